What follows belongs to an exercise in optimizing a design on an open flow for small area; a production flow would make more cautious choices. Where RTL was checked, it was by simulation tests only, not by an equivalence proof against the original. Runs are listed by start time; runs that overlapped did not see each other's results, and the first one shown may already differ from the original design. Some runs may be left out. An edit can pass the tests and still lose a function that they never use. Function not checked in runs 12, 19, 23 and 24: the RTL went through the layout flow alone. Power and IR drop assume default switching activity.

==> design/flow/design.v <==
module sdm_dac_1st #(
    parameter int dac_bw = 16
)(
    input  logic              clk,
    input  logic              rst_n,
    input  logic              valid_in,    
    input  logic [15 : 0]     din,
    output logic              valid_out,   
    output logic              dout
);
    localparam int bw_ext = 2;
    localparam int bw_tot = dac_bw + bw_ext;
    logic                    dout_r;
    logic                    dac_dout;
    logic signed [bw_tot-1:0] DAC_acc_1st;
    logic signed [bw_tot-1:0] dac_val;
    logic signed [bw_tot-1:0] in_ext;
    logic signed [bw_tot-1:0] delta_s0_c0;
    logic signed [bw_tot-1:0] delta_s0_c1;
    localparam logic signed [bw_tot-1:0] max_val = (2 ** (dac_bw - 1)) - 1;
    localparam logic signed [bw_tot-1:0] min_val = -(2 ** (dac_bw - 1));
    always_comb begin
        dac_val = (!dout_r) ? max_val : min_val;
    end
    always_comb begin
        in_ext = {{bw_ext{din[dac_bw - 1]}}, din};
    end
    always_comb begin
        delta_s0_c0 = in_ext + dac_val;
        delta_s0_c1 = DAC_acc_1st + delta_s0_c0;
    end
    always_ff @(posedge clk or negedge rst_n) begin
        if (!rst_n) begin
            DAC_acc_1st <= '0;
        end else if (valid_in) begin  
            DAC_acc_1st <= delta_s0_c1;
        end
    end
    always_ff @(posedge clk or negedge rst_n) begin
        if (!rst_n) begin
            dout_r     <= 1'b0;
            dac_dout   <= 1'b0;
            valid_out  <= 1'b0;
        end else if (valid_in) begin  
            dout_r     <= delta_s0_c1[bw_tot-1];
            dac_dout   <= ~dout_r;
            valid_out  <= 1'b1;  
        end else begin
            valid_out  <= 1'b0;  
        end
    end
    assign dout = dout_r;
endmodule
module comb_decimator #(
    parameter DECIMATION_FACTOR = 16  
)(
    input  logic clk,               
    input  logic reset,             
    input  logic valid_in,          
    input  logic signed [15:0] data_in,  
    output logic valid_out,         
    output logic signed [15:0] data_out  
);
    logic signed [31:0] integrator_reg;  
    logic signed [31:0] decimated_reg;   
    logic signed [31:0] comb_reg;        
    logic [3:0] sample_count;            
    logic valid_decimate;                
    always_ff @(posedge clk or posedge reset) begin
        if (reset) begin
            integrator_reg <= 32'd0;
        end else if (valid_in) begin
            integrator_reg <= integrator_reg + data_in;
        end
    end
    always_ff @(posedge clk or posedge reset) begin
        if (reset) begin
            sample_count <= 4'd0;
            decimated_reg <= 32'd0;
            valid_decimate <= 1'b0;
        end else if (valid_in) begin
            if (sample_count == DECIMATION_FACTOR - 1) begin
                decimated_reg <= integrator_reg;  
                valid_decimate <= 1'b1;          
                sample_count <= 4'd0;            
            end else begin
                sample_count <= sample_count + 4'd1;
                valid_decimate <= 1'b0;
            end
        end else begin
            valid_decimate <= 1'b0;  
        end
    end
    always_ff @(posedge clk or posedge reset) begin
        if (reset) begin
            comb_reg <= 32'd0;
            data_out <= 16'd0;
            valid_out <= 1'b0;
        end else if (valid_decimate) begin
            data_out <= (decimated_reg - comb_reg) >>> 4;  
            comb_reg <= decimated_reg;  
            valid_out <= 1'b1;         
        end else begin
            valid_out <= 1'b0;
        end
    end
endmodule
module fir_decimator #(
    parameter COEFF_WIDTH = 16,
    parameter DATA_WIDTH = 16,
    parameter TAPS = 17,
    parameter DECIMATION_FACTOR = 4
)(
    input  logic clk,
    input  logic rst_n,
    input  logic valid_in,                      
    input  logic signed [DATA_WIDTH-1:0] data_in,  
    output logic valid_out,                     
    output logic signed [DATA_WIDTH-1:0] data_out  
);
    localparam logic [TAPS*COEFF_WIDTH-1:0] COEFFS = {
         -16'sd119, 16'sd197, 16'sd692, 16'sd0,
         -16'sd2613, -16'sd2855, 16'sd5177, 16'sd18681,
         16'sd25580, 16'sd18681, 16'sd5177, -16'sd2855,
         -16'sd2613, 16'sd0, 16'sd692, 16'sd197, -16'sd119
    };
    logic signed [COEFF_WIDTH-1:0] coeff [TAPS];
    always_comb begin
        for (int i = 0; i < TAPS; i++)
            coeff[i] = COEFFS[COEFF_WIDTH*(TAPS-1-i) +: COEFF_WIDTH];
    end
    logic signed [DATA_WIDTH-1:0] delay_line [TAPS-1:0];
    logic valid_pipeline [TAPS-1:0];
    logic signed [DATA_WIDTH+COEFF_WIDTH-1:0] mac_result;
    logic [1:0] decimation_counter;
    always_ff @(posedge clk or negedge rst_n) begin
        if (!rst_n) begin
            for (int i = 0; i < TAPS; i++) begin
                delay_line[i] <= '0;
                valid_pipeline[i] <= 1'b0;
            end
            decimation_counter <= 2'b00;
        end else begin
            if (valid_in) begin
                for (int i = TAPS-1; i > 0; i--) begin
                    delay_line[i] <= delay_line[i-1];
                    valid_pipeline[i] <= valid_pipeline[i-1];
                end
                delay_line[0] <= data_in;
                valid_pipeline[0] <= 1'b1;
                decimation_counter <= decimation_counter + 1;
                if (decimation_counter == DECIMATION_FACTOR - 1) begin
                    decimation_counter <= 2'b00;
                end else begin
                    valid_pipeline[0] <= 1'b0;  
                end
            end else begin
                valid_pipeline[0] <= 1'b0;
            end
        end
    end
    always_comb begin
        mac_result = '0;
        for (int i = 0; i < TAPS; i++) begin
            mac_result = mac_result + delay_line[i] * coeff[i];
        end
    end
    assign data_out = mac_result[DATA_WIDTH+COEFF_WIDTH-1:COEFF_WIDTH];
    assign valid_out = (decimation_counter == DECIMATION_FACTOR - 1);
endmodule
module sdm_adc_art (
    input  logic              clk,
    input  logic              rst_n,
    input  logic              valid_in,    
    input  logic      			din,  
    output logic              valid_out,   
    output logic signed   [15 : 0]   dout  
);
	logic signed [15:0] sdm_bound;
	logic signed [15:0] avg;
	logic						valid;
	 always_comb begin
        sdm_bound = (din) ? 16'sd32767 : -16'sd32767;  
    end
    comb_decimator inst1 (
        .clk(clk),
        .reset(!rst_n),
        .valid_in(valid_in),
        .data_in(sdm_bound),
		  .valid_out(valid),
        .data_out(avg)
    );
	 fir_decimator inst2 (
        .clk(clk),
        .rst_n(rst_n),
        .valid_in(valid),
        .data_in(avg),
		  .valid_out(valid_out),
        .data_out(dout)
    );
endmodule
module top (
    input  logic              		clk,
    input  logic              		rst_n,
    input  logic              		valid_in_dac,    
    input  logic signed [15 : 0]    audio_in,        
    input  logic              		valid_in_adc,    
    input  logic              		sdm_in,          
    output logic              		valid_out_dac,
    output logic              		sdm_out,
    output logic              		valid_out_adc,
    output logic signed [15 : 0]    audio_out
);
  logic valid_out_dac_int;
  logic sdm_out_int;
  logic valid_out_adc_int;
  logic signed [15 : 0] audio_out_int;
  sdm_dac_1st dac_1st_order (
      .clk       (clk),
      .rst_n     (rst_n),
      .valid_in  (valid_in_dac),
      .din       (audio_in),
      .valid_out (valid_out_dac_int),
      .dout      (sdm_out_int)
  );
  assign valid_out_dac = valid_out_dac_int;
  assign sdm_out       = sdm_out_int;
  assign valid_out_adc = valid_out_adc_int;
  assign audio_out     = audio_out_int;
  sdm_adc_art adc_art (
      .clk       (clk),
      .rst_n     (rst_n),
      .valid_in  (valid_in_adc),
      .din       (sdm_in),
      .valid_out (valid_out_adc_int),
      .dout      (audio_out_int)
  );
endmodule
==> design/flow/run.sh <==
#!/bin/bash
# synth_recipe.tcl (not shown) runs the flow's synth.tcl, then flattens the netlist and writes it again
# the make line also repeats each setting of config.mk as NAME=value (left out here)
make -C /OpenROAD-flow-scripts/flow DESIGN_CONFIG=/design/flow/config.mk WORK_HOME=/design/flow/orfs CLKGATE_MAP_FILE= SYNTH_SCRIPT=/design/flow/synth_recipe.tcl finish
==> design/flow/config.mk <==
export PLATFORM = sky130hd
export DESIGN_NAME = top
export DESIGN_NICKNAME = top
export VERILOG_FILES = /design/flow/design.v
export SDC_FILE = /design/flow/constraint.sdc
export NUM_CORES = 4
export LEC_CHECK = 0
export CAP_MARGIN = 20
export CORE_MARGIN = 2
export CORE_UTILIZATION = 40
export SLEW_MARGIN = 20
==> design/flow/constraint.sdc <==
create_clock -name core_clock -period 20.0 [get_ports {clk}]
set_input_delay 4.0000 -clock core_clock [delete_from_list [all_inputs] [get_ports {clk}]]
set_output_delay 4.0000 -clock core_clock [all_outputs]
set_load 0.01 [all_outputs]
==> results of run 1 <==
==> worst max-delay path: cells and delay by family (launching register included) <==
kind                       cells  cell delay, ns
AOI/OAI and AO/OA             11            3.03
xor gates and xnor gates       2            0.64
adders and majority gates     18            7.85
buffers and inverters         13            1.30
DFF                            1            0.56
and+or+nand+nor                2            0.37
==> cells by family after synthesis <==
logic type / Yosys count / share of synthesized area
muxes: 155 / 0.02259
xor gates and xnor gates: 241 / 0.02775
buffers and inverters: 2271 / 0.1114
AOI/OAI and AO/OA: 509 / 0.03923
adders and majority gates: 2989 / 0.6446
DFF: 375 / 0.1226
and+or+nand+nor: 553 / 0.03187
==> layout make-up <==
type,instances,share of cell area
repair buffers,71,0.008058
flip-flops and latches,375,0.1146
inverters,2191,0.1003
multi-input cells,4447,0.7153
well taps,2511,0.03832
clock buffers,75,0.01868
clock inverters,29,0.004655
diodes,3,0.00009157
==> layer usage <==
metal,track usage,vias to the layer above,routed length [microns]
li1,-,21450,-
met1,0.3194,24770,95510
met2,0.3884,942,103500
met3,0.03106,276,10750
met4,0.06978,4,7706
met5,0,-,27
==> worst paths after layout <==
check | cells after the start | slack (ns) | endpoint | from
hold / removal | 1 | 0.48 | adc_art.inst1.integrator_reg[19] | adc_art.inst1.integrator_reg[19]
min in group asynchronous | 1 | 3.22 | dac_1st_order.DAC_acc_1st[8] | rst_n
setup reg to reg | 16 | 15.75 | dac_1st_order.DAC_acc_1st[17] | dac_1st_order.DAC_acc_1st[17]
setup / recovery | 46 | 1.50 | audio_out[15] | adc_art.inst2.delay_line[8][0]
max in group asynchronous | 5 | 13.07 | adc_art.inst2.delay_line[1][8] | rst_n
hold reg to reg | 1 | 0.48 | adc_art.inst1.integrator_reg[19] | adc_art.inst1.integrator_reg[19]
==> synthesized netlist by cell type (2+ instances only) <==
library cell / instances / area, sq um
inv_1: 2189 / 8217
fa_1: 1591 / 31850
ha_1: 1398 / 17490
dfrtp_1: 375 / 9384
nand2_1: 313 / 1175
o21ai_0: 250 / 1251
xnor2_1: 181 / 1585
mux2_2: 142 / 1599
a21oi_1: 100 / 500.5
nor2_1: 86 / 322.8
clkbuf_1: 70 / 262.8
xor2_1: 59 / 516.8
a21o_1: 47 / 352.8
nor3_1: 27 / 135.1
nand3_1: 24 / 120.1
a211oi_1: 20 / 150.1
nor2b_1: 20 / 125.1
nand2b_1: 18 / 112.6
or3_1: 17 / 106.4
o21bai_1: 15 / 112.6
mux2i_1: 13 / 130.1
o31ai_1: 12 / 90.09
o21a_1: 11 / 82.58
buf_1: 10 / 37.54
a31oi_1: 9 / 56.30
and2_1: 9 / 56.30
and3_1: 8 / 50.05
or2_2: 6 / 37.54
a21boi_0: 5 / 37.54
and4_1: 5 / 43.79
a41o_1: 4 / 40.04
nand4_1: 4 / 25.02
nor3b_1: 4 / 30.03
o211ai_1: 4 / 30.03
a211o_1: 3 / 26.28
a31o_2: 3 / 26.28
nand4b_1: 3 / 26.28
o221ai_1: 3 / 26.28
or4_1: 3 / 22.52
a221oi_1: 2 / 17.52
a41oi_1: 2 / 17.52
clkinv_1: 2 / 7.510
nor4b_1: 2 / 17.52
o2111ai_1: 2 / 17.52
==> per-stage QoR <==
step / instance area, sq um / instances / setup WS, ns / utilization / hold WS (ns)
after floorplan: 76550 / 7093 / 4.068 / - / 0.3704
after global placement: 80060 / 9595 / 2.285 / 0.4210 / 0.4623
after detailed placement: 80060 / 9595 / 2.323 / 0.4210 / 0.4699
after CTS: 81980 / 9699 / 1.504 / 0.4310 / 0.4840
after global routing: 81980 / 9699 / 0.8318 / 0.4310 / 0.5044
final: 81980 / 9702 / 1.503 / 0.4311 / 0.4791
==> run summary, run 1 <==
- Slowest-stage cell, CP: dfrtp_1
* Transition time at the pin with the least slew margin: between 1 and 1.5 ns
- Derived from the worst setup path, the maximum achievable clock frequency is approximately 54 MHz.
- The floorplan step set the die height to 441.5 microns.
* CP peak stage delay: 0.56 ns
- Count of final hold-check violations: 0
* DR vias: 47430
- Worst setup path class: reg2out
- Most instantiated flip-flop cell in the synthesis netlist: dfrtp_1
* Post-Syn Instances: between 7000 and 8000
- Hold Crit Class: reg2reg
- Subtracting the final worst setup slack from the clock period gives roughly 18 ns.
- For this run, the post-layout net count is slightly above 10000.
- Wire length of the first global-routing pass: roughly 340000 microns
- Number of library cell types mapped by synthesis: 66
* CTS root buf: clkbuf_16
* Fraction of layout cells with a size suffix above 1: 0.03993
- CTS clk-pin slew, worst paths: 0.06 ns
- Post-Syn Area per Cell: about 11 sq um
- The flow ran to the end and the layout has no timing, DRC or antenna violations.
- Syn_nets: 10100
- Multi-input combinational cell area: between 0.05 and 0.06 sq mm
- For this run, the register share of the synthesized area comes to 0.1226.
- Reported max-cap violation count: 0
* CP Launch Type: flop
- Counting the buffers created by CTS gives 55.
- For this run, the total global-route usage over all layers was measured as 0.2340.
* Number of buffers added to fix hold violations after cts: 0
- Full die area: 0.1949 sq mm
* Wirelength per Cell: 22.41 microns
* Remaining number of nets flagged by the antenna check after routing: 0
- Setup violations remaining at the end of the flow were counted as 0.
* Post-CTS sizing: 0
- Total length of routed wires: 217400 microns
- Worst Path Arrival: 14.50 ns
- Summing all flip-flop and latch instances after layout gives between 0.009 and 0.01 sq mm.
* Width of the die: approximately 440 microns
- Detailed-routing iteration count for the pre-antenna-repair pass: 5
- Post-Synthesis Cell Area: around 0.077 sq mm
- Routability cong.: ~0.94
* Leading cell type in the layout, fill and taps excluded: inv_1
- Initial DRC Count: between 2000 and 2500
* Post-detail-place hpwl: slightly below 200000 microns
- The area growth from synthesis to layout is 7.104%.
- The clock drives 375 sinks.
* Post-synth EDFFs: 0
- Site Rows: 160
- The register with the most flip-flops in the layout has between 200 and 300 of them.
* Ys async rst share: 1.000
* Synth warn: 7
- The library cells used most frequently in the layout, excluding fill and tap cells, are 2189 x inv_1, 1591 x fa_1, 1398 x ha_1, 371 x dfrtp_1, 313 x nand2_1.
* Required time of the critical path: ~16 ns
- In this run the count of I/O pins placed on the die edge is 40.
- Via count of the first global-routing pass: 53490
* PortBufs: 39
- Final Cycle Share: 0.9249
- The total overflow left after global routing is 0.
- More flip-flops sit in one register than any other, and that register is adc_art.inst2.delay_line.
- Worst-case headroom to the max-slew limit: 0.2026
* CP Capture Type: primary output
- After detailed routing, the number of remaining DRC violations is 0.
- After synthesis the netlist holds a flip-flop and latch count of approximately 380.
- Unrepaired setup endpoints after global routing: false
* Clock Tree Buf Depth: 3
- Starting utilization of the core area: 0.4025
* Final max-slew violation count: 0
- The total area inside the core boundary comes to ~0.19 sq mm.
- Setup total negative slack: 0 ns
- Count of buffers added by post-CTS timing repair for setup: 0
- Entering global routing, the biggest net connects between 100 and 150 pins.
- The initial antenna violation count is 11.
- Clock latency on the worst-skew pair, taken at its later pin, is roughly 0.72 ns.
- TritonCTS built the clock tree.
- Using the TritonRoute via totals, the vias-per-cell ratio works out to between 4 and 5.
* CP Max Fanout: 7
- H-tree depth reported by CTS: 2
- Between clock sinks in the finished design, the worst skew comes to 0.1148 ns.
- Worst path most repeated cell: fa_1
* Filler cell count: roughly 18000
Power of run 1 is not shown: default switching activity piles up to over one toggle a cycle in this logic, so the estimate is an artifact.
==> inputs of run 2 (changes only) <==
==> design/flow/design.v (replaced) <==
module sdm_dac_1st (
    input  logic        clk,
    input  logic        rst_n,
    input  logic        valid_in,
    input  logic [15:0] din,
    output logic        valid_out,
    output logic        dout
);
    logic [17:0] acc;
    logic        s;
    assign s = acc[17];
    always_ff @(posedge clk or negedge rst_n) begin
        if (!rst_n) begin
            acc       <= '0;
            valid_out <= 1'b0;
        end else begin
            valid_out <= valid_in;
            if (valid_in)
                acc <= acc + {s, s, din[15] ^ 1'b1, din[14:0]} - {17'd0, ~s};
        end
    end
    assign dout = s;
endmodule
module comb_decimator (
    input  logic       clk,
    input  logic       rst_n,
    input  logic       valid_in,
    input  logic       din,
    output logic       take,       
    output logic [4:0] blk         
);
    logic [3:0] cnt;
    assign take = valid_in & (cnt == 4'd15);
    always_ff @(posedge clk or negedge rst_n) begin
        if (!rst_n) begin
            cnt <= 4'd0;
            blk <= 5'b11000;   
        end else if (valid_in) begin
            cnt <= cnt + 4'd1;
            if (take) blk <= {4'b1100, din};
            else      blk <= blk + {4'd0, din};
        end
    end
endmodule
module fir_decimator (
    input  logic               clk,
    input  logic               rst_n,
    input  logic               take,
    input  logic [4:0]         blk,
    output logic               valid_out,
    output logic signed [15:0] data_out
);
    localparam logic [1:0] IDLE = 2'd0, WAIT = 2'd1, RUN = 2'd2;
    logic [4:0]  hold;       
    logic [3:0]  wp;         
    logic        wrapped;    
    logic        v1, v2;     
    logic [1:0]  cnt4;       
    logic [3:0]  ph;         
    logic        clr;        
    logic        opp;        
    logic [1:0]  st;         
    logic [79:0] ring;       
    logic [31:0] acc;
    logic [3:0]  n;
    logic        op_a, op_b, op_c, use_ring, en, load, f;
    logic [3:0]  s, k, kc;
    logic [4:0]  o;
    assign n      = {wp[3:2], 2'b11};
    assign kc     = n - ph;
    assign op_a   = v2 & (cnt4 == 2'd2);
    assign op_b   = opp & (ph == wp);
    assign op_c   = (st == RUN) & (kc != 4'd1) & (kc != 4'd2) & (kc != 4'd3) & (kc != 4'd13);
    assign use_ring = op_c;
    assign en     = op_a | op_b | op_c;
    assign s      = use_ring ? ph : wp;
    assign k      = n - s;
    assign o      = use_ring ? ring[4:0] : hold;
    assign f      = (s == 4'd1) & ~wrapped;
    assign load   = clr | (v2 & (cnt4 == 2'd3));
    always_ff @(posedge clk or negedge rst_n) begin
        if (!rst_n) begin
            hold    <= '0;
            wp      <= '0;
            wrapped <= 1'b0;
            v1      <= 1'b0;
            v2      <= 1'b0;
            cnt4    <= '0;
            ph      <= '0;
            clr     <= 1'b1;
            opp     <= 1'b0;
            st      <= WAIT;
        end else begin
            ph <= ph + 4'd1;
            if (ph == 4'd15) clr <= 1'b0;
            v1 <= take;
            v2 <= v1;
            if (v2) cnt4 <= cnt4 + 2'd1;
            if (take) begin
                hold <= blk;
                wp   <= wp + 4'd1;
                if (wp == 4'd15) wrapped <= 1'b1;
                opp  <= (wp[1:0] == 2'd0) | (wp[1:0] == 2'd1);
            end else if (op_b) begin
                opp <= 1'b0;
            end
            if (v2 & (cnt4 == 2'd3))          st <= WAIT;
            else if (st == WAIT && ph == 4'd15) st <= RUN;
            else if (st == RUN && ph == 4'd15)  st <= IDLE;
        end
    end
    always_ff @(posedge clk) begin
        ring[74:0]  <= ring[79:5];
        ring[79:75] <= clr ? 5'd0 : (ph == wp) ? hold : ring[4:0];
    end
    logic signed [15:0] c;
    always_comb begin
        case (k)
            4'd0:  c = -16'sd119;
            4'd1:  c = 16'sd197;
            4'd2:  c = 16'sd692;
            4'd3:  c = 16'sd0;
            4'd4:  c = -16'sd2613;
            4'd5:  c = -16'sd2855;
            4'd6:  c = 16'sd5177;
            4'd7:  c = 16'sd18681;
            4'd8:  c = 16'sd25580;
            4'd9:  c = 16'sd18681;
            4'd10: c = 16'sd5177;
            4'd11: c = -16'sd2855;
            4'd12: c = -16'sd2613;
            4'd13: c = 16'sd0;
            4'd14: c = 16'sd692;
            default: c = 16'sd197;
        endcase
    end
    logic signed [2:0] d0, d1;
    logic signed [1:0] e;
    logic signed [2:0] o4s, o1s;
    assign o4s = o[4:2];
    assign o1s = {2'b00, o[1]};
    always_comb begin
        d0 = o[1] ? (o[0] ? -3'sd1 : -3'sd2) : (o[0] ? 3'sd1 : 3'sd0);
        d1 = o4s + o1s;
        if (f) e = (o[4] == 1'b0) ? -2'sd1 : 2'sd0;
        else   e = (o[4] == 1'b0 && o != 5'd0) ? -2'sd1 : (o == 5'b11000) ? 2'sd1 : 2'sd0;
    end
    logic signed [31:0] p0, p1, pe, addend, kload;
    assign p0 = c * d0;
    assign p1 = c * d1;
    assign pe = c * e;
    assign addend = (p0 <<< 12) + (p1 <<< 14) + pe;
    assign kload = wrapped ? 32'sd0 : (wp[3] ^ wp[2]) ? 32'sd5177 * 2048 : 32'sd692 * 2048;
    always_ff @(posedge clk) begin
        if (load)    acc[15:0] <= kload[15:0];
        else if (en) acc[15:0] <= sum[15:0];
    end
    logic [31:0] sum;
    assign sum = acc + addend;
    always_ff @(posedge clk or negedge rst_n) begin
        if (!rst_n)  acc[31:16] <= '0;
        else if (load) acc[31:16] <= kload[31:16];
        else if (en) acc[31:16] <= sum[31:16];
    end
    assign valid_out = (cnt4 == 2'd3);
    assign data_out  = acc[31:16];
endmodule
module sdm_adc_art (
    input  logic               clk,
    input  logic               rst_n,
    input  logic               valid_in,
    input  logic               din,
    output logic               valid_out,
    output logic signed [15:0] dout
);
    logic       take;
    logic [4:0] blk;
    comb_decimator inst1 (
        .clk(clk), .rst_n(rst_n), .valid_in(valid_in), .din(din),
        .take(take), .blk(blk)
    );
    fir_decimator inst2 (
        .clk(clk), .rst_n(rst_n), .take(take), .blk(blk),
        .valid_out(valid_out), .data_out(dout)
    );
endmodule
module top (
    input  logic              		clk,
    input  logic              		rst_n,
    input  logic              		valid_in_dac,    
    input  logic signed [15 : 0]    audio_in,        
    input  logic              		valid_in_adc,    
    input  logic              		sdm_in,          
    output logic              		valid_out_dac,
    output logic              		sdm_out,
    output logic              		valid_out_adc,
    output logic signed [15 : 0]    audio_out
);
  logic valid_out_dac_int;
  logic sdm_out_int;
  logic valid_out_adc_int;
  logic signed [15 : 0] audio_out_int;
  sdm_dac_1st dac_1st_order (
      .clk       (clk),
      .rst_n     (rst_n),
      .valid_in  (valid_in_dac),
      .din       (audio_in),
      .valid_out (valid_out_dac_int),
      .dout      (sdm_out_int)
  );
  assign valid_out_dac = valid_out_dac_int;
  assign sdm_out       = sdm_out_int;
  assign valid_out_adc = valid_out_adc_int;
  assign audio_out     = audio_out_int;
  sdm_adc_art adc_art (
      .clk       (clk),
      .rst_n     (rst_n),
      .valid_in  (valid_in_adc),
      .din       (sdm_in),
      .valid_out (valid_out_adc_int),
      .dout      (audio_out_int)
  );
endmodule
==> run 2 against run 1 <==
  * Critical endpoint is now adc_art.inst2.acc[31]
  * Worst setup slack better by 7.6 ns
  * Register-to-register slack lost 6.6 ns
  * Worst hold slack lost 0.16 ns
  * Area after synthesis fell by 83%
  * Die area down 82%
  * Synthesized cell count shrank 79%
  * First-iteration DRC count is 77% lower
  * Core utilization is 2.0 points higher
  * Design area shrank 82%
  * Maximum frequency increased by 70%
  * Still clean on timing, DRC and antenna
  * Flip-flop and latch count decreased by 213
  * Sequential share of layout area grew 14 points
==> run summary, run 2 <==
* Wirelength per Cell: 15.74 microns (-30%)
- The CTS sink count is 162 (-57%).
- The overall track demand over capacity in global routing came to 0.1824 (-0.05162).
- The worst setup slack for register-to-register paths was 9.15 ns (-6.60 ns).
* Boundary pin count: 40 (unchanged)
- Post-Syn Instances: 1470 (-79%)
- Post-Syn Area per Cell: 9.047 sq um (-16%)
- Syn_nets: 1766 (-83%)
- Worst Skew: 0.01837 ns (-0.09644 ns)
- Site Rows: 66 (-59%)
* Worst hold endpoint: adc_art.inst2.ring[24]
* Number of library cell types mapped by synthesis: 71 (+7.6%)
- CTS clk-pin slew, worst paths: 0.08 ns (+0.02 ns)
- The worst slew slack as a fraction of its limit is 0.3202 (+0.1176).
* Post-synth EDFFs: 16 (+16)
- The CTS buffer count was 17 (-69%).
- Via count of the first global-routing pass: 9682 (-82%)
* Transition time at the pin with the least slew margin: 1.007 ns (-0.1801 ns)
- Slowest-stage cell, CP: nor2_1
* Largest registers ranked by flip-flop count: adc_art.inst2.ring (80), adc_art.inst2.acc (32), dac_1st_order.acc (18)
* Area leader, netlist: ha_1
- DR vias: 9878 (-79%)
* Unrepaired setup endpoints after global routing: false
- Worst setup path class: reg2reg
- Number of register bits inferred by synthesis: 162 (-57%)
- The floorplan die area was 0.03472 sq mm (-82%).
* Number of buffers added to fix hold violations after cts: 0 (unchanged)
* Routability cong.: 0.8940 (-5.3%)
- Sequential cell area fraction in the yosys report: 0.2811 (+0.1585)
- The utilization after layout was 0.4506 (+0.01951).
- H-tree depth reported by CTS: 4 (+2)
- Min cycle time layout: 10.85 ns (-7.646 ns)
* Leading cell type in the layout, fill and taps excluded: inv_1
- The post-CTS setup-driven buffer insertion count came to 0 (unchanged).
* Post-layout nets: 1789 (-82%)
- The min-delay analysis places its worst path in the category reg2reg.
- The chip width was 186.3 microns (-58%).
* Detailed-routing iteration count for the pre-antenna-repair pass: 7 (+2)
* Most instantiated flip-flop cell in the synthesis netlist: dfxtp_1
* Endpoints failing setup: 0 (unchanged)
* Delay-heaviest family, CP: compound AO/OA/AOI/OAI gates
* CP Launch Type: flop
- Largest register FFs: 80 (-71%)
- Number of buffers and inverters on the critical path: 2 (-11)
- The vertical extent of the die came to 186.3 microns (-58%).
- Wire length of the first global-routing pass: 50360 microns (-85%)
- Vias per cell: 5.068 (+3.7%)
- The startpoint identified for the worst hold timing path is adc_art.inst2.ring[29].
* Clock Tree Buf Depth: 2 (-1)
- In the layout the commonest cells are 252 x inv_1, 187 x ha_1, 149 x nand2_1, 121 x nor2_1, 88 x fa_1.
- DRC Markers: 0 (unchanged)
* Pin count of the biggest net entering global routing: 67 (-53%)
* Count leader, synth: inv_1
* CP Max Fanout: 12 (+5)
- Required time of the critical path: 20.33 ns (+4.33 ns)
- Count of final hold-check violations: 0 (unchanged)
- The maximum single-stage delay on the critical path came to 0.68 ns (+0.12 ns).
- Clock insertion delay at the later pin of the skew report: 0.44 ns (-0.28 ns)
- The count of buffers from port buffering is 39 (unchanged).
- Post-CTS sizing: 0 (unchanged)
- Starting utilization of the core area: 0.4077 (+0.005217)
- The worst reg-to-reg path cell count is 40 (+24).
* Final max-slew violation count: 0 (unchanged)
- Initial DRC Count: 572 (-77%)
- Ranked by flip-flop count, first place goes to adc_art.inst2.ring.
- The flow ran to the end and the layout has no timing, DRC or antenna violations.
- Total length of routed wires: 30690 microns (-86%)
* Worst Path Arrival: 11.18 ns (-3.32 ns)
- CTS root buf: clkbuf_16
- Area share of the leading cell type in the synthesized netlist: 0.1759 (-0.2402)
- Core area: 0.03262 sq mm (-83%)
- The fraction of final layout cells with drive strength greater than 1 is 0.04648 (+0.006553).
* Final Cycle Share: 0.5426 (-0.3823)
* Synth warn: 3 (-4)
- Grt total ovfl: 0 (unchanged)
* Ys async rst share: 0.4074 (-0.5926)
- Hold Crit Depth: 0 (-1)
- Relative area change from synthesis to final layout: 10.52%
- Setup total negative slack: 0 ns (unchanged)
- TritonCTS built the clock tree.
- Reg-to-reg critical path startpoint: adc_art.inst2.wp[2]
- Top post-synthesis cells by count: 252 x inv_1, 187 x ha_1, 149 x nand2_1
* Reg2Reg Capture Point: adc_art.inst2.acc[31]
* CP Capture Type: flop
- Top cells by area, synth: ha_1 18%, fa_1 13%, dfxtp_1 12%
- The post-synthesis cell area came to 0.01330 sq mm (-83%).
* Remaining number of nets flagged by the antenna check after routing: 0 (unchanged)
- The most numerous cell type found on the critical path is fa_1.
- Reported max-cap violation count: 0 (unchanged)
- The HPWL reported at the end of detailed placement is 24370 microns (-87%).
- Filler cell count: 3109 (-83%)
* Initial antenna violation count: 0 (-11)
* Max frequency: 92.16 MHz (+70%)
## run 2: cell count changes after synthesis, moves of 35 or more
| cell | before | now |
|---|---|---|
| a21oi_1 | 100 | 63 |
| clkbuf_1 | 70 | 23 |
| dfrtp_1 | 375 | 62 |
| dfxtp_1 | 0 | 80 |
| fa_1 | 1591 | 88 |
| ha_1 | 1398 | 187 |
| inv_1 | 2189 | 252 |
| mux2_2 | 142 | 7 |
| nand2_1 | 313 | 149 |
| nor2_1 | 86 | 121 |
| o21ai_0 | 250 | 74 |
| xnor2_1 | 181 | 44 |
## run 2: per-stage QoR
step / std cells / setup WS [ns] / hold WS (ns) / instance area (sq um)
global route: 1948 / 8.342 / 0.3321 / 14700
floorplan: 1470 / 10.30 / 0.3096 / 13300
detailed placement: 1916 / 9.283 / 0.3121 / 14080
global placement: 1916 / 9.645 / 0.3098 / 14080
CTS: 1948 / 9.235 / 0.3259 / 14700
finish: 1949 / 9.149 / 0.3220 / 14700
## run 2: cells by family after synthesis
group,Yosys count,synth area share
fa+ha+maj,275,0.3084
flops,162,0.2811
compound gates,271,0.1318
simple gates,368,0.1222
xor+xnor,79,0.05306
buf+inv,296,0.08844
mux,19,0.01496
## run 2: worst max path at each step
stage	cells after the start	slack (ns)	endpoint	from
floorplan	42	10.30	adc_art.inst2.acc[31]	adc_art.inst2.wp[2]
global placement	39	9.65	adc_art.inst2.acc[31]	adc_art.inst2.wp[2]
detailed placement	40	9.28	adc_art.inst2.acc[31]	adc_art.inst2.wp[2]
CTS	39	9.23	adc_art.inst2.acc[31]	adc_art.inst2.wp[2]
global route	39	8.34	adc_art.inst2.acc[31]	adc_art.inst2.wp[2]
finish	40	9.15	adc_art.inst2.acc[31]	adc_art.inst2.wp[2]
## run 2: final cells by class
class	count	area, sq um	area share
diodes	1	2.502	0.0001703
clock buffers	18	429.2	0.02920
clock inverters	14	188.9	0.01285
inverters	253	949.7	0.06461
multi-input cells	1012	8388	0.5707
flip-flops and latches	162	3739	0.2544
well taps	442	553.0	0.03763
repair buffers	47	447.9	0.03048
## run 2: per-layer routing
layer | global-route usage | up-vias | part of all wire
met2 | 0.2834 | 235 | 0.45
met3 | 0.03423 | 34 | 0.055
li1 | - | 4869 | -
met5 | 0 | - | 0
met4 | 0.05015 | 0 | 0.018
met1 | 0.2595 | 4740 | 0.48
Power of run 2 is left out for the same reason.
==> inputs of run 3 (changes only) <==
--- a/design/flow/design.v
+++ b/design/flow/design.v
@@ -7,7 +7,20 @@
     output logic        dout
 );
-    logic [17:0] acc;
+    logic [17:0] acc, y, t;
+    logic [15:0] u;
+    logic [16:0] z;    
     logic        s;
     assign s = acc[17];
+    assign u = {~din[15], din[14:0]};
+    always_comb begin
+        z[0] = ~s;
+        for (int i = 0; i < 16; i++) begin
+            z[i+1] = z[i] & ~u[i];
+            y[i]   = u[i] ^ z[i];
+        end
+        y[16] = s | z[16];
+        y[17] = s | z[16];
+    end
+    dac_sum add (.acc(acc), .y(y), .t(t));
     always_ff @(posedge clk or negedge rst_n) begin
         if (!rst_n) begin
@@ -16,10 +29,105 @@
         end else begin
             valid_out <= valid_in;
-            if (valid_in)
-                acc <= acc + {s, s, din[15] ^ 1'b1, din[14:0]} - {17'd0, ~s};
+            if (valid_in) acc <= t;
         end
     end
     assign dout = s;
 endmodule
+module dac_sum (
+    input  logic [17:0] acc,
+    input  logic [17:0] y,
+    output logic [17:0] t
+);
+  logic d_s1;
+  logic d_c1;
+  logic d_s2;
+  logic d_c2;
+  logic d_s3;
+  logic d_c3;
+  logic d_s4;
+  logic d_c4;
+  logic d_s5;
+  logic d_c5;
+  logic d_s6;
+  logic d_c6;
+  logic d_s7;
+  logic d_c7;
+  logic d_s8;
+  logic d_c8;
+  logic d_s9;
+  logic d_c9;
+  logic d_s10;
+  logic d_c10;
+  logic d_s11;
+  logic d_c11;
+  logic d_s12;
+  logic d_c12;
+  logic d_s13;
+  logic d_c13;
+  logic d_s14;
+  logic d_c14;
+  logic d_s15;
+  logic d_c15;
+  logic d_s16;
+  logic d_c16;
+  logic d_s17;
+  logic d_c17;
+  logic d_s18;
+  logic d_c18;
+  assign d_s1 = acc[0] ^ y[0];
+  assign d_c1 = acc[0] & y[0];
+  assign t[0] = d_s1;
+  assign d_s2 = acc[1] ^ y[1] ^ d_c1;
+  assign d_c2 = (acc[1] & y[1]) | (acc[1] & d_c1) | (y[1] & d_c1);
+  assign t[1] = d_s2;
+  assign d_s3 = acc[2] ^ y[2] ^ d_c2;
+  assign d_c3 = (acc[2] & y[2]) | (acc[2] & d_c2) | (y[2] & d_c2);
+  assign t[2] = d_s3;
+  assign d_s4 = acc[3] ^ y[3] ^ d_c3;
+  assign d_c4 = (acc[3] & y[3]) | (acc[3] & d_c3) | (y[3] & d_c3);
+  assign t[3] = d_s4;
+  assign d_s5 = acc[4] ^ y[4] ^ d_c4;
+  assign d_c5 = (acc[4] & y[4]) | (acc[4] & d_c4) | (y[4] & d_c4);
+  assign t[4] = d_s5;
+  assign d_s6 = acc[5] ^ y[5] ^ d_c5;
+  assign d_c6 = (acc[5] & y[5]) | (acc[5] & d_c5) | (y[5] & d_c5);
+  assign t[5] = d_s6;
+  assign d_s7 = acc[6] ^ y[6] ^ d_c6;
+  assign d_c7 = (acc[6] & y[6]) | (acc[6] & d_c6) | (y[6] & d_c6);
+  assign t[6] = d_s7;
+  assign d_s8 = acc[7] ^ y[7] ^ d_c7;
+  assign d_c8 = (acc[7] & y[7]) | (acc[7] & d_c7) | (y[7] & d_c7);
+  assign t[7] = d_s8;
+  assign d_s9 = acc[8] ^ y[8] ^ d_c8;
+  assign d_c9 = (acc[8] & y[8]) | (acc[8] & d_c8) | (y[8] & d_c8);
+  assign t[8] = d_s9;
+  assign d_s10 = acc[9] ^ y[9] ^ d_c9;
+  assign d_c10 = (acc[9] & y[9]) | (acc[9] & d_c9) | (y[9] & d_c9);
+  assign t[9] = d_s10;
+  assign d_s11 = acc[10] ^ y[10] ^ d_c10;
+  assign d_c11 = (acc[10] & y[10]) | (acc[10] & d_c10) | (y[10] & d_c10);
+  assign t[10] = d_s11;
+  assign d_s12 = acc[11] ^ y[11] ^ d_c11;
+  assign d_c12 = (acc[11] & y[11]) | (acc[11] & d_c11) | (y[11] & d_c11);
+  assign t[11] = d_s12;
+  assign d_s13 = acc[12] ^ y[12] ^ d_c12;
+  assign d_c13 = (acc[12] & y[12]) | (acc[12] & d_c12) | (y[12] & d_c12);
+  assign t[12] = d_s13;
+  assign d_s14 = acc[13] ^ y[13] ^ d_c13;
+  assign d_c14 = (acc[13] & y[13]) | (acc[13] & d_c13) | (y[13] & d_c13);
+  assign t[13] = d_s14;
+  assign d_s15 = acc[14] ^ y[14] ^ d_c14;
+  assign d_c15 = (acc[14] & y[14]) | (acc[14] & d_c14) | (y[14] & d_c14);
+  assign t[14] = d_s15;
+  assign d_s16 = acc[15] ^ y[15] ^ d_c15;
+  assign d_c16 = (acc[15] & y[15]) | (acc[15] & d_c15) | (y[15] & d_c15);
+  assign t[15] = d_s16;
+  assign d_s17 = acc[16] ^ y[16] ^ d_c16;
+  assign d_c17 = (acc[16] & y[16]) | (acc[16] & d_c16) | (y[16] & d_c16);
+  assign t[16] = d_s17;
+  assign d_s18 = acc[17] ^ y[17] ^ d_c17;
+  assign d_c18 = (acc[17] & y[17]) | (acc[17] & d_c17) | (y[17] & d_c17);
+  assign t[17] = d_s18;
+endmodule
 module comb_decimator (
     input  logic       clk,
@@ -30,6 +138,9 @@
     output logic [4:0] blk         
 );
-    logic [3:0] cnt;
+    logic [3:0] cnt, cnt_n;
+    logic [4:0] blk_n;
     assign take = valid_in & (cnt == 4'd15);
+    inc4 ic (.x(cnt), .ci(1'b1), .y(cnt_n));
+    inc5 ib (.x(blk), .ci(din), .y(blk_n));
     always_ff @(posedge clk or negedge rst_n) begin
         if (!rst_n) begin
@@ -37,10 +148,37 @@
             blk <= 5'b11000;   
         end else if (valid_in) begin
-            cnt <= cnt + 4'd1;
+            cnt <= cnt_n;
             if (take) blk <= {4'b1100, din};
-            else      blk <= blk + {4'd0, din};
+            else      blk <= blk_n;
         end
     end
 endmodule
+module inc5 (
+    input  logic [4:0] x,
+    input  logic ci,
+    output logic [4:0] y
+);
+  logic inc5_s1;
+  logic inc5_c1;
+  logic inc5_s2;
+  logic inc5_c2;
+  logic inc5_s3;
+  logic inc5_c3;
+  logic inc5_s4;
+  logic inc5_c4;
+  assign inc5_s1 = x[0] ^ ci;
+  assign inc5_c1 = x[0] & ci;
+  assign y[0] = inc5_s1;
+  assign inc5_s2 = x[1] ^ inc5_c1;
+  assign inc5_c2 = x[1] & inc5_c1;
+  assign y[1] = inc5_s2;
+  assign inc5_s3 = x[2] ^ inc5_c2;
+  assign inc5_c3 = x[2] & inc5_c2;
+  assign y[2] = inc5_s3;
+  assign inc5_s4 = x[3] ^ inc5_c3;
+  assign inc5_c4 = x[3] & inc5_c3;
+  assign y[3] = inc5_s4;
+  assign y[4] = (x[4] ^ inc5_c4);
+endmodule
 module fir_decimator (
     input  logic               clk,
@@ -63,10 +201,14 @@
     logic [79:0] ring;       
     logic [31:0] acc;
-    logic [3:0]  n;
+    logic [3:0]  n, ph_n, wp_n;
+    logic [1:0]  cnt4_n;
+    inc4 iph (.x(ph), .ci(1'b1), .y(ph_n));
+    inc4 iwp (.x(wp), .ci(1'b1), .y(wp_n));
+    inc2 ic4 (.x(cnt4), .ci(1'b1), .y(cnt4_n));
     logic        op_a, op_b, op_c, use_ring, en, load, f;
     logic [3:0]  s, k, kc;
     logic [4:0]  o;
     assign n      = {wp[3:2], 2'b11};
-    assign kc     = n - ph;
+    sub4 skc (.x(n), .y(ph), .d(kc));
     assign op_a   = v2 & (cnt4 == 2'd2);
     assign op_b   = opp & (ph == wp);
@@ -75,5 +217,5 @@
     assign en     = op_a | op_b | op_c;
     assign s      = use_ring ? ph : wp;
-    assign k      = n - s;
+    sub4 sk (.x(n), .y(s), .d(k));
     assign o      = use_ring ? ring[4:0] : hold;
     assign f      = (s == 4'd1) & ~wrapped;
@@ -92,12 +234,12 @@
             st      <= WAIT;
         end else begin
-            ph <= ph + 4'd1;
+            ph <= ph_n;
             if (ph == 4'd15) clr <= 1'b0;
             v1 <= take;
             v2 <= v1;
-            if (v2) cnt4 <= cnt4 + 2'd1;
+            if (v2) cnt4 <= cnt4_n;
             if (take) begin
                 hold <= blk;
-                wp   <= wp + 4'd1;
+                wp   <= wp_n;
                 if (wp == 4'd15) wrapped <= 1'b1;
                 opp  <= (wp[1:0] == 2'd0) | (wp[1:0] == 2'd1);
@@ -116,5 +258,6 @@
     logic signed [15:0] c;
     always_comb begin
-        case (k)
+        if (!en) c = 16'sd0;
+        else case (k)
             4'd0:  c = -16'sd119;
             4'd1:  c = 16'sd197;
@@ -135,35 +278,418 @@
         endcase
     end
-    logic signed [2:0] d0, d1;
-    logic signed [1:0] e;
-    logic signed [2:0] o4s, o1s;
-    assign o4s = o[4:2];
-    assign o1s = {2'b00, o[1]};
+    logic [2:0] d1;
+    logic       neg0, two0, one0, neg1, two1, one1, neg3, one3;
+    logic [16:0] m0, m1, t0, t1;
+    logic [15:0] m3, t3;
+    assign d1   = o[4:2] + {2'b00, o[1]};
+    assign neg0 = en & o[1];
+    assign two0 = o[1] & ~o[0];
+    assign one0 = o[0];
+    assign neg1 = en & d1[2];
+    assign two1 = (d1 == 3'd2) | (d1 == 3'b110);
+    assign one1 = d1[0];
     always_comb begin
-        d0 = o[1] ? (o[0] ? -3'sd1 : -3'sd2) : (o[0] ? 3'sd1 : 3'sd0);
-        d1 = o4s + o1s;
-        if (f) e = (o[4] == 1'b0) ? -2'sd1 : 2'sd0;
-        else   e = (o[4] == 1'b0 && o != 5'd0) ? -2'sd1 : (o == 5'b11000) ? 2'sd1 : 2'sd0;
-    end
-    logic signed [31:0] p0, p1, pe, addend, kload;
-    assign p0 = c * d0;
-    assign p1 = c * d1;
-    assign pe = c * e;
-    assign addend = (p0 <<< 12) + (p1 <<< 14) + pe;
-    assign kload = wrapped ? 32'sd0 : (wp[3] ^ wp[2]) ? 32'sd5177 * 2048 : 32'sd692 * 2048;
+        if (f) begin
+            one3 = ~o[4];
+            neg3 = en & ~o[4];
+        end else begin
+            one3 = (~o[4] & (o != 5'd0)) | (o == 5'b11000);
+            neg3 = en & ~o[4] & (o != 5'd0);
+        end
+    end
+    assign m0 = two0 ? {c, 1'b0} : one0 ? {c[15], c} : 17'd0;
+    assign m1 = two1 ? {c, 1'b0} : one1 ? {c[15], c} : 17'd0;
+    assign m3 = one3 ? c : 16'd0;
+    assign t0 = m0 ^ {17{neg0}};
+    assign t1 = m1 ^ {17{neg1}};
+    assign t3 = m3 ^ {16{neg3}};
+    logic [16:0] a0, a1;
+    logic [15:0] a3;
+    logic [31:0] sum, kload;
+    assign a0 = {en & ~t0[16], t0[15:0]};
+    assign a1 = {en & ~t1[16], t1[15:0]};
+    assign a3 = {en & ~t3[15], t3[14:0]};
+    fir_sum add (.acc(acc), .a3(a3), .a0(a0), .a1(a1), .neg0(neg0), .neg1(neg1), .neg3(neg3), .sum(sum));
+    localparam logic [31:0] KBASE = 32'd0 - 32'd15 * (32'h10000000 + 32'h40000000 + 32'h00008000);
+    assign kload = KBASE + (wrapped ? 32'd0 : (wp[3] ^ wp[2]) ? 32'd5177 * 2048 : 32'd692 * 2048);
     always_ff @(posedge clk) begin
-        if (load)    acc[15:0] <= kload[15:0];
-        else if (en) acc[15:0] <= sum[15:0];
+        if (load) acc[15:0] <= kload[15:0];
+        else      acc[15:0] <= sum[15:0];
     end
-    logic [31:0] sum;
-    assign sum = acc + addend;
     always_ff @(posedge clk or negedge rst_n) begin
-        if (!rst_n)  acc[31:16] <= '0;
+        if (!rst_n)    acc[31:16] <= '0;
         else if (load) acc[31:16] <= kload[31:16];
-        else if (en) acc[31:16] <= sum[31:16];
+        else           acc[31:16] <= sum[31:16];
     end
     assign valid_out = (cnt4 == 2'd3);
     assign data_out  = acc[31:16];
 endmodule
+module fir_sum (
+    input  logic [31:0] acc,
+    input  logic [15:0] a3,
+    input  logic [16:0] a0,
+    input  logic [16:0] a1,
+    input  logic neg0,
+    input  logic neg1,
+    input  logic neg3,
+    output logic [31:0] sum
+);
+  logic e_s1;
+  logic e_c1;
+  logic e_s2;
+  logic e_c2;
+  logic e_s3;
+  logic e_c3;
+  logic e_s4;
+  logic e_c4;
+  logic e_s5;
+  logic e_c5;
+  logic e_s6;
+  logic e_c6;
+  logic e_s7;
+  logic e_c7;
+  logic e_s8;
+  logic e_c8;
+  logic e_s9;
+  logic e_c9;
+  logic e_s10;
+  logic e_c10;
+  logic e_s11;
+  logic e_c11;
+  logic e_s12;
+  logic e_c12;
+  logic e_s13;
+  logic e_c13;
+  logic e_s14;
+  logic e_c14;
+  logic e_s15;
+  logic e_c15;
+  logic e_s16;
+  logic e_c16;
+  logic e_s17;
+  logic e_c17;
+  logic e_s18;
+  logic e_c18;
+  logic e_s19;
+  logic e_c19;
+  logic e_s20;
+  logic e_c20;
+  logic e_s21;
+  logic e_c21;
+  logic e_s22;
+  logic e_c22;
+  logic e_s23;
+  logic e_c23;
+  logic e_s24;
+  logic e_c24;
+  logic e_s25;
+  logic e_c25;
+  logic e_s26;
+  logic e_c26;
+  logic e_s27;
+  logic e_c27;
+  logic e_s28;
+  logic e_c28;
+  logic e_s29;
+  logic e_c29;
+  logic e_s30;
+  logic e_c30;
+  logic e_s31;
+  logic e_c31;
+  logic e_s32;
+  logic e_c32;
+  logic e_s33;
+  logic e_c33;
+  logic e_s34;
+  logic e_c34;
+  logic e_s35;
+  logic e_c35;
+  logic e_s36;
+  logic e_c36;
+  logic e_s37;
+  logic e_c37;
+  logic e_s38;
+  logic e_c38;
+  logic e_s39;
+  logic e_c39;
+  logic e_s40;
+  logic e_c40;
+  logic e_s41;
+  logic e_c41;
+  logic e_s42;
+  logic e_c42;
+  logic e_s43;
+  logic e_c43;
+  logic e_s44;
+  logic e_c44;
+  logic e_s45;
+  logic e_c45;
+  logic e_s46;
+  logic e_c46;
+  logic e_s47;
+  logic e_c47;
+  logic e_s48;
+  logic e_c48;
+  logic e_s49;
+  logic e_c49;
+  logic e_s50;
+  logic e_c50;
+  logic e_s51;
+  logic e_c51;
+  logic e_s52;
+  logic e_c52;
+  logic e_s53;
+  logic e_c53;
+  logic e_s54;
+  logic e_c54;
+  logic e_s55;
+  logic e_c55;
+  logic e_s56;
+  logic e_c56;
+  logic e_s57;
+  logic e_c57;
+  logic e_s58;
+  logic e_c58;
+  logic e_s59;
+  logic e_c59;
+  logic e_s60;
+  logic e_c60;
+  logic e_s61;
+  logic e_c61;
+  logic e_s62;
+  logic e_c62;
+  logic e_s63;
+  logic e_c63;
+  logic e_s64;
+  logic e_c64;
+  logic e_s65;
+  logic e_c65;
+  logic e_s66;
+  logic e_c66;
+  assign e_s1 = acc[0] ^ a3[0] ^ neg3;
+  assign e_c1 = (acc[0] & a3[0]) | (acc[0] & neg3) | (a3[0] & neg3);
+  assign sum[0] = e_s1;
+  assign e_s2 = acc[1] ^ a3[1] ^ e_c1;
+  assign e_c2 = (acc[1] & a3[1]) | (acc[1] & e_c1) | (a3[1] & e_c1);
+  assign sum[1] = e_s2;
+  assign e_s3 = acc[2] ^ a3[2] ^ e_c2;
+  assign e_c3 = (acc[2] & a3[2]) | (acc[2] & e_c2) | (a3[2] & e_c2);
+  assign sum[2] = e_s3;
+  assign e_s4 = acc[3] ^ a3[3] ^ e_c3;
+  assign e_c4 = (acc[3] & a3[3]) | (acc[3] & e_c3) | (a3[3] & e_c3);
+  assign sum[3] = e_s4;
+  assign e_s5 = acc[4] ^ a3[4] ^ e_c4;
+  assign e_c5 = (acc[4] & a3[4]) | (acc[4] & e_c4) | (a3[4] & e_c4);
+  assign sum[4] = e_s5;
+  assign e_s6 = acc[5] ^ a3[5] ^ e_c5;
+  assign e_c6 = (acc[5] & a3[5]) | (acc[5] & e_c5) | (a3[5] & e_c5);
+  assign sum[5] = e_s6;
+  assign e_s7 = acc[6] ^ a3[6] ^ e_c6;
+  assign e_c7 = (acc[6] & a3[6]) | (acc[6] & e_c6) | (a3[6] & e_c6);
+  assign sum[6] = e_s7;
+  assign e_s8 = acc[7] ^ a3[7] ^ e_c7;
+  assign e_c8 = (acc[7] & a3[7]) | (acc[7] & e_c7) | (a3[7] & e_c7);
+  assign sum[7] = e_s8;
+  assign e_s9 = acc[8] ^ a3[8] ^ e_c8;
+  assign e_c9 = (acc[8] & a3[8]) | (acc[8] & e_c8) | (a3[8] & e_c8);
+  assign sum[8] = e_s9;
+  assign e_s10 = acc[9] ^ a3[9] ^ e_c9;
+  assign e_c10 = (acc[9] & a3[9]) | (acc[9] & e_c9) | (a3[9] & e_c9);
+  assign sum[9] = e_s10;
+  assign e_s11 = acc[10] ^ a3[10] ^ e_c10;
+  assign e_c11 = (acc[10] & a3[10]) | (acc[10] & e_c10) | (a3[10] & e_c10);
+  assign sum[10] = e_s11;
+  assign e_s12 = acc[11] ^ a3[11] ^ e_c11;
+  assign e_c12 = (acc[11] & a3[11]) | (acc[11] & e_c11) | (a3[11] & e_c11);
+  assign sum[11] = e_s12;
+  assign e_s13 = acc[12] ^ a3[12] ^ a0[0];
+  assign e_c13 = (acc[12] & a3[12]) | (acc[12] & a0[0]) | (a3[12] & a0[0]);
+  assign e_s14 = neg0 ^ e_c12 ^ e_s13;
+  assign e_c14 = (neg0 & e_c12) | (neg0 & e_s13) | (e_c12 & e_s13);
+  assign sum[12] = e_s14;
+  assign e_s15 = acc[13] ^ a3[13] ^ a0[1];
+  assign e_c15 = (acc[13] & a3[13]) | (acc[13] & a0[1]) | (a3[13] & a0[1]);
+  assign e_s16 = e_c13 ^ e_c14 ^ e_s15;
+  assign e_c16 = (e_c13 & e_c14) | (e_c13 & e_s15) | (e_c14 & e_s15);
+  assign sum[13] = e_s16;
+  assign e_s17 = acc[14] ^ a3[14] ^ a0[2];
+  assign e_c17 = (acc[14] & a3[14]) | (acc[14] & a0[2]) | (a3[14] & a0[2]);
+  assign e_s18 = a1[0] ^ neg1 ^ e_c15;
+  assign e_c18 = (a1[0] & neg1) | (a1[0] & e_c15) | (neg1 & e_c15);
+  assign e_s19 = e_c16 ^ e_s17 ^ e_s18;
+  assign e_c19 = (e_c16 & e_s17) | (e_c16 & e_s18) | (e_s17 & e_s18);
+  assign sum[14] = e_s19;
+  assign e_s20 = acc[15] ^ a3[15] ^ a0[3];
+  assign e_c20 = (acc[15] & a3[15]) | (acc[15] & a0[3]) | (a3[15] & a0[3]);
+  assign e_s21 = a1[1] ^ e_c17 ^ e_c18;
+  assign e_c21 = (a1[1] & e_c17) | (a1[1] & e_c18) | (e_c17 & e_c18);
+  assign e_s22 = e_c19 ^ e_s20 ^ e_s21;
+  assign e_c22 = (e_c19 & e_s20) | (e_c19 & e_s21) | (e_s20 & e_s21);
+  assign sum[15] = e_s22;
+  assign e_s23 = acc[16] ^ a0[4] ^ a1[2];
+  assign e_c23 = (acc[16] & a0[4]) | (acc[16] & a1[2]) | (a0[4] & a1[2]);
+  assign e_s24 = e_c20 ^ e_c21 ^ e_c22;
+  assign e_c24 = (e_c20 & e_c21) | (e_c20 & e_c22) | (e_c21 & e_c22);
+  assign e_s25 = e_s23 ^ e_s24;
+  assign e_c25 = e_s23 & e_s24;
+  assign sum[16] = e_s25;
+  assign e_s26 = acc[17] ^ a0[5] ^ a1[3];
+  assign e_c26 = (acc[17] & a0[5]) | (acc[17] & a1[3]) | (a0[5] & a1[3]);
+  assign e_s27 = e_c23 ^ e_c24 ^ e_c25;
+  assign e_c27 = (e_c23 & e_c24) | (e_c23 & e_c25) | (e_c24 & e_c25);
+  assign e_s28 = e_s26 ^ e_s27;
+  assign e_c28 = e_s26 & e_s27;
+  assign sum[17] = e_s28;
+  assign e_s29 = acc[18] ^ a0[6] ^ a1[4];
+  assign e_c29 = (acc[18] & a0[6]) | (acc[18] & a1[4]) | (a0[6] & a1[4]);
+  assign e_s30 = e_c26 ^ e_c27 ^ e_c28;
+  assign e_c30 = (e_c26 & e_c27) | (e_c26 & e_c28) | (e_c27 & e_c28);
+  assign e_s31 = e_s29 ^ e_s30;
+  assign e_c31 = e_s29 & e_s30;
+  assign sum[18] = e_s31;
+  assign e_s32 = acc[19] ^ a0[7] ^ a1[5];
+  assign e_c32 = (acc[19] & a0[7]) | (acc[19] & a1[5]) | (a0[7] & a1[5]);
+  assign e_s33 = e_c29 ^ e_c30 ^ e_c31;
+  assign e_c33 = (e_c29 & e_c30) | (e_c29 & e_c31) | (e_c30 & e_c31);
+  assign e_s34 = e_s32 ^ e_s33;
+  assign e_c34 = e_s32 & e_s33;
+  assign sum[19] = e_s34;
+  assign e_s35 = acc[20] ^ a0[8] ^ a1[6];
+  assign e_c35 = (acc[20] & a0[8]) | (acc[20] & a1[6]) | (a0[8] & a1[6]);
+  assign e_s36 = e_c32 ^ e_c33 ^ e_c34;
+  assign e_c36 = (e_c32 & e_c33) | (e_c32 & e_c34) | (e_c33 & e_c34);
+  assign e_s37 = e_s35 ^ e_s36;
+  assign e_c37 = e_s35 & e_s36;
+  assign sum[20] = e_s37;
+  assign e_s38 = acc[21] ^ a0[9] ^ a1[7];
+  assign e_c38 = (acc[21] & a0[9]) | (acc[21] & a1[7]) | (a0[9] & a1[7]);
+  assign e_s39 = e_c35 ^ e_c36 ^ e_c37;
+  assign e_c39 = (e_c35 & e_c36) | (e_c35 & e_c37) | (e_c36 & e_c37);
+  assign e_s40 = e_s38 ^ e_s39;
+  assign e_c40 = e_s38 & e_s39;
+  assign sum[21] = e_s40;
+  assign e_s41 = acc[22] ^ a0[10] ^ a1[8];
+  assign e_c41 = (acc[22] & a0[10]) | (acc[22] & a1[8]) | (a0[10] & a1[8]);
+  assign e_s42 = e_c38 ^ e_c39 ^ e_c40;
+  assign e_c42 = (e_c38 & e_c39) | (e_c38 & e_c40) | (e_c39 & e_c40);
+  assign e_s43 = e_s41 ^ e_s42;
+  assign e_c43 = e_s41 & e_s42;
+  assign sum[22] = e_s43;
+  assign e_s44 = acc[23] ^ a0[11] ^ a1[9];
+  assign e_c44 = (acc[23] & a0[11]) | (acc[23] & a1[9]) | (a0[11] & a1[9]);
+  assign e_s45 = e_c41 ^ e_c42 ^ e_c43;
+  assign e_c45 = (e_c41 & e_c42) | (e_c41 & e_c43) | (e_c42 & e_c43);
+  assign e_s46 = e_s44 ^ e_s45;
+  assign e_c46 = e_s44 & e_s45;
+  assign sum[23] = e_s46;
+  assign e_s47 = acc[24] ^ a0[12] ^ a1[10];
+  assign e_c47 = (acc[24] & a0[12]) | (acc[24] & a1[10]) | (a0[12] & a1[10]);
+  assign e_s48 = e_c44 ^ e_c45 ^ e_c46;
+  assign e_c48 = (e_c44 & e_c45) | (e_c44 & e_c46) | (e_c45 & e_c46);
+  assign e_s49 = e_s47 ^ e_s48;
+  assign e_c49 = e_s47 & e_s48;
+  assign sum[24] = e_s49;
+  assign e_s50 = acc[25] ^ a0[13] ^ a1[11];
+  assign e_c50 = (acc[25] & a0[13]) | (acc[25] & a1[11]) | (a0[13] & a1[11]);
+  assign e_s51 = e_c47 ^ e_c48 ^ e_c49;
+  assign e_c51 = (e_c47 & e_c48) | (e_c47 & e_c49) | (e_c48 & e_c49);
+  assign e_s52 = e_s50 ^ e_s51;
+  assign e_c52 = e_s50 & e_s51;
+  assign sum[25] = e_s52;
+  assign e_s53 = acc[26] ^ a0[14] ^ a1[12];
+  assign e_c53 = (acc[26] & a0[14]) | (acc[26] & a1[12]) | (a0[14] & a1[12]);
+  assign e_s54 = e_c50 ^ e_c51 ^ e_c52;
+  assign e_c54 = (e_c50 & e_c51) | (e_c50 & e_c52) | (e_c51 & e_c52);
+  assign e_s55 = e_s53 ^ e_s54;
+  assign e_c55 = e_s53 & e_s54;
+  assign sum[26] = e_s55;
+  assign e_s56 = acc[27] ^ a0[15] ^ a1[13];
+  assign e_c56 = (acc[27] & a0[15]) | (acc[27] & a1[13]) | (a0[15] & a1[13]);
+  assign e_s57 = e_c53 ^ e_c54 ^ e_c55;
+  assign e_c57 = (e_c53 & e_c54) | (e_c53 & e_c55) | (e_c54 & e_c55);
+  assign e_s58 = e_s56 ^ e_s57;
+  assign e_c58 = e_s56 & e_s57;
+  assign sum[27] = e_s58;
+  assign e_s59 = acc[28] ^ a0[16] ^ a1[14];
+  assign e_c59 = (acc[28] & a0[16]) | (acc[28] & a1[14]) | (a0[16] & a1[14]);
+  assign e_s60 = e_c56 ^ e_c57 ^ e_c58;
+  assign e_c60 = (e_c56 & e_c57) | (e_c56 & e_c58) | (e_c57 & e_c58);
+  assign e_s61 = e_s59 ^ e_s60;
+  assign e_c61 = e_s59 & e_s60;
+  assign sum[28] = e_s61;
+  assign e_s62 = acc[29] ^ a1[15] ^ e_c59;
+  assign e_c62 = (acc[29] & a1[15]) | (acc[29] & e_c59) | (a1[15] & e_c59);
+  assign e_s63 = e_c60 ^ e_c61 ^ e_s62;
+  assign e_c63 = (e_c60 & e_c61) | (e_c60 & e_s62) | (e_c61 & e_s62);
+  assign sum[29] = e_s63;
+  assign e_s64 = acc[30] ^ a1[16] ^ e_c62;
+  assign e_c64 = (acc[30] & a1[16]) | (acc[30] & e_c62) | (a1[16] & e_c62);
+  assign e_s65 = e_c63 ^ e_s64;
+  assign e_c65 = e_c63 & e_s64;
+  assign sum[30] = e_s65;
+  assign e_s66 = acc[31] ^ e_c64 ^ e_c65;
+  assign e_c66 = (acc[31] & e_c64) | (acc[31] & e_c65) | (e_c64 & e_c65);
+  assign sum[31] = e_s66;
+endmodule
+module inc4 (
+    input  logic [3:0] x,
+    input  logic ci,
+    output logic [3:0] y
+);
+  logic inc4_s1;
+  logic inc4_c1;
+  logic inc4_s2;
+  logic inc4_c2;
+  logic inc4_s3;
+  logic inc4_c3;
+  assign inc4_s1 = x[0] ^ ci;
+  assign inc4_c1 = x[0] & ci;
+  assign y[0] = inc4_s1;
+  assign inc4_s2 = x[1] ^ inc4_c1;
+  assign inc4_c2 = x[1] & inc4_c1;
+  assign y[1] = inc4_s2;
+  assign inc4_s3 = x[2] ^ inc4_c2;
+  assign inc4_c3 = x[2] & inc4_c2;
+  assign y[2] = inc4_s3;
+  assign y[3] = (x[3] ^ inc4_c3);
+endmodule
+module inc2 (
+    input  logic [1:0] x,
+    input  logic ci,
+    output logic [1:0] y
+);
+  logic inc2_s1;
+  logic inc2_c1;
+  assign inc2_s1 = x[0] ^ ci;
+  assign inc2_c1 = x[0] & ci;
+  assign y[0] = inc2_s1;
+  assign y[1] = (x[1] ^ inc2_c1);
+endmodule
+module sub4 (
+    input  logic [3:0] x,
+    input  logic [3:0] y,
+    output logic [3:0] d
+);
+  logic sb_s1;
+  logic sb_c1;
+  logic sb_s2;
+  logic sb_c2;
+  logic sb_s3;
+  logic sb_c3;
+  logic sb_s4;
+  logic sb_c4;
+  assign sb_s1 = x[0] ^ ~y[0] ^ 1'b1;
+  assign sb_c1 = (x[0] & ~y[0]) | (x[0] & 1'b1) | (~y[0] & 1'b1);
+  assign d[0] = sb_s1;
+  assign sb_s2 = x[1] ^ ~y[1] ^ sb_c1;
+  assign sb_c2 = (x[1] & ~y[1]) | (x[1] & sb_c1) | (~y[1] & sb_c1);
+  assign d[1] = sb_s2;
+  assign sb_s3 = x[2] ^ ~y[2] ^ sb_c2;
+  assign sb_c3 = (x[2] & ~y[2]) | (x[2] & sb_c2) | (~y[2] & sb_c2);
+  assign d[2] = sb_s3;
+  assign sb_s4 = x[3] ^ ~y[3] ^ sb_c3;
+  assign sb_c4 = (x[3] & ~y[3]) | (x[3] & sb_c3) | (~y[3] & sb_c3);
+  assign d[3] = sb_s4;
+endmodule
 module sdm_adc_art (
     input  logic               clk,
==> run 3 against run 2 <==
  * Critical path depth grew 26
  * Largest cell class unchanged
  * Wire length shrank 40%
  * Still clean on timing, DRC and antenna
  * Clock skew shrank 0.0082 ns
  * Area after synthesis shrank 32%
  * Core utilization grew 0.82 points
  * Maximum frequency shrank 43%
==> run summary, run 3 <==
* Detailed route wirelength on metal3: 744 microns (-56%)
- Filler cell count: 2113 (-32%)
* Clock sink count: 162 (unchanged)
- Wire length of the first global-routing pass: 31150 microns (-38%)
- Post-synth EDFFs: 0 (-16)
- The pin slew with the least headroom to its limit was 0.9262 ns (-0.08067 ns).
* Count leader, synth: inv_1
- PortBufs: 39 (unchanged)
* Reported max-cap violation count: 0 (unchanged)
* Hold Crit Class: reg2reg
- Synth warn: 3 (unchanged)
- The share of the clock period used by the worst path is 0.9527 (+0.4102).
- Starting utilization of the core area: 0.4049 (-0.002858)
- CP peak stage delay: 0.58 ns (-0.10 ns)
* Via count of the first global-routing pass: 5901 (-39%)
- The starting DRC count in detailed routing is 366 (-36%).
* CTS root buf: clkbuf_16
- The later-pin clock latency in the skew report is 0.43 ns (about the same).
- The slowest stage of the critical path belongs to the cell or4_4.
- Worst Skew: 0.01017 ns (-0.008199 ns)
* Post-detail-place hpwl: 13160 microns (-46%)
- Worst path most repeated cell: fa_1
- The proportion of synthesized flip-flops having asynchronous set or reset is 0.4074 (unchanged).
* Total length of routed wires: 18340 microns (-40%)
- H-tree depth reported by CTS: 4 (unchanged)
- The total nets after synthesis is 995 (-44%).
- Number of library cell types mapped by synthesis: 77 (+8.5%)
- Leaving out fill and tap cells, the most frequent cells in the layout are 114 x inv_1, 96 x dfxtp_1, 68 x nand2_1, 65 x fa_1.
* Largest Register: adc_art.inst2.ring
* Detailed-routing iteration count for the pre-antenna-repair pass: 5 (-2)
- Number of register bits inferred by synthesis: 162 (unchanged)
- Largest registers ranked by flip-flop count: adc_art.inst2.ring (80), adc_art.inst2.acc (32), dac_1st_order.acc (18)
* Remaining number of nets flagged by the antenna check after routing: 0 (unchanged)
- Final non-filler cell total: 1169 (-40%)
- The routed length per instance was 15.69 microns (-0.38%).
- Site Rows: 55 (-17%)
- Worst setup path class: reg2reg
- The vertical extent of the die came to 154.7 microns (-17%).
- Reg-to-reg slack, setup: 0.95 ns (-8.20 ns)
- The routability-driven placement congestion ratio is 0.8761 (-2.0%).
* Vias per cell: 4.941 (-2.5%)
* Post-Syn Area per Cell: 10.72 sq um (+19%)
- The final-report hold violation count came to 0 (unchanged).
- Unrepaired setup endpoints after global routing: false
- Number of clock buffers inserted by TritonCTS: 17 (unchanged)
* DRC Markers: 0 (unchanged)
- The total congestion overflow after global routing came to 0 (unchanged).
* Leading cell type in the layout, fill and taps excluded: inv_1
- The largest buffer count on any clock path was 2 (unchanged).
- The accumulated negative setup slack is 0 ns (unchanged).
- Endpoints failing setup: 0 (unchanged)
- The number of pins exceeding their max-slew limit in the final report was 0 (unchanged).
- The initial antenna violation count was 0 (unchanged).
- Wire length the detailed router placed on met1: 8869 microns (-39%)
* CP Capture Type: flop
* DR vias: 5776 (-42%)
- TritonCTS built the clock tree.
- DP Cell Count: 1137 (-41%)
- The sequential-to-total area share from yosys stat is 0.3940 (+0.1129).
- The top cell type's share of synthesized area was 0.2116 (+0.03567).
* Max frequency: 52.48 MHz (-43%)
- Number of buffers added to fix hold violations after cts: 0 (unchanged)
* Antenna diode count: 0 (-1)
- The largest net degree at the start of global routing was 67 (unchanged).
- GRT Resource Usage Total: 0.1654 (-0.01699)
- The floorplan die area is 0.02393 sq mm (-31%).
- The highest metal layer carrying signal wires in the routed design is met4.
* Met2 wire length: 8340 microns (-40%)
* Delay-heaviest family, CP: adder cells
* CTS clk-pin slew, worst paths: 0.07 ns (about the same)
- The flip-flop count of the largest register after layout came to 80 (unchanged).
- CP Launch Type: flop
- Top post-synthesis cells by count: 114 x inv_1, 96 x dfxtp_1, 68 x nand2_1
* Fraction of layout cells with a size suffix above 1: 0.09842 (+0.05194)
- The flow ran to the end and the layout has no timing, DRC or antenna violations.
* Post-Synthesis Cell Area: 0.009082 sq mm (-32%)
- Among all flip-flop cells after synthesis, the most frequent one is dfxtp_1.
- The core outline area is 0.02243 sq mm (-31%).
- CP Max Fanout: 11 (-1)
- The count of buffer and inverter cells on the critical path is 8 (+6).
* Worst-case headroom to the max-slew limit: 0.3648 (+0.04463)
* Post-layout nets: 1019 (-43%)
- Top cells by area, synth: dfxtp_1 21%, dfrtp_1 17%, fa_1 14%
- Required time of the critical path: 20.31 ns (-0.02 ns)
- The biggest area contributor in the post-synthesis netlist is dfxtp_1.
- Min cycle time layout: 19.05 ns (+8.204 ns)
- The arrival time of the worst setup path was 19.36 ns (+8.18 ns).
* Post-Syn Instances: 847 (-42%)
- The utilization after layout came to 0.4588 (+0.008189).
- The chip width came to 154.7 microns (-17%).
- Relative area change from synthesis to final layout: 13.32%
- Boundary pin count: 40 (unchanged)
## run 3: cell types whose count changed after synthesis, moves of 16 or more
cell / change
xnor2_1: -20
nand2_1: -81
a21oi_1: -34
inv_1: -138
xor2_1: -24
ha_1: -125
a21o_1: -29
o21ai_0: -49
dfxtp_1: +16
nor2_1: -79
edfxtp_1: -16
mux2i_1: +30
fa_1: -23
## run 3: metrics by stage
stage / instance area (sq um) / hold WS, ns / setup WS [ns]
after global placement: 9663 / 0.3100 / 1.071
after global routing: 10290 / 0.3311 / 0.005871
after CTS: 10290 / 0.3284 / 0.7418
after detailed placement: 9663 / 0.3121 / 0.8289
final: 10290 / 0.3259 / 0.9450
after floorplan: 9082 / 0.3096 / 1.687
## run 3: worst paths after layout
kind | endpoint | cells after the start | startpoint
worst max-delay path | adc_art.inst2.acc[31] | 66 | adc_art.inst2.ph[0]
worst min-delay path | adc_art.inst2.ring[37] | 0 | adc_art.inst2.ring[42]
worst max register to register | adc_art.inst2.acc[31] | 66 | adc_art.inst2.ph[0]
worst min register to register | adc_art.inst2.ring[37] | 0 | adc_art.inst2.ring[42]
max in group asynchronous | adc_art.inst2.wp[1] | 1 | rst_n
min in group asynchronous | adc_art.inst2.acc[29] | 1 | rst_n
## run 3: logic make-up after synthesis
family | share of synthesized area
and+or+nand+nor | 0.09988
buffers and inverters | 0.07425
muxes | 0.06929
DFF | 0.3940
AOI/OAI and AO/OA | 0.09175
adders and majority gates | 0.2287
xor gates and xnor gates | 0.04215
## run 3: layout make-up
cell class	count	area, sq um	share of cell area
Timing Repair Buffer	49	457.9	0.04449
Tap cell	285	356.6	0.03465
Multi-Input combinational cell	526	4836	0.4699
Inverter	115	431.7	0.04194
Clock buffer	17	425.4	0.04133
Sequential cell	162	3578	0.3477
Clock inverter	15	206.4	0.02006
## run 3: what timing repair did
item	CTS	global route
endpoints found under the setup margin	0	1
setup buffers	0	0
resized for setup	0	1
## run 3: metal layers
metal | vias to the layer above | track usage
met5 | - | 0
met4 | 0 | 0.05952
met1 | 2795 | 0.2275
li1 | 2820 | -
met2 | 131 | 0.2611
met3 | 30 | 0.03222
Power of run 3 is not shown: the default activity estimate is doubtful for this run.
==> inputs of run 4 (changes only) <==
--- a/design/flow/config.mk
+++ b/design/flow/config.mk
@@ -9,3 +9,4 @@
 export CORE_MARGIN = 2
 export CORE_UTILIZATION = 40
+export CTS_BUF_LIST = sky130_fd_sc_hd__clkbuf_8
 export SLEW_MARGIN = 20
==> run 4 against run 3 <==
  * Worst hold slack gained 0.0053 ns
  * Wire length is 0.95% lower
  * Die area unchanged
  * Clock skew up 0.0018 ns
  * Critical path depth unchanged
  * Flip-flop and latch count stayed put
  * Still clean
  * Design area shrank 1.9%
  * Area after synthesis is the same
  * Global-route usage is 0.24 points lower
  * Synthesized cell count unchanged
  * Critical endpoint unchanged
  * Register-to-register slack hardly changed
  * Count of clock-buffer cells in the layout did not move
==> run summary, run 4 <==
* Unrepaired setup endpoints after global routing: false
- Required time of the critical path: 20.34 ns (+0.03 ns)
* Worst setup path class: reg2reg
* Site Rows: 55 (unchanged)
* Antenna diode count: 0 (unchanged)
* Number of buffers added to fix hold violations after cts: 0 (unchanged)
- Largest registers ranked by flip-flop count: adc_art.inst2.ring (80), adc_art.inst2.acc (32), dac_1st_order.acc (18)
- The fraction of final layout cells with drive strength greater than 1 is 0.09842 (unchanged).
* PortBufs: 39 (unchanged)
- Vias per cell: 4.957 (+0.33%)
- GRT Resource Usage Total: 0.1630 (-0.002411)
- Count of buffers added by post-CTS timing repair for setup: 0 (unchanged)
- The final count of negative-setup-slack endpoints is 0 (unchanged).
* Detailed-routing iteration count for the pre-antenna-repair pass: 5 (unchanged)
* H-tree depth reported by CTS: 4 (unchanged)
- TritonCTS built the clock tree.
- The maximum fanout count along the critical path is 11 (unchanged).
- DR vias: 5795 (+0.33%)
- Largest register FFs: 80 (unchanged)
- Post-Synthesis Cell Area: 0.009082 sq mm (unchanged)
- Core area: 0.02243 sq mm (unchanged)
* Initial DRC Count: 411 (+12%)
- The routability-driven placement congestion ratio is 0.8761 (unchanged).
- Total length of routed wires: 18160 microns (-0.95%)
- Area share of the leading cell type in the synthesized netlist: 0.2116 (unchanged)
- Post-layout nets: 1019 (unchanged)
- Setup total negative slack: 0 ns (unchanged)
* Run status: timing/DRC/antenna clean
* Post-CTS sizing: 0 (unchanged)
* Worst path most repeated cell: fa_1
- Worst Path Arrival: 19.39 ns (+0.03 ns)
- Post-Place Worst Slack: 0.8289 ns (unchanged)
- The chip width came to 154.7 microns (unchanged).
- The largest buffer count on any clock path is 2 (unchanged).
- The mean area per synthesized cell was 10.72 sq um (unchanged).
- Syn_nets: 995 (unchanged)
- Full die area: 0.02393 sq mm (unchanged)
- The number of global-route vias before repair was 5812 (-1.5%).
- Number of clock buffers inserted by TritonCTS: 17 (unchanged)
- Most instantiated flip-flop cell in the synthesis netlist: dfxtp_1
- The wire length of the first global-routing pass came to 30690 microns (-1.5%).
- The proportion of synthesized flip-flops having asynchronous set or reset came to 0.4074 (unchanged).
- Boundary pin count: 40 (unchanged)
* Min cycle time layout: 19.05 ns (-0.009131 ns)
- Yosys attributes the largest share of cell area to dfxtp_1 21%, dfrtp_1 17%, fa_1 14%.
* Delay-heaviest family, CP: adder cells
* CTS root buf: clkbuf_8
- Die boundary height: 154.7 microns (unchanged)
- Commonest non-fill, non-tap cells in the layout: 114 x inv_1, 96 x dfxtp_1, 68 x nand2_1, 65 x fa_1
- The worst slew slack as a fraction of its limit came to 0.3746 (+0.009749).
- Count leader, synth: inv_1
- Worst-case setup margin in the final layout: 0.9542 ns (+0.009131 ns)
* Leading cell type in the layout, fill and taps excluded: inv_1
* Number of register bits inferred by synthesis: 162 (unchanged)
- The later-pin clock latency in the skew report was 0.47 ns (+0.04 ns).
- The number of synthesized flops with an enable pin was 0 (unchanged).
* Top post-synthesis cells by count: 114 x inv_1, 96 x dfxtp_1, 68 x nand2_1
- The CTS sink count came to 162 (unchanged).
- Starting utilization of the core area: 0.4049 (unchanged)
* Relative area change from synthesis to final layout: 11.21%
* Final max-slew violation count: 0 (unchanged)
* Largest Register: adc_art.inst2.ring
- The pin slew with the least headroom to its limit came to 0.9120 ns (-0.01422 ns).
- Max frequency: 52.50 MHz (about the same)
- Count of final hold-check violations: 0 (unchanged)
- Wirelength per Cell: 15.54 microns (-0.95%)
- DRC Markers: 0 (unchanged)
- The maximum single-stage delay on the critical path came to 0.58 ns (about the same).
- Area leader, netlist: dfxtp_1
* Hold Crit Class: reg2reg
* Initial antenna violation count: 0 (unchanged)
* Remaining number of nets flagged by the antenna check after routing: 0 (unchanged)
- The slowest stage of the critical path is the or4_4 cell.
- Grt total ovfl: 0 (unchanged)
- CTS clk-pin slew, worst paths: 0.11 ns (+0.04 ns)
- Number of buffers and inverters on the critical path: 8 (unchanged)
- The number of warnings printed during yosys synthesis came to 3 (unchanged).
- The number of cells produced by synthesis is 847 (unchanged).
* CP Launch Type: flop
- The largest net degree at the start of global routing is 67 (unchanged).
* Number of library cell types mapped by synthesis: 77 (unchanged)
- The sequential-to-total area share from yosys stat is 0.3940 (unchanged).
- Post-detail-place hpwl: 13160 microns (unchanged)
- The max-capacitance violation count was 0 (unchanged).
* CP Capture Type: flop
* Worst Skew: 0.01198 ns (+0.001814 ns)
- Final Cycle Share: 0.9523 (about the same)
==> run 4: changes by cell type in the layout (fill, tap and decap cells not counted) <==
| cell | change |
|---|---|
| clkbuf_16 | -17 |
| clkbuf_8 | +17 |
==> run 4: worst paths after layout <==
| path | start | to | slack, ns | cells after the start |
|---|---|---|---|---|
| max in group asynchronous | rst_n | adc_art.inst1.blk[0] | 15.76 | 1 |
| hold reg to reg | adc_art.inst2.ring[42] | adc_art.inst2.ring[37] | 0.33 | 0 |
| setup / recovery | adc_art.inst2.ph[0] | adc_art.inst2.acc[31] | 0.95 | 66 |
| hold / removal | adc_art.inst2.ring[42] | adc_art.inst2.ring[37] | 0.33 | 0 |
| setup reg to reg | adc_art.inst2.ph[0] | adc_art.inst2.acc[31] | 0.95 | 66 |
| min in group asynchronous | rst_n | adc_art.inst2.acc[29] | 3.63 | 1 |
==> run 4: cells by family after synthesis <==
logic type,after synthesis,synth area share
multiplexers,57,0.06929
XOR/XNOR,38,0.04215
AO/OA/AOI/OAI,116,0.09175
buffers and inverters,159,0.07425
flip-flops,162,0.3940
adder cells (fa/ha/maj),127,0.2287
AND/OR/NAND/NOR,188,0.09988
==> run 4: through the flow <==
stage          instances  cell area (sq um)  utilization  hold slack, ns
2_1_floorplan        847               9082            -          0.3096
3_3_place_gp        1137               9663       0.4307          0.3100
3_5_place_dp        1137               9663       0.4307          0.3121
4_1_cts             1169              10100       0.4504          0.3285
5_1_grt             1169              10100       0.4503          0.3284
6_report            1169              10100       0.4503          0.3312
==> run 4: layout make-up <==
class                           count  area (sq um)
Fill cell                        2150         12330
Multi-Input combinational cell    526          4836
Clock buffer                       17         234.0
Inverter                          115         431.7
Sequential cell                   162          3578
Clock inverter                     15         206.4
Timing Repair Buffer               49         457.9
Tap cell                          285         356.6
==> run 4: routing by layer <==
layer,part of all wire,vias up,GRT usage
met5,0,-,0
met4,0.016,0,0.05644
met3,0.036,25,0.03026
met2,0.46,117,0.2564
met1,0.49,2818,0.2267
li1,-,2835,-
Power of run 4 is not shown: the default activity estimate is doubtful for this run.
==> inputs of run 5 (changes only) <==
--- a/design/flow/design.v
+++ b/design/flow/design.v
@@ -79,53 +79,53 @@
   assign t[0] = d_s1;
   assign d_s2 = acc[1] ^ y[1] ^ d_c1;
-  assign d_c2 = (acc[1] & y[1]) | (acc[1] & d_c1) | (y[1] & d_c1);
+  assign d_c2 = (acc[1] | y[1]) & (acc[1] | d_c1) & (y[1] | d_c1);
   assign t[1] = d_s2;
   assign d_s3 = acc[2] ^ y[2] ^ d_c2;
-  assign d_c3 = (acc[2] & y[2]) | (acc[2] & d_c2) | (y[2] & d_c2);
+  assign d_c3 = (acc[2] | y[2]) & (acc[2] | d_c2) & (y[2] | d_c2);
   assign t[2] = d_s3;
   assign d_s4 = acc[3] ^ y[3] ^ d_c3;
-  assign d_c4 = (acc[3] & y[3]) | (acc[3] & d_c3) | (y[3] & d_c3);
+  assign d_c4 = (acc[3] | y[3]) & (acc[3] | d_c3) & (y[3] | d_c3);
   assign t[3] = d_s4;
   assign d_s5 = acc[4] ^ y[4] ^ d_c4;
-  assign d_c5 = (acc[4] & y[4]) | (acc[4] & d_c4) | (y[4] & d_c4);
+  assign d_c5 = (acc[4] | y[4]) & (acc[4] | d_c4) & (y[4] | d_c4);
   assign t[4] = d_s5;
   assign d_s6 = acc[5] ^ y[5] ^ d_c5;
-  assign d_c6 = (acc[5] & y[5]) | (acc[5] & d_c5) | (y[5] & d_c5);
+  assign d_c6 = (acc[5] | y[5]) & (acc[5] | d_c5) & (y[5] | d_c5);
   assign t[5] = d_s6;
   assign d_s7 = acc[6] ^ y[6] ^ d_c6;
-  assign d_c7 = (acc[6] & y[6]) | (acc[6] & d_c6) | (y[6] & d_c6);
+  assign d_c7 = (acc[6] | y[6]) & (acc[6] | d_c6) & (y[6] | d_c6);
   assign t[6] = d_s7;
   assign d_s8 = acc[7] ^ y[7] ^ d_c7;
-  assign d_c8 = (acc[7] & y[7]) | (acc[7] & d_c7) | (y[7] & d_c7);
+  assign d_c8 = (acc[7] | y[7]) & (acc[7] | d_c7) & (y[7] | d_c7);
   assign t[7] = d_s8;
   assign d_s9 = acc[8] ^ y[8] ^ d_c8;
-  assign d_c9 = (acc[8] & y[8]) | (acc[8] & d_c8) | (y[8] & d_c8);
+  assign d_c9 = (acc[8] | y[8]) & (acc[8] | d_c8) & (y[8] | d_c8);
   assign t[8] = d_s9;
   assign d_s10 = acc[9] ^ y[9] ^ d_c9;
-  assign d_c10 = (acc[9] & y[9]) | (acc[9] & d_c9) | (y[9] & d_c9);
+  assign d_c10 = (acc[9] | y[9]) & (acc[9] | d_c9) & (y[9] | d_c9);
   assign t[9] = d_s10;
   assign d_s11 = acc[10] ^ y[10] ^ d_c10;
-  assign d_c11 = (acc[10] & y[10]) | (acc[10] & d_c10) | (y[10] & d_c10);
+  assign d_c11 = (acc[10] | y[10]) & (acc[10] | d_c10) & (y[10] | d_c10);
   assign t[10] = d_s11;
   assign d_s12 = acc[11] ^ y[11] ^ d_c11;
-  assign d_c12 = (acc[11] & y[11]) | (acc[11] & d_c11) | (y[11] & d_c11);
+  assign d_c12 = (acc[11] | y[11]) & (acc[11] | d_c11) & (y[11] | d_c11);
   assign t[11] = d_s12;
   assign d_s13 = acc[12] ^ y[12] ^ d_c12;
-  assign d_c13 = (acc[12] & y[12]) | (acc[12] & d_c12) | (y[12] & d_c12);
+  assign d_c13 = (acc[12] | y[12]) & (acc[12] | d_c12) & (y[12] | d_c12);
   assign t[12] = d_s13;
   assign d_s14 = acc[13] ^ y[13] ^ d_c13;
-  assign d_c14 = (acc[13] & y[13]) | (acc[13] & d_c13) | (y[13] & d_c13);
+  assign d_c14 = (acc[13] | y[13]) & (acc[13] | d_c13) & (y[13] | d_c13);
   assign t[13] = d_s14;
   assign d_s15 = acc[14] ^ y[14] ^ d_c14;
-  assign d_c15 = (acc[14] & y[14]) | (acc[14] & d_c14) | (y[14] & d_c14);
+  assign d_c15 = (acc[14] | y[14]) & (acc[14] | d_c14) & (y[14] | d_c14);
   assign t[14] = d_s15;
   assign d_s16 = acc[15] ^ y[15] ^ d_c15;
-  assign d_c16 = (acc[15] & y[15]) | (acc[15] & d_c15) | (y[15] & d_c15);
+  assign d_c16 = (acc[15] | y[15]) & (acc[15] | d_c15) & (y[15] | d_c15);
   assign t[15] = d_s16;
   assign d_s17 = acc[16] ^ y[16] ^ d_c16;
-  assign d_c17 = (acc[16] & y[16]) | (acc[16] & d_c16) | (y[16] & d_c16);
+  assign d_c17 = (acc[16] | y[16]) & (acc[16] | d_c16) & (y[16] | d_c16);
   assign t[16] = d_s17;
   assign d_s18 = acc[17] ^ y[17] ^ d_c17;
-  assign d_c18 = (acc[17] & y[17]) | (acc[17] & d_c17) | (y[17] & d_c17);
+  assign d_c18 = (acc[17] | y[17]) & (acc[17] | d_c17) & (y[17] | d_c17);
   assign t[17] = d_s18;
 endmodule
@@ -194,7 +194,5 @@
     logic        wrapped;    
     logic        v1, v2;     
-    logic [1:0]  cnt4;       
     logic [3:0]  ph;         
-    logic        clr;        
     logic        opp;        
     logic [1:0]  st;         
@@ -202,14 +200,14 @@
     logic [31:0] acc;
     logic [3:0]  n, ph_n, wp_n;
-    logic [1:0]  cnt4_n;
     inc4 iph (.x(ph), .ci(1'b1), .y(ph_n));
     inc4 iwp (.x(wp), .ci(1'b1), .y(wp_n));
-    inc2 ic4 (.x(cnt4), .ci(1'b1), .y(cnt4_n));
-    logic        op_a, op_b, op_c, use_ring, en, load, f;
+    logic        op_a, op_b, op_c, use_ring, en, load, f, clr, late;
+    assign clr  = (st == WAIT) & (wp == 4'd0) & ~wrapped;
+    assign late = v1 | v2;
     logic [3:0]  s, k, kc;
     logic [4:0]  o;
     assign n      = {wp[3:2], 2'b11};
     sub4 skc (.x(n), .y(ph), .d(kc));
-    assign op_a   = v2 & (cnt4 == 2'd2);
+    assign op_a   = v2 & (wp[1:0] == 2'd3);
     assign op_b   = opp & (ph == wp);
     assign op_c   = (st == RUN) & (kc != 4'd1) & (kc != 4'd2) & (kc != 4'd3) & (kc != 4'd13);
@@ -220,5 +218,5 @@
     assign o      = use_ring ? ring[4:0] : hold;
     assign f      = (s == 4'd1) & ~wrapped;
-    assign load   = clr | (v2 & (cnt4 == 2'd3));
+    assign load   = clr | (v2 & (wp[1:0] == 2'd0));
     always_ff @(posedge clk or negedge rst_n) begin
         if (!rst_n) begin
@@ -228,15 +226,11 @@
             v1      <= 1'b0;
             v2      <= 1'b0;
-            cnt4    <= '0;
             ph      <= '0;
-            clr     <= 1'b1;
             opp     <= 1'b0;
             st      <= WAIT;
         end else begin
             ph <= ph_n;
-            if (ph == 4'd15) clr <= 1'b0;
             v1 <= take;
             v2 <= v1;
-            if (v2) cnt4 <= cnt4_n;
             if (take) begin
                 hold <= blk;
@@ -247,5 +241,5 @@
                 opp <= 1'b0;
             end
-            if (v2 & (cnt4 == 2'd3))          st <= WAIT;
+            if (v2 & (wp[1:0] == 2'd0))       st <= WAIT;
             else if (st == WAIT && ph == 4'd15) st <= RUN;
             else if (st == RUN && ph == 4'd15)  st <= IDLE;
@@ -322,5 +316,5 @@
         else           acc[31:16] <= sum[31:16];
     end
-    assign valid_out = (cnt4 == 2'd3);
+    assign valid_out = late ? (wp[1:0] == 2'd0) : (wp[1:0] == 2'd3);
     assign data_out  = acc[31:16];
 endmodule
@@ -468,166 +462,166 @@
   logic e_c66;
   assign e_s1 = acc[0] ^ a3[0] ^ neg3;
-  assign e_c1 = (acc[0] & a3[0]) | (acc[0] & neg3) | (a3[0] & neg3);
+  assign e_c1 = (acc[0] | a3[0]) & (acc[0] | neg3) & (a3[0] | neg3);
   assign sum[0] = e_s1;
   assign e_s2 = acc[1] ^ a3[1] ^ e_c1;
-  assign e_c2 = (acc[1] & a3[1]) | (acc[1] & e_c1) | (a3[1] & e_c1);
+  assign e_c2 = (acc[1] | a3[1]) & (acc[1] | e_c1) & (a3[1] | e_c1);
   assign sum[1] = e_s2;
   assign e_s3 = acc[2] ^ a3[2] ^ e_c2;
-  assign e_c3 = (acc[2] & a3[2]) | (acc[2] & e_c2) | (a3[2] & e_c2);
+  assign e_c3 = (acc[2] | a3[2]) & (acc[2] | e_c2) & (a3[2] | e_c2);
   assign sum[2] = e_s3;
   assign e_s4 = acc[3] ^ a3[3] ^ e_c3;
-  assign e_c4 = (acc[3] & a3[3]) | (acc[3] & e_c3) | (a3[3] & e_c3);
+  assign e_c4 = (acc[3] | a3[3]) & (acc[3] | e_c3) & (a3[3] | e_c3);
   assign sum[3] = e_s4;
   assign e_s5 = acc[4] ^ a3[4] ^ e_c4;
-  assign e_c5 = (acc[4] & a3[4]) | (acc[4] & e_c4) | (a3[4] & e_c4);
+  assign e_c5 = (acc[4] | a3[4]) & (acc[4] | e_c4) & (a3[4] | e_c4);
   assign sum[4] = e_s5;
   assign e_s6 = acc[5] ^ a3[5] ^ e_c5;
-  assign e_c6 = (acc[5] & a3[5]) | (acc[5] & e_c5) | (a3[5] & e_c5);
+  assign e_c6 = (acc[5] | a3[5]) & (acc[5] | e_c5) & (a3[5] | e_c5);
   assign sum[5] = e_s6;
   assign e_s7 = acc[6] ^ a3[6] ^ e_c6;
-  assign e_c7 = (acc[6] & a3[6]) | (acc[6] & e_c6) | (a3[6] & e_c6);
+  assign e_c7 = (acc[6] | a3[6]) & (acc[6] | e_c6) & (a3[6] | e_c6);
   assign sum[6] = e_s7;
   assign e_s8 = acc[7] ^ a3[7] ^ e_c7;
-  assign e_c8 = (acc[7] & a3[7]) | (acc[7] & e_c7) | (a3[7] & e_c7);
+  assign e_c8 = (acc[7] | a3[7]) & (acc[7] | e_c7) & (a3[7] | e_c7);
   assign sum[7] = e_s8;
   assign e_s9 = acc[8] ^ a3[8] ^ e_c8;
-  assign e_c9 = (acc[8] & a3[8]) | (acc[8] & e_c8) | (a3[8] & e_c8);
+  assign e_c9 = (acc[8] | a3[8]) & (acc[8] | e_c8) & (a3[8] | e_c8);
   assign sum[8] = e_s9;
   assign e_s10 = acc[9] ^ a3[9] ^ e_c9;
-  assign e_c10 = (acc[9] & a3[9]) | (acc[9] & e_c9) | (a3[9] & e_c9);
+  assign e_c10 = (acc[9] | a3[9]) & (acc[9] | e_c9) & (a3[9] | e_c9);
   assign sum[9] = e_s10;
   assign e_s11 = acc[10] ^ a3[10] ^ e_c10;
-  assign e_c11 = (acc[10] & a3[10]) | (acc[10] & e_c10) | (a3[10] & e_c10);
+  assign e_c11 = (acc[10] | a3[10]) & (acc[10] | e_c10) & (a3[10] | e_c10);
   assign sum[10] = e_s11;
   assign e_s12 = acc[11] ^ a3[11] ^ e_c11;
-  assign e_c12 = (acc[11] & a3[11]) | (acc[11] & e_c11) | (a3[11] & e_c11);
+  assign e_c12 = (acc[11] | a3[11]) & (acc[11] | e_c11) & (a3[11] | e_c11);
   assign sum[11] = e_s12;
   assign e_s13 = acc[12] ^ a3[12] ^ a0[0];
-  assign e_c13 = (acc[12] & a3[12]) | (acc[12] & a0[0]) | (a3[12] & a0[0]);
+  assign e_c13 = (acc[12] | a3[12]) & (acc[12] | a0[0]) & (a3[12] | a0[0]);
   assign e_s14 = neg0 ^ e_c12 ^ e_s13;
-  assign e_c14 = (neg0 & e_c12) | (neg0 & e_s13) | (e_c12 & e_s13);
+  assign e_c14 = (neg0 | e_c12) & (neg0 | e_s13) & (e_c12 | e_s13);
   assign sum[12] = e_s14;
   assign e_s15 = acc[13] ^ a3[13] ^ a0[1];
-  assign e_c15 = (acc[13] & a3[13]) | (acc[13] & a0[1]) | (a3[13] & a0[1]);
+  assign e_c15 = (acc[13] | a3[13]) & (acc[13] | a0[1]) & (a3[13] | a0[1]);
   assign e_s16 = e_c13 ^ e_c14 ^ e_s15;
-  assign e_c16 = (e_c13 & e_c14) | (e_c13 & e_s15) | (e_c14 & e_s15);
+  assign e_c16 = (e_c13 | e_c14) & (e_c13 | e_s15) & (e_c14 | e_s15);
   assign sum[13] = e_s16;
   assign e_s17 = acc[14] ^ a3[14] ^ a0[2];
-  assign e_c17 = (acc[14] & a3[14]) | (acc[14] & a0[2]) | (a3[14] & a0[2]);
+  assign e_c17 = (acc[14] | a3[14]) & (acc[14] | a0[2]) & (a3[14] | a0[2]);
   assign e_s18 = a1[0] ^ neg1 ^ e_c15;
-  assign e_c18 = (a1[0] & neg1) | (a1[0] & e_c15) | (neg1 & e_c15);
+  assign e_c18 = (a1[0] | neg1) & (a1[0] | e_c15) & (neg1 | e_c15);
   assign e_s19 = e_c16 ^ e_s17 ^ e_s18;
-  assign e_c19 = (e_c16 & e_s17) | (e_c16 & e_s18) | (e_s17 & e_s18);
+  assign e_c19 = (e_c16 | e_s17) & (e_c16 | e_s18) & (e_s17 | e_s18);
   assign sum[14] = e_s19;
   assign e_s20 = acc[15] ^ a3[15] ^ a0[3];
-  assign e_c20 = (acc[15] & a3[15]) | (acc[15] & a0[3]) | (a3[15] & a0[3]);
+  assign e_c20 = (acc[15] | a3[15]) & (acc[15] | a0[3]) & (a3[15] | a0[3]);
   assign e_s21 = a1[1] ^ e_c17 ^ e_c18;
-  assign e_c21 = (a1[1] & e_c17) | (a1[1] & e_c18) | (e_c17 & e_c18);
+  assign e_c21 = (a1[1] | e_c17) & (a1[1] | e_c18) & (e_c17 | e_c18);
   assign e_s22 = e_c19 ^ e_s20 ^ e_s21;
-  assign e_c22 = (e_c19 & e_s20) | (e_c19 & e_s21) | (e_s20 & e_s21);
+  assign e_c22 = (e_c19 | e_s20) & (e_c19 | e_s21) & (e_s20 | e_s21);
   assign sum[15] = e_s22;
   assign e_s23 = acc[16] ^ a0[4] ^ a1[2];
-  assign e_c23 = (acc[16] & a0[4]) | (acc[16] & a1[2]) | (a0[4] & a1[2]);
+  assign e_c23 = (acc[16] | a0[4]) & (acc[16] | a1[2]) & (a0[4] | a1[2]);
   assign e_s24 = e_c20 ^ e_c21 ^ e_c22;
-  assign e_c24 = (e_c20 & e_c21) | (e_c20 & e_c22) | (e_c21 & e_c22);
+  assign e_c24 = (e_c20 | e_c21) & (e_c20 | e_c22) & (e_c21 | e_c22);
   assign e_s25 = e_s23 ^ e_s24;
   assign e_c25 = e_s23 & e_s24;
   assign sum[16] = e_s25;
   assign e_s26 = acc[17] ^ a0[5] ^ a1[3];
-  assign e_c26 = (acc[17] & a0[5]) | (acc[17] & a1[3]) | (a0[5] & a1[3]);
+  assign e_c26 = (acc[17] | a0[5]) & (acc[17] | a1[3]) & (a0[5] | a1[3]);
   assign e_s27 = e_c23 ^ e_c24 ^ e_c25;
-  assign e_c27 = (e_c23 & e_c24) | (e_c23 & e_c25) | (e_c24 & e_c25);
+  assign e_c27 = (e_c23 | e_c24) & (e_c23 | e_c25) & (e_c24 | e_c25);
   assign e_s28 = e_s26 ^ e_s27;
   assign e_c28 = e_s26 & e_s27;
   assign sum[17] = e_s28;
   assign e_s29 = acc[18] ^ a0[6] ^ a1[4];
-  assign e_c29 = (acc[18] & a0[6]) | (acc[18] & a1[4]) | (a0[6] & a1[4]);
+  assign e_c29 = (acc[18] | a0[6]) & (acc[18] | a1[4]) & (a0[6] | a1[4]);
   assign e_s30 = e_c26 ^ e_c27 ^ e_c28;
-  assign e_c30 = (e_c26 & e_c27) | (e_c26 & e_c28) | (e_c27 & e_c28);
+  assign e_c30 = (e_c26 | e_c27) & (e_c26 | e_c28) & (e_c27 | e_c28);
   assign e_s31 = e_s29 ^ e_s30;
   assign e_c31 = e_s29 & e_s30;
   assign sum[18] = e_s31;
   assign e_s32 = acc[19] ^ a0[7] ^ a1[5];
-  assign e_c32 = (acc[19] & a0[7]) | (acc[19] & a1[5]) | (a0[7] & a1[5]);
+  assign e_c32 = (acc[19] | a0[7]) & (acc[19] | a1[5]) & (a0[7] | a1[5]);
   assign e_s33 = e_c29 ^ e_c30 ^ e_c31;
-  assign e_c33 = (e_c29 & e_c30) | (e_c29 & e_c31) | (e_c30 & e_c31);
+  assign e_c33 = (e_c29 | e_c30) & (e_c29 | e_c31) & (e_c30 | e_c31);
   assign e_s34 = e_s32 ^ e_s33;
   assign e_c34 = e_s32 & e_s33;
   assign sum[19] = e_s34;
   assign e_s35 = acc[20] ^ a0[8] ^ a1[6];
-  assign e_c35 = (acc[20] & a0[8]) | (acc[20] & a1[6]) | (a0[8] & a1[6]);
+  assign e_c35 = (acc[20] | a0[8]) & (acc[20] | a1[6]) & (a0[8] | a1[6]);
   assign e_s36 = e_c32 ^ e_c33 ^ e_c34;
-  assign e_c36 = (e_c32 & e_c33) | (e_c32 & e_c34) | (e_c33 & e_c34);
+  assign e_c36 = (e_c32 | e_c33) & (e_c32 | e_c34) & (e_c33 | e_c34);
   assign e_s37 = e_s35 ^ e_s36;
   assign e_c37 = e_s35 & e_s36;
   assign sum[20] = e_s37;
   assign e_s38 = acc[21] ^ a0[9] ^ a1[7];
-  assign e_c38 = (acc[21] & a0[9]) | (acc[21] & a1[7]) | (a0[9] & a1[7]);
+  assign e_c38 = (acc[21] | a0[9]) & (acc[21] | a1[7]) & (a0[9] | a1[7]);
   assign e_s39 = e_c35 ^ e_c36 ^ e_c37;
-  assign e_c39 = (e_c35 & e_c36) | (e_c35 & e_c37) | (e_c36 & e_c37);
+  assign e_c39 = (e_c35 | e_c36) & (e_c35 | e_c37) & (e_c36 | e_c37);
   assign e_s40 = e_s38 ^ e_s39;
   assign e_c40 = e_s38 & e_s39;
   assign sum[21] = e_s40;
   assign e_s41 = acc[22] ^ a0[10] ^ a1[8];
-  assign e_c41 = (acc[22] & a0[10]) | (acc[22] & a1[8]) | (a0[10] & a1[8]);
+  assign e_c41 = (acc[22] | a0[10]) & (acc[22] | a1[8]) & (a0[10] | a1[8]);
   assign e_s42 = e_c38 ^ e_c39 ^ e_c40;
-  assign e_c42 = (e_c38 & e_c39) | (e_c38 & e_c40) | (e_c39 & e_c40);
+  assign e_c42 = (e_c38 | e_c39) & (e_c38 | e_c40) & (e_c39 | e_c40);
   assign e_s43 = e_s41 ^ e_s42;
   assign e_c43 = e_s41 & e_s42;
   assign sum[22] = e_s43;
   assign e_s44 = acc[23] ^ a0[11] ^ a1[9];
-  assign e_c44 = (acc[23] & a0[11]) | (acc[23] & a1[9]) | (a0[11] & a1[9]);
+  assign e_c44 = (acc[23] | a0[11]) & (acc[23] | a1[9]) & (a0[11] | a1[9]);
   assign e_s45 = e_c41 ^ e_c42 ^ e_c43;
-  assign e_c45 = (e_c41 & e_c42) | (e_c41 & e_c43) | (e_c42 & e_c43);
+  assign e_c45 = (e_c41 | e_c42) & (e_c41 | e_c43) & (e_c42 | e_c43);
   assign e_s46 = e_s44 ^ e_s45;
   assign e_c46 = e_s44 & e_s45;
   assign sum[23] = e_s46;
   assign e_s47 = acc[24] ^ a0[12] ^ a1[10];
-  assign e_c47 = (acc[24] & a0[12]) | (acc[24] & a1[10]) | (a0[12] & a1[10]);
+  assign e_c47 = (acc[24] | a0[12]) & (acc[24] | a1[10]) & (a0[12] | a1[10]);
   assign e_s48 = e_c44 ^ e_c45 ^ e_c46;
-  assign e_c48 = (e_c44 & e_c45) | (e_c44 & e_c46) | (e_c45 & e_c46);
+  assign e_c48 = (e_c44 | e_c45) & (e_c44 | e_c46) & (e_c45 | e_c46);
   assign e_s49 = e_s47 ^ e_s48;
   assign e_c49 = e_s47 & e_s48;
   assign sum[24] = e_s49;
   assign e_s50 = acc[25] ^ a0[13] ^ a1[11];
-  assign e_c50 = (acc[25] & a0[13]) | (acc[25] & a1[11]) | (a0[13] & a1[11]);
+  assign e_c50 = (acc[25] | a0[13]) & (acc[25] | a1[11]) & (a0[13] | a1[11]);
   assign e_s51 = e_c47 ^ e_c48 ^ e_c49;
-  assign e_c51 = (e_c47 & e_c48) | (e_c47 & e_c49) | (e_c48 & e_c49);
+  assign e_c51 = (e_c47 | e_c48) & (e_c47 | e_c49) & (e_c48 | e_c49);
   assign e_s52 = e_s50 ^ e_s51;
   assign e_c52 = e_s50 & e_s51;
   assign sum[25] = e_s52;
   assign e_s53 = acc[26] ^ a0[14] ^ a1[12];
-  assign e_c53 = (acc[26] & a0[14]) | (acc[26] & a1[12]) | (a0[14] & a1[12]);
+  assign e_c53 = (acc[26] | a0[14]) & (acc[26] | a1[12]) & (a0[14] | a1[12]);
   assign e_s54 = e_c50 ^ e_c51 ^ e_c52;
-  assign e_c54 = (e_c50 & e_c51) | (e_c50 & e_c52) | (e_c51 & e_c52);
+  assign e_c54 = (e_c50 | e_c51) & (e_c50 | e_c52) & (e_c51 | e_c52);
   assign e_s55 = e_s53 ^ e_s54;
   assign e_c55 = e_s53 & e_s54;
   assign sum[26] = e_s55;
   assign e_s56 = acc[27] ^ a0[15] ^ a1[13];
-  assign e_c56 = (acc[27] & a0[15]) | (acc[27] & a1[13]) | (a0[15] & a1[13]);
+  assign e_c56 = (acc[27] | a0[15]) & (acc[27] | a1[13]) & (a0[15] | a1[13]);
   assign e_s57 = e_c53 ^ e_c54 ^ e_c55;
-  assign e_c57 = (e_c53 & e_c54) | (e_c53 & e_c55) | (e_c54 & e_c55);
+  assign e_c57 = (e_c53 | e_c54) & (e_c53 | e_c55) & (e_c54 | e_c55);
   assign e_s58 = e_s56 ^ e_s57;
   assign e_c58 = e_s56 & e_s57;
   assign sum[27] = e_s58;
   assign e_s59 = acc[28] ^ a0[16] ^ a1[14];
-  assign e_c59 = (acc[28] & a0[16]) | (acc[28] & a1[14]) | (a0[16] & a1[14]);
+  assign e_c59 = (acc[28] | a0[16]) & (acc[28] | a1[14]) & (a0[16] | a1[14]);
   assign e_s60 = e_c56 ^ e_c57 ^ e_c58;
-  assign e_c60 = (e_c56 & e_c57) | (e_c56 & e_c58) | (e_c57 & e_c58);
+  assign e_c60 = (e_c56 | e_c57) & (e_c56 | e_c58) & (e_c57 | e_c58);
   assign e_s61 = e_s59 ^ e_s60;
   assign e_c61 = e_s59 & e_s60;
   assign sum[28] = e_s61;
   assign e_s62 = acc[29] ^ a1[15] ^ e_c59;
-  assign e_c62 = (acc[29] & a1[15]) | (acc[29] & e_c59) | (a1[15] & e_c59);
+  assign e_c62 = (acc[29] | a1[15]) & (acc[29] | e_c59) & (a1[15] | e_c59);
   assign e_s63 = e_c60 ^ e_c61 ^ e_s62;
-  assign e_c63 = (e_c60 & e_c61) | (e_c60 & e_s62) | (e_c61 & e_s62);
+  assign e_c63 = (e_c60 | e_c61) & (e_c60 | e_s62) & (e_c61 | e_s62);
   assign sum[29] = e_s63;
   assign e_s64 = acc[30] ^ a1[16] ^ e_c62;
-  assign e_c64 = (acc[30] & a1[16]) | (acc[30] & e_c62) | (a1[16] & e_c62);
+  assign e_c64 = (acc[30] | a1[16]) & (acc[30] | e_c62) & (a1[16] | e_c62);
   assign e_s65 = e_c63 ^ e_s64;
   assign e_c65 = e_c63 & e_s64;
   assign sum[30] = e_s65;
   assign e_s66 = acc[31] ^ e_c64 ^ e_c65;
-  assign e_c66 = (acc[31] & e_c64) | (acc[31] & e_c65) | (e_c64 & e_c65);
+  assign e_c66 = (acc[31] | e_c64) & (acc[31] | e_c65) & (e_c64 | e_c65);
   assign sum[31] = e_s66;
 endmodule
@@ -654,16 +648,4 @@
   assign y[3] = (x[3] ^ inc4_c3);
 endmodule
-module inc2 (
-    input  logic [1:0] x,
-    input  logic ci,
-    output logic [1:0] y
-);
-  logic inc2_s1;
-  logic inc2_c1;
-  assign inc2_s1 = x[0] ^ ci;
-  assign inc2_c1 = x[0] & ci;
-  assign y[0] = inc2_s1;
-  assign y[1] = (x[1] ^ inc2_c1);
-endmodule
 module sub4 (
     input  logic [3:0] x,
@@ -680,14 +662,14 @@
   logic sb_c4;
   assign sb_s1 = x[0] ^ ~y[0] ^ 1'b1;
-  assign sb_c1 = (x[0] & ~y[0]) | (x[0] & 1'b1) | (~y[0] & 1'b1);
+  assign sb_c1 = (x[0] | ~y[0]) & (x[0] | 1'b1) & (~y[0] | 1'b1);
   assign d[0] = sb_s1;
   assign sb_s2 = x[1] ^ ~y[1] ^ sb_c1;
-  assign sb_c2 = (x[1] & ~y[1]) | (x[1] & sb_c1) | (~y[1] & sb_c1);
+  assign sb_c2 = (x[1] | ~y[1]) & (x[1] | sb_c1) & (~y[1] | sb_c1);
   assign d[1] = sb_s2;
   assign sb_s3 = x[2] ^ ~y[2] ^ sb_c2;
-  assign sb_c3 = (x[2] & ~y[2]) | (x[2] & sb_c2) | (~y[2] & sb_c2);
+  assign sb_c3 = (x[2] | ~y[2]) & (x[2] | sb_c2) & (~y[2] | sb_c2);
   assign d[2] = sb_s3;
   assign sb_s4 = x[3] ^ ~y[3] ^ sb_c3;
-  assign sb_c4 = (x[3] & ~y[3]) | (x[3] & sb_c3) | (~y[3] & sb_c3);
+  assign sb_c4 = (x[3] | ~y[3]) & (x[3] | sb_c3) & (~y[3] | sb_c3);
   assign d[3] = sb_s4;
 endmodule
==> run 5 against run 4 <==
  * Core utilization is 0.24 points higher
  * Global-route usage up 0.23 points
  * Flip-flop and latch count decreased by 3
  * Worst setup slack better by 0.099 ns
  * Largest cell class unchanged
  * Worst hold slack lost 0.0042 ns
  * Non-clock buffer count stayed put
  * Highest routed layer unchanged
  * Register-to-register slack improved by 0.099 ns
  * Maximum frequency up 0.52%
==> run summary, run 5 <==
- Following the worst setup path forward leads to its endpoint at adc_art.inst2.acc[31].
- The antenna cell count came to 0 (unchanged).
- The final-report hold violation count is 0 (unchanged).
- Post-Place Worst Slack: 0.8569 ns (+0.02800 ns)
* Worst Skew: 0.02085 ns (+0.008868 ns)
- Reported max-cap violation count: 0 (unchanged)
- The clock input transition at the sequential cells of the worst setup and hold paths was 0.11 ns (about the same).
- The mean area per synthesized cell is 10.68 sq um (-0.39%).
- The total congestion overflow after global routing was 0 (unchanged).
* CTS root buf: clkbuf_8
* Worst-case headroom to the max-slew limit: 0.4492 (+0.07456)
- Fraction of layout cells with a size suffix above 1: 0.09711 (-0.001306)
- The startpoint identified for the worst register-to-register timing path is adc_art.inst2.wp[2].
* Clock insertion delay at the later pin of the skew report: 0.47 ns (about the same)
- The total detailed-routing wirelength was 18100 microns (-0.32%).
- The flip-flop count of the largest register after layout was 80 (unchanged).
- Delay-heaviest family, CP: adder cells
- The number of global-route vias before repair was 5830 (+0.31%).
* Syn_nets: 976 (-1.9%)
- The post-CTS setup-driven buffer insertion count came to 0 (unchanged).
- Initial antenna violation count: 0 (unchanged)
- The starting density of the core was 0.4070 (+0.002153).
- The maximum single-stage delay on the critical path is 0.52 ns (-0.06 ns).
- Non-Filler Cell Area, Final: 0.009847 sq mm (-2.5%)
- Placed instance area: 0.009414 sq mm (-2.6%)
- Transition time at the pin with the least slew margin: 0.8263 ns (-0.08575 ns)
- Worst-case setup margin in the final layout: 1.054 ns (+0.09936 ns)
- Width of the die: 152.8 microns (-1.2%)
* Reg2Reg Capture Point: adc_art.inst2.acc[31]
- Commonest non-fill, non-tap cells in the layout: 96 x dfxtp_1, 86 x inv_1, 66 x nand2_1, 65 x fa_1
- The vertical extent of the die came to 152.8 microns (-1.2%).
* Hold slack: 0.3269 ns (-0.004244 ns)
- Required time of the critical path: 20.36 ns (+0.02 ns)
* Depth of the worst register-to-register path: 62 (-6.1%)
- The worst hold path belongs to the class reg2reg.
- The arrival time of the worst setup path came to 19.31 ns (-0.08 ns).
- Remaining number of nets flagged by the antenna check after routing: 0 (unchanged)
- Most instantiated flip-flop cell in the synthesis netlist: dfxtp_1
- The net count of the finished layout was 999 (-2.0%).
- Worst setup path startpoint: adc_art.inst2.wp[2]
- Final max-slew violation count: 0 (unchanged)
* Area leader, netlist: dfxtp_1
- The CTS buffer count was 17 (unchanged).
- Full die area: 0.02334 sq mm (-2.4%)
* Clock sink count: 159 (-1.9%)
- Core area: 0.02176 sq mm (-3.0%)
* Number of register bits inferred by synthesis: 159 (-1.9%)
- On the critical path, the stage with the largest delay is an instance of nor2_1.
- Largest Register: adc_art.inst2.ring
* Top post-synthesis cells by count: 96 x dfxtp_1, 86 x inv_1, 66 x nand2_1
- STA classifies the critical path startpoint as a flop.
- Wirelength per Cell: 15.81 microns (+1.8%)
- The total number of cells along the worst setup path came to 62 (-6.1%).
- The growth of design area from synthesis to finish is 11.21% (about the same).
- Run status: timing/DRC/antenna clean
- Post-synth EDFFs: 0 (unchanged)
* CP Capture Type: flop
* Post-CTS sizing: 0 (unchanged)
- Site Rows: 54 (-1.8%)
- Vias per cell: 5.105 (+3.0%)
- Initial DRC Count: 356 (-13%)
* Largest registers ranked by flip-flop count: adc_art.inst2.ring (80), adc_art.inst2.acc (32), dac_1st_order.acc (18)
* CTS tree: built
- The post-synthesis cell area is 0.008855 sq mm (-2.5%).
* GRT Resource Usage Total: 0.1653 (+0.002287)
- Wire length of the first global-routing pass: 30750 microns (+0.18%)
- The final count of negative-setup-slack endpoints came to 0 (unchanged).
- The largest net degree at the start of global routing is 64 (-4.5%).
- The number of buffers inserted for hold repair after clock tree synthesis was 0 (unchanged).
* Post-detail-place hpwl: 13180 microns (+0.16%)
- Setup repair after global routing left no endpoint under its margin.
- Number of buffers and inverters on the critical path: 5 (-3)
* Post-Syn Instances: 829 (-2.1%)
* Count leader, synth: dfxtp_1
* Setup total negative slack: 0 ns (unchanged)
- Sequential cell area fraction in the yosys report: 0.3955 (+0.001513)
- The top cell type's share of synthesized area came to 0.2170 (+0.005442).
* Worst setup path class: reg2reg
* Met2 Use GR: 0.2501 (-0.006324)
- Number of library cell types mapped by synthesis: 72 (-6.5%)
- CP Max Fanout: 12 (+1)
- Synth warn: 3 (unchanged)
- Detailed-routing iteration count for the pre-antenna-repair pass: 5 (unchanged)
- Leading cell type in the layout, fill and taps excluded: dfxtp_1
- Worst path most repeated cell: fa_1
- The fraction of met1 tracks used by global routing is 0.2355 (+0.008797).
- The timing-limited maximum frequency came to 52.78 MHz (+0.52%).
- The share of the clock period used by the worst path was 0.9473 (-0.004968).
- The depth of the CTS H-tree is 4 (unchanged).
- Boundary pin count: 40 (unchanged)
* Filler cell count: 2102 (-2.2%)
* DR vias: 5845 (+0.86%)
- The proportion of synthesized flip-flops having asynchronous set or reset is 0.3962 (-0.01118).
- In this run the most used layer during global routing was met2.
* Top cells by area, synth: dfxtp_1 22%, dfrtp_1 17%, fa_1 15%
- Reg-to-reg slack, setup: 1.05 ns (+0.10 ns)
* PortBufs: 39 (unchanged)
- DRC Markers: 0 (unchanged)
* Min cycle time layout: 18.95 ns (-0.09936 ns)
- The met3 track demand over resource is 0.03356 (+0.003300).
- Clock Tree Buf Depth: 2 (unchanged)
- The routability-driven placement congestion ratio was 0.8870 (+1.2%).
[run 5: kinds of logic after synthesis]
logic type                 share of synthesized area
xor gates and xnor gates                     0.03094
adders and majority gates                     0.2331
buffers and inverters                        0.06613
DFF                                           0.3955
AOI/OAI and AO/OA                             0.1051
muxes                                        0.06698
and+or+nand+nor                               0.1022
[run 5: area by class of cell]
| class | count | area [sq um] | share of cell area |
|---|---|---|---|
| repair buffers | 49 | 460.4 | 0.04676 |
| multi-input cells | 537 | 4776 | 0.4850 |
| inverters | 88 | 330.3 | 0.03355 |
| clock buffers | 17 | 234.0 | 0.02376 |
| flip-flops and latches | 159 | 3502 | 0.3557 |
| clock inverters | 15 | 193.9 | 0.01970 |
| well taps | 280 | 350.3 | 0.03558 |
[run 5: worst min path at each step]
stage          depth (start not counted)                   start                     end  slack, ns
5_1_grt                                0  adc_art.inst2.ring[21]  adc_art.inst2.ring[16]       0.32
3_5_place_dp                           0  adc_art.inst2.ring[72]  adc_art.inst2.ring[67]       0.31
6_report                               0  adc_art.inst2.ring[21]  adc_art.inst2.ring[16]       0.33
4_1_cts                                0  adc_art.inst2.ring[20]  adc_art.inst2.ring[15]       0.33
2_1_floorplan                          0   adc_art.inst2.ring[5]   adc_art.inst2.ring[0]       0.31
3_3_place_gp                           0  adc_art.inst2.ring[66]  adc_art.inst2.ring[61]       0.31
[run 5: through the flow]
step           cells    util
6_report        1145  0.4526
5_1_grt         1145  0.4526
4_1_cts         1145  0.4524
3_5_place_dp    1113  0.4327
3_3_place_gp    1113  0.4327
2_1_floorplan    829       -
[run 5: per-layer routing]
metal | share of wire | vias to the layer above | wire length [microns]
li1 | - | 2833 | -
met1 | 0.48 | 2836 | 8769
met2 | 0.45 | 142 | 8115
met3 | 0.041 | 34 | 750
met4 | 0.026 | 0 | 467
met5 | 0 | - | 0
Power of run 5 is not shown: the default activity estimate is doubtful for this run.
==> inputs of run 6 (changes only) <==
--- a/design/flow/design.v
+++ b/design/flow/design.v
@@ -189,5 +189,4 @@
     output logic signed [15:0] data_out
 );
-    localparam logic [1:0] IDLE = 2'd0, WAIT = 2'd1, RUN = 2'd2;
     logic [4:0]  hold;       
     logic [3:0]  wp;         
@@ -195,28 +194,33 @@
     logic        v1, v2;     
     logic [3:0]  ph;         
-    logic        opp;        
+    logic        px, py;     
     logic [1:0]  st;         
+    logic        s0;         
+    logic        clr;        
     logic [79:0] ring;       
     logic [31:0] acc;
-    logic [3:0]  n, ph_n, wp_n;
+    localparam logic [1:0] IDLE = 2'd0, WAIT = 2'd1, SW1 = 2'd2, SW2 = 2'd3;
+    logic [3:0]  n, ph_n, wp_n, kc, k, s;
+    logic        late, run, elig, x_a, y_a, x_b, y_b, use_ring, en, isy, load, f;
+    logic [4:0]  o;
     inc4 iph (.x(ph), .ci(1'b1), .y(ph_n));
     inc4 iwp (.x(wp), .ci(1'b1), .y(wp_n));
-    logic        op_a, op_b, op_c, use_ring, en, load, f, clr, late;
-    assign clr  = (st == WAIT) & (wp == 4'd0) & ~wrapped;
+    assign n    = {wp[3:2], 2'b11};
     assign late = v1 | v2;
-    logic [3:0]  s, k, kc;
-    logic [4:0]  o;
-    assign n      = {wp[3:2], 2'b11};
+    assign run  = st[1];
     sub4 skc (.x(n), .y(ph), .d(kc));
-    assign op_a   = v2 & (wp[1:0] == 2'd3);
-    assign op_b   = opp & (ph == wp);
-    assign op_c   = (st == RUN) & (kc != 4'd1) & (kc != 4'd2) & (kc != 4'd3) & (kc != 4'd13);
-    assign use_ring = op_c;
-    assign en     = op_a | op_b | op_c;
-    assign s      = use_ring ? ph : wp;
+    assign elig = run & (kc != 4'd1) & (kc != 4'd2) & (kc != 4'd3) & (kc != 4'd13);
+    assign x_a  = v1 & (wp[1:0] == 2'd3);
+    assign y_a  = v2 & (wp[1:0] == 2'd3);
+    assign x_b  = px & (ph == wp);
+    assign y_b  = py & (ph_n == wp);
+    assign use_ring = elig;
+    assign isy  = use_ring ? st[0] : (y_a | y_b);
+    assign en   = elig | x_a | y_a | x_b | y_b;
+    assign s    = use_ring ? ph : wp;
     sub4 sk (.x(n), .y(s), .d(k));
-    assign o      = use_ring ? ring[4:0] : hold;
-    assign f      = (s == 4'd1) & ~wrapped;
-    assign load   = clr | (v2 & (wp[1:0] == 2'd0));
+    assign o    = use_ring ? ring[4:0] : hold;
+    assign f    = (s == 4'd1) & ~wrapped;
+    assign load = clr | (v2 & (wp[1:0] == 2'd0));
     always_ff @(posedge clk or negedge rst_n) begin
         if (!rst_n) begin
@@ -227,6 +231,9 @@
             v2      <= 1'b0;
             ph      <= '0;
-            opp     <= 1'b0;
-            st      <= WAIT;
+            px      <= 1'b0;
+            py      <= 1'b0;
+            st      <= IDLE;
+            s0      <= 1'b0;
+            clr     <= 1'b1;
         end else begin
             ph <= ph_n;
@@ -234,14 +241,18 @@
             v2 <= v1;
             if (take) begin
-                hold <= blk;
-                wp   <= wp_n;
+                hold    <= blk;
+                wp      <= wp_n;
                 if (wp == 4'd15) wrapped <= 1'b1;
-                opp  <= (wp[1:0] == 2'd0) | (wp[1:0] == 2'd1);
-            end else if (op_b) begin
-                opp <= 1'b0;
             end
-            if (v2 & (wp[1:0] == 2'd0))       st <= WAIT;
-            else if (st == WAIT && ph == 4'd15) st <= RUN;
-            else if (st == RUN && ph == 4'd15)  st <= IDLE;
+            if (ph == 4'd15) clr <= 1'b0;
+            if (take)     px <= (wp[1:0] == 2'd0) | (wp[1:0] == 2'd1);
+            else if (x_b) px <= 1'b0;
+            if (take)     py <= (wp[1:0] == 2'd0) | (wp[1:0] == 2'd1);
+            else if (y_b) py <= 1'b0;
+            if (v2 & (wp[1:0] == 2'd0)) st <= WAIT;
+            else if (ph[2:0] == 3'd7 && (st == WAIT || ph[3] != s0)) begin
+                s0 <= ph_n[3];
+                st <= (st == WAIT) ? SW1 : (st == SW1) ? SW2 : IDLE;
+            end
         end
     end
@@ -273,38 +284,37 @@
     end
     logic [2:0] d1;
-    logic       neg0, two0, one0, neg1, two1, one1, neg3, one3;
-    logic [16:0] m0, m1, t0, t1;
-    logic [15:0] m3, t3;
-    assign d1   = o[4:2] + {2'b00, o[1]};
-    assign neg0 = en & o[1];
-    assign two0 = o[1] & ~o[0];
-    assign one0 = o[0];
-    assign neg1 = en & d1[2];
-    assign two1 = (d1 == 3'd2) | (d1 == 3'b110);
-    assign one1 = d1[0];
+    logic       neg, two, one, neg3, one3, enx;
+    assign d1  = o[4:2] + {2'b00, o[1]};
+    assign neg = en & (isy ? o[1] : d1[2]);
+    assign two = isy ? (o[1] & ~o[0]) : ((d1 == 3'd2) | (d1 == 3'b110));
+    assign one = isy ? o[0] : d1[0];
+    assign enx = en & ~isy;
     always_comb begin
         if (f) begin
             one3 = ~o[4];
-            neg3 = en & ~o[4];
+            neg3 = enx & ~o[4];
         end else begin
             one3 = (~o[4] & (o != 5'd0)) | (o == 5'b11000);
-            neg3 = en & ~o[4] & (o != 5'd0);
+            neg3 = enx & ~o[4] & (o != 5'd0);
         end
     end
-    assign m0 = two0 ? {c, 1'b0} : one0 ? {c[15], c} : 17'd0;
-    assign m1 = two1 ? {c, 1'b0} : one1 ? {c[15], c} : 17'd0;
-    assign m3 = one3 ? c : 16'd0;
-    assign t0 = m0 ^ {17{neg0}};
-    assign t1 = m1 ^ {17{neg1}};
+    logic [16:0] m, t, ap;
+    logic [15:0] m3, t3, a3;
+    logic [18:0] pp;         
+    assign m  = two ? {c, 1'b0} : one ? {c[15], c} : 17'd0;
+    assign t  = m ^ {17{neg}};
+    assign ap = {en & ~t[16], t[15:0]};
+    assign pp = isy ? {2'b00, ap} : {ap, 2'b00};
+    assign m3 = (one3 & ~isy) ? c : 16'd0;
     assign t3 = m3 ^ {16{neg3}};
-    logic [16:0] a0, a1;
-    logic [15:0] a3;
+    assign a3 = {enx & ~t3[15], t3[14:0]};
     logic [31:0] sum, kload;
-    assign a0 = {en & ~t0[16], t0[15:0]};
-    assign a1 = {en & ~t1[16], t1[15:0]};
-    assign a3 = {en & ~t3[15], t3[14:0]};
-    fir_sum add (.acc(acc), .a3(a3), .a0(a0), .a1(a1), .neg0(neg0), .neg1(neg1), .neg3(neg3), .sum(sum));
-    localparam logic [31:0] KBASE = 32'd0 - 32'd15 * (32'h10000000 + 32'h40000000 + 32'h00008000);
-    assign kload = KBASE + (wrapped ? 32'd0 : (wp[3] ^ wp[2]) ? 32'd5177 * 2048 : 32'd692 * 2048);
+    fir_sum add (.acc(acc), .a3(a3), .pp(pp), .neg12(neg & isy), .neg14(neg & ~isy),
+                 .neg3(neg3), .sum(sum));
+    localparam logic [31:0] KSTEP  = 32'h40000000 + 32'h10000000 + 32'h00008000;
+    localparam logic [31:0] KBASE  = 32'd0 - 32'd15 * KSTEP;
+    localparam logic [31:0] KFIRST = 32'd0 - 32'd3 * KSTEP + 32'd692 * 2048;
+    assign kload = clr ? KFIRST :
+                   KBASE + (wrapped ? 32'd0 : (wp[3] ^ wp[2]) ? 32'd5177 * 2048 : 32'd692 * 2048);
     always_ff @(posedge clk) begin
         if (load) acc[15:0] <= kload[15:0];
@@ -322,8 +332,7 @@
     input  logic [31:0] acc,
     input  logic [15:0] a3,
-    input  logic [16:0] a0,
-    input  logic [16:0] a1,
-    input  logic neg0,
-    input  logic neg1,
+    input  logic [18:0] pp,
+    input  logic neg12,
+    input  logic neg14,
     input  logic neg3,
     output logic [31:0] sum
@@ -435,30 +444,4 @@
   logic e_s53;
   logic e_c53;
-  logic e_s54;
-  logic e_c54;
-  logic e_s55;
-  logic e_c55;
-  logic e_s56;
-  logic e_c56;
-  logic e_s57;
-  logic e_c57;
-  logic e_s58;
-  logic e_c58;
-  logic e_s59;
-  logic e_c59;
-  logic e_s60;
-  logic e_c60;
-  logic e_s61;
-  logic e_c61;
-  logic e_s62;
-  logic e_c62;
-  logic e_s63;
-  logic e_c63;
-  logic e_s64;
-  logic e_c64;
-  logic e_s65;
-  logic e_c65;
-  logic e_s66;
-  logic e_c66;
   assign e_s1 = acc[0] ^ a3[0] ^ neg3;
   assign e_c1 = (acc[0] | a3[0]) & (acc[0] | neg3) & (a3[0] | neg3);
@@ -497,132 +480,106 @@
   assign e_c12 = (acc[11] | a3[11]) & (acc[11] | e_c11) & (a3[11] | e_c11);
   assign sum[11] = e_s12;
-  assign e_s13 = acc[12] ^ a3[12] ^ a0[0];
-  assign e_c13 = (acc[12] | a3[12]) & (acc[12] | a0[0]) & (a3[12] | a0[0]);
-  assign e_s14 = neg0 ^ e_c12 ^ e_s13;
-  assign e_c14 = (neg0 | e_c12) & (neg0 | e_s13) & (e_c12 | e_s13);
+  assign e_s13 = acc[12] ^ a3[12] ^ pp[0];
+  assign e_c13 = (acc[12] | a3[12]) & (acc[12] | pp[0]) & (a3[12] | pp[0]);
+  assign e_s14 = neg12 ^ e_c12 ^ e_s13;
+  assign e_c14 = (neg12 | e_c12) & (neg12 | e_s13) & (e_c12 | e_s13);
   assign sum[12] = e_s14;
-  assign e_s15 = acc[13] ^ a3[13] ^ a0[1];
-  assign e_c15 = (acc[13] | a3[13]) & (acc[13] | a0[1]) & (a3[13] | a0[1]);
+  assign e_s15 = acc[13] ^ a3[13] ^ pp[1];
+  assign e_c15 = (acc[13] | a3[13]) & (acc[13] | pp[1]) & (a3[13] | pp[1]);
   assign e_s16 = e_c13 ^ e_c14 ^ e_s15;
   assign e_c16 = (e_c13 | e_c14) & (e_c13 | e_s15) & (e_c14 | e_s15);
   assign sum[13] = e_s16;
-  assign e_s17 = acc[14] ^ a3[14] ^ a0[2];
-  assign e_c17 = (acc[14] | a3[14]) & (acc[14] | a0[2]) & (a3[14] | a0[2]);
-  assign e_s18 = a1[0] ^ neg1 ^ e_c15;
-  assign e_c18 = (a1[0] | neg1) & (a1[0] | e_c15) & (neg1 | e_c15);
-  assign e_s19 = e_c16 ^ e_s17 ^ e_s18;
-  assign e_c19 = (e_c16 | e_s17) & (e_c16 | e_s18) & (e_s17 | e_s18);
+  assign e_s17 = acc[14] ^ a3[14] ^ pp[2];
+  assign e_c17 = (acc[14] | a3[14]) & (acc[14] | pp[2]) & (a3[14] | pp[2]);
+  assign e_s18 = neg14 ^ e_c15 ^ e_c16;
+  assign e_c18 = (neg14 | e_c15) & (neg14 | e_c16) & (e_c15 | e_c16);
+  assign e_s19 = e_s17 ^ e_s18;
+  assign e_c19 = e_s17 & e_s18;
   assign sum[14] = e_s19;
-  assign e_s20 = acc[15] ^ a3[15] ^ a0[3];
-  assign e_c20 = (acc[15] | a3[15]) & (acc[15] | a0[3]) & (a3[15] | a0[3]);
-  assign e_s21 = a1[1] ^ e_c17 ^ e_c18;
-  assign e_c21 = (a1[1] | e_c17) & (a1[1] | e_c18) & (e_c17 | e_c18);
-  assign e_s22 = e_c19 ^ e_s20 ^ e_s21;
-  assign e_c22 = (e_c19 | e_s20) & (e_c19 | e_s21) & (e_s20 | e_s21);
+  assign e_s20 = acc[15] ^ a3[15] ^ pp[3];
+  assign e_c20 = (acc[15] | a3[15]) & (acc[15] | pp[3]) & (a3[15] | pp[3]);
+  assign e_s21 = e_c17 ^ e_c18 ^ e_c19;
+  assign e_c21 = (e_c17 | e_c18) & (e_c17 | e_c19) & (e_c18 | e_c19);
+  assign e_s22 = e_s20 ^ e_s21;
+  assign e_c22 = e_s20 & e_s21;
   assign sum[15] = e_s22;
-  assign e_s23 = acc[16] ^ a0[4] ^ a1[2];
-  assign e_c23 = (acc[16] | a0[4]) & (acc[16] | a1[2]) & (a0[4] | a1[2]);
-  assign e_s24 = e_c20 ^ e_c21 ^ e_c22;
-  assign e_c24 = (e_c20 | e_c21) & (e_c20 | e_c22) & (e_c21 | e_c22);
-  assign e_s25 = e_s23 ^ e_s24;
-  assign e_c25 = e_s23 & e_s24;
-  assign sum[16] = e_s25;
-  assign e_s26 = acc[17] ^ a0[5] ^ a1[3];
-  assign e_c26 = (acc[17] | a0[5]) & (acc[17] | a1[3]) & (a0[5] | a1[3]);
-  assign e_s27 = e_c23 ^ e_c24 ^ e_c25;
-  assign e_c27 = (e_c23 | e_c24) & (e_c23 | e_c25) & (e_c24 | e_c25);
-  assign e_s28 = e_s26 ^ e_s27;
-  assign e_c28 = e_s26 & e_s27;
-  assign sum[17] = e_s28;
-  assign e_s29 = acc[18] ^ a0[6] ^ a1[4];
-  assign e_c29 = (acc[18] | a0[6]) & (acc[18] | a1[4]) & (a0[6] | a1[4]);
-  assign e_s30 = e_c26 ^ e_c27 ^ e_c28;
-  assign e_c30 = (e_c26 | e_c27) & (e_c26 | e_c28) & (e_c27 | e_c28);
-  assign e_s31 = e_s29 ^ e_s30;
-  assign e_c31 = e_s29 & e_s30;
-  assign sum[18] = e_s31;
-  assign e_s32 = acc[19] ^ a0[7] ^ a1[5];
-  assign e_c32 = (acc[19] | a0[7]) & (acc[19] | a1[5]) & (a0[7] | a1[5]);
-  assign e_s33 = e_c29 ^ e_c30 ^ e_c31;
-  assign e_c33 = (e_c29 | e_c30) & (e_c29 | e_c31) & (e_c30 | e_c31);
-  assign e_s34 = e_s32 ^ e_s33;
-  assign e_c34 = e_s32 & e_s33;
-  assign sum[19] = e_s34;
-  assign e_s35 = acc[20] ^ a0[8] ^ a1[6];
-  assign e_c35 = (acc[20] | a0[8]) & (acc[20] | a1[6]) & (a0[8] | a1[6]);
-  assign e_s36 = e_c32 ^ e_c33 ^ e_c34;
-  assign e_c36 = (e_c32 | e_c33) & (e_c32 | e_c34) & (e_c33 | e_c34);
-  assign e_s37 = e_s35 ^ e_s36;
-  assign e_c37 = e_s35 & e_s36;
-  assign sum[20] = e_s37;
-  assign e_s38 = acc[21] ^ a0[9] ^ a1[7];
-  assign e_c38 = (acc[21] | a0[9]) & (acc[21] | a1[7]) & (a0[9] | a1[7]);
-  assign e_s39 = e_c35 ^ e_c36 ^ e_c37;
-  assign e_c39 = (e_c35 | e_c36) & (e_c35 | e_c37) & (e_c36 | e_c37);
-  assign e_s40 = e_s38 ^ e_s39;
-  assign e_c40 = e_s38 & e_s39;
-  assign sum[21] = e_s40;
-  assign e_s41 = acc[22] ^ a0[10] ^ a1[8];
-  assign e_c41 = (acc[22] | a0[10]) & (acc[22] | a1[8]) & (a0[10] | a1[8]);
-  assign e_s42 = e_c38 ^ e_c39 ^ e_c40;
-  assign e_c42 = (e_c38 | e_c39) & (e_c38 | e_c40) & (e_c39 | e_c40);
-  assign e_s43 = e_s41 ^ e_s42;
-  assign e_c43 = e_s41 & e_s42;
-  assign sum[22] = e_s43;
-  assign e_s44 = acc[23] ^ a0[11] ^ a1[9];
-  assign e_c44 = (acc[23] | a0[11]) & (acc[23] | a1[9]) & (a0[11] | a1[9]);
-  assign e_s45 = e_c41 ^ e_c42 ^ e_c43;
-  assign e_c45 = (e_c41 | e_c42) & (e_c41 | e_c43) & (e_c42 | e_c43);
-  assign e_s46 = e_s44 ^ e_s45;
-  assign e_c46 = e_s44 & e_s45;
-  assign sum[23] = e_s46;
-  assign e_s47 = acc[24] ^ a0[12] ^ a1[10];
-  assign e_c47 = (acc[24] | a0[12]) & (acc[24] | a1[10]) & (a0[12] | a1[10]);
-  assign e_s48 = e_c44 ^ e_c45 ^ e_c46;
-  assign e_c48 = (e_c44 | e_c45) & (e_c44 | e_c46) & (e_c45 | e_c46);
-  assign e_s49 = e_s47 ^ e_s48;
-  assign e_c49 = e_s47 & e_s48;
-  assign sum[24] = e_s49;
-  assign e_s50 = acc[25] ^ a0[13] ^ a1[11];
-  assign e_c50 = (acc[25] | a0[13]) & (acc[25] | a1[11]) & (a0[13] | a1[11]);
-  assign e_s51 = e_c47 ^ e_c48 ^ e_c49;
-  assign e_c51 = (e_c47 | e_c48) & (e_c47 | e_c49) & (e_c48 | e_c49);
-  assign e_s52 = e_s50 ^ e_s51;
-  assign e_c52 = e_s50 & e_s51;
-  assign sum[25] = e_s52;
-  assign e_s53 = acc[26] ^ a0[14] ^ a1[12];
-  assign e_c53 = (acc[26] | a0[14]) & (acc[26] | a1[12]) & (a0[14] | a1[12]);
-  assign e_s54 = e_c50 ^ e_c51 ^ e_c52;
-  assign e_c54 = (e_c50 | e_c51) & (e_c50 | e_c52) & (e_c51 | e_c52);
-  assign e_s55 = e_s53 ^ e_s54;
-  assign e_c55 = e_s53 & e_s54;
-  assign sum[26] = e_s55;
-  assign e_s56 = acc[27] ^ a0[15] ^ a1[13];
-  assign e_c56 = (acc[27] | a0[15]) & (acc[27] | a1[13]) & (a0[15] | a1[13]);
-  assign e_s57 = e_c53 ^ e_c54 ^ e_c55;
-  assign e_c57 = (e_c53 | e_c54) & (e_c53 | e_c55) & (e_c54 | e_c55);
-  assign e_s58 = e_s56 ^ e_s57;
-  assign e_c58 = e_s56 & e_s57;
-  assign sum[27] = e_s58;
-  assign e_s59 = acc[28] ^ a0[16] ^ a1[14];
-  assign e_c59 = (acc[28] | a0[16]) & (acc[28] | a1[14]) & (a0[16] | a1[14]);
-  assign e_s60 = e_c56 ^ e_c57 ^ e_c58;
-  assign e_c60 = (e_c56 | e_c57) & (e_c56 | e_c58) & (e_c57 | e_c58);
-  assign e_s61 = e_s59 ^ e_s60;
-  assign e_c61 = e_s59 & e_s60;
-  assign sum[28] = e_s61;
-  assign e_s62 = acc[29] ^ a1[15] ^ e_c59;
-  assign e_c62 = (acc[29] | a1[15]) & (acc[29] | e_c59) & (a1[15] | e_c59);
-  assign e_s63 = e_c60 ^ e_c61 ^ e_s62;
-  assign e_c63 = (e_c60 | e_c61) & (e_c60 | e_s62) & (e_c61 | e_s62);
-  assign sum[29] = e_s63;
-  assign e_s64 = acc[30] ^ a1[16] ^ e_c62;
-  assign e_c64 = (acc[30] | a1[16]) & (acc[30] | e_c62) & (a1[16] | e_c62);
-  assign e_s65 = e_c63 ^ e_s64;
-  assign e_c65 = e_c63 & e_s64;
-  assign sum[30] = e_s65;
-  assign e_s66 = acc[31] ^ e_c64 ^ e_c65;
-  assign e_c66 = (acc[31] | e_c64) & (acc[31] | e_c65) & (e_c64 | e_c65);
-  assign sum[31] = e_s66;
+  assign e_s23 = acc[16] ^ pp[4] ^ e_c20;
+  assign e_c23 = (acc[16] | pp[4]) & (acc[16] | e_c20) & (pp[4] | e_c20);
+  assign e_s24 = e_c21 ^ e_c22 ^ e_s23;
+  assign e_c24 = (e_c21 | e_c22) & (e_c21 | e_s23) & (e_c22 | e_s23);
+  assign sum[16] = e_s24;
+  assign e_s25 = acc[17] ^ pp[5] ^ e_c23;
+  assign e_c25 = (acc[17] | pp[5]) & (acc[17] | e_c23) & (pp[5] | e_c23);
+  assign e_s26 = e_c24 ^ e_s25;
+  assign e_c26 = e_c24 & e_s25;
+  assign sum[17] = e_s26;
+  assign e_s27 = acc[18] ^ pp[6] ^ e_c25;
+  assign e_c27 = (acc[18] | pp[6]) & (acc[18] | e_c25) & (pp[6] | e_c25);
+  assign e_s28 = e_c26 ^ e_s27;
+  assign e_c28 = e_c26 & e_s27;
+  assign sum[18] = e_s28;
+  assign e_s29 = acc[19] ^ pp[7] ^ e_c27;
+  assign e_c29 = (acc[19] | pp[7]) & (acc[19] | e_c27) & (pp[7] | e_c27);
+  assign e_s30 = e_c28 ^ e_s29;
+  assign e_c30 = e_c28 & e_s29;
+  assign sum[19] = e_s30;
+  assign e_s31 = acc[20] ^ pp[8] ^ e_c29;
+  assign e_c31 = (acc[20] | pp[8]) & (acc[20] | e_c29) & (pp[8] | e_c29);
+  assign e_s32 = e_c30 ^ e_s31;
+  assign e_c32 = e_c30 & e_s31;
+  assign sum[20] = e_s32;
+  assign e_s33 = acc[21] ^ pp[9] ^ e_c31;
+  assign e_c33 = (acc[21] | pp[9]) & (acc[21] | e_c31) & (pp[9] | e_c31);
+  assign e_s34 = e_c32 ^ e_s33;
+  assign e_c34 = e_c32 & e_s33;
+  assign sum[21] = e_s34;
+  assign e_s35 = acc[22] ^ pp[10] ^ e_c33;
+  assign e_c35 = (acc[22] | pp[10]) & (acc[22] | e_c33) & (pp[10] | e_c33);
+  assign e_s36 = e_c34 ^ e_s35;
+  assign e_c36 = e_c34 & e_s35;
+  assign sum[22] = e_s36;
+  assign e_s37 = acc[23] ^ pp[11] ^ e_c35;
+  assign e_c37 = (acc[23] | pp[11]) & (acc[23] | e_c35) & (pp[11] | e_c35);
+  assign e_s38 = e_c36 ^ e_s37;
+  assign e_c38 = e_c36 & e_s37;
+  assign sum[23] = e_s38;
+  assign e_s39 = acc[24] ^ pp[12] ^ e_c37;
+  assign e_c39 = (acc[24] | pp[12]) & (acc[24] | e_c37) & (pp[12] | e_c37);
+  assign e_s40 = e_c38 ^ e_s39;
+  assign e_c40 = e_c38 & e_s39;
+  assign sum[24] = e_s40;
+  assign e_s41 = acc[25] ^ pp[13] ^ e_c39;
+  assign e_c41 = (acc[25] | pp[13]) & (acc[25] | e_c39) & (pp[13] | e_c39);
+  assign e_s42 = e_c40 ^ e_s41;
+  assign e_c42 = e_c40 & e_s41;
+  assign sum[25] = e_s42;
+  assign e_s43 = acc[26] ^ pp[14] ^ e_c41;
+  assign e_c43 = (acc[26] | pp[14]) & (acc[26] | e_c41) & (pp[14] | e_c41);
+  assign e_s44 = e_c42 ^ e_s43;
+  assign e_c44 = e_c42 & e_s43;
+  assign sum[26] = e_s44;
+  assign e_s45 = acc[27] ^ pp[15] ^ e_c43;
+  assign e_c45 = (acc[27] | pp[15]) & (acc[27] | e_c43) & (pp[15] | e_c43);
+  assign e_s46 = e_c44 ^ e_s45;
+  assign e_c46 = e_c44 & e_s45;
+  assign sum[27] = e_s46;
+  assign e_s47 = acc[28] ^ pp[16] ^ e_c45;
+  assign e_c47 = (acc[28] | pp[16]) & (acc[28] | e_c45) & (pp[16] | e_c45);
+  assign e_s48 = e_c46 ^ e_s47;
+  assign e_c48 = e_c46 & e_s47;
+  assign sum[28] = e_s48;
+  assign e_s49 = acc[29] ^ pp[17] ^ e_c47;
+  assign e_c49 = (acc[29] | pp[17]) & (acc[29] | e_c47) & (pp[17] | e_c47);
+  assign e_s50 = e_c48 ^ e_s49;
+  assign e_c50 = e_c48 & e_s49;
+  assign sum[29] = e_s50;
+  assign e_s51 = acc[30] ^ pp[18] ^ e_c49;
+  assign e_c51 = (acc[30] | pp[18]) & (acc[30] | e_c49) & (pp[18] | e_c49);
+  assign e_s52 = e_c50 ^ e_s51;
+  assign e_c52 = e_c50 & e_s51;
+  assign sum[30] = e_s52;
+  assign e_s53 = acc[31] ^ e_c51 ^ e_c52;
+  assign e_c53 = (acc[31] | e_c51) & (acc[31] | e_c52) & (e_c51 | e_c52);
+  assign sum[31] = e_s53;
 endmodule
 module inc4 (
==> run 6 against run 5 <==
  * Worst setup slack improved by 5.5 ns
  * Highest routed layer unchanged
  * Maximum frequency rose by 41%
  * Flip-flop and latch count rose by 3
==> run summary, run 6 <==
- The total detailed-routing wirelength is 16450 microns (-9.1%).
- The flow ran to the end and the layout has no timing, DRC or antenna violations.
- The HPWL reported at the end of detailed placement came to 12240 microns (-7.1%).
- Hold Crit Depth: 0 (unchanged)
* Static Leak: approximately 4.4 nW
- The number of vias per cell came to 4.871 (-4.6%).
- GRT Resource Usage Total: 0.1581 (-0.007143)
* Clock Tree Buf Depth: 2 (unchanged)
- PortBufs: 39 (unchanged)
* Depth of the worst register-to-register path: 55 (-11%)
- Utilization after layout: 0.4513 (-0.001269)
* Remaining number of nets flagged by the antenna check after routing: 0 (unchanged)
- The internal portion of the total power is approximately 0.90 mW.
- Largest Register: adc_art.inst2.ring
- Post-CTS sizing: 0 (unchanged)
* Worst Skew: 0.01432 ns (-0.006532 ns)
- STA classifies the critical path endpoint as a flop.
- Post-synth EDFFs: 0 (unchanged)
- Design Power: 1.579 mW
- The chip width is 150.3 microns (-1.6%).
- The post-CTS setup-driven buffer insertion count was 0 (unchanged).
- The pin slew with the least headroom to its limit came to 1.062 ns (+0.2353 ns).
- The CTS sink count was 162 (+1.9%).
- Required time of the critical path: 20.34 ns (-0.02 ns)
- The share of the clock period used by the worst path is 0.6734 (-0.2739).
* Power share of the sequential group: 0.309
- The number of global-route vias before repair was 5381 (-7.7%).
- The I/O pin count is 40 (unchanged).
* Count leader, synth: dfxtp_1
- Hold path startpoint: adc_art.inst2.ring[8]
* Relative area change from synthesis to final layout: 10.81%
- The number of warnings printed during yosys synthesis came to 3 (unchanged).
- Min cycle time layout: 13.47 ns (-5.478 ns)
* Slowest-stage cell, CP: a21o_1
* Count of final hold-check violations: 0 (unchanged)
- The detailed-route via count came to 5343 (-8.6%).
- Switching fraction of total power: 0.4287
* Unrepaired setup endpoints after global routing: false
- CTS tree: built
- Share of total power in combinational logic: 0.529
- The number of buffers inserted for hold repair after clock tree synthesis is 0 (unchanged).
- Sequential cell area fraction in the yosys report: 0.4178 (+0.02229)
- The share of total power dissipated in the clock network is 0.162.
- Fraction of layout cells with a size suffix above 1: 0.08881 (-0.008302)
- Power density normalized to cell area: around 170 mW/mm^2
* Die boundary height: 150.3 microns (-1.6%)
- Worst-case headroom to the max-slew limit: 0.2875 (-0.1617)
- Detailed-routing iteration count for the pre-antenna-repair pass: 5 (unchanged)
- NetSw: about 0.68 mW
* Wirelength per Cell: 14.99 microns (-5.2%)
* DRC Markers: 0 (unchanged)
* Pin count of the biggest net entering global routing: 67 (+4.7%)
- The clock input transition at the sequential cells of the worst setup and hold paths is 0.11 ns (about the same).
- Post-Synthesis Cell Area: 0.008562 sq mm (-3.3%)
- Worst-case setup margin in the final layout: 6.531 ns (+5.478 ns)
- Top cells by area, synth: dfxtp_1 22%, dfrtp_1 18%, fa_1 12%
- Worst Path Arrival: 13.81 ns (-5.50 ns)
- For this run, the leading register cell type out of synthesis is dfxtp_1.
* Number of library cell types mapped by synthesis: 70 (-2.8%)
- The accumulated negative setup slack was 0 ns (unchanged).
- The max-capacitance violation count was 0 (unchanged).
- Leading cell type in the layout, fill and taps excluded: dfxtp_1
* CP Launch Type: flop
- The net count of the finished layout is 944 (-5.5%).
- The total congestion overflow after global routing is 0 (unchanged).
- Final max-slew violation count: 0 (unchanged)
- Reg-to-reg critical path startpoint: adc_art.inst2.ph[0]
* CTS root buf: clkbuf_8
* Reg-to-reg slack, setup: 6.53 ns (+5.48 ns)
- Top post-synthesis cells by count: 96 x dfxtp_1, 82 x inv_1, 81 x nand2_1
- Initial DRC Count: 302 (-15%)
- Area leader, netlist: dfxtp_1
* Antenna diode count: 0 (unchanged)
- CP peak stage delay: 0.61 ns (+0.09 ns)
- The total of flip-flops plus latches after synthesis was 162 (+1.9%).
* Largest register FFs: 80 (unchanged)
- The maximum fanout count along the critical path is 21 (+9).
* Commonest non-fill, non-tap cells in the layout: 96 x dfxtp_1, 82 x inv_1, 81 x nand2_1, 63 x ha_1, 63 x dfrtp_1
- The worst register-to-register path ends at adc_art.inst2.acc[31].
- The minimum setup slack after placement was 6.564 ns (+5.707 ns).
* Worst setup path class: reg2reg
- The mean area per synthesized cell was 10.81 sq um (+1.2%).
- The core outline area is 0.02102 sq mm (-3.4%).
- The number of cells produced by synthesis was 792 (-4.5%).
- The floorplan die area was 0.02259 sq mm (-3.2%).
- Ys async rst share: 0.4074 (+0.01118)
* H-tree depth reported by CTS: 4 (unchanged)
* Starting utilization of the core area: 0.4073 (about the same)
- Wire length of the first global-routing pass: 27520 microns (-10%)
- The CTS buffer count is 17 (unchanged).
- The initial antenna violation count is 0 (unchanged).
* Largest registers ranked by flip-flop count: adc_art.inst2.ring (80), adc_art.inst2.acc (32), dac_1st_order.acc (18)
* Clock insertion delay at the later pin of the skew report: 0.46 ns (about the same)
- Endpoints failing setup: 0 (unchanged)
* Worst path most repeated cell: ha_1
- The min-delay analysis places its worst path in the category reg2reg.
- The row count was 53 (-1.9%).
- Worst vdd ir: around 0.000053 V
- Area share of the leading cell type in the synthesized netlist: 0.2245 (+0.007422)
* Max frequency: 74.25 MHz (+41%)
* Routability cong.: 0.9023 (+1.7%)
* Syn_nets: 927 (-5.0%)
* Worst hold endpoint: adc_art.inst2.ring[3]
[run 6: cell count changes in the layout (fill, tap and decap cells not counted), sizes merged, moves of 6 or more]
cell and delta:
nand2b -6, xor2 +14, nand2 +14, nor2 -13, o21ai -12, fa -14
[run 6: cell type report]
type	count	area, sq um
multi-input cells	501	4387
clock buffers	17	234.0
clock inverters	15	211.5
repair buffers	44	422.9
well taps	275	344.1
flip-flops and latches	162	3577
fillers	1938	11530
inverters	83	311.5
[run 6: worst max-delay path, delay by kind of cell (launching register included)]
kind	cells	cell delay, ns
compound gates	4	1.52
buf+inv	7	0.46
fa+ha+maj	34	9.12
mux	1	0.18
xor+xnor	2	0.30
flops	1	0.45
simple gates	7	1.29
[run 6: logic make-up after synthesis]
logic type | Yosys count | synth area share
fa+ha+maj | 114 | 0.2113
flops | 162 | 0.4178
mux | 48 | 0.05816
compound gates | 99 | 0.08418
buf+inv | 129 | 0.06985
simple gates | 194 | 0.1074
xor+xnor | 46 | 0.05129
[run 6: stage by stage]
| stage | hold slack (ns) | instance area, sq um | cells |
|---|---|---|---|
| after floorplan | 0.3096 | 8562 | 792 |
| final | 0.3246 | 9488 | 1097 |
| after detailed placement | 0.3121 | 9042 | 1065 |
| after CTS | 0.3329 | 9488 | 1097 |
| after global routing | 0.3347 | 9488 | 1097 |
| after global placement | 0.3101 | 9042 | 1065 |
[run 6: power by group through the flow]
stage / clock [mW] / combinational [mW] / sequential (mW)
2_1_floorplan: 0 / 0.672 / 0.475
3_3_place_gp: 0 / 0.825 / 0.495
3_5_place_dp: 0 / 0.840 / 0.496
4_1_cts: 0.265 / 0.845 / 0.490
5_1_grt: 0.279 / 0.961 / 0.502
6_report: 0.256 / 0.835 / 0.488
[run 6: how the worst max path moves through the flow]
stage / start / to / slack, ns / depth (start not counted)
floorplan: adc_art.inst2.ph[0] / adc_art.inst2.acc[31] / 7.63 / 57
global placement: adc_art.inst2.ph[0] / adc_art.inst2.acc[31] / 6.89 / 55
detailed placement: adc_art.inst2.ph[0] / adc_art.inst2.acc[31] / 6.56 / 55
CTS: adc_art.inst2.ph[0] / adc_art.inst2.acc[31] / 6.50 / 55
global route: adc_art.inst2.ph[0] / adc_art.inst2.acc[31] / 5.65 / 55
finish: adc_art.inst2.ph[0] / adc_art.inst2.acc[31] / 6.53 / 55
[run 6: routing by layer]
| metal | track usage | part of all wire | wire length (microns) | up-vias |
|---|---|---|---|---|
| met5 | 0 | 0 | 0 | - |
| met4 | 0.04858 | 0.018 | 297 | 0 |
| met3 | 0.03364 | 0.042 | 685 | 21 |
| met2 | 0.2502 | 0.45 | 7394 | 114 |
| met1 | 0.2178 | 0.49 | 8071 | 2556 |
| li1 | - | - | - | 2652 |
==> inputs of run 7 (changes only) <==
==> design/flow/flow/run.sh (new file) <==
#!/bin/bash
# The standard layout with two changes: the port buffers are the smallest
# buffer cell, and clock tree synthesis adds no dummy loads. Each tool's full
# output stays in ORFS's own logs; make's output goes to standard.log here.
set -euo pipefail
export BUFFER_PORTS_ARGS="-buffer_cell sky130_fd_sc_hd__buf_1"
export CTS_ARGS="-sink_clustering_enable -repair_clock_nets -buf_list sky130_fd_sc_hd__clkbuf_8 -dont_use_dummy_load"
bash standard.sh > standard.log 2>&1
==> design/flow/standard.sh (new file) <==
#!/bin/bash
# synth_recipe.tcl (not shown) runs the flow's synth.tcl, then flattens the netlist and writes it again
# the make line also repeats each setting of config.mk as NAME=value (left out here)
make -C /OpenROAD-flow-scripts/flow DESIGN_CONFIG=/design/flow/config.mk WORK_HOME=/design/flow/orfs CLKGATE_MAP_FILE= SYNTH_SCRIPT=/design/flow/synth_recipe.tcl "${@:-finish}"
removed: design/flow/run.sh
==> run 7 against run 6 <==
  * Still clean
  * Wire length fell by 0.74%
  * Die area did not move
  * Maximum frequency barely moved
  * Area after synthesis did not move
  * Register-to-register slack barely moved
  * Critical endpoint unchanged
  * Largest cell class unchanged
  * Highest routed layer unchanged
==> run summary, run 7 <==
* Wire length of the first global-routing pass: 27500 microns (about the same)
- The timing-limited maximum frequency was 74.25 MHz (about the same).
* Leading cell type in the layout, fill and taps excluded: dfxtp_1
* Largest family of logic cells by synthesized area: adder cells
- The first-pass iteration count of the detailed router is 4 (-1).
- Delay-heaviest family, CP: adder cells
- Full die area: 0.02259 sq mm (unchanged)
- Required time of the critical path: 20.32 ns (-0.02 ns)
- The starting density of the core was 0.4073 (unchanged).
* Complex-gate fraction of the synthesized area: 0.08417 (unchanged)
- The worst setup path is launched from a flop.
* Setup total negative slack: 0 ns (unchanged)
- Clock insertion delay at the later pin of the skew report: 0.47 ns (about the same)
- Worst path most repeated cell: ha_1
- Unrepaired setup endpoints after global routing: false
- Wirelength per Cell: 15.09 microns (+0.63%)
- The mux cell area share after synthesis is 0.05816 (unchanged).
- Number of clock buffers inserted by TritonCTS: 17 (unchanged)
- Syn_nets: 927 (unchanged)
- Met3 GRT Util: 0.03242 (-0.001212)
- Count of buffers added by post-CTS timing repair for setup: 0 (unchanged)
* Clock Tree Buf Depth: 2 (unchanged)
- Most instantiated flip-flop cell in the synthesis netlist: dfxtp_1
- Transition time at the pin with the least slew margin: 1.013 ns (-0.04886 ns)
* Largest Register: adc_art.inst2.ring
* Number of register bits inferred by synthesis: 162 (unchanged)
- The simple-gate share of the synthesized area came to 0.1074 (unchanged).
* Slowest-stage cell, CP: a21o_1
- The fraction of met1 tracks used by global routing was 0.2176 (about the same).
* Top post-synthesis cells by count: 96 x dfxtp_1, 82 x inv_1, 81 x nand2_1
- The total congestion overflow after global routing was 0 (unchanged).
- DR vias: 5295 (-0.90%)
- The fraction of final layout cells with drive strength greater than 1 was 0.07187 (-0.01694).
- Post-Synthesis Cell Area: 0.008562 sq mm (unchanged)
* Sequential cell area fraction in the yosys report: 0.4178 (unchanged)
- Worst Path Arrival: 13.78 ns (-0.03 ns)
* CTS tree: built
- The antenna cell count came to 0 (unchanged).
* Worst-case headroom to the max-slew limit: 0.3203 (+0.03280)
- Number of library cell types mapped by synthesis: 70 (unchanged)
- Remaining number of nets flagged by the antenna check after routing: 0 (unchanged)
- PortBufs: 39 (unchanged)
- The proportion of synthesized flip-flops having asynchronous set or reset came to 0.4074 (unchanged).
* DRC Markers: 0 (unchanged)
- Final Cycle Share: 0.6734 (about the same)
- The top cell type's share of synthesized area was 0.2245 (unchanged).
- The number of pins exceeding their max-slew limit in the final report came to 0 (unchanged).
- Yosys attributes the largest share of cell area to dfxtp_1 22%, dfrtp_1 18%, fa_1 12%.
- Largest register FFs: 80 (unchanged)
- The number of buffers inserted for hold repair after clock tree synthesis came to 0 (unchanged).
* Site Rows: 53 (unchanged)
- The number of synthesized flops with an enable pin is 0 (unchanged).
* Core area: 0.02102 sq mm (unchanged)
- The total detailed-routing wirelength was 16330 microns (-0.74%).
- The worst clock skew on the final layout was 0.04257 ns (+0.02825 ns).
* Area leader, netlist: dfxtp_1
- Pin count of the biggest net entering global routing: 67 (unchanged)
- The CTS sink count came to 162 (unchanged).
- Post-Syn Instances: 792 (unchanged)
- Largest registers ranked by flip-flop count: adc_art.inst2.ring (80), adc_art.inst2.acc (32), dac_1st_order.acc (18)
- Run status: timing/DRC/antenna clean
* Routability cong.: 0.9257 (+2.6%)
- Post-detail-place hpwl: 12140 microns (-0.86%)
- In this run the clock root is driven by a clkbuf_8.
- Min cycle time layout: 13.47 ns (-0.0008300 ns)
* GRT Resource Usage Total: 0.1580 (about the same)
- Vias per cell: 4.894 (+0.48%)
- Global route hottest layer: met2
- The max-capacitance violation count is 0 (unchanged).
* Met2 Use GR: 0.2477 (-0.002500)
* Commonest non-fill, non-tap cells in the layout: 96 x dfxtp_1, 82 x inv_1, 81 x nand2_1, 63 x ha_1, 63 x dfrtp_1
* Hold Crit Class: reg2reg
- The number of standard cells in the final layout excluding fillers came to 1082 (-1.4%).
- DP Cell Count: 1065 (unchanged)
- CP peak stage delay: 0.58 ns (-0.03 ns)
- The area growth from synthesis to layout is 5.568%.
- Post-Syn Area per Cell: 10.81 sq um (unchanged)
* CTS clk-pin slew, worst paths: 0.11 ns (about the same)
- The number of warnings printed during yosys synthesis came to 3 (unchanged).
- The depth of the CTS H-tree came to 4 (unchanged).
* Synthesized-area fraction occupied by adder cells: 0.2113 (unchanged)
- The number of global-route vias before repair came to 5395 (+0.26%).
- The I/O pin count came to 40 (unchanged).
- The chip width was 150.3 microns (unchanged).
- Post-synthesis share of cell area spent on xor and xnor gates: 0.05129 (unchanged)
- Post-layout nets: 944 (unchanged)
- Number of buffers and inverters on the critical path: 7 (unchanged)
- The final-report hold violation count came to 0 (unchanged).
* Worst setup path class: reg2reg
- By instance count, the leading cell after synthesis is dfxtp_1.
- Post-CTS sizing: 0 (unchanged)
- CP Capture Type: flop
* Initial antenna violation count: 0 (unchanged)
* Initial DRC Count: 213 (-29%)
- CP Max Fanout: 21 (unchanged)
- Endpoints failing setup: 0 (unchanged)
- Die boundary height: 150.3 microns (unchanged)
run 7: cell families after synthesis:
family,after synthesis
buffers and inverters,129
AO/OA/AOI/OAI,99
AND/OR/NAND/NOR,194
multiplexers,48
adder cells (fa/ha/maj),114
flip-flops,162
XOR/XNOR,46
run 7: cell type report:
class,instances,area (sq um)
multi-input combinational,501,4387
clock buffer,17,234.0
tap,275,344.1
timing repair buffer,44,185.2
fill,2040,11980
sequential,162,3577
inverter,83,311.5
run 7: metrics by stage:
step	util	setup slack (ns)	hold WS, ns	cell area (sq um)
2_1_floorplan	-	7.634	0.3096	8562
3_3_place_gp	0.4188	6.839	0.3101	8805
3_5_place_dp	0.4188	6.605	0.3121	8805
4_1_cts	0.4300	6.568	0.2920	9039
5_1_grt	0.4300	5.614	0.2777	9039
6_report	0.4300	6.532	0.2898	9039
run 7: final timing paths:
check	from	end	slack, ns	cells past startpoint
worst min register to register	adc_art.inst2.ring[65]	adc_art.inst2.ring[60]	0.29	0
worst max-delay path	adc_art.inst2.wp[2]	adc_art.inst2.acc[31]	6.53	56
max in group asynchronous	rst_n	adc_art.inst2.wp[1]	15.71	2
worst min-delay path	adc_art.inst2.ring[65]	adc_art.inst2.ring[60]	0.29	0
min in group asynchronous	rst_n	adc_art.inst2.acc[22]	3.72	2
worst max register to register	adc_art.inst2.wp[2]	adc_art.inst2.acc[31]	6.53	56
run 7: layer usage:
layer	vias to the layer above	share of wire
met5	-	0
met4	0	0.018
met3	17	0.035
met2	85	0.45
met1	2561	0.50
li1	2632	-
Power of run 7 is not shown: the default activity estimate is doubtful for this run.
==> inputs of run 8 (changes only) <==
--- a/design/flow/design.v
+++ b/design/flow/design.v
@@ -141,11 +141,11 @@
     logic [4:0] blk_n;
     assign take = valid_in & (cnt == 4'd15);
-    inc4 ic (.x(cnt), .ci(1'b1), .y(cnt_n));
-    inc5 ib (.x(blk), .ci(din), .y(blk_n));
+    inc4 ic (.x(cnt), .ci(valid_in), .y(cnt_n));
+    inc5 ib (.x(blk), .ci(din & valid_in), .y(blk_n));
     always_ff @(posedge clk or negedge rst_n) begin
         if (!rst_n) begin
             cnt <= 4'd0;
             blk <= 5'b11000;   
-        end else if (valid_in) begin
+        end else begin
             cnt <= cnt_n;
             if (take) blk <= {4'b1100, din};
@@ -201,9 +201,9 @@
     logic [31:0] acc;
     localparam logic [1:0] IDLE = 2'd0, WAIT = 2'd1, SW1 = 2'd2, SW2 = 2'd3;
-    logic [3:0]  n, ph_n, wp_n, kc, k, s;
+    logic [3:0]  n, ph_n, wp_n, kc, k;
     logic        late, run, elig, x_a, y_a, x_b, y_b, use_ring, en, isy, load, f;
     logic [4:0]  o;
     inc4 iph (.x(ph), .ci(1'b1), .y(ph_n));
-    inc4 iwp (.x(wp), .ci(1'b1), .y(wp_n));
+    inc4 iwp (.x(wp), .ci(take), .y(wp_n));
     assign n    = {wp[3:2], 2'b11};
     assign late = v1 | v2;
@@ -218,8 +218,7 @@
     assign isy  = use_ring ? st[0] : (y_a | y_b);
     assign en   = elig | x_a | y_a | x_b | y_b;
-    assign s    = use_ring ? ph : wp;
-    sub4 sk (.x(n), .y(s), .d(k));
+    assign k    = use_ring ? kc : {2'b00, ~wp[1:0]};
     assign o    = use_ring ? ring[4:0] : hold;
-    assign f    = (s == 4'd1) & ~wrapped;
+    assign f    = (use_ring ? (ph == 4'd1) : (wp == 4'd1)) & ~wrapped;
     assign load = clr | (v2 & (wp[1:0] == 2'd0));
     always_ff @(posedge clk or negedge rst_n) begin
@@ -240,7 +239,7 @@
             v1 <= take;
             v2 <= v1;
+            wp <= wp_n;
             if (take) begin
                 hold    <= blk;
-                wp      <= wp_n;
                 if (wp == 4'd15) wrapped <= 1'b1;
             end
@@ -259,54 +258,50 @@
     always_ff @(posedge clk) begin
         ring[74:0]  <= ring[79:5];
-        ring[79:75] <= clr ? 5'd0 : (ph == wp) ? hold : ring[4:0];
+        ring[79:75] <= (clr | (ph == wp)) ? hold : ring[4:0];
     end
-    logic signed [15:0] c;
+    logic [14:0] c;
+    logic        cneg;
     always_comb begin
-        if (!en) c = 16'sd0;
-        else case (k)
-            4'd0:  c = -16'sd119;
-            4'd1:  c = 16'sd197;
-            4'd2:  c = 16'sd692;
-            4'd3:  c = 16'sd0;
-            4'd4:  c = -16'sd2613;
-            4'd5:  c = -16'sd2855;
-            4'd6:  c = 16'sd5177;
-            4'd7:  c = 16'sd18681;
-            4'd8:  c = 16'sd25580;
-            4'd9:  c = 16'sd18681;
-            4'd10: c = 16'sd5177;
-            4'd11: c = -16'sd2855;
-            4'd12: c = -16'sd2613;
-            4'd13: c = 16'sd0;
-            4'd14: c = 16'sd692;
-            default: c = 16'sd197;
+        case (k)
+            4'd0, 4'd1, 4'd15: c = (k == 4'd0) ? 15'd119 : 15'd197;
+            4'd2, 4'd14:       c = 15'd692;
+            4'd4, 4'd12:       c = 15'd2613;
+            4'd5, 4'd11:       c = 15'd2855;
+            4'd6, 4'd10:       c = 15'd5177;
+            4'd7, 4'd9:        c = 15'd18681;
+            4'd8:              c = 15'd25580;
+            default:           c = 15'd0;
         endcase
+        cneg = (k == 4'd0) | (k == 4'd4) | (k == 4'd5) | (k == 4'd11) | (k == 4'd12);
     end
     logic [2:0] d1;
-    logic       neg, two, one, neg3, one3, enx;
+    logic       neg, two, one, neg3, one3, enx, e_neg;
     assign d1  = o[4:2] + {2'b00, o[1]};
-    assign neg = en & (isy ? o[1] : d1[2]);
-    assign two = isy ? (o[1] & ~o[0]) : ((d1 == 3'd2) | (d1 == 3'b110));
-    assign one = isy ? o[0] : d1[0];
+    assign neg = en & ((isy ? o[1] : d1[2]) ^ cneg);
+    assign two = en & (isy ? (o[1] & ~o[0]) : ((d1 == 3'd2) | (d1 == 3'b110)));
+    assign one = en & (isy ? o[0] : d1[0]);
     assign enx = en & ~isy;
     always_comb begin
         if (f) begin
-            one3 = ~o[4];
-            neg3 = enx & ~o[4];
+            one3  = enx & ~o[4];
+            e_neg = 1'b1;
         end else begin
-            one3 = (~o[4] & (o != 5'd0)) | (o == 5'b11000);
-            neg3 = enx & ~o[4] & (o != 5'd0);
+            one3  = enx & ((~o[4] & (o != 5'd0)) | (o == 5'b11000));
+            e_neg = ~o[4];
         end
     end
-    logic [16:0] m, t, ap;
-    logic [15:0] m3, t3, a3;
+    assign neg3 = one3 & (e_neg ^ cneg);
+    logic [15:0] m, t;
+    logic [16:0] ap;
+    logic [14:0] m3, t3;
+    logic [15:0] a3;
     logic [18:0] pp;         
-    assign m  = two ? {c, 1'b0} : one ? {c[15], c} : 17'd0;
-    assign t  = m ^ {17{neg}};
-    assign ap = {en & ~t[16], t[15:0]};
+    assign m  = two ? {c, 1'b0} : one ? {1'b0, c} : 16'd0;
+    assign t  = m ^ {16{neg}};
+    assign ap = {en & ~neg, t};
     assign pp = isy ? {2'b00, ap} : {ap, 2'b00};
-    assign m3 = (one3 & ~isy) ? c : 16'd0;
-    assign t3 = m3 ^ {16{neg3}};
-    assign a3 = {enx & ~t3[15], t3[14:0]};
+    assign m3 = one3 ? c : 15'd0;
+    assign t3 = m3 ^ {15{neg3}};
+    assign a3 = {enx & ~neg3, t3};
     logic [31:0] sum, kload;
     fir_sum add (.acc(acc), .a3(a3), .pp(pp), .neg12(neg & isy), .neg14(neg & ~isy),
==> run 8 against run 7 <==
  * Still clean on timing, DRC and antenna
  * Area after synthesis shrank 3.9%
  * Critical path depth shrank 5
  * Count of clock-buffer cells in the layout is the same
  * Wire length shrank 6.2%
  * Die area shrank 3.8%
  * Register-to-register slack lost 0.10 ns
  * Worst setup slack lost 0.10 ns
  * Design area shrank 3.6%
  * Clock skew shrank 0.018 ns
  * Largest cell class unchanged
==> run summary, run 8 <==
- The number of global-route vias before repair was 5050 (-6.4%).
* PortBufs: 39 (unchanged)
- The mux cell area share after synthesis was 0.04577 (-0.01239).
- Synth warn: 3 (unchanged)
- Worst Path Arrival: 13.87 ns (+0.09 ns)
- The minimum clock period after layout was 13.57 ns (+0.09999 ns).
- The most common cell in the synthesized netlist is dfxtp_1.
- Clock insertion delay at the later pin of the skew report: 0.45 ns (-0.02 ns)
- The total congestion overflow after global routing is 0 (unchanged).
- The total detailed-routing wirelength came to 15320 microns (-6.2%).
- Starting utilization of the core area: 0.4066 (-0.0006685)
- The adder and majority cell fraction of the synthesized area came to 0.2062 (-0.005106).
- Remaining number of nets flagged by the antenna check after routing: 0 (unchanged)
- Commonest non-fill, non-tap cells in the layout: 96 x dfxtp_1, 72 x inv_1, 69 x nand2_1, 63 x dfrtp_1, 54 x ha_1
- Top cells by area, synth: dfxtp_1 23%, dfrtp_1 19%, fa_1 12%
- The wire length of the first global-routing pass was 25940 microns (-5.7%).
- Final Cycle Share: 0.6784 (+0.005000)
- Post-Syn Area per Cell: 10.84 sq um (+0.28%)
* Sequential cell area fraction in the yosys report: 0.4348 (+0.01696)
* Most instantiated flip-flop cell in the synthesis netlist: dfxtp_1
- In this run the power density over the cells is around 140 mW/mm^2.
* Largest Register: adc_art.inst2.ring
* Full die area: 0.02173 sq mm (-3.8%)
- Pin count of the biggest net entering global routing: 67 (unchanged)
- H-tree depth reported by CTS: 4 (unchanged)
- Wirelength per Cell: 14.69 microns (-2.7%)
* Top post-synthesis cells by count: 96 x dfxtp_1, 72 x inv_1, 69 x nand2_1
- CTS tree: built
- The HPWL reported at the end of detailed placement was 11340 microns (-6.6%).
* Initial antenna violation count: 0 (unchanged)
- Largest registers ranked by flip-flop count: adc_art.inst2.ring (80), adc_art.inst2.acc (32), dac_1st_order.acc (18)
- CTS root buf: clkbuf_8
- Leaving out fill and tap cells, the most frequent cell in the layout is dfxtp_1.
* Vias per cell: 4.897 (about the same)
* Core area: 0.02023 sq mm (-3.7%)
- The max-capacitance violation count came to 0 (unchanged).
- The run finished with no timing, DRC or antenna violations.
* Largest family of logic cells by synthesized area: adder cells
- Endpoints failing setup: 0 (unchanged)
- The proportion of synthesized flip-flops having asynchronous set or reset is 0.4074 (unchanged).
- Number of clock buffers inserted by TritonCTS: 17 (unchanged)
* Number of buffers added to fix hold violations after cts: 0 (unchanged)
- Worst vdd ir: slightly above 0.00006 V
- The vertical extent of the die was 147.4 microns (-1.9%).
* Clock Tree Buf Depth: 2 (unchanged)
- The maximum single-stage delay on the critical path was 0.75 ns (+0.17 ns).
- Hold Crit Class: reg2reg
- Setup repair after global routing left no endpoint under its margin.
- Worst setup path class: reg2reg
- Worst path most repeated cell: ha_1
- Number of library cell types mapped by synthesis: 67 (-4.3%)
- The worst setup path is captured at a flop.
- DR vias: 5108 (-3.5%)
* Hold slack: 0.3046 ns (+0.01477 ns)
- The clock input transition at the sequential cells of the worst setup and hold paths was 0.08 ns (-0.03 ns).
* Basic-gate share of the synthesized area counting and, or, nand and nor cells: 0.1064 (-0.0009613)
- Slowest-stage cell, CP: xnor2_2
- Post-Synthesis Cell Area: 0.008228 sq mm (-3.9%)
- In this run the static leakage power is approximately 4 nW.
- The xor/xnor share of the synthesized area is 0.05946 (+0.008165).
- The post-CTS setup-driven buffer insertion count came to 0 (unchanged).
- DRC Markers: 0 (unchanged)
- Max frequency: 73.70 MHz (-0.74%)
- Transition time at the pin with the least slew margin: 0.9423 ns (-0.07040 ns)
* Syn_nets: 885 (-4.5%)
- Detailed-routing iteration count for the pre-antenna-repair pass: 7 (+3)
- The flip-flop count of the largest register after layout is 80 (unchanged).
- The total of flip-flops plus latches after synthesis came to 162 (unchanged).
- The row count was 52 (-1.9%).
- The worst clock skew on the final layout came to 0.02500 ns (-0.01757 ns).
- Boundary pin count: 40 (unchanged)
- The worst slew slack as a fraction of its limit is 0.3695 (+0.04919).
- CP Max Fanout: 15 (-29%)
- Final max-slew violation count: 0 (unchanged)
* Complex-gate fraction of the synthesized area: 0.08318 (-0.0009923)
* Antenna diode count: 0 (unchanged)
- Post-CTS sizing: 0 (unchanged)
- Required time of the critical path: 20.30 ns (-0.02 ns)
- The chip width came to 147.4 microns (-1.9%).
* Delay-heaviest family, CP: adder cells
* Clock sink count: 162 (unchanged)
- STA classifies the critical path startpoint as a flop.
* Post-synth EDFFs: 0 (unchanged)
- Relative area change from synthesis to final layout: 5.931%
* Design Power: about 1.2 mW
- Number of buffers and inverters on the critical path: 7 (unchanged)
* Area leader, netlist: dfxtp_1
- Initial DRC Count: 313 (+47%)
- The routability-driven placement congestion ratio was 0.9642 (+4.2%).
- The accumulated negative setup slack came to 0 ns (unchanged).
- The final-report hold violation count was 0 (unchanged).
- The overall track demand over capacity in global routing is 0.1519 (-0.006093).
* Fraction of layout cells with a size suffix above 1: 0.05692 (-0.01495)
- Post-Syn Instances: 759 (-4.2%)
* Area share of the leading cell type in the synthesized netlist: 0.2336 (+0.009114)
* Post-layout nets: 901 (-4.6%)
[run 8: changes by cell type after synthesis, moves of 9 or more]
cell,delta
ha_1,-9
mux2i_1,-14
nand2_1,-12
inv_1,-10
xor2_1,+11
[run 8: cell type report]
cell class	count	area, sq um
fillers	1941	11520
multi-input cells	479	4123
flip-flops and latches	162	3577
well taps	270	337.8
inverters	73	274.0
clock buffers	17	234.0
repair buffers	42	170.2
[run 8: logic make-up (layout without fill, tap and decap cells)]
| logic type | after synthesis | count (layout) |
|---|---|---|
| compound gates | 101 | 101 |
| xor+xnor | 50 | 50 |
| fa+ha+maj | 105 | 105 |
| buf+inv | 118 | 132 |
| flops | 162 | 162 |
| mux | 35 | 35 |
| simple gates | 188 | 188 |
[run 8: where the power goes]
part,leakage (nW),total [mW],switching [mW],internal (mW)
Combinational,2.29,0.577,0.325,0.251
Clock,0.122,0.174,0.0991,0.0750
Sequential,1.58,0.470,0.0569,0.414
Total,3.99,1.22,0.481,0.740
[run 8: worst reg2reg max path, delay by kind of cell, from the launching register on]
kind                     cells  cell delay, ns
AO/OA/AOI/OAI                1            0.34
XOR/XNOR                     4            1.20
adder cells (fa/ha/maj)     33            8.88
buffers and inverters        7            0.57
flip-flops                   1            0.63
AND/OR/NAND/NOR              6            1.80
[run 8: per-stage QoR]
stage | area (sq um) | worst slack, ns | std cells | utilization
after floorplan | 8228 | 7.787 | 759 | -
after global placement | 8482 | 6.678 | 1026 | 0.4192
after detailed placement | 8482 | 6.466 | 1026 | 0.4192
after CTS | 8716 | 6.396 | 1043 | 0.4307
after global routing | 8716 | 5.614 | 1043 | 0.4307
final | 8716 | 6.432 | 1043 | 0.4307
[run 8: routing by layer]
layer	vias up	track usage	routed length [microns]
li1	2515	-	-
met1	2470	0.2155	7615
met2	108	0.2381	6913
met3	15	0.03272	615
met4	0	0.03894	174
met5	-	0	0
[run 8: worst paths after layout]
check / start / to / slack [ns] / depth (start not counted)
worst max register to register: adc_art.inst2.ph[1] / adc_art.inst2.acc[31] / 6.43 / 51
worst min-delay path: adc_art.inst2.ring[8] / adc_art.inst2.ring[3] / 0.30 / 0
worst max-delay path: adc_art.inst2.ph[1] / adc_art.inst2.acc[31] / 6.43 / 51
max in group asynchronous: rst_n / adc_art.inst2.acc[18] / 15.65 / 2
worst min register to register: adc_art.inst2.ring[8] / adc_art.inst2.ring[3] / 0.30 / 0
min in group asynchronous: rst_n / dac_1st_order.acc[7] / 3.73 / 2
==> inputs of run 9 (changes only) <==
--- a/design/flow/flow/run.sh
+++ b/design/flow/flow/run.sh
@@ -5,4 +5,4 @@
 set -euo pipefail
 export BUFFER_PORTS_ARGS="-buffer_cell sky130_fd_sc_hd__buf_1"
-export CTS_ARGS="-sink_clustering_enable -repair_clock_nets -buf_list sky130_fd_sc_hd__clkbuf_8 -dont_use_dummy_load"
+export CTS_ARGS="-sink_clustering_enable -repair_clock_nets -buf_list sky130_fd_sc_hd__clkbuf_8 -sink_clustering_size 30 -sink_clustering_max_diameter 80 -dont_use_dummy_load"
 bash standard.sh > standard.log 2>&1
==> run 9 against run 8 <==
  * Still clean
  * First-iteration DRC count unchanged
  * Design area unchanged
  * Sequential share of layout area did not move
  * Core utilization stayed put
  * Sequential power about the same
  * Worst hold slack unchanged
  * Non-clock buffer count unchanged
  * Largest power group unchanged
==> run summary, run 9 <==
* DRC Markers: 0 (unchanged)
- The I/O pin count is 40 (unchanged).
- The share of the clock period used by the worst path came to 0.6784 (unchanged).
- Sequential cell area fraction in the yosys report: 0.4348 (unchanged)
* Core area: 0.02023 sq mm (unchanged)
- The vertical extent of the die came to 147.4 microns (unchanged).
- Leaving out fill and tap cells, the most frequent cell in the layout is dfxtp_1.
- The flip-flop count of the largest register after layout came to 80 (unchanged).
- The areal power density over the cells is 140.1 mW/mm^2 (unchanged).
- Count of final hold-check violations: 0 (unchanged)
- The mean area per synthesized cell came to 10.84 sq um (unchanged).
* Pin count of the biggest net entering global routing: 67 (unchanged)
- Worst Skew: 0.02500 ns (unchanged)
- The routability-driven placement congestion ratio came to 0.9642 (unchanged).
- Post-CTS sizing: 0 (unchanged)
- The antenna cell count is 0 (unchanged).
* Detailed-routing iteration count for the pre-antenna-repair pass: 7 (unchanged)
* Largest registers ranked by flip-flop count: adc_art.inst2.ring (80), adc_art.inst2.acc (32), dac_1st_order.acc (18)
- The max-capacitance violation count was 0 (unchanged).
- CP Max Fanout: 15 (unchanged)
* Reg2Reg Capture Point: adc_art.inst2.acc[31]
- The number of cells on the worst hold path is 0 (unchanged).
- Worst setup path class: reg2reg
- The post-CTS setup-driven buffer insertion count was 0 (unchanged).
- Syn_nets: 885 (unchanged)
* Post-Synthesis Cell Area: 0.008228 sq mm (unchanged)
* Ys async rst share: 0.4074 (unchanged)
- Worst Path Arrival: 13.87 ns (about the same)
* Width of the die: 147.4 microns (unchanged)
- Full die area: 0.02173 sq mm (unchanged)
* Transition time at the pin with the least slew margin: 0.9423 ns (unchanged)
- Max frequency: 73.70 MHz (unchanged)
- Total length of routed wires: 15320 microns (unchanged)
* Area leader, netlist: dfxtp_1
- The maximum single-stage delay on the critical path was 0.75 ns (about the same).
- The total power consumption of the routed design came to 1.221 mW (unchanged).
* Worst-case setup margin in the final layout: 6.432 ns (unchanged)
* Hold Crit Class: reg2reg
- Post-Syn Instances: 759 (unchanged)
- Final max-slew violation count: 0 (unchanged)
- Non-Filler Cell Area, Final: 0.008716 sq mm (unchanged)
- Clock Tree Buf Depth: 2 (unchanged)
* Wirelength per Cell: 14.69 microns (unchanged)
- Number of buffers and inverters on the critical path: 7 (unchanged)
- The minimum clock period after layout is 13.57 ns (unchanged).
* Post-synth EDFFs: 0 (unchanged)
* Initial antenna violation count: 0 (unchanged)
- Setup repair after global routing left no endpoint under its margin.
* Fraction of layout cells with a size suffix above 1: 0.05692 (unchanged)
* Post-Place Worst Slack: 6.466 ns (unchanged)
- Slowest-stage cell, CP: xnor2_2
* Static Leak: 3.991 nW (unchanged)
- The overall track demand over capacity in global routing came to 0.1519 (unchanged).
- The worst slew slack as a fraction of its limit was 0.3695 (unchanged).
- The detailed-route via count was 5108 (unchanged).
- The CTS buffer count was 17 (unchanged).
- Synth warn: 3 (unchanged)
- Remaining number of nets flagged by the antenna check after routing: 0 (unchanged)
- Count leader, synth: dfxtp_1
- Post-detail-place hpwl: 11340 microns (unchanged)
* Worst hold endpoint: adc_art.inst2.ring[3]
* PortBufs: 39 (unchanged)
- Wire length of the first global-routing pass: 25940 microns (unchanged)
- Number of library cell types mapped by synthesis: 67 (unchanged)
- The worst setup path is captured at a flop.
* Clock insertion delay at the later pin of the skew report: 0.45 ns (about the same)
* Placed instance area: 0.008482 sq mm (unchanged)
* Commonest non-fill, non-tap cells in the layout: 96 x dfxtp_1, 72 x inv_1, 69 x nand2_1, 63 x dfrtp_1, 54 x ha_1
- The maximum resistive drop on vdd is 0.00006105 V (unchanged).
- STA classifies the critical path startpoint as a flop.
- H-tree depth reported by CTS: 4 (unchanged)
- The total congestion overflow after global routing is 0 (unchanged).
- Worst path most repeated cell: ha_1
- Starting utilization of the core area: 0.4066 (unchanged)
- The worst register-to-register path begins at adc_art.inst2.ph[1].
- Number of register bits inferred by synthesis: 162 (unchanged)
- Most instantiated flip-flop cell in the synthesis netlist: dfxtp_1
* Largest Register: adc_art.inst2.ring
- Via count of the first global-routing pass: 5050 (unchanged)
* Vias per cell: 4.897 (unchanged)
- Site Rows: 52 (unchanged)
- Area share of the leading cell type in the synthesized netlist: 0.2336 (unchanged)
* CTS tree: built
- Setup total negative slack: 0 ns (unchanged)
- After synthesis, the most frequently instantiated cells are 96 x dfxtp_1, 72 x inv_1, 69 x nand2_1.
- The required arrival time at the worst endpoint is 20.30 ns (about the same).
* Delay-heaviest family, CP: adder cells
* Clock sink count: 162 (unchanged)
* Run status: timing/DRC/antenna clean
- Depth of the worst register-to-register path: 51 (unchanged)
- The growth of design area from synthesis to finish came to 5.931% (unchanged).
- Top cells by area, synth: dfxtp_1 23%, dfrtp_1 19%, fa_1 12%
- Endpoints failing setup: 0 (unchanged)
- CTS root buf: clkbuf_8
* Number of buffers added to fix hold violations after cts: 0 (unchanged)
- The worst setup slack for register-to-register paths came to 6.43 ns (about the same).
* Initial DRC Count: 313 (unchanged)
* Hold path startpoint: adc_art.inst2.ring[8]
- CTS clk-pin slew, worst paths: 0.08 ns (about the same)
- Post-layout nets: 901 (unchanged)
run 9: cell counts after synthesis:
Identical to the previous run, type by type.
run 9: cell type report:
type                    count  area [sq um]
fillers                  1941         11520
multi-input cells         479          4123
flip-flops and latches    162          3577
well taps                 270         337.8
inverters                  73         274.0
clock buffers              17         234.0
repair buffers             42         170.2
run 9: logic make-up (layout without fill, tap and decap cells):
| logic type | Yosys count | in the layout | share of synthesized area |
|---|---|---|---|
| adders and majority gates | 105 | 105 | 0.2062 |
| buffers and inverters | 118 | 132 | 0.06417 |
| AOI/OAI and AO/OA | 101 | 101 | 0.08318 |
| muxes | 35 | 35 | 0.04577 |
| DFF | 162 | 162 | 0.4348 |
| and+or+nand+nor | 188 | 188 | 0.1064 |
| xor gates and xnor gates | 50 | 50 | 0.05946 |
run 9: metal layers:
layer | up-vias | routed length (microns) | GRT usage
met5 | - | 0 | 0
met4 | 0 | 174 | 0.03894
met3 | 15 | 615 | 0.03272
met2 | 108 | 6913 | 0.2381
met1 | 2470 | 7615 | 0.2155
li1 | 2515 | - | -
run 9: worst max path at each step:
stage	start	end	slack [ns]	cells past startpoint
floorplan	adc_art.inst2.ph[0]	adc_art.inst2.acc[31]	7.79	53
detailed placement	adc_art.inst2.ph[1]	adc_art.inst2.acc[31]	6.47	51
global route	adc_art.inst2.ph[0]	adc_art.inst2.acc[31]	5.61	51
finish	adc_art.inst2.ph[1]	adc_art.inst2.acc[31]	6.43	51
global placement	adc_art.inst2.ph[1]	adc_art.inst2.acc[31]	6.68	51
CTS	adc_art.inst2.ph[1]	adc_art.inst2.acc[31]	6.40	51
run 9: per-stage QoR:
| step | std cells | hold slack [ns] | util |
|---|---|---|---|
| after detailed placement | 1026 | 0.3121 | 0.4192 |
| after global placement | 1026 | 0.3102 | 0.4192 |
| final | 1043 | 0.3046 | 0.4307 |
| after global routing | 1043 | 0.3154 | 0.4307 |
| after CTS | 1043 | 0.3023 | 0.4307 |
| after floorplan | 759 | 0.3096 | - |
run 9: report_power, final:
part	total, mW	internal, mW	switching, mW
clock	0.174	0.0750	0.0991
sequential	0.470	0.414	0.0569
combinational	0.577	0.251	0.325
total	1.22	0.740	0.481
==> inputs of run 10 (changes only) <==
==> design/flow/flow/run.sh (replaced) <==
#!/bin/bash
# The standard layout with two changes: the port buffers are the smallest
# buffer cell, and clock tree synthesis adds no dummy loads. Each tool's full
# output stays in ORFS's own logs; make's output goes to standard.log here.
set -euo pipefail
export BUFFER_PORTS_ARGS="-buffer_cell sky130_fd_sc_hd__buf_1"
export CTS_ARGS="-sink_clustering_enable -repair_clock_nets -buf_list sky130_fd_sc_hd__clkbuf_8 -dont_use_dummy_load"
bash standard.sh > standard.log 2>&1
--- a/design/flow/config.mk
+++ b/design/flow/config.mk
@@ -8,5 +8,5 @@
 export CAP_MARGIN = 20
 export CORE_MARGIN = 2
-export CORE_UTILIZATION = 40
+export CORE_UTILIZATION = 65
 export CTS_BUF_LIST = sky130_fd_sc_hd__clkbuf_8
 export SLEW_MARGIN = 20
==> run 10 against run 9 <==
  * Still clean on timing, DRC and antenna
  * Non-clock buffer count grew 3
  * Clock power is essentially flat
  * Register-to-register slack gained 0.37 ns
  * Area after synthesis is the same
  * Worst setup slack gained 0.37 ns
  * Sequential share of layout area grew 0.48 points
  * Critical endpoint unchanged
  * Largest power group unchanged
==> run summary, run 10 <==
* Detailed-routing iteration count for the pre-antenna-repair pass: 5 (-2)
* Number of clock buffers inserted by TritonCTS: 17 (unchanged)
- Worst-case headroom to the max-slew limit: 0.3828 (+0.01338)
* PortBufs: 39 (unchanged)
* Top cells by area, synth: dfxtp_1 23%, dfrtp_1 19%, fa_1 12%
- Sequential cell area fraction in the yosys report: 0.4348 (unchanged)
* Worst vdd ir: 0.00008349 V (+37%)
* Leading cell type in the layout, fill and taps excluded: dfxtp_1
- Power density normalized to cell area: 144.1 mW/mm^2 (+2.9%)
- The number of cells produced by synthesis came to 759 (unchanged).
- The number of synthesized flops with an enable pin came to 0 (unchanged).
* Worst setup path class: reg2reg
- Hold Crit Class: reg2reg
* Via count of the first global-routing pass: 5381 (+6.6%)
- TritonCTS built the clock tree.
* GRT Resource Usage Total: 0.2643 (+0.1124)
* Post-detail-place hpwl: 12120 microns (+6.9%)
- The post-detailed-route DRC marker count came to 0 (unchanged).
- The count of cell types in the netlist was 67 (unchanged).
- The biggest area contributor in the post-synthesis netlist is dfxtp_1.
- The starting density of the core came to 0.6600 (+0.2534).
- In the layout the commonest cells are 96 x dfxtp_1, 72 x inv_1, 69 x nand2_1, 63 x dfrtp_1, 54 x ha_1.
* Worst Path Arrival: 13.52 ns (-0.35 ns)
- The starting DRC count in detailed routing came to 313 (unchanged).
* Slowest-stage cell, CP: xnor2_2
- The total congestion overflow after global routing is 0 (unchanged).
- CP Max Fanout: 15 (unchanged)
* Required time of the critical path: 20.32 ns (+0.02 ns)
* Routability cong.: 0.8663 (-10%)
* Most instantiated flip-flop cell in the synthesis netlist: dfxtp_1
- STA classifies the critical path endpoint as a flop.
- The accumulated negative setup slack was 0 ns (unchanged).
* CP Launch Type: flop
- Count of final hold-check violations: 0 (unchanged)
- CP peak stage delay: 0.72 ns (-0.03 ns)
* Unrepaired setup endpoints after global routing: false
- In the final layout, the registers with the most flip-flops are adc_art.inst2.ring (80), adc_art.inst2.acc (32), dac_1st_order.acc (18).
* Max frequency: 75.75 MHz (+2.8%)
* Worst path most repeated cell: ha_1
* Vias per cell: 5.575 (+14%)
* Post-CTS sizing: 0 (unchanged)
* Post-Syn Area per Cell: 10.84 sq um (unchanged)
- The largest net degree at the start of global routing came to 67 (unchanged).
* Largest register FFs: 80 (unchanged)
- The number of pins exceeding their max-slew limit in the final report came to 0 (unchanged).
- Count of buffers added by post-CTS timing repair for setup: 0 (unchanged)
- Global route hottest layer: met2
- Wire length of the first global-routing pass: 26770 microns (+3.2%)
* Fraction of layout cells with a size suffix above 1: 0.06057 (+0.003646)
- Reported max-cap violation count: 0 (unchanged)
* Width of the die: 116.5 microns (-21%)
- Post-layout nets: 904 (+0.33%)
- Post-Synthesis Cell Area: 0.008228 sq mm (unchanged)
- Met1 capacity usage during global routing: 0.3268 (+0.1113)
- The initial antenna violation count came to 0 (unchanged).
- DR vias: 5285 (+3.5%)
- The routed length per instance came to 17.04 microns (+16%).
* Relative area change from synthesis to final layout: 4.714%
- Min cycle time layout: 13.20 ns (-0.3668 ns)
- Full die area: 0.01357 sq mm (-38%)
- Worst Skew: 0.02371 ns (-0.001294 ns)
- In this run the clock root is driven by a clkbuf_8.
- The top cell type's share of synthesized area came to 0.2336 (unchanged).
- Count leader, synth: dfxtp_1
- The clock input transition at the sequential cells of the worst setup and hold paths came to 0.08 ns (about the same).
- Post-Place Worst Slack: 6.794 ns (+0.3275 ns)
- Met2 Use GR: 0.4380 (+0.1999)
- The total of flip-flops plus latches after synthesis was 162 (unchanged).
* Worst-case setup margin in the final layout: 6.799 ns (+0.3668 ns)
- The register with the most flip-flops in the final layout is adc_art.inst2.ring.
- Site Rows: 41 (-21%)
- The final count of negative-setup-slack endpoints is 0 (unchanged).
- The I/O pin count came to 40 (unchanged).
- The proportion of synthesized flip-flops having asynchronous set or reset is 0.4074 (unchanged).
- Die boundary height: 116.5 microns (-21%)
- Clock insertion delay at the later pin of the skew report: 0.46 ns (about the same)
- The run finished with no timing, DRC or antenna violations.
- Synth warn: 3 (unchanged)
- Transition time at the pin with the least slew margin: 0.9212 ns (-0.02112 ns)
- The largest buffer count on any clock path is 2 (unchanged).
* Filler cell count: 961 (-50%)
* Core area: 0.01247 sq mm (-38%)
- Antenna diode count: 0 (unchanged)
- The share of the clock period used by the worst path was 0.6601 (-0.01834).
* Number of buffers added to fix hold violations after cts: 0 (unchanged)
- Static Leak: 4.006 nW (+0.38%)
* Syn_nets: 885 (unchanged)
- H-tree depth reported by CTS: 4 (unchanged)
* Hold slack: 0.3196 ns (+0.01497 ns)
- Total length of routed wires: 16150 microns (+5.4%)
* Clock sink count: 162 (unchanged)
* Met3 GRT Util: 0.06487 (+0.03215)
* Remaining number of nets flagged by the antenna check after routing: 0 (unchanged)
- Top post-synthesis cells by count: 96 x dfxtp_1, 72 x inv_1, 69 x nand2_1
==> run 10: layer usage <==
metal	vias up	wire [microns]
met1	2570	6851
met2	142	7899
met5	-	0
li1	2520	-
met4	0	618
met3	53	781
==> run 10: stage by stage <==
step	cells	power (mW)	cell area [sq um]	util
global route	948	1.364	8616	0.6912
detailed placement	931	1.077	8382	0.6724
global placement	931	1.037	8382	0.6724
CTS	948	1.254	8616	0.6912
finish	948	1.242	8616	0.6912
floorplan	759	0.9450	8228	-
==> run 10: final cells by class <==
cell class,instances,area (sq um),area share
inverter,73,274.0,0.03180
sequential,162,3577,0.4152
timing repair buffer,45,192.7,0.02236
clock buffer,17,234.0,0.02716
multi-input combinational,479,4123,0.4785
tap,172,215.2,0.02498
==> run 10: kinds of logic after synthesis <==
| kind of cell | synth area share |
|---|---|
| AOI/OAI and AO/OA | 0.08318 |
| xor gates and xnor gates | 0.05946 |
| adders and majority gates | 0.2062 |
| buffers and inverters | 0.06417 |
| DFF | 0.4348 |
| muxes | 0.04577 |
| and+or+nand+nor | 0.1064 |
==> run 10: power breakdown <==
group	leakage, nW	switching (mW)	internal (mW)
sequential	1.58	0.0564	0.414
combinational	2.31	0.342	0.255
clock	0.122	0.0995	0.0749
==> run 10: final timing paths <==
| kind | start | endpoint | slack (ns) | cells after the start |
|---|---|---|---|---|
| max | adc_art.inst2.ph[0] | adc_art.inst2.acc[31] | 6.80 | 52 |
| min | adc_art.inst2.ring[49] | adc_art.inst2.ring[44] | 0.32 | 0 |
| max reg2reg | adc_art.inst2.ph[0] | adc_art.inst2.acc[31] | 6.80 | 52 |
| min reg2reg | adc_art.inst2.ring[49] | adc_art.inst2.ring[44] | 0.32 | 0 |
| max in group asynchronous | rst_n | adc_art.inst2.ph[1] | 15.66 | 2 |
| min in group asynchronous | rst_n | adc_art.inst2.acc[30] | 3.72 | 2 |
==> run 10: worst max-delay path, delay by kind of cell (launching register included) <==
family	cells	cell delay, ns
XOR/XNOR	4	1.16
adder cells (fa/ha/maj)	33	9.03
buffers and inverters	8	0.75
flip-flops	1	0.59
multiplexers	1	0.28
AND/OR/NAND/NOR	6	1.19
==> inputs of run 11 (changes only) <==
--- a/design/flow/design.v
+++ b/design/flow/design.v
@@ -233,5 +233,4 @@
             py      <= 1'b0;
             st      <= IDLE;
-            s0      <= 1'b0;
             clr     <= 1'b1;
         end else begin
@@ -251,9 +250,10 @@
             if (v2 & (wp[1:0] == 2'd0)) st <= WAIT;
             else if (ph[2:0] == 3'd7 && (st == WAIT || ph[3] != s0)) begin
-                s0 <= ph_n[3];
                 st <= (st == WAIT) ? SW1 : (st == SW1) ? SW2 : IDLE;
             end
         end
     end
+    always_ff @(posedge clk)
+        if (ph[2:0] == 3'd7 && st == WAIT) s0 <= ph_n[3];
     always_ff @(posedge clk) begin
         ring[74:0]  <= ring[79:5];
@@ -300,10 +300,10 @@
     assign t  = m ^ {16{neg}};
     assign ap = {en & ~neg, t};
-    assign pp = isy ? {2'b00, ap} : {ap, 2'b00};
+    assign pp = isy ? {2'b00, ap} : {ap, a3[13:12]};
     assign m3 = one3 ? c : 15'd0;
     assign t3 = m3 ^ {15{neg3}};
     assign a3 = {enx & ~neg3, t3};
     logic [31:0] sum, kload;
-    fir_sum add (.acc(acc), .a3(a3), .pp(pp), .neg12(neg & isy), .neg14(neg & ~isy),
+    fir_sum add (.acc(acc), .a3({a3[15:14], 2'b00, a3[11:0]}), .pp(pp), .neg12(neg & isy), .neg14(neg & ~isy),
                  .neg3(neg3), .sum(sum));
     localparam logic [31:0] KSTEP  = 32'h40000000 + 32'h10000000 + 32'h00008000;
@@ -475,13 +475,13 @@
   assign e_c12 = (acc[11] | a3[11]) & (acc[11] | e_c11) & (a3[11] | e_c11);
   assign sum[11] = e_s12;
-  assign e_s13 = acc[12] ^ a3[12] ^ pp[0];
-  assign e_c13 = (acc[12] | a3[12]) & (acc[12] | pp[0]) & (a3[12] | pp[0]);
-  assign e_s14 = neg12 ^ e_c12 ^ e_s13;
-  assign e_c14 = (neg12 | e_c12) & (neg12 | e_s13) & (e_c12 | e_s13);
+  assign e_s13 = acc[12] ^ pp[0] ^ neg12;
+  assign e_c13 = (acc[12] | pp[0]) & (acc[12] | neg12) & (pp[0] | neg12);
+  assign e_s14 = e_c12 ^ e_s13;
+  assign e_c14 = e_c12 & e_s13;
   assign sum[12] = e_s14;
-  assign e_s15 = acc[13] ^ a3[13] ^ pp[1];
-  assign e_c15 = (acc[13] | a3[13]) & (acc[13] | pp[1]) & (a3[13] | pp[1]);
-  assign e_s16 = e_c13 ^ e_c14 ^ e_s15;
-  assign e_c16 = (e_c13 | e_c14) & (e_c13 | e_s15) & (e_c14 | e_s15);
+  assign e_s15 = acc[13] ^ pp[1] ^ e_c13;
+  assign e_c15 = (acc[13] | pp[1]) & (acc[13] | e_c13) & (pp[1] | e_c13);
+  assign e_s16 = e_c14 ^ e_s15;
+  assign e_c16 = e_c14 & e_s15;
   assign sum[13] = e_s16;
   assign e_s17 = acc[14] ^ a3[14] ^ pp[2];
--- a/design/flow/config.mk
+++ b/design/flow/config.mk
@@ -8,5 +8,5 @@
 export CAP_MARGIN = 20
 export CORE_MARGIN = 2
-export CORE_UTILIZATION = 65
+export CORE_UTILIZATION = 40
 export CTS_BUF_LIST = sky130_fd_sc_hd__clkbuf_8
 export SLEW_MARGIN = 20
==> run 11 against run 10 <==
  * Synthesized cell count up 0.66%
  * First-iteration DRC count decreased by 4.2%
  * Flip-flop and latch count is the same
  * Design area rose by 1.7%
  * Count of clock-buffer cells in the layout stayed put
  * Maximum frequency is 3.4% higher
  * Worst setup slack better by 0.43 ns
  * Area after synthesis increased by 0.59%
  * Non-clock buffer count fell by 2
  * Worst hold slack lost 0.00071 ns
  * Core utilization down 26 points
  * Critical path type unchanged
  * Critical endpoint unchanged
==> run summary, run 11 <==
- CP Launch Type: flop
- Remaining number of nets flagged by the antenna check after routing: 0 (unchanged)
- Most instantiated flip-flop cell in the synthesis netlist: dfxtp_1
* Slowest-stage cell, CP: dfrtp_1
* Number of clock buffers inserted by TritonCTS: 17 (unchanged)
- The later-pin clock latency in the skew report is 0.45 ns (about the same).
* Post-Syn Area per Cell: 10.83 sq um (about the same)
* Width of the die: 147.8 microns (+27%)
- The CTS sink count was 162 (unchanged).
- Required time of the critical path: 20.30 ns (-0.02 ns)
* Relative area change from synthesis to final layout: 5.820%
* Wire length of the first global-routing pass: 27040 microns (+1.0%)
* GRT Resource Usage Total: 0.1575 (-0.1068)
- Reg-to-reg slack, setup: 7.23 ns (+0.43 ns)
* Worst setup path class: reg2reg
* Pin count of the biggest net entering global routing: 66 (-1.5%)
- The endpoint identified for the worst register-to-register timing path is adc_art.inst2.acc[31].
- The proportion of synthesized flip-flops having asynchronous set or reset came to 0.4012 (-0.006173).
- In the final layout, the registers with the most flip-flops are adc_art.inst2.ring (80), adc_art.inst2.acc (32), dac_1st_order.acc (18).
* DR vias: 5161 (-2.3%)
* Routability cong.: 0.9062 (+4.6%)
* DRC Markers: 0 (unchanged)
* Count of final hold-check violations: 0 (unchanged)
- The fraction of final layout cells with drive strength greater than 1 is 0.07042 (+0.009856).
* Hold path startpoint: adc_art.inst2.ring[14]
- Run status: timing/DRC/antenna clean
- The row count came to 52 (+27%).
- The clock input transition at the sequential cells of the worst setup and hold paths came to 0.07 ns (about the same).
* Filler cell count: 1966 (+100%)
- The starting DRC count in detailed routing came to 300 (-4.2%).
- The maximum fanout count along the critical path is 16 (+1).
- Commonest non-fill, non-tap cells in the layout: 96 x dfxtp_1, 72 x inv_1, 70 x nand2_1, 62 x dfrtp_1
* Grt total ovfl: 0 (unchanged)
- Starting utilization of the core area: 0.4077 (-0.2523)
- Post-Syn Instances: 764 (+0.66%)
- The floorplan die area was 0.02186 sq mm (+61%).
- The count of cell types in the netlist was 72 (+7.5%).
- The count of buffer and inverter cells on the critical path was 7 (-1).
* Area share of the leading cell type in the synthesized netlist: 0.2322 (-0.001377)
- The worst reg-to-reg path cell count was 51 (-1.9%).
- The first-pass iteration count of the detailed router was 5 (unchanged).
* Antenna diode count: 0 (unchanged)
* Hold Crit Class: reg2reg
- Vias per cell: 4.911 (-12%)
* Post-synth EDFFs: 1 (+1)
- The pin slew with the least headroom to its limit was 1.002 ns (+0.08127 ns).
- The flip-flop count of the largest register after layout is 80 (unchanged).
- The core outline area was 0.02030 sq mm (+63%).
* Clock Tree Buf Depth: 2 (unchanged)
- The vertical extent of the die is 147.8 microns (+27%).
- Final Cycle Share: 0.6384 (-0.02166)
* Count leader, synth: dfxtp_1
- CTS tree: built
* H-tree depth reported by CTS: 4 (unchanged)
* Register cell area after layout: 0.003582 sq mm (+0.14%)
- The number of pins exceeding their max-slew limit in the final report is 0 (unchanged).
- adc_art.inst2.ring holds more flip-flops than any other register.
- Setup repair after global routing left no endpoint under its margin.
- The library cell used most frequently in the layout, excluding fill and tap cells, is dfxtp_1.
- Post-CTS sizing: 0 (unchanged)
* PortBufs: 39 (unchanged)
- Min cycle time layout: 12.77 ns (-0.4332 ns)
* End point of the critical path: adc_art.inst2.acc[31]
- CP Capture Type: flop
- Worst-case headroom to the max-slew limit: 0.3316 (-0.05125)
- Number of buffers added to fix hold violations after cts: 0 (unchanged)
- Endpoints failing setup: 0 (unchanged)
- Delay-heaviest family, CP: adder cells
- Worst Path Arrival: 13.07 ns (-0.45 ns)
- CTS root buf: clkbuf_8
- Of all cell types, the one taking the most synthesized area is dfxtp_1.
* Max frequency: 78.32 MHz (+3.4%)
- Worst path most repeated cell: ha_1
- Hold slack: 0.3188 ns (-0.0007080 ns)
* Worst Skew: 0.02995 ns (+0.006244 ns)
* Reported max-cap violation count: 0 (unchanged)
* Top post-synthesis cells by count: 96 x dfxtp_1, 72 x inv_1, 70 x nand2_1
* Worst setup path startpoint: adc_art.inst2.ph[0]
- The I/O pin count came to 40 (unchanged).
* Number of register bits inferred by synthesis: 162 (unchanged)
- Wirelength per Cell: 14.96 microns (-12%)
* Post-layout nets: 909 (+0.55%)
- The number of global-route vias before repair was 5203 (-3.3%).
- Top cells by area, synth: dfxtp_1 23%, dfrtp_1 19%, fa_1 12%
- The post-CTS setup-driven buffer insertion count is 0 (unchanged).
- Initial antenna violation count: 0 (unchanged)
- Reg-to-reg critical path startpoint: adc_art.inst2.ph[0]
- Syn_nets: 890 (+0.56%)
* CP peak stage delay: 0.59 ns (-0.13 ns)
* Total length of routed wires: 15720 microns (-2.7%)
- Sequential cell area fraction in the yosys report: 0.4328 (-0.001959)
- Critical Path Stages: 51 (-1.9%)
- The post-synthesis cell area was 0.008277 sq mm (+0.59%).
* Post-detail-place hpwl: 11750 microns (-3.1%)
- The accumulated negative setup slack came to 0 ns (unchanged).
- The area taken by multi-input logic gates is 0.004149 sq mm (+0.64%).
- Synth warn: 3 (unchanged)
-- run 11: layout make-up --
type                            count  area share
Tap cell                          270     0.03857
Multi-Input combinational cell    485      0.4737
Clock buffer                       17     0.02671
Sequential cell                   162      0.4090
Timing Repair Buffer               43     0.02029
Inverter                           74     0.03171
-- run 11: cell families (layout without fill, tap and decap cells) --
kind of cell / count (synthesis) / in the layout / synth area share
AND/OR/NAND/NOR: 188 / 188 / 0.1020
flip-flops: 162 / 162 / 0.4328
buffers and inverters: 117 / 134 / 0.06591
AO/OA/AOI/OAI: 114 / 114 / 0.09947
adder cells (fa/ha/maj): 105 / 105 / 0.2032
XOR/XNOR: 47 / 47 / 0.05760
multiplexers: 31 / 31 / 0.03900
-- run 11: how the worst min path moves through the flow --
stage	endpoint	slack, ns	depth (start not counted)
floorplan	adc_art.inst2.ring[0]	0.31	0
global placement	adc_art.inst2.ring[27]	0.31	0
detailed placement	adc_art.inst2.ring[42]	0.31	0
CTS	adc_art.inst2.ring[9]	0.32	0
global route	adc_art.inst2.ring[9]	0.32	0
finish	adc_art.inst2.ring[9]	0.32	0
-- run 11: stage by stage --
step / util / worst slack, ns / cells / area [sq um]
after floorplan: - / 8.335 / 764 / 8277
after global placement: 0.4199 / 7.382 / 1034 / 8524
after detailed placement: 0.4199 / 7.234 / 1034 / 8524
after CTS: 0.4315 / 7.183 / 1051 / 8758
after global routing: 0.4315 / 6.408 / 1051 / 8758
final: 0.4315 / 7.232 / 1051 / 8758
-- run 11: per-layer routing --
metal,part of all wire,GRT usage
met5,0,0
met4,0.011,0.04286
met3,0.037,0.03858
met2,0.45,0.2407
met1,0.50,0.2243
-- run 11: worst reg2reg max path, delay by kind of cell, from the launching register on --
family	cells	cell delay [ns]
XOR/XNOR	4	0.94
adder cells (fa/ha/maj)	33	8.68
AO/OA/AOI/OAI	3	0.96
flip-flops	1	0.59
AND/OR/NAND/NOR	4	0.92
buffers and inverters	7	0.55
Power of run 11 is not shown: the default activity estimate is doubtful for this run.
==> inputs of run 12 (changes only) <==
--- a/design/flow/design.v
+++ b/design/flow/design.v
@@ -233,4 +233,5 @@
             py      <= 1'b0;
             st      <= IDLE;
+            s0      <= 1'b0;
             clr     <= 1'b1;
         end else begin
@@ -250,10 +251,9 @@
             if (v2 & (wp[1:0] == 2'd0)) st <= WAIT;
             else if (ph[2:0] == 3'd7 && (st == WAIT || ph[3] != s0)) begin
+                s0 <= ph_n[3];
                 st <= (st == WAIT) ? SW1 : (st == SW1) ? SW2 : IDLE;
             end
         end
     end
-    always_ff @(posedge clk)
-        if (ph[2:0] == 3'd7 && st == WAIT) s0 <= ph_n[3];
     always_ff @(posedge clk) begin
         ring[74:0]  <= ring[79:5];
@@ -292,20 +292,20 @@
     end
     assign neg3 = one3 & (e_neg ^ cneg);
-    logic [15:0] m, t;
-    logic [16:0] ap;
+    logic [16:0] cx;
+    logic [17:0] m, t;
     logic [14:0] m3, t3;
     logic [15:0] a3;
     logic [18:0] pp;         
-    assign m  = two ? {c, 1'b0} : one ? {1'b0, c} : 16'd0;
-    assign t  = m ^ {16{neg}};
-    assign ap = {en & ~neg, t};
-    assign pp = isy ? {2'b00, ap} : {ap, a3[13:12]};
+    assign cx = isy ? {2'b00, c} : {c, 2'b00};
+    assign m  = two ? {cx, 1'b0} : one ? {1'b0, cx} : 18'd0;
+    assign t  = m ^ {18{neg}};
+    assign pp = {en & ~neg, t};
     assign m3 = one3 ? c : 15'd0;
     assign t3 = m3 ^ {15{neg3}};
     assign a3 = {enx & ~neg3, t3};
     logic [31:0] sum, kload;
-    fir_sum add (.acc(acc), .a3({a3[15:14], 2'b00, a3[11:0]}), .pp(pp), .neg12(neg & isy), .neg14(neg & ~isy),
+    fir_sum add (.acc(acc), .a3(a3), .pp(pp), .neg12(neg), .neg14(1'b0),
                  .neg3(neg3), .sum(sum));
-    localparam logic [31:0] KSTEP  = 32'h40000000 + 32'h10000000 + 32'h00008000;
+    localparam logic [31:0] KSTEP  = 32'h40000000 + 32'h40000000 + 32'h00008000;
     localparam logic [31:0] KBASE  = 32'd0 - 32'd15 * KSTEP;
     localparam logic [31:0] KFIRST = 32'd0 - 32'd3 * KSTEP + 32'd692 * 2048;
@@ -475,13 +475,13 @@
   assign e_c12 = (acc[11] | a3[11]) & (acc[11] | e_c11) & (a3[11] | e_c11);
   assign sum[11] = e_s12;
-  assign e_s13 = acc[12] ^ pp[0] ^ neg12;
-  assign e_c13 = (acc[12] | pp[0]) & (acc[12] | neg12) & (pp[0] | neg12);
-  assign e_s14 = e_c12 ^ e_s13;
-  assign e_c14 = e_c12 & e_s13;
+  assign e_s13 = acc[12] ^ a3[12] ^ pp[0];
+  assign e_c13 = (acc[12] | a3[12]) & (acc[12] | pp[0]) & (a3[12] | pp[0]);
+  assign e_s14 = neg12 ^ e_c12 ^ e_s13;
+  assign e_c14 = (neg12 | e_c12) & (neg12 | e_s13) & (e_c12 | e_s13);
   assign sum[12] = e_s14;
-  assign e_s15 = acc[13] ^ pp[1] ^ e_c13;
-  assign e_c15 = (acc[13] | pp[1]) & (acc[13] | e_c13) & (pp[1] | e_c13);
-  assign e_s16 = e_c14 ^ e_s15;
-  assign e_c16 = e_c14 & e_s15;
+  assign e_s15 = acc[13] ^ a3[13] ^ pp[1];
+  assign e_c15 = (acc[13] | a3[13]) & (acc[13] | pp[1]) & (a3[13] | pp[1]);
+  assign e_s16 = e_c13 ^ e_c14 ^ e_s15;
+  assign e_c16 = (e_c13 | e_c14) & (e_c13 | e_s15) & (e_c14 | e_s15);
   assign sum[13] = e_s16;
   assign e_s17 = acc[14] ^ a3[14] ^ pp[2];
==> run 12 against run 11 <==
  * Count of clock-buffer cells in the layout unchanged
  * Clock skew rose by 0.0038 ns
  * Register-to-register slack lost 1.1 ns
  * Die area fell by 2.1%
  * Area after synthesis shrank 2.1%
  * Flip-flop and latch count did not move
  * Via count down 4.7%
  * Wire length decreased by 7.0%
  * Worst hold slack lost 0.015 ns
  * Maximum frequency fell by 8.1%
  * Highest routed layer unchanged
==> run summary, run 12 <==
- The run finished with no timing, DRC or antenna violations.
* Worst setup path class: reg2reg
- Count of final hold-check violations: 0 (unchanged)
- The worst setup path is launched from a flop.
- Post-Synthesis Cell Area: 0.008100 sq mm (-2.1%)
* Area share of the leading cell type in the synthesized netlist: 0.2373 (+0.005057)
- Detailed-routing iteration count for the pre-antenna-repair pass: 4 (-1)
* Hold Crit Depth: 0 (unchanged)
- The HPWL reported at the end of detailed placement came to 10910 microns (-7.1%).
* Largest registers ranked by flip-flop count: adc_art.inst2.ring (80), adc_art.inst2.acc (32), dac_1st_order.acc (18)
* Power density normalized to cell area: roughly 140 mW/mm^2
* Worst Skew: 0.03375 ns (+0.003803 ns)
- The wire length of the first global-routing pass is 24880 microns (-8.0%).
- The wire length on met2 was 6726 microns (-5.7%).
* Required time of the critical path: 20.27 ns (-0.03 ns)
* Post-layout nets: 885 (-2.6%)
- Width of the die: 146.3 microns (-1.0%)
- Count of buffers added by post-CTS timing repair for setup: 0 (unchanged)
- Via count of the first global-routing pass: 4948 (-4.9%)
- By area, the combinational part of the netlist is dominated by adder cells.
* Post-synth EDFFs: 0 (-1)
- Hold Crit Class: reg2reg
- Ys async rst share: 0.4074 (+0.006173)
- Remaining number of nets flagged by the antenna check after routing: 0 (unchanged)
- The depth of the CTS H-tree was 4 (unchanged).
- Unrepaired setup endpoints after global routing: false
- DRC Markers: 0 (unchanged)
* Largest register FFs: 80 (unchanged)
- Wirelength per Cell: 14.25 microns (-4.7%)
- Antenna diode count: 0 (unchanged)
- Among all stages on the critical path, the largest delay is contributed by xnor2_2.
* Basic-gate share of the synthesized area counting and, or, nand and nor cells: 0.09917 (-0.002875)
- The mean area per synthesized cell is 10.98 sq um (+1.3%).
* Clock sink count: 162 (unchanged)
- The floorplan die area is 0.02141 sq mm (-2.1%).
- CTS tree: built
- The total detailed-routing wirelength is 14620 microns (-7.0%).
- Grt total ovfl: 0 (unchanged)
* DR vias: 4921 (-4.7%)
- Top cells by area, synth: dfxtp_1 24%, dfrtp_1 19%, fa_1 13%
- Final non-filler cell total: 1026 (-2.4%)
- adc_art.inst2.ring holds more flip-flops than any other register.
* Worst-case headroom to the max-slew limit: 0.3581 (+0.02652)
- Depth of the worst register-to-register path: 52 (+2.0%)
- The final count of negative-setup-slack endpoints was 0 (unchanged).
* Setup total negative slack: 0 ns (unchanged)
* Syn_nets: 865 (-2.8%)
- Number of register bits inferred by synthesis: 162 (unchanged)
- The worst setup path is captured at a flop.
- The wire length the detailed router placed on met1 is 7143 microns (-8.8%).
* Worst vdd ir: around 0.000063 V
* Synth warn: 3 (unchanged)
* Static Leak: 3.927 nW
* Final Cycle Share: 0.6943 (+0.05593)
- Post-CTS sizing: 0 (unchanged)
- The mux cell area share after synthesis is 0.03383 (-0.005175).
- The total instance count after detailed placement came to 1009 (-2.4%).
* Final max-slew violation count: 0 (unchanged)
* Synthesized-area fraction occupied by adder cells: 0.2110 (+0.007823)
- Transition time at the pin with the least slew margin: 0.9581 ns (-0.04437 ns)
* Clock Tree Buf Depth: 2 (unchanged)
- The number of cells produced by synthesis was 738 (-3.4%).
- The complex-gate fraction of the synthesized area was 0.08712 (-0.01235).
* Post-synthesis share of cell area spent on xor and xnor gates: 0.06209 (+0.004498)
* Pin count of the biggest net entering global routing: 67 (+1.5%)
- The fraction of final layout cells with drive strength greater than 1 came to 0.06217 (-0.008253).
- Initial DRC Count: 135 (-55%)
- By instance count, the cell type seen most on the critical path is ha_1.
* Number of library cell types mapped by synthesis: 65 (-9.7%)
* CTS root buf: clkbuf_8
* Site Rows: 52 (unchanged)
- Compared with the post-synthesis result, the final layout area differs by 6.117%.
* Commonest non-fill, non-tap cells in the layout: 96 x dfxtp_1, 73 x inv_1, 64 x nand2_1, 63 x dfrtp_1, 55 x ha_1
- Starting utilization of the core area: 0.4042 (-0.003508)
- The overall track demand over capacity in global routing is 0.1459 (-0.01165).
* Clock insertion delay at the later pin of the skew report: 0.45 ns (about the same)
* Number of clock buffers inserted by TritonCTS: 17 (unchanged)
* Min cycle time layout: 13.89 ns (+1.119 ns)
* Detailed route wirelength on metal3: 610 microns (+4.5%)
- Sequential cell area fraction in the yosys report: 0.4416 (+0.008808)
- In the synthesized netlist the dominant register cell turns out to be dfxtp_1.
- Top post-synthesis cells by count: 96 x dfxtp_1, 73 x inv_1, 64 x nand2_1
- The number of vias per cell came to 4.796 (-2.3%).
- Die boundary height: 146.3 microns (-1.0%)
* Routability cong.: 0.9217 (+1.7%)
* Count leader, synth: dfxtp_1
- The arrival time of the worst setup path is 14.16 ns (+1.09 ns).
- The maximum single-stage delay on the critical path came to 0.78 ns (+0.19 ns).
* CP Max Fanout: 15 (-1)
* Core area: 0.02004 sq mm (-1.3%)
- The count of buffers from port buffering came to 39 (unchanged).
- Number of buffers added to fix hold violations after cts: 0 (unchanged)
- Boundary pin count: 40 (unchanged)
- The clock input transition at the sequential cells of the worst setup and hold paths was 0.09 ns (+0.02 ns).
- The initial antenna violation count came to 0 (unchanged).
- Reported max-cap violation count: 0 (unchanged)
- The timing-limited maximum frequency is 72.01 MHz (-8.1%).
* Highest layer used for signal routing: met4
- Leaving out fill and tap cells, the most frequent cell in the layout is dfxtp_1.
- Total power for the finished layout comes to around 1.2 mW.
- Area leader, netlist: dfxtp_1
run 12: final cells by class:
| type | instances | area [sq um] |
|---|---|---|
| Timing Repair Buffer | 43 | 177.7 |
| Clock buffer | 17 | 234.0 |
| Inverter | 73 | 274.0 |
| Sequential cell | 162 | 3577 |
| Fill cell | 1976 | 11440 |
| Multi-Input combinational cell | 461 | 3995 |
| Tap cell | 270 | 337.8 |
run 12: through the flow:
stage                     setup slack [ns]    util  hold WS (ns)  instance area (sq um)
after floorplan                      7.346       -        0.3096                   8100
after CTS                            6.076  0.4289        0.3064                   8596
after global placement               6.378  0.4173        0.3102                   8362
after detailed placement             6.135  0.4173        0.3121                   8362
final                                6.113  0.4289        0.3043                   8596
after global routing                 5.165  0.4289        0.3058                   8596
run 12: final timing paths:
kind,slack [ns],from,end
min,0.30,adc_art.inst2.ring[30],adc_art.inst2.ring[25]
max reg2reg,6.11,adc_art.inst2.ph[0],adc_art.inst2.acc[31]
min in group asynchronous,3.75,rst_n,dac_1st_order.acc[6]
max in group asynchronous,15.63,rst_n,adc_art.inst2.s0
max,6.11,adc_art.inst2.ph[0],adc_art.inst2.acc[31]
min reg2reg,0.30,adc_art.inst2.ring[30],adc_art.inst2.ring[25]
run 12: kinds of logic after synthesis:
| kind of cell | count (synthesis) |
|---|---|
| AOI/OAI and AO/OA | 105 |
| xor gates and xnor gates | 53 |
| adders and majority gates | 106 |
| buffers and inverters | 115 |
| DFF | 162 |
| muxes | 26 |
| and+or+nand+nor | 171 |
run 12: where the power goes:
part           switching (mW)  internal, mW  total (mW)
Sequential             0.0531         0.413       0.467
Combinational           0.316         0.249       0.565
Clock                  0.0985        0.0751       0.174
Total                   0.468         0.738        1.21
run 12: per-layer routing:
| metal | vias to the layer above | track usage |
|---|---|---|
| met5 | - | 0 |
| met4 | 0 | 0.03301 |
| met3 | 13 | 0.03688 |
| met2 | 98 | 0.2337 |
| met1 | 2380 | 0.2009 |
| li1 | 2430 | - |
run 12: worst max-delay path, delay by kind of cell (launching register included):
kind	cells	cell delay (ns)
xor gates and xnor gates	3	1.09
buffers and inverters	7	0.63
AOI/OAI and AO/OA	3	0.34
and+or+nand+nor	5	1.42
adders and majority gates	33	9.48
DFF	1	0.61
muxes	1	0.19
==> inputs of run 13 (changes only) <==
--- a/design/flow/design.v
+++ b/design/flow/design.v
@@ -292,20 +292,20 @@
     end
     assign neg3 = one3 & (e_neg ^ cneg);
-    logic [16:0] cx;
-    logic [17:0] m, t;
+    logic [15:0] m, t;
+    logic [16:0] ap;
     logic [14:0] m3, t3;
     logic [15:0] a3;
     logic [18:0] pp;         
-    assign cx = isy ? {2'b00, c} : {c, 2'b00};
-    assign m  = two ? {cx, 1'b0} : one ? {1'b0, cx} : 18'd0;
-    assign t  = m ^ {18{neg}};
-    assign pp = {en & ~neg, t};
+    assign m  = two ? {c, 1'b0} : one ? {1'b0, c} : 16'd0;
+    assign t  = m ^ {16{neg}};
+    assign ap = {en & ~neg, t};
+    assign pp = isy ? {2'b00, ap} : {ap, a3[13:12]};
     assign m3 = one3 ? c : 15'd0;
     assign t3 = m3 ^ {15{neg3}};
     assign a3 = {enx & ~neg3, t3};
     logic [31:0] sum, kload;
-    fir_sum add (.acc(acc), .a3(a3), .pp(pp), .neg12(neg), .neg14(1'b0),
+    fir_sum add (.acc(acc), .a3({a3[15:14], 2'b00, a3[11:0]}), .pp(pp), .neg12(neg & isy), .neg14(neg & ~isy),
                  .neg3(neg3), .sum(sum));
-    localparam logic [31:0] KSTEP  = 32'h40000000 + 32'h40000000 + 32'h00008000;
+    localparam logic [31:0] KSTEP  = 32'h40000000 + 32'h10000000 + 32'h00008000;
     localparam logic [31:0] KBASE  = 32'd0 - 32'd15 * KSTEP;
     localparam logic [31:0] KFIRST = 32'd0 - 32'd3 * KSTEP + 32'd692 * 2048;
@@ -475,13 +475,13 @@
   assign e_c12 = (acc[11] | a3[11]) & (acc[11] | e_c11) & (a3[11] | e_c11);
   assign sum[11] = e_s12;
-  assign e_s13 = acc[12] ^ a3[12] ^ pp[0];
-  assign e_c13 = (acc[12] | a3[12]) & (acc[12] | pp[0]) & (a3[12] | pp[0]);
-  assign e_s14 = neg12 ^ e_c12 ^ e_s13;
-  assign e_c14 = (neg12 | e_c12) & (neg12 | e_s13) & (e_c12 | e_s13);
+  assign e_s13 = acc[12] ^ pp[0] ^ neg12;
+  assign e_c13 = (acc[12] | pp[0]) & (acc[12] | neg12) & (pp[0] | neg12);
+  assign e_s14 = e_c12 ^ e_s13;
+  assign e_c14 = e_c12 & e_s13;
   assign sum[12] = e_s14;
-  assign e_s15 = acc[13] ^ a3[13] ^ pp[1];
-  assign e_c15 = (acc[13] | a3[13]) & (acc[13] | pp[1]) & (a3[13] | pp[1]);
-  assign e_s16 = e_c13 ^ e_c14 ^ e_s15;
-  assign e_c16 = (e_c13 | e_c14) & (e_c13 | e_s15) & (e_c14 | e_s15);
+  assign e_s15 = acc[13] ^ pp[1] ^ e_c13;
+  assign e_c15 = (acc[13] | pp[1]) & (acc[13] | e_c13) & (pp[1] | e_c13);
+  assign e_s16 = e_c14 ^ e_s15;
+  assign e_c16 = e_c14 & e_s15;
   assign sum[13] = e_s16;
   assign e_s17 = acc[14] ^ a3[14] ^ pp[2];
==> run 13 against run 12 <==
  * Still clean on timing, DRC and antenna
  * Die area increased by 0.21%
  * Clock skew increased by 0.0033 ns
  * Global-route usage decreased by 0.44 points
  * Clock power about the same
  * Non-clock buffer count unchanged
  * Register-to-register slack improved by 0.95 ns
  * Count of clock-buffer cells in the layout unchanged
==> run summary, run 13 <==
* CTS root buf: clkbuf_8
- Top cells by area, synth: dfxtp_1 24%, dfrtp_1 19%, fa_1 12%
- Largest register FFs: 80 (unchanged)
- Starting utilization of the core area: 0.4038 (-0.0004369)
- CTS tree: built
* Fraction of layout cells with a size suffix above 1: 0.07268 (+0.01051)
* CP peak stage delay: 0.68 ns (-0.10 ns)
* DRC Markers: 0 (unchanged)
- CTS clk-pin slew, worst paths: 0.10 ns (about the same)
* Count leader, synth: dfxtp_1
- Run status: timing/DRC/antenna clean
* Ys async rst share: 0.4074 (unchanged)
* Final non-filler cell total: 1013 (-1.3%)
- Worst vdd ir: 0.00006750 V (+6.3%)
* Design Power: 1.218 mW (+1.1%)
- Sequential cell area fraction in the yosys report: 0.4407 (-0.0009529)
- Worst-case headroom to the max-slew limit: 0.3792 (+0.02110)
* CP Launch Type: flop
* Syn_nets: 854 (-1.3%)
- The endpoint identified for the worst register-to-register timing path is adc_art.inst2.acc[31].
- The fraction of met1 tracks used by global routing came to 0.1948 (-0.006110).
* Post-Syn Instances: 728 (-1.4%)
- The minimum clock period after layout is 12.93 ns (-0.9519 ns).
* Area share of the leading cell type in the synthesized netlist: 0.2367 (-0.0005120)
- The routability-driven placement congestion ratio is 0.8969 (-2.7%).
- The overall track demand over capacity in global routing was 0.1415 (-0.004371).
* Hold path startpoint: adc_art.inst2.ring[21]
- Clock insertion delay at the later pin of the skew report: 0.45 ns (about the same)
- Endpoints failing setup: 0 (unchanged)
* Static Leak: 3.924 nW (about the same)
- The post-synthesis cell area was 0.008118 sq mm (+0.22%).
* Post-Syn Area per Cell: 11.15 sq um (+1.6%)
- Reg-to-reg slack, setup: 7.07 ns (+0.95 ns)
- Total length of routed wires: 14100 microns (-3.6%)
- Wirelength per Cell: 13.92 microns (-2.3%)
- Area leader, netlist: dfxtp_1
- The share of the clock period used by the worst path was 0.6467 (-0.04760).
- Worst setup path class: reg2reg
- After global routing, the most crowded layer is met2.
- The row count was 52 (unchanged).
* Hold Crit Class: reg2reg
- Clock Tree Buf Depth: 2 (unchanged)
* DR vias: 4778 (-2.9%)
- Largest registers ranked by flip-flop count: adc_art.inst2.ring (80), adc_art.inst2.acc (32), dac_1st_order.acc (18)
* H-tree depth reported by CTS: 4 (unchanged)
- Number of library cell types mapped by synthesis: 67 (+3.1%)
* Most instantiated flip-flop cell in the synthesis netlist: dfxtp_1
* Initial antenna violation count: 0 (unchanged)
- The number of buffers inserted for hold repair after clock tree synthesis came to 0 (unchanged).
- The I/O pin count came to 40 (unchanged).
* Met2 Use GR: 0.2257 (-0.008019)
- Post-synth EDFFs: 0 (unchanged)
- Worst path most repeated cell: ha_1
- The number of cells on the worst hold path is 0 (unchanged).
- The largest individual stage delay along the critical path comes from the cell dfrtp_1.
- The utilization after layout came to 0.4267 (-0.002197).
- Grt total ovfl: 0 (unchanged)
* Reported max-cap violation count: 0 (unchanged)
- The path with the worst hold slack has its endpoint at adc_art.inst2.ring[16].
- Post-CTS sizing: 0 (unchanged)
- Count of final hold-check violations: 0 (unchanged)
* Number of buffers and inverters on the critical path: 8 (+1)
- The largest net degree at the start of global routing was 67 (unchanged).
- Leading cell type in the layout, fill and taps excluded: dfxtp_1
* Setup total negative slack: 0 ns (unchanged)
* Remaining number of nets flagged by the antenna check after routing: 0 (unchanged)
- Required time of the critical path: 20.28 ns (about the same)
- The chip width came to 146.5 microns (+0.11%).
- The floorplan die area was 0.02145 sq mm (+0.21%).
- The top cell types in the final layout, fill and taps aside, are 96 x dfxtp_1, 67 x inv_1, 64 x nand2_1, 63 x dfrtp_1, 56 x ha_1.
* Count of buffers added by post-CTS timing repair for setup: 0 (unchanged)
* Depth of the worst register-to-register path: 52 (unchanged)
- Antenna diode count: 0 (unchanged)
- Worst Path Arrival: 13.22 ns (-0.94 ns)
- The number of warnings printed during yosys synthesis came to 3 (unchanged).
* Delay-heaviest family, CP: adder cells
- Number of register bits inferred by synthesis: 162 (unchanged)
* Die boundary height: 146.5 microns (+0.11%)
- Max frequency: 77.31 MHz (+7.4%)
- Relative area change from synthesis to final layout: 5.687%
- The starting DRC count in detailed routing is 188 (+39%).
- Vias per cell: 4.717 (-1.7%)
- Clock sink count: 162 (unchanged)
* Met3 GRT Util: 0.03688 (unchanged)
* Number of clock buffers inserted by TritonCTS: 17 (unchanged)
- Wire length of the first global-routing pass: 24360 microns (-2.1%)
- The pin slew with the least headroom to its limit came to 0.9266 ns (-0.03149 ns).
* Top post-synthesis cells by count: 96 x dfxtp_1, 67 x inv_1, 64 x nand2_1
- CP Capture Type: flop
- The number of global-route vias before repair is 4876 (-1.5%).
* Detailed-routing iteration count for the pre-antenna-repair pass: 4 (unchanged)
* Post-detail-place hpwl: 10510 microns (-3.7%)
* DP Cell Count: 996 (-1.3%)
* Core area: 0.02010 sq mm (+0.32%)
- PortBufs: 39 (unchanged)
- Worst Skew: 0.03709 ns (+0.003335 ns)
- The number of pins exceeding their max-slew limit in the final report was 0 (unchanged).
* CP Max Fanout: 20 (+5)
- Power density normalized to cell area: 142.0 mW/mm^2 (+1.2%)
- Unrepaired setup endpoints after global routing: false
- More flip-flops sit in one register than any other, and that register is adc_art.inst2.ring.
* Reg-to-reg critical path startpoint: adc_art.inst2.ph[0]
- The net count of the finished layout came to 871 (-1.6%).
-- run 13: cell count changes after synthesis, moves of 5 or more --
cell | previous run | this run
mux2i_1 | 18 | 24
a21o_1 | 13 | 2
a21oi_1 | 25 | 30
xnor2_1 | 27 | 21
inv_1 | 73 | 67
-- run 13: area by class of cell --
type | count | area [sq um]
tap | 270 | 337.8
multi-input combinational | 452 | 3994
sequential | 162 | 3577
timing repair buffer | 43 | 177.7
fill | 1944 | 11520
inverter | 69 | 259.0
clock buffer | 17 | 234.0
-- run 13: power by group --
| group | internal [mW] | switching (mW) | total [mW] |
|---|---|---|---|
| Clock | 0.0751 | 0.0993 | 0.174 |
| Combinational | 0.252 | 0.324 | 0.576 |
| Sequential | 0.415 | 0.0531 | 0.468 |
| Total | 0.742 | 0.476 | 1.22 |
-- run 13: worst max-delay path by stage --
stage	start	to	slack, ns	cells past startpoint
after floorplan	adc_art.inst2.ph[1]	adc_art.inst2.acc[31]	8.12	55
after global placement	adc_art.inst2.ph[0]	adc_art.inst2.acc[31]	7.35	52
after detailed placement	adc_art.inst2.ph[0]	adc_art.inst2.acc[31]	7.04	52
after CTS	adc_art.inst2.ph[0]	adc_art.inst2.acc[31]	7.00	52
after global routing	adc_art.inst2.ph[0]	adc_art.inst2.acc[31]	6.27	52
final	adc_art.inst2.ph[0]	adc_art.inst2.acc[31]	7.07	52
-- run 13: through the flow --
stage	instance area [sq um]	hold slack (ns)	setup slack [ns]
floorplan	8118	0.3096	8.122
global placement	8346	0.3099	7.349
detailed placement	8346	0.3128	7.040
CTS	8579	0.3098	7.002
global route	8579	0.3125	6.269
finish	8579	0.3090	7.065
-- run 13: logic make-up after synthesis --
logic type / after synthesis / share of synthesized area
XOR/XNOR: 50 / 0.05949
multiplexers: 35 / 0.04655
AND/OR/NAND/NOR: 169 / 0.09680
flip-flops: 162 / 0.4407
buffers and inverters: 114 / 0.06782
AO/OA/AOI/OAI: 93 / 0.08153
adder cells (fa/ha/maj): 105 / 0.2072
-- run 13: per-layer routing --
layer | share of wire | vias to the layer above
li1 | - | 2395
met1 | 0.49 | 2294
met2 | 0.46 | 79
met3 | 0.039 | 10
met4 | 0.0088 | 0
met5 | 0 | -
==> inputs of run 14 (changes only) <==
--- a/design/flow/flow/run.sh
+++ b/design/flow/flow/run.sh
@@ -5,4 +5,4 @@
 set -euo pipefail
 export BUFFER_PORTS_ARGS="-buffer_cell sky130_fd_sc_hd__buf_1"
-export CTS_ARGS="-sink_clustering_enable -repair_clock_nets -buf_list sky130_fd_sc_hd__clkbuf_8 -dont_use_dummy_load"
+export CTS_ARGS="-sink_clustering_enable -repair_clock_nets -buf_list \"sky130_fd_sc_hd__clkbuf_4 sky130_fd_sc_hd__clkbuf_8\" -dont_use_dummy_load"
 bash standard.sh > standard.log 2>&1
==> run 14 against run 13 <==
  * Flip-flop and latch count did not move
  * Cell count is the same
  * Wire length is the same
  * First-iteration DRC count unchanged
  * Largest cell class unchanged
  * Critical path type unchanged
  * Die area did not move
  * Global-route usage stayed put
  * Sequential share of layout area did not move
  * Clock skew unchanged
==> run summary, run 14 <==
- Run status: timing/DRC/antenna clean
- In the synthesized netlist the dominant register cell turns out to be dfxtp_1.
- Sequential cell area fraction in the yosys report: 0.4407 (unchanged)
* Site Rows: 52 (unchanged)
- The first-pass iteration count of the detailed router was 4 (unchanged).
- The pin slew with the least headroom to its limit came to 0.9266 ns (unchanged).
* Full die area: 0.02145 sq mm (unchanged)
* Fraction of layout cells with a size suffix above 1: 0.07268 (unchanged)
- dfxtp_1 takes more of the synthesized area than any other cell.
* Top post-synthesis cells by count: 96 x dfxtp_1, 67 x inv_1, 64 x nand2_1
* Worst Path Arrival: 13.22 ns (about the same)
- The library cells used most frequently in the layout, excluding fill and tap cells, are 96 x dfxtp_1, 67 x inv_1, 64 x nand2_1, 63 x dfrtp_1, 56 x ha_1.
* CP Launch Type: flop
- Largest Register: adc_art.inst2.ring
* Clock sink count: 162 (unchanged)
- The starting DRC count in detailed routing was 188 (unchanged).
* Die boundary height: 146.5 microns (unchanged)
- Clock insertion delay at the later pin of the skew report: 0.45 ns (about the same)
- The post-synthesis cell area came to 0.008118 sq mm (unchanged).
- The final count of negative-setup-slack endpoints came to 0 (unchanged).
- CTS clk-pin slew, worst paths: 0.10 ns (about the same)
* Worst-case setup margin in the final layout: 7.065 ns (unchanged)
- The number of warnings printed during yosys synthesis is 3 (unchanged).
* CTS tree: built
- The max-capacitance violation count is 0 (unchanged).
* Power density normalized to cell area: 142.0 mW/mm^2 (unchanged)
* Post-Syn Instances: 728 (unchanged)
- The total of flip-flops plus latches after synthesis is 162 (unchanged).
* Count leader, synth: dfxtp_1
- The maximum fanout count along the critical path came to 20 (unchanged).
- Worst-case headroom to the max-slew limit: 0.3792 (unchanged)
- The timing-limited maximum frequency is 77.31 MHz (unchanged).
* Worst path most repeated cell: ha_1
- DRC Markers: 0 (unchanged)
- The accumulated negative setup slack was 0 ns (unchanged).
* Static Leak: 3.924 nW (unchanged)
* Leading cell type in the layout, fill and taps excluded: dfxtp_1
- Clock Tree Buf Depth: 2 (unchanged)
* Placed instance area: 0.008346 sq mm (unchanged)
- The largest individual stage delay along the critical path comes from the cell dfrtp_1.
* Number of clock buffers inserted by TritonCTS: 17 (unchanged)
- The I/O pin count came to 40 (unchanged).
* Ys async rst share: 0.4074 (unchanged)
- The number of buffers inserted for hold repair after clock tree synthesis is 0 (unchanged).
* Initial antenna violation count: 0 (unchanged)
* Area share of the leading cell type in the synthesized netlist: 0.2367 (unchanged)
- The count of cell types in the netlist was 67 (unchanged).
* Syn_nets: 854 (unchanged)
- Remaining number of nets flagged by the antenna check after routing: 0 (unchanged)
- Setup repair after global routing left no endpoint under its margin.
- Post-layout nets: 871 (unchanged)
- The routed length per instance was 13.92 microns (unchanged).
* Largest registers ranked by flip-flop count: adc_art.inst2.ring (80), adc_art.inst2.acc (32), dac_1st_order.acc (18)
* Post-detail-place hpwl: 10510 microns (unchanged)
- The detailed-route via count was 4778 (unchanged).
- Via count of the first global-routing pass: 4876 (unchanged)
- The number of vias per cell was 4.717 (unchanged).
* Post-Syn Area per Cell: 11.15 sq um (unchanged)
* Required time of the critical path: 20.28 ns (about the same)
- Total length of routed wires: 14100 microns (unchanged)
- CP peak stage delay: 0.68 ns (about the same)
- GRT Resource Usage Total: 0.1415 (unchanged)
- Top cells by area, synth: dfxtp_1 24%, dfrtp_1 19%, fa_1 12%
* Relative area change from synthesis to final layout: 5.687% (unchanged)
- The count of buffers from port buffering came to 39 (unchanged).
* CP Capture Type: flop
* Count of final hold-check violations: 0 (unchanged)
- The routability-driven placement congestion ratio was 0.8969 (unchanged).
* Post-synth EDFFs: 0 (unchanged)
- The maximum resistive drop on vdd came to 0.00006750 V (unchanged).
* Largest register FFs: 80 (unchanged)
- Wire length of the first global-routing pass: 24360 microns (unchanged)
* Core area: 0.02010 sq mm (unchanged)
- Non-Filler Cell Area, Final: 0.008579 sq mm (unchanged)
* Starting utilization of the core area: 0.4038 (unchanged)
- Post-Place Worst Slack: 7.040 ns (unchanged)
* Final max-slew violation count: 0 (unchanged)
- Hold Crit Class: reg2reg
* Post-CTS sizing: 0 (unchanged)
- The chip width came to 146.5 microns (unchanged).
- Final Cycle Share: 0.6467 (unchanged)
- Worst Skew: 0.03709 ns (unchanged)
* H-tree depth reported by CTS: 4 (unchanged)
- Worst setup path class: reg2reg
* Grt total ovfl: 0 (unchanged)
* Min cycle time layout: 12.93 ns (unchanged)
- The largest net degree at the start of global routing was 67 (unchanged).
- The cell sitting at the root of the clock tree is a clkbuf_8.
- Count of buffers added by post-CTS timing repair for setup: 0 (unchanged)
- The antenna cell count came to 0 (unchanged).
==> run 14: final cells by class <==
cell class	count	area [sq um]
fillers	1944	11520
multi-input cells	452	3994
flip-flops and latches	162	3577
well taps	270	337.8
inverters	69	259.0
clock buffers	17	234.0
repair buffers	43	177.7
==> run 14: critical path: cells and delay by family, from the launching register on <==
family / cells / cell delay (ns)
flip-flops: 1 / 0.68
AND/OR/NAND/NOR: 5 / 1.16
XOR/XNOR: 4 / 0.94
AO/OA/AOI/OAI: 2 / 0.38
adder cells (fa/ha/maj): 33 / 8.69
buffers and inverters: 8 / 0.89
==> run 14: power by group <==
group | switching, mW | internal (mW)
logic | 0.324 | 0.252
registers | 0.0531 | 0.415
clock network | 0.0993 | 0.0751
total | 0.476 | 0.742
==> run 14: path summary, 6_finish.rpt <==
| check | slack [ns] | cells after the start | startpoint | end |
|---|---|---|---|---|
| min | 0.31 | 0 | adc_art.inst2.ring[21] | adc_art.inst2.ring[16] |
| min in group asynchronous | 3.75 | 2 | rst_n | dac_1st_order.acc[6] |
| max in group asynchronous | 15.64 | 2 | rst_n | adc_art.inst2.acc[20] |
| max reg2reg | 7.07 | 52 | adc_art.inst2.ph[0] | adc_art.inst2.acc[31] |
| max | 7.07 | 52 | adc_art.inst2.ph[0] | adc_art.inst2.acc[31] |
| min reg2reg | 0.31 | 0 | adc_art.inst2.ring[21] | adc_art.inst2.ring[16] |
==> run 14: logic make-up after synthesis <==
| kind of cell | count (synthesis) | share of synthesized area |
|---|---|---|
| AO/OA/AOI/OAI | 93 | 0.08153 |
| XOR/XNOR | 50 | 0.05949 |
| adder cells (fa/ha/maj) | 105 | 0.2072 |
| buffers and inverters | 114 | 0.06782 |
| flip-flops | 162 | 0.4407 |
| multiplexers | 35 | 0.04655 |
| AND/OR/NAND/NOR | 169 | 0.09680 |
==> run 14: through the flow <==
| step | utilization | hold slack [ns] | total power [mW] | cells |
|---|---|---|---|---|
| after floorplan | - | 0.3096 | 0.9494 | 728 |
| after global placement | 0.4151 | 0.3099 | 1.043 | 996 |
| after detailed placement | 0.4151 | 0.3128 | 1.060 | 996 |
| after CTS | 0.4267 | 0.3098 | 1.239 | 1013 |
| after global routing | 0.4267 | 0.3125 | 1.352 | 1013 |
| final | 0.4267 | 0.3090 | 1.218 | 1013 |
==> run 14: layer usage <==
metal,global-route usage,vias up,routed length [microns]
met5,0,-,0
met4,0.03204,0,124
met3,0.03688,10,543
met2,0.2257,79,6500
met1,0.1948,2294,6930
li1,-,2395,-
==> inputs of run 15 (changes only) <==
--- a/design/flow/flow/run.sh
+++ b/design/flow/flow/run.sh
@@ -5,4 +5,5 @@
 set -euo pipefail
 export BUFFER_PORTS_ARGS="-buffer_cell sky130_fd_sc_hd__buf_1"
-export CTS_ARGS="-sink_clustering_enable -repair_clock_nets -buf_list \"sky130_fd_sc_hd__clkbuf_4 sky130_fd_sc_hd__clkbuf_8\" -dont_use_dummy_load"
+export RECOVER_POWER=100
+export CTS_ARGS="-sink_clustering_enable -repair_clock_nets -buf_list sky130_fd_sc_hd__clkbuf_8 -dont_use_dummy_load"
 bash standard.sh > standard.log 2>&1
==> run 15 against run 14 <==
  * The layout now fails its checks (max-capacitance violations, max-slew violations)
  * Core utilization shrank 0.093 points
  * Sequential share of layout area grew 0.091 points
  * Combinational power is essentially flat
  * Worst setup slack lost 0.90 ns
  * Worst hold slack about the same
  * Global-route usage unchanged
  * Clock power is essentially flat
  * Wire length fell by 0.18%
  * Register-to-register slack worse by 0.90 ns
  * Synthesized cell count is the same
  * Count of clock-buffer cells in the layout is the same
  * Sequential power hardly changed
  * Critical endpoint unchanged
  * Largest power group unchanged
==> run summary, run 15 <==
- The flow ran to the end, but the layout failed its checks.
* Failed layout checks: max-capacitance violations, max-slew violations
- The total congestion overflow after global routing came to 0 (unchanged).
* Post-Synthesis Cell Area: 0.008118 sq mm (unchanged)
- Critical Path Stages: 52 (unchanged)
* Pin count of the biggest net entering global routing: 67 (unchanged)
- Area share of the leading cell type in the synthesized netlist: 0.2367 (unchanged)
- Reported max-cap violation count: 2 (+2)
* Relative area change from synthesis to final layout: 5.456%
- STA classifies the critical path endpoint as a flop.
* Highest layer used for signal routing: met4
- The CTS buffer count is 17 (unchanged).
* CP peak stage delay: 0.84 ns (+0.16 ns)
- Wirelength per Cell: 13.89 microns (-0.18%)
- Ys async rst share: 0.4074 (unchanged)
* H-tree depth reported by CTS: 4 (unchanged)
* DRC Markers: 0 (unchanged)
* Most instantiated flip-flop cell in the synthesis netlist: dfxtp_1
- Min cycle time layout: 13.84 ns (+0.9042 ns)
* Share of total power in combinational logic: 0.472 (about the same)
* Final non-filler cell total: 1013 (unchanged)
- In the final layout, the registers with the most flip-flops are adc_art.inst2.ring (80), adc_art.inst2.acc (32), dac_1st_order.acc (18).
- The remaining number of nets flagged by the antenna check after routing is 0 (unchanged).
- The number of pins exceeding their max-slew limit in the final report came to 83 (+83).
* Static Leak: 3.906 nW (-0.44%)
- The fraction of power spent switching nets was 0.3912 (about the same).
- The number of cells produced by synthesis came to 728 (unchanged).
* Met2 wire length: 6535 microns (+0.54%)
- Full die area: 0.02145 sq mm (unchanged)
- The total of flip-flops plus latches after synthesis was 162 (unchanged).
- The starting DRC count in detailed routing came to 197 (+4.8%).
- Internal power: 0.7400 mW (-0.22%)
- On the critical path, the stage with the largest delay is an instance of clkbuf_1.
- CTS tree: built
* Worst-case setup margin in the final layout: 6.161 ns (-0.9042 ns)
* Clock sink count: 162 (unchanged)
* Vias per cell: 4.721 (about the same)
* Worst Path Arrival: 14.13 ns (+0.91 ns)
* NetSw: 0.4754 mW (-0.21%)
* Detailed-routing iteration count for the pre-antenna-repair pass: 6 (+2)
- Reg2Reg Capture Point: adc_art.inst2.acc[31]
- The library cells used most frequently in the layout, excluding fill and tap cells, are 96 x dfxtp_1, 67 x inv_1, 64 x nand2_1, 63 x dfrtp_1, 56 x ha_1.
* Post-Place Worst Slack: 7.040 ns (unchanged)
* Design Power: 1.215 mW (-0.22%)
- The maximum resistive drop on vdd was 0.00006750 V (about the same).
- Core area: 0.02010 sq mm (unchanged)
- Die boundary height: 146.5 microns (unchanged)
- The library cell used most frequently in the layout, excluding fill and tap cells, is dfxtp_1.
- Worst setup path startpoint: adc_art.inst2.ph[0]
* Initial antenna violation count: 0 (unchanged)
- Reg-to-reg slack, setup: 6.16 ns (-0.90 ns)
- The I/O pin count was 40 (unchanged).
* Total length of routed wires: 14070 microns (-0.18%)
* Count leader, synth: dfxtp_1
- The sequential-to-total area share from yosys stat is 0.4407 (unchanged).
* Count of buffers added by post-CTS timing repair for setup: 0 (unchanged)
* Fraction of layout cells with a size suffix above 1: 0.06326 (-0.009421)
- Hold Crit Class: reg2reg
- The areal power density over the cells came to 142.0 mW/mm^2 (about the same).
- CP Max Fanout: 20 (unchanged)
- The net count of the finished layout came to 871 (unchanged).
- Max frequency: 72.26 MHz (-6.5%)
* Top post-synthesis cells by count: 96 x dfxtp_1, 67 x inv_1, 64 x nand2_1
* Endpoints failing setup: 0 (unchanged)
* Via count of the first global-routing pass: 4876 (unchanged)
- Area leader, netlist: dfxtp_1
- Number of buffers and inverters on the critical path: 8 (unchanged)
- CTS placed an instance of clkbuf_8 at the clock tree root.
- DP Cell Count: 996 (unchanged)
- Synth warn: 3 (unchanged)
- The worst clock skew on the final layout is 0.03652 ns (-0.0005689 ns).
- Required time of the critical path: 20.29 ns (about the same)
* Hold slack: 0.3095 ns (+0.0004960 ns)
- PortBufs: 39 (unchanged)
- Worst-case headroom to the max-slew limit: -1.410 (-1.789)
- Syn_nets: 854 (unchanged)
- Worst setup path class: reg2reg
- Depth of the worst register-to-register path: 52 (unchanged)
* Power share of the sequential group: 0.385 (about the same)
* CTS clk-pin slew, worst paths: 0.10 ns (about the same)
- The mean area per synthesized cell was 11.15 sq um (unchanged).
- Setup repair after global routing left no endpoint under its margin.
- The kind of cell with the highest combined delay along the critical path is adder cells.
* Setup total negative slack: 0 ns (unchanged)
- Post-detail-place hpwl: 10510 microns (unchanged)
- The antenna cell count is 0 (unchanged).
* Detailed route wirelength on metal3: 540 microns (-0.55%)
* Routability cong.: 0.8969 (unchanged)
- Clock Tree Buf Depth: 2 (unchanged)
- The overall track demand over capacity in global routing was 0.1415 (unchanged).
- Reg-to-reg critical path startpoint: adc_art.inst2.ph[0]
- Starting utilization of the core area: 0.4038 (unchanged)
- The number of synthesized flops with an enable pin is 0 (unchanged).
* CP Launch Type: flop
- The later-pin clock latency in the skew report came to 0.45 ns (about the same).
* Post-CTS sizing: 0 (unchanged)
* Number of library cell types mapped by synthesis: 67 (unchanged)
* Wire length of the first global-routing pass: 24360 microns (unchanged)
* DR vias: 4782 (+0.084%)
- Transition time at the pin with the least slew margin: 3.614 ns (+2.688 ns)
- Number of buffers added to fix hold violations after cts: 0 (unchanged)
- Clock network power share: 0.143 (about the same)
- Largest register FFs: 80 (unchanged)
* Top cells by area, synth: dfxtp_1 24%, dfrtp_1 19%, fa_1 12%
- Wire length the detailed router placed on met1: 6867 microns (-0.91%)
- The share of the clock period used by the worst path was 0.6919 (+0.04521).
* Site Rows: 52 (unchanged)
- Width of the die: 146.5 microns (unchanged)
- The most critical setup path has its endpoint at adc_art.inst2.acc[31].
- Count of final hold-check violations: 0 (unchanged)
* Largest Register: adc_art.inst2.ring
* Worst path most repeated cell: ha_1
-- run 15: cell counts after synthesis --
No cell type changed its count.
-- run 15: layout make-up --
cell class / count / area, sq um
clock buffer: 17 / 234.0
fill: 1945 / 11540
inverter: 69 / 259.0
multi-input combinational: 452 / 3986
sequential: 162 / 3577
tap: 270 / 337.8
timing repair buffer: 43 / 166.4
-- run 15: power by group through the flow --
stage               Sequential (mW)  Clock, mW  Combinational [mW]
floorplan                     0.456          0               0.493
global placement              0.475          0               0.569
detailed placement            0.476          0               0.584
CTS                           0.470      0.182               0.587
global route                  0.481      0.196               0.673
finish                        0.468      0.174               0.574
-- run 15: per-stage QoR --
step / util / cell area, sq um
5_1_grt: 0.4258 / 8561
6_report: 0.4258 / 8561
3_5_place_dp: 0.4151 / 8346
3_3_place_gp: 0.4151 / 8346
2_1_floorplan: - / 8118
4_1_cts: 0.4267 / 8579
-- run 15: worst min-delay path by stage --
stage / start / to / slack, ns / cells past startpoint
global placement: adc_art.inst2.ring[5] / adc_art.inst2.ring[0] / 0.31 / 0
floorplan: adc_art.inst2.ring[5] / adc_art.inst2.ring[0] / 0.31 / 0
CTS: adc_art.inst2.ring[22] / adc_art.inst2.ring[17] / 0.31 / 0
finish: adc_art.inst2.ring[21] / adc_art.inst2.ring[16] / 0.31 / 0
global route: adc_art.inst2.ring[37] / adc_art.inst2.ring[32] / 0.31 / 0
detailed placement: adc_art.inst2.ring[55] / adc_art.inst2.ring[50] / 0.31 / 0
-- run 15: kinds of logic (layout without fill, tap and decap cells) --
group | Yosys count | after routing | synth area share
compound gates | 93 | 93 | 0.08153
xor+xnor | 50 | 50 | 0.05949
fa+ha+maj | 105 | 105 | 0.2072
buf+inv | 114 | 129 | 0.06782
flops | 162 | 162 | 0.4407
mux | 35 | 35 | 0.04655
simple gates | 169 | 169 | 0.09680
-- run 15: routing by layer --
| metal | vias to the layer above | track usage |
|---|---|---|
| met1 | 2291 | 0.1948 |
| met3 | 12 | 0.03688 |
| met4 | 0 | 0.03204 |
| li1 | 2399 | - |
| met5 | - | 0 |
| met2 | 80 | 0.2257 |
==> inputs of run 16 (changes only) <==
--- a/design/flow/flow/run.sh
+++ b/design/flow/flow/run.sh
@@ -5,5 +5,5 @@
 set -euo pipefail
 export BUFFER_PORTS_ARGS="-buffer_cell sky130_fd_sc_hd__buf_1"
-export RECOVER_POWER=100
+export POST_FLOORPLAN_TCL="$PWD/flow/restructure.tcl"
 export CTS_ARGS="-sink_clustering_enable -repair_clock_nets -buf_list sky130_fd_sc_hd__clkbuf_8 -dont_use_dummy_load"
 bash standard.sh > standard.log 2>&1
==> design/flow/flow/restructure.tcl (new file) <==
# area recovery on the combinational logic (registers untouched)
restructure -target area -liberty_file $::env(LIB_FILES) -tielo_port sky130_fd_sc_hd__conb_1/LO -tiehi_port sky130_fd_sc_hd__conb_1/HI -work_dir $::env(RESULTS_DIR)/rmp
==> run 16 against run 15 <==
  * The run now fails in floorplan (2_1_floorplan)
  * Synthesized cell count is the same
  * Area after synthesis is the same
==> run summary, run 16 <==
- The flow did not finish.
* Most instantiated flip-flop cell in the synthesis netlist: dfxtp_1
- The total of flip-flops plus latches after synthesis came to 162 (unchanged).
* Post-Synthesis Cell Area: 0.008118 sq mm (unchanged)
- Starting utilization of the core area: 0.4038 (unchanged)
- The sequential-to-total area share from yosys stat is 0.4407 (unchanged).
- Top cells by area, synth: dfxtp_1 24%, dfrtp_1 19%, fa_1 12%
* Post-Syn Instances: 728 (unchanged)
* Area share of the leading cell type in the synthesized netlist: 0.2367 (unchanged)
* Syn_nets: 854 (unchanged)
- Ys async rst share: 0.4074 (unchanged)
- dfxtp_1 is the most common cell in the netlist.
- Die boundary height: 146.5 microns (unchanged)
- Post-Syn Area per Cell: 11.15 sq um (unchanged)
* Site Rows: 52 (unchanged)
- Area leader, netlist: dfxtp_1
* Width of the die: 146.5 microns (unchanged)
- Top post-synthesis cells by count: 96 x dfxtp_1, 67 x inv_1, 64 x nand2_1
- The number of warnings printed during yosys synthesis came to 3 (unchanged).
* Error that halted the flow: [ERROR RMP-0003] Cannot open file /design/flow/orfs/results/sky130hd/top/base/rmp/top0ord_abc_script.tcl for writing.
* Number of library cell types mapped by synthesis: 67 (unchanged)
* Last stage reached: floorplan (2_1_floorplan)
- The number of synthesized flops with an enable pin came to 0 (unchanged).
==> run 16: cell families after synthesis <==
family          count (synthesis)  synth area share
simple gates                  169           0.09680
flops                         162            0.4407
buf+inv                       114           0.06782
fa+ha+maj                     105            0.2072
compound gates                 93           0.08153
xor+xnor                       50           0.05949
mux                            35           0.04655
==> inputs of run 17 (changes only) <==
==> design/flow/flow/run.sh (replaced) <==
#!/bin/bash
# The standard layout with these changes: the port buffers are the
# smallest buffer cell, clock tree synthesis adds no dummy loads, and after
# floorplanning OpenROAD's restructure re-maps the combinational logic for
# area (flow/restructure.tcl). Logs here: standard.log (make), filter_lib.log,
# restructure_abc.log; ORFS's own logs are under orfs/logs.
set -euo pipefail
export RUN_DIR="$PWD"
export BUFFER_PORTS_ARGS="-buffer_cell sky130_fd_sc_hd__buf_1"
export POST_FLOORPLAN_TCL="$PWD/flow/restructure.tcl"
export CTS_ARGS="-sink_clustering_enable -repair_clock_nets -buf_list sky130_fd_sc_hd__clkbuf_8 -dont_use_dummy_load"
bash standard.sh > standard.log 2>&1
==> design/flow/flow/filter_lib.py (new file) <==
"""Write a copy of the platform's liberty without the cells the platform marks
don't-use, for the logic restructuring step (which reads a liberty file itself)."""
import sys, re
src, dst = sys.argv[1], sys.argv[2]
dont = set(sys.argv[3].split())
text = open(src).read()
out, i, dropped = [], 0, 0


pos = 0
pat = re.compile(r'\n(\s*)cell\s*\(\s*"?(\w+)"?\s*\)\s*\{')
while True:
    m = pat.search(text, pos)
    if not m:
        out.append(text[pos:])
        break
    # find the end of this cell group by brace counting
    depth, j = 1, m.end()
    while depth:
        c = text[j]
        if c == '{':
            depth += 1
        elif c == '}':
            depth -= 1
        j += 1
    if m.group(2) in dont:
        out.append(text[pos:m.start()])
        dropped += 1
    else:
        out.append(text[pos:j])
    pos = j
open(dst, 'w').write(''.join(out))
print(f"dropped {dropped} cells")
==> design/flow/flow/restructure.tcl (replaced) <==
# Area recovery on the combinational logic between registers (registers and
# ports untouched), mapped onto the platform's cells minus its don't-use list.
set rmp_dir $::env(RESULTS_DIR)/rmp
file mkdir $rmp_dir
set rmp_lib $rmp_dir/rmp.lib
exec python3 [file join [file dirname [info script]] filter_lib.py] \
  [lindex $::env(LIB_FILES) 0] $rmp_lib $::env(DONT_USE_CELLS) \
  > $::env(RUN_DIR)/filter_lib.log 2>@1
restructure -target area -liberty_file $rmp_lib \
  -tielo_port sky130_fd_sc_hd__conb_1/LO -tiehi_port sky130_fd_sc_hd__conb_1/HI \
  -work_dir $rmp_dir -abc_logfile $::env(RUN_DIR)/restructure_abc.log
==> run 17 against run 16 <==
  * Now clean on timing, DRC and antenna
  * Area after synthesis unchanged
  * Synthesized cell count is the same
==> run summary, run 17 <==
- After the last flow step, the layout net total stands at slightly below 1000.
* Transition time at the pin with the least slew margin: about 0.9 ns
- Post-detail-place hpwl: about 11000 microns
* Setup total negative slack: 0 ns
- Portion of netlist area occupied by mux cells: 0.04655 (unchanged)
- Max frequency: 71.52 MHz
- The number of clock buffers added by TritonCTS is 17.
- Wirelength per Cell: around 13 microns
- The library cells used most frequently in the layout, excluding fill and tap cells, are 125 x nor2_1, 110 x o21ai_0, 99 x clkinv_1, 96 x dfxtp_1, 89 x nand2_1.
- Final max-slew violation count: 0
- Post-Syn Area per Cell: 11.15 sq um (unchanged)
- Compared with the post-synthesis result, the final layout area differs by 0.1542%.
- The number of warnings printed during yosys synthesis came to 3 (unchanged).
- Along the worst path, the maximum fanout reaches 14.
- The starting density of the core is 0.4038 (unchanged).
- The row count is 52 (unchanged).
* Vias per cell: roughly 5.1
- Worst Path Arrival: between 10 and 15 ns
* Clock sink count: roughly 160
- The top cell type's share of synthesized area is 0.2367 (unchanged).
* Clock Tree Buf Depth: 2
- Before antenna repair, the detailed router went through 6 iterations.
- Ranked by total cell area, the synthesized netlist is headed by dfxtp_1 24%, dfrtp_1 19%, fa_1 12%.
- The later pin in the worst-skew pair is clocked with a latency of 0.45 ns.
- Antenna diode count: 0
* H-tree depth reported by CTS: 4
* Remaining number of nets flagged by the antenna check after routing: 0
* CTS tree: built
* Hold path startpoint: adc_art.inst2.ring[49]
* Area leader, netlist: dfxtp_1
- Clock-pin slew was measured on the worst setup and hold paths at approximately 0.08 ns.
* Number of library cell types mapped by synthesis: 67 (unchanged)
- The run finished with no timing, DRC or antenna violations.
* Count of final hold-check violations: 0
* Endpoints failing setup: 0
* Worst-case headroom to the max-slew limit: 0.4157
- By instance count, the cell type seen most on the critical path is nor2_1.
* Reg-to-reg slack, setup: 6.02 ns
- Largest family of logic cells by synthesized area: adder cells
- The vertical extent of the die came to 146.5 microns (unchanged).
- CP Capture Type: flop
* Via count of the first global-routing pass: 5643
- CP Launch Type: flop
- Largest register FFs: 80
- Data on the critical path is required at its endpoint by 20.33 ns.
- Grt total ovfl: 0
- For this run, design rule violations remaining after detail routing come to 0.
- Once layout is done, the placed cells without fillers occupy about 0.0081 sq mm.
* Unrepaired setup endpoints after global routing: false
- Complex-gate fraction of the synthesized area: 0.08154 (unchanged)
- Largest Register: adc_art.inst2.ring
- The critical path starts at adc_art.inst2.ph[3].
* Reported max-cap violation count: 0
- Counting instances in the post-synthesis netlist gives the leading cell types as 96 x dfxtp_1, 67 x inv_1, 64 x nand2_1.
* PortBufs: 39
* Worst Skew: 0.02382 ns
- In this run the clock root is driven by a clkbuf_8.
* Post-Syn Instances: 728 (unchanged)
- Number of buffers added to fix hold violations after cts: 0
- In the global route stage, overall resource usage came out at 0.1502.
* DR vias: 6244
- In the final layout, the share of cells above drive strength 1 is 0.03037.
* Count of buffers added by post-CTS timing repair for setup: 0
- Sequential cell area fraction in the yosys report: 0.4407 (unchanged)
* Most instantiated flip-flop cell in the synthesis netlist: dfxtp_1
* Routability cong.: 0.8458
* Number of register bits inferred by synthesis: 162 (unchanged)
- Core area: 0.02010 sq mm
- CP peak stage delay: between 0.7 and 0.8 ns
- Once the clock tree was built, the resizer swapped 0 gates to a different size.
* Post-Synthesis Cell Area: 0.008118 sq mm (unchanged)
* Ys async rst share: 0.4074 (unchanged)
- Post-synthesis share of cell area spent on xor and xnor gates: 0.05949 (unchanged)
- The largest individual stage delay along the critical path comes from the cell o2bb2ai_1.
- Count leader, synth: dfxtp_1
* Boundary pin count: 40
* Min cycle time layout: 13.98 ns
- The critical path is of the reg2reg type.
* Synthesized-area fraction occupied by adder cells: 0.2072 (unchanged)
- The chip width came to 146.5 microns (unchanged).
- After detailed routing, the total wire length is between 15000 and 20000 microns.
- Basic-gate share of the synthesized area counting and, or, nand and nor cells: 0.09679 (unchanged)
- Hold Crit Class: reg2reg
* Initial DRC Count: approximately 340
- Wire length of the first global-routing pass: around 26000 microns
- Largest registers ranked by flip-flop count: adc_art.inst2.ring (80), adc_art.inst2.acc (32), dac_1st_order.acc (18)
- In this run the critical register-to-register path is launched from adc_art.inst2.ph[3].
* Syn_nets: 854 (unchanged)
- Leaving out fill and tap cells, the most frequent cell in the layout is nor2_1.
- Pin count of the biggest net entering global routing: 67
- In this run the cell area measured after placement is 0.007896 sq mm.
* Filler cell count: between 2000 and 2500
- Initial antenna violation count: 0
- Dividing the final minimum period by the clock period gives 0.6991.
* Full die area: approximately 0.021 sq mm
- Post-synth EDFFs: 0 (unchanged)
-- run 17: cell counts after synthesis --
Identical to the previous run, type by type.
-- run 17: stage by stage --
step | setup WS [ns] | hold slack, ns | std cells | utilization
floorplan | 8.122 | 0.3096 | 728 | -
global placement | 6.860 | 0.3099 | 1208 | 0.3928
detailed placement | 6.342 | 0.3121 | 1208 | 0.3928
CTS | 6.200 | 0.3128 | 1225 | 0.4044
global route | 3.856 | 0.3174 | 1225 | 0.4044
finish | 6.018 | 0.3080 | 1225 | 0.4044
-- run 17: worst paths after layout --
path / endpoint / cells past startpoint
hold reg to reg: adc_art.inst2.ring[44] / 0
min in group asynchronous: dac_1st_order.acc[12] / 2
max in group asynchronous: adc_art.inst2.hold[2] / 2
setup / recovery: adc_art.inst2.acc[31] / 61
hold / removal: adc_art.inst2.ring[44] / 0
setup reg to reg: adc_art.inst2.acc[31] / 61
-- run 17: area by class of cell --
| type | count | area, sq um | area share |
|---|---|---|---|
| sequential | 162 | 3577 | 0.4400 |
| multi-input combinational | 631 | 3410 | 0.4194 |
| inverter | 99 | 371.6 | 0.04571 |
| tap | 270 | 337.8 | 0.04155 |
| clock buffer | 17 | 234.0 | 0.02878 |
| timing repair buffer | 46 | 200.2 | 0.02462 |
-- run 17: cell families (layout without fill, tap and decap cells) --
group           count (synthesis)  after routing
buf+inv                       114            162
flops                         162            162
compound gates                 93            364
simple gates                  169            262
xor+xnor                       50              5
mux                            35              0
fa+ha+maj                     105              0
-- run 17: routing by layer --
layer  vias to the layer above  routed length (microns)  track usage
li1                       3304                        -            -
met1                      2759                     7771       0.2066
met2                       155                     6773       0.2354
met3                        26                      819      0.03688
met4                         0                      228      0.04417
met5                         -                        0            0
-- run 17: critical path, delay by kind of cell, from the launching register on --
| kind | cells | cell delay (ns) |
|---|---|---|
| simple gates | 32 | 5.58 |
| buf+inv | 5 | 1.29 |
| compound gates | 23 | 6.41 |
| flops | 1 | 0.40 |
| xor+xnor | 1 | 0.16 |
Power of run 17 is not shown: the default activity estimate is doubtful for this run.
==> inputs of run 18 (changes only) <==
--- a/design/flow/flow/restructure.tcl
+++ b/design/flow/flow/restructure.tcl
@@ -10,2 +10,5 @@
   -tielo_port sky130_fd_sc_hd__conb_1/LO -tiehi_port sky130_fd_sc_hd__conb_1/HI \
   -work_dir $rmp_dir -abc_logfile $::env(RUN_DIR)/restructure_abc.log
+restructure -target area -liberty_file $rmp_lib \
+  -tielo_port sky130_fd_sc_hd__conb_1/LO -tiehi_port sky130_fd_sc_hd__conb_1/HI \
+  -work_dir $rmp_dir -abc_logfile $::env(RUN_DIR)/restructure_abc2.log
==> run 18 against run 17 <==
  * Register-to-register slack better by 0.70 ns
  * Critical path type unchanged
  * Via count up 1.4%
  * Sequential share of layout area down 0.34 points
  * Die area unchanged
  * Synthesized cell count unchanged
  * Wire length up 1.0%
  * Area after synthesis unchanged
  * Global-route usage up 0.13 points
  * Critical path depth down 3
  * Cell count up 1.8%
==> run summary, run 18 <==
- The flow ran to the end and the layout has no timing, DRC or antenna violations.
* DRC Markers: 0 (unchanged)
- The total nets after synthesis was 854 (unchanged).
* Clock sink count: 162 (unchanged)
- Grt total ovfl: 0 (unchanged)
* Final Cycle Share: 0.6639 (-0.03518)
- The floorplan die area is 0.02145 sq mm (unchanged).
- CP Launch Type: flop
- Hold slack: 0.3109 ns (+0.002904 ns)
* Vias per cell: 5.076 (-0.41%)
- Relative area change from synthesis to final layout: 0.9248%
* GRT Resource Usage Total: 0.1515 (+0.001292)
* Remaining number of nets flagged by the antenna check after routing: 0 (unchanged)
- The I/O pin count was 40 (unchanged).
- The worst register-to-register path begins at adc_art.inst2.wp[2].
- Worst Skew: 0.02958 ns (+0.005764 ns)
- TritonCTS built the clock tree.
- Routability cong.: 0.8975 (+6.1%)
* Count leader, synth: dfxtp_1
- Worst setup path class: reg2reg
- The minimum setup slack after placement was 7.037 ns (+0.6954 ns).
* Detailed-routing iteration count for the pre-antenna-repair pass: 5 (-1)
- Post-CTS sizing: 0 (unchanged)
- CP Capture Type: flop
* H-tree depth reported by CTS: 4 (unchanged)
- Clock Tree Buf Depth: 2 (unchanged)
* Min cycle time layout: 13.28 ns (-0.7036 ns)
- Max frequency: 75.31 MHz (+5.3%)
* Initial DRC Count: 430 (+27%)
- CTS root buf: clkbuf_8
* Endpoints failing setup: 0 (unchanged)
* Slowest-stage cell, CP: o21ai_0
* Final max-slew violation count: 0 (unchanged)
* CP Max Fanout: 14 (unchanged)
- The later-pin clock latency in the skew report is 0.45 ns (about the same).
- Starting utilization of the core area: 0.4038 (unchanged)
- Area share of the leading cell type in the synthesized netlist: 0.2367 (unchanged)
- Worst setup path startpoint: adc_art.inst2.wp[2]
* Hold path startpoint: adc_art.inst2.ring[37]
- Largest register FFs: 80 (unchanged)
* Post-Syn Area per Cell: 11.15 sq um (unchanged)
- The detailed-route via count came to 6330 (+1.4%).
* Required time of the critical path: 20.35 ns (+0.02 ns)
- Number of register bits inferred by synthesis: 162 (unchanged)
* Worst path most repeated cell: nor2_1
* Most instantiated flip-flop cell in the synthesis netlist: dfxtp_1
* Reported max-cap violation count: 0 (unchanged)
- The number of warnings printed during yosys synthesis is 3 (unchanged).
* Transition time at the pin with the least slew margin: 0.8413 ns (-0.03506 ns)
* Pin count of the biggest net entering global routing: 67 (unchanged)
- Post-layout nets: 1000 (+2.2%)
* Top cells by area, synth: dfxtp_1 24%, dfrtp_1 19%, fa_1 12%
- The final setup slack of the worst path was 6.721 ns (+0.7036 ns).
* Via count of the first global-routing pass: 5708 (+1.2%)
- Worst-case headroom to the max-slew limit: 0.4332 (+0.01744)
- The routed length per instance was 12.63 microns (-0.77%).
- The post-CTS setup-driven buffer insertion count came to 0 (unchanged).
- The total detailed-routing wirelength was 15750 microns (+1.0%).
* Number of library cell types mapped by synthesis: 67 (unchanged)
- Ys async rst share: 0.4074 (unchanged)
- Fraction of layout cells with a size suffix above 1: 0.02968 (-0.0006838)
- PortBufs: 39 (unchanged)
- CP peak stage delay: 0.70 ns (-0.08 ns)
- Ranked by instance count, the synthesized netlist is headed by 96 x dfxtp_1, 67 x inv_1, 64 x nand2_1.
* Commonest non-fill, non-tap cells in the layout: 139 x nor2_1, 126 x o21ai_0, 113 x clkinv_1, 96 x dfxtp_1, 95 x nand2_1
* CTS clk-pin slew, worst paths: 0.08 ns (about the same)
* Filler cell count: 2041 (-0.29%)
- The count of buffer and inverter cells on the critical path was 4 (-1).
* Largest Register: adc_art.inst2.ring
* Hold Crit Class: reg2reg
- Area leader, netlist: dfxtp_1
* Unrepaired setup endpoints after global routing: false
- The HPWL reported at the end of detailed placement was 11600 microns (+1.5%).
- Number of clock buffers inserted by TritonCTS: 17 (unchanged)
- The library cell used most frequently in the layout, excluding fill and tap cells, is nor2_1.
* Die boundary height: 146.5 microns (unchanged)
- The number of buffers inserted for hold repair after clock tree synthesis is 0 (unchanged).
- Among cell families on the critical path, the largest total delay comes from compound AO/OA/AOI/OAI gates.
- Post-Synthesis Cell Area: 0.008118 sq mm (unchanged)
- Setup total negative slack: 0 ns (unchanged)
- The number of synthesized flops with an enable pin was 0 (unchanged).
- The core outline area came to 0.02010 sq mm (unchanged).
- The wire length of the first global-routing pass was 26450 microns (+0.73%).
- Post-Syn Instances: 728 (unchanged)
- The final-report hold violation count was 0 (unchanged).
* Worst Path Arrival: 13.63 ns (-0.68 ns)
* Site Rows: 52 (unchanged)
- The sequential-to-total area share from yosys stat is 0.4407 (unchanged).
* Width of the die: 146.5 microns (unchanged)
* Initial antenna violation count: 0 (unchanged)
- Largest registers ranked by flip-flop count: adc_art.inst2.ring (80), adc_art.inst2.acc (32), dac_1st_order.acc (18)
- Antenna diode count: 0 (unchanged)
## run 18: stage by stage
step / area, sq um / util / instances
after floorplan: 8118 / - / 728
after global placement: 7959 / 0.3959 / 1230
after detailed placement: 7959 / 0.3959 / 1230
after CTS: 8193 / 0.4075 / 1247
after global routing: 8193 / 0.4075 / 1247
final: 8193 / 0.4075 / 1247
## run 18: layer usage
| metal | vias to the layer above | global-route usage | wire (microns) |
|---|---|---|---|
| met5 | - | 0 | 0 |
| met4 | 0 | 0.05534 | 297 |
| met3 | 21 | 0.03219 | 623 |
| met2 | 119 | 0.2321 | 6660 |
| met1 | 2824 | 0.2116 | 8168 |
| li1 | 3366 | - | - |
## run 18: area by class of cell
type | count | area [sq um] | share of cell area
well taps | 270 | 337.8 | 0.04123
multi-input cells | 638 | 3412 | 0.4165
flip-flops and latches | 162 | 3577 | 0.4366
clock buffers | 17 | 234.0 | 0.02856
repair buffers | 47 | 207.7 | 0.02535
inverters | 113 | 424.2 | 0.05177
## run 18: final timing paths
kind | slack, ns | depth (start not counted) | to
max | 6.72 | 58 | adc_art.inst2.acc[31]
min | 0.31 | 0 | adc_art.inst2.ring[32]
max reg2reg | 6.72 | 58 | adc_art.inst2.acc[31]
min reg2reg | 0.31 | 0 | adc_art.inst2.ring[32]
max in group asynchronous | 15.69 | 2 | adc_art.inst2.acc[18]
min in group asynchronous | 3.73 | 2 | dac_1st_order.acc[12]
## run 18: logic make-up (layout without fill, tap and decap cells)
kind of cell             after synthesis  in the layout  share of synthesized area
AO/OA/AOI/OAI                         93            350                    0.08153
XOR/XNOR                              50              3                    0.05949
adder cells (fa/ha/maj)              105              0                     0.2072
buffers and inverters                114            177                    0.06782
flip-flops                           162            162                     0.4407
multiplexers                          35              1                    0.04655
AND/OR/NAND/NOR                      169            284                    0.09680
Power of run 18 is not shown: the default activity estimate is doubtful for this run.
==> inputs of run 19 (changes only) <==
--- a/design/flow/design.v
+++ b/design/flow/design.v
@@ -292,20 +292,20 @@
     end
     assign neg3 = one3 & (e_neg ^ cneg);
-    logic [15:0] m, t;
-    logic [16:0] ap;
+    logic [16:0] cx;
+    logic [17:0] m, t;
     logic [14:0] m3, t3;
     logic [15:0] a3;
     logic [18:0] pp;         
-    assign m  = two ? {c, 1'b0} : one ? {1'b0, c} : 16'd0;
-    assign t  = m ^ {16{neg}};
-    assign ap = {en & ~neg, t};
-    assign pp = isy ? {2'b00, ap} : {ap, a3[13:12]};
+    assign cx = isy ? {2'b00, c} : {c, 2'b00};
+    assign m  = two ? {cx, 1'b0} : one ? {1'b0, cx} : 18'd0;
+    assign t  = m ^ {18{neg}};
+    assign pp = {en & ~neg, t};
     assign m3 = one3 ? c : 15'd0;
     assign t3 = m3 ^ {15{neg3}};
     assign a3 = {enx & ~neg3, t3};
     logic [31:0] sum, kload;
-    fir_sum add (.acc(acc), .a3({a3[15:14], 2'b00, a3[11:0]}), .pp(pp), .neg12(neg & isy), .neg14(neg & ~isy),
+    fir_sum add (.acc(acc), .a3(a3), .pp(pp), .neg12(neg), .neg14(1'b0),
                  .neg3(neg3), .sum(sum));
-    localparam logic [31:0] KSTEP  = 32'h40000000 + 32'h10000000 + 32'h00008000;
+    localparam logic [31:0] KSTEP  = 32'h40000000 + 32'h40000000 + 32'h00008000;
     localparam logic [31:0] KBASE  = 32'd0 - 32'd15 * KSTEP;
     localparam logic [31:0] KFIRST = 32'd0 - 32'd3 * KSTEP + 32'd692 * 2048;
@@ -475,13 +475,13 @@
   assign e_c12 = (acc[11] | a3[11]) & (acc[11] | e_c11) & (a3[11] | e_c11);
   assign sum[11] = e_s12;
-  assign e_s13 = acc[12] ^ pp[0] ^ neg12;
-  assign e_c13 = (acc[12] | pp[0]) & (acc[12] | neg12) & (pp[0] | neg12);
-  assign e_s14 = e_c12 ^ e_s13;
-  assign e_c14 = e_c12 & e_s13;
+  assign e_s13 = acc[12] ^ a3[12] ^ pp[0];
+  assign e_c13 = (acc[12] | a3[12]) & (acc[12] | pp[0]) & (a3[12] | pp[0]);
+  assign e_s14 = neg12 ^ e_c12 ^ e_s13;
+  assign e_c14 = (neg12 | e_c12) & (neg12 | e_s13) & (e_c12 | e_s13);
   assign sum[12] = e_s14;
-  assign e_s15 = acc[13] ^ pp[1] ^ e_c13;
-  assign e_c15 = (acc[13] | pp[1]) & (acc[13] | e_c13) & (pp[1] | e_c13);
-  assign e_s16 = e_c14 ^ e_s15;
-  assign e_c16 = e_c14 & e_s15;
+  assign e_s15 = acc[13] ^ a3[13] ^ pp[1];
+  assign e_c15 = (acc[13] | a3[13]) & (acc[13] | pp[1]) & (a3[13] | pp[1]);
+  assign e_s16 = e_c13 ^ e_c14 ^ e_s15;
+  assign e_c16 = (e_c13 | e_c14) & (e_c13 | e_s15) & (e_c14 | e_s15);
   assign sum[13] = e_s16;
   assign e_s17 = acc[14] ^ a3[14] ^ pp[2];
--- a/design/flow/flow/restructure.tcl
+++ b/design/flow/flow/restructure.tcl
@@ -10,5 +10,2 @@
   -tielo_port sky130_fd_sc_hd__conb_1/LO -tiehi_port sky130_fd_sc_hd__conb_1/HI \
   -work_dir $rmp_dir -abc_logfile $::env(RUN_DIR)/restructure_abc.log
-restructure -target area -liberty_file $rmp_lib \
-  -tielo_port sky130_fd_sc_hd__conb_1/LO -tiehi_port sky130_fd_sc_hd__conb_1/HI \
-  -work_dir $rmp_dir -abc_logfile $::env(RUN_DIR)/restructure_abc2.log
==> run 19 against run 18 <==
  * Non-clock buffer count is 4 lower
  * Wire length increased by 0.57%
  * Worst setup slack worse by 0.064 ns
  * Global-route usage rose by 0.21 points
  * Critical path depth is 7 higher
  * Area after synthesis shrank 0.22%
  * Sequential share of layout area is 0.29 points higher
  * Clock skew fell by 0.0012 ns
  * Die area is 0.21% lower
  * Design area decreased by 0.66%
==> run summary, run 19 <==
- Pin count of the biggest net entering global routing: 67 (unchanged)
- PortBufs: 39 (unchanged)
- Endpoints failing setup: 0 (unchanged)
- The number of vias per cell is 5.121 (+0.89%).
* Boundary pin count: 40 (unchanged)
- The post-synthesis cell area was 0.008100 sq mm (-0.22%).
- CP Max Fanout: 14 (unchanged)
- Setup repair after global routing left no endpoint under its margin.
- Worst Skew: 0.02839 ns (-0.001194 ns)
- The floorplan die area is 0.02141 sq mm (-0.21%).
- Post-CTS sizing: 0 (unchanged)
- The row count was 52 (unchanged).
* CP Launch Type: flop
- The arrival time of the worst setup path is 13.64 ns (about the same).
- Top post-synthesis cells by count: 96 x dfxtp_1, 73 x inv_1, 64 x nand2_1
* Number of buffers added to fix hold violations after cts: 0 (unchanged)
- The depth of the CTS H-tree came to 4 (unchanged).
* Starting utilization of the core area: 0.4042 (+0.0004369)
- The worst slew slack as a fraction of its limit came to 0.3246 (-0.1086).
- Initial DRC Count: 409 (-4.9%)
- CP peak stage delay: 0.84 ns (+0.14 ns)
* Synth warn: 3 (unchanged)
- Transition time at the pin with the least slew margin: 1.009 ns (+0.1680 ns)
* Number of clock buffers inserted by TritonCTS: 17 (unchanged)
- Total length of routed wires: 15840 microns (+0.57%)
- Detailed-routing iteration count for the pre-antenna-repair pass: 5 (unchanged)
- The worst setup path is captured at a flop.
* Width of the die: 146.3 microns (-0.11%)
* Slowest-stage cell, CP: a2bb2oi_1
- Clock insertion delay at the later pin of the skew report: 0.44 ns (about the same)
- Largest Register: adc_art.inst2.ring
- The core outline area came to 0.02004 sq mm (-0.32%).
* Sequential cell area fraction in the yosys report: 0.4416 (+0.0009529)
- Setup total negative slack: 0 ns (unchanged)
- DR vias: 6253 (-1.2%)
- The largest total area in the synthesized netlist belongs to dfxtp_1.
- DRC Markers: 0 (unchanged)
- Max frequency: 74.95 MHz (-0.48%)
- The min-delay analysis places its worst path in the category reg2reg.
- GRT Resource Usage Total: 0.1536 (+0.002090)
- Area share of the leading cell type in the synthesized netlist: 0.2373 (+0.0005120)
* Post-Syn Instances: 738 (+1.4%)
* Worst setup path class: reg2reg
- Hold Crit Depth: 0 (unchanged)
* Number of library cell types mapped by synthesis: 65 (-3.0%)
* CTS root buf: clkbuf_8
* Count leader, synth: dfxtp_1
* Routability cong.: 0.9383 (+4.5%)
- The number of pins exceeding their max-slew limit in the final report is 0 (unchanged).
* Fraction of layout cells with a size suffix above 1: 0.02629 (-0.003395)
- The antenna cell count was 0 (unchanged).
- The required arrival time at the worst endpoint was 20.30 ns (-0.05 ns).
- Die boundary height: 146.3 microns (-0.11%)
- The total nets after synthesis came to 865 (+1.3%).
- The number of global-route vias before repair came to 5575 (-2.3%).
* Ys async rst share: 0.4074 (unchanged)
- The max-capacitance violation count was 0 (unchanged).
- Top cells by area, synth: dfxtp_1 24%, dfrtp_1 19%, fa_1 13%
- Filler cell count: 2030 (-0.54%)
- Post-synth EDFFs: 0 (unchanged)
- The cell that appears most often on the critical path is nor2_1.
- The minimum clock period after layout is 13.34 ns (+0.06395 ns).
- Wire length of the first global-routing pass: 26940 microns (+1.9%)
* Leading cell type in the layout, fill and taps excluded: nor2_1
- The share of the clock period used by the worst path was 0.6671 (+0.003197).
- Depth of the worst register-to-register path: 65 (+12%)
* CTS clk-pin slew, worst paths: 0.09 ns (about the same)
- Wirelength per Cell: 12.97 microns (+2.7%)
- Largest register FFs: 80 (unchanged)
* Grt total ovfl: 0 (unchanged)
- The mean area per synthesized cell was 10.98 sq um (-1.6%).
- The initial antenna violation count was 0 (unchanged).
- In the layout the commonest cells are 133 x nor2_1, 101 x nand2_1, 96 x dfxtp_1, 96 x o21ai_0, 92 x clkinv_1.
- Relative area change from synthesis to final layout: 0.4789%
* Count of final hold-check violations: 0 (unchanged)
- For this run, the leading register cell type out of synthesis is dfxtp_1.
- The remaining number of nets flagged by the antenna check after routing was 0 (unchanged).
* CTS tree: built
- Largest registers ranked by flip-flop count: adc_art.inst2.ring (80), adc_art.inst2.acc (32), dac_1st_order.acc (18)
- Post-layout nets: 974 (-2.6%)
- Post-detail-place hpwl: 11520 microns (-0.76%)
* Run status: timing/DRC/antenna clean
- The total of flip-flops plus latches after synthesis was 162 (unchanged).
- Count of buffers added by post-CTS timing repair for setup: 0 (unchanged)
- The CTS sink count came to 162 (unchanged).
- Clock Tree Buf Depth: 2 (unchanged)
==> run 19: metrics by stage <==
stage,hold slack (ns),util,instances,setup slack [ns],area (sq um)
global placement,0.3099,0.3945,1204,7.395,7905
floorplan,0.3096,-,738,7.346,8100
finish,0.3029,0.4062,1221,6.657,8139
global route,0.3044,0.4062,1221,4.779,8139
CTS,0.3034,0.4062,1221,6.820,8139
detailed placement,0.3121,0.3945,1204,6.913,7905
==> run 19: layer usage <==
layer / wire [microns] / up-vias / track usage
met1: 8285 / 2813 / 0.2246
met5: 0 / - / 0
met3: 598 / 15 / 0.03313
met4: 195 / 0 / 0.05097
li1: - / 3315 / -
met2: 6761 / 110 / 0.2257
==> run 19: critical path, delay by kind of cell, from the launching register on <==
| family | cells | cell delay (ns) |
|---|---|---|
| DFF | 1 | 0.43 |
| AOI/OAI and AO/OA | 28 | 6.37 |
| xor gates and xnor gates | 1 | 0.09 |
| and+or+nand+nor | 30 | 5.20 |
| buffers and inverters | 6 | 1.09 |
==> run 19: cell type report <==
type                    count  area (sq um)  area share
flip-flops and latches    162          3577      0.4395
multi-input cells         637          3467      0.4260
inverters                  92         345.3     0.04243
well taps                 270         337.8     0.04151
repair buffers             43         177.7     0.02183
clock buffers              17         234.0     0.02875
==> run 19: kinds of logic (layout without fill, tap and decap cells) <==
| group | Yosys count | in the layout | share of synthesized area |
|---|---|---|---|
| AO/OA/AOI/OAI | 105 | 328 | 0.08712 |
| XOR/XNOR | 53 | 14 | 0.06209 |
| adder cells (fa/ha/maj) | 106 | 0 | 0.2110 |
| buffers and inverters | 115 | 152 | 0.06518 |
| flip-flops | 162 | 162 | 0.4416 |
| multiplexers | 26 | 0 | 0.03383 |
| AND/OR/NAND/NOR | 171 | 295 | 0.09917 |
==> run 19: worst paths after layout <==
path	from	end	slack, ns
setup reg to reg	adc_art.inst2.ph[3]	adc_art.inst2.acc[31]	6.66
max in group asynchronous	rst_n	adc_art.inst2.acc[30]	15.64
hold reg to reg	adc_art.inst2.ring[76]	adc_art.inst2.ring[71]	0.30
hold / removal	adc_art.inst2.ring[76]	adc_art.inst2.ring[71]	0.30
setup / recovery	adc_art.inst2.ph[3]	adc_art.inst2.acc[31]	6.66
min in group asynchronous	rst_n	dac_1st_order.acc[1]	3.75
Power of run 19 is not shown: the default activity estimate is doubtful for this run.
==> inputs of run 20 (changes only) <==
--- a/design/flow/design.v
+++ b/design/flow/design.v
@@ -292,20 +292,20 @@
     end
     assign neg3 = one3 & (e_neg ^ cneg);
-    logic [16:0] cx;
-    logic [17:0] m, t;
+    logic [15:0] m, t;
+    logic [16:0] ap;
     logic [14:0] m3, t3;
     logic [15:0] a3;
     logic [18:0] pp;         
-    assign cx = isy ? {2'b00, c} : {c, 2'b00};
-    assign m  = two ? {cx, 1'b0} : one ? {1'b0, cx} : 18'd0;
-    assign t  = m ^ {18{neg}};
-    assign pp = {en & ~neg, t};
+    assign m  = two ? {c, 1'b0} : one ? {1'b0, c} : 16'd0;
+    assign t  = m ^ {16{neg}};
+    assign ap = {en & ~neg, t};
+    assign pp = isy ? {2'b00, ap} : {ap, a3[13:12]};
     assign m3 = one3 ? c : 15'd0;
     assign t3 = m3 ^ {15{neg3}};
     assign a3 = {enx & ~neg3, t3};
     logic [31:0] sum, kload;
-    fir_sum add (.acc(acc), .a3(a3), .pp(pp), .neg12(neg), .neg14(1'b0),
+    fir_sum add (.acc(acc), .a3({a3[15:14], 2'b00, a3[11:0]}), .pp(pp), .neg12(neg & isy), .neg14(neg & ~isy),
                  .neg3(neg3), .sum(sum));
-    localparam logic [31:0] KSTEP  = 32'h40000000 + 32'h40000000 + 32'h00008000;
+    localparam logic [31:0] KSTEP  = 32'h40000000 + 32'h10000000 + 32'h00008000;
     localparam logic [31:0] KBASE  = 32'd0 - 32'd15 * KSTEP;
     localparam logic [31:0] KFIRST = 32'd0 - 32'd3 * KSTEP + 32'd692 * 2048;
@@ -475,13 +475,13 @@
   assign e_c12 = (acc[11] | a3[11]) & (acc[11] | e_c11) & (a3[11] | e_c11);
   assign sum[11] = e_s12;
-  assign e_s13 = acc[12] ^ a3[12] ^ pp[0];
-  assign e_c13 = (acc[12] | a3[12]) & (acc[12] | pp[0]) & (a3[12] | pp[0]);
-  assign e_s14 = neg12 ^ e_c12 ^ e_s13;
-  assign e_c14 = (neg12 | e_c12) & (neg12 | e_s13) & (e_c12 | e_s13);
+  assign e_s13 = acc[12] ^ pp[0] ^ neg12;
+  assign e_c13 = (acc[12] | pp[0]) & (acc[12] | neg12) & (pp[0] | neg12);
+  assign e_s14 = e_c12 ^ e_s13;
+  assign e_c14 = e_c12 & e_s13;
   assign sum[12] = e_s14;
-  assign e_s15 = acc[13] ^ a3[13] ^ pp[1];
-  assign e_c15 = (acc[13] | a3[13]) & (acc[13] | pp[1]) & (a3[13] | pp[1]);
-  assign e_s16 = e_c13 ^ e_c14 ^ e_s15;
-  assign e_c16 = (e_c13 | e_c14) & (e_c13 | e_s15) & (e_c14 | e_s15);
+  assign e_s15 = acc[13] ^ pp[1] ^ e_c13;
+  assign e_c15 = (acc[13] | pp[1]) & (acc[13] | e_c13) & (pp[1] | e_c13);
+  assign e_s16 = e_c14 ^ e_s15;
+  assign e_c16 = e_c14 & e_s15;
   assign sum[13] = e_s16;
   assign e_s17 = acc[14] ^ a3[14] ^ pp[2];
--- a/design/flow/config.mk
+++ b/design/flow/config.mk
@@ -6,4 +6,5 @@
 export NUM_CORES = 4
 export LEC_CHECK = 0
+export ABC_AREA = 1
 export CAP_MARGIN = 20
 export CORE_MARGIN = 2
==> run 20 against run 19 <==
  * Maximum frequency is 2.0% higher
  * First-iteration DRC count is 2.4% higher
  * Largest cell class unchanged
  * Still clean on timing, DRC and antenna
  * Area after synthesis is 2.7% higher
  * Critical path depth is 7 lower
  * Cell count hardly changed
  * Die area is 2.7% higher
==> run summary, run 20 <==
* Setup total negative slack: 0 ns (unchanged)
- GRT Resource Usage Total: 0.1485 (-0.005075)
* CP Capture Type: flop
- The total instance count after detailed placement was 1205 (+0.083%).
* Final non-filler cell total: 1222 (+0.082%)
* PortBufs: 39 (unchanged)
* Largest Register: adc_art.inst2.ring
* Largest register FFs: 80 (unchanged)
- Antenna diode count: 0 (unchanged)
* Post-layout nets: 975 (+0.10%)
* CTS clk-pin slew, worst paths: 0.08 ns (about the same)
- Reg2Reg Capture Point: adc_art.inst2.acc[30]
- The number of cells on the worst hold path is 0 (unchanged).
- In this run the worst setup path terminates at adc_art.inst2.acc[30].
- Wire length of the first global-routing pass: 26300 microns (-2.4%)
* Pin count of the biggest net entering global routing: 67 (unchanged)
* Grt total ovfl: 0 (unchanged)
* Relative area change from synthesis to final layout: -2.721%
* Worst setup path class: reg2reg
* Critical Path Stages: 58 (-11%)
- Wirelength per Cell: 12.57 microns (-3.1%)
- Reg-to-reg critical path startpoint: adc_art.inst2.ph[3]
- The largest buffer count on any clock path is 2 (unchanged).
- The area taken by multi-input logic gates came to 0.003346 sq mm (-3.5%).
- The depth of the CTS H-tree was 4 (unchanged).
- Delay-heaviest family, CP: compound AO/OA/AOI/OAI gates
- Starting utilization of the core area: 0.4100 (+0.005789)
- Area share of the leading cell type in the synthesized netlist: 0.2309 (-0.006349)
* Required time of the critical path: 20.33 ns (+0.03 ns)
* Width of the die: 148.2 microns (+1.3%)
* Area leader, netlist: dfxtp_1
- The number of pins exceeding their max-slew limit in the final report is 0 (unchanged).
* CTS tree: built
- The row count was 52 (unchanged).
- Run status: timing/DRC/antenna clean
- Clock insertion delay at the later pin of the skew report: 0.46 ns (+0.02 ns)
- Synth warn: 3 (unchanged)
* Die boundary height: 148.2 microns (+1.3%)
- CTS root buf: clkbuf_8
- Largest registers ranked by flip-flop count: adc_art.inst2.ring (80), adc_art.inst2.acc (32), dac_1st_order.acc (18)
- Leading cell type in the layout, fill and taps excluded: nor2_1
- Transition time at the pin with the least slew margin: 0.9176 ns (-0.09171 ns)
- The first-pass iteration count of the detailed router was 5 (unchanged).
* Post-synth EDFFs: 0 (unchanged)
* Post-detail-place hpwl: 11450 microns (-0.55%)
* DR vias: 6097 (-2.5%)
- The number of vias per cell was 4.989 (-2.6%).
* Fraction of layout cells with a size suffix above 1: 0.02941 (+0.003124)
- Slowest-stage cell, CP: a2bb2oi_1
- Routability cong.: 0.8530 (-9.1%)
* DRC Markers: 0 (unchanged)
* Top cells by area, synth: dfxtp_1 23%, dfrtp_1 19%, fa_1 12%
* Register cell area after layout: 0.003577 sq mm (unchanged)
- Depth of the worst register-to-register path: 58 (-11%)
* Sequential cell area fraction in the yosys report: 0.4298 (-0.01182)
* Count of buffers added by post-CTS timing repair for setup: 0 (unchanged)
- Count leader, synth: nand2_1
- Final Cycle Share: 0.6543 (-0.01283)
- CP Launch Type: flop
* Worst Path Arrival: 13.41 ns (-0.23 ns)
- The minimum clock period after layout came to 13.09 ns (-0.2566 ns).
- The most critical setup path has its startpoint at adc_art.inst2.ph[3].
- Number of buffers added to fix hold violations after cts: 0 (unchanged)
- Commonest non-fill, non-tap cells in the layout: 147 x nor2_1, 111 x clkinv_1, 99 x nand2_1, 96 x dfxtp_1, 94 x o21ai_0
* CP peak stage delay: 0.65 ns (-0.19 ns)
- The total of flip-flops plus latches after synthesis is 162 (unchanged).
- Number of buffers and inverters on the critical path: 11 (+5)
- The worst setup slack for register-to-register paths came to 6.91 ns (+0.26 ns).
- Setup repair after global routing left no endpoint under its margin.
- Filler cell count: 2072 (+2.1%)
- Most instantiated flip-flop cell in the synthesis netlist: dfxtp_1
* Post-Syn Instances: 926 (+25%)
- Reported max-cap violation count: 0 (unchanged)
- Hold Crit Class: reg2reg
- Full die area: 0.02198 sq mm (+2.7%)
* Ys async rst share: 0.4074 (unchanged)
- The total of cells resized after clock tree synthesis was 0 (unchanged).
- The CTS buffer count was 17 (unchanged).
- Boundary pin count: 40 (unchanged)
- The worst slew slack as a fraction of its limit came to 0.3883 (+0.06362).
- Initial antenna violation count: 0 (unchanged)
- Post-Syn Area per Cell: 8.988 sq um (-18%)
* Worst Skew: 0.03738 ns (+0.008992 ns)
- Endpoints failing setup: 0 (unchanged)
- Top post-synthesis cells by count: 223 x nand2_1, 118 x inv_1, 96 x dfxtp_1
- Initial DRC Count: 419 (+2.4%)
- Remaining number of nets flagged by the antenna check after routing: 0 (unchanged)
* Via count of the first global-routing pass: 5636 (+1.1%)
- The total detailed-routing wirelength is 15360 microns (-3.1%).
* Number of library cell types mapped by synthesis: 37 (-43%)
- The timing-limited maximum frequency came to 76.42 MHz (+2.0%).
* Core area: 0.02030 sq mm (+1.3%)
- The post-synthesis cell area was 0.008323 sq mm (+2.7%).
- CP Max Fanout: 10 (-4)
- The final-report hold violation count was 0 (unchanged).
* Clock sink count: 162 (unchanged)
- The total nets after synthesis was 1052 (+22%).
-- run 20: cell families (layout without fill, tap and decap cells) --
family / Yosys count / after routing / share of synthesized area
xor+xnor: 10 / 18 / 0.01052
compound gates: 70 / 293 / 0.04330
simple gates: 419 / 307 / 0.2253
flops: 162 / 162 / 0.4298
fa+ha+maj: 105 / 0 / 0.2020
buf+inv: 160 / 172 / 0.08899
-- run 20: worst min-delay path by stage --
stage	start	end	slack, ns
global route	adc_art.inst2.ring[72]	adc_art.inst2.ring[67]	0.31
finish	adc_art.inst2.ring[72]	adc_art.inst2.ring[67]	0.31
global placement	adc_art.inst2.ring[13]	adc_art.inst2.ring[8]	0.31
detailed placement	adc_art.inst2.ring[62]	adc_art.inst2.ring[57]	0.31
CTS	adc_art.inst2.ring[63]	adc_art.inst2.ring[58]	0.31
floorplan	adc_art.inst2.ring[5]	adc_art.inst2.ring[0]	0.31
-- run 20: cell type report --
| type | instances | share of cell area |
|---|---|---|
| Inverter | 111 | 0.05146 |
| Timing Repair Buffer | 44 | 0.02287 |
| Sequential cell | 162 | 0.4418 |
| Multi-Input combinational cell | 618 | 0.4132 |
| Tap cell | 270 | 0.04172 |
| Clock buffer | 17 | 0.02890 |
-- run 20: per-layer routing --
metal | share of wire | global-route usage | vias up
met3 | 0.032 | 0.03067 | 15
met1 | 0.51 | 0.2018 | 2733
met5 | 0 | 0 | -
met4 | 0.013 | 0.04857 | 0
li1 | - | - | 3265
met2 | 0.45 | 0.2375 | 84
-- run 20: worst reg2reg max path: cells and delay by family (launching register included) --
family	cells	cell delay, ns
compound gates	27	6.89
simple gates	19	3.49
buf+inv	11	1.98
flops	1	0.44
xor+xnor	1	0.21
-- run 20: metrics by stage --
step           instance area (sq um)  utilization  hold slack (ns)  setup slack (ns)
6_report                        8097       0.3989           0.3090             6.914
5_1_grt                         8097       0.3989           0.3099             5.021
4_1_cts                         8097       0.3989           0.3115             7.085
3_5_place_dp                    7863       0.3873           0.3121             7.110
3_3_place_gp                    7863       0.3873           0.3109             7.620
2_1_floorplan                   8323            -           0.3096             8.928
Power of run 20 is not shown: the default activity estimate is doubtful for this run.
==> inputs of run 21 (changes only) <==
--- a/design/flow/design.v
+++ b/design/flow/design.v
@@ -233,5 +233,4 @@
             py      <= 1'b0;
             st      <= IDLE;
-            s0      <= 1'b0;
             clr     <= 1'b1;
         end else begin
@@ -251,9 +250,10 @@
             if (v2 & (wp[1:0] == 2'd0)) st <= WAIT;
             else if (ph[2:0] == 3'd7 && (st == WAIT || ph[3] != s0)) begin
-                s0 <= ph_n[3];
                 st <= (st == WAIT) ? SW1 : (st == SW1) ? SW2 : IDLE;
             end
         end
     end
+    always_ff @(posedge clk)
+        if (ph[2:0] == 3'd7 && st == WAIT) s0 <= ph_n[3];
     always_ff @(posedge clk) begin
         ring[74:0]  <= ring[79:5];
==> run 21 against run 20 <==
  * Cell count decreased by 0.25%
  * Flip-flop and latch count is the same
  * Clock skew decreased by 0.0034 ns
  * Die area rose by 0.40%
  * Wire length grew 0.49%
  * Worst setup slack got worse by 0.0039 ns
  * Register-to-register slack about the same
  * Worst hold slack worse by 0.015 ns
  * Area after synthesis grew 0.41%
  * Maximum frequency is essentially flat
  * Critical endpoint is now adc_art.inst2.acc[31]
  * Largest cell class unchanged
==> run summary, run 21 <==
- Run status: timing/DRC/antenna clean
- The CTS buffer count came to 17 (unchanged).
- TritonCTS built the clock tree.
- The largest individual stage delay along the critical path comes from the cell o21ai_0.
* Worst Path Arrival: 13.40 ns (about the same)
- The antenna cell count is 0 (unchanged).
- The number of global-route vias before repair was 5380 (-4.5%).
- In the post-synthesis netlist, the cell with the most instances is nand2_1.
* Final max-slew violation count: 0 (unchanged)
- The total nets after synthesis came to 1053 (+0.095%).
* Synth warn: 3 (unchanged)
- The tightest min-delay check is of the reg2reg type.
- Vias per cell: 4.984 (about the same)
- The floorplan die area came to 0.02206 sq mm (+0.40%).
- The count of buffers from port buffering is 39 (unchanged).
- Leaving out fill and tap cells, the most frequent cells in the layout are 150 x nor2_1, 125 x o21ai_0, 98 x nand2_1, 96 x dfxtp_1, 95 x clkinv_1.
- Post-Syn Area per Cell: 9.015 sq um (+0.30%)
* Routability cong.: 0.8761 (+2.7%)
* Width of the die: 148.5 microns (+0.20%)
- Setup total negative slack: 0 ns (unchanged)
* Ys async rst share: 0.4012 (-0.006173)
- Pin count of the biggest net entering global routing: 66 (-1.5%)
* Leading cell type in the layout, fill and taps excluded: nor2_1
* Reported max-cap violation count: 0 (unchanged)
- Remaining number of nets flagged by the antenna check after routing: 0 (unchanged)
* Die boundary height: 148.5 microns (+0.20%)
* Core area: 0.02036 sq mm (+0.32%)
* Worst path most repeated cell: nor2_1
- Final Cycle Share: 0.6545 (about the same)
- The post-synthesis cell area came to 0.008357 sq mm (+0.41%).
* Number of buffers added to fix hold violations after cts: 0 (unchanged)
* Area leader, netlist: dfxtp_1
* CTS clk-pin slew, worst paths: 0.10 ns (+0.02 ns)
- Worst Skew: 0.03399 ns (-0.003397 ns)
* Clock sink count: 162 (unchanged)
- CTS root buf: clkbuf_8
* Worst-case headroom to the max-slew limit: 0.3467 (-0.04160)
- Top post-synthesis cells by count: 223 x nand2_1, 131 x inv_1, 96 x dfxtp_1
- Clock insertion delay at the later pin of the skew report: 0.45 ns (about the same)
- Unrepaired setup endpoints after global routing: false
* Count of buffers added by post-CTS timing repair for setup: 0 (unchanged)
- The worst setup path is of the reg2reg kind.
- The total of cells resized after clock tree synthesis came to 0 (unchanged).
- Post-Syn Instances: 927 (+0.11%)
- The timing-limited maximum frequency is 76.39 MHz (about the same).
- The pin slew with the least headroom to its limit came to 0.9698 ns (+0.05215 ns).
* Post-detail-place hpwl: 11370 microns (-0.72%)
- CP Capture Type: flop
- The starting DRC count in detailed routing is 431 (+2.9%).
* Endpoints failing setup: 0 (unchanged)
- Initial antenna violation count: 0 (unchanged)
- The critical path starts at adc_art.inst2.ph[2].
- Largest Register: adc_art.inst2.ring
- Top cells by area, synth: dfxtp_1 23%, dfrtp_1 19%, fa_1 12%
* DR vias: 6076 (-0.34%)
* Most instantiated flip-flop cell in the synthesis netlist: dfxtp_1
- STA classifies the critical path startpoint as a flop.
- The required arrival time at the worst endpoint came to 20.31 ns (-0.02 ns).
* Total length of routed wires: 15430 microns (+0.49%)
- Number of library cell types mapped by synthesis: 40 (+8.1%)
* Area share of the leading cell type in the synthesized netlist: 0.2300 (-0.0009335)
* Grt total ovfl: 0 (unchanged)
- Number of register bits inferred by synthesis: 162 (unchanged)
- The sequential-to-total area share from yosys stat came to 0.4287 (-0.001139).
- Post-layout nets: 972 (-0.31%)
- The post-detailed-route DRC marker count was 0 (unchanged).
* CP peak stage delay: 0.77 ns (+0.12 ns)
- The depth of the CTS H-tree came to 4 (unchanged).
- The largest buffer count on any clock path came to 2 (unchanged).
- The row count was 52 (unchanged).
- Compared with the post-synthesis result, the final layout area differs by -4.267%.
- Starting utilization of the core area: 0.4104 (about the same)
* Detailed-routing iteration count for the pre-antenna-repair pass: 5 (unchanged)
- CP Max Fanout: 11 (+1)
- Post-synth EDFFs: 1 (+1)
* Count of final hold-check violations: 0 (unchanged)
- The worst register-to-register path begins at adc_art.inst2.ph[2].
- The I/O pin count is 40 (unchanged).
- Largest register FFs: 80 (unchanged)
- Min cycle time layout: 13.09 ns (+0.003900 ns)
- The routed length per instance was 12.66 microns (+0.74%).
* Hold path startpoint: adc_art.inst2.ring[55]
- The number of cells on the worst hold path was 0 (unchanged).
- The worst reg-to-reg path cell count was 62 (+6.9%).
* GRT Resource Usage Total: 0.1433 (-0.005217)
* Wire length of the first global-routing pass: 25480 microns (-3.1%)
* Largest registers ranked by flip-flop count: adc_art.inst2.ring (80), adc_art.inst2.acc (32), dac_1st_order.acc (18)
- Fraction of layout cells with a size suffix above 1: 0.02950 (+0.00009298)
-- run 21: changes by cell type after synthesis, moves of 3 or more --
cell / delta
inv_1: +13
buf_6: -5
nand2_2: -4
nand3_4: +4
o21ai_1: -4
nand4_1: -3
nor2_1: -3
nor3_2: -3
-- run 21: area by class of cell --
type / instances / area, sq um
fillers: 2054 / 12360
flip-flops and latches: 162 / 3582
multi-input cells: 629 / 3289
inverters: 95 / 356.6
well taps: 270 / 337.8
clock buffers: 17 / 234.0
repair buffers: 46 / 200.2
-- run 21: path summary, 6_finish.rpt --
kind,slack [ns],to
worst max-delay path,6.91,adc_art.inst2.acc[31]
worst min-delay path,0.29,adc_art.inst2.ring[50]
worst max register to register,6.91,adc_art.inst2.acc[31]
worst min register to register,0.29,adc_art.inst2.ring[50]
max in group asynchronous,15.68,adc_art.inst2.acc[17]
min in group asynchronous,3.74,dac_1st_order.acc[11]
-- run 21: kinds of logic (layout without fill, tap and decap cells) --
family                   count (synthesis)  after routing  share of synthesized area
XOR/XNOR                                10             10                    0.01048
AND/OR/NAND/NOR                        410            294                     0.2264
adder cells (fa/ha/maj)                105              0                     0.2012
buffers and inverters                  170            158                    0.08923
AO/OA/AOI/OAI                           70            324                    0.04402
multiplexers                             0              1                          0
flip-flops                             162            162                     0.4287
-- run 21: critical path, delay by kind of cell, from the launching register on --
| family | cells | cell delay (ns) |
|---|---|---|
| compound gates | 14 | 3.98 |
| xor+xnor | 1 | 0.19 |
| buf+inv | 3 | 0.77 |
| flops | 1 | 0.36 |
| mux | 1 | 0.35 |
| simple gates | 43 | 7.30 |
-- run 21: metal layers --
layer / track usage / wire (microns) / share of wire
met1: 0.2049 / 8014 / 0.52
met2: 0.2167 / 6513 / 0.42
met3: 0.03436 / 681 / 0.044
met4: 0.04000 / 221 / 0.014
met5: 0 / 0 / 0
-- run 21: metrics by stage --
step | hold WS [ns] | cell area, sq um | cells | setup slack [ns] | utilization
detailed placement | 0.3121 | 7766 | 1202 | 7.088 | 0.3814
global route | 0.3068 | 8000 | 1219 | 5.634 | 0.3928
finish | 0.2937 | 8000 | 1219 | 6.910 | 0.3928
CTS | 0.2920 | 8000 | 1219 | 7.031 | 0.3928
floorplan | 0.3096 | 8357 | 927 | 9.017 | -
global placement | 0.3101 | 7766 | 1202 | 7.567 | 0.3814
Power of run 21 is not shown: the default activity estimate is doubtful for this run.
==> inputs of run 22 (changes only) <==
--- a/design/flow/design.v
+++ b/design/flow/design.v
@@ -13,12 +13,14 @@
     assign s = acc[17];
     assign u = {~din[15], din[14:0]};
+    logic sv;
+    assign sv = s & valid_in;
     always_comb begin
-        z[0] = ~s;
+        z[0] = ~s & valid_in;
         for (int i = 0; i < 16; i++) begin
             z[i+1] = z[i] & ~u[i];
-            y[i]   = u[i] ^ z[i];
+            y[i]   = (u[i] & valid_in) ^ z[i];
         end
-        y[16] = s | z[16];
-        y[17] = s | z[16];
+        y[16] = sv | z[16];
+        y[17] = sv | z[16];
     end
     dac_sum add (.acc(acc), .y(y), .t(t));
@@ -29,5 +31,5 @@
         end else begin
             valid_out <= valid_in;
-            if (valid_in) acc <= t;
+            acc <= t;
         end
     end
@@ -233,4 +235,5 @@
             py      <= 1'b0;
             st      <= IDLE;
+            s0      <= 1'b0;
             clr     <= 1'b1;
         end else begin
@@ -250,10 +253,9 @@
             if (v2 & (wp[1:0] == 2'd0)) st <= WAIT;
             else if (ph[2:0] == 3'd7 && (st == WAIT || ph[3] != s0)) begin
+                s0 <= ph_n[3];
                 st <= (st == WAIT) ? SW1 : (st == SW1) ? SW2 : IDLE;
             end
         end
     end
-    always_ff @(posedge clk)
-        if (ph[2:0] == 3'd7 && st == WAIT) s0 <= ph_n[3];
     always_ff @(posedge clk) begin
         ring[74:0]  <= ring[79:5];
==> run 22 against run 21 <==
  * Die area decreased by 1.5%
  * Global-route usage decreased by 0.086 points
  * Maximum frequency decreased by 4.6%
  * Register-to-register slack got worse by 0.63 ns
  * Non-clock buffer count decreased by 3
==> run summary, run 22 <==
- Run status: timing/DRC/antenna clean
- The later-pin clock latency in the skew report is 0.45 ns (about the same).
- The number of pins exceeding their max-slew limit in the final report came to 0 (unchanged).
- Number of clock buffers inserted by TritonCTS: 17 (unchanged)
* H-tree depth reported by CTS: 4 (unchanged)
* Wire length of the first global-routing pass: 24980 microns (-2.0%)
- Worst-case headroom to the max-slew limit: 0.3273 (-0.01935)
- By startpoint and endpoint, the worst setup path is classified as reg2reg.
- The share of the clock period used by the worst path came to 0.6862 (+0.03167).
* Largest Register: adc_art.inst2.ring
- Post-synthesis share of cell area spent on xor and xnor gates: 0.02129 (+0.01081)
* CP Max Fanout: 23 (+12)
- Area leader, netlist: dfxtp_1
- STA classifies the critical path startpoint as a flop.
- Grt total ovfl: 0 (unchanged)
- DR vias: 6018 (-0.95%)
* Min cycle time layout: 13.72 ns (+0.6333 ns)
* Area share of the leading cell type in the synthesized netlist: 0.2336 (+0.003602)
* Count of final hold-check violations: 0 (unchanged)
* Leading cell type in the layout, fill and taps excluded: nor2_1
- The max-capacitance violation count is 0 (unchanged).
* Worst setup path startpoint: adc_art.inst2.ph[3]
* Unrepaired setup endpoints after global routing: false
- TritonCTS built the clock tree.
* Boundary pin count: 40 (unchanged)
- After synthesis, the cell types taking the most area are dfxtp_1 23%, dfrtp_1 19%, fa_1 12%.
- The total of cells resized after clock tree synthesis is 0 (unchanged).
* Width of the die: 147.4 microns (-0.75%)
- GRT Resource Usage Total: 0.1424 (-0.0008643)
* Worst Path Arrival: 14.05 ns (+0.65 ns)
- The number of vias per cell came to 5.032 (+0.95%).
- Routability cong.: 0.8090 (-7.7%)
- The largest individual stage delay along the critical path comes from the cell a31oi_1.
- Setup total negative slack: 0 ns (unchanged)
- Max frequency: 72.87 MHz (-4.6%)
- Complex-gate fraction of the synthesized area: 0.03878 (-0.005241)
- The largest buffer count on any clock path was 2 (unchanged).
* Number of buffers added to fix hold violations after cts: 0 (unchanged)
- Largest register FFs: 80 (unchanged)
- Count leader, synth: nand2_1
- CP Capture Type: flop
- Via count of the first global-routing pass: 5202 (-3.3%)
- Syn_nets: 1041 (-1.1%)
- The floorplan die area was 0.02173 sq mm (-1.5%).
* DRC Markers: 0 (unchanged)
- Reg-to-reg critical path startpoint: adc_art.inst2.ph[3]
- In the synthesized netlist the dominant register cell turns out to be dfxtp_1.
- Detailed-routing iteration count for the pre-antenna-repair pass: 5 (unchanged)
- The post-synthesis cell area came to 0.008228 sq mm (-1.5%).
- The count of cell types in the netlist was 38 (-5.0%).
- Relative area change from synthesis to final layout: -3.376%
- The routed length per instance came to 12.47 microns (-1.5%).
- The mux cell area share after synthesis was 0 (unchanged).
- The worst clock skew on the final layout is 0.03516 ns (+0.001178 ns).
* Transition time at the pin with the least slew margin: 1.009 ns (+0.03927 ns)
- PortBufs: 39 (unchanged)
- After synthesis, the largest family of logic cells by area is simple AND/OR/NAND/NOR gates.
- Site Rows: 52 (unchanged)
- Initial antenna violation count: 0 (unchanged)
- Hold path startpoint: adc_art.inst2.ring[27]
- The largest net degree at the start of global routing came to 67 (+1.5%).
- Top post-synthesis cells by count: 219 x nand2_1, 142 x inv_1, 96 x dfxtp_1
* Ys async rst share: 0.4074 (+0.006173)
- Post-synth EDFFs: 0 (-1)
- Post-Syn Area per Cell: 8.838 sq um (-2.0%)
- Post-Syn Instances: 931 (+0.43%)
- Fraction of layout cells with a size suffix above 1: 0.02700 (-0.002507)
* Commonest non-fill, non-tap cells in the layout: 135 x nor2_1, 119 x o21ai_0, 96 x dfxtp_1, 92 x clkinv_1, 73 x a21oi_1
- The tightest min-delay check is of the reg2reg type.
* Endpoints failing setup: 0 (unchanged)
- The total detailed-routing wirelength came to 14920 microns (-3.3%).
- The remaining number of nets flagged by the antenna check after routing came to 0 (unchanged).
* CTS root buf: clkbuf_8
- Count of buffers added by post-CTS timing repair for setup: 0 (unchanged)
- Core area: 0.02023 sq mm (-0.64%)
* Die boundary height: 147.4 microns (-0.75%)
* Synth warn: 3 (unchanged)
- The antenna cell count came to 0 (unchanged).
- Clock sink count: 162 (unchanged)
- Required time of the critical path: 20.33 ns (+0.02 ns)
- The net count of the finished layout came to 949 (-2.4%).
* Worst path most repeated cell: nor2_1
* CTS clk-pin slew, worst paths: 0.07 ns (-0.03 ns)
- Synthesized-area fraction occupied by adder cells: 0.1800 (-0.02118)
* Basic-gate share of the synthesized area counting and, or, nand and nor cells: 0.2302 (+0.003850)
* Initial DRC Count: 427 (-0.93%)
- The maximum single-stage delay on the critical path was 0.72 ns (-0.05 ns).
- Sequential cell area fraction in the yosys report: 0.4348 (+0.006106)
- Largest registers ranked by flip-flop count: adc_art.inst2.ring (80), adc_art.inst2.acc (32), dac_1st_order.acc (18)
- Starting utilization of the core area: 0.4066 (-0.003730)
- The total of flip-flops plus latches after synthesis is 162 (unchanged).
* Post-detail-place hpwl: 11040 microns (-2.9%)
==> run 22: cell types whose count changed after synthesis, sizes merged, moves of 2 or more <==
cell,previous run,this run
a21oi,11,15
ha,56,40
inv,137,145
nand2,239,228
nand3,86,91
nand3b,3,1
nand4,5,9
nor2,72,84
nor3,1,3
o21ai,54,41
xnor2,4,9
xor2,6,11
==> run 22: worst paths after layout <==
path / endpoint / slack, ns / cells past startpoint
worst max register to register: adc_art.inst2.acc[30] / 6.28 / 62
max in group asynchronous: adc_art.inst2.wrapped / 15.68 / 2
worst max-delay path: adc_art.inst2.acc[30] / 6.28 / 62
min in group asynchronous: dac_1st_order.acc[10] / 3.75 / 2
worst min register to register: adc_art.inst2.ring[22] / 0.31 / 0
worst min-delay path: adc_art.inst2.ring[22] / 0.31 / 0
==> run 22: cells by family (layout without fill, tap and decap cells) <==
family          after synthesis  count (layout)
compound gates               61             337
simple gates                420             258
fa+ha+maj                    89               0
flops                       162             162
buf+inv                     179             152
xor+xnor                     20              17
==> run 22: layout make-up <==
| class | count | area [sq um] |
|---|---|---|
| Fill cell | 2035 | 12280 |
| Sequential cell | 162 | 3577 |
| Tap cell | 270 | 337.8 |
| Clock buffer | 17 | 234.0 |
| Multi-Input combinational cell | 612 | 3278 |
| Inverter | 92 | 345.3 |
| Timing Repair Buffer | 43 | 177.7 |
==> run 22: worst max-delay path: cells and delay by family (launching register included) <==
| family | cells | cell delay [ns] |
|---|---|---|
| AND/OR/NAND/NOR | 30 | 5.73 |
| AO/OA/AOI/OAI | 25 | 5.48 |
| buffers and inverters | 6 | 1.73 |
| flip-flops | 1 | 0.41 |
| XOR/XNOR | 1 | 0.24 |
==> run 22: layer usage <==
metal / GRT usage / routed length, microns / vias to the layer above
met5: 0 / 0 / -
met4: 0.04279 / 178 / 0
met3: 0.03704 / 761 / 17
met2: 0.2145 / 6496 / 128
met1: 0.2019 / 7482 / 2665
li1: - / - / 3208
==> run 22: through the flow <==
stage          cells  setup slack, ns  utilization  cell area [sq um]  hold slack [ns]
2_1_floorplan    931            8.861            -               8228           0.3096
3_3_place_gp    1179            7.008       0.3813               7716           0.3102
3_5_place_dp    1179            6.563       0.3813               7716           0.3121
4_1_cts         1196            6.483       0.3929               7950           0.3096
5_1_grt         1196            4.619       0.3929               7950           0.3134
6_report        1196            6.277       0.3929               7950           0.3069
Power of run 22 is not shown: the default activity estimate is doubtful for this run.
==> inputs of run 23 (changes only) <==
--- a/design/flow/design.v
+++ b/design/flow/design.v
@@ -235,5 +235,4 @@
             py      <= 1'b0;
             st      <= IDLE;
-            s0      <= 1'b0;
             clr     <= 1'b1;
         end else begin
@@ -253,9 +252,10 @@
             if (v2 & (wp[1:0] == 2'd0)) st <= WAIT;
             else if (ph[2:0] == 3'd7 && (st == WAIT || ph[3] != s0)) begin
-                s0 <= ph_n[3];
                 st <= (st == WAIT) ? SW1 : (st == SW1) ? SW2 : IDLE;
             end
         end
     end
+    always_ff @(posedge clk)
+        if (ph[2:0] == 3'd7 && st == WAIT) s0 <= ph_n[3];
     always_ff @(posedge clk) begin
         ring[74:0]  <= ring[79:5];
==> run 23 against run 22 <==
  * First-iteration DRC count decreased by 15%
  * Wire length increased by 3.2%
  * Area after synthesis increased by 0.76%
  * Clock skew decreased by 0.0050 ns
  * Critical path depth decreased by 5
  * Maximum frequency increased by 9.5%
  * Core utilization increased by 0.18 points
  * Via count increased by 0.18%
==> run summary, run 23 <==
- The flip-flop count of the largest register after layout came to 80 (unchanged).
- Ys async rst share: 0.4012 (-0.006173)
- The post-detailed-route DRC marker count came to 0 (unchanged).
* Worst hold endpoint: adc_art.inst2.ring[63]
- Hold Crit Depth: 0 (unchanged)
- The library cell used most frequently in the layout, excluding fill and tap cells, is nor2_1.
* Static Leak: roughly 3.0 nW
* H-tree depth reported by CTS: 4 (unchanged)
* Delay-heaviest family, CP: compound AO/OA/AOI/OAI gates
- The number of warnings printed during yosys synthesis was 3 (unchanged).
- CTS tree: built
- The adder and majority cell fraction of the synthesized area was 0.1787 (-0.001359).
- The mean area per synthesized cell is 8.953 sq um (+1.3%).
- Fraction of layout cells with a size suffix above 1: 0.02972 (+0.002726)
* Vias per cell: 4.974 (-1.1%)
* Relative area change from synthesis to final layout: -3.350% (about the same)
- Worst-case setup margin in the final layout: 7.472 ns (+1.196 ns)
- The worst clock skew on the final layout is 0.03014 ns (-0.005025 ns).
- Reg-to-reg slack, setup: 7.47 ns (+1.20 ns)
- Full die area: 0.02189 sq mm (+0.74%)
* Initial DRC Count: 362 (-15%)
* Largest registers ranked by flip-flop count: adc_art.inst2.ring (80), adc_art.inst2.acc (32), dac_1st_order.acc (18)
- The worst-case IR drop observed on VDD is 0.00006680 V.
- More flip-flops sit in one register than any other, and that register is adc_art.inst2.ring.
- Via count of the first global-routing pass: 5547 (+6.6%)
- The simple-gate share of the synthesized area is 0.2317 (+0.001432).
- The mux cell area share after synthesis is 0 (unchanged).
- The number of synthesized flops with an enable pin came to 1 (+1).
- Worst Path Arrival: 12.86 ns (-1.19 ns)
- The overall track demand over capacity in global routing came to 0.1493 (+0.006871).
- The number of pins exceeding their max-slew limit in the final report came to 0 (unchanged).
- Remaining number of nets flagged by the antenna check after routing: 0 (unchanged)
- The minimum clock period after layout came to 12.53 ns (-1.196 ns).
- CP Max Fanout: 12 (-48%)
* CP Launch Type: flop
- The total of fill cells in the finished design is 2097 (+3.0%).
* Transition time at the pin with the least slew margin: 0.8955 ns (-0.1135 ns)
* Slowest-stage cell, CP: a2bb2oi_1
- The HPWL reported at the end of detailed placement was 11240 microns (+1.9%).
- Width of the die: 148.0 microns (+0.37%)
* Largest family of logic cells by synthesized area: simple AND/OR/NAND/NOR gates
* Sequential cell area fraction in the yosys report: 0.4321 (-0.002677)
- Core area: 0.02030 sq mm (+0.32%)
* Final Cycle Share: 0.6264 (-0.05978)
* Top post-synthesis cells by count: 211 x nand2_1, 131 x inv_1, 96 x dfxtp_1
* Worst setup path class: reg2reg
- PortBufs: 39 (unchanged)
- The first-pass iteration count of the detailed router came to 5 (unchanged).
* Depth of the worst register-to-register path: 57 (-8.1%)
- Post-CTS sizing: 0 (unchanged)
- Starting utilization of the core area: 0.4084 (+0.001779)
- The cell sitting at the root of the clock tree is a clkbuf_8.
- The CTS buffer count came to 17 (unchanged).
* Most instantiated flip-flop cell in the synthesis netlist: dfxtp_1
* Complex-gate fraction of the synthesized area: 0.04196 (+0.003179)
* Count of final hold-check violations: 0 (unchanged)
- Required time of the critical path: 20.34 ns (about the same)
- Initial antenna violation count: 0 (unchanged)
* Clock insertion delay at the later pin of the skew report: 0.44 ns (about the same)
- The clock input transition at the sequential cells of the worst setup and hold paths is 0.08 ns (about the same).
* Pin count of the biggest net entering global routing: 66 (-1.5%)
* Setup total negative slack: 0 ns (unchanged)
* Reported max-cap violation count: 0 (unchanged)
- The number of cells produced by synthesis was 926 (-0.54%).
* Worst path most repeated cell: o21ai_0
- The final count of negative-setup-slack endpoints was 0 (unchanged).
- The worst setup path is captured at a flop.
- The routability-driven placement congestion ratio was 0.8836 (+9.2%).
* Reg-to-reg critical path startpoint: adc_art.inst2.ph[3]
- The post-synthesis cell area was 0.008290 sq mm (+0.76%).
* CP peak stage delay: 0.73 ns (about the same)
- Clock sink count: 162 (unchanged)
- Wirelength per Cell: 12.70 microns (+1.8%)
- Post-synthesis share of cell area spent on xor and xnor gates: 0.02219 (+0.0008958)
- The antenna cell count was 0 (unchanged).
- Number of buffers added to fix hold violations after cts: 0 (unchanged)
* Number of register bits inferred by synthesis: 162 (unchanged)
- Post-Place Worst Slack: 7.778 ns (+1.215 ns)
- The I/O pin count is 40 (unchanged).
* Critical Path Stages: 57 (-8.1%)
- The detailed-route via count was 6029 (+0.18%).
- Number of buffers and inverters on the critical path: 9 (+3)
- Hold Crit Class: reg2reg
- Unrepaired setup endpoints after global routing: false
- Reg2Reg Capture Point: adc_art.inst2.acc[30]
* Count leader, synth: nand2_1
* Run status: timing/DRC/antenna clean
- Of all cell types, the one taking the most synthesized area is dfxtp_1.
- Grt total ovfl: 0 (unchanged)
* Die boundary height: 148.0 microns (+0.37%)
* Commonest non-fill, non-tap cells in the layout: 148 x nor2_1, 118 x o21ai_0, 106 x clkinv_1, 96 x dfxtp_1, 69 x a21oi_1
- The row count is 52 (unchanged).
- Post-layout nets: 965 (+1.7%)
* Number of library cell types mapped by synthesis: 40 (+5.3%)
- Count of buffers added by post-CTS timing repair for setup: 0 (unchanged)
* Total length of routed wires: 15390 microns (+3.2%)
- The worst hold path begins at adc_art.inst2.ring[68].
* Worst-case headroom to the max-slew limit: 0.3967 (+0.06936)
- Power density normalized to cell area: about 180 mW/mm^2
* Wire length of the first global-routing pass: 26430 microns (+5.8%)
* Syn_nets: 1036 (-0.48%)
- The largest buffer count on any clock path came to 2 (unchanged).
* Area share of the leading cell type in the synthesized netlist: 0.2318 (-0.001763)
- Top cells by area, synth: dfxtp_1 23%, dfrtp_1 19%, fa_1 12%
* Max frequency: 79.82 MHz (+9.5%)
run 23: cell count changes after synthesis, moves of 2 or more:
cell,change
inv_2,+9
o21ai_0,-3
nor2_2,+3
o21ai_1,+5
inv_1,-11
nor2_1,-13
nand2_2,+8
nand3_2,-2
nand3_1,+2
nand2_1,-8
run 23: cells by family after synthesis:
logic type	count (synthesis)
and+or+nand+nor	413
buffers and inverters	176
DFF	162
adders and majority gates	89
AOI/OAI and AO/OA	65
xor gates and xnor gates	21
run 23: cell type report:
cell class,instances,area (sq um),share of cell area
flip-flops and latches,162,3582,0.4471
multi-input cells,612,3267,0.4077
inverters,106,397.9,0.04966
well taps,270,337.8,0.04216
clock buffers,17,234.0,0.02920
repair buffers,45,193.9,0.02420
run 23: routing by layer:
metal / global-route usage / up-vias / routed length, microns
met1: 0.2098 / 2658 / 7874
met3: 0.03457 / 23 / 622
met5: 0 / - / 0
met2: 0.2273 / 114 / 6672
li1: - / 3234 / -
met4: 0.04952 / 0 / 221
run 23: through the flow:
step / hold slack, ns / cells / total power [mW] / utilization / area (sq um)
2_1_floorplan: 0.3096 / 926 / 0.9674 / - / 8290
3_3_place_gp: 0.3107 / 1195 / 1.241 / 0.3831 / 7777
3_5_place_dp: 0.3121 / 1195 / 1.249 / 0.3831 / 7777
4_1_cts: 0.3167 / 1212 / 1.434 / 0.3947 / 8011
5_1_grt: 0.3151 / 1212 / 1.573 / 0.3947 / 8013
6_report: 0.3148 / 1212 / 1.429 / 0.3947 / 8013
run 23: worst max path at each step:
| stage | startpoint | to | slack, ns |
|---|---|---|---|
| finish | adc_art.inst2.ph[3] | adc_art.inst2.acc[30] | 7.47 |
| global route | adc_art.inst2.ph[3] | adc_art.inst2.acc[30] | 5.86 |
| CTS | adc_art.inst2.ph[3] | adc_art.inst2.acc[30] | 7.69 |
| detailed placement | adc_art.inst2.ph[3] | adc_art.inst2.acc[30] | 7.78 |
| global placement | adc_art.inst2.ph[3] | adc_art.inst2.acc[30] | 8.23 |
| floorplan | valid_in_dac | dac_1st_order.acc[17] | 8.86 |
run 23: report_power, final:
| part | total (mW) | switching, mW | leakage [nW] | internal, mW |
|---|---|---|---|---|
| Clock | 0.175 | 0.100 | 0.122 | 0.0751 |
| Sequential | 0.501 | 0.0597 | 1.57 | 0.441 |
| Combinational | 0.753 | 0.467 | 1.29 | 0.286 |
| Total | 1.43 | 0.627 | 2.98 | 0.802 |
==> inputs of run 24 (changes only) <==
--- a/design/flow/design.v
+++ b/design/flow/design.v
@@ -143,11 +143,11 @@
     logic [4:0] blk_n;
     assign take = valid_in & (cnt == 4'd15);
-    inc4 ic (.x(cnt), .ci(valid_in), .y(cnt_n));
-    inc5 ib (.x(blk), .ci(din & valid_in), .y(blk_n));
+    inc4 ic (.x(cnt), .ci(1'b1), .y(cnt_n));
+    inc5 ib (.x(blk), .ci(din), .y(blk_n));
     always_ff @(posedge clk or negedge rst_n) begin
         if (!rst_n) begin
             cnt <= 4'd0;
             blk <= 5'b11000;   
-        end else begin
+        end else if (valid_in) begin
             cnt <= cnt_n;
             if (take) blk <= {4'b1100, din};
@@ -207,5 +207,5 @@
     logic [4:0]  o;
     inc4 iph (.x(ph), .ci(1'b1), .y(ph_n));
-    inc4 iwp (.x(wp), .ci(take), .y(wp_n));
+    inc4 iwp (.x(wp), .ci(1'b1), .y(wp_n));
     assign n    = {wp[3:2], 2'b11};
     assign late = v1 | v2;
@@ -235,4 +235,5 @@
             py      <= 1'b0;
             st      <= IDLE;
+            s0      <= 1'b0;
             clr     <= 1'b1;
         end else begin
@@ -240,6 +241,6 @@
             v1 <= take;
             v2 <= v1;
-            wp <= wp_n;
             if (take) begin
+                wp      <= wp_n;
                 hold    <= blk;
                 if (wp == 4'd15) wrapped <= 1'b1;
@@ -252,10 +253,9 @@
             if (v2 & (wp[1:0] == 2'd0)) st <= WAIT;
             else if (ph[2:0] == 3'd7 && (st == WAIT || ph[3] != s0)) begin
+                s0 <= ph_n[3];
                 st <= (st == WAIT) ? SW1 : (st == SW1) ? SW2 : IDLE;
             end
         end
     end
-    always_ff @(posedge clk)
-        if (ph[2:0] == 3'd7 && st == WAIT) s0 <= ph_n[3];
     always_ff @(posedge clk) begin
         ring[74:0]  <= ring[79:5];
==> run 24 against run 23 <==
  * Still clean on timing, DRC and antenna
  * Design area fell by 0.84%
  * Worst setup slack got worse by 1.2 ns
  * Non-clock buffer count did not move
  * Worst hold slack got worse by 0.012 ns
  * Core utilization fell by 0.46 points
  * Register-to-register slack got worse by 1.2 ns
  * Clock skew rose by 0.0061 ns
  * Flip-flop and latch count did not move
==> run summary, run 24 <==
* CP Max Fanout: 13 (+1)
- Max frequency: 73.01 MHz (-8.5%)
* Commonest non-fill, non-tap cells in the layout: 133 x nor2_1, 113 x o21ai_0, 96 x dfxtp_1, 90 x clkinv_1, 72 x a21oi_1
* GRT Resource Usage Total: 0.1459 (-0.003349)
- Fraction of layout cells with a size suffix above 1: 0.02925 (-0.0004716)
* Area share of the leading cell type in the synthesized netlist: 0.2301 (-0.001702)
* Reported max-cap violation count: 0 (unchanged)
- Remaining number of nets flagged by the antenna check after routing: 0 (unchanged)
- Reg-to-reg critical path startpoint: adc_art.inst2.ph[3]
- The endpoint identified for the worst register-to-register timing path is adc_art.inst2.acc[30].
- Worst Skew: 0.03624 ns (+0.006101 ns)
- The initial antenna violation count is 0 (unchanged).
* Number of buffers added to fix hold violations after cts: 0 (unchanged)
- The synthesized design spends more area on one cell type than any other, namely dfxtp_1.
- The cell that appears most often on the critical path is nor2_1.
* H-tree depth reported by CTS: 4 (unchanged)
- The minimum clock period after layout is 13.70 ns (+1.169 ns).
* Core area: 0.02036 sq mm (+0.32%)
- Final max-slew violation count: 0 (unchanged)
* Starting utilization of the core area: 0.4101 (+0.001706)
* Filler cell count: 2070 (-1.3%)
- The sequential-to-total area share from yosys stat came to 0.4283 (-0.003771).
* Post-synthesis share of cell area spent on xor and xnor gates: 0.02097 (-0.001212)
- STA classifies the critical path startpoint as a flop.
- Wirelength per Cell: 12.51 microns (-1.5%)
* Wire length of the first global-routing pass: 25910 microns (-2.0%)
* Post-CTS sizing: 0 (unchanged)
- The clock input transition at the sequential cells of the worst setup and hold paths was 0.08 ns (about the same).
* Post-detail-place hpwl: 11110 microns (-1.2%)
* End point of the critical path: adc_art.inst2.acc[30]
* Portion of netlist area occupied by mux cells: 0.001348 (+0.001348)
- Most instantiated flip-flop cell in the synthesis netlist: dfxtp_1
- The worst hold path belongs to the class reg2reg.
- The net count of the finished layout was 946 (-2.0%).
- The maximum single-stage delay on the critical path is 0.54 ns (-0.19 ns).
- The count of cell types in the netlist is 39 (-2.5%).
* Relative area change from synthesis to final layout: -4.869%
- The total congestion overflow after global routing came to 0 (unchanged).
- The starting DRC count in detailed routing came to 420 (+16%).
- By area, the combinational part of the netlist is dominated by simple AND/OR/NAND/NOR gates.
- CTS root buf: clkbuf_8
* Worst Path Arrival: 14.02 ns (+1.16 ns)
- DRC Markers: 0 (unchanged)
- The total of flip-flops plus latches after synthesis came to 162 (unchanged).
* Synth warn: 3 (unchanged)
- Required time of the critical path: 20.32 ns (-0.02 ns)
- Leading cell type in the layout, fill and taps excluded: nor2_1
- Synthesized-area fraction occupied by adder cells: 0.1774 (-0.001312)
* Count of final hold-check violations: 0 (unchanged)
- The count of buffers from port buffering came to 39 (unchanged).
- Site Rows: 52 (unchanged)
* Antenna diode count: 0 (unchanged)
- Final Cycle Share: 0.6849 (+0.05847)
- Endpoints failing setup: 0 (unchanged)
* Clock insertion delay at the later pin of the skew report: 0.45 ns (about the same)
* Clock Tree Buf Depth: 2 (unchanged)
* Routability cong.: 0.8534 (-3.4%)
* Total length of routed wires: 14930 microns (-3.0%)
* Width of the die: 148.5 microns (+0.36%)
- Top post-synthesis cells by count: 224 x nand2_1, 137 x inv_1, 96 x dfxtp_1
- The I/O pin count came to 40 (unchanged).
- The proportion of synthesized flip-flops having asynchronous set or reset came to 0.4074 (+0.006173).
- Vias per cell: 4.998 (+0.48%)
* Die boundary height: 148.5 microns (+0.36%)
* Number of clock buffers inserted by TritonCTS: 17 (unchanged)
* Clock sink count: 162 (unchanged)
- Depth of the worst register-to-register path: 65 (+14%)
- Largest registers ranked by flip-flop count: adc_art.inst2.ring (80), adc_art.inst2.acc (32), dac_1st_order.acc (18)
- The post-CTS setup-driven buffer insertion count was 0 (unchanged).
* Count leader, synth: nand2_1
- Worst setup path class: reg2reg
- Reg-to-reg slack, setup: 6.30 ns (-1.17 ns)
- The pin slew with the least headroom to its limit was 0.9321 ns (+0.03653 ns).
- The slowest stage of the critical path is the a22oi_1 cell.
- CP Capture Type: flop
- Setup total negative slack: 0 ns (unchanged)
- The flip-flop count of the largest register after layout came to 80 (unchanged).
* Complex-gate fraction of the synthesized area: 0.04180 (-0.0001582)
- The number of cells produced by synthesis was 948 (+2.4%).
- DR vias: 5963 (-1.1%)
- Run status: timing/DRC/antenna clean
* Pin count of the biggest net entering global routing: 67 (+1.5%)
- The mean area per synthesized cell was 8.810 sq um (-1.6%).
* Worst setup path startpoint: adc_art.inst2.ph[3]
- Detailed-routing iteration count for the pre-antenna-repair pass: 5 (unchanged)
- Largest Register: adc_art.inst2.ring
- Syn_nets: 1058 (+2.1%)
- Via count of the first global-routing pass: 5383 (-3.0%)
- Post-Synthesis Cell Area: 0.008352 sq mm (+0.74%)
* Post-synth EDFFs: 0 (-1)
* Top cells by area, synth: dfxtp_1 23%, dfrtp_1 19%, fa_1 12%
* Basic-gate share of the synthesized area counting and, or, nand and nor cells: 0.2322 (+0.0005466)
- Setup repair after global routing left no endpoint under its margin.
- The worst slew slack as a fraction of its limit came to 0.3786 (-0.01804).
* CTS tree: built
* Full die area: 0.02205 sq mm (+0.72%)
==> run 24: cell type report <==
cell class | count | area (sq um) | share of cell area
multi-input combinational | 609 | 3266 | 0.4110
tap | 270 | 337.8 | 0.04252
timing repair buffer | 45 | 192.7 | 0.02425
inverter | 90 | 337.8 | 0.04252
clock buffer | 17 | 234.0 | 0.02945
sequential | 162 | 3577 | 0.4502
==> run 24: worst max-delay path: cells and delay by family (launching register included) <==
family / cells / cell delay [ns]
compound gates: 25 / 5.73
xor+xnor: 1 / 0.26
flops: 1 / 0.44
simple gates: 32 / 5.67
buf+inv: 7 / 1.48
==> run 24: metal layers <==
layer | global-route usage | part of all wire
met5 | 0 | 0
met4 | 0.04238 | 0.015
met1 | 0.2066 | 0.52
met2 | 0.2208 | 0.42
met3 | 0.03742 | 0.045
==> run 24: cells by family after synthesis <==
| kind of cell | count (synthesis) |
|---|---|
| AOI/OAI and AO/OA | 68 |
| xor gates and xnor gates | 20 |
| adders and majority gates | 89 |
| buffers and inverters | 182 |
| DFF | 162 |
| muxes | 1 |
| and+or+nand+nor | 426 |
==> run 24: how the worst min path moves through the flow <==
stage,from,end,slack [ns],depth (start not counted)
after floorplan,adc_art.inst2.ring[5],adc_art.inst2.ring[0],0.31,0
after global placement,adc_art.inst2.ring[18],adc_art.inst2.ring[13],0.31,0
after detailed placement,adc_art.inst2.ring[25],adc_art.inst2.ring[20],0.31,0
after CTS,adc_art.inst2.ring[51],adc_art.inst2.ring[46],0.31,0
after global routing,adc_art.inst2.ring[40],adc_art.inst2.ring[35],0.31,0
final,adc_art.inst2.ring[42],adc_art.inst2.ring[37],0.30,0
==> run 24: per-stage QoR <==
step / cell area [sq um] / cells / utilization / hold WS, ns / setup slack [ns]
floorplan: 8352 / 948 / - / 0.3096 / 8.811
global placement: 7711 / 1176 / 0.3787 / 0.3100 / 7.024
detailed placement: 7711 / 1176 / 0.3787 / 0.3121 / 6.525
CTS: 7945 / 1193 / 0.3901 / 0.3072 / 6.463
global route: 7945 / 1193 / 0.3901 / 0.3120 / 4.395
finish: 7945 / 1193 / 0.3901 / 0.3026 / 6.303
Power of run 24 is not shown: the default activity estimate is doubtful for this run.
==> inputs of run 25 (changes only) <==
--- a/design/flow/design.v
+++ b/design/flow/design.v
@@ -143,11 +143,11 @@
     logic [4:0] blk_n;
     assign take = valid_in & (cnt == 4'd15);
-    inc4 ic (.x(cnt), .ci(1'b1), .y(cnt_n));
-    inc5 ib (.x(blk), .ci(din), .y(blk_n));
+    inc4 ic (.x(cnt), .ci(valid_in), .y(cnt_n));
+    inc5 ib (.x(blk), .ci(din & valid_in), .y(blk_n));
     always_ff @(posedge clk or negedge rst_n) begin
         if (!rst_n) begin
             cnt <= 4'd0;
             blk <= 5'b11000;   
-        end else if (valid_in) begin
+        end else begin
             cnt <= cnt_n;
             if (take) blk <= {4'b1100, din};
@@ -207,5 +207,5 @@
     logic [4:0]  o;
     inc4 iph (.x(ph), .ci(1'b1), .y(ph_n));
-    inc4 iwp (.x(wp), .ci(1'b1), .y(wp_n));
+    inc4 iwp (.x(wp), .ci(take), .y(wp_n));
     assign n    = {wp[3:2], 2'b11};
     assign late = v1 | v2;
@@ -241,6 +241,6 @@
             v1 <= take;
             v2 <= v1;
+            wp <= wp_n;
             if (take) begin
-                wp      <= wp_n;
                 hold    <= blk;
                 if (wp == 4'd15) wrapped <= 1'b1;
--- a/design/flow/flow/run.sh
+++ b/design/flow/flow/run.sh
@@ -3,6 +3,7 @@
 # smallest buffer cell, clock tree synthesis adds no dummy loads, and after
 # floorplanning OpenROAD's restructure re-maps the combinational logic for
-# area (flow/restructure.tcl). Logs here: standard.log (make), filter_lib.log,
-# restructure_abc.log; ORFS's own logs are under orfs/logs.
+# area (flow/restructure.tcl). Logs here: standard.log (make's output) and
+# filter_lib.log; OpenROAD's output, restructure's included, is in ORFS's own
+# logs under orfs/logs.
 set -euo pipefail
 export RUN_DIR="$PWD"
--- a/design/flow/flow/filter_lib.py
+++ b/design/flow/flow/filter_lib.py
@@ -5,7 +5,5 @@
 dont = set(sys.argv[3].split())
 text = open(src).read()
-out, i, dropped = [], 0, 0
-
-
+out, dropped = [], 0
 pos = 0
 pat = re.compile(r'\n(\s*)cell\s*\(\s*"?(\w+)"?\s*\)\s*\{')
==> run 25 against run 24 <==
  * Core utilization rose by 0.28 points
  * Count of clock-buffer cells in the layout did not move
  * Global-route usage fell by 0.35 points
  * Worst setup slack got worse by 0.026 ns
  * Area after synthesis fell by 1.5%
  * Worst hold slack improved by 0.0043 ns
==> run summary, run 25 <==
* Top post-synthesis cells by count: 219 x nand2_1, 142 x inv_1, 96 x dfxtp_1
- Hold Crit Class: reg2reg
- Worst path most repeated cell: nor2_1
- The arrival time of the worst setup path came to 14.05 ns (+0.03 ns).
* Area leader, netlist: dfxtp_1
- Most instantiated flip-flop cell in the synthesis netlist: dfxtp_1
- Reg2Reg Capture Point: adc_art.inst2.acc[30]
- The most critical setup path has its endpoint at adc_art.inst2.acc[30].
- Final max-slew violation count: 0 (unchanged)
- The initial antenna violation count was 0 (unchanged).
- CP Launch Type: flop
- Worst setup path startpoint: adc_art.inst2.ph[3]
* Grt total ovfl: 0 (unchanged)
* Post-CTS sizing: 0 (unchanged)
- Reg-to-reg critical path startpoint: adc_art.inst2.ph[3]
- Largest family of logic cells by synthesized area: simple AND/OR/NAND/NOR gates
- The worst clock skew on the final layout is 0.03516 ns (-0.001076 ns).
- The starting DRC count in detailed routing came to 427 (+1.7%).
* Ys async rst share: 0.4074 (unchanged)
- The share of the clock period used by the worst path is 0.6862 (+0.001310).
- CTS tree: built
- The total instance count after detailed placement is 1179 (+0.26%).
* Complex-gate fraction of the synthesized area: 0.03878 (-0.003020)
- Clock sink count: 162 (unchanged)
* Post-synthesis share of cell area spent on xor and xnor gates: 0.02129 (+0.0003158)
* Unrepaired setup endpoints after global routing: false
- The maximum fanout count along the critical path came to 23 (+10).
* Starting utilization of the core area: 0.4066 (-0.003484)
* Portion of netlist area occupied by mux cells: 0 (-0.001348)
- Worst-case headroom to the max-slew limit: 0.3273 (-0.05132)
- The pin slew with the least headroom to its limit came to 1.009 ns (+0.07698 ns).
- The first-pass iteration count of the detailed router was 5 (unchanged).
- The floorplan die area was 0.02173 sq mm (-1.4%).
* Synth warn: 3 (unchanged)
* Largest register FFs: 80 (unchanged)
* Number of buffers and inverters on the critical path: 6 (-1)
- The maximum single-stage delay on the critical path is 0.72 ns (+0.18 ns).
- Count of final hold-check violations: 0 (unchanged)
- Post-Syn Instances: 931 (-1.8%)
- Wire length of the first global-routing pass: 24980 microns (-3.6%)
- The largest buffer count on any clock path was 2 (unchanged).
- Width of the die: 147.4 microns (-0.72%)
- The fraction of final layout cells with drive strength greater than 1 was 0.02700 (-0.002255).
- Die boundary height: 147.4 microns (-0.72%)
- The simple-gate share of the synthesized area came to 0.2302 (-0.001979).
- PortBufs: 39 (unchanged)
* Endpoints failing setup: 0 (unchanged)
- The tree is rooted in a clkbuf_8.
* Filler cell count: 2035 (-1.7%)
- Remaining number of nets flagged by the antenna check after routing: 0 (unchanged)
- The post-detailed-route DRC marker count is 0 (unchanged).
- The number of standard cells in the final layout excluding fillers is 1196 (+0.25%).
- The register with the most flip-flops in the final layout is adc_art.inst2.ring.
- STA classifies the critical path endpoint as a flop.
- Setup total negative slack: 0 ns (unchanged)
* Number of buffers added to fix hold violations after cts: 0 (unchanged)
- Boundary pin count: 40 (unchanged)
* Routability cong.: 0.8090 (-5.2%)
- The total detailed-routing wirelength is 14920 microns (about the same).
- Max frequency: 72.87 MHz (-0.19%)
- The number of global-route vias before repair came to 5202 (-3.4%).
- Post-layout nets: 949 (+0.32%)
* Depth of the worst register-to-register path: 62 (-4.6%)
- Area share of the leading cell type in the synthesized netlist: 0.2336 (+0.003464)
- Required time of the critical path: 20.33 ns (about the same)
- Antenna diode count: 0 (unchanged)
- The clock input transition at the sequential cells of the worst setup and hold paths was 0.07 ns (about the same).
- In this design, the largest share of critical-path delay is due to simple AND/OR/NAND/NOR gates.
- Post-Synthesis Cell Area: 0.008228 sq mm (-1.5%)
- Leading cell type in the layout, fill and taps excluded: nor2_1
- The post-CTS setup-driven buffer insertion count is 0 (unchanged).
- Sequential cell area fraction in the yosys report: 0.4348 (+0.006448)
- The routed length per instance was 12.47 microns (-0.32%).
- The total of flip-flops plus latches after synthesis was 162 (unchanged).
* Post-synth EDFFs: 0 (unchanged)
- The minimum clock period after layout came to 13.72 ns (+0.02620 ns).
- Post-detail-place hpwl: 11040 microns (-0.65%)
* Critical Path Stages: 62 (-4.6%)
- The adder and majority cell fraction of the synthesized area was 0.1800 (+0.002670).
- Commonest non-fill, non-tap cells in the layout: 135 x nor2_1, 119 x o21ai_0, 96 x dfxtp_1, 92 x clkinv_1, 73 x a21oi_1
- Site Rows: 52 (unchanged)
* Largest registers ranked by flip-flop count: adc_art.inst2.ring (80), adc_art.inst2.acc (32), dac_1st_order.acc (18)
- The run finished with no timing, DRC or antenna violations.
* Core area: 0.02023 sq mm (-0.64%)
- The number of vias per cell came to 5.032 (+0.67%).
- Reported max-cap violation count: 0 (unchanged)
- Slowest-stage cell, CP: a31oi_1
- The count of cell types in the netlist is 38 (-2.6%).
* Pin count of the biggest net entering global routing: 67 (unchanged)
- The overall track demand over capacity in global routing was 0.1424 (-0.003522).
* Reg-to-reg slack, setup: 6.28 ns (-0.03 ns)
- The detailed-route via count came to 6018 (+0.92%).
- In the post-synthesis netlist, the cell with the most instances is nand2_1.
- From synthesis to final layout, the design area changed by -3.376%.
- In the post-synthesis netlist, the biggest area contributors are dfxtp_1 23%, dfrtp_1 19%, fa_1 12%.
* Number of clock buffers inserted by TritonCTS: 17 (unchanged)
* Worst setup path class: reg2reg
- Clock insertion delay at the later pin of the skew report: 0.45 ns (about the same)
* Syn_nets: 1041 (-1.6%)
* Post-Syn Area per Cell: 8.838 sq um (+0.32%)
* H-tree depth reported by CTS: 4 (unchanged)
==> run 25: worst register-to-register path, delay by kind of cell (launching register included) <==
kind / cells / cell delay [ns]
buffers and inverters: 6 / 1.74
AOI/OAI and AO/OA: 25 / 5.48
and+or+nand+nor: 30 / 5.74
DFF: 1 / 0.41
xor gates and xnor gates: 1 / 0.24
==> run 25: stage by stage <==
step	hold WS, ns	util	setup slack (ns)	instance area (sq um)
after global placement	0.3102	0.3813	7.008	7716
after detailed placement	0.3121	0.3813	6.563	7716
after CTS	0.3096	0.3929	6.483	7950
final	0.3069	0.3929	6.277	7950
after floorplan	0.3096	-	8.861	8228
after global routing	0.3134	0.3929	4.619	7950
==> run 25: area by class of cell <==
| type | instances | area (sq um) | area share |
|---|---|---|---|
| inverter | 92 | 345.3 | 0.04344 |
| multi-input combinational | 612 | 3278 | 0.4123 |
| timing repair buffer | 43 | 177.7 | 0.02235 |
| sequential | 162 | 3577 | 0.4500 |
| tap | 270 | 337.8 | 0.04249 |
| clock buffer | 17 | 234.0 | 0.02943 |
==> run 25: per-layer routing <==
metal,global-route usage,wire [microns]
met1,0.2019,7482
met3,0.03704,761
met2,0.2145,6496
met4,0.04279,178
met5,0,0
==> run 25: worst min path at each step <==
stage | start | depth (start not counted) | slack (ns) | endpoint
floorplan | adc_art.inst2.ring[5] | 0 | 0.31 | adc_art.inst2.ring[0]
global placement | adc_art.inst2.ring[40] | 0 | 0.31 | adc_art.inst2.ring[35]
detailed placement | adc_art.inst2.ring[23] | 0 | 0.31 | adc_art.inst2.ring[18]
CTS | adc_art.inst2.ring[62] | 0 | 0.31 | adc_art.inst2.ring[57]
global route | adc_art.inst2.ring[27] | 0 | 0.31 | adc_art.inst2.ring[22]
finish | adc_art.inst2.ring[27] | 0 | 0.31 | adc_art.inst2.ring[22]
==> run 25: logic make-up (layout without fill, tap and decap cells) <==
logic type      count (synthesis)  in the layout
compound gates                 61            337
xor+xnor                       20             17
fa+ha+maj                      89              0
buf+inv                       179            152
flops                         162            162
simple gates                  420            258
Power of run 25 is not shown: the default activity estimate is doubtful for this run.
==> inputs of run 26 (changes only) <==
--- a/design/flow/config.mk
+++ b/design/flow/config.mk
@@ -9,5 +9,5 @@
 export CAP_MARGIN = 20
 export CORE_MARGIN = 2
-export CORE_UTILIZATION = 40
+export CORE_UTILIZATION = 60
 export CTS_BUF_LIST = sky130_fd_sc_hd__clkbuf_8
 export SLEW_MARGIN = 20
==> run 26 against run 25 <==
  * Still clean
  * Worst hold slack better by 0.0022 ns
  * Wire length up 2.6%
  * Global-route usage up 7.4 points
  * Area after synthesis unchanged
  * Flip-flop and latch count unchanged
  * Worst setup slack worse by 0.12 ns
  * Clock skew up 0.0041 ns
==> run summary, run 26 <==
- GRT Resource Usage Total: 0.2168 (+0.07440)
- Width of the die: 121.1 microns (-18%)
- Syn_nets: 1041 (unchanged)
* Max frequency: 72.25 MHz (-0.84%)
- Clock sink count: 162 (unchanged)
- The flip-flop count of the largest register after layout was 80 (unchanged).
* CTS tree: built
- The final count of negative-setup-slack endpoints was 0 (unchanged).
* Via count of the first global-routing pass: 5367 (+3.2%)
* Reported max-cap violation count: 0 (unchanged)
- The accumulated negative setup slack came to 0 ns (unchanged).
- Wire length of the first global-routing pass: 25060 microns (+0.33%)
* Relative area change from synthesis to final layout: -4.805%
- The maximum single-stage delay on the critical path was 0.71 ns (about the same).
- The fraction of final layout cells with drive strength greater than 1 is 0.02700 (unchanged).
* Total length of routed wires: 15310 microns (+2.6%)
- Hold Crit Depth: 0 (unchanged)
- Reg-to-reg slack, setup: 6.16 ns (-0.12 ns)
* Final max-slew violation count: 0 (unchanged)
- Depth of the worst register-to-register path: 62 (unchanged)
- The routed length per instance came to 13.89 microns (+11%).
- The number of buffers inserted for hold repair after clock tree synthesis is 0 (unchanged).
- Hold path startpoint: adc_art.inst2.ring[69]
* Hold Crit Class: reg2reg
- The total of cells resized after clock tree synthesis was 0 (unchanged).
- Grt total ovfl: 0 (unchanged)
- Remaining number of nets flagged by the antenna check after routing: 0 (unchanged)
- The routability-driven placement congestion ratio was 0.8396 (+3.8%).
- Number of library cell types mapped by synthesis: 38 (unchanged)
* Detailed-routing iteration count for the pre-antenna-repair pass: 6 (+1)
- Register cell area after layout: 0.003577 sq mm (unchanged)
- The I/O pin count is 40 (unchanged).
- Filler cell count: 1194 (-41%)
* Unrepaired setup endpoints after global routing: false
- The largest buffer count on any clock path was 2 (unchanged).
- The row count came to 42 (-19%).
- The share of the clock period used by the worst path was 0.6920 (+0.005832).
* Core area: 0.01330 sq mm (-34%)
* Worst-case headroom to the max-slew limit: 0.3931 (+0.06581)
- Largest registers ranked by flip-flop count: adc_art.inst2.ring (80), adc_art.inst2.acc (32), dac_1st_order.acc (18)
- Worst Path Arrival: 14.15 ns (+0.10 ns)
- Post-Syn Instances: 931 (unchanged)
* CP Launch Type: flop
* Transition time at the pin with the least slew margin: 0.9061 ns (-0.1029 ns)
* Area share of the leading cell type in the synthesized netlist: 0.2336 (unchanged)
- The worst register-to-register path begins at adc_art.inst2.ph[3].
- H-tree depth reported by CTS: 4 (unchanged)
- CTS clk-pin slew, worst paths: 0.07 ns (about the same)
- Hold slack: 0.3091 ns (+0.002235 ns)
- The post-CTS setup-driven buffer insertion count came to 0 (unchanged).
- Initial antenna violation count: 0 (unchanged)
- The worst setup path is of the reg2reg kind.
- The minimum clock period after layout came to 13.84 ns (+0.1166 ns).
- Counting flops per register, the top entry is adc_art.inst2.ring.
* Post-layout nets: 949 (unchanged)
- The area taken by multi-input logic gates is 0.003278 sq mm (unchanged).
- Slowest-stage cell, CP: a31oi_1
- The number of synthesized flops with an enable pin was 0 (unchanged).
- DR vias: 6175 (+2.6%)
- The minimum setup slack after placement came to 6.442 ns (-0.1212 ns).
* Pin count of the biggest net entering global routing: 67 (unchanged)
- The antenna cell count came to 0 (unchanged).
* Run status: timing/DRC/antenna clean
- Count leader, synth: nand2_1
- Utilization after layout: 0.5891 (+0.1962)
- The mean area per synthesized cell came to 8.838 sq um (unchanged).
* Post-detail-place hpwl: 11540 microns (+4.6%)
* PortBufs: 39 (unchanged)
* CP Max Fanout: 23 (unchanged)
- The proportion of synthesized flip-flops having asynchronous set or reset came to 0.4074 (unchanged).
- Full die area: 0.01467 sq mm (-33%)
- The vertical extent of the die was 121.1 microns (-18%).
- Top post-synthesis cells by count: 219 x nand2_1, 142 x inv_1, 96 x dfxtp_1
* Synth warn: 3 (unchanged)
* Clock insertion delay at the later pin of the skew report: 0.44 ns (about the same)
- Worst path most repeated cell: nor2_1
- Top cells by area, synth: dfxtp_1 23%, dfrtp_1 19%, fa_1 12%
- The synthesized design spends more area on one cell type than any other, namely dfxtp_1.
- The starting DRC count in detailed routing is 396 (-7.3%).
- CP Capture Type: flop
- CTS placed an instance of clkbuf_8 at the clock tree root.
- Leaving out fill and tap cells, the most frequent cell in the layout is nor2_1.
- Worst-case setup margin in the final layout: 6.160 ns (-0.1166 ns)
* Reg2Reg Capture Point: adc_art.inst2.acc[30]
- Number of register bits inferred by synthesis: 162 (unchanged)
* Post-Synthesis Cell Area: 0.008228 sq mm (unchanged)
* Starting utilization of the core area: 0.6189 (+0.2122)
- Required time of the critical path: 20.31 ns (-0.02 ns)
- In the layout the commonest cells are 135 x nor2_1, 119 x o21ai_0, 96 x dfxtp_1, 92 x clkinv_1, 73 x a21oi_1.
* Sequential cell area fraction in the yosys report: 0.4348 (unchanged)
- Number of clock buffers inserted by TritonCTS: 17 (unchanged)
* Most instantiated flip-flop cell in the synthesis netlist: dfxtp_1
* Count of final hold-check violations: 0 (unchanged)
* Worst hold endpoint: adc_art.inst2.ring[64]
* DRC Markers: 0 (unchanged)
* Vias per cell: 5.603 (+11%)
- Worst Skew: 0.03929 ns (+0.004128 ns)
[run 26: cell counts after synthesis]
Identical to the previous run, type by type.
[run 26: final cells by class]
type                       count  area share
sequential                   162      0.4567
multi-input combinational    612      0.4185
inverter                      92     0.04409
clock buffer                  17     0.02987
tap                          176     0.02811
timing repair buffer          43     0.02268
[run 26: how the worst max path moves through the flow]
stage | startpoint | endpoint | slack [ns] | depth (start not counted)
2_1_floorplan | adc_art.inst2.wp[2] | adc_art.inst2.acc[30] | 8.86 | 57
3_3_place_gp | adc_art.inst2.ph[3] | adc_art.inst2.acc[30] | 7.21 | 62
3_5_place_dp | adc_art.inst2.ph[3] | adc_art.inst2.acc[30] | 6.44 | 62
4_1_cts | adc_art.inst2.ph[3] | adc_art.inst2.acc[30] | 6.39 | 62
5_1_grt | adc_art.inst2.ph[3] | adc_art.inst2.acc[30] | 4.27 | 62
6_report | adc_art.inst2.ph[3] | adc_art.inst2.acc[30] | 6.16 | 62
[run 26: cells by family after synthesis]
group | after synthesis | share of synthesized area
xor gates and xnor gates | 20 | 0.02129
DFF | 162 | 0.4348
AOI/OAI and AO/OA | 61 | 0.03878
and+or+nand+nor | 420 | 0.2302
buffers and inverters | 179 | 0.09489
adders and majority gates | 89 | 0.1800
[run 26: critical path: cells and delay by family (launching register included)]
family / cells / cell delay [ns]
AO/OA/AOI/OAI: 25 / 5.58
XOR/XNOR: 1 / 0.24
buffers and inverters: 6 / 1.70
flip-flops: 1 / 0.42
AND/OR/NAND/NOR: 30 / 5.77
[run 26: stage by stage]
step / cells / instance area [sq um]
detailed placement: 1085 / 7599
global placement: 1085 / 7599
finish: 1102 / 7833
floorplan: 931 / 8228
CTS: 1102 / 7833
global route: 1102 / 7833
[run 26: metal layers]
layer / wire, microns / up-vias / GRT usage
met5: 0 / - / 0
met4: 357 / 0 / 0.08212
met3: 662 / 30 / 0.05310
met2: 7076 / 148 / 0.3388
met1: 7209 / 2809 / 0.2911
li1: - / 3188 / -
Power of run 26 is not shown: the default activity estimate is doubtful for this run.
==> inputs of run 27 (changes only) <==
--- a/design/flow/config.mk
+++ b/design/flow/config.mk
@@ -9,5 +9,6 @@
 export CAP_MARGIN = 20
 export CORE_MARGIN = 2
-export CORE_UTILIZATION = 60
+export CORE_UTILIZATION = 40
 export CTS_BUF_LIST = sky130_fd_sc_hd__clkbuf_8
+export PLACE_DENSITY = 0.75
 export SLEW_MARGIN = 20
==> run 27 against run 26 <==
  * Clock skew decreased by 0.011 ns
  * Synthesized cell count unchanged
  * Die area increased by 48%
  * Worst hold slack improved by 0.010 ns
  * Non-clock buffer count unchanged
  * Core utilization decreased by 20 points
  * Flip-flop and latch count unchanged
  * First-iteration DRC count increased by 7.6%
  * Critical path depth unchanged
  * Critical endpoint unchanged
==> run summary, run 27 <==
- The run finished with no timing, DRC or antenna violations.
* Post-detail-place hpwl: 10960 microns (-5.0%)
- The post-synthesis cell area was 0.008228 sq mm (unchanged).
- H-tree depth reported by CTS: 4 (unchanged)
* DRC Markers: 0 (unchanged)
- The share of the clock period used by the worst path was 0.6841 (-0.007931).
- Min cycle time layout: 13.68 ns (-0.1586 ns)
* CTS clk-pin slew, worst paths: 0.08 ns (about the same)
- Routability cong.: 0.9461 (+13%)
- Remaining number of nets flagged by the antenna check after routing: 0 (unchanged)
- Required time of the critical path: 20.32 ns (about the same)
- STA classifies the critical path endpoint as a flop.
- Max frequency: 73.09 MHz (+1.2%)
- The proportion of synthesized flip-flops having asynchronous set or reset is 0.4074 (unchanged).
- The count of cell types in the netlist is 38 (unchanged).
* Leading cell type in the layout, fill and taps excluded: nor2_1
- Vias per cell: 5.045 (-10%)
- Top post-synthesis cells by count: 219 x nand2_1, 142 x inv_1, 96 x dfxtp_1
* Final max-slew violation count: 0 (unchanged)
- The accumulated negative setup slack was 0 ns (unchanged).
* Met3 GRT Util: 0.03241 (-0.02069)
- TritonCTS built the clock tree.
* Via count of the first global-routing pass: 5571 (+3.8%)
- Largest Register: adc_art.inst2.ring
* CP peak stage delay: 0.71 ns (about the same)
* Clock sink count: 162 (unchanged)
* Unrepaired setup endpoints after global routing: false
- Met2 Use GR: 0.2357 (-0.1031)
- Global route hottest layer: met2
* Transition time at the pin with the least slew margin: 1.027 ns (+0.1205 ns)
- The post-CTS setup-driven buffer insertion count is 0 (unchanged).
- Boundary pin count: 40 (unchanged)
- Starting utilization of the core area: 0.4066 (-0.2122)
* PortBufs: 39 (unchanged)
- Relative area change from synthesis to final layout: -3.376%
* Hold Crit Class: reg2reg
- The net count of the finished layout was 949 (unchanged).
- The vertical extent of the die came to 147.4 microns (+22%).
* Grt total ovfl: 0 (unchanged)
- Core area: 0.02023 sq mm (+52%)
- The number of buffers inserted for hold repair after clock tree synthesis was 0 (unchanged).
- Number of clock buffers inserted by TritonCTS: 17 (unchanged)
- The number of synthesized flops with an enable pin is 0 (unchanged).
- The fraction of met1 tracks used by global routing is 0.1848 (-0.1063).
* Commonest non-fill, non-tap cells in the layout: 135 x nor2_1, 119 x o21ai_0, 96 x dfxtp_1, 92 x clkinv_1, 73 x a21oi_1
* Antenna diode count: 0 (unchanged)
- The overall track demand over capacity in global routing was 0.1451 (-0.07169).
* CTS root buf: clkbuf_8
- Largest register FFs: 80 (unchanged)
* Initial antenna violation count: 0 (unchanged)
- The worst setup path is launched from a flop.
- The worst clock skew on the final layout was 0.02855 ns (-0.01075 ns).
* Wirelength per Cell: 12.38 microns (-11%)
- Slowest-stage cell, CP: a31oi_1
- Area share of the leading cell type in the synthesized netlist: 0.2336 (unchanged)
* Total length of routed wires: 14800 microns (-3.3%)
- Count leader, synth: nand2_1
- The floorplan die area came to 0.02173 sq mm (+48%).
* Reported max-cap violation count: 0 (unchanged)
- Width of the die: 147.4 microns (+22%)
- Worst path most repeated cell: nor2_1
- Largest registers ranked by flip-flop count: adc_art.inst2.ring (80), adc_art.inst2.acc (32), dac_1st_order.acc (18)
* Endpoints failing setup: 0 (unchanged)
* Count of final hold-check violations: 0 (unchanged)
* Worst setup path class: reg2reg
- Synth warn: 3 (unchanged)
- Worst-case headroom to the max-slew limit: 0.3156 (-0.07751)
* Clock insertion delay at the later pin of the skew report: 0.45 ns (about the same)
* Post-Syn Area per Cell: 8.838 sq um (unchanged)
- Sequential cell area fraction in the yosys report: 0.4348 (unchanged)
- The largest net degree at the start of global routing came to 67 (unchanged).
- The largest buffer count on any clock path came to 2 (unchanged).
- CP Max Fanout: 23 (unchanged)
- The row count is 52 (+24%).
* Syn_nets: 1041 (unchanged)
- Yosys attributes the largest share of cell area to dfxtp_1 23%, dfrtp_1 19%, fa_1 12%.
* Fraction of layout cells with a size suffix above 1: 0.02700 (unchanged)
- The first-pass iteration count of the detailed router is 5 (-1).
* Worst Path Arrival: 14.00 ns (-0.15 ns)
* Most instantiated flip-flop cell in the synthesis netlist: dfxtp_1
- Number of register bits inferred by synthesis: 162 (unchanged)
- The largest total area in the synthesized netlist belongs to dfxtp_1.
- Initial DRC Count: 426 (+7.6%)
- The wire length of the first global-routing pass is 25450 microns (+1.6%).
- The detailed-route via count was 6034 (-2.3%).
* Post-Syn Instances: 931 (unchanged)
- Post-CTS sizing: 0 (unchanged)
-- run 27: cell counts after synthesis --
No cell type changed its count.
-- run 27: critical path, delay by kind of cell (launching register included) --
family          cells  cell delay, ns
buf+inv             6            1.75
compound gates     25            5.44
flops               1            0.42
xor+xnor            1            0.24
simple gates       30            5.67
-- run 27: kinds of logic after synthesis --
logic type | count (synthesis) | synth area share
DFF | 162 | 0.4348
AOI/OAI and AO/OA | 61 | 0.03878
and+or+nand+nor | 420 | 0.2302
xor gates and xnor gates | 20 | 0.02129
adders and majority gates | 89 | 0.1800
buffers and inverters | 179 | 0.09489
-- run 27: layout make-up --
| cell class | instances | area, sq um |
|---|---|---|
| fillers | 1986 | 12280 |
| flip-flops and latches | 162 | 3577 |
| multi-input cells | 612 | 3278 |
| inverters | 92 | 345.3 |
| well taps | 270 | 337.8 |
| clock buffers | 17 | 234.0 |
| repair buffers | 43 | 177.7 |
-- run 27: metal layers --
layer	up-vias	share of wire
li1	3212	-
met1	2672	0.48
met2	122	0.46
met3	28	0.036
met4	0	0.026
met5	-	0
-- run 27: path summary, 6_finish.rpt --
kind	start	to	slack [ns]	cells after the start
setup / recovery	adc_art.inst2.ph[3]	adc_art.inst2.acc[30]	6.32	62
hold / removal	adc_art.inst2.ring[14]	adc_art.inst2.ring[9]	0.32	0
setup reg to reg	adc_art.inst2.ph[3]	adc_art.inst2.acc[30]	6.32	62
hold reg to reg	adc_art.inst2.ring[14]	adc_art.inst2.ring[9]	0.32	0
max in group asynchronous	rst_n	adc_art.inst2.ph[0]	15.67	2
min in group asynchronous	rst_n	adc_art.inst2.acc[27]	3.75	2
-- run 27: metrics by stage --
stage                     cells  hold WS (ns)  utilization  worst slack [ns]  area [sq um]
final                      1196        0.3193       0.3929             6.319          7950
after global routing       1196        0.3283       0.3929             4.595          7950
after CTS                  1196        0.3202       0.3929             6.522          7950
after detailed placement   1179        0.3121       0.3813             6.619          7716
after global placement     1179        0.3114       0.3813             7.177          7716
after floorplan             931        0.3096            -             8.861          8228
Power of run 27 is not shown: the default activity estimate is doubtful for this run.
==> inputs of run 28 (changes only) <==
--- a/design/flow/flow/filter_lib.py
+++ b/design/flow/flow/filter_lib.py
@@ -22,5 +22,5 @@
             depth -= 1
         j += 1
-    if m.group(2) in dont:
+    if m.group(2) in dont or re.search(r'_(2|3|4|6|8|12|16)$', m.group(2)):
         out.append(text[pos:m.start()])
         dropped += 1
--- a/design/flow/config.mk
+++ b/design/flow/config.mk
@@ -11,4 +11,3 @@
 export CORE_UTILIZATION = 40
 export CTS_BUF_LIST = sky130_fd_sc_hd__clkbuf_8
-export PLACE_DENSITY = 0.75
 export SLEW_MARGIN = 20
==> run 28 against run 27 <==
  * Synthesized cell count unchanged
  * Area after synthesis did not move
  * The run now fails in floorplan (2_1_floorplan)
==> run summary, run 28 <==
* Number of library cell types mapped by synthesis: 38 (unchanged)
- Top cells by area, synth: dfxtp_1 23%, dfrtp_1 19%, fa_1 12%
- The row count came to 52 (unchanged).
- The number of cells produced by synthesis is 931 (unchanged).
* Starting utilization of the core area: 0.4066 (unchanged)
* Area share of the leading cell type in the synthesized netlist: 0.2336 (unchanged)
- The run stopped with a tool error.
- The mean area per synthesized cell is 8.838 sq um (unchanged).
- Synth warn: 3 (unchanged)
- The sequential-to-total area share from yosys stat is 0.4348 (unchanged).
- Number of register bits inferred by synthesis: 162 (unchanged)
- The first error in the log reads "[ERROR RMP-0006] Error executing ABC command source /design/flow/orfs/results/sky130hd/top/base/rmp/top0ord_abc_script.tcl".
- Ys async rst share: 0.4074 (unchanged)
- The number of synthesized flops with an enable pin was 0 (unchanged).
* Post-Synthesis Cell Area: 0.008228 sq mm (unchanged)
- dfxtp_1 takes more of the synthesized area than any other cell.
* Top post-synthesis cells by count: 219 x nand2_1, 142 x inv_1, 96 x dfxtp_1
- Width of the die: 147.4 microns (unchanged)
- Count leader, synth: nand2_1
* Syn_nets: 1041 (unchanged)
* Last stage reached: floorplan (2_1_floorplan)
* Most instantiated flip-flop cell in the synthesis netlist: dfxtp_1
- Die boundary height: 147.4 microns (unchanged)
[run 28: cell counts after synthesis]
No cell type changed its count.
[run 28: cells by family after synthesis]
family	synth area share
and+or+nand+nor	0.2302
buffers and inverters	0.09489
DFF	0.4348
adders and majority gates	0.1800
AOI/OAI and AO/OA	0.03878
xor gates and xnor gates	0.02129
==> inputs of run 29 (changes only) <==
--- a/design/flow/design.v
+++ b/design/flow/design.v
@@ -209,4 +209,5 @@
     inc4 iwp (.x(wp), .ci(take), .y(wp_n));
     assign n    = {wp[3:2], 2'b11};
+    assign clr  = (st == SW2) & (wp == 4'd0) & ~wrapped;
     assign late = v1 | v2;
     assign run  = st[1];
@@ -234,7 +235,6 @@
             px      <= 1'b0;
             py      <= 1'b0;
-            st      <= IDLE;
+            st      <= SW2;      
             s0      <= 1'b0;
-            clr     <= 1'b1;
         end else begin
             ph <= ph_n;
@@ -246,5 +246,4 @@
                 if (wp == 4'd15) wrapped <= 1'b1;
             end
-            if (ph == 4'd15) clr <= 1'b0;
             if (take)     px <= (wp[1:0] == 2'd0) | (wp[1:0] == 2'd1);
             else if (x_b) px <= 1'b0;
--- a/design/flow/flow/filter_lib.py
+++ b/design/flow/flow/filter_lib.py
@@ -22,5 +22,5 @@
             depth -= 1
         j += 1
-    if m.group(2) in dont or re.search(r'_(2|3|4|6|8|12|16)$', m.group(2)):
+    if m.group(2) in dont:
         out.append(text[pos:m.start()])
         dropped += 1
==> run 29 against run 28 <==
  * Now clean on timing, DRC and antenna
  * Area after synthesis up 0.52%
  * Synthesized cell count decreased by 0.11%
==> run summary, run 29 <==
- Largest registers ranked by flip-flop count: adc_art.inst2.ring (80), adc_art.inst2.acc (32), dac_1st_order.acc (18)
- The floorplan step defined a core boundary enclosing roughly 0.02 sq mm.
* Pin count of the biggest net entering global routing: 66
- Summed over all failing endpoints, the final setup total negative slack is 0 ns.
- Unrepaired setup endpoints after global routing: false
- Hold slack: ~0.31 ns
- The sequential-to-total area share from yosys stat was 0.4297 (-0.005111).
- Area leader, netlist: dfxtp_1
* Clock Tree Buf Depth: 2
* CTS tree: built
- Count of buffers added by post-CTS timing repair for setup: 0
- In the final layout, the share of cells above drive strength 1 is 0.03047.
- CP Launch Type: flop
* Width of the die: 147.8 microns (+0.25%)
- After global routing the overflow that remains totals 0.
- Final max-slew violation count: 0
- The routed layout has 5942 vias.
- The floorplan step defined a die boundary enclosing 0.02184 sq mm.
* Post-Syn Area per Cell: 8.893 sq um (+0.63%)
- Synth warn: 3 (unchanged)
* Initial DRC Count: 350
- Transition time at the pin with the least slew margin: between 0.8 and 0.9 ns
- The largest single stage delay on the critical path is about 0.58 ns.
* Initial antenna violation count: 0
- The row count came to 52 (unchanged).
* CTS clk-pin slew, worst paths: approximately 0.10 ns
- Between clock sinks in the finished design, the worst skew comes to roughly 0.044 ns.
- Dividing the detail-routed via count by the number of cells gives about 5.
* Post-Synthesis Cell Area: 0.008270 sq mm (+0.52%)
- The tree is rooted in a clkbuf_8.
* Number of clock buffers inserted by TritonCTS: 17
- The final layout contains 942 nets.
- Gates resized during post-CTS repair numbered 0.
- Post-synth EDFFs: 0 (unchanged)
- Routability cong.: slightly below 0.9
- The H-tree was split into 4 levels.
- Number of library cell types mapped by synthesis: 37 (-2.6%)
* Wirelength per Cell: about 13 microns
- The starting density of the core is 0.4087 (+0.002102).
* Syn_nets: 1042 (+0.096%)
- Clock insertion delay at the later pin of the skew report: between 0.4 and 0.5 ns
- Die boundary height: 147.8 microns (+0.25%)
- The first global-routing pass estimated approximately 25000 microns of wire.
* Most instantiated flip-flop cell in the synthesis netlist: dfxtp_1
- The proportion of synthesized flip-flops having asynchronous set or reset came to 0.4037 (-0.003681).
- The final-report hold violation count is 0.
- In the routed design, unresolved DRC markers number 0.
- Detailed-routing iteration count for the pre-antenna-repair pass: 5
- Filler cell count: 2029
* CP Capture Type: flop
- Worst setup path class: reg2reg
- Counting I/O delays and the setup requirement, the final critical path takes ~13 ns.
- Required time of the critical path: between 20 and 25 ns
- Endpoints failing setup: 0
* Slowest-stage cell, CP: nor2_1
- For this run, the total global-route usage over all layers was measured as 0.1423.
- Post-detail-place hpwl: roughly 11000 microns
* Worst path most repeated cell: nor2_1
- Run status: timing/DRC/antenna clean
- nand2_1 is the most common cell in the netlist.
- Of the available clock period, the critical path in the final layout requires 0.6540.
* Antenna diode count: 0
- Largest register FFs: 80
- The worst hold path belongs to the class reg2reg.
- 40 I/O pins were placed.
* Worst-case headroom to the max-slew limit: 0.4413
- Across the run, the number of max-cap violations was 0.
- Relative area change from synthesis to final layout: -4.221%
- The number of cells produced by synthesis is 930 (-0.11%).
* CP Max Fanout: 20
* Top cells by area, synth: dfxtp_1 23%, dfrtp_1 18%, fa_1 12%
- Leading cell type in the layout, fill and taps excluded: nor2_1
- The top cell type's share of synthesized area came to 0.2324 (-0.001201).
* Worst Path Arrival: 13.39 ns
- Total length of routed wires: ~15000 microns
* Top post-synthesis cells by count: 216 x nand2_1, 141 x inv_1, 96 x dfxtp_1
* Number of register bits inferred by synthesis: 161 (-0.62%)
- Once detail routing completed, the nets flagged for antenna violations numbered 0.
* Via count of the first global-routing pass: 5261
- After clock tree synthesis, the flow added hold-fix buffers numbering 0.
- Commonest non-fill, non-tap cells in the layout: 133 x nor2_1, 119 x o21ai_0, 96 x dfxtp_1, 83 x clkinv_1, 73 x nand2_1
- Counting flops per register, the top entry is adc_art.inst2.ring.
- Port buffering added 39 buffers.
- Derived from the worst setup path, the maximum achievable clock frequency is about 76 MHz.
- Clock tree synthesis found a total of around 160 sinks.
==> run 29: layout make-up <==
cell class              count  area (sq um)  share of cell area
well taps                 270         337.8             0.04265
flip-flops and latches    161          3553              0.4486
clock buffers              17         234.0             0.02954
multi-input cells         613          3292              0.4156
inverters                  83         311.5             0.03933
repair buffers             45         192.7             0.02432
==> run 29: cells by family after synthesis <==
kind of cell,synth area share
simple gates,0.2324
buf+inv,0.09667
flops,0.4297
fa+ha+maj,0.1821
compound gates,0.03903
xor+xnor,0.02012
==> run 29: critical path, delay by kind of cell, from the launching register on <==
kind            cells  cell delay [ns]
flops               1             0.41
compound gates     23             5.12
simple gates       30             5.49
buf+inv             8             1.71
xor+xnor            1             0.24
==> run 29: path summary, 6_finish.rpt <==
path                                                to  slack (ns)                   start  cells past startpoint
worst min-delay path            adc_art.inst2.ring[67]        0.31  adc_art.inst2.ring[72]                      0
min in group asynchronous        adc_art.inst2.acc[26]        3.74                   rst_n                      2
worst max register to register   adc_art.inst2.acc[30]        6.92     adc_art.inst2.wp[3]                     62
worst max-delay path             adc_art.inst2.acc[30]        6.92     adc_art.inst2.wp[3]                     62
max in group asynchronous        adc_art.inst2.hold[2]       15.67                   rst_n                      2
worst min register to register  adc_art.inst2.ring[67]        0.31  adc_art.inst2.ring[72]                      0
==> run 29: metrics by stage <==
stage	setup WS [ns]	cell area (sq um)	std cells	utilization
3_3_place_gp	7.636	7687	1172	0.3799
4_1_cts	7.082	7921	1189	0.3915
3_5_place_dp	7.150	7687	1172	0.3799
5_1_grt	5.190	7921	1189	0.3915
2_1_floorplan	8.881	8270	930	-
6_report	6.921	7921	1189	0.3915
==> run 29: metal layers <==
layer  vias up  track usage  routed length, microns
met5         -            0                       0
met4         0      0.04231                     203
li1       3196            -                       -
met1      2635       0.2009                    7730
met3        15      0.03272                     513
met2        96       0.2181                    6450
Power of run 29 is not shown: the default activity estimate is doubtful for this run.

[what the ideal ports hide]
How much do the figures lean on ideal ports? The routed layouts below were timed once more, with nothing changed but the port constraints.
Step 1 (the two cells are an assumption about what drives the block):
set clk [get_ports {clk}]
set_driving_cell -lib_cell sky130_fd_sc_hd__clkbuf_16 $clk
set_driving_cell -lib_cell sky130_fd_sc_hd__buf_2 [delete_from_list [all_inputs] $clk]
Step 2 adds t to the input delays and takes it off the output delays; t is the mean of the earliest and latest rising clock arrival at the registers after step 1. Input paths then give back, and output paths get back, about the clock's delay inside the block.
Three values: no drivers, after step 1, after step 2; two values: the first two.
| run | shift t [ns] | slack for setup (ns) | slew at the worst register clock pin (ns) | worst slew at a driven data input, ns | cell pins on the clock port's net |
|---|---|---|---|---|---|
| run 1 | 0.747 | 1.503 / 1.423 / 2.170 | 0.08 / 0.08 | 0.05 | 1 |
| run 2 | 0.481 | 9.149 / 9.149 / 9.149 | 0.08 / 0.08 | 0.03 | 1 |
| run 3 | 0.475 | 0.945 / 0.945 / 0.945 | 0.08 / 0.08 | 0.03 | 1 |
| run 4 | 0.502 | 0.954 / 0.954 / 0.954 | 0.11 / 0.11 | 0.03 | 1 |
| run 5 | 0.496 | 1.054 / 1.054 / 1.054 | 0.11 / 0.11 | 0.03 | 1 |
| run 6 | 0.493 | 6.531 / 6.531 / 6.531 | 0.11 / 0.11 | 0.04 | 1 |
| run 7 | 0.490 | 6.532 / 6.532 / 6.532 | 0.11 / 0.11 | 0.04 | 1 |
| run 8 | 0.474 | 6.432 / 6.432 / 6.432 | 0.09 / 0.09 | 0.03 | 1 |
| run 9 | 0.474 | 6.432 / 6.432 / 6.432 | 0.09 / 0.09 | 0.03 | 1 |
| run 10 | 0.488 | 6.799 / 6.799 / 6.799 | 0.08 / 0.08 | 0.04 | 1 |
| run 11 | 0.468 | 7.232 / 7.232 / 7.232 | 0.09 / 0.09 | 0.03 | 1 |
| run 12 | 0.460 | 6.113 / 6.113 / 6.113 | 0.10 / 0.10 | 0.03 | 1 |
| run 13 | 0.463 | 7.065 / 7.065 / 7.065 | 0.10 / 0.10 | 0.03 | 1 |
| run 14 | 0.463 | 7.065 / 7.065 / 7.065 | 0.10 / 0.10 | 0.03 | 1 |
| run 15 | 0.467 | 6.161 / 6.161 / 6.161 | 0.10 / 0.10 | 0.03 | 1 |
| run 17 | 0.473 | 6.018 / 6.018 / 6.018 | 0.09 / 0.09 | 0.04 | 1 |
| run 18 | 0.473 | 6.721 / 6.721 / 6.721 | 0.09 / 0.09 | 0.03 | 1 |
| run 19 | 0.465 | 6.657 / 6.657 / 6.657 | 0.10 / 0.10 | 0.04 | 1 |
| run 20 | 0.476 | 6.914 / 6.914 / 6.914 | 0.10 / 0.10 | 0.03 | 1 |
| run 21 | 0.463 | 6.910 / 6.910 / 6.910 | 0.10 / 0.10 | 0.04 | 1 |
| run 22 | 0.467 | 6.277 / 6.277 / 6.277 | 0.09 / 0.09 | 0.04 | 1 |
| run 23 | 0.469 | 7.472 / 7.472 / 7.472 | 0.09 / 0.09 | 0.03 | 1 |
| run 24 | 0.466 | 6.303 / 6.303 / 6.303 | 0.09 / 0.09 | 0.03 | 1 |
| run 25 | 0.467 | 6.277 / 6.277 / 6.277 | 0.09 / 0.09 | 0.04 | 1 |
| run 26 | 0.463 | 6.160 / 6.160 / 6.160 | 0.10 / 0.10 | 0.04 | 1 |
| run 27 | 0.473 | 6.319 / 6.319 / 6.319 | 0.09 / 0.09 | 0.04 | 1 |
| run 29 | 0.469 | 6.921 / 6.921 / 6.921 | 0.10 / 0.10 | 0.04 | 1 |
